Source: an optimization exercise on an open RTL-to-GDS flow (aim: small area). Production flows keep margins and buffers that such runs may drop. RTL that was checked went through simulation tests only; none was proved equivalent to the original. The runs stand in the order in which they began. Some may have run side by side, so a run need not build on the results above it, and the first need not be the original design. Not every run is shown, and edits may drop behaviour that the tests do not exercise. Only the layout flow was run in runs 3 to 6, 11 and 12; the RTL was not checked for function there. Power figures rest on the tool's default switching activity, not on a simulated workload.

==> flow/design.v <==
module	Reset_Delay( input iCLK, input iRST_N, output reg oRESET);
reg	[11:0]	Cont;
always@(posedge iCLK or negedge iRST_N)
begin
	if(!iRST_N)
	begin
		Cont	<=	0;
		oRESET	<=	1'b0;
	end
	else if(Cont!=12'hFFF)
	begin
		Cont	<=	Cont + 1'b1;
		oRESET	<=	1'b0;
	end
	else
	oRESET	<=	1'b1;
end
endmodule
module LCD_Controller (	
input rst,
input [7:0] iDATA,
input iRS,
input iStart,
output reg oDone,
input iCLK,iRST_N,
output [7:0] LCD_DATA,
output LCD_RW,
output reg LCD_EN,
output LCD_RS	);
parameter	CLK_Divide	=	16;
reg		[4:0]	Cont;
reg		[1:0]	ST;
reg		preStart,mStart;
assign	LCD_DATA	=	iDATA; 
assign	LCD_RW		=	1'b0;
assign	LCD_RS		=	iRS;
always@(posedge iCLK or negedge iRST_N)
begin
	if(!iRST_N)
	begin
		oDone	<=	1'b0;
		LCD_EN	<=	1'b0;
		preStart<=	1'b0;
		mStart	<=	1'b0;
		Cont	<=	0;
		ST		<=	0;
	end
	else
	begin
		if(rst <= 1'b0)
			begin
			oDone	<=	1'b0;
			LCD_EN	<=	1'b0;
			preStart<=	1'b0;
			mStart	<=	1'b0;
			Cont	<=	0;
			ST		<=	0;
			end
		preStart<=	iStart;
		if({preStart,iStart}==2'b01)
		begin
			mStart	<=	1'b1;
			oDone	<=	1'b0;
		end
		if(mStart)
		begin
			case(ST)
			0:	ST	<=	1;	 
			1:	begin
					LCD_EN	<=	1'b1;
					ST		<=	2;
				end
			2:	begin					
					if(Cont<CLK_Divide)
					Cont	<=	Cont + 1'b1;
					else
					ST		<=	3;
				end
			3:	begin
					LCD_EN	<=	1'b0;
					mStart	<=	1'b0;
					oDone	<=	1'b1;
					Cont	<=	0;
					ST		<=	0;
				end
			endcase
		end
	end
end
endmodule
module    LCD_TEST (
	input rst, Pulse,
	input [4:0]Display,
  input iCLK,iRST_N,
  output [7:0]     LCD_DATA,
  output LCD_RW,LCD_EN,LCD_RS  
);
reg    [5:0]    LUT_INDEX;
reg    [8:0]    LUT_DATA;
reg    [5:0]    mLCD_ST;
reg    [9:0]    mDLY;
reg        mLCD_Start;
reg    [7:0]    mLCD_DATA;
reg        mLCD_RS;
wire        mLCD_Done;
parameter    LCD_INTIAL    =    0;
parameter    LCD_LINE1    =    5;
parameter    LCD_CH_LINE    =    LCD_LINE1+16;
parameter    LCD_LINE2    =    LCD_LINE1+16+1;
parameter    LUT_SIZE    =    LCD_LINE1+32+1;
parameter
				Start = 5'd0,
				Correct= 5'd1,
				Wrong = 5'd2,
				Q0 = 5'd3,
				Q1 = 5'd4,
				Q2 = 5'd5,
				Q3 = 5'd6,
				Q4 = 5'd7,
				Q5 = 5'd8,
				Q6 = 5'd9,
				Q7 = 5'd10,
				Q8 = 5'd11,
				Q9 = 5'd12,
				Q10 = 5'd13,
				Q11 = 5'd14,
				Q12 = 5'd15,
				Q13 = 5'd16,
				Q14 = 5'd17,
				Q15 = 5'd18,
				Q20 = 5'd19,
				Q30 = 5'd20,
				Q40 = 5'd21,
				Q50 = 5'd22,
				Q60 = 5'd23,
				Q70 = 5'd24,
				Q80 = 5'd25,
				Q90 = 5'd26;
always@(posedge iCLK or negedge iRST_N)
begin
    if(!iRST_N)
    begin
        LUT_INDEX    <=    0;
        mLCD_ST        <=    0;
        mDLY        <=    0;
        mLCD_Start    <=    0;
        mLCD_DATA    <=    0;
        mLCD_RS        <=    0;
    end
	else
	begin
	if(Pulse == 1'b1)
	begin
			LUT_INDEX    <=    0;
        mLCD_ST        <=    0;
        mDLY        <=    0;
        mLCD_Start    <=    0;
        mLCD_DATA    <=    0;
        mLCD_RS        <=    0;
	end
		if(LUT_INDEX<LUT_SIZE)
        begin
            case(mLCD_ST)
            0:    begin
                    mLCD_DATA    <=    LUT_DATA[7:0];
                    mLCD_RS        <=    LUT_DATA[8];
                    mLCD_Start    <=    1;
                    mLCD_ST        <=    1;
                end
            1:    begin
                    if(mLCD_Done)
                    begin
                        mLCD_Start    <=    0;
                        mLCD_ST        <=    2;                    
                    end
                end
            2:    begin
                    if(mDLY<10'h3FE)
                    mDLY    <=    mDLY + 1'b1;
                    else
                    begin
                        mDLY    <=    0;
                        mLCD_ST    <=    3;
                    end
                end
            3:    begin
                    LUT_INDEX    <=    LUT_INDEX + 1'b1;
                    mLCD_ST    <=    0;
                end
            endcase
        end
		end
end
always @(*)
begin
	case(Display)
	Start:
    case(LUT_INDEX)
    LCD_INTIAL+0:    LUT_DATA    =    9'h038;
    LCD_INTIAL+1:    LUT_DATA    =    9'h00C;
    LCD_INTIAL+2:    LUT_DATA    =    9'h001;
    LCD_INTIAL+3:    LUT_DATA    =    9'h006;
    LCD_INTIAL+4:    LUT_DATA    =    9'h080;
	 LCD_LINE1+0:	LUT_DATA	=	9'h153;	 
		LCD_LINE1+1:	LUT_DATA	=	9'h170;	 
		LCD_LINE1+2:	LUT_DATA	=	9'h161;	 
		LCD_LINE1+3:	LUT_DATA	=	9'h16E;	 
		LCD_LINE1+4:	LUT_DATA	=	9'h169;	 
		LCD_LINE1+5:	LUT_DATA	=	9'h173;	 
		LCD_LINE1+6:	LUT_DATA	=	9'h168;	 
		LCD_LINE1+7:	LUT_DATA	=	9'h13E;	 
		LCD_LINE1+8:	LUT_DATA	=	9'h145;	 
		LCD_LINE1+9:	LUT_DATA	=	9'h16E;	 
		LCD_LINE1+10:	LUT_DATA	=	9'h167;	 
		LCD_LINE1+11:	LUT_DATA	=	9'h16C;	 
		LCD_LINE1+12:	LUT_DATA	=	9'h169;	 
		LCD_LINE1+13:	LUT_DATA	=	9'h173;	 
		LCD_LINE1+14:	LUT_DATA	=	9'h168;	 
		LCD_LINE1+15:	LUT_DATA	=	9'h120;	 
    LCD_CH_LINE:    LUT_DATA    =    9'h0C0;
		LCD_LINE2+0:    LUT_DATA    =    9'h14E;     
    LCD_LINE2+1:    LUT_DATA    =    9'h169;
    LCD_LINE2+2:    LUT_DATA    =    9'h163;
    LCD_LINE2+3:    LUT_DATA    =    9'h165;
    LCD_LINE2+4:    LUT_DATA    =    9'h120;
    LCD_LINE2+5:    LUT_DATA    =    9'h154;
    LCD_LINE2+6:    LUT_DATA    =    9'h16F;
    LCD_LINE2+7:    LUT_DATA    =    9'h120;
    LCD_LINE2+8:    LUT_DATA    =    9'h153;
    LCD_LINE2+9:    LUT_DATA    =    9'h165;
    LCD_LINE2+10:    LUT_DATA    =    9'h165;
    LCD_LINE2+11:    LUT_DATA    =    9'h120;
    LCD_LINE2+12:    LUT_DATA    =    9'h159;
    LCD_LINE2+13:    LUT_DATA    =    9'h16F;
    LCD_LINE2+14:    LUT_DATA    =    9'h175;
    LCD_LINE2+15:    LUT_DATA    =    9'h121;
    default:        LUT_DATA    =    9'h000 ;
    endcase
	Q0:
    case(LUT_INDEX)
    LCD_INTIAL+0:    LUT_DATA    =    9'h038;
    LCD_INTIAL+1:    LUT_DATA    =    9'h00C;
    LCD_INTIAL+2:    LUT_DATA    =    9'h001;
    LCD_INTIAL+3:    LUT_DATA    =    9'h006;
    LCD_INTIAL+4:    LUT_DATA    =    9'h080;
	 LCD_LINE1+0:	LUT_DATA	=	9'h153;	 
		LCD_LINE1+1:	LUT_DATA	=	9'h170;	 
		LCD_LINE1+2:	LUT_DATA	=	9'h161;	 
		LCD_LINE1+3:	LUT_DATA	=	9'h16E;	 
		LCD_LINE1+4:	LUT_DATA	=	9'h169;	 
		LCD_LINE1+5:	LUT_DATA	=	9'h173;	 
		LCD_LINE1+6:	LUT_DATA	=	9'h168;	 
		LCD_LINE1+7:	LUT_DATA	=	9'h13E;	 
		LCD_LINE1+8:	LUT_DATA	=	9'h145;	 
		LCD_LINE1+9:	LUT_DATA	=	9'h16E;	 
		LCD_LINE1+10:	LUT_DATA	=	9'h167;	 
		LCD_LINE1+11:	LUT_DATA	=	9'h16C;	 
		LCD_LINE1+12:	LUT_DATA	=	9'h169;	 
		LCD_LINE1+13:	LUT_DATA	=	9'h173;	 
		LCD_LINE1+14:	LUT_DATA	=	9'h168;	 
		LCD_LINE1+15:	LUT_DATA	=	9'h120;	 
    LCD_CH_LINE:    LUT_DATA    =    9'h0C0;
		LCD_LINE2+0:	LUT_DATA	=	9'h120;	 
		LCD_LINE2+1:	LUT_DATA	=	9'h120;	 
		LCD_LINE2+2:	LUT_DATA	=	9'h120;	 
		LCD_LINE2+3:	LUT_DATA	=	9'h120;	 
		LCD_LINE2+4:	LUT_DATA	=	9'h120;	 
		LCD_LINE2+5:	LUT_DATA	=	9'h120;	 
		LCD_LINE2+6:	LUT_DATA	=	9'h143;	 
		LCD_LINE2+7:	LUT_DATA	=	9'h165;	 
		LCD_LINE2+8:	LUT_DATA	=	9'h172;	 
		LCD_LINE2+9:	LUT_DATA	=	9'h16F;	 
		LCD_LINE2+10:	LUT_DATA	=	9'h13F;	 
		LCD_LINE2+11:	LUT_DATA	=	9'h120;	 
		LCD_LINE2+12:	LUT_DATA	=	9'h120;	 
		LCD_LINE2+13:	LUT_DATA	=	9'h120;	 
		LCD_LINE2+14:	LUT_DATA	=	9'h120;	 
		LCD_LINE2+15:	LUT_DATA	=	9'h120;	 
		default:		LUT_DATA	=	9'h000 ;
		endcase
	Correct: 
		case(LUT_INDEX)
		LCD_INTIAL+0:	LUT_DATA	=	9'h038;
		LCD_INTIAL+1:	LUT_DATA	=	9'h00C;
		LCD_INTIAL+2:	LUT_DATA	=	9'h001;
		LCD_INTIAL+3:	LUT_DATA	=	9'h006;
		LCD_INTIAL+4:	LUT_DATA	=	9'h080;
		LCD_LINE1+0:	LUT_DATA	=	9'h153;	 
		LCD_LINE1+1:	LUT_DATA	=	9'h170;	 
		LCD_LINE1+2:	LUT_DATA	=	9'h161;	 
		LCD_LINE1+3:	LUT_DATA	=	9'h16E;	 
		LCD_LINE1+4:	LUT_DATA	=	9'h169;	 
		LCD_LINE1+5:	LUT_DATA	=	9'h173;	 
		LCD_LINE1+6:	LUT_DATA	=	9'h168;	 
		LCD_LINE1+7:	LUT_DATA	=	9'h13E;	 
		LCD_LINE1+8:	LUT_DATA	=	9'h145;	 
		LCD_LINE1+9:	LUT_DATA	=	9'h16E;	 
		LCD_LINE1+10:	LUT_DATA	=	9'h167;	 
		LCD_LINE1+11:	LUT_DATA	=	9'h16C;	 
		LCD_LINE1+12:	LUT_DATA	=	9'h169;	 
		LCD_LINE1+13:	LUT_DATA	=	9'h173;	 
		LCD_LINE1+14:	LUT_DATA	=	9'h168;	 
		LCD_LINE1+15:	LUT_DATA	=	9'h120;	 
		LCD_CH_LINE:	LUT_DATA	=	9'h0C0;
		LCD_LINE2+0:	LUT_DATA	=	9'h120;	 
		LCD_LINE2+1:	LUT_DATA	=	9'h120;	 
		LCD_LINE2+2:	LUT_DATA	=	9'h120;	 
		LCD_LINE2+3:	LUT_DATA	=	9'h120;	 
		LCD_LINE2+4:	LUT_DATA	=	9'h143;	 
		LCD_LINE2+5:	LUT_DATA	=	9'h16F;	 
		LCD_LINE2+6:	LUT_DATA	=	9'h172;	 
		LCD_LINE2+7:	LUT_DATA	=	9'h172;	 
		LCD_LINE2+8:	LUT_DATA	=	9'h165;	 
		LCD_LINE2+9:	LUT_DATA	=	9'h163;	 
		LCD_LINE2+10:	LUT_DATA	=	9'h174;	 
		LCD_LINE2+11:	LUT_DATA	=	9'h121;	 
		LCD_LINE2+12:	LUT_DATA	=	9'h120;	 
		LCD_LINE2+13:	LUT_DATA	=	9'h120;	 
		LCD_LINE2+14:	LUT_DATA	=	9'h120;	 
		LCD_LINE2+15:	LUT_DATA	=	9'h120;	 
		default:		LUT_DATA	=	9'h000 ;
		endcase
	Wrong:
		case(LUT_INDEX)
		LCD_INTIAL+0:	LUT_DATA	=	9'h038;
		LCD_INTIAL+1:	LUT_DATA	=	9'h00C;
		LCD_INTIAL+2:	LUT_DATA	=	9'h001;
		LCD_INTIAL+3:	LUT_DATA	=	9'h006;
		LCD_INTIAL+4:	LUT_DATA	=	9'h080;
		LCD_LINE1+0:	LUT_DATA	=	9'h153;	 
		LCD_LINE1+1:	LUT_DATA	=	9'h170;	 
		LCD_LINE1+2:	LUT_DATA	=	9'h161;	 
		LCD_LINE1+3:	LUT_DATA	=	9'h16E;	 
		LCD_LINE1+4:	LUT_DATA	=	9'h169;	 
		LCD_LINE1+5:	LUT_DATA	=	9'h173;	 
		LCD_LINE1+6:	LUT_DATA	=	9'h168;	 
		LCD_LINE1+7:	LUT_DATA	=	9'h13E;	 
		LCD_LINE1+8:	LUT_DATA	=	9'h145;	 
		LCD_LINE1+9:	LUT_DATA	=	9'h16E;	 
		LCD_LINE1+10:	LUT_DATA	=	9'h167;	 
		LCD_LINE1+11:	LUT_DATA	=	9'h16C;	 
		LCD_LINE1+12:	LUT_DATA	=	9'h169;	 
		LCD_LINE1+13:	LUT_DATA	=	9'h173;	 
		LCD_LINE1+14:	LUT_DATA	=	9'h168;	 
		LCD_LINE1+15:	LUT_DATA	=	9'h120;	 
		LCD_CH_LINE:	LUT_DATA	=	9'h0C0;
		LCD_LINE2+0:	LUT_DATA	=	9'h120;	 
		LCD_LINE2+1:	LUT_DATA	=	9'h120;	 
		LCD_LINE2+2:	LUT_DATA	=	9'h120;	 
		LCD_LINE2+3:	LUT_DATA	=	9'h120;	 
		LCD_LINE2+4:	LUT_DATA	=	9'h120;	 
		LCD_LINE2+5:	LUT_DATA	=	9'h157;	 
		LCD_LINE2+6:	LUT_DATA	=	9'h172;	 
		LCD_LINE2+7:	LUT_DATA	=	9'h16F;	 
		LCD_LINE2+8:	LUT_DATA	=	9'h16E;	 
		LCD_LINE2+9:	LUT_DATA	=	9'h167;	 
		LCD_LINE2+10:	LUT_DATA	=	9'h121;	 
		LCD_LINE2+11:	LUT_DATA	=	9'h120;	 
		LCD_LINE2+12:	LUT_DATA	=	9'h120;	 
		LCD_LINE2+13:	LUT_DATA	=	9'h120;	 
		LCD_LINE2+14:	LUT_DATA	=	9'h120;	 
		LCD_LINE2+15:	LUT_DATA	=	9'h120;	 
		default:		LUT_DATA	=	9'h000 ;
		endcase
	Q1:
	case(LUT_INDEX)
    LCD_INTIAL+0:    LUT_DATA    =    9'h038;
    LCD_INTIAL+1:    LUT_DATA    =    9'h00C;
    LCD_INTIAL+2:    LUT_DATA    =    9'h001;
    LCD_INTIAL+3:    LUT_DATA    =    9'h006;
    LCD_INTIAL+4:    LUT_DATA    =    9'h080;
		LCD_LINE1+0:	LUT_DATA	=	9'h153;	 
		LCD_LINE1+1:	LUT_DATA	=	9'h170;	 
		LCD_LINE1+2:	LUT_DATA	=	9'h161;	 
		LCD_LINE1+3:	LUT_DATA	=	9'h16E;	 
		LCD_LINE1+4:	LUT_DATA	=	9'h169;	 
		LCD_LINE1+5:	LUT_DATA	=	9'h173;	 
		LCD_LINE1+6:	LUT_DATA	=	9'h168;	 
		LCD_LINE1+7:	LUT_DATA	=	9'h13E;	 
		LCD_LINE1+8:	LUT_DATA	=	9'h145;	 
		LCD_LINE1+9:	LUT_DATA	=	9'h16E;	 
		LCD_LINE1+10:	LUT_DATA	=	9'h167;	 
		LCD_LINE1+11:	LUT_DATA	=	9'h16C;	 
		LCD_LINE1+12:	LUT_DATA	=	9'h169;	 
		LCD_LINE1+13:	LUT_DATA	=	9'h173;	 
		LCD_LINE1+14:	LUT_DATA	=	9'h168;	 
		LCD_LINE1+15:	LUT_DATA	=	9'h120;	 
		LCD_CH_LINE:    LUT_DATA    =    9'h0C0;
		LCD_LINE2+0:	LUT_DATA	=	9'h120;	 
		LCD_LINE2+1:	LUT_DATA	=	9'h120;	 
		LCD_LINE2+2:	LUT_DATA	=	9'h120;	 
		LCD_LINE2+3:	LUT_DATA	=	9'h120;	 
		LCD_LINE2+4:	LUT_DATA	=	9'h120;	 
		LCD_LINE2+5:	LUT_DATA	=	9'h120;	 
		LCD_LINE2+6:	LUT_DATA	=	9'h155;	 
		LCD_LINE2+7:	LUT_DATA	=	9'h16E;	 
		LCD_LINE2+8:	LUT_DATA	=	9'h16F;	 
		LCD_LINE2+9:	LUT_DATA	=	9'h13F;	 
		LCD_LINE2+10:	LUT_DATA	=	9'h120;	 
		LCD_LINE2+11:	LUT_DATA	=	9'h120;	 
		LCD_LINE2+12:	LUT_DATA	=	9'h120;	 
		LCD_LINE2+13:	LUT_DATA	=	9'h120;	 
		LCD_LINE2+14:	LUT_DATA	=	9'h120;	 
		LCD_LINE2+15:	LUT_DATA	=	9'h120;	 
		default:		LUT_DATA	=	9'h000 ;
		endcase
		Q2:
	case(LUT_INDEX)
    LCD_INTIAL+0:    LUT_DATA    =    9'h038;
    LCD_INTIAL+1:    LUT_DATA    =    9'h00C;
    LCD_INTIAL+2:    LUT_DATA    =    9'h001;
    LCD_INTIAL+3:    LUT_DATA    =    9'h006;
    LCD_INTIAL+4:    LUT_DATA    =    9'h080;
		LCD_LINE1+0:	LUT_DATA	=	9'h153;	 
		LCD_LINE1+1:	LUT_DATA	=	9'h170;	 
		LCD_LINE1+2:	LUT_DATA	=	9'h161;	 
		LCD_LINE1+3:	LUT_DATA	=	9'h16E;	 
		LCD_LINE1+4:	LUT_DATA	=	9'h169;	 
		LCD_LINE1+5:	LUT_DATA	=	9'h173;	 
		LCD_LINE1+6:	LUT_DATA	=	9'h168;	 
		LCD_LINE1+7:	LUT_DATA	=	9'h13E;	 
		LCD_LINE1+8:	LUT_DATA	=	9'h145;	 
		LCD_LINE1+9:	LUT_DATA	=	9'h16E;	 
		LCD_LINE1+10:	LUT_DATA	=	9'h167;	 
		LCD_LINE1+11:	LUT_DATA	=	9'h16C;	 
		LCD_LINE1+12:	LUT_DATA	=	9'h169;	 
		LCD_LINE1+13:	LUT_DATA	=	9'h173;	 
		LCD_LINE1+14:	LUT_DATA	=	9'h168;	 
		LCD_LINE1+15:	LUT_DATA	=	9'h120;	 
		LCD_CH_LINE:    LUT_DATA    =    9'h0C0;
		LCD_LINE2+0:	LUT_DATA	=	9'h120;	 
		LCD_LINE2+1:	LUT_DATA	=	9'h120;	 
		LCD_LINE2+2:	LUT_DATA	=	9'h120;	 
		LCD_LINE2+3:	LUT_DATA	=	9'h120;	 
		LCD_LINE2+4:	LUT_DATA	=	9'h120;	 
		LCD_LINE2+5:	LUT_DATA	=	9'h120;	 
		LCD_LINE2+6:	LUT_DATA	=	9'h144;	 
		LCD_LINE2+7:	LUT_DATA	=	9'h16F;	 
		LCD_LINE2+8:	LUT_DATA	=	9'h173;	 
		LCD_LINE2+9:	LUT_DATA	=	9'h13F;	 
		LCD_LINE2+10:	LUT_DATA	=	9'h120;	 
		LCD_LINE2+11:	LUT_DATA	=	9'h120;	 
		LCD_LINE2+12:	LUT_DATA	=	9'h120;	 
		LCD_LINE2+13:	LUT_DATA	=	9'h120;	 
		LCD_LINE2+14:	LUT_DATA	=	9'h120;	 
		LCD_LINE2+15:	LUT_DATA	=	9'h120;	 
		default:		LUT_DATA	=	9'h000 ;
		endcase
	Q3:
		case(LUT_INDEX)
		LCD_INTIAL+0:    LUT_DATA    =    9'h038;
		LCD_INTIAL+1:    LUT_DATA    =    9'h00C;
		LCD_INTIAL+2:    LUT_DATA    =    9'h001;
		LCD_INTIAL+3:    LUT_DATA    =    9'h006;
		LCD_INTIAL+4:    LUT_DATA    =    9'h080;
		LCD_LINE1+0:	LUT_DATA	=	9'h153;	 
		LCD_LINE1+1:	LUT_DATA	=	9'h170;	 
		LCD_LINE1+2:	LUT_DATA	=	9'h161;	 
		LCD_LINE1+3:	LUT_DATA	=	9'h16E;	 
		LCD_LINE1+4:	LUT_DATA	=	9'h169;	 
		LCD_LINE1+5:	LUT_DATA	=	9'h173;	 
		LCD_LINE1+6:	LUT_DATA	=	9'h168;	 
		LCD_LINE1+7:	LUT_DATA	=	9'h13E;	 
		LCD_LINE1+8:	LUT_DATA	=	9'h145;	 
		LCD_LINE1+9:	LUT_DATA	=	9'h16E;	 
		LCD_LINE1+10:	LUT_DATA	=	9'h167;	 
		LCD_LINE1+11:	LUT_DATA	=	9'h16C;	 
		LCD_LINE1+12:	LUT_DATA	=	9'h169;	 
		LCD_LINE1+13:	LUT_DATA	=	9'h173;	 
		LCD_LINE1+14:	LUT_DATA	=	9'h168;	 
		LCD_LINE1+15:	LUT_DATA	=	9'h120;	 
		LCD_CH_LINE:    LUT_DATA    =    9'h0C0;
		LCD_LINE2+0:	LUT_DATA	=	9'h120;	 
		LCD_LINE2+1:	LUT_DATA	=	9'h120;	 
		LCD_LINE2+2:	LUT_DATA	=	9'h120;	 
		LCD_LINE2+3:	LUT_DATA	=	9'h120;	 
		LCD_LINE2+4:	LUT_DATA	=	9'h120;	 
		LCD_LINE2+5:	LUT_DATA	=	9'h154;	 
		LCD_LINE2+6:	LUT_DATA	=	9'h172;	 
		LCD_LINE2+7:	LUT_DATA	=	9'h165;	 
		LCD_LINE2+8:	LUT_DATA	=	9'h173;	 
		LCD_LINE2+9:	LUT_DATA	=	9'h13F;	 
		LCD_LINE2+10:	LUT_DATA	=	9'h120;	 
		LCD_LINE2+11:	LUT_DATA	=	9'h120;	 
		LCD_LINE2+12:	LUT_DATA	=	9'h120;	 
		LCD_LINE2+13:	LUT_DATA	=	9'h120;	 
		LCD_LINE2+14:	LUT_DATA	=	9'h120;	 
		LCD_LINE2+15:	LUT_DATA	=	9'h120;	 
		default:		LUT_DATA	=	9'h000 ;
		endcase
	Q4: 
		case(LUT_INDEX)
		LCD_INTIAL+0:	LUT_DATA	=	9'h038;
		LCD_INTIAL+1:	LUT_DATA	=	9'h00C;
		LCD_INTIAL+2:	LUT_DATA	=	9'h001;
		LCD_INTIAL+3:	LUT_DATA	=	9'h006;
		LCD_INTIAL+4:	LUT_DATA	=	9'h080;
		LCD_LINE1+0:	LUT_DATA	=	9'h153;	 
		LCD_LINE1+1:	LUT_DATA	=	9'h170;	 
		LCD_LINE1+2:	LUT_DATA	=	9'h161;	 
		LCD_LINE1+3:	LUT_DATA	=	9'h16E;	 
		LCD_LINE1+4:	LUT_DATA	=	9'h169;	 
		LCD_LINE1+5:	LUT_DATA	=	9'h173;	 
		LCD_LINE1+6:	LUT_DATA	=	9'h168;	 
		LCD_LINE1+7:	LUT_DATA	=	9'h13E;	 
		LCD_LINE1+8:	LUT_DATA	=	9'h145;	 
		LCD_LINE1+9:	LUT_DATA	=	9'h16E;	 
		LCD_LINE1+10:	LUT_DATA	=	9'h167;	 
		LCD_LINE1+11:	LUT_DATA	=	9'h16C;	 
		LCD_LINE1+12:	LUT_DATA	=	9'h169;	 
		LCD_LINE1+13:	LUT_DATA	=	9'h173;	 
		LCD_LINE1+14:	LUT_DATA	=	9'h168;	 
		LCD_LINE1+15:	LUT_DATA	=	9'h120;	 
		LCD_CH_LINE:	LUT_DATA	=	9'h0C0;
		LCD_LINE2+0:	LUT_DATA	=	9'h120;	 
		LCD_LINE2+1:	LUT_DATA	=	9'h120;	 
		LCD_LINE2+2:	LUT_DATA	=	9'h120;	 
		LCD_LINE2+3:	LUT_DATA	=	9'h120;	 
		LCD_LINE2+4:	LUT_DATA	=	9'h120;	 
		LCD_LINE2+5:	LUT_DATA	=	9'h143;	 
		LCD_LINE2+6:	LUT_DATA	=	9'h175;	 
		LCD_LINE2+7:	LUT_DATA	=	9'h161;	 
		LCD_LINE2+8:	LUT_DATA	=	9'h174;	 
		LCD_LINE2+9:	LUT_DATA	=	9'h172;	 
		LCD_LINE2+10:	LUT_DATA	=	9'h16F;	 
		LCD_LINE2+11:	LUT_DATA	=	9'h13F;	 
		LCD_LINE2+12:	LUT_DATA	=	9'h120;	 
		LCD_LINE2+13:	LUT_DATA	=	9'h120;	 
		LCD_LINE2+14:	LUT_DATA	=	9'h120;	 
		LCD_LINE2+15:	LUT_DATA	=	9'h120;	 
		default:		LUT_DATA	=	9'h000 ;
		endcase
	Q5:
		case(LUT_INDEX)
		LCD_INTIAL+0:	LUT_DATA	=	9'h038;
		LCD_INTIAL+1:	LUT_DATA	=	9'h00C;
		LCD_INTIAL+2:	LUT_DATA	=	9'h001;
		LCD_INTIAL+3:	LUT_DATA	=	9'h006;
		LCD_INTIAL+4:	LUT_DATA	=	9'h080;
		LCD_LINE1+0:	LUT_DATA	=	9'h153;	 
		LCD_LINE1+1:	LUT_DATA	=	9'h170;	 
		LCD_LINE1+2:	LUT_DATA	=	9'h161;	 
		LCD_LINE1+3:	LUT_DATA	=	9'h16E;	 
		LCD_LINE1+4:	LUT_DATA	=	9'h169;	 
		LCD_LINE1+5:	LUT_DATA	=	9'h173;	 
		LCD_LINE1+6:	LUT_DATA	=	9'h168;	 
		LCD_LINE1+7:	LUT_DATA	=	9'h13E;	 
		LCD_LINE1+8:	LUT_DATA	=	9'h145;	 
		LCD_LINE1+9:	LUT_DATA	=	9'h16E;	 
		LCD_LINE1+10:	LUT_DATA	=	9'h167;	 
		LCD_LINE1+11:	LUT_DATA	=	9'h16C;	 
		LCD_LINE1+12:	LUT_DATA	=	9'h169;	 
		LCD_LINE1+13:	LUT_DATA	=	9'h173;	 
		LCD_LINE1+14:	LUT_DATA	=	9'h168;	 
		LCD_LINE1+15:	LUT_DATA	=	9'h120;	 
		LCD_CH_LINE:	LUT_DATA	=	9'h0C0;
		LCD_LINE2+0:	LUT_DATA	=	9'h120;	 
		LCD_LINE2+1:	LUT_DATA	=	9'h120;	 
		LCD_LINE2+2:	LUT_DATA	=	9'h120;	 
		LCD_LINE2+3:	LUT_DATA	=	9'h120;	 
		LCD_LINE2+4:	LUT_DATA	=	9'h120;	 
		LCD_LINE2+5:	LUT_DATA	=	9'h143;	 
		LCD_LINE2+6:	LUT_DATA	=	9'h169;	 
		LCD_LINE2+7:	LUT_DATA	=	9'h16E;	 
		LCD_LINE2+8:	LUT_DATA	=	9'h163;	 
		LCD_LINE2+9:	LUT_DATA	=	9'h16F;	 
		LCD_LINE2+10:	LUT_DATA	=	9'h13F;	 
		LCD_LINE2+11:	LUT_DATA	=	9'h120;	 
		LCD_LINE2+12:	LUT_DATA	=	9'h120;	 
		LCD_LINE2+13:	LUT_DATA	=	9'h120;	 
		LCD_LINE2+14:	LUT_DATA	=	9'h120;	 
		LCD_LINE2+15:	LUT_DATA	=	9'h120;	 
		default:		LUT_DATA	=	9'h000 ;
		endcase
	Q6: 
		case(LUT_INDEX)
		LCD_INTIAL+0:	LUT_DATA	=	9'h038;
		LCD_INTIAL+1:	LUT_DATA	=	9'h00C;
		LCD_INTIAL+2:	LUT_DATA	=	9'h001;
		LCD_INTIAL+3:	LUT_DATA	=	9'h006;
		LCD_INTIAL+4:	LUT_DATA	=	9'h080;
		LCD_LINE1+0:	LUT_DATA	=	9'h153;	 
		LCD_LINE1+1:	LUT_DATA	=	9'h170;	 
		LCD_LINE1+2:	LUT_DATA	=	9'h161;	 
		LCD_LINE1+3:	LUT_DATA	=	9'h16E;	 
		LCD_LINE1+4:	LUT_DATA	=	9'h169;	 
		LCD_LINE1+5:	LUT_DATA	=	9'h173;	 
		LCD_LINE1+6:	LUT_DATA	=	9'h168;	 
		LCD_LINE1+7:	LUT_DATA	=	9'h13E;	 
		LCD_LINE1+8:	LUT_DATA	=	9'h145;	 
		LCD_LINE1+9:	LUT_DATA	=	9'h16E;	 
		LCD_LINE1+10:	LUT_DATA	=	9'h167;	 
		LCD_LINE1+11:	LUT_DATA	=	9'h16C;	 
		LCD_LINE1+12:	LUT_DATA	=	9'h169;	 
		LCD_LINE1+13:	LUT_DATA	=	9'h173;	 
		LCD_LINE1+14:	LUT_DATA	=	9'h168;	 
		LCD_LINE1+15:	LUT_DATA	=	9'h120;	 
		LCD_CH_LINE:	LUT_DATA	=	9'h0C0;
		LCD_LINE2+0:	LUT_DATA	=	9'h120;	 
		LCD_LINE2+1:	LUT_DATA	=	9'h120;	 
		LCD_LINE2+2:	LUT_DATA	=	9'h120;	 
		LCD_LINE2+3:	LUT_DATA	=	9'h120;	 
		LCD_LINE2+4:	LUT_DATA	=	9'h120;	 
		LCD_LINE2+5:	LUT_DATA	=	9'h120;	 
		LCD_LINE2+6:	LUT_DATA	=	9'h153;	 
		LCD_LINE2+7:	LUT_DATA	=	9'h165;	 
		LCD_LINE2+8:	LUT_DATA	=	9'h169;	 
		LCD_LINE2+9:	LUT_DATA	=	9'h173;	 
		LCD_LINE2+10:	LUT_DATA	=	9'h13F;	 
		LCD_LINE2+11:	LUT_DATA	=	9'h120;	 
		LCD_LINE2+12:	LUT_DATA	=	9'h120;	 
		LCD_LINE2+13:	LUT_DATA	=	9'h120;	 
		LCD_LINE2+14:	LUT_DATA	=	9'h120;	 
		LCD_LINE2+15:	LUT_DATA	=	9'h120;	 
		default:		LUT_DATA	=	9'h000 ;
		endcase
	Q7:
		case(LUT_INDEX)
		LCD_INTIAL+0:	LUT_DATA	=	9'h038;
		LCD_INTIAL+1:	LUT_DATA	=	9'h00C;
		LCD_INTIAL+2:	LUT_DATA	=	9'h001;
		LCD_INTIAL+3:	LUT_DATA	=	9'h006;
		LCD_INTIAL+4:	LUT_DATA	=	9'h080;
		LCD_LINE1+0:	LUT_DATA	=	9'h153;	 
		LCD_LINE1+1:	LUT_DATA	=	9'h170;	 
		LCD_LINE1+2:	LUT_DATA	=	9'h161;	 
		LCD_LINE1+3:	LUT_DATA	=	9'h16E;	 
		LCD_LINE1+4:	LUT_DATA	=	9'h169;	 
		LCD_LINE1+5:	LUT_DATA	=	9'h173;	 
		LCD_LINE1+6:	LUT_DATA	=	9'h168;	 
		LCD_LINE1+7:	LUT_DATA	=	9'h13E;	 
		LCD_LINE1+8:	LUT_DATA	=	9'h145;	 
		LCD_LINE1+9:	LUT_DATA	=	9'h16E;	 
		LCD_LINE1+10:	LUT_DATA	=	9'h167;	 
		LCD_LINE1+11:	LUT_DATA	=	9'h16C;	 
		LCD_LINE1+12:	LUT_DATA	=	9'h169;	 
		LCD_LINE1+13:	LUT_DATA	=	9'h173;	 
		LCD_LINE1+14:	LUT_DATA	=	9'h168;	 
		LCD_LINE1+15:	LUT_DATA	=	9'h120;	 
		LCD_CH_LINE:	LUT_DATA	=	9'h0C0;
		LCD_LINE2+0:	LUT_DATA	=	9'h120;	 
		LCD_LINE2+1:	LUT_DATA	=	9'h120;	 
		LCD_LINE2+2:	LUT_DATA	=	9'h120;	 
		LCD_LINE2+3:	LUT_DATA	=	9'h120;	 
		LCD_LINE2+4:	LUT_DATA	=	9'h120;	 
		LCD_LINE2+5:	LUT_DATA	=	9'h153;	 
		LCD_LINE2+6:	LUT_DATA	=	9'h169;	 
		LCD_LINE2+7:	LUT_DATA	=	9'h165;	 
		LCD_LINE2+8:	LUT_DATA	=	9'h174;	 
		LCD_LINE2+9:	LUT_DATA	=	9'h165;	 
		LCD_LINE2+10:	LUT_DATA	=	9'h13F;	 
		LCD_LINE2+11:	LUT_DATA	=	9'h120;	 
		LCD_LINE2+12:	LUT_DATA	=	9'h120;	 
		LCD_LINE2+13:	LUT_DATA	=	9'h120;	 
		LCD_LINE2+14:	LUT_DATA	=	9'h120;	 
		LCD_LINE2+15:	LUT_DATA	=	9'h120;	 
		default:		LUT_DATA	=	9'h000 ;
		endcase
	Q8: 
		case(LUT_INDEX)
		LCD_INTIAL+0:	LUT_DATA	=	9'h038;
		LCD_INTIAL+1:	LUT_DATA	=	9'h00C;
		LCD_INTIAL+2:	LUT_DATA	=	9'h001;
		LCD_INTIAL+3:	LUT_DATA	=	9'h006;
		LCD_INTIAL+4:	LUT_DATA	=	9'h080;
		LCD_LINE1+0:	LUT_DATA	=	9'h153;	 
		LCD_LINE1+1:	LUT_DATA	=	9'h170;	 
		LCD_LINE1+2:	LUT_DATA	=	9'h161;	 
		LCD_LINE1+3:	LUT_DATA	=	9'h16E;	 
		LCD_LINE1+4:	LUT_DATA	=	9'h169;	 
		LCD_LINE1+5:	LUT_DATA	=	9'h173;	 
		LCD_LINE1+6:	LUT_DATA	=	9'h168;	 
		LCD_LINE1+7:	LUT_DATA	=	9'h13E;	 
		LCD_LINE1+8:	LUT_DATA	=	9'h145;	 
		LCD_LINE1+9:	LUT_DATA	=	9'h16E;	 
		LCD_LINE1+10:	LUT_DATA	=	9'h167;	 
		LCD_LINE1+11:	LUT_DATA	=	9'h16C;	 
		LCD_LINE1+12:	LUT_DATA	=	9'h169;	 
		LCD_LINE1+13:	LUT_DATA	=	9'h173;	 
		LCD_LINE1+14:	LUT_DATA	=	9'h168;	 
		LCD_LINE1+15:	LUT_DATA	=	9'h120;	 
		LCD_CH_LINE:	LUT_DATA	=	9'h0C0;
		LCD_LINE2+0:	LUT_DATA	=	9'h120;	 
		LCD_LINE2+1:	LUT_DATA	=	9'h120;	 
		LCD_LINE2+2:	LUT_DATA	=	9'h120;	 
		LCD_LINE2+3:	LUT_DATA	=	9'h120;	 
		LCD_LINE2+4:	LUT_DATA	=	9'h120;	 
		LCD_LINE2+5:	LUT_DATA	=	9'h14F;	 
		LCD_LINE2+6:	LUT_DATA	=	9'h163;	 
		LCD_LINE2+7:	LUT_DATA	=	9'h168;	 
		LCD_LINE2+8:	LUT_DATA	=	9'h16F;	 
		LCD_LINE2+9:	LUT_DATA	=	9'h13F;	 
		LCD_LINE2+10:	LUT_DATA	=	9'h120;	 
		LCD_LINE2+11:	LUT_DATA	=	9'h120;	 
		LCD_LINE2+12:	LUT_DATA	=	9'h120;	 
		LCD_LINE2+13:	LUT_DATA	=	9'h120;	 
		LCD_LINE2+14:	LUT_DATA	=	9'h120;	 
		LCD_LINE2+15:	LUT_DATA	=	9'h120;	 
		default:		LUT_DATA	=	9'h000 ;
		endcase
	Q9:
		case(LUT_INDEX)
		LCD_INTIAL+0:	LUT_DATA	=	9'h038;
		LCD_INTIAL+1:	LUT_DATA	=	9'h00C;
		LCD_INTIAL+2:	LUT_DATA	=	9'h001;
		LCD_INTIAL+3:	LUT_DATA	=	9'h006;
		LCD_INTIAL+4:	LUT_DATA	=	9'h080;
		LCD_LINE1+0:	LUT_DATA	=	9'h153;	 
		LCD_LINE1+1:	LUT_DATA	=	9'h170;	 
		LCD_LINE1+2:	LUT_DATA	=	9'h161;	 
		LCD_LINE1+3:	LUT_DATA	=	9'h16E;	 
		LCD_LINE1+4:	LUT_DATA	=	9'h169;	 
		LCD_LINE1+5:	LUT_DATA	=	9'h173;	 
		LCD_LINE1+6:	LUT_DATA	=	9'h168;	 
		LCD_LINE1+7:	LUT_DATA	=	9'h13E;	 
		LCD_LINE1+8:	LUT_DATA	=	9'h145;	 
		LCD_LINE1+9:	LUT_DATA	=	9'h16E;	 
		LCD_LINE1+10:	LUT_DATA	=	9'h167;	 
		LCD_LINE1+11:	LUT_DATA	=	9'h16C;	 
		LCD_LINE1+12:	LUT_DATA	=	9'h169;	 
		LCD_LINE1+13:	LUT_DATA	=	9'h173;	 
		LCD_LINE1+14:	LUT_DATA	=	9'h168;	 
		LCD_LINE1+15:	LUT_DATA	=	9'h120;	 
		LCD_CH_LINE:	LUT_DATA	=	9'h0C0;
		LCD_LINE2+0:	LUT_DATA	=	9'h120;	 
		LCD_LINE2+1:	LUT_DATA	=	9'h120;	 
		LCD_LINE2+2:	LUT_DATA	=	9'h120;	 
		LCD_LINE2+3:	LUT_DATA	=	9'h120;	 
		LCD_LINE2+4:	LUT_DATA	=	9'h120;	 
		LCD_LINE2+5:	LUT_DATA	=	9'h14E;	 
		LCD_LINE2+6:	LUT_DATA	=	9'h175;	 
		LCD_LINE2+7:	LUT_DATA	=	9'h165;	 
		LCD_LINE2+8:	LUT_DATA	=	9'h176;	 
		LCD_LINE2+9:	LUT_DATA	=	9'h165;	 
		LCD_LINE2+10:	LUT_DATA	=	9'h13F;	 
		LCD_LINE2+11:	LUT_DATA	=	9'h120;	 
		LCD_LINE2+12:	LUT_DATA	=	9'h120;	 
		LCD_LINE2+13:	LUT_DATA	=	9'h120;	 
		LCD_LINE2+14:	LUT_DATA	=	9'h120;	 
		LCD_LINE2+15:	LUT_DATA	=	9'h120;	 
		default:		LUT_DATA	=	9'h000 ;
		endcase
	Q10:
		case(LUT_INDEX)
		LCD_INTIAL+0:    LUT_DATA    =    9'h038;
		LCD_INTIAL+1:    LUT_DATA    =    9'h00C;
		LCD_INTIAL+2:    LUT_DATA    =    9'h001;
		LCD_INTIAL+3:    LUT_DATA    =    9'h006;
		LCD_INTIAL+4:    LUT_DATA    =    9'h080;
		LCD_LINE1+0:	LUT_DATA	=	9'h153;	 
		LCD_LINE1+1:	LUT_DATA	=	9'h170;	 
		LCD_LINE1+2:	LUT_DATA	=	9'h161;	 
		LCD_LINE1+3:	LUT_DATA	=	9'h16E;	 
		LCD_LINE1+4:	LUT_DATA	=	9'h169;	 
		LCD_LINE1+5:	LUT_DATA	=	9'h173;	 
		LCD_LINE1+6:	LUT_DATA	=	9'h168;	 
		LCD_LINE1+7:	LUT_DATA	=	9'h13E;	 
		LCD_LINE1+8:	LUT_DATA	=	9'h145;	 
		LCD_LINE1+9:	LUT_DATA	=	9'h16E;	 
		LCD_LINE1+10:	LUT_DATA	=	9'h167;	 
		LCD_LINE1+11:	LUT_DATA	=	9'h16C;	 
		LCD_LINE1+12:	LUT_DATA	=	9'h169;	 
		LCD_LINE1+13:	LUT_DATA	=	9'h173;	 
		LCD_LINE1+14:	LUT_DATA	=	9'h168;	 
		LCD_LINE1+15:	LUT_DATA	=	9'h120;	 
		LCD_CH_LINE:    LUT_DATA    =    9'h0C0;
		LCD_LINE2+0:	LUT_DATA	=	9'h120;	 
		LCD_LINE2+1:	LUT_DATA	=	9'h120;	 
		LCD_LINE2+2:	LUT_DATA	=	9'h120;	 
		LCD_LINE2+3:	LUT_DATA	=	9'h120;	 
		LCD_LINE2+4:	LUT_DATA	=	9'h120;	 
		LCD_LINE2+5:	LUT_DATA	=	9'h144;	 
		LCD_LINE2+6:	LUT_DATA	=	9'h169;	 
		LCD_LINE2+7:	LUT_DATA	=	9'h165;	 
		LCD_LINE2+8:	LUT_DATA	=	9'h17A;	 
		LCD_LINE2+9:	LUT_DATA	=	9'h13F;	 
		LCD_LINE2+10:	LUT_DATA	=	9'h120;	 
		LCD_LINE2+11:	LUT_DATA	=	9'h120;	 
		LCD_LINE2+12:	LUT_DATA	=	9'h120;	 
		LCD_LINE2+13:	LUT_DATA	=	9'h120;	 
		LCD_LINE2+14:	LUT_DATA	=	9'h120;	 
		LCD_LINE2+15:	LUT_DATA	=	9'h120;	 
		default:		LUT_DATA	=	9'h000 ;
		endcase
		Q11:
		case(LUT_INDEX)
		LCD_INTIAL+0:    LUT_DATA    =    9'h038;
		LCD_INTIAL+1:    LUT_DATA    =    9'h00C;
		LCD_INTIAL+2:    LUT_DATA    =    9'h001;
			LCD_INTIAL+3:    LUT_DATA    =    9'h006;
		 LCD_INTIAL+4:    LUT_DATA    =    9'h080;
		LCD_LINE1+0:	LUT_DATA	=	9'h153;	 
		LCD_LINE1+1:	LUT_DATA	=	9'h170;	 
		LCD_LINE1+2:	LUT_DATA	=	9'h161;	 
		LCD_LINE1+3:	LUT_DATA	=	9'h16E;	 
		LCD_LINE1+4:	LUT_DATA	=	9'h169;	 
		LCD_LINE1+5:	LUT_DATA	=	9'h173;	 
		LCD_LINE1+6:	LUT_DATA	=	9'h168;	 
		LCD_LINE1+7:	LUT_DATA	=	9'h13E;	 
		LCD_LINE1+8:	LUT_DATA	=	9'h145;	 
		LCD_LINE1+9:	LUT_DATA	=	9'h16E;	 
		LCD_LINE1+10:	LUT_DATA	=	9'h167;	 
		LCD_LINE1+11:	LUT_DATA	=	9'h16C;	 
		LCD_LINE1+12:	LUT_DATA	=	9'h169;	 
		LCD_LINE1+13:	LUT_DATA	=	9'h173;	 
		LCD_LINE1+14:	LUT_DATA	=	9'h168;	 
		LCD_LINE1+15:	LUT_DATA	=	9'h120;	 
		LCD_CH_LINE:    LUT_DATA    =    9'h0C0;
		LCD_LINE2+0:	LUT_DATA	=	9'h120;	 
		LCD_LINE2+1:	LUT_DATA	=	9'h120;	 
		LCD_LINE2+2:	LUT_DATA	=	9'h120;	 
		LCD_LINE2+3:	LUT_DATA	=	9'h120;	 
		LCD_LINE2+4:	LUT_DATA	=	9'h120;	 
		LCD_LINE2+5:	LUT_DATA	=	9'h14F;	 
		LCD_LINE2+6:	LUT_DATA	=	9'h16E;	 
		LCD_LINE2+7:	LUT_DATA	=	9'h163;	 
		LCD_LINE2+8:	LUT_DATA	=	9'h165;	 
		LCD_LINE2+9:	LUT_DATA	=	9'h13F;	 
		LCD_LINE2+10:	LUT_DATA	=	9'h120;	 
		LCD_LINE2+11:	LUT_DATA	=	9'h120;	 
		LCD_LINE2+12:	LUT_DATA	=	9'h120;	 
		LCD_LINE2+13:	LUT_DATA	=	9'h120;	 
		LCD_LINE2+14:	LUT_DATA	=	9'h120;	 
		LCD_LINE2+15:	LUT_DATA	=	9'h120;	 
		default:		LUT_DATA	=	9'h000 ;
		endcase
	Q12:
		case(LUT_INDEX)
		LCD_INTIAL+0:    LUT_DATA    =    9'h038;
		LCD_INTIAL+1:    LUT_DATA    =    9'h00C;
		LCD_INTIAL+2:    LUT_DATA    =    9'h001;
		LCD_INTIAL+3:    LUT_DATA    =    9'h006;
		LCD_INTIAL+4:    LUT_DATA    =    9'h080;
		LCD_LINE1+0:	LUT_DATA	=	9'h153;	 
		LCD_LINE1+1:	LUT_DATA	=	9'h170;	 
		LCD_LINE1+2:	LUT_DATA	=	9'h161;	 
		LCD_LINE1+3:	LUT_DATA	=	9'h16E;	 
		LCD_LINE1+4:	LUT_DATA	=	9'h169;	 
		LCD_LINE1+5:	LUT_DATA	=	9'h173;	 
		LCD_LINE1+6:	LUT_DATA	=	9'h168;	 
		LCD_LINE1+7:	LUT_DATA	=	9'h13E;	 
		LCD_LINE1+8:	LUT_DATA	=	9'h145;	 
		LCD_LINE1+9:	LUT_DATA	=	9'h16E;	 
		LCD_LINE1+10:	LUT_DATA	=	9'h167;	 
		LCD_LINE1+11:	LUT_DATA	=	9'h16C;	 
		LCD_LINE1+12:	LUT_DATA	=	9'h169;	 
		LCD_LINE1+13:	LUT_DATA	=	9'h173;	 
		LCD_LINE1+14:	LUT_DATA	=	9'h168;	 
		LCD_LINE1+15:	LUT_DATA	=	9'h120;	 
		LCD_CH_LINE:    LUT_DATA    =    9'h0C0;
		LCD_LINE2+0:	LUT_DATA	=	9'h120;	 
		LCD_LINE2+1:	LUT_DATA	=	9'h120;	 
		LCD_LINE2+2:	LUT_DATA	=	9'h120;	 
		LCD_LINE2+3:	LUT_DATA	=	9'h120;	 
		LCD_LINE2+4:	LUT_DATA	=	9'h120;	 
		LCD_LINE2+5:	LUT_DATA	=	9'h144;	 
		LCD_LINE2+6:	LUT_DATA	=	9'h16F;	 
		LCD_LINE2+7:	LUT_DATA	=	9'h163;	 
		LCD_LINE2+8:	LUT_DATA	=	9'h165;	 
		LCD_LINE2+9:	LUT_DATA	=	9'h13F;	 
		LCD_LINE2+10:	LUT_DATA	=	9'h120;	 
		LCD_LINE2+11:	LUT_DATA	=	9'h120;	 
		LCD_LINE2+12:	LUT_DATA	=	9'h120;	 
		LCD_LINE2+13:	LUT_DATA	=	9'h120;	 
		LCD_LINE2+14:	LUT_DATA	=	9'h120;	 
		LCD_LINE2+15:	LUT_DATA	=	9'h120;	 
		default:		LUT_DATA	=	9'h000 ;
		endcase
	Q13: 
		case(LUT_INDEX)
		LCD_INTIAL+0:	LUT_DATA	=	9'h038;
		LCD_INTIAL+1:	LUT_DATA	=	9'h00C;
		LCD_INTIAL+2:	LUT_DATA	=	9'h001;
		LCD_INTIAL+3:	LUT_DATA	=	9'h006;
		LCD_INTIAL+4:	LUT_DATA	=	9'h080;
		LCD_LINE1+0:	LUT_DATA	=	9'h153;	 
		LCD_LINE1+1:	LUT_DATA	=	9'h170;	 
		LCD_LINE1+2:	LUT_DATA	=	9'h161;	 
		LCD_LINE1+3:	LUT_DATA	=	9'h16E;	 
		LCD_LINE1+4:	LUT_DATA	=	9'h169;	 
		LCD_LINE1+5:	LUT_DATA	=	9'h173;	 
		LCD_LINE1+6:	LUT_DATA	=	9'h168;	 
		LCD_LINE1+7:	LUT_DATA	=	9'h13E;	 
		LCD_LINE1+8:	LUT_DATA	=	9'h145;	 
		LCD_LINE1+9:	LUT_DATA	=	9'h16E;	 
		LCD_LINE1+10:	LUT_DATA	=	9'h167;	 
		LCD_LINE1+11:	LUT_DATA	=	9'h16C;	 
		LCD_LINE1+12:	LUT_DATA	=	9'h169;	 
		LCD_LINE1+13:	LUT_DATA	=	9'h173;	 
		LCD_LINE1+14:	LUT_DATA	=	9'h168;	 
		LCD_LINE1+15:	LUT_DATA	=	9'h120;	 
		LCD_CH_LINE:	LUT_DATA	=	9'h0C0;
		LCD_LINE2+0:	LUT_DATA	=	9'h120;	 
		LCD_LINE2+1:	LUT_DATA	=	9'h120;	 
		LCD_LINE2+2:	LUT_DATA	=	9'h120;	 
		LCD_LINE2+3:	LUT_DATA	=	9'h120;	 
		LCD_LINE2+4:	LUT_DATA	=	9'h120;	 
		LCD_LINE2+5:	LUT_DATA	=	9'h154;	 
		LCD_LINE2+6:	LUT_DATA	=	9'h172;	 
		LCD_LINE2+7:	LUT_DATA	=	9'h165;	 
		LCD_LINE2+8:	LUT_DATA	=	9'h163;	 
		LCD_LINE2+9:	LUT_DATA	=	9'h165;	 
		LCD_LINE2+10:	LUT_DATA	=	9'h13F;	 
		LCD_LINE2+11:	LUT_DATA	=	9'h120;	 
		LCD_LINE2+12:	LUT_DATA	=	9'h120;	 
		LCD_LINE2+13:	LUT_DATA	=	9'h120;	 
		LCD_LINE2+14:	LUT_DATA	=	9'h120;	 
		LCD_LINE2+15:	LUT_DATA	=	9'h120;	 
		default:		LUT_DATA	=	9'h000 ;
		endcase
	Q14:
		case(LUT_INDEX)
		LCD_INTIAL+0:	LUT_DATA	=	9'h038;
		LCD_INTIAL+1:	LUT_DATA	=	9'h00C;
		LCD_INTIAL+2:	LUT_DATA	=	9'h001;
		LCD_INTIAL+3:	LUT_DATA	=	9'h006;
		LCD_INTIAL+4:	LUT_DATA	=	9'h080;
		LCD_LINE1+0:	LUT_DATA	=	9'h153;	 
		LCD_LINE1+1:	LUT_DATA	=	9'h170;	 
		LCD_LINE1+2:	LUT_DATA	=	9'h161;	 
		LCD_LINE1+3:	LUT_DATA	=	9'h16E;	 
		LCD_LINE1+4:	LUT_DATA	=	9'h169;	 
		LCD_LINE1+5:	LUT_DATA	=	9'h173;	 
		LCD_LINE1+6:	LUT_DATA	=	9'h168;	 
		LCD_LINE1+7:	LUT_DATA	=	9'h13E;	 
		LCD_LINE1+8:	LUT_DATA	=	9'h145;	 
		LCD_LINE1+9:	LUT_DATA	=	9'h16E;	 
		LCD_LINE1+10:	LUT_DATA	=	9'h167;	 
		LCD_LINE1+11:	LUT_DATA	=	9'h16C;	 
		LCD_LINE1+12:	LUT_DATA	=	9'h169;	 
		LCD_LINE1+13:	LUT_DATA	=	9'h173;	 
		LCD_LINE1+14:	LUT_DATA	=	9'h168;	 
		LCD_LINE1+15:	LUT_DATA	=	9'h120;	 
		LCD_CH_LINE:	LUT_DATA	=	9'h0C0;
		LCD_LINE2+0:	LUT_DATA	=	9'h120;	 
		LCD_LINE2+1:	LUT_DATA	=	9'h120;	 
		LCD_LINE2+2:	LUT_DATA	=	9'h120;	 
		LCD_LINE2+3:	LUT_DATA	=	9'h120;	 
		LCD_LINE2+4:	LUT_DATA	=	9'h143;	 
		LCD_LINE2+5:	LUT_DATA	=	9'h161;	 
		LCD_LINE2+6:	LUT_DATA	=	9'h174;	 
		LCD_LINE2+7:	LUT_DATA	=	9'h16F;	 
		LCD_LINE2+8:	LUT_DATA	=	9'h172;	 
		LCD_LINE2+9:	LUT_DATA	=	9'h163;	 
		LCD_LINE2+10:	LUT_DATA	=	9'h165;	 
		LCD_LINE2+11:	LUT_DATA	=	9'h13F;	 
		LCD_LINE2+12:	LUT_DATA	=	9'h120;	 
		LCD_LINE2+13:	LUT_DATA	=	9'h120;	 
		LCD_LINE2+14:	LUT_DATA	=	9'h120;	 
		LCD_LINE2+15:	LUT_DATA	=	9'h120;	 
		default:		LUT_DATA	=	9'h000 ;
		endcase
	Q15: 
		case(LUT_INDEX)
		LCD_INTIAL+0:	LUT_DATA	=	9'h038;
		LCD_INTIAL+1:	LUT_DATA	=	9'h00C;
		LCD_INTIAL+2:	LUT_DATA	=	9'h001;
		LCD_INTIAL+3:	LUT_DATA	=	9'h006;
		LCD_INTIAL+4:	LUT_DATA	=	9'h080;
		LCD_LINE1+0:	LUT_DATA	=	9'h153;	 
		LCD_LINE1+1:	LUT_DATA	=	9'h170;	 
		LCD_LINE1+2:	LUT_DATA	=	9'h161;	 
		LCD_LINE1+3:	LUT_DATA	=	9'h16E;	 
		LCD_LINE1+4:	LUT_DATA	=	9'h169;	 
		LCD_LINE1+5:	LUT_DATA	=	9'h173;	 
		LCD_LINE1+6:	LUT_DATA	=	9'h168;	 
		LCD_LINE1+7:	LUT_DATA	=	9'h13E;	 
		LCD_LINE1+8:	LUT_DATA	=	9'h145;	 
		LCD_LINE1+9:	LUT_DATA	=	9'h16E;	 
		LCD_LINE1+10:	LUT_DATA	=	9'h167;	 
		LCD_LINE1+11:	LUT_DATA	=	9'h16C;	 
		LCD_LINE1+12:	LUT_DATA	=	9'h169;	 
		LCD_LINE1+13:	LUT_DATA	=	9'h173;	 
		LCD_LINE1+14:	LUT_DATA	=	9'h168;	 
		LCD_LINE1+15:	LUT_DATA	=	9'h120;	 
		LCD_CH_LINE:	LUT_DATA	=	9'h0C0;
		LCD_LINE2+0:	LUT_DATA	=	9'h120;	 
		LCD_LINE2+1:	LUT_DATA	=	9'h120;	 
		LCD_LINE2+2:	LUT_DATA	=	9'h120;	 
		LCD_LINE2+3:	LUT_DATA	=	9'h120;	 
		LCD_LINE2+4:	LUT_DATA	=	9'h151;	 
		LCD_LINE2+5:	LUT_DATA	=	9'h175;	 
		LCD_LINE2+6:	LUT_DATA	=	9'h169;	 
		LCD_LINE2+7:	LUT_DATA	=	9'h16E;	 
		LCD_LINE2+8:	LUT_DATA	=	9'h163;	 
		LCD_LINE2+9:	LUT_DATA	=	9'h165;	 
		LCD_LINE2+10:	LUT_DATA	=	9'h13F;	 
		LCD_LINE2+11:	LUT_DATA	=	9'h120;	 
		LCD_LINE2+12:	LUT_DATA	=	9'h120;	 
		LCD_LINE2+13:	LUT_DATA	=	9'h120;	 
		LCD_LINE2+14:	LUT_DATA	=	9'h120;	 
		LCD_LINE2+15:	LUT_DATA	=	9'h120;	 
		default:		LUT_DATA	=	9'h000 ;
		endcase
	Q20:
		case(LUT_INDEX)
		LCD_INTIAL+0:	LUT_DATA	=	9'h038;
		LCD_INTIAL+1:	LUT_DATA	=	9'h00C;
		LCD_INTIAL+2:	LUT_DATA	=	9'h001;
		LCD_INTIAL+3:	LUT_DATA	=	9'h006;
		LCD_INTIAL+4:	LUT_DATA	=	9'h080;
		LCD_LINE1+0:	LUT_DATA	=	9'h153;	 
		LCD_LINE1+1:	LUT_DATA	=	9'h170;	 
		LCD_LINE1+2:	LUT_DATA	=	9'h161;	 
		LCD_LINE1+3:	LUT_DATA	=	9'h16E;	 
		LCD_LINE1+4:	LUT_DATA	=	9'h169;	 
		LCD_LINE1+5:	LUT_DATA	=	9'h173;	 
		LCD_LINE1+6:	LUT_DATA	=	9'h168;	 
		LCD_LINE1+7:	LUT_DATA	=	9'h13E;	 
		LCD_LINE1+8:	LUT_DATA	=	9'h145;	 
		LCD_LINE1+9:	LUT_DATA	=	9'h16E;	 
		LCD_LINE1+10:	LUT_DATA	=	9'h167;	 
		LCD_LINE1+11:	LUT_DATA	=	9'h16C;	 
		LCD_LINE1+12:	LUT_DATA	=	9'h169;	 
		LCD_LINE1+13:	LUT_DATA	=	9'h173;	 
		LCD_LINE1+14:	LUT_DATA	=	9'h168;	 
		LCD_LINE1+15:	LUT_DATA	=	9'h120;	 
		LCD_CH_LINE:	LUT_DATA	=	9'h0C0;
		LCD_LINE2+0:	LUT_DATA	=	9'h120;	 
		LCD_LINE2+1:	LUT_DATA	=	9'h120;	 
		LCD_LINE2+2:	LUT_DATA	=	9'h120;	 
		LCD_LINE2+3:	LUT_DATA	=	9'h120;	 
		LCD_LINE2+4:	LUT_DATA	=	9'h156;	 
		LCD_LINE2+5:	LUT_DATA	=	9'h165;	 
		LCD_LINE2+6:	LUT_DATA	=	9'h169;	 
		LCD_LINE2+7:	LUT_DATA	=	9'h16E;	 
		LCD_LINE2+8:	LUT_DATA	=	9'h174;	 
		LCD_LINE2+9:	LUT_DATA	=	9'h165;	 
		LCD_LINE2+10:	LUT_DATA	=	9'h13F;	 
		LCD_LINE2+11:	LUT_DATA	=	9'h120;	 
		LCD_LINE2+12:	LUT_DATA	=	9'h120;	 
		LCD_LINE2+13:	LUT_DATA	=	9'h120;	 
		LCD_LINE2+14:	LUT_DATA	=	9'h120;	 
		LCD_LINE2+15:	LUT_DATA	=	9'h120;	 
		default:		LUT_DATA	=	9'h000 ;
		endcase
	Q30: 
		case(LUT_INDEX)
		LCD_INTIAL+0:	LUT_DATA	=	9'h038;
		LCD_INTIAL+1:	LUT_DATA	=	9'h00C;
		LCD_INTIAL+2:	LUT_DATA	=	9'h001;
		LCD_INTIAL+3:	LUT_DATA	=	9'h006;
		LCD_INTIAL+4:	LUT_DATA	=	9'h080;
		LCD_LINE1+0:	LUT_DATA	=	9'h153;	 
		LCD_LINE1+1:	LUT_DATA	=	9'h170;	 
		LCD_LINE1+2:	LUT_DATA	=	9'h161;	 
		LCD_LINE1+3:	LUT_DATA	=	9'h16E;	 
		LCD_LINE1+4:	LUT_DATA	=	9'h169;	 
		LCD_LINE1+5:	LUT_DATA	=	9'h173;	 
		LCD_LINE1+6:	LUT_DATA	=	9'h168;	 
		LCD_LINE1+7:	LUT_DATA	=	9'h13E;	 
		LCD_LINE1+8:	LUT_DATA	=	9'h145;	 
		LCD_LINE1+9:	LUT_DATA	=	9'h16E;	 
		LCD_LINE1+10:	LUT_DATA	=	9'h167;	 
		LCD_LINE1+11:	LUT_DATA	=	9'h16C;	 
		LCD_LINE1+12:	LUT_DATA	=	9'h169;	 
		LCD_LINE1+13:	LUT_DATA	=	9'h173;	 
		LCD_LINE1+14:	LUT_DATA	=	9'h168;	 
		LCD_LINE1+15:	LUT_DATA	=	9'h120;	 
		LCD_CH_LINE:	LUT_DATA	=	9'h0C0;
		LCD_LINE2+0:	LUT_DATA	=	9'h120;	 
		LCD_LINE2+1:	LUT_DATA	=	9'h120;	 
		LCD_LINE2+2:	LUT_DATA	=	9'h120;	 
		LCD_LINE2+3:	LUT_DATA	=	9'h154;	 
		LCD_LINE2+4:	LUT_DATA	=	9'h172;	 
		LCD_LINE2+5:	LUT_DATA	=	9'h165;	 
		LCD_LINE2+6:	LUT_DATA	=	9'h169;	 
		LCD_LINE2+7:	LUT_DATA	=	9'h16E;	 
		LCD_LINE2+8:	LUT_DATA	=	9'h174;	 
		LCD_LINE2+9:	LUT_DATA	=	9'h161;	 
		LCD_LINE2+10:	LUT_DATA	=	9'h13F;	 
		LCD_LINE2+11:	LUT_DATA	=	9'h120;	 
		LCD_LINE2+12:	LUT_DATA	=	9'h120;	 
		LCD_LINE2+13:	LUT_DATA	=	9'h120;	 
		LCD_LINE2+14:	LUT_DATA	=	9'h120;	 
		LCD_LINE2+15:	LUT_DATA	=	9'h120;	 
		default:		LUT_DATA	=	9'h000 ;
		endcase
	Q40:
		case(LUT_INDEX)
		LCD_INTIAL+0:	LUT_DATA	=	9'h038;
		LCD_INTIAL+1:	LUT_DATA	=	9'h00C;
		LCD_INTIAL+2:	LUT_DATA	=	9'h001;
		LCD_INTIAL+3:	LUT_DATA	=	9'h006;
		LCD_INTIAL+4:	LUT_DATA	=	9'h080;
		LCD_LINE1+0:	LUT_DATA	=	9'h153;	 
		LCD_LINE1+1:	LUT_DATA	=	9'h170;	 
		LCD_LINE1+2:	LUT_DATA	=	9'h161;	 
		LCD_LINE1+3:	LUT_DATA	=	9'h16E;	 
		LCD_LINE1+4:	LUT_DATA	=	9'h169;	 
		LCD_LINE1+5:	LUT_DATA	=	9'h173;	 
		LCD_LINE1+6:	LUT_DATA	=	9'h168;	 
		LCD_LINE1+7:	LUT_DATA	=	9'h13E;	 
		LCD_LINE1+8:	LUT_DATA	=	9'h145;	 
		LCD_LINE1+9:	LUT_DATA	=	9'h16E;	 
		LCD_LINE1+10:	LUT_DATA	=	9'h167;	 
		LCD_LINE1+11:	LUT_DATA	=	9'h16C;	 
		LCD_LINE1+12:	LUT_DATA	=	9'h169;	 
		LCD_LINE1+13:	LUT_DATA	=	9'h173;	 
		LCD_LINE1+14:	LUT_DATA	=	9'h168;	 
		LCD_LINE1+15:	LUT_DATA	=	9'h120;	 
		LCD_CH_LINE:	LUT_DATA	=	9'h0C0;
		LCD_LINE2+0:	LUT_DATA	=	9'h120;	 
		LCD_LINE2+1:	LUT_DATA	=	9'h120;	 
		LCD_LINE2+2:	LUT_DATA	=	9'h120;	 
		LCD_LINE2+3:	LUT_DATA	=	9'h120;	 
		LCD_LINE2+4:	LUT_DATA	=	9'h143;	 
		LCD_LINE2+5:	LUT_DATA	=	9'h161;	 
		LCD_LINE2+6:	LUT_DATA	=	9'h175;	 
		LCD_LINE2+7:	LUT_DATA	=	9'h172;	 
		LCD_LINE2+8:	LUT_DATA	=	9'h165;	 
		LCD_LINE2+9:	LUT_DATA	=	9'h16E;	 
		LCD_LINE2+10:	LUT_DATA	=	9'h174;	 
		LCD_LINE2+11:	LUT_DATA	=	9'h161;	 
		LCD_LINE2+12:	LUT_DATA	=	9'h13F;	 
		LCD_LINE2+13:	LUT_DATA	=	9'h120;	 
		LCD_LINE2+14:	LUT_DATA	=	9'h120;	 
		LCD_LINE2+15:	LUT_DATA	=	9'h120;	 
		default:		LUT_DATA	=	9'h000 ;
		endcase
	Q50:
		case(LUT_INDEX)
		LCD_INTIAL+0:	LUT_DATA	=	9'h038;
		LCD_INTIAL+1:	LUT_DATA	=	9'h00C;
		LCD_INTIAL+2:	LUT_DATA	=	9'h001;
		LCD_INTIAL+3:	LUT_DATA	=	9'h006;
		LCD_INTIAL+4:	LUT_DATA	=	9'h080;
		LCD_LINE1+0:	LUT_DATA	=	9'h153;	 
		LCD_LINE1+1:	LUT_DATA	=	9'h170;	 
		LCD_LINE1+2:	LUT_DATA	=	9'h161;	 
		LCD_LINE1+3:	LUT_DATA	=	9'h16E;	 
		LCD_LINE1+4:	LUT_DATA	=	9'h169;	 
		LCD_LINE1+5:	LUT_DATA	=	9'h173;	 
		LCD_LINE1+6:	LUT_DATA	=	9'h168;	 
		LCD_LINE1+7:	LUT_DATA	=	9'h13E;	 
		LCD_LINE1+8:	LUT_DATA	=	9'h145;	 
		LCD_LINE1+9:	LUT_DATA	=	9'h16E;	 
		LCD_LINE1+10:	LUT_DATA	=	9'h167;	 
		LCD_LINE1+11:	LUT_DATA	=	9'h16C;	 
		LCD_LINE1+12:	LUT_DATA	=	9'h169;	 
		LCD_LINE1+13:	LUT_DATA	=	9'h173;	 
		LCD_LINE1+14:	LUT_DATA	=	9'h168;	 
		LCD_LINE1+15:	LUT_DATA	=	9'h120;	 
		LCD_CH_LINE:	LUT_DATA	=	9'h0C0;
		LCD_LINE2+0:	LUT_DATA	=	9'h120;	 
		LCD_LINE2+1:	LUT_DATA	=	9'h120;	 
		LCD_LINE2+2:	LUT_DATA	=	9'h120;	 
		LCD_LINE2+3:	LUT_DATA	=	9'h143;	 
		LCD_LINE2+4:	LUT_DATA	=	9'h169;	 
		LCD_LINE2+5:	LUT_DATA	=	9'h16E;	 
		LCD_LINE2+6:	LUT_DATA	=	9'h163;	 
		LCD_LINE2+7:	LUT_DATA	=	9'h175;	 
		LCD_LINE2+8:	LUT_DATA	=	9'h165;	 
		LCD_LINE2+9:	LUT_DATA	=	9'h16E;	 
		LCD_LINE2+10:	LUT_DATA	=	9'h174;	 
		LCD_LINE2+11:	LUT_DATA	=	9'h161;	 
		LCD_LINE2+12:	LUT_DATA	=	9'h13F;	 
		LCD_LINE2+13:	LUT_DATA	=	9'h120;	 
		LCD_LINE2+14:	LUT_DATA	=	9'h120;	 
		LCD_LINE2+15:	LUT_DATA	=	9'h120;	 
		default:		LUT_DATA	=	9'h000 ;
		endcase	
	Q60: 
		case(LUT_INDEX)
		LCD_INTIAL+0:	LUT_DATA	=	9'h038;
		LCD_INTIAL+1:	LUT_DATA	=	9'h00C;
		LCD_INTIAL+2:	LUT_DATA	=	9'h001;
		LCD_INTIAL+3:	LUT_DATA	=	9'h006;
		LCD_INTIAL+4:	LUT_DATA	=	9'h080;
		LCD_LINE1+0:	LUT_DATA	=	9'h153;	 
		LCD_LINE1+1:	LUT_DATA	=	9'h170;	 
		LCD_LINE1+2:	LUT_DATA	=	9'h161;	 
		LCD_LINE1+3:	LUT_DATA	=	9'h16E;	 
		LCD_LINE1+4:	LUT_DATA	=	9'h169;	 
		LCD_LINE1+5:	LUT_DATA	=	9'h173;	 
		LCD_LINE1+6:	LUT_DATA	=	9'h168;	 
		LCD_LINE1+7:	LUT_DATA	=	9'h13E;	 
		LCD_LINE1+8:	LUT_DATA	=	9'h145;	 
		LCD_LINE1+9:	LUT_DATA	=	9'h16E;	 
		LCD_LINE1+10:	LUT_DATA	=	9'h167;	 
		LCD_LINE1+11:	LUT_DATA	=	9'h16C;	 
		LCD_LINE1+12:	LUT_DATA	=	9'h169;	 
		LCD_LINE1+13:	LUT_DATA	=	9'h173;	 
		LCD_LINE1+14:	LUT_DATA	=	9'h168;	 
		LCD_LINE1+15:	LUT_DATA	=	9'h120;	 
		LCD_CH_LINE:	LUT_DATA	=	9'h0C0;
		LCD_LINE2+0:	LUT_DATA	=	9'h120;	 
		LCD_LINE2+1:	LUT_DATA	=	9'h120;	 
		LCD_LINE2+2:	LUT_DATA	=	9'h120;	 
		LCD_LINE2+3:	LUT_DATA	=	9'h153;	 
		LCD_LINE2+4:	LUT_DATA	=	9'h165;	 
		LCD_LINE2+5:	LUT_DATA	=	9'h173;	 
		LCD_LINE2+6:	LUT_DATA	=	9'h165;	 
		LCD_LINE2+7:	LUT_DATA	=	9'h16E;	 
		LCD_LINE2+8:	LUT_DATA	=	9'h174;	 
		LCD_LINE2+9:	LUT_DATA	=	9'h161;	 
		LCD_LINE2+10:	LUT_DATA	=	9'h13F;	 
		LCD_LINE2+11:	LUT_DATA	=	9'h120;	 
		LCD_LINE2+12:	LUT_DATA	=	9'h120;	 
		LCD_LINE2+13:	LUT_DATA	=	9'h120;	 
		LCD_LINE2+14:	LUT_DATA	=	9'h120;	 
		LCD_LINE2+15:	LUT_DATA	=	9'h120;	 
		default:		LUT_DATA	=	9'h000 ;
		endcase
	Q70:
		case(LUT_INDEX)
		LCD_INTIAL+0:	LUT_DATA	=	9'h038;
		LCD_INTIAL+1:	LUT_DATA	=	9'h00C;
		LCD_INTIAL+2:	LUT_DATA	=	9'h001;
		LCD_INTIAL+3:	LUT_DATA	=	9'h006;
		LCD_INTIAL+4:	LUT_DATA	=	9'h080;
		LCD_LINE1+0:	LUT_DATA	=	9'h153;	 
		LCD_LINE1+1:	LUT_DATA	=	9'h170;	 
		LCD_LINE1+2:	LUT_DATA	=	9'h161;	 
		LCD_LINE1+3:	LUT_DATA	=	9'h16E;	 
		LCD_LINE1+4:	LUT_DATA	=	9'h169;	 
		LCD_LINE1+5:	LUT_DATA	=	9'h173;	 
		LCD_LINE1+6:	LUT_DATA	=	9'h168;	 
		LCD_LINE1+7:	LUT_DATA	=	9'h13E;	 
		LCD_LINE1+8:	LUT_DATA	=	9'h145;	 
		LCD_LINE1+9:	LUT_DATA	=	9'h16E;	 
		LCD_LINE1+10:	LUT_DATA	=	9'h167;	 
		LCD_LINE1+11:	LUT_DATA	=	9'h16C;	 
		LCD_LINE1+12:	LUT_DATA	=	9'h169;	 
		LCD_LINE1+13:	LUT_DATA	=	9'h173;	 
		LCD_LINE1+14:	LUT_DATA	=	9'h168;	 
		LCD_LINE1+15:	LUT_DATA	=	9'h120;	 
		LCD_CH_LINE:	LUT_DATA	=	9'h0C0;
		LCD_LINE2+0:	LUT_DATA	=	9'h120;	 
		LCD_LINE2+1:	LUT_DATA	=	9'h120;	 
		LCD_LINE2+2:	LUT_DATA	=	9'h120;	 
		LCD_LINE2+3:	LUT_DATA	=	9'h153;	 
		LCD_LINE2+4:	LUT_DATA	=	9'h165;	 
		LCD_LINE2+5:	LUT_DATA	=	9'h174;	 
		LCD_LINE2+6:	LUT_DATA	=	9'h165;	 
		LCD_LINE2+7:	LUT_DATA	=	9'h16E;	 
		LCD_LINE2+8:	LUT_DATA	=	9'h174;	 
		LCD_LINE2+9:	LUT_DATA	=	9'h161;	 
		LCD_LINE2+10:	LUT_DATA	=	9'h13F;	 
		LCD_LINE2+11:	LUT_DATA	=	9'h120;	 
		LCD_LINE2+12:	LUT_DATA	=	9'h120;	 
		LCD_LINE2+13:	LUT_DATA	=	9'h120;	 
		LCD_LINE2+14:	LUT_DATA	=	9'h120;	 
		LCD_LINE2+15:	LUT_DATA	=	9'h120;	 
		default:		LUT_DATA	=	9'h000 ;
		endcase
	Q80: 
		case(LUT_INDEX)
		LCD_INTIAL+0:	LUT_DATA	=	9'h038;
		LCD_INTIAL+1:	LUT_DATA	=	9'h00C;
		LCD_INTIAL+2:	LUT_DATA	=	9'h001;
		LCD_INTIAL+3:	LUT_DATA	=	9'h006;
		LCD_INTIAL+4:	LUT_DATA	=	9'h080;
		LCD_LINE1+0:	LUT_DATA	=	9'h153;	 
		LCD_LINE1+1:	LUT_DATA	=	9'h170;	 
		LCD_LINE1+2:	LUT_DATA	=	9'h161;	 
		LCD_LINE1+3:	LUT_DATA	=	9'h16E;	 
		LCD_LINE1+4:	LUT_DATA	=	9'h169;	 
		LCD_LINE1+5:	LUT_DATA	=	9'h173;	 
		LCD_LINE1+6:	LUT_DATA	=	9'h168;	 
		LCD_LINE1+7:	LUT_DATA	=	9'h13E;	 
		LCD_LINE1+8:	LUT_DATA	=	9'h145;	 
		LCD_LINE1+9:	LUT_DATA	=	9'h16E;	 
		LCD_LINE1+10:	LUT_DATA	=	9'h167;	 
		LCD_LINE1+11:	LUT_DATA	=	9'h16C;	 
		LCD_LINE1+12:	LUT_DATA	=	9'h169;	 
		LCD_LINE1+13:	LUT_DATA	=	9'h173;	 
		LCD_LINE1+14:	LUT_DATA	=	9'h168;	 
		LCD_LINE1+15:	LUT_DATA	=	9'h120;	 
		LCD_CH_LINE:	LUT_DATA	=	9'h0C0;
		LCD_LINE2+0:	LUT_DATA	=	9'h120;	 
		LCD_LINE2+1:	LUT_DATA	=	9'h120;	 
		LCD_LINE2+2:	LUT_DATA	=	9'h120;	 
		LCD_LINE2+3:	LUT_DATA	=	9'h120;	 
		LCD_LINE2+4:	LUT_DATA	=	9'h120;	 
		LCD_LINE2+5:	LUT_DATA	=	9'h14F;	 
		LCD_LINE2+6:	LUT_DATA	=	9'h163;	 
		LCD_LINE2+7:	LUT_DATA	=	9'h168;	 
		LCD_LINE2+8:	LUT_DATA	=	9'h165;	 
		LCD_LINE2+9:	LUT_DATA	=	9'h16E;	 
		LCD_LINE2+10:	LUT_DATA	=	9'h174;	 
		LCD_LINE2+11:	LUT_DATA	=	9'h161;	 
		LCD_LINE2+12:	LUT_DATA	=	9'h13F;	 
		LCD_LINE2+13:	LUT_DATA	=	9'h120;	 
		LCD_LINE2+14:	LUT_DATA	=	9'h120;	 
		LCD_LINE2+15:	LUT_DATA	=	9'h120;	 
		default:		LUT_DATA	=	9'h000 ;
		endcase
	Q90:
		case(LUT_INDEX)
		LCD_INTIAL+0:	LUT_DATA	=	9'h038;
		LCD_INTIAL+1:	LUT_DATA	=	9'h00C;
		LCD_INTIAL+2:	LUT_DATA	=	9'h001;
		LCD_INTIAL+3:	LUT_DATA	=	9'h006;
		LCD_INTIAL+4:	LUT_DATA	=	9'h080;
		LCD_LINE1+0:	LUT_DATA	=	9'h153;	 
		LCD_LINE1+1:	LUT_DATA	=	9'h170;	 
		LCD_LINE1+2:	LUT_DATA	=	9'h161;	 
		LCD_LINE1+3:	LUT_DATA	=	9'h16E;	 
		LCD_LINE1+4:	LUT_DATA	=	9'h169;	 
		LCD_LINE1+5:	LUT_DATA	=	9'h173;	 
		LCD_LINE1+6:	LUT_DATA	=	9'h168;	 
		LCD_LINE1+7:	LUT_DATA	=	9'h13E;	 
		LCD_LINE1+8:	LUT_DATA	=	9'h145;	 
		LCD_LINE1+9:	LUT_DATA	=	9'h16E;	 
		LCD_LINE1+10:	LUT_DATA	=	9'h167;	 
		LCD_LINE1+11:	LUT_DATA	=	9'h16C;	 
		LCD_LINE1+12:	LUT_DATA	=	9'h169;	 
		LCD_LINE1+13:	LUT_DATA	=	9'h173;	 
		LCD_LINE1+14:	LUT_DATA	=	9'h168;	 
		LCD_LINE1+15:	LUT_DATA	=	9'h120;	 
		LCD_CH_LINE:	LUT_DATA	=	9'h0C0;
		LCD_LINE2+0:	LUT_DATA	=	9'h120;	 
		LCD_LINE2+1:	LUT_DATA	=	9'h120;	 
		LCD_LINE2+2:	LUT_DATA	=	9'h120;	 
		LCD_LINE2+3:	LUT_DATA	=	9'h120;	 
		LCD_LINE2+4:	LUT_DATA	=	9'h120;	 
		LCD_LINE2+5:	LUT_DATA	=	9'h14E;	 
		LCD_LINE2+6:	LUT_DATA	=	9'h16F;	 
		LCD_LINE2+7:	LUT_DATA	=	9'h176;	 
		LCD_LINE2+8:	LUT_DATA	=	9'h165;	 
		LCD_LINE2+9:	LUT_DATA	=	9'h16E;	 
		LCD_LINE2+10:	LUT_DATA	=	9'h174;	 
		LCD_LINE2+11:	LUT_DATA	=	9'h161;	 
		LCD_LINE2+12:	LUT_DATA	=	9'h13F;	 
		LCD_LINE2+13:	LUT_DATA	=	9'h120;	 
		LCD_LINE2+14:	LUT_DATA	=	9'h120;	 
		LCD_LINE2+15:	LUT_DATA	=	9'h120;	 
		default:		LUT_DATA	=	9'h000 ;
		endcase
	default:
	case(LUT_INDEX)
    LCD_INTIAL+0:    LUT_DATA    =    9'h038;
    LCD_INTIAL+1:    LUT_DATA    =    9'h00C;
    LCD_INTIAL+2:    LUT_DATA    =    9'h001;
    LCD_INTIAL+3:    LUT_DATA    =    9'h006;
    LCD_INTIAL+4:    LUT_DATA    =    9'h080;
		LCD_LINE1+0:	LUT_DATA	=	9'h153;	 
		LCD_LINE1+1:	LUT_DATA	=	9'h170;	 
		LCD_LINE1+2:	LUT_DATA	=	9'h161;	 
		LCD_LINE1+3:	LUT_DATA	=	9'h16E;	 
		LCD_LINE1+4:	LUT_DATA	=	9'h169;	 
		LCD_LINE1+5:	LUT_DATA	=	9'h173;	 
		LCD_LINE1+6:	LUT_DATA	=	9'h168;	 
		LCD_LINE1+7:	LUT_DATA	=	9'h13E;	 
		LCD_LINE1+8:	LUT_DATA	=	9'h145;	 
		LCD_LINE1+9:	LUT_DATA	=	9'h16E;	 
		LCD_LINE1+10:	LUT_DATA	=	9'h167;	 
		LCD_LINE1+11:	LUT_DATA	=	9'h16C;	 
		LCD_LINE1+12:	LUT_DATA	=	9'h169;	 
		LCD_LINE1+13:	LUT_DATA	=	9'h173;	 
		LCD_LINE1+14:	LUT_DATA	=	9'h168;	 
		LCD_LINE1+15:	LUT_DATA	=	9'h120;	 
		LCD_CH_LINE:    LUT_DATA    =    9'h0C0;
		LCD_LINE2+0:	LUT_DATA	=	9'h120;	 
		LCD_LINE2+1:	LUT_DATA	=	9'h120;	 
		LCD_LINE2+2:	LUT_DATA	=	9'h120;	 
		LCD_LINE2+3:	LUT_DATA	=	9'h120;	 
		LCD_LINE2+4:	LUT_DATA	=	9'h120;	 
		LCD_LINE2+5:	LUT_DATA	=	9'h120;	 
		LCD_LINE2+6:	LUT_DATA	=	9'h120;	 
		LCD_LINE2+7:	LUT_DATA	=	9'h120;	 
		LCD_LINE2+8:	LUT_DATA	=	9'h120;	 
		LCD_LINE2+9:	LUT_DATA	=	9'h120;	 
		LCD_LINE2+10:	LUT_DATA	=	9'h120;	 
		LCD_LINE2+11:	LUT_DATA	=	9'h120;	 
		LCD_LINE2+12:	LUT_DATA	=	9'h120;	 
		LCD_LINE2+13:	LUT_DATA	=	9'h120;	 
		LCD_LINE2+14:	LUT_DATA	=	9'h120;	 
		LCD_LINE2+15:	LUT_DATA	=	9'h120;	 
		default:		LUT_DATA	=	9'h000 ;
		endcase
	endcase
end
LCD_Controller u0(
.rst(rst),
.iDATA(mLCD_DATA),
.iRS(mLCD_RS),
.iStart(mLCD_Start),
.oDone(mLCD_Done),
.iCLK(iCLK),
.iRST_N(iRST_N),
.LCD_DATA(LCD_DATA),
.LCD_RW(LCD_RW),
.LCD_EN(LCD_EN),
.LCD_RS(LCD_RS)    );
endmodule
module lcdlab1(
	input rst,
  input CLOCK_50,	 
  output LCD_ON,	 
  output LCD_RW,	 
  output LCD_EN,	 
  output LCD_RS,	 
  output [7:0] LCD_DATA,	 
  input [4:0] Display,
  input Pulse
);
wire DLY_RST;
Reset_Delay r0(	.iCLK(CLOCK_50),.iRST_N(rst),.oRESET(DLY_RST) );
assign	LCD_ON		=	1'b1;
LCD_TEST u1(
	.rst(rst),
	.Pulse(Pulse),
	.Display(Display),
   .iCLK(CLOCK_50),
   .iRST_N(DLY_RST),
   .LCD_DATA(LCD_DATA),
   .LCD_RW(LCD_RW),
   .LCD_EN(LCD_EN),
   .LCD_RS(LCD_RS)
);
endmodule 
module FinalProject(answer, submit, clk, rst, redOut, greenOut, LCD_ON, LCD_RW, LCD_EN, LCD_RS, LCD_DATA);
output LCD_ON;	 
output LCD_RW;	 
output LCD_EN;	 
output LCD_RS;	 
output [7:0] LCD_DATA;	 
input [10:0] answer;
input submit, clk, rst;
output redOut, greenOut;
reg redOut, greenOut;
reg [7:0] S, NS;
reg Pulse;
reg [10:0] Answer;
reg [4:0] Display;
parameter
				Start = 8'd0,
				pulseS = 8'd13,
				Q0 = 8'd1,
				check0 = 8'd2,
				wrong0 = 8'd3,
				correct0 = 8'd4,
				pulseW0 = 8'd9,
				pulseC0 = 8'd10,
				Q1 = 8'd5,
				check1 = 8'd6,
				wrong1 = 8'd7,
				correct1 = 8'd8,
				pulseW1 = 8'd11,
				pulseC1 = 8'd12,
				Q2 = 8'd14,
				check2 = 8'd15,
				wrong2 = 8'd16,
				correct2 = 8'd17,
				pulseW2 = 8'd18,
				pulseC2 = 8'd19,
				Q3 = 8'd20,
				check3 = 8'd21,
				wrong3 = 8'd22,
				correct3 = 8'd23,
				pulseW3 = 8'd24,
				pulseC3 = 8'd25,
				Q4 = 8'd26,
				check4 = 8'd27,
				wrong4 = 8'd28,
				correct4 = 8'd29,
				pulseW4 = 8'd30,
				pulseC4 = 8'd31,
				Q5 = 8'd32,
				check5 = 8'd33,
				wrong5 = 8'd34,
				correct5 = 8'd35,
				pulseW5 = 8'd36,
				pulseC5 = 8'd37,
				Q6 = 8'd38,
				check6 = 8'd39,
				wrong6 = 8'd40,
				correct6 = 8'd41,
				pulseW6 = 8'd42,
				pulseC6 = 8'd43,
				Q7 = 8'd44,
				check7 = 8'd45,
				wrong7 = 8'd46,
				correct7 = 8'd47,
				pulseW7 = 8'd48,
				pulseC7 = 8'd49,
				Q8 = 8'd50,
				check8 = 8'd51,
				wrong8 = 8'd52,
				correct8 = 8'd53,
				pulseW8 = 8'd54,
				pulseC8 = 8'd55,
				Q9 = 8'd56,
				check9 = 8'd57,
				wrong9 = 8'd58,
				correct9 = 8'd59,
				pulseW9 = 8'd60,
				pulseC9 = 8'd61,
				Q10 = 8'd62,
				check10 = 8'd63,
				wrong10 = 8'd64,
				correct10 = 8'd65,
				pulseW10 = 8'd66,
				pulseC10 = 8'd67,
				Q11 = 8'd68,
				check11 = 8'd69,
				wrong11 = 8'd70,
				correct11 = 8'd71,
				pulseW11 = 8'd72,
				pulseC11 = 8'd73,
				Q12 = 8'd74,
				check12 = 8'd75,
				wrong12 = 8'd76,
				correct12 = 8'd77,
				pulseW12 = 8'd78,
				pulseC12 = 8'd79,
				Q13 = 8'd80,
				check13 = 8'd81,
				wrong13 = 8'd82,
				correct13 = 8'd83,
				pulseW13 = 8'd84,
				pulseC13 = 8'd85,
				Q14 = 8'd86,
				check14 = 8'd87,
				wrong14 = 8'd88,
				correct14 = 8'd89,
				pulseW14 = 8'd90,
				pulseC14 = 8'd91,
				Q15 = 8'd92,
				check15 = 8'd93,
				wrong15 = 8'd94,
				correct15 = 8'd95,
				pulseW15 = 8'd96,
				pulseC15 = 8'd97,
				Q20 = 8'd98,
				check20 = 8'd99,
				wrong20 = 8'd100,
				correct20 = 8'd101,
				pulseW20 = 8'd102,
				pulseC20 = 8'd103,
				Q30 = 8'd104,
				check30 = 8'd105,
				wrong30 = 8'd106,
				correct30 = 8'd107,
				pulseW30 = 8'd108,
				pulseC30 = 8'd109,
				Q40 = 8'd110,
				check40 = 8'd111,
				wrong40 = 8'd112,
				correct40 = 8'd113,
				pulseW40 = 8'd114,
				pulseC40 = 8'd115,
				Q50 = 8'd116,
				check50 = 8'd117,
				wrong50 = 8'd118,
				correct50 = 8'd119,
				pulseW50 = 8'd120,
				pulseC50 = 8'd121,
				Q60 = 8'd122,
				check60 = 8'd123,
				wrong60 = 8'd124,
				correct60 = 8'd125,
				pulseW60 = 8'd126,
				pulseC60 = 8'd127,
				Q70 = 8'd128,
				check70 = 8'd129,
				wrong70 = 8'd130,
				correct70 = 8'd131,
				pulseW70 = 8'd132,
				pulseC70 = 8'd133,
				Q80 = 8'd134,
				check80 = 8'd135,
				wrong80 = 8'd136,
				correct80 = 8'd137,
				pulseW80 = 8'd138,
				pulseC80 = 8'd139,
				Q90 = 8'd140,
				check90 = 8'd141,
				wrong90 = 8'd142,
				correct90 = 8'd143,
				pulseW90 = 8'd144,
				pulseC90 = 8'd145;
		wire [10:0]SWO;
debounce_DE2_SW deb(clk, rst, answer, SWO);		
always @ (posedge clk or negedge rst)
begin
	if (rst == 1'b0)
	begin
		S <= Start;
	end
	else
	begin
		S<= NS;
	end
end
always @ (*)
begin
	case(S) 
	Start: 
	begin
		if(submit == 1'b0)
		begin
			NS = Start;
		end
		else
		begin
		NS = pulseS;
		end
	end
	pulseS: 
		if( submit == 1'b1) 
		begin	
			NS = pulseS;
		end
		else
		begin
			NS = Q0;
		end
	Q0:
	begin
		if (submit == 1'b0)
		begin	
			NS = Q0;
		end
		else
		begin	
			NS = check0;
		end
	end
	check0:
	begin
		if(submit == 1'b1)
		begin 
			if (Answer == 11'b00000000001 )
			begin
				NS = correct0;
			end
			else 
			begin
				NS = wrong0;
			end
		end
		else 
		begin
			NS = Q0;
		end
	end
	wrong0:
	begin
		if (submit == 0)
		begin
			NS = pulseW0;
		end
		else
		begin
			NS = wrong0;
		end
	end
	correct0:
	begin
		if (submit == 0)
		begin
			NS = pulseC0;
		end
		else
		begin
			NS = correct0;
		end
	end
	pulseC0:NS =Q1;
	pulseW0:	NS= Q0;
	Q1:
	begin
		if (submit == 1'b0)
		begin	
			NS = Q1;
		end
		else
		begin	
			NS = check1;
		end
	end
	check1:
	begin
		if(submit == 1'b1)
		begin
			if (Answer == 11'b00000000010 )
			begin
				NS = correct1;
			end
			else 
			begin
				NS = wrong1;
			end
		end
		else 
		begin
			NS = Q1;
		end
	end
	wrong1:
	begin
		if (submit == 0)
		begin
			NS = pulseW1;
		end
		else
		begin
			NS = wrong1;
		end
	end
	correct1:
	begin
		if (submit == 0)
		begin
			NS = pulseC1;
		end
		else
		begin
			NS = correct1;
		end
	end
	pulseC1:NS = Q2;
	pulseW1:	NS= Q1;
	Q2:
	begin
		if (submit == 1'b0)
		begin	
			NS = Q2;
		end
		else
		begin	
			NS = check2;
		end
	end
	check2:
	begin
		if(submit == 1'b1)
		begin 
			if (Answer == 11'b00000000100 )
			begin
				NS = correct2;
			end
			else 
			begin
				NS = wrong2;
			end
		end
		else 
		begin
			NS = Q2;
		end
	end
	wrong2:
	begin
		if (submit == 0)
		begin
			NS = pulseW2;
		end
		else
		begin
			NS = wrong2;
		end
	end
	correct2:
	begin
		if (submit == 0)
		begin
			NS = pulseC2;
		end
		else
		begin
			NS = correct2;
		end
	end
	pulseC2:NS =Q3;
	pulseW2:	NS= Q2;
	Q4:
	begin
		if (submit == 1'b0)
		begin	
			NS = Q4;
		end
		else
		begin	
			NS = check4;
		end
	end
	check4:
	begin
		if(submit == 1'b1)
		begin 
			if (Answer == 11'b00000010000 )
			begin
				NS = correct4;
			end
			else 
			begin
				NS = wrong4;
			end
		end
		else 
		begin
			NS = Q4;
		end
	end
	wrong4:
	begin
		if (submit == 0)
		begin
			NS = pulseW4;
		end
		else
		begin
			NS = wrong4;
		end
	end
	correct4:
	begin
		if (submit == 0)
		begin
			NS = pulseC4;
		end
		else
		begin
			NS = correct4;
		end
	end
	pulseC4:NS =Q5;
	pulseW4:	NS= Q4;
	Q3:
	begin
		if (submit == 1'b0)
		begin	
			NS = Q3;
		end
		else
		begin	
			NS = check3;
		end
	end
	check3:
	begin
		if(submit == 1'b1)
		begin
			if (Answer == 11'b00000001000 )
			begin
				NS = correct3;
			end
			else 
			begin
				NS = wrong3;
			end
		end
		else 
		begin
			NS = Q3;
		end
	end
	wrong3:
	begin
		if (submit == 0)
		begin
			NS = pulseW3;
		end
		else
		begin
			NS = wrong3;
		end
	end
	correct3:
	begin
		if (submit == 0)
		begin
			NS = pulseC3;
		end
		else
		begin
			NS = correct3;
		end
	end
	pulseC3:NS = Q4;
	pulseW3:	NS= Q3;
		Q5:
	begin
		if (submit == 1'b0)
		begin	
			NS = Q5;
		end
		else
		begin	
			NS = check5;
		end
	end
	check5:
	begin
		if(submit == 1'b1)
		begin
			if (Answer == 11'b00000100000 )
			begin
				NS = correct5;
			end
			else 
			begin
				NS = wrong5;
			end
		end
		else 
		begin
			NS = Q5;
		end
	end
	wrong5:
	begin
		if (submit == 0)
		begin
			NS = pulseW5;
		end
		else
		begin
			NS = wrong5;
		end
	end
	correct5:
	begin
		if (submit == 0)
		begin
			NS = pulseC5;
		end
		else
		begin
			NS = correct5;
		end
	end
	pulseC5:NS = Q6;
	pulseW5:	NS= Q5;
	Q6:
	begin
		if (submit == 1'b0)
		begin	
			NS = Q6;
		end
		else
		begin	
			NS = check6;
		end
	end
	check6:
	begin
		if(submit == 1'b1)
		begin 
			if (Answer == 11'b00001000000 )
			begin
				NS = correct6;
			end
			else 
			begin
				NS = wrong6;
			end
		end
		else 
		begin
			NS = Q6;
		end
	end
	wrong6:
	begin
		if (submit == 0)
		begin
			NS = pulseW6;
		end
		else
		begin
			NS = wrong6;
		end
	end
	correct6:
	begin
		if (submit == 0)
		begin
			NS = pulseC6;
		end
		else
		begin
			NS = correct6;
		end
	end
	pulseC6:NS =Q7;
	pulseW6:	NS= Q6;
	Q7:
	begin
		if (submit == 1'b0)
		begin	
			NS = Q7;
		end
		else
		begin	
			NS = check7;
		end
	end
	check7:
	begin
		if(submit == 1'b1)
		begin
			if (Answer == 11'b00010000000 )
			begin
				NS = correct7;
			end
			else 
			begin
				NS = wrong7;
			end
		end
		else 
		begin
			NS = Q7;
		end
	end
	wrong7:
	begin
		if (submit == 0)
		begin
			NS = pulseW7;
		end
		else
		begin
			NS = wrong7;
		end
	end
	correct7:
	begin
		if (submit == 0)
		begin
			NS = pulseC7;
		end
		else
		begin
			NS = correct7;
		end
	end
	pulseC7:NS = Q8;
	pulseW7:	NS= Q7;
	Q8:
	begin
		if (submit == 1'b0)
		begin	
			NS = Q8;
		end
		else
		begin	
			NS = check8;
		end
	end
	check8:
	begin
		if(submit == 1'b1)
		begin
			if (Answer == 11'b00100000000 )
			begin
				NS = correct8;
			end
			else 
			begin
				NS = wrong8;
			end
		end
		else 
		begin
			NS = Q8;
		end
	end
	wrong8:
	begin
		if (submit == 0)
		begin
			NS = pulseW8;
		end
		else
		begin
			NS = wrong8;
		end
	end
	correct8:
	begin
		if (submit == 0)
		begin
			NS = pulseC8;
		end
		else
		begin
			NS = correct8;
		end
	end
	pulseC8:NS = Q9;
	pulseW8:	NS= Q8;
	Q9:
	begin
		if (submit == 1'b0)
		begin	
			NS = Q9;
		end
		else
		begin	
			NS = check9;
		end
	end
	check9:
	begin
		if(submit == 1'b1)
		begin 
			if (Answer == 11'b01000000000 )
			begin
				NS = correct9;
			end
			else 
			begin
				NS = wrong9;
			end
		end
		else 
		begin
			NS = Q9;
		end
	end
	wrong9:
	begin
		if (submit == 1'b0)
		begin
			NS = pulseW9;
		end
		else
		begin
			NS = wrong9;
		end
	end
	correct9:
	begin
		if (submit == 0)
		begin
			NS = pulseC9;
		end
		else
		begin
			NS = correct9;
		end
	end
	pulseC9:NS =Q10;
	pulseW9:	NS= Q9;
	Q10:
	begin
		if (submit == 1'b0)
		begin	
			NS = Q10;
		end
		else
		begin	
			NS = check10;
		end
	end
	check10:
	begin
		if(submit == 1'b1)
		begin
			if (Answer == 11'b10000000000 )
			begin
				NS = correct10;
			end
			else 
			begin
				NS = wrong10;
			end
		end
		else 
		begin
			NS = Q10;
		end
	end
	wrong10:
	begin
		if (submit == 0)
		begin
			NS = pulseW10;
		end
		else
		begin
			NS = wrong10;
		end
	end
	correct10:
	begin
		if (submit == 0)
		begin
			NS = pulseC10;
		end
		else
		begin
			NS = correct10;
		end
	end
	pulseC10:NS = Q11;
	pulseW10:	NS= Q10;
	Q11:
	begin
		if (submit == 1'b0)
		begin	
			NS = Q11;
		end
		else
		begin	
			NS = check11;
		end
	end
	check11:
	begin
		if(submit == 1'b1)
		begin
			if (Answer == 11'b10000000010 )
			begin
				NS = correct11;
			end
			else 
			begin
				NS = wrong11;
			end
		end
		else 
		begin
			NS = Q11;
		end
	end
	wrong11:
	begin
		if (submit == 0)
		begin
			NS = pulseW11;
		end
		else
		begin
			NS = wrong11;
		end
	end
	correct11:
	begin
		if (submit == 0)
		begin
			NS = pulseC11;
		end
		else
		begin
			NS = correct11;
		end
	end
	pulseC11:NS = Q12;
	pulseW11:	NS= Q11;
	Q12:
	begin
		if (submit == 1'b0)
		begin	
			NS = Q12;
		end
		else
		begin	
			NS = check12;
		end
	end
	check12:
	begin
		if(submit == 1'b1)
		begin 
			if (Answer == 11'b10000000100 )
			begin
				NS = correct12;
			end
			else 
			begin
				NS = wrong12;
			end
		end
		else 
		begin
			NS = Q12;
		end
	end
	wrong12:
	begin
		if (submit == 0)
		begin
			NS = pulseW12;
		end
		else
		begin
			NS = wrong12;
		end
	end
	correct12:
	begin
		if (submit == 0)
		begin
			NS = pulseC12;
		end
		else
		begin
			NS = correct12;
		end
	end
	pulseC12:NS =Q13;
	pulseW12:	NS= Q12;
	Q14:
	begin
		if (submit == 1'b0)
		begin	
			NS = Q14;
		end
		else
		begin	
			NS = check14;
		end
	end
	check14:
	begin
		if(submit == 1'b1)
		begin 
			if (Answer == 11'b10000010000 )
			begin
				NS = correct14;
			end
			else 
			begin
				NS = wrong14;
			end
		end
		else 
		begin
			NS = Q14;
		end
	end
	wrong14:
	begin
		if (submit == 0)
		begin
			NS = pulseW14;
		end
		else
		begin
			NS = wrong14;
		end
	end
	correct14:
	begin
		if (submit == 0)
		begin
			NS = pulseC14;
		end
		else
		begin
			NS = correct14;
		end
	end
	pulseC14:NS =Q15;
	pulseW14:	NS= Q14;
	Q13:
	begin
		if (submit == 1'b0)
		begin	
			NS = Q13;
		end
		else
		begin	
			NS = check13;
		end
	end
	check13:
	begin
		if(submit == 1'b1)
		begin
			if (Answer == 11'b10000001000 )
			begin
				NS = correct13;
			end
			else 
			begin
				NS = wrong13;
			end
		end
		else 
		begin
			NS = Q13;
		end
	end
	wrong13:
	begin
		if (submit == 0)
		begin
			NS = pulseW13;
		end
		else
		begin
			NS = wrong13;
		end
	end
	correct13:
	begin
		if (submit == 0)
		begin
			NS = pulseC13;
		end
		else
		begin
			NS = correct13;
		end
	end
	pulseC13:NS = Q14;
	pulseW13:	NS= Q13;
		Q15:
	begin
		if (submit == 1'b0)
		begin	
			NS = Q15;
		end
		else
		begin	
			NS = check15;
		end
	end
	check15:
	begin
		if(submit == 1'b1)
		begin
			if (Answer == 11'b10000100000 )
			begin
				NS = correct15;
			end
			else 
			begin
				NS = wrong15;
			end
		end
		else 
		begin
			NS = Q15;
		end
	end
	wrong15:
	begin
		if (submit == 0)
		begin
			NS = pulseW15;
		end
		else
		begin
			NS = wrong15;
		end
	end
	correct15:
	begin
		if (submit == 0)
		begin
			NS = pulseC15;
		end
		else
		begin
			NS = correct15;
		end
	end
	pulseC15:NS = Q20;
	pulseW15:	NS= Q15;
	Q20:
	begin
		if (submit == 1'b0)
		begin	
			NS = Q20;
		end
		else
		begin	
			NS = check20;
		end
	end
	check20:
	begin
		if(submit == 1'b1)
		begin 
			if (Answer == 11'b00000000101 )
			begin
				NS = correct20;
			end
			else 
			begin
				NS = wrong20;
			end
		end
		else 
		begin
			NS = Q20;
		end
	end
	wrong20:
	begin
		if (submit == 0)
		begin
			NS = pulseW20;
		end
		else
		begin
			NS = wrong20;
		end
	end
	correct20:
	begin
		if (submit == 0)
		begin
			NS = pulseC20;
		end
		else
		begin
			NS = correct20;
		end
	end
	pulseC20:NS = Q30;
	pulseW20:	NS= Q20;
	Q40:
	begin
		if (submit == 1'b0)
		begin	
			NS = Q40;
		end
		else
		begin	
			NS = check40;
		end
	end
	check40:
	begin
		if(submit == 1'b1)
		begin 
			if (Answer == 11'b00000010001 )
			begin
				NS = correct40;
			end
			else 
			begin
				NS = wrong40;
			end
		end
		else 
		begin
			NS = Q40;
		end
	end
	wrong40:
	begin
		if (submit == 0)
		begin
			NS = pulseW40;
		end
		else
		begin
			NS = wrong40;
		end
	end
	correct40:
	begin
		if (submit == 0)
		begin
			NS = pulseC40;
		end
		else
		begin
			NS = correct40;
		end
	end
	pulseC40:NS =Q50;
	pulseW40:	NS= Q40;
	Q30:
	begin
		if (submit == 1'b0)
		begin	
			NS = Q30;
		end
		else
		begin	
			NS = check30;
		end
	end
	check30:
	begin
		if(submit == 1'b1)
		begin
			if (Answer == 11'b00000001001 )
			begin
				NS = correct30;
			end
			else 
			begin
				NS = wrong30;
			end
		end
		else 
		begin
			NS = Q30;
		end
	end
	wrong30:
	begin
		if (submit == 0)
		begin
			NS = pulseW30;
		end
		else
		begin
			NS = wrong30;
		end
	end
	correct30:
	begin
		if (submit == 0)
		begin
			NS = pulseC30;
		end
		else
		begin
			NS = correct30;
		end
	end
	pulseC30:NS = Q40;
	pulseW30:	NS= Q30;
		Q50:
	begin
		if (submit == 1'b0)
		begin	
			NS = Q50;
		end
		else
		begin	
			NS = check50;
		end
	end
	check50:
	begin
		if(submit == 1'b1)
		begin
			if (Answer == 11'b00000100001 )
			begin
				NS = correct50;
			end
			else 
			begin
				NS = wrong50;
			end
		end
		else 
		begin
			NS = Q50;
		end
	end
	wrong50:
	begin
		if (submit == 0)
		begin
			NS = pulseW50;
		end
		else
		begin
			NS = wrong50;
		end
	end
	correct50:
	begin
		if (submit == 0)
		begin
			NS = pulseC50;
		end
		else
		begin
			NS = correct50;
		end
	end
	pulseC50:NS = Q60;
	pulseW50:	NS= Q50;
	Q60:
	begin
		if (submit == 1'b0)
		begin	
			NS = Q60;
		end
		else
		begin	
			NS = check60;
		end
	end
	check60:
	begin
		if(submit == 1'b1)
		begin 
			if (Answer == 11'b00001000001 )
			begin
				NS = correct60;
			end
			else 
			begin
				NS = wrong60;
			end
		end
		else 
		begin
			NS = Q60;
		end
	end
	wrong60:
	begin
		if (submit == 0)
		begin
			NS = pulseW60;
		end
		else
		begin
			NS = wrong60;
		end
	end
	correct60:
	begin
		if (submit == 0)
		begin
			NS = pulseC60;
		end
		else
		begin
			NS = correct60;
		end
	end
	pulseC60:NS =Q70;
	pulseW60:	NS= Q60;
	Q70:
	begin
		if (submit == 1'b0)
		begin	
			NS = Q70;
		end
		else
		begin	
			NS = check70;
		end
	end
	check70:
	begin
		if(submit == 1'b1)
		begin
			if (Answer == 11'b00010000001 )
			begin
				NS = correct70;
			end
			else 
			begin
				NS = wrong70;
			end
		end
		else 
		begin
			NS = Q70;
		end
	end
	wrong70:
	begin
		if (submit == 0)
		begin
			NS = pulseW70;
		end
		else
		begin
			NS = wrong70;
		end
	end
	correct70:
	begin
		if (submit == 0)
		begin
			NS = pulseC70;
		end
		else
		begin
			NS = correct70;
		end
	end
	pulseC70:NS = Q80;
	pulseW70:	NS= Q70;
	Q80:
	begin
		if (submit == 1'b0)
		begin	
			NS = Q80;
		end
		else
		begin	
			NS = check80;
		end
	end
	check80:
	begin
		if(submit == 1'b1)
		begin
			if (Answer == 11'b00100000001 )
			begin
				NS = correct80;
			end
			else 
			begin
				NS = wrong80;
			end
		end
		else 
		begin
			NS = Q80;
		end
	end
	wrong80:
	begin
		if (submit == 0)
		begin
			NS = pulseW80;
		end
		else
		begin
			NS = wrong80;
		end
	end
	correct80:
	begin
		if (submit == 0)
		begin
			NS = pulseC80;
		end
		else
		begin
			NS = correct80;
		end
	end
	pulseC80:NS = Q90;
	pulseW80:	NS= Q80;
	Q90:
	begin
		if (submit == 1'b0)
		begin	
			NS = Q90;
		end
		else
		begin	
			NS = check90;
		end
	end
	check90:
	begin
		if(submit == 1'b1)
		begin 
			if (Answer == 11'b01000000001 )
			begin
				NS = correct90;
			end
			else 
			begin
				NS = wrong90;
			end
		end
		else 
		begin
			NS = Q90;
		end
	end
	wrong90:
	begin
		if (submit == 0)
		begin
			NS = pulseW90;
		end
		else
		begin
			NS = wrong90;
		end
	end
	correct90:
	begin
		if (submit == 0)
		begin
			NS = pulseC90;
		end
		else
		begin
			NS = correct90;
		end
	end
	pulseC90:NS =Start;
	pulseW90:	NS= Q90;
	default:	NS = Start;
	endcase
end	
always @ (posedge clk or negedge rst)
begin
	if(rst == 1'b0)
	begin
	Pulse <= 1'b1;
	greenOut <= 1'b0;
	redOut <= 1'b0;
	Answer <= 10'b0;
	Display <= 5'd0;
	end
	else
	begin
		case(S)
		Start:
		begin
		greenOut <= 1'b0;
		redOut <= 1'b0;
		Display <= 5'd0;
		Pulse <= 1'b0;
		end
		pulseS: Pulse <= 1'b1; 
		Q0: 
		begin
		Pulse <= 1'b0;
		Answer <= SWO;
		greenOut <= 1'b0;
		redOut <= 1'b0;
		Display <= 5'd3;
		end	
	check0: Pulse <= 1'b1;
	correct0: 
		begin
						greenOut <= 1'b1;
						Display <= 5'd1;
						Pulse <= 1'b0;
						Answer <= 11'b0;
		end
	wrong0: 
		begin
		Display <= 5'd2;
			redOut <= 1'b1;
			Pulse <= 1'b0;
		end
		pulseW0: Pulse <= 1'b1;
		pulseC0: Pulse <= 1'b1;
	Q1: 
		begin
		Pulse <= 1'b0;
		Answer <= SWO;
		greenOut <= 1'b0;
		redOut <= 1'b0;
		Display <= 5'd4;
		end
	check1: Pulse <= 1'b1;
	correct1: 
		begin
						greenOut <= 1'b1;
						Pulse <= 1'b0;
						Display <= 5'd1;
						Answer <= 11'b0;
		end
	wrong1: 
		begin
			redOut <= 1'b1;
			Display <= 5'd2;
			Pulse <= 1'b0;
		end
	pulseW1: Pulse <= 1'b1;
	pulseC1: Pulse <= 1'b1;
	Q2: 
		begin
		Pulse <= 1'b0;
		Answer <= SWO;
		greenOut <= 1'b0;
		redOut <= 1'b0;
		Display <= 5'd5;
		end	
	check2: Pulse <= 1'b1;
	correct2: 
		begin
						greenOut <= 1'b1;
						Display <= 5'd1;
						Pulse <= 1'b0;
						Answer <= 11'b0;
		end
	wrong2: 
		begin
			Display <= 5'd2;
			redOut <= 1'b1;
			Pulse <= 1'b0;
		end
	pulseW2: Pulse <= 1'b1;
	pulseC2: Pulse <= 1'b1;
	Q3: 
		begin
		Pulse <= 1'b0;
		Answer <= SWO;
		greenOut <= 1'b0;
		redOut <= 1'b0;
		Display <= 5'd6;
		end
	check3: Pulse <= 1'b1;
	correct3: 
		begin
						Answer <= 11'b0;
						greenOut <= 1'b1;
						Pulse <= 1'b0;
						Display <= 5'd1;
		end
	wrong3: 
		begin
			redOut <= 1'b1;
			Display <= 5'd2;
			Pulse <= 1'b0;
		end
	pulseW3: Pulse <= 1'b1;
	pulseC3: Pulse <= 1'b1;
		Q4: 
		begin
		Pulse <= 1'b0;
		Answer <= SWO;
		greenOut <= 1'b0;
		redOut <= 1'b0;
		Display <= 5'd7;
		end
		check4: Pulse <= 1'b1;
		correct4: 
		begin
						greenOut <= 1'b1;
						Pulse <= 1'b0;
						Display <= 5'd1;
						Answer <= 10'b0;
		end
		wrong4: 
		begin
			redOut <= 1'b1;
			Display <= 5'd2;
			Pulse <= 1'b0;
		end
		pulseW4: Pulse <= 1'b1;
		pulseC4: Pulse <= 1'b1;
	Q5: 
		begin
		Pulse <= 1'b0;
		Answer <= SWO;
		greenOut <= 1'b0;
		redOut <= 1'b0;
		Display <= 5'd8;
		end
	check5: Pulse <= 1'b1;
	correct5: 
		begin
						greenOut <= 1'b1;
						Pulse <= 1'b0;
						Display <= 5'd1;
						Answer <= 11'b0;
		end
	wrong5: 
		begin
			redOut <= 1'b1;
			Display <= 5'd2;
			Pulse <= 1'b0;
		end
	pulseW5: Pulse <= 1'b1;
	pulseC5: Pulse <= 1'b1;
	Q6: 
		begin
		Pulse <= 1'b0;
		Answer <= SWO;
		greenOut <= 1'b0;
		redOut <= 1'b0;
		Display <= 5'd9;
		end
	check6: Pulse <= 1'b1;
	correct6: 
		begin
						greenOut <= 1'b1;
						Pulse <= 1'b0;
						Display <= 5'd1;
						Answer <= 11'b0;
		end
	wrong6: 
		begin
			redOut <= 1'b1;
			Display <= 5'd2;
			Pulse <= 1'b0;
		end
	pulseW6: Pulse <= 1'b1;
	pulseC6: Pulse <= 1'b1;
	Q7: 
		begin
		Pulse <= 1'b0;
		Answer <= SWO;
		greenOut <= 1'b0;
		redOut <= 1'b0;
		Display <= 5'd10;
		end
		check7: Pulse <= 1'b1;
		correct7: 
		begin
						greenOut <= 1'b1;
						Pulse <= 1'b0;
						Display <= 5'd1;
						Answer <= 11'b0;
		end
		wrong7: 
		begin
			redOut <= 1'b1;
			Display <= 5'd2;
			Pulse <= 1'b0;
		end
		pulseW7: Pulse <= 1'b1;
		pulseC7: Pulse <= 1'b1;
	Q8: 
		begin
		Pulse <= 1'b0;
		Answer <= SWO;
		greenOut <= 1'b0;
		redOut <= 1'b0;
		Display <= 5'd11;
		end
	check8: Pulse <= 1'b1;
	correct8: 
		begin
						greenOut <= 1'b1;
						Pulse <= 1'b0;
						Display <= 5'd1;
						Answer <= 11'b0;
		end
	wrong8: 
		begin
			redOut <= 1'b1;
			Display <= 5'd2;
			Pulse <= 1'b0;
		end
	pulseW8: Pulse <= 1'b1;
	pulseC8: Pulse <= 1'b1;
	Q9: 
		begin
		Pulse <= 1'b0;
		Answer <= SWO;
		greenOut <= 1'b0;
		redOut <= 1'b0;
		Display <= 5'd12;
		end
	check9: Pulse <= 1'b1;
	correct9: 
		begin
						greenOut <= 1'b1;
						Pulse <= 1'b0;
						Display <= 5'd1;
						Answer <= 11'b0;
		end
	wrong9: 
		begin
			redOut <= 1'b1;
			Display <= 5'd2;
			Pulse <= 1'b0;
		end
	pulseW9: Pulse <= 1'b1;
	pulseC9: Pulse <= 1'b1;
	Q10: 
		begin
		Pulse <= 1'b0;
		Answer <= SWO;
		greenOut <= 1'b0;
		redOut <= 1'b0;
		Display <= 5'd13;
		end
	check10: Pulse <= 1'b1;
	correct10: 
		begin
						greenOut <= 1'b1;
						Pulse <= 1'b0;
						Display <= 5'd1;
						Answer <= 11'b0;
		end
	wrong10: 
		begin
			redOut <= 1'b1;
			Display <= 5'd2;
			Pulse <= 1'b0;
		end
	pulseW10: Pulse <= 1'b1;
	pulseC10: Pulse <= 1'b1;
	Q11: 
		begin
		Pulse <= 1'b0;
		Answer <= SWO;
		greenOut <= 1'b0;
		redOut <= 1'b0;
		Display <= 5'd14;
		end
	check11: Pulse <= 1'b1;
	correct11: 
		begin
						greenOut <= 1'b1;
						Pulse <= 1'b0;
						Display <= 5'd1;
						Answer <= 11'b0;
		end
	wrong11: 
		begin
			redOut <= 1'b1;
			Display <= 5'd2;
			Pulse <= 1'b0;
		end
	pulseW11: Pulse <= 1'b1;
	pulseC11: Pulse <= 1'b1;
	Q12: 
		begin
		Pulse <= 1'b0;
		Answer <= SWO;
		greenOut <= 1'b0;
		redOut <= 1'b0;
		Display <= 5'd15;
		end	
	check12: Pulse <= 1'b1;
	correct12: 
		begin
						greenOut <= 1'b1;
						Display <= 5'd1;
						Pulse <= 1'b0;
						Answer <= 11'b0;
		end
	wrong12: 
		begin
			Display <= 5'd2;
			redOut <= 1'b1;
			Pulse <= 1'b0;
		end
	pulseW12: Pulse <= 1'b1;
	pulseC12: Pulse <= 1'b1;
	Q13: 
		begin
		Pulse <= 1'b0;
		Answer <= SWO;
		greenOut <= 1'b0;
		redOut <= 1'b0;
		Display <= 5'd16;
		end
	check13: Pulse <= 1'b1;
	correct13: 
		begin
						Answer <= 11'b0;
						greenOut <= 1'b1;
						Pulse <= 1'b0;
						Display <= 5'd1;
		end
	wrong13: 
		begin
			redOut <= 1'b1;
			Display <= 5'd2;
			Pulse <= 1'b0;
		end
	pulseW13: Pulse <= 1'b1;
	pulseC13: Pulse <= 1'b1;
		Q14: 
		begin
		Pulse <= 1'b0;
		Answer <= SWO;
		greenOut <= 1'b0;
		redOut <= 1'b0;
		Display <= 5'd17;
		end
		check14: Pulse <= 1'b1;
		correct14: 
		begin
						greenOut <= 1'b1;
						Pulse <= 1'b0;
						Display <= 5'd1;
						Answer <= 11'b0;
		end
		wrong14: 
		begin
			redOut <= 1'b1;
			Display <= 5'd2;
			Pulse <= 1'b0;
		end
		pulseW14: Pulse <= 1'b1;
		pulseC14: Pulse <= 1'b1;
	Q15: 
		begin
		Pulse <= 1'b0;
		Answer <= SWO;
		greenOut <= 1'b0;
		redOut <= 1'b0;
		Display <= 5'd18;
		end
	check15: Pulse <= 1'b1;
	correct15: 
		begin
						greenOut <= 1'b1;
						Pulse <= 1'b0;
						Display <= 5'd1;
						Answer <= 11'b0;
		end
	wrong15: 
		begin
			redOut <= 1'b1;
			Display <= 5'd2;
			Pulse <= 1'b0;
		end
	pulseW15: Pulse <= 1'b1;
	pulseC15: Pulse <= 1'b1;
	Q20: 
		begin
		Pulse <= 1'b0;
		Answer <= SWO;
		greenOut <= 1'b0;
		redOut <= 1'b0;
		Display <= 5'd19;
		end	
	check20: Pulse <= 1'b1;
	correct20: 
		begin
						greenOut <= 1'b1;
						Display <= 5'd1;
						Pulse <= 1'b0;
						Answer <= 11'b0;
		end
	wrong20: 
		begin
			Display <= 5'd2;
			redOut <= 1'b1;
			Pulse <= 1'b0;
		end
	pulseW20: Pulse <= 1'b1;
	pulseC20: Pulse <= 1'b1;
	Q30: 
		begin
		Pulse <= 1'b0;
		Answer <= SWO;
		greenOut <= 1'b0;
		redOut <= 1'b0;
		Display <= 5'd20;
		end
		check30: Pulse <= 1'b1;
		correct30: 
		begin
						Answer <= 11'b0;
						greenOut <= 1'b1;
						Pulse <= 1'b0;
						Display <= 5'd1;
		end
		wrong30: 
		begin
			redOut <= 1'b1;
			Display <= 5'd2;
			Pulse <= 1'b0;
		end
		pulseW30: Pulse <= 1'b1;
		pulseC30: Pulse <= 1'b1;
		Q40: 
		begin
		Pulse <= 1'b0;
		Answer <= SWO;
		greenOut <= 1'b0;
		redOut <= 1'b0;
		Display <= 5'd21;
		end
		check40: Pulse <= 1'b1;
		correct40: 
		begin
						greenOut <= 1'b1;
						Pulse <= 1'b0;
						Display <= 5'd1;
						Answer <= 11'b0;
		end
		wrong40: 
		begin
			redOut <= 1'b1;
			Display <= 5'd2;
			Pulse <= 1'b0;
		end
		pulseW40: Pulse <= 1'b1;
		pulseC40: Pulse <= 1'b1;
	Q50: 
		begin
		Pulse <= 1'b0;
		Answer <= SWO;
		greenOut <= 1'b0;
		redOut <= 1'b0;
		Display <= 5'd22;
		end
	check50: Pulse <= 1'b1;
	correct50: 
		begin
						greenOut <= 1'b1;
						Pulse <= 1'b0;
						Display <= 5'd1;
						Answer <= 11'b0;
		end
	wrong50: 
		begin
			redOut <= 1'b1;
			Display <= 5'd2;
			Pulse <= 1'b0;
		end
	pulseW50: Pulse <= 1'b1;
	pulseC50: Pulse <= 1'b1;
	Q60: 
		begin
		Pulse <= 1'b0;
		Answer <= SWO;
		greenOut <= 1'b0;
		redOut <= 1'b0;
		Display <= 5'd23;
		end
	check60: Pulse <= 1'b1;
	correct60: 
		begin
						greenOut <= 1'b1;
						Pulse <= 1'b0;
						Display <= 5'd1;
						Answer <= 11'b0;
		end
	wrong60: 
		begin
			redOut <= 1'b1;
			Display <= 5'd2;
			Pulse <= 1'b0;
		end
	pulseW60: Pulse <= 1'b1;
	pulseC60: Pulse <= 1'b1;
	Q70: 
		begin
		Pulse <= 1'b0;
		Answer <= SWO;
		greenOut <= 1'b0;
		redOut <= 1'b0;
		Display <= 5'd24;
		end
		check70: Pulse <= 1'b1;
		correct70: 
		begin
						greenOut <= 1'b1;
						Pulse <= 1'b0;
						Display <= 5'd1;
						Answer <= 11'b0;
		end
		wrong70: 
		begin
			redOut <= 1'b1;
			Display <= 5'd2;
			Pulse <= 1'b0;
		end
		pulseW70: Pulse <= 1'b1;
		pulseC70: Pulse <= 1'b1;
	Q80: 
		begin
		Pulse <= 1'b0;
		Answer <= SWO;
		greenOut <= 1'b0;
		redOut <= 1'b0;
		Display <= 5'd25;
		end
	check80: Pulse <= 1'b1;
	correct80: 
		begin
						greenOut <= 1'b1;
						Pulse <= 1'b0;
						Display <= 5'd1;
						Answer <= 11'b0;
		end
	wrong80: 
		begin
			redOut <= 1'b1;
			Display <= 5'd2;
			Pulse <= 1'b0;
		end
	pulseW80: Pulse <= 1'b1;
	pulseC80: Pulse <= 1'b1;
	Q90: 
		begin
		Pulse <= 1'b0;
		Answer <= SWO;
		greenOut <= 1'b0;
		redOut <= 1'b0;
		Display <= 5'd26;
		end
	check90: Pulse <= 1'b1;
	correct90: 
		begin
						greenOut <= 1'b1;
						Pulse <= 1'b0;
						Display <= 5'd1;
						Answer <= 11'b0;
		end
	wrong90: 
		begin
			redOut <= 1'b1;
			Display <= 5'd2;
			Pulse <= 1'b0;
		end
	pulseW90: Pulse <= 1'b1;
	pulseC90: Pulse <= 1'b1;
		endcase
	end
end
lcdlab1 info(
	.rst(rst),
  .CLOCK_50(clk),	 
  .LCD_ON(LCD_ON),	 
  .LCD_RW(LCD_RW),	 
  .LCD_EN(LCD_EN),	 
  .LCD_RS(LCD_RS),	 
  .LCD_DATA(LCD_DATA),	 
  .Display(Display),
  .Pulse(Pulse)
);
endmodule
module debounce_DE2_SW (clk, rst_n, answer, SWO);
input rst_n, clk;
input [10:0]answer;
output [10:0]SWO;
wire [10:0]SWO;
debouncer sw0(clk, rst_n, answer[0], SWO[0]);
debouncer sw1(clk, rst_n, answer[1], SWO[1]);
debouncer sw2(clk, rst_n, answer[2], SWO[2]);
debouncer sw3(clk, rst_n, answer[3], SWO[3]);
debouncer sw4(clk, rst_n, answer[4], SWO[4]);
debouncer sw5(clk, rst_n, answer[5], SWO[5]);
debouncer sw6(clk, rst_n, answer[6], SWO[6]);
debouncer sw7(clk, rst_n, answer[7], SWO[7]);
debouncer sw8(clk, rst_n, answer[8], SWO[8]);
debouncer sw9(clk, rst_n, answer[9], SWO[9]);
debouncer sw10(clk, rst_n, answer[10], SWO[10]);
endmodule
module debouncer (clk, rst_n, noisy, clean);
input rst_n, clk, noisy;
output clean;
reg xnew, clean;
reg [1:0] b_state;
reg [19:0] b_counter;
parameter 	ON=		2'd0, 
		ON_2_OFF=	2'd1, 
		OFF=		2'd2, 
		OFF_2_ON=	2'd3;
always @ (posedge clk or negedge rst_n) 
begin
	if (rst_n == 1'b0) 
	begin
		b_state <= OFF;
		b_counter <= 20'b0;
		clean <= 1'b0;
	end
	else 
	begin
		case (b_state)
			ON:
			begin
				b_state <= (noisy == 1'b0) ? ON_2_OFF : ON; 
				b_counter <= 20'b0;
				clean <= 1'b1;
			end
			OFF:
			begin
				b_state <= (noisy == 1'b1) ? OFF_2_ON : OFF; 
				b_counter <= 20'b0;
				clean <= 1'b0;
			end
			ON_2_OFF:
			begin
				b_state <= (b_counter >= 20'd5000) ? OFF : ON_2_OFF; 
				b_counter <= b_counter + 1'b1;
				clean <= 1'b1;
			end
			OFF_2_ON:
			begin
				b_state <= (b_counter >= 20'd5000) ? ON : OFF_2_ON; 
				b_counter <= b_counter + 1'b1;
				clean <= 1'b0;
			end
		endcase
	end
end
endmodule
==> flow/run.sh <==
#!/bin/bash
# synth_recipe.tcl (not shown) runs the flow's synth.tcl, then flattens the netlist and writes it again
# the make line also repeats each setting of config.mk as NAME=value (left out here)
make -C /OpenROAD-flow-scripts/flow DESIGN_CONFIG=/design/flow/config.mk WORK_HOME=/design/flow/orfs CLKGATE_MAP_FILE= SYNTH_SCRIPT=/design/flow/synth_recipe.tcl finish
==> flow/config.mk <==
export PLATFORM = sky130hd
export DESIGN_NAME = FinalProject
export DESIGN_NICKNAME = FinalProject
export VERILOG_FILES = /design/flow/design.v
export SDC_FILE = /design/flow/constraint.sdc
export NUM_CORES = 4
export LEC_CHECK = 0
export CAP_MARGIN = 20
export CORE_MARGIN = 2
export CORE_UTILIZATION = 40
export SLEW_MARGIN = 20
==> flow/constraint.sdc <==
create_clock -name core_clock -period 10.0 [get_ports {clk}]
set_input_delay 2.0000 -clock core_clock [delete_from_list [all_inputs] [get_ports {clk}]]
set_output_delay 2.0000 -clock core_clock [all_outputs]
set_load 0.01 [all_outputs]
==> summary.md, run 1 <==
| Metric | Value |
|---|---|
| Clk latency of the worst-skew pair | `around 0.58 ns` |
| TNS Setup | `0 ns` |
| Post-Syn Area | `0.02287 sq mm` |
| Overall Global Routing Usage | `0.2594` |
| DRC Markers | `0` |
| PortBufs | `25` |
| Syn. warnings | `5` |
| Final Util | `0.4414` |
| Fmax | `227.2 MHz` |
| Max Transition Viols Final | `0` |
| Diodes inserted | `0` |
| Detail Route Antenna Nets | `0` |
| Critical path launch point type | `primary input` |
| Layout Nets | `around 2700` |
| Commonest cells after routing, fill and taps aside | `dfrtp_1, nor2_1, nand2_1, o21ai_0, a21oi_1` |
| Total Wirelength | `78540 um` |
| Via count | `21890` |
| Sequential share of power | `0.308` |
| I/O pin count | `28` |
| Status | `timing/DRC/antenna clean` |
| Share of layout cells above drive strength 1 | `0.06562` |
| Number of hold violations in the final report | `0` |
| H-tree Lvls | `2` |
| Die Wd | `between 200 and 250 um` |
| Worst Skew | `around 0.018 ns` |
| Die Area | `0.05910 sq mm` |
| Post-cts resize count | `0` |
| Placed Instances | `around 3400` |
| Pleak | `roughly 10 nW` |
| Critical path arrival | `just under 5 ns` |
| Worst hold path type | `reg2async` |
| Syn_area_per_cell | `a little over 8 sq um` |
| Layout area overhead | `9.033%` |
| Vias in the first global route | `20590` |
| Type of the worst setup path | `in2reg` |
| Synth cell types | `109` |
| Total CTS buffers | `41` |
| Main synth FF type | `dfrtp_1` |
| Starting density of the core | `0.4048` |
| Die span in y | `~240 um` |
| Clk pwr share | `0.287` |
| Cells after synthesis | `around 2800` |
| Post-cts hold buffer count | `0` |
| CP Capture Type | `flip-flop` |
| RD Place Congestion | `around 1.1` |
| Max-capacitance violation count | `0` |
| Worst-Margin Slew | `about 1.1 ns` |
| # fillers | `between 5000 and 6000` |
| Combinational fraction of design power | `0.405` |
| Clock sink count | `between 300 and 400` |
| Post-synth ARST share | `1.000` |
| Psw | `roughly 2.2 mW` |
| Largest net degree at the start of global routing | `78` |
| Final Non-Filler Cells | `approximately 3500` |
| Clk pin slew, worst setup/hold paths | `0.07 ns` |
| Core Region | `between 0.05 and 0.06 sq mm` |
| Peak supply drop | `between 0.1 and 0.15 mV` |
| Sequential cell area fraction in the yosys report | `0.3683` |
| Total grt overflow | `0` |
| Syn_nets | `between 2000 and 3000` |
| Vias/cell | `~6.3` |
| RSZ-0062 raised after global routing | `false` |
| Initial DRT Pass Iterations | `8` |
| Post-synth EDFFs | `0` |
| Setup violations, final | `0` |
| Initial antenna violation count | `0` |
| CTS tree | `done` |
| Post-DP HPWL | `about 54000 um` |
| DR WL/cell | `22.54 um` |
| Root Buffer | `clkbuf_16` |
| DRT iter0 DRCs | `2574` |
| Power per cell area | `just over 200 mW/mm^2` |
| Post-synthesis register bit count | `about 340` |
| CP required | `about 10 ns` |
| Switching portion of total power | `0.4264` |
| Post CTS Setup Buffer Count | `0` |
| Minimum clock period | `around 4.4 ns` |
| Part of the cycle the worst path needs | `0.4401` |
| Relative slew slack | `0.2333` |
| Row cnt | `between 80 and 90` |
| Worst-path fanout max | `21` |
| P_int | `approximately 3 mW` |
| Global-route wire length before repair | `between 100000 and 150000 um` |
| Clock Path Buffers | `3` |
## final timing paths
path                               startpoint               endpoint  slack, ns  cells after the start
hold reg to reg                info.r0.oRESET   info.u1.mLCD_DATA[4]       0.35                      1
hold / removal                 info.r0.oRESET   info.u1.mLCD_DATA[4]       0.35                      1
max in group asynchronous                 rst  deb.sw1.b_counter[12]       6.55                      3
min in group core_clock    info.u1.mLCD_Start    info.u1.u0.preStart       0.40                      0
setup / recovery                       submit                   S[0]       5.60                      7
setup reg to reg                         S[1]              Answer[0]       5.67                      8
## cell usage after synthesis (49+ instances only)
master    count  share of area
nand2_1     246          0.040
buf_2        49          0.011
nor3_1       61          0.013
nor2_1      317          0.052
nand4_1      50          0.014
o21ai_0     187          0.041
and3_1       59          0.016
nand3_1     152          0.033
xor2_1      137          0.052
inv_1        80          0.013
dfrtp_1     324           0.35
clkbuf_1    112          0.018
a21oi_1     174          0.038
xnor2_1      65          0.025
## per-stage QoR
stage / total power [mW] / hold slack (ns) / worst slack [ns] / area, sq um
after floorplan: 2.942 / 0.3671 / 6.607 / 22870
after global placement: 3.631 / 0.3820 / 5.064 / 23570
after detailed placement: 3.610 / 0.3863 / 5.039 / 23570
after CTS: 5.130 / 0.3981 / 5.697 / 24930
after global routing: 5.403 / 0.4091 / 5.404 / 24940
final: 5.168 / 0.3512 / 5.599 / 24940
## worst max-delay path, stage by stage
cell	delay (ns)
clkdlybuf4s50_1	1.04
clkinv_1	0.49
a22o_1	0.31
a311o_1	0.37
a41oi_1	0.19
o2111ai_1	0.14
or3_1	0.32
## cell families after synthesis
group                      Yosys count  share of synthesized area
other                                2                  0.0003284
and+or+nand+nor                   1170                     0.2614
muxes                               17                   0.008207
DFF                                336                     0.3683
adders and majority gates           36                    0.01970
buffers and inverters              277                    0.05176
xor gates and xnor gates           203                    0.07856
AOI/OAI and AO/OA                  734                     0.2117
## power by group through the flow
stage	clock network (mW)	logic [mW]	registers (mW)
floorplan	0	1.40	1.54
global placement	0	2.02	1.61
detailed placement	0	2.00	1.61
CTS	1.53	2.01	1.59
global route	1.60	2.20	1.61
finish	1.48	2.09	1.59
## state kept, by name, indices dropped and copies added (netlist names), 6 cells and up, named ones only
register	flops
deb.sw0.b_counter	20
deb.sw1.b_counter	20
deb.sw10.b_counter	20
deb.sw2.b_counter	20
deb.sw3.b_counter	20
deb.sw4.b_counter	20
deb.sw5.b_counter	20
deb.sw6.b_counter	20
deb.sw7.b_counter	20
deb.sw8.b_counter	20
deb.sw9.b_counter	20
info.r0.Cont	12
Answer	11
info.u1.mDLY	10
S	8
info.u1.mLCD_DATA	8
info.u1.LUT_INDEX	6
info.u1.mLCD_ST	6
## layer usage
| layer | part of all wire | up-vias | track usage |
|---|---|---|---|
| li1 | - | 9916 | - |
| met1 | 0.43 | 10650 | 0.3547 |
| met2 | 0.44 | 1060 | 0.3892 |
| met3 | 0.084 | 258 | 0.05285 |
| met4 | 0.051 | 0 | 0.1296 |
| met5 | 0 | - | 0 |
## area by class of cell
| type | count | area (sq um) | area share |
|---|---|---|---|
| repair buffers | 71 | 600.6 | 0.02409 |
| well taps | 756 | 945.9 | 0.03793 |
| multi-input cells | 2162 | 13280 | 0.5327 |
| inverters | 84 | 315.3 | 0.01264 |
| clock inverters | 13 | 162.7 | 0.006523 |
| clock buffers | 62 | 1195 | 0.04792 |
| flip-flops and latches | 336 | 8432 | 0.3382 |
==> run 2, diff against run 1 <==
==> flow/design.v (replaced) <==
module	Reset_Delay( input iCLK, input iRST_N, input iCarry, output reg oRESET);
reg	[1:0]	Cont;
always@(posedge iCLK or negedge iRST_N)
begin
	if(!iRST_N)
	begin
		Cont	<=	2'd0;
		oRESET	<=	1'b0;
	end
	else if(!oRESET && iCarry)
	begin
		Cont	<=	Cont + 1'b1;
		if(&Cont)
			oRESET	<=	1'b1;
	end
end
endmodule
module LCD_Controller (
input [7:0] iDATA,
input iRS,
input iStart,
output reg oDone,
input iCLK,iRST_N,
output [7:0] LCD_DATA,
output LCD_RW,
output LCD_EN,
output LCD_RS	);
reg		[4:0]	Cont;
reg		preStart;
wire	rise = iStart & ~preStart;
assign	LCD_DATA	=	iDATA;
assign	LCD_RW		=	1'b0;
assign	LCD_RS		=	iRS;
assign	LCD_EN		=	Cont[4] | (&Cont[3:1]);
always@(posedge iCLK or negedge iRST_N)
begin
	if(!iRST_N)
	begin
		oDone	<=	1'b0;
		preStart<=	1'b0;
		Cont	<=	5'd0;
	end
	else
	begin
		preStart<=	iStart;
		if(Cont != 5'd0)
			Cont	<=	Cont + 1'b1;
		else if(rise)
			Cont	<=	5'd12;
		if(&Cont)
			oDone	<=	1'b1;
		else if(rise)
			oDone	<=	1'b0;
	end
end
endmodule
module    LCD_TEST (
	input rst, Pulse,
	input [4:0]Display,
  input iCLK,iRST_N,
  output oCarry,
  output [7:0]     LCD_DATA,
  output LCD_RW,LCD_EN,LCD_RS
);
reg    [5:0]    LUT_INDEX;
wire   [8:0]    LUT_DATA;
reg    [1:0]    mLCD_ST;
reg    [9:0]    mDLY;
reg    [7:0]    mLCD_DATA;
reg        mLCD_RS;
wire        mLCD_Done;
wire        mLCD_Start = (mLCD_ST == 2'd1);
wire        run = ~(LUT_INDEX[5] & LUT_INDEX[4]);
wire        dly_end = ~(mDLY < 10'h3FE);
assign oCarry = &mDLY;
always@(posedge iCLK or negedge iRST_N)
begin
    if(!iRST_N)
    begin
        LUT_INDEX    <=    6'd10;
        mLCD_ST      <=    2'd0;
        mLCD_DATA    <=    8'd0;
        mLCD_RS      <=    1'b0;
    end
    else
    begin
        if(Pulse)
        begin
            LUT_INDEX    <=    6'd10;
            mLCD_ST      <=    2'd0;
            mLCD_DATA    <=    8'd0;
            mLCD_RS      <=    1'b0;
        end
        if(run)
        begin
            case(mLCD_ST)
            2'd0:    begin
                    mLCD_DATA    <=    LUT_DATA[7:0];
                    mLCD_RS      <=    LUT_DATA[8];
                    mLCD_ST      <=    2'd1;
                end
            2'd1:    if(mLCD_Done) mLCD_ST <= 2'd2;
            2'd2:    if(dly_end) mLCD_ST <= 2'd3;
            2'd3:    begin
                    LUT_INDEX    <=    LUT_INDEX + 1'b1;
                    mLCD_ST      <=    2'd0;
                end
            endcase
        end
    end
end
always@(posedge iCLK or negedge rst)
begin
    if(!rst)
        mDLY    <=    10'd0;
    else if(!iRST_N)
        mDLY    <=    mDLY + 1'b1;
    else
    begin
        if(Pulse)
            mDLY    <=    10'd0;
        if(run && mLCD_ST == 2'd2)
            mDLY    <=    dly_end ? 10'd0 : mDLY + 1'b1;
    end
end
LCD_LUT lut(.idx(LUT_INDEX), .disp(Display), .data(LUT_DATA));
LCD_Controller u0(
.iDATA(mLCD_DATA),
.iRS(mLCD_RS),
.iStart(mLCD_Start),
.oDone(mLCD_Done),
.iCLK(iCLK),
.iRST_N(iRST_N),
.LCD_DATA(LCD_DATA),
.LCD_RW(LCD_RW),
.LCD_EN(LCD_EN),
.LCD_RS(LCD_RS)    );
endmodule
module LCD_LUT(input [5:0] idx, input [4:0] disp, output reg [8:0] data);
always @(*) begin
  if (idx[5]) begin
    data[8] = 1'b1;
    case ({disp, idx[3:0]})
      9'd384: data[7:0] = 8'h4E;
      9'd385: data[7:0] = 8'h69;
      9'd386: data[7:0] = 8'h63;
      9'd387: data[7:0] = 8'h65;
      9'd388: data[7:0] = 8'h20;
      9'd389: data[7:0] = 8'h54;
      9'd390: data[7:0] = 8'h6F;
      9'd391: data[7:0] = 8'h20;
      9'd392: data[7:0] = 8'h53;
      9'd393: data[7:0] = 8'h65;
      9'd394: data[7:0] = 8'h65;
      9'd395: data[7:0] = 8'h20;
      9'd396: data[7:0] = 8'h59;
      9'd397: data[7:0] = 8'h6F;
      9'd398: data[7:0] = 8'h75;
      9'd399: data[7:0] = 8'h21;
      9'd0: data[7:0] = 8'h20;
      9'd1: data[7:0] = 8'h20;
      9'd2: data[7:0] = 8'h20;
      9'd3: data[7:0] = 8'h20;
      9'd4: data[7:0] = 8'h20;
      9'd5: data[7:0] = 8'h20;
      9'd6: data[7:0] = 8'h43;
      9'd7: data[7:0] = 8'h65;
      9'd8: data[7:0] = 8'h72;
      9'd9: data[7:0] = 8'h6F;
      9'd10: data[7:0] = 8'h3F;
      9'd11: data[7:0] = 8'h20;
      9'd12: data[7:0] = 8'h20;
      9'd13: data[7:0] = 8'h20;
      9'd14: data[7:0] = 8'h20;
      9'd15: data[7:0] = 8'h20;
      9'd400: data[7:0] = 8'h20;
      9'd401: data[7:0] = 8'h20;
      9'd402: data[7:0] = 8'h20;
      9'd403: data[7:0] = 8'h20;
      9'd404: data[7:0] = 8'h43;
      9'd405: data[7:0] = 8'h6F;
      9'd406: data[7:0] = 8'h72;
      9'd407: data[7:0] = 8'h72;
      9'd408: data[7:0] = 8'h65;
      9'd409: data[7:0] = 8'h63;
      9'd410: data[7:0] = 8'h74;
      9'd411: data[7:0] = 8'h21;
      9'd412: data[7:0] = 8'h20;
      9'd413: data[7:0] = 8'h20;
      9'd414: data[7:0] = 8'h20;
      9'd415: data[7:0] = 8'h20;
      9'd416: data[7:0] = 8'h20;
      9'd417: data[7:0] = 8'h20;
      9'd418: data[7:0] = 8'h20;
      9'd419: data[7:0] = 8'h20;
      9'd420: data[7:0] = 8'h20;
      9'd421: data[7:0] = 8'h57;
      9'd422: data[7:0] = 8'h72;
      9'd423: data[7:0] = 8'h6F;
      9'd424: data[7:0] = 8'h6E;
      9'd425: data[7:0] = 8'h67;
      9'd426: data[7:0] = 8'h21;
      9'd427: data[7:0] = 8'h20;
      9'd428: data[7:0] = 8'h20;
      9'd429: data[7:0] = 8'h20;
      9'd430: data[7:0] = 8'h20;
      9'd431: data[7:0] = 8'h20;
      9'd16: data[7:0] = 8'h20;
      9'd17: data[7:0] = 8'h20;
      9'd18: data[7:0] = 8'h20;
      9'd19: data[7:0] = 8'h20;
      9'd20: data[7:0] = 8'h20;
      9'd21: data[7:0] = 8'h20;
      9'd22: data[7:0] = 8'h55;
      9'd23: data[7:0] = 8'h6E;
      9'd24: data[7:0] = 8'h6F;
      9'd25: data[7:0] = 8'h3F;
      9'd26: data[7:0] = 8'h20;
      9'd27: data[7:0] = 8'h20;
      9'd28: data[7:0] = 8'h20;
      9'd29: data[7:0] = 8'h20;
      9'd30: data[7:0] = 8'h20;
      9'd31: data[7:0] = 8'h20;
      9'd32: data[7:0] = 8'h20;
      9'd33: data[7:0] = 8'h20;
      9'd34: data[7:0] = 8'h20;
      9'd35: data[7:0] = 8'h20;
      9'd36: data[7:0] = 8'h20;
      9'd37: data[7:0] = 8'h20;
      9'd38: data[7:0] = 8'h44;
      9'd39: data[7:0] = 8'h6F;
      9'd40: data[7:0] = 8'h73;
      9'd41: data[7:0] = 8'h3F;
      9'd42: data[7:0] = 8'h20;
      9'd43: data[7:0] = 8'h20;
      9'd44: data[7:0] = 8'h20;
      9'd45: data[7:0] = 8'h20;
      9'd46: data[7:0] = 8'h20;
      9'd47: data[7:0] = 8'h20;
      9'd48: data[7:0] = 8'h20;
      9'd49: data[7:0] = 8'h20;
      9'd50: data[7:0] = 8'h20;
      9'd51: data[7:0] = 8'h20;
      9'd52: data[7:0] = 8'h20;
      9'd53: data[7:0] = 8'h54;
      9'd54: data[7:0] = 8'h72;
      9'd55: data[7:0] = 8'h65;
      9'd56: data[7:0] = 8'h73;
      9'd57: data[7:0] = 8'h3F;
      9'd58: data[7:0] = 8'h20;
      9'd59: data[7:0] = 8'h20;
      9'd60: data[7:0] = 8'h20;
      9'd61: data[7:0] = 8'h20;
      9'd62: data[7:0] = 8'h20;
      9'd63: data[7:0] = 8'h20;
      9'd64: data[7:0] = 8'h20;
      9'd65: data[7:0] = 8'h20;
      9'd66: data[7:0] = 8'h20;
      9'd67: data[7:0] = 8'h20;
      9'd68: data[7:0] = 8'h20;
      9'd69: data[7:0] = 8'h43;
      9'd70: data[7:0] = 8'h75;
      9'd71: data[7:0] = 8'h61;
      9'd72: data[7:0] = 8'h74;
      9'd73: data[7:0] = 8'h72;
      9'd74: data[7:0] = 8'h6F;
      9'd75: data[7:0] = 8'h3F;
      9'd76: data[7:0] = 8'h20;
      9'd77: data[7:0] = 8'h20;
      9'd78: data[7:0] = 8'h20;
      9'd79: data[7:0] = 8'h20;
      9'd80: data[7:0] = 8'h20;
      9'd81: data[7:0] = 8'h20;
      9'd82: data[7:0] = 8'h20;
      9'd83: data[7:0] = 8'h20;
      9'd84: data[7:0] = 8'h20;
      9'd85: data[7:0] = 8'h43;
      9'd86: data[7:0] = 8'h69;
      9'd87: data[7:0] = 8'h6E;
      9'd88: data[7:0] = 8'h63;
      9'd89: data[7:0] = 8'h6F;
      9'd90: data[7:0] = 8'h3F;
      9'd91: data[7:0] = 8'h20;
      9'd92: data[7:0] = 8'h20;
      9'd93: data[7:0] = 8'h20;
      9'd94: data[7:0] = 8'h20;
      9'd95: data[7:0] = 8'h20;
      9'd96: data[7:0] = 8'h20;
      9'd97: data[7:0] = 8'h20;
      9'd98: data[7:0] = 8'h20;
      9'd99: data[7:0] = 8'h20;
      9'd100: data[7:0] = 8'h20;
      9'd101: data[7:0] = 8'h20;
      9'd102: data[7:0] = 8'h53;
      9'd103: data[7:0] = 8'h65;
      9'd104: data[7:0] = 8'h69;
      9'd105: data[7:0] = 8'h73;
      9'd106: data[7:0] = 8'h3F;
      9'd107: data[7:0] = 8'h20;
      9'd108: data[7:0] = 8'h20;
      9'd109: data[7:0] = 8'h20;
      9'd110: data[7:0] = 8'h20;
      9'd111: data[7:0] = 8'h20;
      9'd112: data[7:0] = 8'h20;
      9'd113: data[7:0] = 8'h20;
      9'd114: data[7:0] = 8'h20;
      9'd115: data[7:0] = 8'h20;
      9'd116: data[7:0] = 8'h20;
      9'd117: data[7:0] = 8'h53;
      9'd118: data[7:0] = 8'h69;
      9'd119: data[7:0] = 8'h65;
      9'd120: data[7:0] = 8'h74;
      9'd121: data[7:0] = 8'h65;
      9'd122: data[7:0] = 8'h3F;
      9'd123: data[7:0] = 8'h20;
      9'd124: data[7:0] = 8'h20;
      9'd125: data[7:0] = 8'h20;
      9'd126: data[7:0] = 8'h20;
      9'd127: data[7:0] = 8'h20;
      9'd128: data[7:0] = 8'h20;
      9'd129: data[7:0] = 8'h20;
      9'd130: data[7:0] = 8'h20;
      9'd131: data[7:0] = 8'h20;
      9'd132: data[7:0] = 8'h20;
      9'd133: data[7:0] = 8'h4F;
      9'd134: data[7:0] = 8'h63;
      9'd135: data[7:0] = 8'h68;
      9'd136: data[7:0] = 8'h6F;
      9'd137: data[7:0] = 8'h3F;
      9'd138: data[7:0] = 8'h20;
      9'd139: data[7:0] = 8'h20;
      9'd140: data[7:0] = 8'h20;
      9'd141: data[7:0] = 8'h20;
      9'd142: data[7:0] = 8'h20;
      9'd143: data[7:0] = 8'h20;
      9'd144: data[7:0] = 8'h20;
      9'd145: data[7:0] = 8'h20;
      9'd146: data[7:0] = 8'h20;
      9'd147: data[7:0] = 8'h20;
      9'd148: data[7:0] = 8'h20;
      9'd149: data[7:0] = 8'h4E;
      9'd150: data[7:0] = 8'h75;
      9'd151: data[7:0] = 8'h65;
      9'd152: data[7:0] = 8'h76;
      9'd153: data[7:0] = 8'h65;
      9'd154: data[7:0] = 8'h3F;
      9'd155: data[7:0] = 8'h20;
      9'd156: data[7:0] = 8'h20;
      9'd157: data[7:0] = 8'h20;
      9'd158: data[7:0] = 8'h20;
      9'd159: data[7:0] = 8'h20;
      9'd160: data[7:0] = 8'h20;
      9'd161: data[7:0] = 8'h20;
      9'd162: data[7:0] = 8'h20;
      9'd163: data[7:0] = 8'h20;
      9'd164: data[7:0] = 8'h20;
      9'd165: data[7:0] = 8'h44;
      9'd166: data[7:0] = 8'h69;
      9'd167: data[7:0] = 8'h65;
      9'd168: data[7:0] = 8'h7A;
      9'd169: data[7:0] = 8'h3F;
      9'd170: data[7:0] = 8'h20;
      9'd171: data[7:0] = 8'h20;
      9'd172: data[7:0] = 8'h20;
      9'd173: data[7:0] = 8'h20;
      9'd174: data[7:0] = 8'h20;
      9'd175: data[7:0] = 8'h20;
      9'd176: data[7:0] = 8'h20;
      9'd177: data[7:0] = 8'h20;
      9'd178: data[7:0] = 8'h20;
      9'd179: data[7:0] = 8'h20;
      9'd180: data[7:0] = 8'h20;
      9'd181: data[7:0] = 8'h4F;
      9'd182: data[7:0] = 8'h6E;
      9'd183: data[7:0] = 8'h63;
      9'd184: data[7:0] = 8'h65;
      9'd185: data[7:0] = 8'h3F;
      9'd186: data[7:0] = 8'h20;
      9'd187: data[7:0] = 8'h20;
      9'd188: data[7:0] = 8'h20;
      9'd189: data[7:0] = 8'h20;
      9'd190: data[7:0] = 8'h20;
      9'd191: data[7:0] = 8'h20;
      9'd192: data[7:0] = 8'h20;
      9'd193: data[7:0] = 8'h20;
      9'd194: data[7:0] = 8'h20;
      9'd195: data[7:0] = 8'h20;
      9'd196: data[7:0] = 8'h20;
      9'd197: data[7:0] = 8'h44;
      9'd198: data[7:0] = 8'h6F;
      9'd199: data[7:0] = 8'h63;
      9'd200: data[7:0] = 8'h65;
      9'd201: data[7:0] = 8'h3F;
      9'd202: data[7:0] = 8'h20;
      9'd203: data[7:0] = 8'h20;
      9'd204: data[7:0] = 8'h20;
      9'd205: data[7:0] = 8'h20;
      9'd206: data[7:0] = 8'h20;
      9'd207: data[7:0] = 8'h20;
      9'd208: data[7:0] = 8'h20;
      9'd209: data[7:0] = 8'h20;
      9'd210: data[7:0] = 8'h20;
      9'd211: data[7:0] = 8'h20;
      9'd212: data[7:0] = 8'h20;
      9'd213: data[7:0] = 8'h54;
      9'd214: data[7:0] = 8'h72;
      9'd215: data[7:0] = 8'h65;
      9'd216: data[7:0] = 8'h63;
      9'd217: data[7:0] = 8'h65;
      9'd218: data[7:0] = 8'h3F;
      9'd219: data[7:0] = 8'h20;
      9'd220: data[7:0] = 8'h20;
      9'd221: data[7:0] = 8'h20;
      9'd222: data[7:0] = 8'h20;
      9'd223: data[7:0] = 8'h20;
      9'd224: data[7:0] = 8'h20;
      9'd225: data[7:0] = 8'h20;
      9'd226: data[7:0] = 8'h20;
      9'd227: data[7:0] = 8'h20;
      9'd228: data[7:0] = 8'h43;
      9'd229: data[7:0] = 8'h61;
      9'd230: data[7:0] = 8'h74;
      9'd231: data[7:0] = 8'h6F;
      9'd232: data[7:0] = 8'h72;
      9'd233: data[7:0] = 8'h63;
      9'd234: data[7:0] = 8'h65;
      9'd235: data[7:0] = 8'h3F;
      9'd236: data[7:0] = 8'h20;
      9'd237: data[7:0] = 8'h20;
      9'd238: data[7:0] = 8'h20;
      9'd239: data[7:0] = 8'h20;
      9'd240: data[7:0] = 8'h20;
      9'd241: data[7:0] = 8'h20;
      9'd242: data[7:0] = 8'h20;
      9'd243: data[7:0] = 8'h20;
      9'd244: data[7:0] = 8'h51;
      9'd245: data[7:0] = 8'h75;
      9'd246: data[7:0] = 8'h69;
      9'd247: data[7:0] = 8'h6E;
      9'd248: data[7:0] = 8'h63;
      9'd249: data[7:0] = 8'h65;
      9'd250: data[7:0] = 8'h3F;
      9'd251: data[7:0] = 8'h20;
      9'd252: data[7:0] = 8'h20;
      9'd253: data[7:0] = 8'h20;
      9'd254: data[7:0] = 8'h20;
      9'd255: data[7:0] = 8'h20;
      9'd256: data[7:0] = 8'h20;
      9'd257: data[7:0] = 8'h20;
      9'd258: data[7:0] = 8'h20;
      9'd259: data[7:0] = 8'h20;
      9'd260: data[7:0] = 8'h56;
      9'd261: data[7:0] = 8'h65;
      9'd262: data[7:0] = 8'h69;
      9'd263: data[7:0] = 8'h6E;
      9'd264: data[7:0] = 8'h74;
      9'd265: data[7:0] = 8'h65;
      9'd266: data[7:0] = 8'h3F;
      9'd267: data[7:0] = 8'h20;
      9'd268: data[7:0] = 8'h20;
      9'd269: data[7:0] = 8'h20;
      9'd270: data[7:0] = 8'h20;
      9'd271: data[7:0] = 8'h20;
      9'd272: data[7:0] = 8'h20;
      9'd273: data[7:0] = 8'h20;
      9'd274: data[7:0] = 8'h20;
      9'd275: data[7:0] = 8'h54;
      9'd276: data[7:0] = 8'h72;
      9'd277: data[7:0] = 8'h65;
      9'd278: data[7:0] = 8'h69;
      9'd279: data[7:0] = 8'h6E;
      9'd280: data[7:0] = 8'h74;
      9'd281: data[7:0] = 8'h61;
      9'd282: data[7:0] = 8'h3F;
      9'd283: data[7:0] = 8'h20;
      9'd284: data[7:0] = 8'h20;
      9'd285: data[7:0] = 8'h20;
      9'd286: data[7:0] = 8'h20;
      9'd287: data[7:0] = 8'h20;
      9'd288: data[7:0] = 8'h20;
      9'd289: data[7:0] = 8'h20;
      9'd290: data[7:0] = 8'h20;
      9'd291: data[7:0] = 8'h20;
      9'd292: data[7:0] = 8'h43;
      9'd293: data[7:0] = 8'h61;
      9'd294: data[7:0] = 8'h75;
      9'd295: data[7:0] = 8'h72;
      9'd296: data[7:0] = 8'h65;
      9'd297: data[7:0] = 8'h6E;
      9'd298: data[7:0] = 8'h74;
      9'd299: data[7:0] = 8'h61;
      9'd300: data[7:0] = 8'h3F;
      9'd301: data[7:0] = 8'h20;
      9'd302: data[7:0] = 8'h20;
      9'd303: data[7:0] = 8'h20;
      9'd304: data[7:0] = 8'h20;
      9'd305: data[7:0] = 8'h20;
      9'd306: data[7:0] = 8'h20;
      9'd307: data[7:0] = 8'h43;
      9'd308: data[7:0] = 8'h69;
      9'd309: data[7:0] = 8'h6E;
      9'd310: data[7:0] = 8'h63;
      9'd311: data[7:0] = 8'h75;
      9'd312: data[7:0] = 8'h65;
      9'd313: data[7:0] = 8'h6E;
      9'd314: data[7:0] = 8'h74;
      9'd315: data[7:0] = 8'h61;
      9'd316: data[7:0] = 8'h3F;
      9'd317: data[7:0] = 8'h20;
      9'd318: data[7:0] = 8'h20;
      9'd319: data[7:0] = 8'h20;
      9'd320: data[7:0] = 8'h20;
      9'd321: data[7:0] = 8'h20;
      9'd322: data[7:0] = 8'h20;
      9'd323: data[7:0] = 8'h53;
      9'd324: data[7:0] = 8'h65;
      9'd325: data[7:0] = 8'h73;
      9'd326: data[7:0] = 8'h65;
      9'd327: data[7:0] = 8'h6E;
      9'd328: data[7:0] = 8'h74;
      9'd329: data[7:0] = 8'h61;
      9'd330: data[7:0] = 8'h3F;
      9'd331: data[7:0] = 8'h20;
      9'd332: data[7:0] = 8'h20;
      9'd333: data[7:0] = 8'h20;
      9'd334: data[7:0] = 8'h20;
      9'd335: data[7:0] = 8'h20;
      9'd336: data[7:0] = 8'h20;
      9'd337: data[7:0] = 8'h20;
      9'd338: data[7:0] = 8'h20;
      9'd339: data[7:0] = 8'h53;
      9'd340: data[7:0] = 8'h65;
      9'd341: data[7:0] = 8'h74;
      9'd342: data[7:0] = 8'h65;
      9'd343: data[7:0] = 8'h6E;
      9'd344: data[7:0] = 8'h74;
      9'd345: data[7:0] = 8'h61;
      9'd346: data[7:0] = 8'h3F;
      9'd347: data[7:0] = 8'h20;
      9'd348: data[7:0] = 8'h20;
      9'd349: data[7:0] = 8'h20;
      9'd350: data[7:0] = 8'h20;
      9'd351: data[7:0] = 8'h20;
      9'd352: data[7:0] = 8'h20;
      9'd353: data[7:0] = 8'h20;
      9'd354: data[7:0] = 8'h20;
      9'd355: data[7:0] = 8'h20;
      9'd356: data[7:0] = 8'h20;
      9'd357: data[7:0] = 8'h4F;
      9'd358: data[7:0] = 8'h63;
      9'd359: data[7:0] = 8'h68;
      9'd360: data[7:0] = 8'h65;
      9'd361: data[7:0] = 8'h6E;
      9'd362: data[7:0] = 8'h74;
      9'd363: data[7:0] = 8'h61;
      9'd364: data[7:0] = 8'h3F;
      9'd365: data[7:0] = 8'h20;
      9'd366: data[7:0] = 8'h20;
      9'd367: data[7:0] = 8'h20;
      9'd368: data[7:0] = 8'h20;
      9'd369: data[7:0] = 8'h20;
      9'd370: data[7:0] = 8'h20;
      9'd371: data[7:0] = 8'h20;
      9'd372: data[7:0] = 8'h20;
      9'd373: data[7:0] = 8'h4E;
      9'd374: data[7:0] = 8'h6F;
      9'd375: data[7:0] = 8'h76;
      9'd376: data[7:0] = 8'h65;
      9'd377: data[7:0] = 8'h6E;
      9'd378: data[7:0] = 8'h74;
      9'd379: data[7:0] = 8'h61;
      9'd380: data[7:0] = 8'h3F;
      9'd381: data[7:0] = 8'h20;
      9'd382: data[7:0] = 8'h20;
      9'd383: data[7:0] = 8'h20;
      default: data[7:0] = 8'h20;
    endcase
  end else begin
    case (idx[4:0])
      5'd10: data = 9'h038;
      5'd11: data = 9'h00C;
      5'd12: data = 9'h001;
      5'd13: data = 9'h006;
      5'd14: data = 9'h080;
      5'd15: data = 9'h153;
      5'd16: data = 9'h170;
      5'd17: data = 9'h161;
      5'd18: data = 9'h16E;
      5'd19: data = 9'h169;
      5'd20: data = 9'h173;
      5'd21: data = 9'h168;
      5'd22: data = 9'h13E;
      5'd23: data = 9'h145;
      5'd24: data = 9'h16E;
      5'd25: data = 9'h167;
      5'd26: data = 9'h16C;
      5'd27: data = 9'h169;
      5'd28: data = 9'h173;
      5'd29: data = 9'h168;
      5'd30: data = 9'h120;
      5'd31: data = 9'h0C0;
      default: data = 9'h038;
    endcase
  end
end
endmodule
module lcdlab1(
	input rst,
  input CLOCK_50,
  output LCD_ON,	 
  output LCD_RW,	 
  output LCD_EN,	 
  output LCD_RS,	 
  output [7:0] LCD_DATA,	 
  input [4:0] Display,
  input Pulse
);
wire DLY_RST;
wire DLY_CARRY;
Reset_Delay r0(.iCLK(CLOCK_50), .iRST_N(rst), .iCarry(DLY_CARRY), .oRESET(DLY_RST));
assign	LCD_ON		=	1'b1;
LCD_TEST u1(
	.rst(rst),
	.Pulse(Pulse),
	.Display(Display),
   .iCLK(CLOCK_50),
   .iRST_N(DLY_RST),
   .oCarry(DLY_CARRY),
   .LCD_DATA(LCD_DATA),
   .LCD_RW(LCD_RW),
   .LCD_EN(LCD_EN),
   .LCD_RS(LCD_RS)
);
endmodule
module FinalProject(answer, submit, clk, rst, redOut, greenOut, LCD_ON, LCD_RW, LCD_EN, LCD_RS, LCD_DATA);
output LCD_ON;	 
output LCD_RW;	 
output LCD_EN;	 
output LCD_RS;	 
output [7:0] LCD_DATA;	 
input [10:0] answer;
input submit, clk, rst;
output redOut, greenOut;
reg redOut, greenOut;
localparam	Start   = 3'd0,
		pulseS  = 3'd1,
		Q       = 3'd2,
		check   = 3'd3,
		wrong   = 3'd4,
		correct = 3'd5,
		pulseW  = 3'd6,
		pulseC  = 3'd7;
localparam	D_START   = 5'd24,
		D_CORRECT = 5'd25,
		D_WRONG   = 5'd26;
reg [2:0] S;
reg [4:0] q;
reg Pulse;
reg Match;	 
reg [4:0] Display;
wire [10:0] SWO;
debounce_DE2_SW deb(clk, rst, answer, SWO);
reg [10:0] Key;
always @(*)
begin
	case (q)
	5'd0:  Key = 11'b00000000001;
	5'd1:  Key = 11'b00000000010;
	5'd2:  Key = 11'b00000000100;
	5'd3:  Key = 11'b00000001000;
	5'd4:  Key = 11'b00000010000;
	5'd5:  Key = 11'b00000100000;
	5'd6:  Key = 11'b00001000000;
	5'd7:  Key = 11'b00010000000;
	5'd8:  Key = 11'b00100000000;
	5'd9:  Key = 11'b01000000000;
	5'd10: Key = 11'b10000000000;
	5'd11: Key = 11'b10000000010;
	5'd12: Key = 11'b10000000100;
	5'd13: Key = 11'b10000001000;
	5'd14: Key = 11'b10000010000;
	5'd15: Key = 11'b10000100000;
	5'd16: Key = 11'b00000000101;
	5'd17: Key = 11'b00000001001;
	5'd18: Key = 11'b00000010001;
	5'd19: Key = 11'b00000100001;
	5'd20: Key = 11'b00001000001;
	5'd21: Key = 11'b00010000001;
	5'd22: Key = 11'b00100000001;
	default: Key = 11'b01000000001;
	endcase
end
always @ (posedge clk or negedge rst)
begin
	if (rst == 1'b0)
	begin
		S <= Start;
		q <= 5'd0;
		Pulse <= 1'b1;
		Match <= 1'b0;
		greenOut <= 1'b0;
		redOut <= 1'b0;
		Display <= D_START;
	end
	else
	begin
		case (S)
		Start:
		begin
			greenOut <= 1'b0;
			redOut <= 1'b0;
			Display <= D_START;
			Pulse <= 1'b0;
			if (submit) S <= pulseS;
		end
		pulseS:
		begin
			Pulse <= 1'b1;
			if (!submit) S <= Q;
		end
		Q:
		begin
			Pulse <= 1'b0;
			Match <= (SWO == Key);
			greenOut <= 1'b0;
			redOut <= 1'b0;
			Display <= q;
			if (submit) S <= check;
		end
		check:
		begin
			Pulse <= 1'b1;
			if (!submit) S <= Q;
			else if (Match) S <= correct;
			else S <= wrong;
		end
		wrong:
		begin
			Display <= D_WRONG;
			redOut <= 1'b1;
			Pulse <= 1'b0;
			if (!submit) S <= pulseW;
		end
		correct:
		begin
			greenOut <= 1'b1;
			Display <= D_CORRECT;
			Pulse <= 1'b0;
			if (!submit) S <= pulseC;
		end
		pulseW:
		begin
			Pulse <= 1'b1;
			S <= Q;
		end
		pulseC:
		begin
			Pulse <= 1'b1;
			if (q == 5'd23)
			begin
				q <= 5'd0;
				S <= Start;
			end
			else
			begin
				q <= q + 1'b1;
				S <= Q;
			end
		end
		endcase
	end
end
lcdlab1 info(
	.rst(rst),
  .CLOCK_50(clk),
  .LCD_ON(LCD_ON),
  .LCD_RW(LCD_RW),
  .LCD_EN(LCD_EN),
  .LCD_RS(LCD_RS),
  .LCD_DATA(LCD_DATA),
  .Display(Display),
  .Pulse(Pulse)
);
endmodule
module debounce_DE2_SW (clk, rst_n, answer, SWO);
input rst_n, clk;
input [10:0]answer;
output [10:0]SWO;
wire [10:0]SWO;
debouncer sw0(clk, rst_n, answer[0], SWO[0]);
debouncer sw1(clk, rst_n, answer[1], SWO[1]);
debouncer sw2(clk, rst_n, answer[2], SWO[2]);
debouncer sw3(clk, rst_n, answer[3], SWO[3]);
debouncer sw4(clk, rst_n, answer[4], SWO[4]);
debouncer sw5(clk, rst_n, answer[5], SWO[5]);
debouncer sw6(clk, rst_n, answer[6], SWO[6]);
debouncer sw7(clk, rst_n, answer[7], SWO[7]);
debouncer sw8(clk, rst_n, answer[8], SWO[8]);
debouncer sw9(clk, rst_n, answer[9], SWO[9]);
debouncer sw10(clk, rst_n, answer[10], SWO[10]);
endmodule
module debouncer (clk, rst_n, noisy, clean);
input rst_n, clk, noisy;
output clean;
reg lvl;
reg [12:0] cnt;
wire low0 = ~|cnt[10:0];
wire settled = low0 & ~cnt[11];
wire fresh = settled & cnt[12];
wire last = low0 & cnt[11] & ~cnt[12];
wire fb = (cnt[12] ^ cnt[3] ^ cnt[2] ^ cnt[0]) & ~settled;
assign clean = lvl ^ fresh;
always @ (posedge clk or negedge rst_n)
begin
	if (rst_n == 1'b0)
	begin
		lvl <= 1'b0;
		cnt <= 13'd0;
	end
	else
	begin
		if (settled & (noisy ^ lvl))
			cnt <= 13'h0B1C;
		else
			cnt <= {cnt[11:0], fb};
		if (last)
			lvl <= ~lvl;
	end
end
endmodule
==> run 2 against run 1 <==
Still clean on timing, DRC and antenna. Die area decreased by 51%. Clock skew decreased by 0.0063 ns. Clock power decreased by 43%. Global-route usage decreased by 7.5 points. Cell count decreased by 58%. Power decreased by 32%. Combinational power decreased by 45%. Sequential share of layout area increased by 9.7 points.
==> summary.md, run 2 <==
| Metric | Value |
|---|---|
| PortBufs | `25` |
| Syn_nets | `1218` |
| Synth area leaders | `dfrtp_1, nand2b_1, clkbuf_1` |
| Worst-path fanout max | `23` |
| Count leader, synth | `dfrtp_1` |
| Detail Route Antenna Nets | `0` |
| RD Place Congestion | `0.9353` |
| Global-route wire length before repair | `approximately 43000 um` |
| Post-synth EDFFs | `0` |
| RSZ-0062 raised after global routing | `false` |
| Overall Global Routing Usage | `0.1841` |
| Post-cts resize count | `0` |
| Clk pin slew, worst setup/hold paths | `0.05 ns` |
| Fmax | `267.5 MHz` |
| Total Wirelength | `roughly 26000 um` |
| Met2 Resource Use GR | `0.2806` |
| Starting density of the core | `0.4077` |
| Sequential cell area fraction in the yosys report | `0.4743` |
| Post-Syn Area | `between 0.01 and 0.015 sq mm` |
| Post-DP HPWL | `about 17000 um` |
| Post-synthesis register bit count | `208` |
| Power per cell area | `between 200 and 300 mW/mm^2` |
| Post CTS Setup Buffer Count | `0` |
| Status | `timing/DRC/antenna clean` |
| I/O pin count | `28` |
| Largest net degree at the start of global routing | `roughly 100` |
| Main synth FF type | `dfrtp_1` |
| Clock Path Buffers | `3` |
| Syn. warnings | `6` |
| Root Buffer | `clkbuf_16` |
| Share of layout cells above drive strength 1 | `0.06440` |
| Initial antenna violation count | `1` |
| Die span in y | `~170 um` |
| Part of the cycle the worst path needs | `0.3738` |
| Minimum clock period | `~3.7 ns` |
| TNS Setup | `0 ns` |
| Met3 Use GR | `0.03032` |
| Total grt overflow | `0` |
| Vias/cell | `5.842` |
| Cells after synthesis | `roughly 1200` |
| DRT iter0 DRCs | `just under 900` |
| Post-cts hold buffer count | `0` |
| DR WL/cell | `17.76 um` |
| Die Wd | `between 150 and 200 um` |
| Critical path launch point type | `flip-flop` |
| Initial DRT Pass Iterations | `5` |
| H-tree Lvls | `1` |
| Max-capacitance violation count | `0` |
| Setup violations, final | `0` |
| Worst hold path type | `reg2async` |
| Row cnt | `60` |
| Final Util | `0.4442` |
| Type of the worst setup path | `reg2reg` |
| Die Area | `around 0.029 sq mm` |
| Area leader, netlist | `dfrtp_1` |
| Peak supply drop | `0.1941 mV` |
| Via count | `8529` |
| Post-synth ARST share | `1.000` |
| Clk latency of the worst-skew pair | `approximately 0.5 ns` |
| Worst Skew | `between 0.01 and 0.015 ns` |
| Critical path arrival | `4.08 ns` |
| Commonest cells after routing, fill and taps aside | `dfrtp_1, nand2_1, nor2_1, nand2b_1, o21ai_0` |
| GR peak layer | `met2` |
| Total CTS buffers | `23` |
| Number of hold violations in the final report | `0` |
| Clock sink count | `about 210` |
| CTS tree | `done` |
| Max Transition Viols Final | `0` |
| Synth cell types | `78` |
| Pleak | `between 5 and 6 nW` |
| Most common cell after layout, fill and taps aside | `dfrtp_1` |
| Worst-Margin Slew | `about 1.0 ns` |
| Layout area overhead | `8.951%` |
| DRC Markers | `0` |
| Syn_area_per_cell | `between 9 and 10 sq um` |
| Layout Nets | `1144` |
| Relative slew slack | `0.3200` |
| CP Capture Type | `flip-flop` |
| Synth top area share | `0.4624` |
| Commonest cells in the netlist | `dfrtp_1, clkbuf_1, nand2_1` |
| CP required | `roughly 10 ns` |
| Core Region | `~0.027 sq mm` |
| Grt met1 use | `0.2581` |
| Vias in the first global route | `around 8400` |
==> run 2: cell types whose count changed after synthesis, moves of 48 or more <==
cell / change
a21oi_1: -104
nand3_1: -110
and3_1: -52
nor2_1: -238
dfrtp_1: -121
o21ai_0: -115
xor2_1: -105
inv_1: -63
nand2b_1: +48
nand2_1: -152
==> run 2: layout make-up <==
type,count,area (sq um)
diodes,1,2.502
clock buffers,27,600.6
clock inverters,10,153.9
fillers,2564,14980
inverters,20,75.07
multi-input cells,819,5174
flip-flops and latches,208,5213
well taps,341,426.7
repair buffers,34,325.3
==> run 2: final timing paths <==
check,startpoint,end,slack [ns],depth (start not counted)
setup / recovery,info.u1.LUT_INDEX[1],info.u1.mLCD_DATA[0],6.26,9
hold / removal,info.r0.oRESET,info.u1.mLCD_ST[0],0.14,0
setup reg to reg,info.u1.LUT_INDEX[1],info.u1.mLCD_DATA[0],6.26,9
hold reg to reg,info.r0.oRESET,info.u1.mLCD_ST[0],0.14,0
max in group asynchronous,rst,deb.sw1.cnt[12],7.24,2
min in group core_clock,deb.sw8.cnt[9],deb.sw8.cnt[10],0.37,0
==> run 2: metal layers <==
layer	vias to the layer above	share of wire
li1	3970	-
met4	0	0.042
met3	85	0.073
met1	4103	0.44
met2	371	0.44
met5	-	0
==> run 2: per-stage QoR <==
| step | setup WS, ns | hold WS (ns) | total power [mW] | area [sq um] | instances |
|---|---|---|---|---|---|
| 6_report | 6.262 | 0.1407 | 3.524 | 11970 | 1460 |
| 5_1_grt | 6.032 | 0.1732 | 3.765 | 11970 | 1459 |
| 4_1_cts | 6.302 | 0.1526 | 3.539 | 11960 | 1459 |
| 3_5_place_dp | 6.266 | 0.1494 | 2.665 | 11210 | 1422 |
| 3_3_place_gp | 6.271 | 0.1404 | 2.656 | 11210 | 1422 |
| 2_1_floorplan | 7.240 | 0.3466 | 2.400 | 10990 | 1180 |
==> run 2: critical path, stage by stage (launching register included) <==
cell	delay [ns]
dfstp_2	0.83
inv_1	0.26
ha_1	0.68
and2_1	0.32
o21ai_0	0.22
nand4_1	0.12
a21oi_1	0.15
a21oi_1	0.05
a2111oi_0	0.74
o21ai_0	0.21
==> run 2: cells by family after synthesis <==
| group | Yosys count | synth area share |
|---|---|---|
| AO/OA/AOI/OAI | 286 | 0.1706 |
| multiplexers | 10 | 0.01082 |
| buffers and inverters | 153 | 0.05478 |
| AND/OR/NAND/NOR | 417 | 0.1951 |
| flip-flops | 208 | 0.4743 |
| XOR/XNOR | 80 | 0.06639 |
| other | 2 | 0.0006835 |
| adder cells (fa/ha/maj) | 24 | 0.02733 |
==> run 2: where the power goes <==
group	leakage (nW)	total (mW)	switching [mW]	internal, mW
logic	2.11	1.15	0.620	0.532
registers	2.51	1.52	0.310	1.21
clock network	0.374	0.848	0.319	0.529
total	5.00	3.52	1.25	2.27
==> run 3, diff against run 2 <==
==> flow/design.v (replaced) <==
module	Reset_Delay( input iCLK, input iRST_N, input iWrap, output reg oRESET);
reg	[2:0]	Cont;
always@(posedge iCLK or negedge iRST_N)
begin
	if(!iRST_N)
	begin
		Cont	<=	3'd0;
		oRESET	<=	1'b0;
	end
	else if(!oRESET && iWrap)
	begin
		Cont	<=	Cont + 1'b1;
		if(Cont[2])
			oRESET	<=	1'b1;
	end
end
endmodule
module LCD_Controller (
input [7:0] iDATA,
input iRS,
input iStart,
output reg oDone,
input iCLK,iRST_N,
output [7:0] LCD_DATA,
output LCD_RW,
output LCD_EN,
output LCD_RS	);
reg		[4:0]	Cont;
reg		preStart;
wire	rise = iStart & ~preStart;
assign	LCD_DATA	=	iDATA;
assign	LCD_RW		=	1'b0;
assign	LCD_RS		=	iRS;
assign	LCD_EN		=	Cont[4] | (&Cont[3:1]);
always@(posedge iCLK or negedge iRST_N)
begin
	if(!iRST_N)
	begin
		oDone	<=	1'b0;
		preStart<=	1'b0;
		Cont	<=	5'd0;
	end
	else
	begin
		preStart<=	iStart;
		if(Cont != 5'd0)
			Cont	<=	Cont + 1'b1;
		else if(rise)
			Cont	<=	5'd12;
		if(&Cont)
			oDone	<=	1'b1;
		else if(rise)
			oDone	<=	1'b0;
	end
end
endmodule
module    LCD_TEST (
	input rst, Pulse,
	input [1:0]Kind,
	input [4:0]Qn,
  input iCLK,iRST_N,
  output oWrap,
  output [7:0]     LCD_DATA,
  output LCD_RW,LCD_EN,LCD_RS
);
reg    [5:0]    LUT_INDEX;
wire   [8:0]    LUT_DATA;
reg    [1:0]    mLCD_ST;
reg    [9:0]    mDLY;
reg    [7:0]    mLCD_DATA;
reg        mLCD_RS;
wire        mLCD_Done;
wire        mLCD_Start = (mLCD_ST == 2'd1);
wire        run = ~(LUT_INDEX[5] & LUT_INDEX[4]);
wire   [9:0]    mDLY_next = {mDLY[8:0], mDLY[9] ^ mDLY[6]};
wire        dly_end = (mDLY == 10'h200);
assign oWrap = dly_end;
always@(posedge iCLK or negedge iRST_N)
begin
    if(!iRST_N)
    begin
        LUT_INDEX    <=    6'd10;
        mLCD_ST      <=    2'd0;
        mLCD_DATA    <=    8'd0;
        mLCD_RS      <=    1'b0;
    end
    else
    begin
        if(Pulse)
        begin
            LUT_INDEX    <=    6'd10;
            mLCD_ST      <=    2'd0;
            mLCD_DATA    <=    8'd0;
            mLCD_RS      <=    1'b0;
        end
        if(run)
        begin
            case(mLCD_ST)
            2'd0:    begin
                    mLCD_DATA    <=    LUT_DATA[7:0];
                    mLCD_RS      <=    LUT_DATA[8];
                    mLCD_ST      <=    2'd1;
                end
            2'd1:    if(mLCD_Done) mLCD_ST <= 2'd2;
            2'd2:    if(dly_end) mLCD_ST <= 2'd3;
            2'd3:    begin
                    LUT_INDEX    <=    LUT_INDEX + 1'b1;
                    mLCD_ST      <=    2'd0;
                end
            endcase
        end
    end
end
always@(posedge iCLK or negedge rst)
begin
    if(!rst)
        mDLY    <=    10'h240;
    else if(!iRST_N)
        mDLY    <=    mDLY_next;
    else
    begin
        if(Pulse)
            mDLY    <=    10'h001;
        if(run && mLCD_ST == 2'd2)
            mDLY    <=    mDLY_next;
    end
end
LCD_LUT lut(.idx(LUT_INDEX), .kind(Kind), .qn(Qn), .data(LUT_DATA));
LCD_Controller u0(
.iDATA(mLCD_DATA),
.iRS(mLCD_RS),
.iStart(mLCD_Start),
.oDone(mLCD_Done),
.iCLK(iCLK),
.iRST_N(iRST_N),
.LCD_DATA(LCD_DATA),
.LCD_RW(LCD_RW),
.LCD_EN(LCD_EN),
.LCD_RS(LCD_RS)    );
endmodule
module LCD_LUT(input [5:0] idx, input [1:0] kind, input [4:0] qn, output reg [8:0] data);
always @(*) begin
  if (idx[5]) begin
    data[8] = 1'b1;
    casez ({kind, qn, idx[3:0]})
      {2'b01, 5'b?????, 4'd0}: data[7:0] = 8'h20;
      {2'b01, 5'b?????, 4'd1}: data[7:0] = 8'h20;
      {2'b01, 5'b?????, 4'd2}: data[7:0] = 8'h20;
      {2'b01, 5'b?????, 4'd3}: data[7:0] = 8'h20;
      {2'b01, 5'b?????, 4'd4}: data[7:0] = 8'h20;
      {2'b01, 5'b?????, 4'd5}: data[7:0] = 8'h57;
      {2'b01, 5'b?????, 4'd6}: data[7:0] = 8'h72;
      {2'b01, 5'b?????, 4'd7}: data[7:0] = 8'h6F;
      {2'b01, 5'b?????, 4'd8}: data[7:0] = 8'h6E;
      {2'b01, 5'b?????, 4'd9}: data[7:0] = 8'h67;
      {2'b01, 5'b?????, 4'd10}: data[7:0] = 8'h21;
      {2'b01, 5'b?????, 4'd11}: data[7:0] = 8'h20;
      {2'b01, 5'b?????, 4'd12}: data[7:0] = 8'h20;
      {2'b01, 5'b?????, 4'd13}: data[7:0] = 8'h20;
      {2'b01, 5'b?????, 4'd14}: data[7:0] = 8'h20;
      {2'b01, 5'b?????, 4'd15}: data[7:0] = 8'h20;
      {2'b10, 5'b?????, 4'd0}: data[7:0] = 8'h20;
      {2'b10, 5'b?????, 4'd1}: data[7:0] = 8'h20;
      {2'b10, 5'b?????, 4'd2}: data[7:0] = 8'h20;
      {2'b10, 5'b?????, 4'd3}: data[7:0] = 8'h20;
      {2'b10, 5'b?????, 4'd4}: data[7:0] = 8'h43;
      {2'b10, 5'b?????, 4'd5}: data[7:0] = 8'h6F;
      {2'b10, 5'b?????, 4'd6}: data[7:0] = 8'h72;
      {2'b10, 5'b?????, 4'd7}: data[7:0] = 8'h72;
      {2'b10, 5'b?????, 4'd8}: data[7:0] = 8'h65;
      {2'b10, 5'b?????, 4'd9}: data[7:0] = 8'h63;
      {2'b10, 5'b?????, 4'd10}: data[7:0] = 8'h74;
      {2'b10, 5'b?????, 4'd11}: data[7:0] = 8'h21;
      {2'b10, 5'b?????, 4'd12}: data[7:0] = 8'h20;
      {2'b10, 5'b?????, 4'd13}: data[7:0] = 8'h20;
      {2'b10, 5'b?????, 4'd14}: data[7:0] = 8'h20;
      {2'b10, 5'b?????, 4'd15}: data[7:0] = 8'h20;
      {2'b11, 5'b?????, 4'd0}: data[7:0] = 8'h4E;
      {2'b11, 5'b?????, 4'd1}: data[7:0] = 8'h69;
      {2'b11, 5'b?????, 4'd2}: data[7:0] = 8'h63;
      {2'b11, 5'b?????, 4'd3}: data[7:0] = 8'h65;
      {2'b11, 5'b?????, 4'd4}: data[7:0] = 8'h20;
      {2'b11, 5'b?????, 4'd5}: data[7:0] = 8'h54;
      {2'b11, 5'b?????, 4'd6}: data[7:0] = 8'h6F;
      {2'b11, 5'b?????, 4'd7}: data[7:0] = 8'h20;
      {2'b11, 5'b?????, 4'd8}: data[7:0] = 8'h53;
      {2'b11, 5'b?????, 4'd9}: data[7:0] = 8'h65;
      {2'b11, 5'b?????, 4'd10}: data[7:0] = 8'h65;
      {2'b11, 5'b?????, 4'd11}: data[7:0] = 8'h20;
      {2'b11, 5'b?????, 4'd12}: data[7:0] = 8'h59;
      {2'b11, 5'b?????, 4'd13}: data[7:0] = 8'h6F;
      {2'b11, 5'b?????, 4'd14}: data[7:0] = 8'h75;
      {2'b11, 5'b?????, 4'd15}: data[7:0] = 8'h21;
      {2'b00, 5'd0, 4'd0}: data[7:0] = 8'h20;
      {2'b00, 5'd0, 4'd1}: data[7:0] = 8'h20;
      {2'b00, 5'd0, 4'd2}: data[7:0] = 8'h20;
      {2'b00, 5'd0, 4'd3}: data[7:0] = 8'h20;
      {2'b00, 5'd0, 4'd4}: data[7:0] = 8'h20;
      {2'b00, 5'd0, 4'd5}: data[7:0] = 8'h20;
      {2'b00, 5'd0, 4'd6}: data[7:0] = 8'h43;
      {2'b00, 5'd0, 4'd7}: data[7:0] = 8'h65;
      {2'b00, 5'd0, 4'd8}: data[7:0] = 8'h72;
      {2'b00, 5'd0, 4'd9}: data[7:0] = 8'h6F;
      {2'b00, 5'd0, 4'd10}: data[7:0] = 8'h3F;
      {2'b00, 5'd0, 4'd11}: data[7:0] = 8'h20;
      {2'b00, 5'd0, 4'd12}: data[7:0] = 8'h20;
      {2'b00, 5'd0, 4'd13}: data[7:0] = 8'h20;
      {2'b00, 5'd0, 4'd14}: data[7:0] = 8'h20;
      {2'b00, 5'd0, 4'd15}: data[7:0] = 8'h20;
      {2'b00, 5'd1, 4'd0}: data[7:0] = 8'h20;
      {2'b00, 5'd1, 4'd1}: data[7:0] = 8'h20;
      {2'b00, 5'd1, 4'd2}: data[7:0] = 8'h20;
      {2'b00, 5'd1, 4'd3}: data[7:0] = 8'h20;
      {2'b00, 5'd1, 4'd4}: data[7:0] = 8'h20;
      {2'b00, 5'd1, 4'd5}: data[7:0] = 8'h20;
      {2'b00, 5'd1, 4'd6}: data[7:0] = 8'h55;
      {2'b00, 5'd1, 4'd7}: data[7:0] = 8'h6E;
      {2'b00, 5'd1, 4'd8}: data[7:0] = 8'h6F;
      {2'b00, 5'd1, 4'd9}: data[7:0] = 8'h3F;
      {2'b00, 5'd1, 4'd10}: data[7:0] = 8'h20;
      {2'b00, 5'd1, 4'd11}: data[7:0] = 8'h20;
      {2'b00, 5'd1, 4'd12}: data[7:0] = 8'h20;
      {2'b00, 5'd1, 4'd13}: data[7:0] = 8'h20;
      {2'b00, 5'd1, 4'd14}: data[7:0] = 8'h20;
      {2'b00, 5'd1, 4'd15}: data[7:0] = 8'h20;
      {2'b00, 5'd2, 4'd0}: data[7:0] = 8'h20;
      {2'b00, 5'd2, 4'd1}: data[7:0] = 8'h20;
      {2'b00, 5'd2, 4'd2}: data[7:0] = 8'h20;
      {2'b00, 5'd2, 4'd3}: data[7:0] = 8'h20;
      {2'b00, 5'd2, 4'd4}: data[7:0] = 8'h20;
      {2'b00, 5'd2, 4'd5}: data[7:0] = 8'h20;
      {2'b00, 5'd2, 4'd6}: data[7:0] = 8'h44;
      {2'b00, 5'd2, 4'd7}: data[7:0] = 8'h6F;
      {2'b00, 5'd2, 4'd8}: data[7:0] = 8'h73;
      {2'b00, 5'd2, 4'd9}: data[7:0] = 8'h3F;
      {2'b00, 5'd2, 4'd10}: data[7:0] = 8'h20;
      {2'b00, 5'd2, 4'd11}: data[7:0] = 8'h20;
      {2'b00, 5'd2, 4'd12}: data[7:0] = 8'h20;
      {2'b00, 5'd2, 4'd13}: data[7:0] = 8'h20;
      {2'b00, 5'd2, 4'd14}: data[7:0] = 8'h20;
      {2'b00, 5'd2, 4'd15}: data[7:0] = 8'h20;
      {2'b00, 5'd3, 4'd0}: data[7:0] = 8'h20;
      {2'b00, 5'd3, 4'd1}: data[7:0] = 8'h20;
      {2'b00, 5'd3, 4'd2}: data[7:0] = 8'h20;
      {2'b00, 5'd3, 4'd3}: data[7:0] = 8'h20;
      {2'b00, 5'd3, 4'd4}: data[7:0] = 8'h20;
      {2'b00, 5'd3, 4'd5}: data[7:0] = 8'h54;
      {2'b00, 5'd3, 4'd6}: data[7:0] = 8'h72;
      {2'b00, 5'd3, 4'd7}: data[7:0] = 8'h65;
      {2'b00, 5'd3, 4'd8}: data[7:0] = 8'h73;
      {2'b00, 5'd3, 4'd9}: data[7:0] = 8'h3F;
      {2'b00, 5'd3, 4'd10}: data[7:0] = 8'h20;
      {2'b00, 5'd3, 4'd11}: data[7:0] = 8'h20;
      {2'b00, 5'd3, 4'd12}: data[7:0] = 8'h20;
      {2'b00, 5'd3, 4'd13}: data[7:0] = 8'h20;
      {2'b00, 5'd3, 4'd14}: data[7:0] = 8'h20;
      {2'b00, 5'd3, 4'd15}: data[7:0] = 8'h20;
      {2'b00, 5'd4, 4'd0}: data[7:0] = 8'h20;
      {2'b00, 5'd4, 4'd1}: data[7:0] = 8'h20;
      {2'b00, 5'd4, 4'd2}: data[7:0] = 8'h20;
      {2'b00, 5'd4, 4'd3}: data[7:0] = 8'h20;
      {2'b00, 5'd4, 4'd4}: data[7:0] = 8'h20;
      {2'b00, 5'd4, 4'd5}: data[7:0] = 8'h43;
      {2'b00, 5'd4, 4'd6}: data[7:0] = 8'h75;
      {2'b00, 5'd4, 4'd7}: data[7:0] = 8'h61;
      {2'b00, 5'd4, 4'd8}: data[7:0] = 8'h74;
      {2'b00, 5'd4, 4'd9}: data[7:0] = 8'h72;
      {2'b00, 5'd4, 4'd10}: data[7:0] = 8'h6F;
      {2'b00, 5'd4, 4'd11}: data[7:0] = 8'h3F;
      {2'b00, 5'd4, 4'd12}: data[7:0] = 8'h20;
      {2'b00, 5'd4, 4'd13}: data[7:0] = 8'h20;
      {2'b00, 5'd4, 4'd14}: data[7:0] = 8'h20;
      {2'b00, 5'd4, 4'd15}: data[7:0] = 8'h20;
      {2'b00, 5'd5, 4'd0}: data[7:0] = 8'h20;
      {2'b00, 5'd5, 4'd1}: data[7:0] = 8'h20;
      {2'b00, 5'd5, 4'd2}: data[7:0] = 8'h20;
      {2'b00, 5'd5, 4'd3}: data[7:0] = 8'h20;
      {2'b00, 5'd5, 4'd4}: data[7:0] = 8'h20;
      {2'b00, 5'd5, 4'd5}: data[7:0] = 8'h43;
      {2'b00, 5'd5, 4'd6}: data[7:0] = 8'h69;
      {2'b00, 5'd5, 4'd7}: data[7:0] = 8'h6E;
      {2'b00, 5'd5, 4'd8}: data[7:0] = 8'h63;
      {2'b00, 5'd5, 4'd9}: data[7:0] = 8'h6F;
      {2'b00, 5'd5, 4'd10}: data[7:0] = 8'h3F;
      {2'b00, 5'd5, 4'd11}: data[7:0] = 8'h20;
      {2'b00, 5'd5, 4'd12}: data[7:0] = 8'h20;
      {2'b00, 5'd5, 4'd13}: data[7:0] = 8'h20;
      {2'b00, 5'd5, 4'd14}: data[7:0] = 8'h20;
      {2'b00, 5'd5, 4'd15}: data[7:0] = 8'h20;
      {2'b00, 5'd6, 4'd0}: data[7:0] = 8'h20;
      {2'b00, 5'd6, 4'd1}: data[7:0] = 8'h20;
      {2'b00, 5'd6, 4'd2}: data[7:0] = 8'h20;
      {2'b00, 5'd6, 4'd3}: data[7:0] = 8'h20;
      {2'b00, 5'd6, 4'd4}: data[7:0] = 8'h20;
      {2'b00, 5'd6, 4'd5}: data[7:0] = 8'h20;
      {2'b00, 5'd6, 4'd6}: data[7:0] = 8'h53;
      {2'b00, 5'd6, 4'd7}: data[7:0] = 8'h65;
      {2'b00, 5'd6, 4'd8}: data[7:0] = 8'h69;
      {2'b00, 5'd6, 4'd9}: data[7:0] = 8'h73;
      {2'b00, 5'd6, 4'd10}: data[7:0] = 8'h3F;
      {2'b00, 5'd6, 4'd11}: data[7:0] = 8'h20;
      {2'b00, 5'd6, 4'd12}: data[7:0] = 8'h20;
      {2'b00, 5'd6, 4'd13}: data[7:0] = 8'h20;
      {2'b00, 5'd6, 4'd14}: data[7:0] = 8'h20;
      {2'b00, 5'd6, 4'd15}: data[7:0] = 8'h20;
      {2'b00, 5'd7, 4'd0}: data[7:0] = 8'h20;
      {2'b00, 5'd7, 4'd1}: data[7:0] = 8'h20;
      {2'b00, 5'd7, 4'd2}: data[7:0] = 8'h20;
      {2'b00, 5'd7, 4'd3}: data[7:0] = 8'h20;
      {2'b00, 5'd7, 4'd4}: data[7:0] = 8'h20;
      {2'b00, 5'd7, 4'd5}: data[7:0] = 8'h53;
      {2'b00, 5'd7, 4'd6}: data[7:0] = 8'h69;
      {2'b00, 5'd7, 4'd7}: data[7:0] = 8'h65;
      {2'b00, 5'd7, 4'd8}: data[7:0] = 8'h74;
      {2'b00, 5'd7, 4'd9}: data[7:0] = 8'h65;
      {2'b00, 5'd7, 4'd10}: data[7:0] = 8'h3F;
      {2'b00, 5'd7, 4'd11}: data[7:0] = 8'h20;
      {2'b00, 5'd7, 4'd12}: data[7:0] = 8'h20;
      {2'b00, 5'd7, 4'd13}: data[7:0] = 8'h20;
      {2'b00, 5'd7, 4'd14}: data[7:0] = 8'h20;
      {2'b00, 5'd7, 4'd15}: data[7:0] = 8'h20;
      {2'b00, 5'd8, 4'd0}: data[7:0] = 8'h20;
      {2'b00, 5'd8, 4'd1}: data[7:0] = 8'h20;
      {2'b00, 5'd8, 4'd2}: data[7:0] = 8'h20;
      {2'b00, 5'd8, 4'd3}: data[7:0] = 8'h20;
      {2'b00, 5'd8, 4'd4}: data[7:0] = 8'h20;
      {2'b00, 5'd8, 4'd5}: data[7:0] = 8'h4F;
      {2'b00, 5'd8, 4'd6}: data[7:0] = 8'h63;
      {2'b00, 5'd8, 4'd7}: data[7:0] = 8'h68;
      {2'b00, 5'd8, 4'd8}: data[7:0] = 8'h6F;
      {2'b00, 5'd8, 4'd9}: data[7:0] = 8'h3F;
      {2'b00, 5'd8, 4'd10}: data[7:0] = 8'h20;
      {2'b00, 5'd8, 4'd11}: data[7:0] = 8'h20;
      {2'b00, 5'd8, 4'd12}: data[7:0] = 8'h20;
      {2'b00, 5'd8, 4'd13}: data[7:0] = 8'h20;
      {2'b00, 5'd8, 4'd14}: data[7:0] = 8'h20;
      {2'b00, 5'd8, 4'd15}: data[7:0] = 8'h20;
      {2'b00, 5'd9, 4'd0}: data[7:0] = 8'h20;
      {2'b00, 5'd9, 4'd1}: data[7:0] = 8'h20;
      {2'b00, 5'd9, 4'd2}: data[7:0] = 8'h20;
      {2'b00, 5'd9, 4'd3}: data[7:0] = 8'h20;
      {2'b00, 5'd9, 4'd4}: data[7:0] = 8'h20;
      {2'b00, 5'd9, 4'd5}: data[7:0] = 8'h4E;
      {2'b00, 5'd9, 4'd6}: data[7:0] = 8'h75;
      {2'b00, 5'd9, 4'd7}: data[7:0] = 8'h65;
      {2'b00, 5'd9, 4'd8}: data[7:0] = 8'h76;
      {2'b00, 5'd9, 4'd9}: data[7:0] = 8'h65;
      {2'b00, 5'd9, 4'd10}: data[7:0] = 8'h3F;
      {2'b00, 5'd9, 4'd11}: data[7:0] = 8'h20;
      {2'b00, 5'd9, 4'd12}: data[7:0] = 8'h20;
      {2'b00, 5'd9, 4'd13}: data[7:0] = 8'h20;
      {2'b00, 5'd9, 4'd14}: data[7:0] = 8'h20;
      {2'b00, 5'd9, 4'd15}: data[7:0] = 8'h20;
      {2'b00, 5'd10, 4'd0}: data[7:0] = 8'h20;
      {2'b00, 5'd10, 4'd1}: data[7:0] = 8'h20;
      {2'b00, 5'd10, 4'd2}: data[7:0] = 8'h20;
      {2'b00, 5'd10, 4'd3}: data[7:0] = 8'h20;
      {2'b00, 5'd10, 4'd4}: data[7:0] = 8'h20;
      {2'b00, 5'd10, 4'd5}: data[7:0] = 8'h44;
      {2'b00, 5'd10, 4'd6}: data[7:0] = 8'h69;
      {2'b00, 5'd10, 4'd7}: data[7:0] = 8'h65;
      {2'b00, 5'd10, 4'd8}: data[7:0] = 8'h7A;
      {2'b00, 5'd10, 4'd9}: data[7:0] = 8'h3F;
      {2'b00, 5'd10, 4'd10}: data[7:0] = 8'h20;
      {2'b00, 5'd10, 4'd11}: data[7:0] = 8'h20;
      {2'b00, 5'd10, 4'd12}: data[7:0] = 8'h20;
      {2'b00, 5'd10, 4'd13}: data[7:0] = 8'h20;
      {2'b00, 5'd10, 4'd14}: data[7:0] = 8'h20;
      {2'b00, 5'd10, 4'd15}: data[7:0] = 8'h20;
      {2'b00, 5'd11, 4'd0}: data[7:0] = 8'h20;
      {2'b00, 5'd11, 4'd1}: data[7:0] = 8'h20;
      {2'b00, 5'd11, 4'd2}: data[7:0] = 8'h20;
      {2'b00, 5'd11, 4'd3}: data[7:0] = 8'h20;
      {2'b00, 5'd11, 4'd4}: data[7:0] = 8'h20;
      {2'b00, 5'd11, 4'd5}: data[7:0] = 8'h4F;
      {2'b00, 5'd11, 4'd6}: data[7:0] = 8'h6E;
      {2'b00, 5'd11, 4'd7}: data[7:0] = 8'h63;
      {2'b00, 5'd11, 4'd8}: data[7:0] = 8'h65;
      {2'b00, 5'd11, 4'd9}: data[7:0] = 8'h3F;
      {2'b00, 5'd11, 4'd10}: data[7:0] = 8'h20;
      {2'b00, 5'd11, 4'd11}: data[7:0] = 8'h20;
      {2'b00, 5'd11, 4'd12}: data[7:0] = 8'h20;
      {2'b00, 5'd11, 4'd13}: data[7:0] = 8'h20;
      {2'b00, 5'd11, 4'd14}: data[7:0] = 8'h20;
      {2'b00, 5'd11, 4'd15}: data[7:0] = 8'h20;
      {2'b00, 5'd12, 4'd0}: data[7:0] = 8'h20;
      {2'b00, 5'd12, 4'd1}: data[7:0] = 8'h20;
      {2'b00, 5'd12, 4'd2}: data[7:0] = 8'h20;
      {2'b00, 5'd12, 4'd3}: data[7:0] = 8'h20;
      {2'b00, 5'd12, 4'd4}: data[7:0] = 8'h20;
      {2'b00, 5'd12, 4'd5}: data[7:0] = 8'h44;
      {2'b00, 5'd12, 4'd6}: data[7:0] = 8'h6F;
      {2'b00, 5'd12, 4'd7}: data[7:0] = 8'h63;
      {2'b00, 5'd12, 4'd8}: data[7:0] = 8'h65;
      {2'b00, 5'd12, 4'd9}: data[7:0] = 8'h3F;
      {2'b00, 5'd12, 4'd10}: data[7:0] = 8'h20;
      {2'b00, 5'd12, 4'd11}: data[7:0] = 8'h20;
      {2'b00, 5'd12, 4'd12}: data[7:0] = 8'h20;
      {2'b00, 5'd12, 4'd13}: data[7:0] = 8'h20;
      {2'b00, 5'd12, 4'd14}: data[7:0] = 8'h20;
      {2'b00, 5'd12, 4'd15}: data[7:0] = 8'h20;
      {2'b00, 5'd13, 4'd0}: data[7:0] = 8'h20;
      {2'b00, 5'd13, 4'd1}: data[7:0] = 8'h20;
      {2'b00, 5'd13, 4'd2}: data[7:0] = 8'h20;
      {2'b00, 5'd13, 4'd3}: data[7:0] = 8'h20;
      {2'b00, 5'd13, 4'd4}: data[7:0] = 8'h20;
      {2'b00, 5'd13, 4'd5}: data[7:0] = 8'h54;
      {2'b00, 5'd13, 4'd6}: data[7:0] = 8'h72;
      {2'b00, 5'd13, 4'd7}: data[7:0] = 8'h65;
      {2'b00, 5'd13, 4'd8}: data[7:0] = 8'h63;
      {2'b00, 5'd13, 4'd9}: data[7:0] = 8'h65;
      {2'b00, 5'd13, 4'd10}: data[7:0] = 8'h3F;
      {2'b00, 5'd13, 4'd11}: data[7:0] = 8'h20;
      {2'b00, 5'd13, 4'd12}: data[7:0] = 8'h20;
      {2'b00, 5'd13, 4'd13}: data[7:0] = 8'h20;
      {2'b00, 5'd13, 4'd14}: data[7:0] = 8'h20;
      {2'b00, 5'd13, 4'd15}: data[7:0] = 8'h20;
      {2'b00, 5'd14, 4'd0}: data[7:0] = 8'h20;
      {2'b00, 5'd14, 4'd1}: data[7:0] = 8'h20;
      {2'b00, 5'd14, 4'd2}: data[7:0] = 8'h20;
      {2'b00, 5'd14, 4'd3}: data[7:0] = 8'h20;
      {2'b00, 5'd14, 4'd4}: data[7:0] = 8'h43;
      {2'b00, 5'd14, 4'd5}: data[7:0] = 8'h61;
      {2'b00, 5'd14, 4'd6}: data[7:0] = 8'h74;
      {2'b00, 5'd14, 4'd7}: data[7:0] = 8'h6F;
      {2'b00, 5'd14, 4'd8}: data[7:0] = 8'h72;
      {2'b00, 5'd14, 4'd9}: data[7:0] = 8'h63;
      {2'b00, 5'd14, 4'd10}: data[7:0] = 8'h65;
      {2'b00, 5'd14, 4'd11}: data[7:0] = 8'h3F;
      {2'b00, 5'd14, 4'd12}: data[7:0] = 8'h20;
      {2'b00, 5'd14, 4'd13}: data[7:0] = 8'h20;
      {2'b00, 5'd14, 4'd14}: data[7:0] = 8'h20;
      {2'b00, 5'd14, 4'd15}: data[7:0] = 8'h20;
      {2'b00, 5'd15, 4'd0}: data[7:0] = 8'h20;
      {2'b00, 5'd15, 4'd1}: data[7:0] = 8'h20;
      {2'b00, 5'd15, 4'd2}: data[7:0] = 8'h20;
      {2'b00, 5'd15, 4'd3}: data[7:0] = 8'h20;
      {2'b00, 5'd15, 4'd4}: data[7:0] = 8'h51;
      {2'b00, 5'd15, 4'd5}: data[7:0] = 8'h75;
      {2'b00, 5'd15, 4'd6}: data[7:0] = 8'h69;
      {2'b00, 5'd15, 4'd7}: data[7:0] = 8'h6E;
      {2'b00, 5'd15, 4'd8}: data[7:0] = 8'h63;
      {2'b00, 5'd15, 4'd9}: data[7:0] = 8'h65;
      {2'b00, 5'd15, 4'd10}: data[7:0] = 8'h3F;
      {2'b00, 5'd15, 4'd11}: data[7:0] = 8'h20;
      {2'b00, 5'd15, 4'd12}: data[7:0] = 8'h20;
      {2'b00, 5'd15, 4'd13}: data[7:0] = 8'h20;
      {2'b00, 5'd15, 4'd14}: data[7:0] = 8'h20;
      {2'b00, 5'd15, 4'd15}: data[7:0] = 8'h20;
      {2'b00, 5'd16, 4'd0}: data[7:0] = 8'h20;
      {2'b00, 5'd16, 4'd1}: data[7:0] = 8'h20;
      {2'b00, 5'd16, 4'd2}: data[7:0] = 8'h20;
      {2'b00, 5'd16, 4'd3}: data[7:0] = 8'h20;
      {2'b00, 5'd16, 4'd4}: data[7:0] = 8'h56;
      {2'b00, 5'd16, 4'd5}: data[7:0] = 8'h65;
      {2'b00, 5'd16, 4'd6}: data[7:0] = 8'h69;
      {2'b00, 5'd16, 4'd7}: data[7:0] = 8'h6E;
      {2'b00, 5'd16, 4'd8}: data[7:0] = 8'h74;
      {2'b00, 5'd16, 4'd9}: data[7:0] = 8'h65;
      {2'b00, 5'd16, 4'd10}: data[7:0] = 8'h3F;
      {2'b00, 5'd16, 4'd11}: data[7:0] = 8'h20;
      {2'b00, 5'd16, 4'd12}: data[7:0] = 8'h20;
      {2'b00, 5'd16, 4'd13}: data[7:0] = 8'h20;
      {2'b00, 5'd16, 4'd14}: data[7:0] = 8'h20;
      {2'b00, 5'd16, 4'd15}: data[7:0] = 8'h20;
      {2'b00, 5'd17, 4'd0}: data[7:0] = 8'h20;
      {2'b00, 5'd17, 4'd1}: data[7:0] = 8'h20;
      {2'b00, 5'd17, 4'd2}: data[7:0] = 8'h20;
      {2'b00, 5'd17, 4'd3}: data[7:0] = 8'h54;
      {2'b00, 5'd17, 4'd4}: data[7:0] = 8'h72;
      {2'b00, 5'd17, 4'd5}: data[7:0] = 8'h65;
      {2'b00, 5'd17, 4'd6}: data[7:0] = 8'h69;
      {2'b00, 5'd17, 4'd7}: data[7:0] = 8'h6E;
      {2'b00, 5'd17, 4'd8}: data[7:0] = 8'h74;
      {2'b00, 5'd17, 4'd9}: data[7:0] = 8'h61;
      {2'b00, 5'd17, 4'd10}: data[7:0] = 8'h3F;
      {2'b00, 5'd17, 4'd11}: data[7:0] = 8'h20;
      {2'b00, 5'd17, 4'd12}: data[7:0] = 8'h20;
      {2'b00, 5'd17, 4'd13}: data[7:0] = 8'h20;
      {2'b00, 5'd17, 4'd14}: data[7:0] = 8'h20;
      {2'b00, 5'd17, 4'd15}: data[7:0] = 8'h20;
      {2'b00, 5'd18, 4'd0}: data[7:0] = 8'h20;
      {2'b00, 5'd18, 4'd1}: data[7:0] = 8'h20;
      {2'b00, 5'd18, 4'd2}: data[7:0] = 8'h20;
      {2'b00, 5'd18, 4'd3}: data[7:0] = 8'h20;
      {2'b00, 5'd18, 4'd4}: data[7:0] = 8'h43;
      {2'b00, 5'd18, 4'd5}: data[7:0] = 8'h61;
      {2'b00, 5'd18, 4'd6}: data[7:0] = 8'h75;
      {2'b00, 5'd18, 4'd7}: data[7:0] = 8'h72;
      {2'b00, 5'd18, 4'd8}: data[7:0] = 8'h65;
      {2'b00, 5'd18, 4'd9}: data[7:0] = 8'h6E;
      {2'b00, 5'd18, 4'd10}: data[7:0] = 8'h74;
      {2'b00, 5'd18, 4'd11}: data[7:0] = 8'h61;
      {2'b00, 5'd18, 4'd12}: data[7:0] = 8'h3F;
      {2'b00, 5'd18, 4'd13}: data[7:0] = 8'h20;
      {2'b00, 5'd18, 4'd14}: data[7:0] = 8'h20;
      {2'b00, 5'd18, 4'd15}: data[7:0] = 8'h20;
      {2'b00, 5'd19, 4'd0}: data[7:0] = 8'h20;
      {2'b00, 5'd19, 4'd1}: data[7:0] = 8'h20;
      {2'b00, 5'd19, 4'd2}: data[7:0] = 8'h20;
      {2'b00, 5'd19, 4'd3}: data[7:0] = 8'h43;
      {2'b00, 5'd19, 4'd4}: data[7:0] = 8'h69;
      {2'b00, 5'd19, 4'd5}: data[7:0] = 8'h6E;
      {2'b00, 5'd19, 4'd6}: data[7:0] = 8'h63;
      {2'b00, 5'd19, 4'd7}: data[7:0] = 8'h75;
      {2'b00, 5'd19, 4'd8}: data[7:0] = 8'h65;
      {2'b00, 5'd19, 4'd9}: data[7:0] = 8'h6E;
      {2'b00, 5'd19, 4'd10}: data[7:0] = 8'h74;
      {2'b00, 5'd19, 4'd11}: data[7:0] = 8'h61;
      {2'b00, 5'd19, 4'd12}: data[7:0] = 8'h3F;
      {2'b00, 5'd19, 4'd13}: data[7:0] = 8'h20;
      {2'b00, 5'd19, 4'd14}: data[7:0] = 8'h20;
      {2'b00, 5'd19, 4'd15}: data[7:0] = 8'h20;
      {2'b00, 5'd20, 4'd0}: data[7:0] = 8'h20;
      {2'b00, 5'd20, 4'd1}: data[7:0] = 8'h20;
      {2'b00, 5'd20, 4'd2}: data[7:0] = 8'h20;
      {2'b00, 5'd20, 4'd3}: data[7:0] = 8'h53;
      {2'b00, 5'd20, 4'd4}: data[7:0] = 8'h65;
      {2'b00, 5'd20, 4'd5}: data[7:0] = 8'h73;
      {2'b00, 5'd20, 4'd6}: data[7:0] = 8'h65;
      {2'b00, 5'd20, 4'd7}: data[7:0] = 8'h6E;
      {2'b00, 5'd20, 4'd8}: data[7:0] = 8'h74;
      {2'b00, 5'd20, 4'd9}: data[7:0] = 8'h61;
      {2'b00, 5'd20, 4'd10}: data[7:0] = 8'h3F;
      {2'b00, 5'd20, 4'd11}: data[7:0] = 8'h20;
      {2'b00, 5'd20, 4'd12}: data[7:0] = 8'h20;
      {2'b00, 5'd20, 4'd13}: data[7:0] = 8'h20;
      {2'b00, 5'd20, 4'd14}: data[7:0] = 8'h20;
      {2'b00, 5'd20, 4'd15}: data[7:0] = 8'h20;
      {2'b00, 5'd21, 4'd0}: data[7:0] = 8'h20;
      {2'b00, 5'd21, 4'd1}: data[7:0] = 8'h20;
      {2'b00, 5'd21, 4'd2}: data[7:0] = 8'h20;
      {2'b00, 5'd21, 4'd3}: data[7:0] = 8'h53;
      {2'b00, 5'd21, 4'd4}: data[7:0] = 8'h65;
      {2'b00, 5'd21, 4'd5}: data[7:0] = 8'h74;
      {2'b00, 5'd21, 4'd6}: data[7:0] = 8'h65;
      {2'b00, 5'd21, 4'd7}: data[7:0] = 8'h6E;
      {2'b00, 5'd21, 4'd8}: data[7:0] = 8'h74;
      {2'b00, 5'd21, 4'd9}: data[7:0] = 8'h61;
      {2'b00, 5'd21, 4'd10}: data[7:0] = 8'h3F;
      {2'b00, 5'd21, 4'd11}: data[7:0] = 8'h20;
      {2'b00, 5'd21, 4'd12}: data[7:0] = 8'h20;
      {2'b00, 5'd21, 4'd13}: data[7:0] = 8'h20;
      {2'b00, 5'd21, 4'd14}: data[7:0] = 8'h20;
      {2'b00, 5'd21, 4'd15}: data[7:0] = 8'h20;
      {2'b00, 5'd22, 4'd0}: data[7:0] = 8'h20;
      {2'b00, 5'd22, 4'd1}: data[7:0] = 8'h20;
      {2'b00, 5'd22, 4'd2}: data[7:0] = 8'h20;
      {2'b00, 5'd22, 4'd3}: data[7:0] = 8'h20;
      {2'b00, 5'd22, 4'd4}: data[7:0] = 8'h20;
      {2'b00, 5'd22, 4'd5}: data[7:0] = 8'h4F;
      {2'b00, 5'd22, 4'd6}: data[7:0] = 8'h63;
      {2'b00, 5'd22, 4'd7}: data[7:0] = 8'h68;
      {2'b00, 5'd22, 4'd8}: data[7:0] = 8'h65;
      {2'b00, 5'd22, 4'd9}: data[7:0] = 8'h6E;
      {2'b00, 5'd22, 4'd10}: data[7:0] = 8'h74;
      {2'b00, 5'd22, 4'd11}: data[7:0] = 8'h61;
      {2'b00, 5'd22, 4'd12}: data[7:0] = 8'h3F;
      {2'b00, 5'd22, 4'd13}: data[7:0] = 8'h20;
      {2'b00, 5'd22, 4'd14}: data[7:0] = 8'h20;
      {2'b00, 5'd22, 4'd15}: data[7:0] = 8'h20;
      {2'b00, 5'd23, 4'd0}: data[7:0] = 8'h20;
      {2'b00, 5'd23, 4'd1}: data[7:0] = 8'h20;
      {2'b00, 5'd23, 4'd2}: data[7:0] = 8'h20;
      {2'b00, 5'd23, 4'd3}: data[7:0] = 8'h20;
      {2'b00, 5'd23, 4'd4}: data[7:0] = 8'h20;
      {2'b00, 5'd23, 4'd5}: data[7:0] = 8'h4E;
      {2'b00, 5'd23, 4'd6}: data[7:0] = 8'h6F;
      {2'b00, 5'd23, 4'd7}: data[7:0] = 8'h76;
      {2'b00, 5'd23, 4'd8}: data[7:0] = 8'h65;
      {2'b00, 5'd23, 4'd9}: data[7:0] = 8'h6E;
      {2'b00, 5'd23, 4'd10}: data[7:0] = 8'h74;
      {2'b00, 5'd23, 4'd11}: data[7:0] = 8'h61;
      {2'b00, 5'd23, 4'd12}: data[7:0] = 8'h3F;
      {2'b00, 5'd23, 4'd13}: data[7:0] = 8'h20;
      {2'b00, 5'd23, 4'd14}: data[7:0] = 8'h20;
      {2'b00, 5'd23, 4'd15}: data[7:0] = 8'h20;
      default: data[7:0] = 8'h20;
    endcase
  end else begin
    case (idx[4:0])
      5'd10: data = 9'h038;
      5'd11: data = 9'h00C;
      5'd12: data = 9'h001;
      5'd13: data = 9'h006;
      5'd14: data = 9'h080;
      5'd15: data = 9'h153;
      5'd16: data = 9'h170;
      5'd17: data = 9'h161;
      5'd18: data = 9'h16E;
      5'd19: data = 9'h169;
      5'd20: data = 9'h173;
      5'd21: data = 9'h168;
      5'd22: data = 9'h13E;
      5'd23: data = 9'h145;
      5'd24: data = 9'h16E;
      5'd25: data = 9'h167;
      5'd26: data = 9'h16C;
      5'd27: data = 9'h169;
      5'd28: data = 9'h173;
      5'd29: data = 9'h168;
      5'd30: data = 9'h120;
      5'd31: data = 9'h0C0;
      default: data = 9'h038;
    endcase
  end
end
endmodule
module lcdlab1(
	input rst,
  input CLOCK_50,
  output LCD_ON,	 
  output LCD_RW,	 
  output LCD_EN,	 
  output LCD_RS,	 
  output [7:0] LCD_DATA,	 
  input [1:0] Kind,
  input [4:0] Qn,
  input Pulse
);
wire DLY_RST;
wire DLY_WRAP;
Reset_Delay r0(.iCLK(CLOCK_50), .iRST_N(rst), .iWrap(DLY_WRAP), .oRESET(DLY_RST));
assign	LCD_ON		=	1'b1;
LCD_TEST u1(
	.rst(rst),
	.Pulse(Pulse),
	.Kind(Kind),
	.Qn(Qn),
   .iCLK(CLOCK_50),
   .iRST_N(DLY_RST),
   .oWrap(DLY_WRAP),
   .LCD_DATA(LCD_DATA),
   .LCD_RW(LCD_RW),
   .LCD_EN(LCD_EN),
   .LCD_RS(LCD_RS)
);
endmodule
module FinalProject(answer, submit, clk, rst, redOut, greenOut, LCD_ON, LCD_RW, LCD_EN, LCD_RS, LCD_DATA);
output LCD_ON;	 
output LCD_RW;	 
output LCD_EN;	 
output LCD_RS;	 
output [7:0] LCD_DATA;	 
input [10:0] answer;
input submit, clk, rst;
output redOut, greenOut;
localparam	Start   = 3'd0,
		pulseS  = 3'd1,
		Q       = 3'd2,
		check   = 3'd3,
		wrong   = 3'd4,
		correct = 3'd5,
		pulseW  = 3'd6,
		pulseC  = 3'd7;
localparam	K_Q       = 2'b00,
		K_WRONG   = 2'b01,
		K_CORRECT = 2'b10,
		K_START   = 2'b11;
reg [2:0] S;
reg [4:0] q;
reg Pulse;
reg Match;	 
reg [1:0] Kind;
assign greenOut = Kind[1] & ~Kind[0];
assign redOut = Kind[0] & ~Kind[1];
wire [10:0] SWO;
debounce_DE2_SW deb(clk, rst, answer, SWO);
reg [10:0] Key;
always @(*)
begin
	case (q)
	5'd0:  Key = 11'b00000000001;
	5'd1:  Key = 11'b00000000010;
	5'd2:  Key = 11'b00000000100;
	5'd3:  Key = 11'b00000001000;
	5'd4:  Key = 11'b00000010000;
	5'd5:  Key = 11'b00000100000;
	5'd6:  Key = 11'b00001000000;
	5'd7:  Key = 11'b00010000000;
	5'd8:  Key = 11'b00100000000;
	5'd9:  Key = 11'b01000000000;
	5'd10: Key = 11'b10000000000;
	5'd11: Key = 11'b10000000010;
	5'd12: Key = 11'b10000000100;
	5'd13: Key = 11'b10000001000;
	5'd14: Key = 11'b10000010000;
	5'd15: Key = 11'b10000100000;
	5'd16: Key = 11'b00000000101;
	5'd17: Key = 11'b00000001001;
	5'd18: Key = 11'b00000010001;
	5'd19: Key = 11'b00000100001;
	5'd20: Key = 11'b00001000001;
	5'd21: Key = 11'b00010000001;
	5'd22: Key = 11'b00100000001;
	default: Key = 11'b01000000001;
	endcase
end
always @ (posedge clk or negedge rst)
begin
	if (rst == 1'b0)
	begin
		S <= Start;
		q <= 5'd0;
		Pulse <= 1'b1;
		Match <= 1'b0;
		Kind <= K_START;
	end
	else
	begin
		case (S)
		Start:
		begin
			Kind <= K_START;
			Pulse <= 1'b0;
			if (submit) S <= pulseS;
		end
		pulseS:
		begin
			Pulse <= 1'b1;
			if (!submit) S <= Q;
		end
		Q:
		begin
			Pulse <= 1'b0;
			Match <= (SWO == Key);
			Kind <= K_Q;
			if (submit) S <= check;
		end
		check:
		begin
			Pulse <= 1'b1;
			if (!submit) S <= Q;
			else if (Match) S <= correct;
			else S <= wrong;
		end
		wrong:
		begin
			Kind <= K_WRONG;
			Pulse <= 1'b0;
			if (!submit) S <= pulseW;
		end
		correct:
		begin
			Kind <= K_CORRECT;
			Pulse <= 1'b0;
			if (!submit) S <= pulseC;
		end
		pulseW:
		begin
			Pulse <= 1'b1;
			S <= Q;
		end
		pulseC:
		begin
			Pulse <= 1'b1;
			if (q == 5'd23)
			begin
				q <= 5'd0;
				S <= Start;
			end
			else
			begin
				q <= q + 1'b1;
				S <= Q;
			end
		end
		endcase
	end
end
lcdlab1 info(
	.rst(rst),
  .CLOCK_50(clk),
  .LCD_ON(LCD_ON),
  .LCD_RW(LCD_RW),
  .LCD_EN(LCD_EN),
  .LCD_RS(LCD_RS),
  .LCD_DATA(LCD_DATA),
  .Kind(Kind),
  .Qn(q),
  .Pulse(Pulse)
);
endmodule
module debounce_DE2_SW (clk, rst_n, answer, SWO);
input rst_n, clk;
input [10:0]answer;
output [10:0]SWO;
wire [10:0]SWO;
debouncer sw0(clk, rst_n, answer[0], SWO[0]);
debouncer sw1(clk, rst_n, answer[1], SWO[1]);
debouncer sw2(clk, rst_n, answer[2], SWO[2]);
debouncer sw3(clk, rst_n, answer[3], SWO[3]);
debouncer sw4(clk, rst_n, answer[4], SWO[4]);
debouncer sw5(clk, rst_n, answer[5], SWO[5]);
debouncer sw6(clk, rst_n, answer[6], SWO[6]);
debouncer sw7(clk, rst_n, answer[7], SWO[7]);
debouncer sw8(clk, rst_n, answer[8], SWO[8]);
debouncer sw9(clk, rst_n, answer[9], SWO[9]);
debouncer sw10(clk, rst_n, answer[10], SWO[10]);
endmodule
module debouncer (clk, rst_n, noisy, clean);
input rst_n, clk, noisy;
output clean;
reg lvl;
reg [12:0] cnt;
wire low0 = ~|cnt[10:0];
wire settled = low0 & ~cnt[11];
wire fresh = settled & cnt[12];
wire last = low0 & cnt[11] & ~cnt[12];
wire fb = (cnt[12] ^ cnt[3] ^ cnt[2] ^ cnt[0]) & ~settled;
assign clean = lvl ^ fresh;
always @ (posedge clk or negedge rst_n)
begin
	if (rst_n == 1'b0)
	begin
		lvl <= 1'b0;
		cnt <= 13'd0;
	end
	else
	begin
		if (settled & (noisy ^ lvl))
			cnt <= 13'h0B1C;
		else
			cnt <= {cnt[11:0], fb};
		if (last)
			lvl <= ~lvl;
	end
end
endmodule
--- a/flow/config.mk
+++ b/flow/config.mk
@@ -10,2 +10,3 @@
 export CORE_UTILIZATION = 40
+export CTS_BUF_LIST = sky130_fd_sc_hd__clkbuf_4
 export SLEW_MARGIN = 20
==> run 3 against run 2 <==
Design area fell by 6.0%. Non-clock buffer count fell by 1. Combinational power fell by 16%. Largest power group unchanged. Clock power fell by 16%. Cell count fell by 3.2%. Critical path depth fell by 6. Maximum frequency fell by 14%. Via count fell by 9.8%. Sequential share of layout area rose by 1.9 points. Highest routed layer unchanged.
==> summary.md, run 3 <==
| Metric | Value |
|---|---|
| Power per cell area | `280.3 mW/mm^2` |
| Clock Path Buffers | `3` |
| Slowest CP cell | `dfstp_2` |
| Setup violations, final | `0` |
| Minimum clock period | `between 4 and 5 ns` |
| Syn_nets | `between 1000 and 1500` |
| Post-synthesis register bit count | `between 200 and 250` |
| Type of the worst setup path | `reg2out` |
| Clock sink count | `around 200` |
| Max Transition Viols Final | `0` |
| CP bufs+invs | `2` |
| PnR worst setup slack | `about 5.7 ns` |
| Synth cell types | `80` |
| R2r setup slk | `approximately 6.4 ns` |
| CP Capture Type | `output port` |
| Worst Skew | `0.03617 ns` |
| Die Area | `approximately 0.027 sq mm` |
| Count leader, synth | `dfrtp_1` |
| PortBufs | `25` |
| RSZ-0062 raised after global routing | `false` |
| DRT iter0 DRCs | `604` |
| Pleak | `4.823 nW` |
| Max-capacitance violation count | `0` |
| Initial antenna violation count | `1` |
| Fmax | `roughly 230 MHz` |
| # fillers | `roughly 2400` |
| TNS Setup | `0 ns` |
| Syn. warnings | `6` |
| H-tree Lvls | `2` |
| RD Place Congestion | `between 1 and 1.5` |
| Synth area leaders | `dfrtp_1, nand2b_1, xnor2_1` |
| Root Buffer | `clkbuf_4` |
| Commonest cells in the netlist | `dfrtp_1, clkbuf_1, nand2_1` |
| Post-cts resize count | `0` |
| Status | `timing/DRC/antenna clean` |
| Area leader, netlist | `dfrtp_1` |
| Commonest cells after routing, fill and taps aside | `dfrtp_1, nand2_1, clkbuf_4, nand2b_1, nor2_1` |
| Initial DRT Pass Iterations | `6` |
| Total CTS buffers | `53` |
| Worst-path fanout max | `18` |
| Syn_area_per_cell | `just under 10 sq um` |
| Vias/cell | `around 5.4` |
| Part of the cycle the worst path needs | `0.4340` |
| CP required | `roughly 8 ns` |
| DP Worst Slack | `6.270 ns` |
| Die Wd | `approximately 170 um` |
| Critical path arrival | `2.34 ns` |
| Worst hold path type | `reg2async` |
| Total grt overflow | `0` |
| Peak supply drop | `~0.14 mV` |
| DR WL/cell | `17.30 um` |
| I/O pin count | `28` |
| Via count | `about 7700` |
| Post-synth EDFFs | `0` |
| Cell chain of the critical path | `nand2_1 -> inv_1 -> clkdlybuf4s50_1` |
| Crit-path max cell delay | `around 0.74 ns` |
| Share of layout cells above drive strength 1 | `0.1204` |
| Sequential cell area fraction in the yosys report | `0.4930` |
| Global-route wire length before repair | `between 40000 and 50000 um` |
| Final Util | `0.4445` |
| Clk pin slew, worst setup/hold paths | `roughly 0.070 ns` |
| Post-DP HPWL | `16530 um` |
| Vias in the first global route | `between 7000 and 8000` |
| Synth top area share | `0.4753` |
| Post CTS Setup Buffer Count | `0` |
| Post-synth ARST share | `1.000` |
| Power, Total | `about 3.2 mW` |
| Total Wirelength | `around 24000 um` |
| CTS tree | `done` |
| Relative slew slack | `0.3422` |
| Most common cell after layout, fill and taps aside | `dfrtp_1` |
| Worst-Margin Slew | `between 0.9 and 1 ns` |
| Cells after synthesis | `between 1000 and 1500` |
| Layout area overhead | `8.528%` |
| Overall Global Routing Usage | `0.1868` |
| Starting density of the core | `0.4095` |
| Core Region | `around 0.025 sq mm` |
| Row cnt | `58` |
| Die span in y | `between 150 and 200 um` |
| Clk latency of the worst-skew pair | `approximately 0.64 ns` |
| Post-Syn Area | `0.01037 sq mm` |
| Largest net degree at the start of global routing | `between 100 and 150` |
| Detail Route Antenna Nets | `0` |
| Post-cts hold buffer count | `0` |
| Layout Nets | `about 1100` |
| Number of hold violations in the final report | `0` |
| Main synth FF type | `dfrtp_1` |
| Critical path launch point type | `flip-flop` |
| Kind of cell adding the most delay to the critical path | `buffers and inverters` |
| DRC Markers | `0` |
## run 3: worst paths after layout
path,start,endpoint,cells past startpoint
worst max-delay path,Kind[0],redOut,3
worst min-delay path,info.r0.oRESET,info.u1.mLCD_RS,0
worst max register to register,info.u1.LUT_INDEX[0],info.u1.mLCD_DATA[6],9
worst min register to register,info.r0.oRESET,info.u1.mLCD_RS,0
max in group asynchronous,rst,S[0],2
min in group core_clock,deb.sw0.cnt[9],deb.sw0.cnt[10],0
## run 3: through the flow
step / area [sq um] / instances / hold WS [ns]
2_1_floorplan: 10370 / 1073 / 0.3301
3_3_place_gp: 10570 / 1314 / 0.3593
3_5_place_dp: 10570 / 1314 / 0.3611
4_1_cts: 11250 / 1410 / 0.3605
5_1_grt: 11260 / 1413 / 0.3237
6_report: 11260 / 1413 / 0.2642
## run 3: where the power goes
part	switching [mW]	total, mW	leakage (nW)	internal, mW
logic	0.511	0.969	1.95	0.459
clock network	0.335	0.712	0.404	0.377
registers	0.283	1.47	2.47	1.19
## run 3: logic make-up after synthesis
group	synth area share
AO/OA/AOI/OAI	0.1222
buffers and inverters	0.05911
XOR/XNOR	0.07093
adder cells (fa/ha/maj)	0.02292
other	0.0007240
AND/OR/NAND/NOR	0.2210
multiplexers	0.01013
flip-flops	0.4930
## run 3: layer usage
layer,track usage,routed length (um)
met3,0.03491,1587
met4,0.08063,846
met2,0.2663,10560
met5,0,0
met1,0.2762,11440
## run 3: area by class of cell
cell class / count / area, sq um / area share
diodes: 3 / 7.507 / 0.0006669
well taps: 330 / 412.9 / 0.03668
repair buffers: 33 / 311.5 / 0.02768
clock inverters: 13 / 58.81 / 0.005224
clock buffers: 83 / 623.1 / 0.05535
inverters: 22 / 82.58 / 0.007336
flip-flops and latches: 204 / 5115 / 0.4544
multi-input cells: 725 / 4646 / 0.4127
==> run 4, diff against run 3 <==
--- a/flow/config.mk
+++ b/flow/config.mk
@@ -10,3 +10,4 @@
 export CORE_UTILIZATION = 40
-export CTS_BUF_LIST = sky130_fd_sc_hd__clkbuf_4
+export CTS_BUF_LIST = sky130_fd_sc_hd__clkbuf_8
+export CTS_CLUSTER_SIZE = 30
 export SLEW_MARGIN = 20
==> run 4 against run 3 <==
Cell count down 2.8%. Via count is 1.4% lower. Combinational power barely moved. Maximum frequency is 3.2% higher. Register-to-register slack barely moved. Clock skew decreased by 0.016 ns. Power rose by 2.2%. Critical path depth unchanged. Synthesized area unchanged. Non-clock buffer count is the same. Largest cell class unchanged. Highest routed layer unchanged.
==> summary.md, run 4 <==
| Metric | Value |
|---|---|
| Worst hold path type | `reg2async` |
| Number of hold violations in the final report | `0` |
| Main synth FF type | `dfrtp_1` |
| Worst-path fanout max | `18` |
| Share of layout cells above drive strength 1 | `0.08716` |
| Clock sink count | `just over 200` |
| Post-synth EDFFs | `0` |
| Post-Syn Area | `0.01037 sq mm` |
| Total CTS buffers | `36` |
| Fmax | `approximately 240 MHz` |
| Relative slew slack | `0.3580` |
| Max-capacitance violation count | `0` |
| Switching portion of total power | `0.3460` |
| Post-cts hold buffer count | `0` |
| Die Area | `around 0.027 sq mm` |
| Pleak | `between 4 and 5 nW` |
| Die Wd | `~170 um` |
| Synth top area share | `0.4753` |
| Diodes inserted | `0` |
| Core Region | `approximately 0.025 sq mm` |
| P_int | `approximately 2.1 mW` |
| Combinational fraction of design power | `0.300` |
| DR WL/cell | `roughly 18 um` |
| Minimum clock period | `around 4.2 ns` |
| Row cnt | `58` |
| Cells after synthesis | `roughly 1100` |
| Status | `timing/DRC/antenna clean` |
| CP required | `roughly 8.0 ns` |
| Sequential share of power | `0.457` |
| RD Place Congestion | `approximately 1.0` |
| Clk latency of the worst-skew pair | `~0.5 ns` |
| # fillers | `approximately 2400` |
| Syn. warnings | `6` |
| Setup violations, final | `0` |
| DRT iter0 DRCs | `between 600 and 700` |
| Overall Global Routing Usage | `0.1850` |
| Worst-Margin Slew | `approximately 0.96 ns` |
| Max Transition Viols Final | `0` |
| Cell chain of the critical path | `nand2_1 -> inv_1 -> clkdlybuf4s50_1` |
| Commonest cells after routing, fill and taps aside | `dfrtp_1, nand2_1, nand2b_1, nor2_1, xnor2_1` |
| Via count | `7590` |
| Post CTS Setup Buffer Count | `0` |
| TNS Setup | `0 ns` |
| Detail Route Antenna Nets | `0` |
| Synth area leaders | `dfrtp_1, nand2b_1, xnor2_1` |
| Total Wirelength | `between 20000 and 25000 um` |
| Slowest CP cell | `dfstp_2` |
| Total grt overflow | `0` |
| Root Buffer | `clkbuf_8` |
| Type of the worst setup path | `reg2out` |
| Post-cts resize count | `0` |
| Count leader, synth | `dfrtp_1` |
| Sequential cell area fraction in the yosys report | `0.4930` |
| Layout area overhead | `8.963%` |
| Layout Nets | `1055` |
| CP Capture Type | `output port` |
| Post-synth ARST share | `1.000` |
| I/O pin count | `28` |
| Most common cell after layout, fill and taps aside | `dfrtp_1` |
| Commonest cells in the netlist | `dfrtp_1, clkbuf_1, nand2_1` |
| Vias/cell | `5.524` |
| Power per cell area | `~290 mW/mm^2` |
| Post-synthesis register bit count | `around 200` |
| Reg-to-Reg Start | `info.u1.LUT_INDEX[0]` |
| Worst R2R End | `info.u1.mLCD_DATA[6]` |
| Clk pin slew, worst setup/hold paths | `~0.06 ns` |
| Syn_nets | `1106` |
| Worst Skew | `approximately 0.02 ns` |
| Synth cell types | `80` |
| R2r setup slk | `between 6 and 7 ns` |
| Post-route cell area | `roughly 0.011 sq mm` |
| CTS tree | `done` |
| Part of the cycle the worst path needs | `0.4204` |
| Vias in the first global route | `between 7000 and 8000` |
| Global-route wire length before repair | `39880 um` |
| Die span in y | `about 170 um` |
| Area leader, netlist | `dfrtp_1` |
| Worst R2R Path Depth | `9` |
| Critical path launch point type | `flip-flop` |
| Clock Path Buffers | `3` |
| H-tree Lvls | `2` |
| Clk pwr share | `0.243` |
| Placed inst area | `roughly 0.011 sq mm` |
| Initial DRT Pass Iterations | `5` |
| Psw | `roughly 1.1 mW` |
| Initial antenna violation count | `0` |
| Crit-path max cell delay | `around 0.74 ns` |
| RSZ-0062 raised after global routing | `false` |
| Critical path arrival | `between 2 and 2.5 ns` |
| DRC Markers | `0` |
| Peak supply drop | `0.1501 mV` |
| Syn_area_per_cell | `9.667 sq um` |
| Largest net degree at the start of global routing | `110` |
| Post-DP HPWL | `16530 um` |
| PortBufs | `25` |
| Starting density of the core | `0.4095` |
run 4: cell counts after synthesis:
Identical to the previous run, type by type.
run 4: power by group through the flow:
| stage | clock, mW | combinational (mW) | sequential, mW |
|---|---|---|---|
| floorplan | 0 | 0.851 | 1.38 |
| global placement | 0 | 0.964 | 1.48 |
| detailed placement | 0 | 0.962 | 1.49 |
| CTS | 0.813 | 0.970 | 1.48 |
| global route | 0.854 | 1.08 | 1.53 |
| finish | 0.783 | 0.968 | 1.47 |
run 4: area by class of cell:
type / instances / area (sq um) / area share
multi-input combinational: 725 / 4646 / 0.4110
clock buffer: 42 / 578.1 / 0.05115
tap: 330 / 412.9 / 0.03653
sequential: 204 / 5115 / 0.4526
inverter: 22 / 82.58 / 0.007307
clock inverter: 18 / 156.4 / 0.01384
timing repair buffer: 33 / 311.5 / 0.02757
run 4: worst max-delay path, delay by kind of cell, from the launching register on:
kind,cells,cell delay [ns]
buf+inv,2,0.75
flops,1,0.74
simple gates,1,0.21
run 4: logic make-up (layout without fill, tap and decap cells):
family / Yosys count / count (layout) / synth area share
simple gates: 421 / 421 / 0.2210
flops: 204 / 204 / 0.4930
compound gates: 189 / 189 / 0.1222
buf+inv: 144 / 115 / 0.05911
xor+xnor: 84 / 84 / 0.07093
fa+ha+maj: 19 / 19 / 0.02292
mux: 10 / 10 / 0.01013
other cells: 2 / 2 / 0.0007240
run 4: per-stage QoR:
stage	setup WS (ns)	instances	hold slack (ns)	util	power, mW
floorplan	6.930	1073	0.3301	-	2.235
global placement	6.280	1314	0.3593	0.4172	2.448
detailed placement	6.270	1314	0.3611	0.4172	2.449
CTS	5.774	1374	0.3679	0.4462	3.260
global route	5.696	1374	0.3202	0.4463	3.464
finish	5.796	1374	0.2609	0.4463	3.225
run 4: metal layers:
| layer | track usage | routed length, um | vias to the layer above |
|---|---|---|---|
| li1 | - | - | 3590 |
| met1 | 0.2777 | 11300 | 3663 |
| met2 | 0.2642 | 10560 | 283 |
| met3 | 0.03365 | 1557 | 54 |
| met4 | 0.07036 | 741 | 0 |
| met5 | 0 | 0 | - |
run 4: how the worst max path moves through the flow:
stage,from,to,depth (start not counted)
4_1_cts,Kind[0],redOut,3
3_5_place_dp,rst,deb.sw1.cnt[7],2
3_3_place_gp,rst,deb.sw3.cnt[11],2
5_1_grt,Kind[0],redOut,3
6_report,Kind[0],redOut,3
2_1_floorplan,info.u1.LUT_INDEX[1],info.u1.mLCD_DATA[6],10
==> run 5, diff against run 4 <==
==> flow/flow/run.sh (new file) <==
#!/bin/bash
# Own layout flow: the standard ORFS flow (standard.sh), with two
# changes: synthesis maps the logic with an area-oriented ABC script
# (flow/abc_area.script, in a copy of ORFS's scripts folder), and clock tree
# synthesis uses fewer, larger clusters and no dummy loads.
set -euo pipefail
W=$PWD
rm -rf "$W/scr"
cp -r "$FLOW_HOME/scripts" "$W/scr"
cp "$W/flow/abc_area.script" "$W/scr/abc_area.script"
CTS="$(cat "$W/flow/cts_args.txt")"
bash "$W/standard.sh" SCRIPTS_DIR="$W/scr" ABC_AREA=1 "CTS_ARGS=$CTS" finish > "$W/orfs_make.log" 2>&1
==> flow/flow/abc_area.script (new file) <==
strash
&get -n
&deepsyn -T 30
&dch
&nf -R 1000
&put
topo
==> flow/flow/cts_args.txt (new file) <==
-sink_clustering_enable -repair_clock_nets -dont_use_dummy_load -buf_list sky130_fd_sc_hd__clkbuf_16 -sink_clustering_size 30 -sink_clustering_max_diameter 100
==> flow/standard.sh (new file) <==
#!/bin/bash
# synth_recipe.tcl (not shown) runs the flow's synth.tcl, then flattens the netlist and writes it again
# the make line also repeats each setting of config.mk as NAME=value (left out here)
make -C /OpenROAD-flow-scripts/flow DESIGN_CONFIG=/design/flow/config.mk WORK_HOME=/design/flow/orfs CLKGATE_MAP_FILE= SYNTH_SCRIPT=/design/flow/synth_recipe.tcl "${@:-finish}"
--- a/flow/config.mk
+++ b/flow/config.mk
@@ -10,4 +10,2 @@
 export CORE_UTILIZATION = 40
-export CTS_BUF_LIST = sky130_fd_sc_hd__clkbuf_8
-export CTS_CLUSTER_SIZE = 30
 export SLEW_MARGIN = 20
removed: flow/run.sh
==> run 5 against run 4 <==
Still clean on timing, DRC and antenna. Register-to-register slack got worse by 0.31 ns. Setup slack worse by 0.086 ns. Count of clock-buffer cells in the layout down 31. Via count decreased by 13%. Die area is 9.4% lower. Clock power is 43% lower. Clock skew increased by 0.031 ns. Hold slack got worse by 0.0076 ns. Combinational power increased by 1%. Sequential share of layout area grew 5.4 points. Synthesized cell count is 13% lower. Core utilization down 1.2 points.
==> summary.md, run 5 <==
| Metric | Value |
|---|---|
| Status | `timing/DRC/antenna clean` |
| Layout Nets | `947` |
| I/O pin count | `28` |
| Global-route wire length before repair | `34470 um` |
| P_int | `between 1.5 and 2 mW` |
| Commonest cells after routing, fill and taps aside | `dfrtp_1, nor2_1, nand2_1, nand2b_1, xnor2_1` |
| Main synth FF type | `dfrtp_1` |
| Total Wirelength | `between 20000 and 25000 um` |
| Number of hold violations in the final report | `0` |
| Relative slew slack | `0.3730` |
| Max-capacitance violation count | `0` |
| Worst-path fanout max | `11` |
| Root Buffer | `clkbuf_16` |
| Slowest CP cell | `dfstp_2` |
| DP Worst Slack | `approximately 6.2 ns` |
| Commonest cells in the netlist | `dfrtp_1, nor2_1, nand2_1` |
| Synth top area share | `0.5258` |
| Post-cts resize count | `0` |
| Worst-Margin Slew | `0.9405 ns` |
| Post CTS Setup Buffer Count | `0` |
| Initial antenna violation count | `0` |
| CP required | `about 8.0 ns` |
| Setup violations, final | `0` |
| Clk pin slew, worst setup/hold paths | `~0.1 ns` |
| Vias/cell | `roughly 5.4` |
| Post-synth EDFFs | `0` |
| Switching portion of total power | `0.3673` |
| PortBufs | `25` |
| Diodes inserted | `0` |
| Die Area | `between 0.02 and 0.025 sq mm` |
| Fmax | `roughly 230 MHz` |
| Area leader, netlist | `dfrtp_1` |
| Synth cell types | `57` |
| Clock Path Buffers | `3` |
| Part of the cycle the worst path needs | `0.4290` |
| Largest net degree at the start of global routing | `109` |
| Syn. warnings | `6` |
| Total grt overflow | `0` |
| Post-cts hold buffer count | `0` |
| Vias in the first global route | `roughly 6500` |
| Cell chain of the critical path | `nor2b_1 -> clkdlybuf4s50_1` |
| TNS Setup | `0 ns` |
| Sequential cell area fraction in the yosys report | `0.5454` |
| Crit-path max cell delay | `~0.65 ns` |
| Initial DRT Pass Iterations | `8` |
| Core Region | `0.02326 sq mm` |
| Die span in y | `between 150 and 200 um` |
| Power per cell area | `slightly below 300 mW/mm^2` |
| Synth area leaders | `dfrtp_1, nand2b_1, xnor2_1` |
| Critical path arrival | `roughly 2.3 ns` |
| CP Capture Type | `output port` |
| CTS tree | `done` |
| Worst hold path type | `reg2async` |
| Total CTS buffers | `11` |
| Via count | `6638` |
| Overall Global Routing Usage | `0.1723` |
| DRC Markers | `0` |
| Share of layout cells above drive strength 1 | `0.02851` |
| Die Wd | `157.1 um` |
| Power, Total | `2.916 mW` |
| Clk pwr share | `0.153` |
| Syn_area_per_cell | `between 10 and 15 sq um` |
| H-tree Lvls | `1` |
| Combinational fraction of design power | `0.336` |
| Clk latency of the worst-skew pair | `roughly 0.48 ns` |
| Type of the worst setup path | `reg2out` |
| PnR worst setup slack | `between 5 and 6 ns` |
| Layout area overhead | `7.633%` |
| Psw | `around 1.1 mW` |
| R2r setup slk | `6.05 ns` |
| Final Util | `0.4338` |
| DRT iter0 DRCs | `~740` |
| Post-DP HPWL | `between 10000 and 15000 um` |
| RSZ-0062 raised after global routing | `false` |
| DR WL/cell | `between 15 and 20 um` |
| Post-Syn Area | `0.009376 sq mm` |
| Post-synth ARST share | `1.000` |
| Clock sink count | `just over 200` |
| Critical path launch point type | `flip-flop` |
| # fillers | `2274` |
| Most common cell after layout, fill and taps aside | `dfrtp_1` |
| Worst Skew | `0.05088 ns` |
| Max Transition Viols Final | `0` |
| Post-synthesis register bit count | `204` |
| Peak supply drop | `roughly 0.10 mV` |
| RD Place Congestion | `slightly below 1` |
| Sequential share of power | `0.511` |
| Row cnt | `56` |
| Count leader, synth | `dfrtp_1` |
| Syn_nets | `slightly below 1000` |
| Starting density of the core | `0.4031` |
| Pleak | `between 4 and 5 nW` |
| Detail Route Antenna Nets | `0` |
| Minimum clock period | `between 4 and 5 ns` |
| Cells after synthesis | `about 940` |
## run 5: cell count changes after synthesis, moves of 7 or more
| cell | delta |
|---|---|
| nor2_1 | +32 |
| inv_1 | -21 |
| a22o_1 | +12 |
| nand3b_1 | -14 |
| o31ai_1 | -7 |
| clkbuf_1 | -100 |
| buf_1 | +65 |
| clkinv_1 | +17 |
| buf_4 | -9 |
| buf_2 | -7 |
| o21ai_0 | -10 |
| nand2_1 | -16 |
## run 5: critical path, delay by kind of cell (launching register included)
family	cells	cell delay, ns
buf+inv	1	0.65
flops	1	0.65
simple gates	1	0.52
## run 5: cells by family after synthesis
logic type	count (synthesis)	synth area share
AO/OA/AOI/OAI	156	0.1098
AND/OR/NAND/NOR	391	0.2084
buffers and inverters	85	0.03483
adder cells (fa/ha/maj)	19	0.02535
multiplexers	3	0.003469
other	2	0.0008009
flip-flops	204	0.5454
XOR/XNOR	77	0.07192
## run 5: final timing paths
kind,start,cells after the start,endpoint
setup / recovery,Kind[1],2,greenOut
hold / removal,info.r0.oRESET,1,info.u1.mLCD_ST[1]
setup reg to reg,q[2],10,info.u1.mLCD_DATA[1]
hold reg to reg,info.r0.oRESET,1,info.u1.mLCD_ST[1]
max in group asynchronous,rst,2,Match
min in group core_clock,deb.sw5.cnt[5],0,deb.sw5.cnt[6]
## run 5: final cells by class
| cell class | instances | area, sq um | area share |
|---|---|---|---|
| Sequential cell | 204 | 5114 | 0.5067 |
| Multi-Input combinational cell | 648 | 3936 | 0.3900 |
| Tap cell | 319 | 399.1 | 0.03955 |
| Timing Repair Buffer | 32 | 304.0 | 0.03013 |
| Clock buffer | 11 | 275.3 | 0.02727 |
| Inverter | 17 | 63.81 | 0.006323 |
## run 5: power groups by stage
stage               combinational, mW  clock [mW]  sequential (mW)
floorplan                       0.799           0             1.43
detailed placement              0.971           0             1.51
global route                     1.10       0.494             1.55
finish                          0.980       0.445             1.49
global placement                0.974           0             1.50
CTS                             0.979       0.469             1.50
## run 5: stage by stage
step | instances | area (sq um) | hold WS (ns)
after CTS | 1231 | 10090 | 0.2776
after global placement | 1220 | 9817 | 0.2609
after global routing | 1231 | 10090 | 0.3226
after floorplan | 937 | 9376 | 0.3275
after detailed placement | 1220 | 9817 | 0.2637
final | 1231 | 10090 | 0.2533
## run 5: metal layers
metal  up-vias  GRT usage  share of wire
li1       3155          -              -
met1      3201     0.2583           0.47
met2       230     0.2546           0.43
met3        52    0.02753          0.058
met4         0    0.05671          0.034
met5         -          0              0
==> run 6, diff against run 5 <==
==> flow/flow/cts_args.txt (replaced) <==
-sink_clustering_enable -repair_clock_nets -dont_use_dummy_load -buf_list sky130_fd_sc_hd__clkbuf_8 -sink_clustering_size 20 -sink_clustering_max_diameter 60
==> run 6 against run 5 <==
Largest cell class unchanged. Non-clock buffer count unchanged. Hold slack worse by 0.012 ns. Core utilization down 0.12 points. Power down 0.96%. Still clean on timing, DRC and antenna. Via count about the same. Clock power down 6.7%. Flip-flop and latch count unchanged. Maximum frequency down 1.3%. Wire length up 1.3%.
==> summary.md, run 6 <==
| Metric | Value |
|---|---|
| Total CTS buffers | `18` |
| RD Place Congestion | `~0.96` |
| Total Wirelength | `~21000 um` |
| Post-synthesis register bit count | `204` |
| Clock sink count | `just over 200` |
| Commonest cells in the netlist | `dfrtp_1, nor2_1, nand2_1` |
| Via count | `about 6600` |
| Vias in the first global route | `between 6000 and 7000` |
| CP Capture Type | `output port` |
| Setup violations, final | `0` |
| Post-synth ARST share | `1.000` |
| Clock Path Buffers | `3` |
| Worst Skew | `between 0.04 and 0.05 ns` |
| Clk pin slew, worst setup/hold paths | `~0.10 ns` |
| Relative slew slack | `0.3783` |
| Crit-path max cell delay | `0.68 ns` |
| Initial DRT Pass Iterations | `6` |
| Global-route wire length before repair | `roughly 35000 um` |
| Type of the worst setup path | `reg2out` |
| DR WL/cell | `between 15 and 20 um` |
| Worst R2R Path Depth | `11` |
| Fmax | `about 230 MHz` |
| Die Area | `~0.025 sq mm` |
| DP Worst Slack | `between 6 and 7 ns` |
| DRC Markers | `0` |
| Synth area leaders | `dfrtp_1, nand2b_1, xnor2_1` |
| Synth cell types | `57` |
| Core Region | `~0.023 sq mm` |
| Starting density of the core | `0.4031` |
| Part of the cycle the worst path needs | `0.4349` |
| H-tree Lvls | `1` |
| Critical path launch point type | `flip-flop` |
| CP required | `about 8.0 ns` |
| Die Wd | `157.1 um` |
| Slowest CP cell | `dfstp_2` |
| PnR worst setup slack | `approximately 5.7 ns` |
| Minimum clock period | `between 4 and 5 ns` |
| Syn_nets | `between 900 and 1000` |
| Syn. warnings | `6` |
| Commonest cells after routing, fill and taps aside | `dfrtp_1, nor2_1, nand2_1, nand2b_1, xnor2_1` |
| Post-synth EDFFs | `0` |
| Clk latency of the worst-skew pair | `0.54 ns` |
| Max Transition Viols Final | `0` |
| Root Buffer | `clkbuf_8` |
| Cell chain of the critical path | `nor2b_1 -> clkdlybuf4s50_1` |
| Worst hold path type | `reg2async` |
| Share of layout cells above drive strength 1 | `0.03591` |
| Post-Syn Area | `between 0.009 and 0.01 sq mm` |
| Status | `timing/DRC/antenna clean` |
| Critical path arrival | `roughly 2.4 ns` |
| Sequential cell area fraction in the yosys report | `0.5454` |
| DRT iter0 DRCs | `~750` |
| CP bufs+invs | `1` |
| Worst-path fanout max | `14` |
| Total grt overflow | `0` |
| RSZ-0062 raised after global routing | `false` |
| Post-cts hold buffer count | `0` |
| Post CTS Setup Buffer Count | `0` |
| CP Depth | `2` |
| TNS Setup | `0 ns` |
| Syn_area_per_cell | `between 10 and 15 sq um` |
| Largest net degree at the start of global routing | `109` |
| Layout Nets | `around 950` |
| Detail Route Antenna Nets | `0` |
| Power per cell area | `approximately 290 mW/mm^2` |
| Diodes inserted | `0` |
| Row cnt | `56` |
| Number of hold violations in the final report | `0` |
| Die span in y | `approximately 160 um` |
| PortBufs | `25` |
| Most common cell after layout, fill and taps aside | `dfrtp_1` |
| Cells after synthesis | `about 940` |
| Layout area overhead | `7.340%` |
| Post-cts resize count | `0` |
| Synth top area share | `0.5258` |
| Initial antenna violation count | `0` |
| Pleak | `approximately 4.2 nW` |
| Count leader, synth | `dfrtp_1` |
| Kind of cell adding the most delay to the critical path | `flip-flops` |
| CTS tree | `done` |
| Final Util | `0.4327` |
| Main synth FF type | `dfrtp_1` |
| Post-DP HPWL | `14690 um` |
| I/O pin count | `28` |
| Peak supply drop | `between 0.09 and 0.1 mV` |
| Vias/cell | `5.363` |
| Area leader, netlist | `dfrtp_1` |
| Max-capacitance violation count | `0` |
| Overall Global Routing Usage | `0.1751` |
| Worst-Margin Slew | `about 0.93 ns` |
-- run 6: cell counts after synthesis --
No cell type changed its count.
-- run 6: path summary, 6_finish.rpt --
check	startpoint	end	slack, ns
min	info.r0.oRESET	info.u1.LUT_INDEX[0]	0.24
max	Kind[0]	redOut	5.65
max in group asynchronous	rst	deb.sw3.cnt[10]	6.94
min reg2reg	info.r0.oRESET	info.u1.LUT_INDEX[0]	0.24
max reg2reg	q[2]	info.u1.mLCD_DATA[2]	6.03
min in group core_clock	deb.sw10.cnt[5]	deb.sw10.cnt[6]	0.36
-- run 6: report_power, final --
group | switching [mW] | leakage (nW) | internal, mW
clock network | 0.254 | 0.129 | 0.162
registers | 0.295 | 2.47 | 1.20
logic | 0.531 | 1.62 | 0.450
-- run 6: cell families after synthesis --
group / Yosys count / synth area share
other: 2 / 0.0008009
and+or+nand+nor: 391 / 0.2084
AOI/OAI and AO/OA: 156 / 0.1098
xor gates and xnor gates: 77 / 0.07192
buffers and inverters: 85 / 0.03483
adders and majority gates: 19 / 0.02535
muxes: 3 / 0.003469
DFF: 204 / 0.5454
-- run 6: cell type report --
class / instances / area, sq um
Multi-Input combinational cell: 648 / 3936
Inverter: 17 / 63.81
Tap cell: 319 / 399.1
Sequential cell: 204 / 5114
Fill cell: 2270 / 13200
Clock buffer: 18 / 247.7
Timing Repair Buffer: 32 / 304.0
-- run 6: per-layer routing --
metal,vias to the layer above,wire (um),track usage
met1,3177,9754,0.2576
li1,3168,-,-
met4,0,804,0.06970
met5,-,0,0
met2,234,9118,0.2581
met3,60,1242,0.02863
-- run 6: metrics by stage --
step / cell area [sq um] / hold WS [ns] / cells / power [mW]
floorplan: 9376 / 0.3275 / 937 / 2.230
global placement: 9817 / 0.2609 / 1220 / 2.475
detailed placement: 9817 / 0.2637 / 1220 / 2.480
CTS: 10060 / 0.2646 / 1238 / 2.917
global route: 10060 / 0.3157 / 1238 / 3.121
finish: 10060 / 0.2413 / 1238 / 2.888
==> run 7, diff against run 6 <==
--- a/flow/design.v
+++ b/flow/design.v
@@ -30,2 +30,4 @@
 wire	rise = iStart & ~preStart;
+always@(posedge iCLK)
+	preStart	<=	iStart;
 assign	LCD_DATA	=	iDATA;
@@ -39,3 +41,2 @@
 		oDone	<=	1'b0;
-		preStart<=	1'b0;
 		Cont	<=	5'd0;
@@ -44,3 +45,2 @@
 	begin
-		preStart<=	iStart;
 		if(Cont != 5'd0)
@@ -705,3 +705,2 @@
 		Pulse <= 1'b1;
-		Match <= 1'b0;
 		Kind <= K_START;
@@ -725,3 +724,2 @@
 			Pulse <= 1'b0;
-			Match <= (SWO == Key);
 			Kind <= K_Q;
@@ -770,2 +768,7 @@
 end
+always @ (posedge clk)
+begin
+	if (S == Q)
+		Match <= (SWO == Key);
+end
 lcdlab1 info(
@@ -809,3 +812,3 @@
 wire last = low0 & cnt[11] & ~cnt[12];
-wire fb = (cnt[12] ^ cnt[3] ^ cnt[2] ^ cnt[0]) & ~settled;
+wire fb = cnt[12] ^ cnt[10] ^ cnt[3] ^ (cnt[8] & cnt[0]);
 assign clean = lvl ^ fresh;
@@ -820,6 +823,3 @@
 	begin
-		if (settled & (noisy ^ lvl))
-			cnt <= 13'h0B1C;
-		else
-			cnt <= {cnt[11:0], fb};
+		cnt <= {cnt[11:0], settled ? (noisy ^ lvl) : fb};
 		if (last)
--- a/flow/flow/run.sh
+++ b/flow/flow/run.sh
@@ -11,2 +11,4 @@
 CTS="$(cat "$W/flow/cts_args.txt")"
-bash "$W/standard.sh" SCRIPTS_DIR="$W/scr" ABC_AREA=1 "CTS_ARGS=$CTS" finish > "$W/orfs_make.log" 2>&1
+EXTRA=()
+if [[ -f "$W/flow/buffer_ports_args.txt" ]]; then EXTRA+=("BUFFER_PORTS_ARGS=$(cat "$W/flow/buffer_ports_args.txt")"); fi
+bash "$W/standard.sh" SCRIPTS_DIR="$W/scr" ABC_AREA=1 "CTS_ARGS=$CTS" "${EXTRA[@]}" finish > "$W/orfs_make.log" 2>&1
==> flow/flow/buffer_ports_args.txt (new file) <==
-buffer_cell sky130_fd_sc_hd__buf_1
==> flow/flow/cts_args.txt (replaced) <==
-sink_clustering_enable -repair_clock_nets -dont_use_dummy_load -buf_list {sky130_fd_sc_hd__clkbuf_4 sky130_fd_sc_hd__clkbuf_8} -sink_clustering_size 12 -sink_clustering_max_diameter 50
==> run 7 against run 6 <==
Via count is 3.2% lower. Clock power is about 20% higher. Cell count is 6.9% lower. Sequential share of layout area is 2.6 points higher. First-iteration DRC count is 24% lower. Still clean on timing, DRC and antenna. Synthesized cell count is 12% lower. Largest power group unchanged. Maximum frequency is 6.1% higher. Design area is 4.9% lower.
==> summary.md, run 7 <==
| Metric | Value |
|---|---|
| Status | `timing/DRC/antenna clean` |
| Layout Nets | `~910` |
| Post-synth EDFFs | `1` |
| Syn_nets | `853` |
| Post-synth ARST share | `0.9902` |
| Worst Skew | `0.04730 ns` |
| Syn_area_per_cell | `10.68 sq um` |
| Worst-path fanout max | `25` |
| Commonest cells after routing, fill and taps aside | `dfrtp_1, nand2_1, nor2_1, a21oi_1, xnor2_1` |
| Clk pin slew, worst setup/hold paths | `around 0.060 ns` |
| Total Wirelength | `between 15000 and 20000 um` |
| Max Transition Viols Final | `0` |
| CP Capture Type | `flip-flop` |
| Min Hold Slack | `between 0.2 and 0.3 ns` |
| Relative slew slack | `0.4302` |
| Sequential share of power | `0.497` |
| Total CTS buffers | `26` |
| Syn. warnings | `6` |
| CTS tree | `done` |
| Diodes inserted | `0` |
| Post CTS Setup Buffer Count | `0` |
| Root Buffer | `clkbuf_8` |
| Power per cell area | `201.6 mW/mm^2` |
| Clock Path Buffers | `3` |
| Power, Total | `between 1.5 and 2 mW` |
| Largest net degree at the start of global routing | `between 60 and 70` |
| Worst hold path type | `reg2async` |
| DRC Markers | `0` |
| Max-capacitance violation count | `0` |
| Post-cts hold buffer count | `0` |
| DRT iter0 DRCs | `571` |
| CP required | `around 10 ns` |
| Die span in y | `around 150 um` |
| Cells after synthesis | `820` |
| Post-Syn Area | `0.008756 sq mm` |
| Type of the worst setup path | `reg2reg` |
| Starting density of the core | `0.4050` |
| Die Wd | `152.0 um` |
| Setup violations, final | `0` |
| Most common cell after layout, fill and taps aside | `dfrtp_1` |
| Post-DP HPWL | `13950 um` |
| Post-cts resize count | `0` |
| Count leader, synth | `dfrtp_1` |
| Layout area overhead | `9.303%` |
| Clk pwr share | `0.257` |
| Synth top area share | `0.5573` |
| Core Region | `approximately 0.022 sq mm` |
| Detail Route Antenna Nets | `0` |
| Global-route wire length before repair | `roughly 33000 um` |
| Sequential cell area fraction in the yosys report | `0.5840` |
| RD Place Congestion | `0.9611` |
| Fmax | `between 200 and 250 MHz` |
| I/O pin count | `28` |
| Clk latency of the worst-skew pair | `0.54 ns` |
| Critical path arrival | `approximately 4.5 ns` |
| Critical path launch point type | `flip-flop` |
| Area leader, netlist | `dfrtp_1` |
| Via count | `6425` |
| Worst-Margin Slew | `around 0.84 ns` |
| Clock sink count | `between 200 and 250` |
| Vias in the first global route | `~6200` |
| Row cnt | `54` |
| Main synth FF type | `dfrtp_1` |
| Overall Global Routing Usage | `0.1698` |
| Number of hold violations in the final report | `0` |
| # fillers | `2070` |
| Total grt overflow | `0` |
| Initial antenna violation count | `0` |
| H-tree Lvls | `1` |
| P_int | `1.269 mW` |
| Placed Instances | `1126` |
| DR WL/cell | `17.13 um` |
| Pleak | `roughly 3.8 nW` |
| PortBufs | `25` |
| Synth cell types | `52` |
| Combinational fraction of design power | `0.246` |
| Die Area | `approximately 0.023 sq mm` |
| Initial DRT Pass Iterations | `6` |
| TNS Setup | `0 ns` |
| Synth area leaders | `dfrtp_1, xnor2_1, nand2_1` |
| Minimum clock period | `about 4.1 ns` |
| Vias/cell | `between 5 and 6` |
| Switching portion of total power | `0.3424` |
| Part of the cycle the worst path needs | `0.4100` |
| RSZ-0062 raised after global routing | `false` |
| Commonest cells in the netlist | `dfrtp_1, nand2_1, nor2_1` |
| Share of layout cells above drive strength 1 | `0.04358` |
| Peak supply drop | `between 0.08 and 0.09 mV` |
| Post-synthesis register bit count | `~200` |
| Final Non-Filler Cells | `approximately 1200` |
| Psw | `between 0.6 and 0.7 mW` |
## run 7: area by class of cell
type / count / area (sq um) / area share
Sequential cell: 204 / 5115 / 0.5344
Multi-Input combinational cell: 595 / 3556 / 0.3716
Clock buffer: 26 / 357.8 / 0.03739
Tap cell: 280 / 350.3 / 0.03661
Timing Repair Buffer: 28 / 120.1 / 0.01255
Inverter: 19 / 71.32 / 0.007452
## run 7: cell families (layout without fill, tap and decap cells)
kind of cell | Yosys count | count (layout) | share of synthesized area
xor gates and xnor gates | 74 | 74 | 0.07402
adders and majority gates | 19 | 19 | 0.02715
muxes | 3 | 3 | 0.003715
and+or+nand+nor | 324 | 324 | 0.1759
buffers and inverters | 21 | 73 | 0.009860
other | 2 | 2 | 0.0008577
AOI/OAI and AO/OA | 173 | 173 | 0.1245
DFF | 204 | 204 | 0.5840
## run 7: routing by layer
layer	wire, um	part of all wire	GRT usage
met4	631	0.032	0.05919
met2	8701	0.44	0.2520
met5	0	0	0
met1	9289	0.47	0.2527
met3	1109	0.056	0.02881
## run 7: path summary, 6_finish.rpt
kind / cells past startpoint / endpoint / slack (ns) / from
setup / recovery: 12 / info.u1.mLCD_DATA[0] / 5.90 / q[4]
setup reg to reg: 12 / info.u1.mLCD_DATA[0] / 5.90 / q[4]
min in group core_clock: 0 / deb.sw8.cnt[12] / 0.37 / deb.sw8.cnt[11]
max in group asynchronous: 3 / deb.sw3.cnt[12] / 6.49 / rst
hold / removal: 0 / info.u1.mLCD_ST[1] / 0.26 / info.r0.oRESET
hold reg to reg: 0 / info.u1.mLCD_ST[1] / 0.26 / info.r0.oRESET
## run 7: power by group through the flow
stage                     clock [mW]  sequential [mW]  combinational, mW
final                          0.497            0.959              0.474
after global routing           0.551            0.969              0.528
after CTS                      0.518            0.957              0.470
after detailed placement           0            0.973              0.468
after global placement             0            0.972              0.471
after floorplan                    0            0.957              0.320
## run 7: critical path, stage by stage (launching register included)
cell,delay [ns]
dfrtp_1,0.83
nor2_1,0.23
a22o_1,0.32
nand2_1,0.24
a21oi_1,0.12
o21ai_0,0.16
nor4b_1,0.70
clkinv_1,0.17
nor2_1,0.23
o2111ai_1,0.18
nor4_1,0.37
nand3_1,0.13
a32o_1,0.26
## run 7: per-stage QoR
step | cell area (sq um) | setup slack [ns] | util
2_1_floorplan | 8756 | 7.102 | -
3_3_place_gp | 9211 | 5.812 | 0.4260
3_5_place_dp | 9211 | 5.782 | 0.4260
4_1_cts | 9569 | 6.111 | 0.4426
5_1_grt | 9570 | 5.825 | 0.4427
6_report | 9570 | 5.900 | 0.4427
==> run 8, diff against run 7 <==
==> flow/flow/cts_args.txt (replaced) <==
-sink_clustering_enable -repair_clock_nets -dont_use_dummy_load -buf_list sky130_fd_sc_hd__clkbuf_8 -sink_clustering_size 20 -sink_clustering_max_diameter 60
removed: flow/flow/buffer_ports_args.txt
==> run 8 against run 7 <==
Critical endpoint is now greenOut. Power is 2.7% lower. Sequential share of layout area is 0.28 points lower. Core utilization is 0.24 points higher. Global-route usage is 0.72 points higher. Synthesized cell count stayed put. Count of clock-buffer cells in the layout is 8 lower. Design area is 0.54% higher. Die area stayed put. Clock skew is 0.037 ns higher. Still clean. First-iteration DRC count is 21% higher. Register-to-register slack better by 0.13 ns. Non-clock buffer count is 1 higher.
==> summary.md, run 8 <==
| Metric | Value |
|---|---|
| Status | `timing/DRC/antenna clean` |
| Critical path arrival | `~2.2 ns` |
| DR WL met2 | `8926 um` |
| Worst hold path type | `reg2async` |
| Most common cell after layout, fill and taps aside | `dfrtp_1` |
| Footprint of the multi-input gates | `0.003556 sq mm` |
| Top Layer Used | `met4` |
| Syn_area_per_cell | `about 11 sq um` |
| Final Non-Filler Cells | `around 1100` |
| Initial DRT Pass Iterations | `7` |
| Post-route cell area | `roughly 0.0096 sq mm` |
| # fillers | `2096` |
| Vias/cell | `5.563` |
| Cells after synthesis | `between 800 and 900` |
| Total grt overflow | `0` |
| Clk latency of the worst-skew pair | `0.54 ns` |
| Starting density of the core | `0.4050` |
| Layout Nets | `900` |
| Part of the cycle the worst path needs | `0.4156` |
| Post-Syn Area | `0.008756 sq mm` |
| Pleak | `3.827 nW` |
| Synth cell types | `52` |
| Clock sink count | `between 200 and 250` |
| Synth top area share | `0.5573` |
| Type of the worst setup path | `reg2out` |
| Post-DP HPWL | `around 14000 um` |
| CP required | `around 8 ns` |
| Die span in y | `approximately 150 um` |
| RSZ-0062 raised after global routing | `false` |
| Power per cell area | `roughly 200 mW/mm^2` |
| Core Region | `around 0.022 sq mm` |
| Overall Global Routing Usage | `0.1770` |
| Total Wirelength | `20240 um` |
| Row cnt | `54` |
| Worst Skew | `0.08406 ns` |
| Number of hold violations in the final report | `0` |
| DR WL/cell | `17.68 um` |
| Clk pin slew, worst setup/hold paths | `between 0.1 and 0.15 ns` |
| Commonest cells after routing, fill and taps aside | `dfrtp_1, nand2_1, nor2_1, a21oi_1, xnor2_1` |
| Placed inst area | `between 0.009 and 0.01 sq mm` |
| Placed Instances | `1127` |
| Worst-path fanout max | `11` |
| CTS tree | `done` |
| Relative slew slack | `0.3716` |
| Post-synth EDFFs | `1` |
| Area leader, netlist | `dfrtp_1` |
| DRT iter0 DRCs | `~690` |
| Worst-Margin Slew | `between 0.9 and 1 ns` |
| Post-synthesis register bit count | `~200` |
| Layout area overhead | `9.889%` |
| Max-capacitance violation count | `0` |
| Post-synth ARST share | `0.9902` |
| H-tree Lvls | `1` |
| Detail Route Antenna Nets | `0` |
| Storage cell area | `roughly 0.005 sq mm` |
| I/O pin count | `28` |
| Root Buffer | `clkbuf_8` |
| Share of layout cells above drive strength 1 | `0.03584` |
| Critical path launch point type | `flip-flop` |
| Global-route wire length before repair | `roughly 34000 um` |
| WL met1 | `~9400 um` |
| Total CTS buffers | `18` |
| Via count | `around 6400` |
| Fmax | `roughly 240 MHz` |
| Min Hold Slack | `between 0.3 and 0.4 ns` |
| Peak supply drop | `0.08092 mV` |
| Diodes inserted | `0` |
| CP Capture Type | `output port` |
| RD Place Congestion | `between 0.9 and 1` |
| Synth area leaders | `dfrtp_1, xnor2_1, nand2_1` |
| Count leader, synth | `dfrtp_1` |
| DRC Markers | `0` |
| Commonest cells in the netlist | `dfrtp_1, nand2_1, nor2_1` |
| Post CTS Setup Buffer Count | `0` |
| Reg-to-Reg Start | `q[2]` |
| Met3 Routed Length | `around 1100 um` |
| Clock Path Buffers | `3` |
| Minimum clock period | `just over 4 ns` |
| PortBufs | `25` |
| Largest net degree at the start of global routing | `between 70 and 80` |
| Die Area | `roughly 0.023 sq mm` |
| R2r setup slk | `6.03 ns` |
| TNS Setup | `0 ns` |
| Syn_nets | `roughly 850` |
| Worst R2R End | `info.u1.mLCD_DATA[0]` |
| Syn. warnings | `6` |
| Max Transition Viols Final | `0` |
| Initial antenna violation count | `0` |
| Sequential cell area fraction in the yosys report | `0.5840` |
| Setup violations, final | `0` |
| Main synth FF type | `dfrtp_1` |
| Worst R2R Path Depth | `12` |
| Die Wd | `~150 um` |
| Post-cts hold buffer count | `0` |
| Vias in the first global route | `6314` |
| Post-cts resize count | `0` |
-- run 8: through the flow --
stage	worst slack, ns	total power, mW	utilization
floorplan	7.102	1.277	-
CTS	5.842	1.901	0.4450
finish	5.844	1.877	0.4450
global route	5.720	2.009	0.4450
detailed placement	6.038	1.478	0.4335
global placement	6.039	1.480	0.4335
-- run 8: layer usage --
layer  up-vias  GRT usage
met4         0    0.06676
met2       223     0.2675
li1       3038          -
met5         -          0
met3        57    0.02938
met1      3052     0.2576
-- run 8: layout make-up --
| class | instances | share of cell area |
|---|---|---|
| Sequential cell | 204 | 0.5316 |
| Timing Repair Buffer | 29 | 0.02926 |
| Multi-Input combinational cell | 595 | 0.3696 |
| Inverter | 19 | 0.007412 |
| Tap cell | 280 | 0.03641 |
| Clock buffer | 18 | 0.02575 |
-- run 8: how the worst max path moves through the flow --
stage / to / cells past startpoint / slack [ns] / from
finish: greenOut / 3 / 5.84 / Kind[0]
global route: info.u1.mLCD_DATA[0] / 12 / 5.72 / q[2]
floorplan: info.u1.mLCD_DATA[0] / 12 / 7.10 / q[4]
CTS: greenOut / 3 / 5.84 / Kind[0]
detailed placement: deb.sw1.cnt[11] / 3 / 6.04 / rst
global placement: deb.sw1.cnt[11] / 3 / 6.04 / rst
-- run 8: logic make-up after synthesis --
| group | Yosys count | share of synthesized area |
|---|---|---|
| AND/OR/NAND/NOR | 324 | 0.1759 |
| AO/OA/AOI/OAI | 173 | 0.1245 |
| XOR/XNOR | 74 | 0.07402 |
| multiplexers | 3 | 0.003715 |
| buffers and inverters | 21 | 0.009860 |
| flip-flops | 204 | 0.5840 |
| other | 2 | 0.0008577 |
| adder cells (fa/ha/maj) | 19 | 0.02715 |
-- run 8: worst max-delay path, stage by stage (launching register included) --
cell	delay, ns
dfstp_2	0.67
nand2b_1	0.24
clkinv_1	0.19
clkdlybuf4s50_1	0.52
-- run 8: power by group --
group | switching (mW) | total, mW | internal [mW]
Clock | 0.248 | 0.410 | 0.162
Sequential | 0.0739 | 0.959 | 0.885
Combinational | 0.327 | 0.509 | 0.182
==> run 9, diff against run 8 <==
--- a/flow/design.v
+++ b/flow/design.v
@@ -1,3 +1,2 @@
-module	Reset_Delay( input iCLK, input iRST_N, input iWrap, output reg oRESET);
-reg	[2:0]	Cont;
+module	Reset_Delay( input iCLK, input iRST_N, input iEnd, output reg oRESET);
 always@(posedge iCLK or negedge iRST_N)
@@ -5,12 +4,5 @@
 	if(!iRST_N)
-	begin
-		Cont	<=	3'd0;
 		oRESET	<=	1'b0;
-	end
-	else if(!oRESET && iWrap)
-	begin
-		Cont	<=	Cont + 1'b1;
-		if(Cont[2])
-			oRESET	<=	1'b1;
-	end
+	else if(iEnd)
+		oRESET	<=	1'b1;
 end
@@ -61,3 +53,3 @@
   input iCLK,iRST_N,
-  output oWrap,
+  output oEnd,
   output [7:0]     LCD_DATA,
@@ -66,3 +58,3 @@
 reg    [5:0]    LUT_INDEX;
-wire   [8:0]    LUT_DATA;
+wire   [7:0]    LUT_DATA;
 reg    [1:0]    mLCD_ST;
@@ -70,3 +62,3 @@
 reg    [7:0]    mLCD_DATA;
-reg        mLCD_RS;
+wire        mLCD_RS = ~mLCD_DATA[7] & (mLCD_DATA[6] | (mLCD_DATA[5] & (~mLCD_DATA[4] | mLCD_DATA[1])));
 wire        mLCD_Done;
@@ -76,3 +68,3 @@
 wire        dly_end = (mDLY == 10'h200);
-assign oWrap = dly_end;
+assign oEnd = ~iRST_N & dly_end & (LUT_INDEX == 6'd9);
 always@(posedge iCLK or negedge iRST_N)
@@ -81,6 +73,4 @@
     begin
-        LUT_INDEX    <=    6'd10;
         mLCD_ST      <=    2'd0;
         mLCD_DATA    <=    8'd0;
-        mLCD_RS      <=    1'b0;
     end
@@ -90,6 +80,4 @@
         begin
-            LUT_INDEX    <=    6'd10;
             mLCD_ST      <=    2'd0;
             mLCD_DATA    <=    8'd0;
-            mLCD_RS      <=    1'b0;
         end
@@ -99,4 +87,3 @@
             2'd0:    begin
-                    mLCD_DATA    <=    LUT_DATA[7:0];
-                    mLCD_RS      <=    LUT_DATA[8];
+                    mLCD_DATA    <=    LUT_DATA;
                     mLCD_ST      <=    2'd1;
@@ -105,6 +92,3 @@
             2'd2:    if(dly_end) mLCD_ST <= 2'd3;
-            2'd3:    begin
-                    LUT_INDEX    <=    LUT_INDEX + 1'b1;
-                    mLCD_ST      <=    2'd0;
-                end
+            2'd3:    mLCD_ST      <=    2'd0;
             endcase
@@ -116,2 +100,19 @@
     if(!rst)
+        LUT_INDEX    <=    6'd5;
+    else if(!iRST_N)
+    begin
+        if(dly_end)
+            LUT_INDEX    <=    LUT_INDEX + 1'b1;
+    end
+    else
+    begin
+        if(Pulse)
+            LUT_INDEX    <=    6'd10;
+        if(run && mLCD_ST == 2'd3)
+            LUT_INDEX    <=    LUT_INDEX + 1'b1;
+    end
+end
+always@(posedge iCLK or negedge rst)
+begin
+    if(!rst)
         mDLY    <=    10'h240;
@@ -140,6 +141,5 @@
 endmodule
-module LCD_LUT(input [5:0] idx, input [1:0] kind, input [4:0] qn, output reg [8:0] data);
+module LCD_LUT(input [5:0] idx, input [1:0] kind, input [4:0] qn, output reg [7:0] data);
 always @(*) begin
   if (idx[5]) begin
-    data[8] = 1'b1;
     casez ({kind, qn, idx[3:0]})
@@ -581,25 +581,25 @@
     case (idx[4:0])
-      5'd10: data = 9'h038;
-      5'd11: data = 9'h00C;
-      5'd12: data = 9'h001;
-      5'd13: data = 9'h006;
-      5'd14: data = 9'h080;
-      5'd15: data = 9'h153;
-      5'd16: data = 9'h170;
-      5'd17: data = 9'h161;
-      5'd18: data = 9'h16E;
-      5'd19: data = 9'h169;
-      5'd20: data = 9'h173;
-      5'd21: data = 9'h168;
-      5'd22: data = 9'h13E;
-      5'd23: data = 9'h145;
-      5'd24: data = 9'h16E;
-      5'd25: data = 9'h167;
-      5'd26: data = 9'h16C;
-      5'd27: data = 9'h169;
-      5'd28: data = 9'h173;
-      5'd29: data = 9'h168;
-      5'd30: data = 9'h120;
-      5'd31: data = 9'h0C0;
-      default: data = 9'h038;
+      5'd10: data = 8'h38;
+      5'd11: data = 8'h0C;
+      5'd12: data = 8'h01;
+      5'd13: data = 8'h06;
+      5'd14: data = 8'h80;
+      5'd15: data = 8'h53;
+      5'd16: data = 8'h70;
+      5'd17: data = 8'h61;
+      5'd18: data = 8'h6E;
+      5'd19: data = 8'h69;
+      5'd20: data = 8'h73;
+      5'd21: data = 8'h68;
+      5'd22: data = 8'h3E;
+      5'd23: data = 8'h45;
+      5'd24: data = 8'h6E;
+      5'd25: data = 8'h67;
+      5'd26: data = 8'h6C;
+      5'd27: data = 8'h69;
+      5'd28: data = 8'h73;
+      5'd29: data = 8'h68;
+      5'd30: data = 8'h20;
+      5'd31: data = 8'hC0;
+      default: data = 8'h38;
     endcase
@@ -621,4 +621,4 @@
 wire DLY_RST;
-wire DLY_WRAP;
-Reset_Delay r0(.iCLK(CLOCK_50), .iRST_N(rst), .iWrap(DLY_WRAP), .oRESET(DLY_RST));
+wire DLY_END;
+Reset_Delay r0(.iCLK(CLOCK_50), .iRST_N(rst), .iEnd(DLY_END), .oRESET(DLY_RST));
 assign	LCD_ON		=	1'b1;
@@ -631,3 +631,3 @@
    .iRST_N(DLY_RST),
-   .oWrap(DLY_WRAP),
+   .oEnd(DLY_END),
    .LCD_DATA(LCD_DATA),
==> flow/flow/buffer_ports_args.txt (new file) <==
-buffer_cell sky130_fd_sc_hd__buf_1
==> flow/flow/cts_args.txt (replaced) <==
-sink_clustering_enable -repair_clock_nets -dont_use_dummy_load -buf_list sky130_fd_sc_hd__clkbuf_16 -sink_clustering_size 32 -sink_clustering_max_diameter 60
--- a/flow/config.mk
+++ b/flow/config.mk
@@ -9,3 +9,3 @@
 export CORE_MARGIN = 2
-export CORE_UTILIZATION = 40
+export CORE_UTILIZATION = 65
 export SLEW_MARGIN = 20
==> run 9 against run 8 <==
Flip-flop and latch count decreased by 4. Core utilization increased by 29 points. Critical path depth increased by 9. Count of clock-buffer cells in the layout decreased by 1. Power increased by 4.0%. Die area decreased by 39%. Critical path type is now reg2reg. Largest cell class unchanged. Largest power group unchanged. Highest routed layer unchanged.
==> summary.md, run 9 <==
| Metric | Value |
|---|---|
| Layout Nets | `just under 900` |
| Switching portion of total power | `0.3295` |
| Core Region | `between 0.01 and 0.015 sq mm` |
| RSZ-0062 raised after global routing | `false` |
| DR WL/cell | `around 22 um` |
| Vias in the first global route | `6776` |
| CTS tree | `done` |
| Psw | `0.6436 mW` |
| Worst-path fanout max | `23` |
| Critical path launch point type | `flip-flop` |
| Post-cts hold buffer count | `0` |
| Area leader, netlist | `dfrtp_1` |
| Combinational fraction of design power | `0.229` |
| Overall Global Routing Usage | `0.3339` |
| Die Area | `between 0.01 and 0.015 sq mm` |
| Clk latency of the worst-skew pair | `between 0.4 and 0.5 ns` |
| Via count | `6574` |
| Status | `timing/DRC/antenna clean` |
| Synth cell types | `54` |
| # fillers | `835` |
| H-tree Lvls | `4` |
| Fmax | `254.1 MHz` |
| Post CTS Setup Buffer Count | `0` |
| CP Depth | `12` |
| Post-synth ARST share | `0.9900` |
| Max-capacitance violation count | `0` |
| PnR worst setup slack | `just over 6 ns` |
| Max Transition Viols Final | `0` |
| Power per cell area | `around 210 mW/mm^2` |
| Post-Syn Area | `0.008539 sq mm` |
| TNS Setup | `0 ns` |
| Min Hold Slack | `0.3187 ns` |
| DRT iter0 DRCs | `just under 900` |
| CP Capture Type | `flip-flop` |
| Part of the cycle the worst path needs | `0.3935` |
| Post-synthesis register bit count | `200` |
| Cell chain of the critical path | `nand2b_1 -> o21ai_0 -> nand2_1 -> a21oi_1 -> a21oi_1 -> nand3_1 -> or4_1 -> nor2_1 -> nand2_1 -> or4_1 -> a222oi_1 -> o21ai_0` |
| PortBufs | `25` |
| I/O pin count | `28` |
| DRC Markers | `0` |
| Power, Total | `between 1.5 and 2 mW` |
| Syn_area_per_cell | `10.74 sq um` |
| Die span in y | `118.6 um` |
| DP Worst Slack | `a little under 6 ns` |
| Number of hold violations in the final report | `0` |
| Total Wirelength | `about 22000 um` |
| Clock Path Buffers | `2` |
| Kind of cell adding the most delay to the critical path | `simple AND/OR/NAND/NOR gates` |
| Relative slew slack | `0.3880` |
| Synth top area share | `0.5597` |
| Clock sink count | `200` |
| Final Util | `0.7304` |
| Global-route wire length before repair | `~36000 um` |
| Minimum clock period | `3.935 ns` |
| Worst-Margin Slew | `between 0.9 and 1 ns` |
| Main synth FF type | `dfrtp_1` |
| Diodes inserted | `0` |
| Most common cell after layout, fill and taps aside | `dfrtp_1` |
| Type of the worst setup path | `reg2reg` |
| Sequential cell area fraction in the yosys report | `0.5871` |
| RD Place Congestion | `between 1 and 1.5` |
| Initial antenna violation count | `0` |
| Peak supply drop | `~0.16 mV` |
| Largest net degree at the start of global routing | `74` |
| Vias/cell | `between 6 and 7` |
| Worst hold path type | `reg2async` |
| Syn_nets | `slightly above 800` |
| Commonest cells after routing, fill and taps aside | `dfrtp_1, nand2_1, nor2_1, xnor2_1, a21oi_1` |
| Layout area overhead | `8.820%` |
| Detail Route Antenna Nets | `0` |
| Starting density of the core | `0.6712` |
| Post-DP HPWL | `15280 um` |
| Share of layout cells above drive strength 1 | `0.03456` |
| Sequential share of power | `0.488` |
| Crit-path max cell delay | `between 0.8 and 0.9 ns` |
| Die Wd | `around 120 um` |
| Synth area leaders | `dfrtp_1, xnor2_1, nand2_1` |
| P_int | `between 1 and 1.5 mW` |
| CP bufs+invs | `0` |
| Initial DRT Pass Iterations | `8` |
| Row cnt | `41` |
| Commonest cells in the netlist | `dfrtp_1, nand2_1, nor2_1` |
| Syn. warnings | `6` |
| Total grt overflow | `0` |
| Root Buffer | `clkbuf_16` |
| Setup violations, final | `0` |
| Worst R2R Path Depth | `12` |
| Critical path arrival | `~4.2 ns` |
| Total CTS buffers | `17` |
| Post-synth EDFFs | `1` |
| Count leader, synth | `dfrtp_1` |
| Worst Skew | `between 0.02 and 0.03 ns` |
| Slowest CP cell | `dfrtp_1` |
| Pleak | `between 3 and 4 nW` |
| Post-cts resize count | `0` |
| CP required | `a little over 10 ns` |
| Clk pwr share | `0.282` |
| Cells after synthesis | `about 800` |
| Clk pin slew, worst setup/hold paths | `roughly 0.060 ns` |
-- run 9: cell families after synthesis --
| group | synth area share |
|---|---|
| buffers and inverters | 0.01055 |
| AOI/OAI and AO/OA | 0.1225 |
| other | 0.0008794 |
| adders and majority gates | 0.02344 |
| muxes | 0.001319 |
| DFF | 0.5871 |
| and+or+nand+nor | 0.1722 |
| xor gates and xnor gates | 0.08205 |
-- run 9: path summary, 6_finish.rpt --
| kind | end | slack, ns | startpoint |
|---|---|---|---|
| hold / removal | info.u1.mLCD_ST[1] | 0.32 | info.r0.oRESET |
| setup reg to reg | info.u1.mLCD_DATA[1] | 6.07 | q[3] |
| max in group asynchronous | deb.sw8.lvl | 6.37 | rst |
| setup / recovery | info.u1.mLCD_DATA[1] | 6.07 | q[3] |
| min in group core_clock | deb.sw7.cnt[2] | 0.37 | deb.sw7.cnt[1] |
| hold reg to reg | info.u1.mLCD_ST[1] | 0.32 | info.r0.oRESET |
-- run 9: metal layers --
layer | GRT usage | routed length [um] | part of all wire
met1 | 0.4311 | 9052 | 0.41
met4 | 0.1376 | 803 | 0.036
met2 | 0.5593 | 11250 | 0.50
met5 | 0 | 0 | 0
met3 | 0.06226 | 1240 | 0.055
-- run 9: power by group through the flow --
stage | Combinational, mW | Clock [mW] | Sequential (mW)
2_1_floorplan | 0.299 | 0 | 0.942
3_3_place_gp | 0.422 | 0 | 0.960
3_5_place_dp | 0.432 | 0 | 0.965
4_1_cts | 0.439 | 0.559 | 0.950
5_1_grt | 0.485 | 0.589 | 0.961
6_report | 0.448 | 0.552 | 0.954
-- run 9: final cells by class --
type / count / area [sq um] / area share
clock buffer: 17 / 425.4 / 0.04578
inverter: 20 / 75.07 / 0.008079
timing repair buffer: 29 / 127.6 / 0.01373
tap: 172 / 215.2 / 0.02316
sequential: 200 / 5014 / 0.5395
multi-input combinational: 573 / 3436 / 0.3697
-- run 9: stage by stage --
stage / area [sq um] / std cells
after CTS: 9293 / 1011
after global routing: 9293 / 1011
after global placement: 8867 / 994
after detailed placement: 8867 / 994
final: 9293 / 1011
after floorplan: 8539 / 795
==> run 10, diff against run 9 <==
==> flow/flow/cts_args.txt (replaced) <==
-sink_clustering_enable -repair_clock_nets -dont_use_dummy_load -buf_list sky130_fd_sc_hd__clkbuf_8 -sink_clustering_size 20 -sink_clustering_max_diameter 50
==> run 10 against run 9 <==
Die area is the same. Flip-flop and latch count is the same. Cell count is the same. Wire length shrank 6.1%. Critical path depth is the same. Maximum frequency grew 0.40%. Synthesized cell count is the same. Clock skew grew 0.0087 ns. First-iteration DRC count shrank 19%. Sequential share of layout area grew 1.1 points. Hold slack gained 0.0011 ns. Global-route usage shrank 1.4 points. Largest cell class unchanged.
==> summary.md, run 10 <==
| Metric | Value |
|---|---|
| Post-DP HPWL | `between 15000 and 20000 um` |
| Post-synthesis register bit count | `200` |
| Initial DRT Pass Iterations | `7` |
| R2r setup slk | `6.08 ns` |
| Reg-to-Reg Start | `q[3]` |
| CP Capture Type | `flip-flop` |
| Share of layout cells above drive strength 1 | `0.03456` |
| CP required | `just over 10 ns` |
| Initial antenna violation count | `0` |
| Number of hold violations in the final report | `0` |
| Die span in y | `approximately 120 um` |
| Minimum clock period | `about 3.9 ns` |
| Global-route wire length before repair | `34740 um` |
| CP bufs+invs | `0` |
| DR WL/cell | `approximately 21 um` |
| PnR worst setup slack | `approximately 6.1 ns` |
| CTS tree | `done` |
| Setup violations, final | `0` |
| Worst-Margin Slew | `0.9167 ns` |
| Row cnt | `approximately 40` |
| Largest net degree at the start of global routing | `74` |
| I/O pin count | `28` |
| Commonest cells after routing, fill and taps aside | `dfrtp_1, nand2_1, nor2_1, xnor2_1, a21oi_1` |
| Worst R2R Path Depth | `12` |
| Placed inst area | `slightly below 0.009 sq mm` |
| Post-synth EDFFs | `1` |
| Cells after synthesis | `around 800` |
| Status | `timing/DRC/antenna clean` |
| Main synth FF type | `dfrtp_1` |
| Fmax | `between 200 and 300 MHz` |
| Relative slew slack | `0.3889` |
| Total grt overflow | `0` |
| RSZ-0062 raised after global routing | `false` |
| Starting density of the core | `0.6712` |
| PortBufs | `25` |
| Detail Route Antenna Nets | `0` |
| Layout Nets | `just under 900` |
| Count leader, synth | `dfrtp_1` |
| Synth area leaders | `dfrtp_1, xnor2_1, nand2_1` |
| Sequential cell area fraction in the yosys report | `0.5871` |
| Worst-path fanout max | `23` |
| Most common cell after layout, fill and taps aside | `dfrtp_1` |
| Layout area overhead | `6.579%` |
| Core Region | `0.01272 sq mm` |
| Kind of cell adding the most delay to the critical path | `simple AND/OR/NAND/NOR gates` |
| Vias/cell | `roughly 6.4` |
| Worst Skew | `~0.036 ns` |
| Syn. warnings | `6` |
| Worst R2R End | `info.u1.mLCD_DATA[1]` |
| Syn_nets | `~830` |
| Post-route cell area | `0.009101 sq mm` |
| Final Util | `0.7154` |
| Max Transition Viols Final | `0` |
| Min Hold Slack | `between 0.3 and 0.4 ns` |
| GR peak layer | `met2` |
| Critical path launch point type | `flip-flop` |
| Met3 Use GR | `0.06322` |
| Via count | `between 6000 and 7000` |
| Met2 Resource Use GR | `0.5140` |
| Syn_area_per_cell | `between 10 and 15 sq um` |
| Storage cell area | `between 0.005 and 0.006 sq mm` |
| Synth top area share | `0.5597` |
| Part of the cycle the worst path needs | `0.3920` |
| DRT iter0 DRCs | `between 700 and 800` |
| Post-cts hold buffer count | `0` |
| Worst hold path type | `reg2async` |
| Final Non-Filler Cells | `1011` |
| Overall Global Routing Usage | `0.3196` |
| Critical path arrival | `about 4.2 ns` |
| Type of the worst setup path | `reg2reg` |
| Vias in the first global route | `6613` |
| Total Wirelength | `roughly 21000 um` |
| Post-Syn Area | `0.008539 sq mm` |
| Post-cts resize count | `0` |
| Slowest CP cell | `dfrtp_1` |
| RD Place Congestion | `between 1 and 1.5` |
| # fillers | `slightly below 900` |
| CP Depth | `12` |
| Peak supply drop | `roughly 0.20 mV` |
| Clock sink count | `200` |
| Diodes inserted | `0` |
| Area leader, netlist | `dfrtp_1` |
| Critical path origin | `q[3]` |
| Grt met1 use | `0.4234` |
| Footprint of the multi-input gates | `between 0.003 and 0.004 sq mm` |
| Clk latency of the worst-skew pair | `0.47 ns` |
| Post-synth ARST share | `0.9900` |
| Die Area | `roughly 0.014 sq mm` |
| Cell chain of the critical path | `nand2b_1 -> o21ai_0 -> nand2_1 -> a21oi_1 -> a21oi_1 -> nand3_1 -> or4_1 -> nor2_1 -> nand2_1 -> or4_1 -> a222oi_1 -> o21ai_0` |
| Clk pin slew, worst setup/hold paths | `roughly 0.070 ns` |
| TNS Setup | `0 ns` |
| Crit-path max cell delay | `0.84 ns` |
| Power, Total | `~1.8 mW` |
| Power per cell area | `approximately 190 mW/mm^2` |
| Clock Path Buffers | `2` |
| Critical path capture point | `info.u1.mLCD_DATA[1]` |
| Root Buffer | `clkbuf_8` |
| H-tree Lvls | `4` |
| Die Wd | `118.6 um` |
| DRC Markers | `0` |
| Total CTS buffers | `17` |
| DP Worst Slack | `around 6 ns` |
| Post CTS Setup Buffer Count | `0` |
| Commonest cells in the netlist | `dfrtp_1, nand2_1, nor2_1` |
| Pleak | `3.557 nW` |
| Max-capacitance violation count | `0` |
| Placed Instances | `994` |
| Synth cell types | `54` |
-- run 10: layer usage --
| metal | vias to the layer above | wire, um |
|---|---|---|
| met3 | 73 | 1337 |
| met4 | 0 | 788 |
| met1 | 3114 | 8641 |
| met5 | - | 0 |
| met2 | 305 | 10220 |
| li1 | 2935 | - |
-- run 10: kinds of logic after synthesis --
family                   Yosys count  share of synthesized area
adder cells (fa/ha/maj)           16                    0.02344
flip-flops                       200                     0.5871
other                              2                  0.0008794
multiplexers                       1                   0.001319
AND/OR/NAND/NOR                  311                     0.1722
XOR/XNOR                          80                    0.08205
buffers and inverters             22                    0.01055
AO/OA/AOI/OAI                    163                     0.1225
-- run 10: how the worst min path moves through the flow --
stage          slack [ns]  depth (start not counted)      startpoint              endpoint
6_report             0.32                          0  info.r0.oRESET    info.u1.mLCD_ST[1]
5_1_grt              0.37                          0  deb.sw7.cnt[7]        deb.sw7.cnt[8]
4_1_cts              0.34                          0  info.r0.oRESET    info.u1.mLCD_ST[0]
3_5_place_dp         0.33                          0  info.r0.oRESET    info.u1.mLCD_ST[0]
3_3_place_gp         0.32                          0  info.r0.oRESET    info.u1.mLCD_ST[0]
2_1_floorplan        0.24                          0  info.r0.oRESET  info.u1.mLCD_DATA[0]
-- run 10: area by class of cell --
class,count,share of cell area
inverters,20,0.008249
multi-input cells,573,0.3775
flip-flops and latches,200,0.5509
clock buffers,17,0.02571
repair buffers,29,0.01402
well taps,172,0.02365
-- run 10: report_power, final --
part           total (mW)  switching (mW)  internal [mW]
clock               0.379           0.228          0.150
combinational       0.440           0.293          0.147
sequential          0.952          0.0867          0.866
total                1.77           0.608           1.16
==> run 11, diff against run 10 <==
--- a/flow/design.v
+++ b/flow/design.v
@@ -647,14 +647,10 @@
 output redOut, greenOut;
-localparam	Start   = 3'd0,
-		pulseS  = 3'd1,
-		Q       = 3'd2,
-		check   = 3'd3,
-		wrong   = 3'd4,
-		correct = 3'd5,
-		pulseW  = 3'd6,
-		pulseC  = 3'd7;
-localparam	K_Q       = 2'b00,
-		K_WRONG   = 2'b01,
-		K_CORRECT = 2'b10,
-		K_START   = 2'b11;
+localparam	Q       = 3'b000,
+		wrong   = 3'b001,
+		correct = 3'b010,
+		Start   = 3'b011,
+		check   = 3'b100,
+		pulseW  = 3'b101,
+		pulseC  = 3'b110,
+		pulseS  = 3'b111;
 reg [2:0] S;
@@ -705,3 +701,3 @@
 		Pulse <= 1'b1;
-		Kind <= K_START;
+		Kind <= Start[1:0];
 	end
@@ -709,23 +705,11 @@
 	begin
+		Pulse <= S[2];
+		if (!S[2])
+			Kind <= S[1:0];
 		case (S)
-		Start:
-		begin
-			Kind <= K_START;
-			Pulse <= 1'b0;
-			if (submit) S <= pulseS;
-		end
-		pulseS:
-		begin
-			Pulse <= 1'b1;
-			if (!submit) S <= Q;
-		end
-		Q:
-		begin
-			Pulse <= 1'b0;
-			Kind <= K_Q;
-			if (submit) S <= check;
-		end
+		Start:   if (submit) S <= pulseS;
+		pulseS:  if (!submit) S <= Q;
+		Q:       if (submit) S <= check;
 		check:
 		begin
-			Pulse <= 1'b1;
 			if (!submit) S <= Q;
@@ -734,22 +718,7 @@
 		end
-		wrong:
-		begin
-			Kind <= K_WRONG;
-			Pulse <= 1'b0;
-			if (!submit) S <= pulseW;
-		end
-		correct:
-		begin
-			Kind <= K_CORRECT;
-			Pulse <= 1'b0;
-			if (!submit) S <= pulseC;
-		end
-		pulseW:
-		begin
-			Pulse <= 1'b1;
-			S <= Q;
-		end
+		wrong:   if (!submit) S <= pulseW;
+		correct: if (!submit) S <= pulseC;
+		pulseW:  S <= Q;
 		pulseC:
 		begin
-			Pulse <= 1'b1;
 			if (q == 5'd23)
==> flow/flow/cts_args.txt (replaced) <==
-sink_clustering_enable -repair_clock_nets -dont_use_dummy_load -buf_list sky130_fd_sc_hd__clkbuf_8 -sink_clustering_size 26 -sink_clustering_max_diameter 60
==> run 11 against run 10 <==
Still clean on timing, DRC and antenna. Cell count is 0.59% lower. Clock skew is 0.0028 ns higher. Flip-flop and latch count stayed put. Register-to-register slack better by 0.05 ns. Power is 4.7% lower. Largest cell class unchanged. Combinational power is 14% lower.
==> summary.md, run 11 <==
| Metric | Value |
|---|---|
| Status | `timing/DRC/antenna clean` |
| Syn_area_per_cell | `between 10 and 15 sq um` |
| Psw | `~0.55 mW` |
| CP bufs+invs | `1` |
| Number of hold violations in the final report | `0` |
| Initial DRT Pass Iterations | `8` |
| DRT iter0 DRCs | `about 850` |
| Sequential cell area fraction in the yosys report | `0.5859` |
| Clock sink count | `200` |
| Clock Path Buffers | `2` |
| Detail Route Antenna Nets | `0` |
| Critical path origin | `q[2]` |
| Fmax | `~260 MHz` |
| Count leader, synth | `dfrtp_1` |
| Total grt overflow | `0` |
| Via count | `between 6000 and 7000` |
| Clk latency of the worst-skew pair | `approximately 0.46 ns` |
| Vias in the first global route | `~6600` |
| Type of the worst setup path | `reg2reg` |
| Core Region | `around 0.013 sq mm` |
| Most common cell after layout, fill and taps aside | `dfrtp_1` |
| Initial antenna violation count | `0` |
| RSZ-0062 raised after global routing | `false` |
| Worst-path fanout max | `21` |
| RD Place Congestion | `between 1 and 1.5` |
| Syn. warnings | `6` |
| Part of the cycle the worst path needs | `0.3866` |
| Peak supply drop | `0.1231 mV` |
| Power per cell area | `185.1 mW/mm^2` |
| Sequential share of power | `0.551` |
| TNS Setup | `0 ns` |
| Total Wirelength | `a little over 20000 um` |
| Die Area | `between 0.01 and 0.015 sq mm` |
| Post-DP HPWL | `approximately 15000 um` |
| Min Hold Slack | `0.3348 ns` |
| Root Buffer | `clkbuf_8` |
| Share of layout cells above drive strength 1 | `0.03601` |
| Commonest cells in the netlist | `dfrtp_1, nand2_1, nor2_1` |
| DR WL/cell | `~21 um` |
| Critical path arrival | `roughly 4.2 ns` |
| I/O pin count | `28` |
| Die span in y | `118.8 um` |
| Setup violations, final | `0` |
| Area leader, netlist | `dfrtp_1` |
| Relative slew slack | `0.3304` |
| Combinational fraction of design power | `0.225` |
| Diodes inserted | `0` |
| Clk pwr share | `0.224` |
| Post-Syn Area | `between 0.008 and 0.009 sq mm` |
| CP Capture Type | `flip-flop` |
| H-tree Lvls | `4` |
| Largest net degree at the start of global routing | `69` |
| Storage cell area | `approximately 0.0050 sq mm` |
| Reg-to-Reg Start | `q[2]` |
| Overall Global Routing Usage | `0.3091` |
| CTS tree | `done` |
| Minimum clock period | `3.866 ns` |
| P_int | `1.140 mW` |
| Worst hold path type | `reg2async` |
| Max Transition Viols Final | `0` |
| Row cnt | `just over 40` |
| CP required | `between 10 and 15 ns` |
| Kind of cell adding the most delay to the critical path | `simple AND/OR/NAND/NOR gates` |
| Worst Skew | `~0.039 ns` |
| # fillers | `894` |
| Critical path launch point type | `flip-flop` |
| Crit-path max cell delay | `0.81 ns` |
| Layout area overhead | `6.475%` |
| Syn_nets | `between 800 and 900` |
| Starting density of the core | `0.6729` |
| Layout Nets | `~870` |
| DRC Markers | `0` |
| Post-synthesis register bit count | `200` |
| Post-cts hold buffer count | `0` |
| Commonest cells after routing, fill and taps aside | `dfrtp_1, nand2_1, nor2_1, xnor2_1, a21oi_1` |
| Cell chain of the critical path | `clkinv_1 -> nor2_1 -> nand2_1 -> o211ai_1 -> o221ai_1 -> a31oi_1 -> o21ai_0 -> or4_1 -> a222oi_1 -> o21ai_0` |
| PortBufs | `25` |
| Max-capacitance violation count | `0` |
| Vias/cell | `between 6 and 7` |
| Clk pin slew, worst setup/hold paths | `0.07 ns` |
| Pleak | `3.644 nW` |
| Post-synth ARST share | `0.9900` |
| Synth area leaders | `dfrtp_1, xnor2_1, nand2_1` |
| Global-route wire length before repair | `34020 um` |
| Post-cts resize count | `0` |
| Post-synth EDFFs | `1` |
| Post CTS Setup Buffer Count | `0` |
| Cells after synthesis | `790` |
| Footprint of the multi-input gates | `0.003473 sq mm` |
| Synth cell types | `54` |
| Slowest CP cell | `dfrtp_1` |
| Main synth FF type | `dfrtp_1` |
| Synth top area share | `0.5525` |
| Worst-Margin Slew | `around 0.99 ns` |
| Die Wd | `118.8 um` |
| Total CTS buffers | `17` |
| Critical Path Most Common Cell | `o21ai_0` |
| Switching portion of total power | `0.3242` |
[run 11: cell count changes after synthesis, sizes merged, moves of 4 or more]
| cell | previous run | this run |
|---|---|---|
| nand2 | 81 | 87 |
| o22ai | 12 | 8 |
| clkinv | 20 | 15 |
| nor2 | 79 | 63 |
| o21a | 0 | 5 |
| a22oi | 5 | 1 |
| a31oi | 8 | 18 |
| or3 | 14 | 18 |
| nand3 | 38 | 33 |
| nor3 | 32 | 39 |
[run 11: final timing paths]
kind / end / slack [ns] / cells past startpoint
min in group core_clock: deb.sw3.cnt[6] / 0.37 / 0
setup / recovery: info.u1.mLCD_DATA[1] / 6.13 / 10
max in group asynchronous: deb.sw2.lvl / 6.38 / 3
hold / removal: info.u1.mLCD_ST[1] / 0.33 / 0
hold reg to reg: info.u1.mLCD_ST[1] / 0.33 / 0
setup reg to reg: info.u1.mLCD_DATA[1] / 6.13 / 10
[run 11: cell type report]
class,instances,area share
Timing Repair Buffer,28,0.01318
Multi-Input combinational cell,573,0.3811
Clock buffer,17,0.02567
Inverter,15,0.006177
Tap cell,172,0.02361
Sequential cell,200,0.5503
[run 11: layer usage]
metal	track usage	vias to the layer above	wire length, um
met5	0	-	0
li1	-	2936	-
met3	0.05792	97	1294
met1	0.4015	3136	8386
met2	0.5011	325	9929
met4	0.1548	0	1120
[run 11: worst reg2reg max path, stage by stage, from the launching register on]
cell	delay (ns)
dfrtp_1	0.81
clkinv_1	0.49
nor2_1	0.53
nand2_1	0.30
o211ai_1	0.17
o221ai_1	0.18
a31oi_1	0.17
o21ai_0	0.16
or4_1	0.55
a222oi_1	0.28
o21ai_0	0.11
[run 11: logic make-up (layout without fill, tap and decap cells)]
family	count (synthesis)	in the layout	synth area share
DFF	200	200	0.5859
AOI/OAI and AO/OA	167	167	0.1260
muxes	4	4	0.004969
adders and majority gates	16	16	0.02338
other	2	2	0.0008773
buffers and inverters	17	60	0.008330
and+or+nand+nor	305	305	0.1697
xor gates and xnor gates	79	79	0.08083
[run 11: power by group through the flow]
stage	logic (mW)	registers [mW]	clock network, mW
after CTS	0.368	0.927	0.387
after global routing	0.412	0.936	0.414
after global placement	0.356	0.940	0
after floorplan	0.253	0.925	0
final	0.380	0.930	0.377
after detailed placement	0.365	0.943	0
[run 11: stage by stage]
step	power, mW	cells	utilization	worst slack [ns]	instance area [sq um]
CTS	1.682	1005	0.7165	6.182	9115
finish	1.687	1005	0.7165	6.134	9115
global route	1.762	1005	0.7165	5.870	9115
global placement	1.296	988	0.6981	5.937	8881
detailed placement	1.307	988	0.6981	5.784	8881
floorplan	1.178	790	-	6.987	8561
==> run 12, diff against run 11 <==
--- a/flow/design.v
+++ b/flow/design.v
@@ -22,4 +22,4 @@
 wire	rise = iStart & ~preStart;
-always@(posedge iCLK)
-	preStart	<=	iStart;
+wire	idle = (Cont == 5'd0);
+wire	fb = Cont[4] ^ ~(Cont[3] | Cont[2]);
 assign	LCD_DATA	=	iDATA;
@@ -27,3 +27,5 @@
 assign	LCD_RS		=	iRS;
-assign	LCD_EN		=	Cont[4] | (&Cont[3:1]);
+assign	LCD_EN		=	Cont[4] | Cont[3] | Cont[2] | (Cont[1] & ~Cont[0]);
+always@(posedge iCLK)
+	preStart	<=	iStart;
 always@(posedge iCLK or negedge iRST_N)
@@ -37,7 +39,4 @@
 	begin
-		if(Cont != 5'd0)
-			Cont	<=	Cont + 1'b1;
-		else if(rise)
-			Cont	<=	5'd12;
-		if(&Cont)
+		Cont	<=	{Cont[3:0], idle ? rise : fb};
+		if(Cont == 5'b10000)
 			oDone	<=	1'b1;
==> flow/flow/cts_args.txt (replaced) <==
-sink_clustering_enable -repair_clock_nets -dont_use_dummy_load -buf_list {sky130_fd_sc_hd__clkbuf_2 sky130_fd_sc_hd__clkbuf_4 sky130_fd_sc_hd__clkbuf_8} -sink_clustering_size 20 -sink_clustering_max_diameter 80
==> run 12 against run 11 <==
Synthesized cell count grew 0.76%. Combinational power rose by 5%. Clock power grew 2%. Non-clock buffer count unchanged. Critical path type unchanged. Power grew 1.6%. Wire length rose by 3.7%. Core utilization decreased by 0.35 points. Global-route usage increased by 1.5 points. Die area decreased by 0.55%.
==> summary.md, run 12 <==
| Metric | Value |
|---|---|
| DRC Markers | `0` |
| Starting density of the core | `0.6691` |
| Die Wd | `118.4 um` |
| Layout area overhead | `6.556%` |
| Synth top area share | `0.5556` |
| Slowest CP cell | `a2111oi_0` |
| Power per cell area | `189.1 mW/mm^2` |
| Critical path launch point type | `flip-flop` |
| Fmax | `260.3 MHz` |
| RD Place Congestion | `around 1.0` |
| RSZ-0062 raised after global routing | `false` |
| Clock sink count | `200` |
| Syn. warnings | `6` |
| Via count | `about 6600` |
| Cell chain of the critical path | `clkinv_1 -> ha_1 -> nand2_1 -> nor2_1 -> a2111oi_0 -> o22ai_1 -> a211oi_1 -> o21ai_0 -> a21oi_1 -> o21ai_0 -> nor2_1 -> nand3_1 -> or3_1 -> a32o_1` |
| Crit-path max cell delay | `0.50 ns` |
| Syn_area_per_cell | `around 11 sq um` |
| Post CTS Setup Buffer Count | `0` |
| CTS tree | `done` |
| Die Area | `around 0.014 sq mm` |
| Minimum clock period | `~3.8 ns` |
| Vias/cell | `roughly 6.5` |
| Root Buffer | `clkbuf_8` |
| Clock Path Buffers | `2` |
| Commonest cells after routing, fill and taps aside | `dfrtp_1, nand2_1, nor2_1, xnor2_1, a21oi_1` |
| Largest net degree at the start of global routing | `95` |
| H-tree Lvls | `4` |
| Global-route wire length before repair | `around 35000 um` |
| Worst Skew | `slightly above 0.04 ns` |
| Core Region | `between 0.01 and 0.015 sq mm` |
| Post-cts resize count | `0` |
| Met2 Resource Use GR | `0.5217` |
| Sequential cell area fraction in the yosys report | `0.5893` |
| Met3 Use GR | `0.06226` |
| Grt met1 use | `0.4366` |
| Synth cell types | `between 50 and 60` |
| Vias in the first global route | `between 6000 and 7000` |
| Main synth FF type | `dfrtp_1` |
| DRT iter0 DRCs | `~650` |
| Count leader, synth | `dfrtp_1` |
| Worst hold path type | `reg2async` |
| Setup violations, final | `0` |
| CP Capture Type | `flip-flop` |
| Placed Instances | `roughly 1000` |
| Syn_nets | `between 800 and 900` |
| Share of layout cells above drive strength 1 | `0.03576` |
| Peak supply drop | `approximately 0.22 mV` |
| Post-synth ARST share | `0.9900` |
| GR peak layer | `met2` |
| DR WL/cell | `between 20 and 25 um` |
| Post-synth EDFFs | `1` |
| CP bufs+invs | `1` |
| TNS Setup | `0 ns` |
| Diodes inserted | `0` |
| Total Wirelength | `between 20000 and 25000 um` |
| Total grt overflow | `0` |
| Post-DP HPWL | `around 15000 um` |
| Critical path arrival | `about 4.2 ns` |
| Pleak | `around 3.6 nW` |
| Max-capacitance violation count | `0` |
| Die span in y | `118.4 um` |
| Type of the worst setup path | `reg2reg` |
| Post-synthesis register bit count | `200` |
| Worst-Margin Slew | `a little over 1 ns` |
| CP required | `approximately 10 ns` |
| Synth area leaders | `dfrtp_1, xnor2_1, nand2_1` |
| Post-cts hold buffer count | `0` |
| Final Non-Filler Cells | `between 1000 and 1500` |
| Initial DRT Pass Iterations | `5` |
| Layout Nets | `between 800 and 900` |
| Initial antenna violation count | `0` |
| Worst-path fanout max | `14` |
| Area leader, netlist | `dfrtp_1` |
| Kind of cell adding the most delay to the critical path | `compound AO/OA/AOI/OAI gates` |
| Row cnt | `around 40` |
| Post-Syn Area | `about 0.0085 sq mm` |
| Total CTS buffers | `17` |
| Status | `timing/DRC/antenna clean` |
| Clk pin slew, worst setup/hold paths | `0.09 ns` |
| Commonest cells in the netlist | `dfrtp_1, nand2_1, nor2_1` |
| Cells after synthesis | `796` |
| Part of the cycle the worst path needs | `0.3842` |
| Clk latency of the worst-skew pair | `roughly 0.46 ns` |
| Max Transition Viols Final | `0` |
| Overall Global Routing Usage | `0.3237` |
| Most common cell after layout, fill and taps aside | `dfrtp_1` |
| Power, Total | `approximately 1.7 mW` |
| I/O pin count | `28` |
| Relative slew slack | `0.3118` |
| Number of hold violations in the final report | `0` |
| Detail Route Antenna Nets | `0` |
| PortBufs | `25` |
-- run 12: layout make-up --
cell class / instances / area [sq um]
sequential: 200 / 5016
tap: 172 / 215.2
timing repair buffer: 28 / 123.9
clock buffer: 17 / 234.0
multi-input combinational: 580 / 3428
inverter: 14 / 52.55
fill: 924 / 3652
-- run 12: path summary, 6_finish.rpt --
path                                     start  slack (ns)  depth (start not counted)              endpoint
worst max register to register            q[0]        6.16                         14  info.u1.mLCD_DATA[0]
min in group core_clock         deb.sw2.cnt[7]        0.36                          0        deb.sw2.cnt[8]
worst min register to register  info.r0.oRESET        0.34                          0    info.u1.mLCD_ST[0]
max in group asynchronous                  rst        6.69                          3  info.u1.LUT_INDEX[1]
worst max-delay path                      q[0]        6.16                         14  info.u1.mLCD_DATA[0]
worst min-delay path            info.r0.oRESET        0.34                          0    info.u1.mLCD_ST[0]
-- run 12: logic make-up (layout without fill, tap and decap cells) --
| group | Yosys count | in the layout | share of synthesized area |
|---|---|---|---|
| and+or+nand+nor | 326 | 326 | 0.1798 |
| AOI/OAI and AO/OA | 163 | 163 | 0.1244 |
| muxes | 3 | 3 | 0.003528 |
| adders and majority gates | 13 | 13 | 0.01911 |
| buffers and inverters | 16 | 59 | 0.007937 |
| other | 2 | 2 | 0.0008823 |
| xor gates and xnor gates | 73 | 73 | 0.07511 |
| DFF | 200 | 200 | 0.5893 |
-- run 12: layer usage --
metal,vias up,part of all wire
met5,-,0
met4,0,0.039
met3,73,0.071
met2,339,0.49
met1,3243,0.40
li1,2941,-
-- run 12: where the power goes --
| group | switching (mW) | leakage [nW] | internal, mW | total (mW) |
|---|---|---|---|---|
| Clock | 0.232 | 0.122 | 0.151 | 0.383 |
| Combinational | 0.275 | 1.15 | 0.123 | 0.398 |
| Sequential | 0.0712 | 2.36 | 0.863 | 0.934 |
-- run 12: through the flow --
step	setup WS (ns)	utilization	cell area [sq um]	hold WS [ns]
after floorplan	7.052	-	8512	0.2480
after global placement	5.925	0.6942	8832	0.3120
after detailed placement	5.759	0.6942	8832	0.3246
after CTS	6.233	0.7126	9066	0.3579
after global routing	5.750	0.7129	9070	0.3760
final	6.158	0.7129	9070	0.3450
==> run 13, diff against run 12 <==
--- a/flow/design.v
+++ b/flow/design.v
@@ -737,6 +737,3 @@
 always @ (posedge clk)
-begin
-	if (S == Q)
-		Match <= (SWO == Key);
-end
+	Match <= (SWO == Key);
 lcdlab1 info(
==> flow/flow/run.sh (replaced) <==
#!/bin/bash
# Own layout flow: the standard ORFS flow (standard.sh), with these
# changes: synthesis leaves adders to ABC (no half/full-adder cells) and maps
# the logic with an area-oriented ABC script (flow/abc_area.script, in a copy
# of ORFS's scripts folder); clock tree synthesis uses the options in
# flow/cts_args.txt (larger clusters, no dummy loads); the ports get the
# buffer cell named in flow/buffer_ports_args.txt.
set -euo pipefail
W=$PWD
rm -rf "$W/scr"
cp -r "$FLOW_HOME/scripts" "$W/scr"
cp "$W/flow/abc_area.script" "$W/scr/abc_area.script"
CTS="$(cat "$W/flow/cts_args.txt")"
EXTRA=()
if [[ -f "$W/flow/buffer_ports_args.txt" ]]; then EXTRA+=("BUFFER_PORTS_ARGS=$(cat "$W/flow/buffer_ports_args.txt")"); fi
bash "$W/standard.sh" SCRIPTS_DIR="$W/scr" ABC_AREA=1 ADDER_MAP_FILE= "CTS_ARGS=$CTS" "${EXTRA[@]}" finish > "$W/orfs_make.log" 2>&1
==> flow/flow/cts_args.txt (replaced) <==
-sink_clustering_enable -repair_clock_nets -dont_use_dummy_load -buf_list sky130_fd_sc_hd__clkbuf_8 -sink_clustering_size 20 -sink_clustering_max_diameter 50
==> run 13 against run 12 <==
Register-to-register slack worse by 1.4 ns. Power shrank 5.0%. Sequential power increased by 0.9%. Synthesized area is 3.1% lower. Clock power is 2% higher. Design area is 3.0% lower. Setup slack worse by 1.4 ns. Hold slack lost 0.056 ns. Core utilization is 0.99 points lower. Global-route usage fell by 1.1 points. Critical path type unchanged. Largest cell class unchanged.
==> summary.md, run 13 <==
| Metric | Value |
|---|---|
| Status | `timing/DRC/antenna clean` |
| Clk latency of the worst-skew pair | `approximately 0.47 ns` |
| Final Util | `0.7030` |
| Synth top area share | `0.5733` |
| Cells after synthesis | `760` |
| DRC Markers | `0` |
| Die span in y | `roughly 120 um` |
| Overall Global Routing Usage | `0.3131` |
| RSZ-0062 raised after global routing | `false` |
| Setup violations, final | `0` |
| Detail Route Antenna Nets | `0` |
| Layout Nets | `818` |
| Total grt overflow | `0` |
| Power per cell area | `185.2 mW/mm^2` |
| Worst-path fanout max | `15` |
| CP Capture Type | `flip-flop` |
| Count leader, synth | `dfrtp_1` |
| RD Place Congestion | `1.006` |
| Most common cell after layout, fill and taps aside | `dfrtp_1` |
| Share of layout cells above drive strength 1 | `0.03616` |
| Largest net degree at the start of global routing | `roughly 90` |
| Number of hold violations in the final report | `0` |
| TNS Setup | `0 ns` |
| Worst Skew | `about 0.034 ns` |
| Pleak | `3.518 nW` |
| Syn. warnings | `6` |
| Commonest cells after routing, fill and taps aside | `dfrtp_1, nand2_1, nor2_1, a21oi_1, xnor2_1` |
| DRT iter0 DRCs | `between 500 and 600` |
| Final Non-Filler Cells | `~970` |
| Core Region | `about 0.013 sq mm` |
| Vias/cell | `6.360` |
| Global-route wire length before repair | `approximately 32000 um` |
| Initial antenna violation count | `0` |
| Post-DP HPWL | `14120 um` |
| Synth cell types | `52` |
| Worst-Margin Slew | `0.9068 ns` |
| Area leader, netlist | `dfrtp_1` |
| Post-synth EDFFs | `0` |
| Row cnt | `41` |
| Worst R2R Path Depth | `18` |
| Max-capacitance violation count | `0` |
| # fillers | `927` |
| Max Transition Viols Final | `0` |
| Root Buffer | `clkbuf_8` |
| PortBufs | `25` |
| H-tree Lvls | `4` |
| Post-synth ARST share | `0.9900` |
| Diodes inserted | `0` |
| Starting density of the core | `0.6590` |
| Die Area | `about 0.014 sq mm` |
| CTS tree | `done` |
| Die Wd | `around 120 um` |
| Layout area overhead | `6.674%` |
| Post-synthesis register bit count | `200` |
| Placed Instances | `~960` |
| DR WL/cell | `slightly above 20 um` |
| Commonest cells in the netlist | `dfrtp_1, nand2_1, nor2_1` |
| Vias in the first global route | `6133` |
| Syn_nets | `774` |
| Post CTS Setup Buffer Count | `0` |
| Relative slew slack | `0.3908` |
| CP required | `about 10 ns` |
| Part of the cycle the worst path needs | `0.5279` |
| Initial DRT Pass Iterations | `7` |
| Worst hold path type | `reg2async` |
| Via count | `6195` |
| Critical path arrival | `between 5 and 6 ns` |
| Total Wirelength | `between 15000 and 20000 um` |
| Synth area leaders | `dfrtp_1, xnor2_1, nand2_1` |
| Post-Syn Area | `0.008249 sq mm` |
| Sequential cell area fraction in the yosys report | `0.6069` |
| Clock sink count | `200` |
| Fmax | `between 150 and 200 MHz` |
| Minimum clock period | `around 5.3 ns` |
| I/O pin count | `28` |
| Clk pin slew, worst setup/hold paths | `around 0.08 ns` |
| Peak supply drop | `approximately 0.16 mV` |
| Total CTS buffers | `17` |
| Post-cts resize count | `0` |
| Main synth FF type | `dfrtp_1` |
| Clock Path Buffers | `2` |
| Post-cts hold buffer count | `0` |
| Type of the worst setup path | `reg2reg` |
| Syn_area_per_cell | `between 10 and 15 sq um` |
| Critical path launch point type | `flip-flop` |
## run 13: cell types whose count changed in the layout (fill, tap and decap cells not counted), sizes merged, moves of 7 or more
cell,previous run,this run
nor3,29,37
a21oi,45,55
o21ai,34,22
nand2,88,81
nor2,85,74
ha,13,0
## run 13: power by group
group	switching [mW]	leakage [nW]	internal, mW	total (mW)
registers	0.0838	2.36	0.859	0.942
logic	0.195	1.03	0.101	0.296
clock network	0.240	0.122	0.151	0.391
## run 13: critical path: stages, from the launching register on
cell and delay (ns):
dfrtp_1 0.60, nor2b_1 0.48, nand2_1 0.14, nor3_1 0.72
nand3_1 0.23, o32a_1 0.26, nand2_1 0.09, a21oi_1 0.06
nor3_1 0.22, a211oi_1 0.09, nand2_1 0.12, nor3_1 0.05
and3_1 0.22, a21oi_1 0.21, nand2_1 0.10, or3_1 0.37
or4_1 0.56, or3_1 0.39, a32o_1 0.25
## run 13: layer usage
| metal | global-route usage | wire length [um] | vias to the layer above |
|---|---|---|---|
| met1 | 0.4122 | 8266 | 3035 |
| met4 | 0.1247 | 575 | 0 |
| met5 | 0 | 0 | - |
| met2 | 0.5050 | 9512 | 296 |
| met3 | 0.07992 | 1373 | 70 |
| li1 | - | - | 2794 |
## run 13: logic make-up after synthesis
logic type      synth area share
buf+inv                 0.006825
compound gates            0.1101
simple gates              0.1875
xor+xnor                 0.08281
flops                     0.6069
other cells            0.0009104
mux                     0.005005
## run 13: area by class of cell
class                           count  area, sq um  area share
Sequential cell                   200         5006      0.5689
Timing Repair Buffer               27        116.4     0.01322
Multi-Input combinational cell    547         3187      0.3622
Tap cell                          172        215.2     0.02446
Inverter                           11        41.29    0.004692
Clock buffer                       17        234.0     0.02659
## run 13: worst paths after layout
| kind | startpoint | end | slack, ns |
|---|---|---|---|
| max | q[1] | info.u1.mLCD_DATA[6] | 4.72 |
| min | info.r0.oRESET | info.u1.mLCD_ST[1] | 0.29 |
| max reg2reg | q[1] | info.u1.mLCD_DATA[6] | 4.72 |
| min reg2reg | info.r0.oRESET | info.u1.mLCD_ST[1] | 0.29 |
| max in group asynchronous | rst | info.u1.LUT_INDEX[4] | 6.64 |
| min in group core_clock | deb.sw5.cnt[5] | deb.sw5.cnt[6] | 0.36 |
## run 13: per-stage QoR
stage | setup slack, ns | total power, mW | instance area [sq um] | hold WS [ns]
2_1_floorplan | 5.685 | 1.129 | 8249 | 0.2297
3_3_place_gp | 4.948 | 1.239 | 8562 | 0.2864
3_5_place_dp | 4.877 | 1.243 | 8562 | 0.3181
4_1_cts | 4.855 | 1.623 | 8796 | 0.3228
5_1_grt | 4.321 | 1.700 | 8800 | 0.3600
6_report | 4.721 | 1.630 | 8800 | 0.2894
==> run 14, diff against run 13 <==
--- a/flow/design.v
+++ b/flow/design.v
@@ -771,10 +771,8 @@
 output clean;
-reg lvl;
+reg clean;
 reg [12:0] cnt;
-wire low0 = ~|cnt[10:0];
-wire settled = low0 & ~cnt[11];
+wire settled = ~|cnt[11:0];
 wire fresh = settled & cnt[12];
-wire last = low0 & cnt[11] & ~cnt[12];
-wire fb = cnt[12] ^ cnt[10] ^ cnt[3] ^ (cnt[8] & cnt[0]);
-assign clean = lvl ^ fresh;
+wire m = cnt[9] ? cnt[2] : cnt[5];
+wire in = cnt[12] ^ (settled ? (noisy ^ clean) : ~m);
 always @ (posedge clk or negedge rst_n)
@@ -783,3 +781,3 @@
 	begin
-		lvl <= 1'b0;
+		clean <= 1'b0;
 		cnt <= 13'd0;
@@ -788,5 +786,5 @@
 	begin
-		cnt <= {cnt[11:0], settled ? (noisy ^ lvl) : fb};
-		if (last)
-			lvl <= ~lvl;
+		cnt <= {cnt[11:0], in};
+		if (fresh)
+			clean <= ~clean;
 	end
==> run 14 against run 13 <==
Hold slack improved by 0.0048 ns. Synthesized area shrank 3.5%. Register-to-register slack got worse by 0.68 ns. Largest cell class unchanged. Global-route usage down 0.26 points. Highest routed layer unchanged. Power increased by 41%. First-iteration DRC count up 44%. Design area down 3.4%. Critical path depth grew 2. Core utilization is 0.73 points higher.
==> summary.md, run 14 <==
| Metric | Value |
|---|---|
| Post-synth EDFFs | `0` |
| Syn_area_per_cell | `11.14 sq um` |
| Synth area leaders | `dfrtp_1, nor4_1, nor2_1` |
| Syn_nets | `approximately 730` |
| Global-route wire length before repair | `~31000 um` |
| P_int | `1.500 mW` |
| Max-capacitance violation count | `0` |
| TNS Setup | `0 ns` |
| Post-synthesis register bit count | `200` |
| Layout Nets | `a little under 800` |
| Switching portion of total power | `0.3468` |
| RSZ-0062 raised after global routing | `false` |
| Worst R2R Path Depth | `20` |
| Top Layer Used | `met4` |
| Commonest cells after routing, fill and taps aside | `dfrtp_1, nor2_1, nand2_1, o21ai_0, nor4_1` |
| Type of the worst setup path | `reg2reg` |
| Compound-gate portion of the synthesized area | `0.1130` |
| Core Region | `around 0.012 sq mm` |
| Post-DP HPWL | `roughly 14000 um` |
| Die span in y | `between 100 and 150 um` |
| Worst R2R End | `info.u1.mLCD_DATA[4]` |
| Psw | `about 0.8 mW` |
| Synth cell types | `between 50 and 60` |
| Initial antenna violation count | `0` |
| Sequential cell area fraction in the yosys report | `0.6287` |
| Total grt overflow | `0` |
| CP required | `approximately 10 ns` |
| Detail Route Antenna Nets | `0` |
| Overall Global Routing Usage | `0.3105` |
| Fmax | `approximately 170 MHz` |
| Post CTS Setup Buffer Count | `0` |
| Pleak | `around 3.5 nW` |
| Post-cts hold buffer count | `0` |
| Sequential share of power | `0.636` |
| Critical path launch point type | `flip-flop` |
| Power per cell area | `270.2 mW/mm^2` |
| Cells after synthesis | `~700` |
| Post-route cell area | `about 0.0085 sq mm` |
| Max Transition Viols Final | `0` |
| R2r setup slk | `4.04 ns` |
| Clk pwr share | `0.165` |
| Total CTS buffers | `17` |
| Simple-gate share of the synthesized area | `0.1959` |
| Final Util | `0.7104` |
| Largest net degree at the start of global routing | `between 90 and 100` |
| DR WL met2 | `between 8000 and 9000 um` |
| Number of hold violations in the final report | `0` |
| Post-synthesis adder-cell area fraction | `0` |
| Root Buffer | `clkbuf_8` |
| Vias/cell | `6.641` |
| Die Area | `between 0.01 and 0.015 sq mm` |
| RD Place Congestion | `1.085` |
| Area leader, netlist | `dfrtp_1` |
| Layout area overhead | `6.710%` |
| Total Wirelength | `19160 um` |
| Clk pin slew, worst setup/hold paths | `around 0.08 ns` |
| Met3 Routed Length | `between 1500 and 2000 um` |
| Reg-to-Reg Start | `q[2]` |
| H-tree Lvls | `4` |
| Critical path origin | `q[2]` |
| Starting density of the core | `0.6657` |
| WL met1 | `around 8100 um` |
| Setup violations, final | `0` |
| Status | `timing/DRC/antenna clean` |
| Diodes inserted | `0` |
| Share of layout cells above drive strength 1 | `0.04084` |
| Combinational fraction of design power | `0.199` |
| Relative slew slack | `0.3825` |
| Clock Path Buffers | `2` |
| Clk latency of the worst-skew pair | `approximately 0.46 ns` |
| I/O pin count | `28` |
| Syn. warnings | `6` |
| Synth Area in XOR/XNOR | `0.04070` |
| Main synth FF type | `dfrtp_1` |
| Critical path capture point | `info.u1.mLCD_DATA[4]` |
| Post-Syn Area | `~0.008 sq mm` |
| Vias in the first global route | `approximately 6000` |
| Synth top area share | `0.5940` |
| Die Wd | `between 100 and 150 um` |
| CP Capture Type | `flip-flop` |
| Count leader, synth | `dfrtp_1` |
| Worst hold path type | `reg2async` |
| Critical path arrival | `6.29 ns` |
| Clock sink count | `200` |
| DRC Markers | `0` |
| PortBufs | `25` |
| Post-synth ARST share | `0.9900` |
| Peak supply drop | `0.2242 mV` |
| CTS tree | `done` |
| Commonest cells in the netlist | `dfrtp_1, nor2_1, nand2_1` |
| Part of the cycle the worst path needs | `0.5962` |
| Row cnt | `40` |
| Placed inst area | `0.008259 sq mm` |
| Worst-path fanout max | `24` |
| Most common cell after layout, fill and taps aside | `dfrtp_1` |
| Minimum clock period | `5.962 ns` |
| Worst Skew | `roughly 0.040 ns` |
| Via count | `6017` |
| Worst-Margin Slew | `a little over 0.9 ns` |
| Initial DRT Pass Iterations | `6` |
| Largest family of logic cells by synthesized area | `simple AND/OR/NAND/NOR gates` |
| Mux contribution to synthesized area | `0.01508` |
| Post-cts resize count | `0` |
| DR WL/cell | `21.15 um` |
| DRT iter0 DRCs | `855` |
[run 14: final cells by class]
class,count,area [sq um]
inverter,8,30.03
sequential,200,5006
tap,147,183.9
timing repair buffer,29,131.4
fill,835,3465
multi-input combinational,505,2912
clock buffer,17,234.0
[run 14: how the worst min path moves through the flow]
stage	to	slack (ns)	startpoint
2_1_floorplan	info.u1.mLCD_DATA[0]	0.23	info.r0.oRESET
3_3_place_gp	info.u1.mLCD_ST[1]	0.29	info.r0.oRESET
3_5_place_dp	info.u1.u0.Cont[2]	0.30	info.r0.oRESET
4_1_cts	info.u1.u0.Cont[2]	0.31	info.r0.oRESET
5_1_grt	info.u1.u0.Cont[2]	0.37	info.r0.oRESET
6_report	info.u1.u0.Cont[2]	0.29	info.r0.oRESET
[run 14: stage by stage]
| stage | total power [mW] | std cells | hold slack, ns | setup WS (ns) |
|---|---|---|---|---|
| floorplan | 1.686 | 715 | 0.2297 | 5.274 |
| global placement | 1.862 | 889 | 0.2892 | 4.464 |
| detailed placement | 1.908 | 889 | 0.3032 | 4.288 |
| CTS | 2.290 | 906 | 0.3147 | 4.250 |
| global route | 2.421 | 906 | 0.3665 | 3.713 |
| finish | 2.296 | 906 | 0.2942 | 4.038 |
[run 14: kinds of logic (layout without fill, tap and decap cells)]
logic type | Yosys count | in the layout
flops | 200 | 200
mux | 12 | 12
simple gates | 311 | 311
other cells | 2 | 2
buf+inv | 10 | 54
xor+xnor | 37 | 37
compound gates | 143 | 143
[run 14: power by group through the flow]
stage	Clock [mW]	Combinational [mW]	Sequential (mW)
6_report	0.379	0.457	1.46
5_1_grt	0.416	0.504	1.50
4_1_cts	0.386	0.448	1.45
3_5_place_dp	0	0.446	1.46
3_3_place_gp	0	0.428	1.43
2_1_floorplan	0	0.323	1.36
[run 14: worst max-delay path: stages, from the launching register on]
cell and delay (ns):
dfrtp_1 0.89, nor2b_1 0.34, nor2b_1 0.28, nor2_1 0.09
o21ai_0 0.45, nand2b_1 0.17, nor3_1 0.38, a31o_1 0.19
nor3_1 0.07, o211a_1 0.15, nor4_1 0.40, o21ai_0 0.21
a211o_1 0.33, nor4b_1 0.48, o21ai_0 0.15, and3_1 0.19
nand2_1 0.07, or3_1 0.13, o31ai_1 0.11, or4_1 0.52
a32o_1 0.25
[run 14: routing by layer]
layer / vias up / track usage
li1: 2716 / -
met4: 0 / 0.1244
met2: 312 / 0.4726
met1: 2932 / 0.4294
met5: - / 0
met3: 57 / 0.08576
==> run 15, diff against run 14 <==
--- a/flow/design.v
+++ b/flow/design.v
@@ -699,3 +699,2 @@
 		q <= 5'd0;
-		Pulse <= 1'b1;
 		Kind <= Start[1:0];
@@ -704,3 +703,2 @@
 	begin
-		Pulse <= S[2];
 		if (!S[2])
@@ -737,2 +735,4 @@
 always @ (posedge clk)
+	Pulse <= S[2];
+always @ (posedge clk)
 	Match <= (SWO == Key);
==> run 15 against run 14 <==
Design area is 0.28% lower. Still clean. Synthesized area is 0.30% lower. Highest routed layer unchanged. Flip-flop and latch count stayed put. Die area is 0.29% lower. Non-clock buffer count stayed put.
==> summary.md, run 15 <==
| Metric | Value |
|---|---|
| Critical Path Most Common Cell | `a211oi_1` |
| Global-route wire length before repair | `about 35000 um` |
| Critical path launch point type | `flip-flop` |
| Via count | `slightly above 6000` |
| Main synth FF type | `dfrtp_1` |
| Pleak | `3.451 nW` |
| Setup violations, final | `0` |
| Most common cell after layout, fill and taps aside | `dfrtp_1` |
| Synth area leaders | `dfrtp_1, nand2_1, nor4_1` |
| Post-cts resize count | `0` |
| Synth cell types | `50` |
| Part of the cycle the worst path needs | `0.5775` |
| Row cnt | `40` |
| RSZ-0062 raised after global routing | `false` |
| Post-DP HPWL | `15050 um` |
| Fmax | `173.2 MHz` |
| Syn_area_per_cell | `~11 sq um` |
| Sequential cell area fraction in the yosys report | `0.6298` |
| Worst-path fanout max | `18` |
| DRT iter0 DRCs | `702` |
| DRC Markers | `0` |
| CP required | `between 10 and 15 ns` |
| Post-synth ARST share | `0.9850` |
| Worst-Margin Slew | `roughly 0.85 ns` |
| Count leader, synth | `dfrtp_1` |
| Post-cts hold buffer count | `0` |
| Syn_nets | `726` |
| Slowest CP cell | `dfrtp_1` |
| Minimum clock period | `5.775 ns` |
| CTS tree | `done` |
| Diodes inserted | `0` |
| Type of the worst setup path | `reg2reg` |
| I/O pin count | `28` |
| Largest net degree at the start of global routing | `just under 90` |
| Initial antenna violation count | `0` |
| Status | `timing/DRC/antenna clean` |
| Clock sink count | `200` |
| Crit-path max cell delay | `approximately 0.70 ns` |
| Cell chain of the critical path | `nor2b_1 -> o21ai_0 -> a21oi_1 -> a21oi_1 -> nand2b_1 -> o21ai_0 -> or4_1 -> nor2_1 -> nand4_1 -> a211oi_1 -> a211oi_1 -> nand2_1 -> or3_1 -> nor4_1 -> a31oi_1 -> and2_0 -> nand3_1 -> nor3_1 -> a211oi_1 -> nand4_1 -> nor4_1 -> o31ai_1` |
| Detail Route Antenna Nets | `0` |
| Power per cell area | `roughly 290 mW/mm^2` |
| Layout area overhead | `6.730%` |
| Number of hold violations in the final report | `0` |
| Total Wirelength | `~21000 um` |
| Overall Global Routing Usage | `0.3504` |
| Area leader, netlist | `dfrtp_1` |
| Vias/cell | `6.909` |
| Die Wd | `about 110 um` |
| Core Region | `between 0.01 and 0.015 sq mm` |
| Post-synthesis register bit count | `200` |
| Max-capacitance violation count | `0` |
| Total grt overflow | `0` |
| Die Area | `between 0.01 and 0.015 sq mm` |
| Peak supply drop | `between 0.2 and 0.25 mV` |
| RD Place Congestion | `1.083` |
| Root Buffer | `clkbuf_8` |
| Worst hold path type | `reg2async` |
| Post-synth EDFFs | `0` |
| Clk pin slew, worst setup/hold paths | `roughly 0.080 ns` |
| Clk latency of the worst-skew pair | `0.47 ns` |
| Vias in the first global route | `roughly 6300` |
| Initial DRT Pass Iterations | `7` |
| Starting density of the core | `0.6637` |
| Post CTS Setup Buffer Count | `0` |
| Max Transition Viols Final | `0` |
| CP Capture Type | `flip-flop` |
| Critical path arrival | `approximately 6.1 ns` |
| Share of layout cells above drive strength 1 | `0.03968` |
| Syn. warnings | `6` |
| Final Util | `0.7084` |
| TNS Setup | `0 ns` |
| Layout Nets | `around 770` |
| Relative slew slack | `0.4176` |
| Worst Skew | `approximately 0.04 ns` |
| Die span in y | `between 100 and 150 um` |
| Total CTS buffers | `17` |
| H-tree Lvls | `4` |
| Cells after synthesis | `712` |
| Commonest cells after routing, fill and taps aside | `dfrtp_1, nand2_1, nor2_1, o21ai_0, a21oi_1` |
| DR WL/cell | `roughly 23 um` |
| Commonest cells in the netlist | `dfrtp_1, nand2_1, nor2_1` |
| PortBufs | `25` |
| Clock Path Buffers | `2` |
| Post-Syn Area | `0.007939 sq mm` |
| Synth top area share | `0.5957` |
run 15: cell count changes in the layout (fill, tap and decap cells not counted), sizes merged, moves of 5 or more:
cell,delta
and3,-5
o21ai,-7
nor4,-7
or3,-7
nand2b,-6
a21oi,+11
nor2,-5
a211oi,+5
nand2,+5
nand3,+6
run 15: where the power goes:
part	total (mW)	switching, mW	internal (mW)	leakage (nW)
clock network	0.385	0.234	0.151	0.122
logic	0.549	0.345	0.204	0.933
registers	1.49	0.324	1.16	2.40
run 15: area by class of cell:
cell class,count,area [sq um]
tap,147,183.9
clock buffer,17,234.0
sequential,200,5000
timing repair buffer,29,131.4
inverter,12,45.04
fill,822,3488
multi-input combinational,498,2879
run 15: final timing paths:
check	from	endpoint	slack (ns)	cells after the start
max	q[3]	info.u1.mLCD_DATA[1]	4.22	22
min	info.r0.oRESET	info.u1.mLCD_ST[1]	0.30	0
max reg2reg	q[3]	info.u1.mLCD_DATA[1]	4.22	22
min reg2reg	info.r0.oRESET	info.u1.mLCD_ST[1]	0.30	0
max in group asynchronous	rst	info.u1.mDLY[1]	7.14	2
min in group core_clock	deb.sw1.cnt[11]	deb.sw1.cnt[12]	0.36	0
run 15: cells by family after synthesis:
logic type,Yosys count,share of synthesized area
AOI/OAI and AO/OA,164,0.1316
other,2,0.0009460
muxes,13,0.01655
buffers and inverters,14,0.007564
and+or+nand+nor,280,0.1705
DFF,200,0.6298
xor gates and xnor gates,39,0.04303
run 15: critical path: cells and delay by family, from the launching register on:
| kind | cells | cell delay [ns] |
|---|---|---|
| and+or+nand+nor | 13 | 2.95 |
| DFF | 1 | 0.70 |
| AOI/OAI and AO/OA | 9 | 2.00 |
run 15: metal layers:
metal	part of all wire	wire, um	vias up	GRT usage
met5	0	0	-	0
met4	0.036	748	0	0.1407
met3	0.075	1583	74	0.08100
met2	0.48	10080	339	0.5436
met1	0.41	8645	3128	0.4858
li1	-	-	2698	-
run 15: metrics by stage:
stage | hold WS (ns) | power, mW | instance area [sq um] | cells | setup slack (ns)
finish | 0.3031 | 2.422 | 8473 | 903 | 4.225
global placement | 0.2876 | 1.958 | 8235 | 886 | 4.624
global route | 0.3560 | 2.547 | 8473 | 903 | 3.826
detailed placement | 0.3156 | 2.016 | 8235 | 886 | 4.595
floorplan | 0.2297 | 1.745 | 7939 | 712 | 5.399
CTS | 0.3275 | 2.410 | 8469 | 903 | 4.561
==> run 16, diff against run 15 <==
==> flow/flow/cts_args.txt (replaced) <==
-sink_clustering_enable -repair_clock_nets -dont_use_dummy_load -buf_list sky130_fd_sc_hd__buf_6 -sink_clustering_size 20 -sink_clustering_max_diameter 50
==> run 16 against run 15 <==
Clock skew is 0.0033 ns higher. Die area is the same. Power is 1.1% lower. Sequential share of layout area up 0.30 points. Critical path type unchanged. Setup slack better by 0.017 ns. Global-route usage is 0.60 points lower. Largest power group unchanged. Synthesized cell count unchanged.
==> summary.md, run 16 <==
| Metric | Value |
|---|---|
| Clock sink count | `200` |
| Starting density of the core | `0.6637` |
| Critical Path Most Common Cell | `a211oi_1` |
| CP Capture Type | `flip-flop` |
| RSZ-0062 raised after global routing | `false` |
| Placed Instances | `between 800 and 900` |
| DRC Markers | `0` |
| Initial antenna violation count | `0` |
| Kind of cell adding the most delay to the critical path | `simple AND/OR/NAND/NOR gates` |
| Cells after synthesis | `712` |
| Total CTS buffers | `17` |
| Total Wirelength | `about 21000 um` |
| I/O pin count | `28` |
| Post-cts hold buffer count | `0` |
| Worst Skew | `between 0.04 and 0.05 ns` |
| Via count | `6254` |
| Clk latency of the worst-skew pair | `roughly 0.44 ns` |
| Crit-path max cell delay | `about 0.68 ns` |
| Global-route wire length before repair | `roughly 34000 um` |
| Main synth FF type | `dfrtp_1` |
| Number of hold violations in the final report | `0` |
| Die Wd | `around 110 um` |
| H-tree Lvls | `4` |
| CTS tree | `done` |
| Storage cell area | `about 0.005 sq mm` |
| Relative slew slack | `0.4307` |
| Type of the worst setup path | `reg2reg` |
| Max-capacitance violation count | `0` |
| Most common cell after layout, fill and taps aside | `dfrtp_1` |
| Post-cts resize count | `0` |
| RD Place Congestion | `~1.1` |
| Syn. warnings | `6` |
| Row cnt | `40` |
| TNS Setup | `0 ns` |
| Fmax | `roughly 170 MHz` |
| Critical path arrival | `approximately 6.0 ns` |
| Layout Nets | `about 770` |
| Syn_area_per_cell | `11.15 sq um` |
| Final Non-Filler Cells | `around 900` |
| CP bufs+invs | `0` |
| Critical path launch point type | `flip-flop` |
| CP required | `around 10 ns` |
| Peak supply drop | `~0.26 mV` |
| Cell chain of the critical path | `nor2b_1 -> o21ai_0 -> a21oi_1 -> a21oi_1 -> nand2b_1 -> o21ai_0 -> or4_1 -> nor2_1 -> nand4_1 -> a211oi_1 -> a211oi_1 -> nand2_1 -> or3_1 -> nor4_1 -> a31oi_1 -> and2_0 -> nand3_1 -> nor3_1 -> a211oi_1 -> nand4_1 -> nor4_1 -> o31ai_1` |
| Minimum clock period | `around 5.8 ns` |
| Vias/cell | `~7` |
| Pleak | `3.432 nW` |
| Clk pin slew, worst setup/hold paths | `0.09 ns` |
| Status | `timing/DRC/antenna clean` |
| Vias in the first global route | `6218` |
| Die Area | `~0.013 sq mm` |
| Initial DRT Pass Iterations | `7` |
| Largest net degree at the start of global routing | `87` |
| Commonest cells in the netlist | `dfrtp_1, nand2_1, nor2_1` |
| Max Transition Viols Final | `0` |
| Layout area overhead | `6.194%` |
| Synth area leaders | `dfrtp_1, nand2_1, nor4_1` |
| DRT iter0 DRCs | `659` |
| Worst-Margin Slew | `approximately 0.83 ns` |
| Slowest CP cell | `dfrtp_1` |
| Syn_nets | `about 730` |
| Worst-path fanout max | `18` |
| Clock Path Buffers | `2` |
| Commonest cells after routing, fill and taps aside | `dfrtp_1, nand2_1, nor2_1, o21ai_0, a21oi_1` |
| # fillers | `834` |
| Area leader, netlist | `dfrtp_1` |
| Synth top area share | `0.5957` |
| Share of layout cells above drive strength 1 | `0.03968` |
| Core Region | `~0.012 sq mm` |
| Worst hold path type | `reg2async` |
| Synth cell types | `50` |
| Root Buffer | `buf_6` |
| PortBufs | `25` |
| Count leader, synth | `dfrtp_1` |
| Total grt overflow | `0` |
| Overall Global Routing Usage | `0.3444` |
| Setup violations, final | `0` |
| Sequential cell area fraction in the yosys report | `0.6298` |
| Part of the cycle the worst path needs | `0.5758` |
| Detail Route Antenna Nets | `0` |
| Post-synth ARST share | `0.9850` |
| Post-DP HPWL | `roughly 15000 um` |
| Post-synth EDFFs | `0` |
| Post CTS Setup Buffer Count | `0` |
| Diodes inserted | `0` |
| Post-synthesis register bit count | `200` |
| Post-Syn Area | `a little under 0.008 sq mm` |
| Power per cell area | `284.2 mW/mm^2` |
| Footprint of the multi-input gates | `about 0.0029 sq mm` |
| DR WL/cell | `around 23 um` |
| Die span in y | `around 110 um` |
[run 16: path summary, 6_finish.rpt]
path	startpoint	to	slack (ns)	depth (start not counted)
min in group core_clock	deb.sw1.cnt[11]	deb.sw1.cnt[12]	0.36	0
min	info.r0.oRESET	info.u1.mLCD_ST[1]	0.30	0
min reg2reg	info.r0.oRESET	info.u1.mLCD_ST[1]	0.30	0
max in group asynchronous	rst	info.u1.mDLY[1]	7.10	2
max	q[3]	info.u1.mLCD_DATA[1]	4.24	22
max reg2reg	q[3]	info.u1.mLCD_DATA[1]	4.24	22
[run 16: logic make-up (layout without fill, tap and decap cells)]
logic type	after synthesis	in the layout	synth area share
simple gates	280	280	0.1705
flops	200	200	0.6298
compound gates	164	164	0.1316
xor+xnor	39	39	0.04303
buf+inv	14	58	0.007564
mux	13	13	0.01655
other cells	2	2	0.0009460
[run 16: stage by stage]
step           hold WS (ns)  total power [mW]  setup slack (ns)  instance area (sq um)  utilization
2_1_floorplan        0.2297             1.745             5.399                   7939            -
3_3_place_gp         0.2876             1.958             4.624                   8235       0.6885
3_5_place_dp         0.3156             2.016             4.595                   8235       0.6885
4_1_cts              0.3277             2.386             4.556                   8427       0.7045
5_1_grt              0.3554             2.524             3.824                   8431       0.7048
6_report             0.3027             2.396             4.242                   8431       0.7048
[run 16: cell type report]
class,instances,area share
repair buffers,29,0.01558
flip-flops and latches,200,0.5931
well taps,147,0.02182
multi-input cells,498,0.3415
inverters,12,0.005343
clock buffers,17,0.02271
[run 16: where the power goes]
group          total [mW]  internal [mW]  switching, mW
Sequential           1.49           1.17          0.322
Clock               0.363          0.130          0.233
Combinational       0.546          0.204          0.342
[run 16: worst register-to-register path: stages, from the launching register on]
cell and delay [ns]:
dfrtp_1 0.68, nor2b_1 0.40, o21ai_0 0.21, a21oi_1 0.22, a21oi_1 0.07, nand2b_1 0.28
o21ai_0 0.33, or4_1 0.22, nor2_1 0.07, nand4_1 0.16, a211oi_1 0.08, a211oi_1 0.28
nand2_1 0.13, or3_1 0.37, nor4_1 0.48, a31oi_1 0.21, and2_0 0.24, nand3_1 0.12
nor3_1 0.06, a211oi_1 0.42, nand4_1 0.20, nor4_1 0.27, o31ai_1 0.13
[run 16: metal layers]
metal | wire length, um | track usage | share of wire | up-vias
met2 | 9925 | 0.5341 | 0.48 | 357
met4 | 764 | 0.1366 | 0.037 | 0
met1 | 8485 | 0.4830 | 0.41 | 3116
met5 | 0 | 0 | 0 | -
met3 | 1626 | 0.07358 | 0.078 | 76
li1 | - | - | - | 2705
==> run 17, diff against run 16 <==
--- a/flow/flow/run.sh
+++ b/flow/flow/run.sh
@@ -5,3 +5,3 @@
 # of ORFS's scripts folder); clock tree synthesis uses the options in
-# flow/cts_args.txt (larger clusters, no dummy loads); the ports get the
+# flow/cts_args.txt (buf_6 clock buffers, no dummy loads); the ports get the
 # buffer cell named in flow/buffer_ports_args.txt.
==> run 17 against run 16 <==
Largest power group unchanged. Register-to-register slack hardly changed. Critical endpoint unchanged. Flip-flop and latch count unchanged. Critical path type unchanged. Setup slack unchanged. Count of clock-buffer cells in the layout did not move. Sequential power barely moved. Combinational power hardly changed. Wire length is the same. Sequential share of layout area stayed put. Largest cell class unchanged. Core utilization is the same. Non-clock buffer count did not move. Synthesized area is the same.
==> summary.md, run 17 <==
| Metric | Value |
|---|---|
| Status | `timing/DRC/antenna clean` |
| TNS Setup | `0 ns` |
| Die Area | `approximately 0.013 sq mm` |
| Clk pin slew, worst setup/hold paths | `0.09 ns` |
| Clk latency of the worst-skew pair | `0.44 ns` |
| Final Util | `0.7048` |
| Post-synthesis adder-cell area fraction | `0` |
| Area leader, netlist | `dfrtp_1` |
| Post CTS Setup Buffer Count | `0` |
| Clk pwr share | `0.151` |
| Vias in the first global route | `6218` |
| Critical path origin | `q[3]` |
| Pleak | `~3.4 nW` |
| Placed Instances | `886` |
| WL met1 | `~8500 um` |
| Relative slew slack | `0.4307` |
| Worst Skew | `0.04306 ns` |
| Simple-gate share of the synthesized area | `0.1705` |
| Reg-to-Reg Start | `q[3]` |
| Max Transition Viols Final | `0` |
| Combinational fraction of design power | `0.228` |
| DR WL met2 | `9925 um` |
| Type of the worst setup path | `reg2reg` |
| Fmax | `173.7 MHz` |
| Commonest cells in the netlist | `dfrtp_1, nand2_1, nor2_1` |
| Commonest cells after routing, fill and taps aside | `dfrtp_1, nand2_1, nor2_1, o21ai_0, a21oi_1` |
| Synth top area share | `0.5957` |
| Top Layer Used | `met4` |
| Overall Global Routing Usage | `0.3444` |
| Critical path arrival | `between 6 and 7 ns` |
| Power per cell area | `284.2 mW/mm^2` |
| Crit-path max cell delay | `a little under 0.7 ns` |
| Worst-path fanout max | `18` |
| DR WL/cell | `between 20 and 25 um` |
| Post-synth EDFFs | `0` |
| Count leader, synth | `dfrtp_1` |
| Syn. warnings | `6` |
| P_int | `1.500 mW` |
| Via count | `6254` |
| Row cnt | `40` |
| Synth area leaders | `dfrtp_1, nand2_1, nor4_1` |
| Layout Nets | `772` |
| Peak supply drop | `~0.26 mV` |
| Worst-Margin Slew | `approximately 0.83 ns` |
| Mux contribution to synthesized area | `0.01655` |
| Switching portion of total power | `0.3741` |
| Met3 Routed Length | `1626 um` |
| Post-route cell area | `about 0.0084 sq mm` |
| RD Place Congestion | `around 1.1` |
| PortBufs | `25` |
| Total CTS buffers | `17` |
| Syn_area_per_cell | `between 10 and 15 sq um` |
| I/O pin count | `28` |
| Share of layout cells above drive strength 1 | `0.03968` |
| CP bufs+invs | `0` |
| Most common cell after layout, fill and taps aside | `dfrtp_1` |
| CP required | `between 10 and 15 ns` |
| Critical path launch point type | `flip-flop` |
| Post-synthesis register bit count | `200` |
| Total grt overflow | `0` |
| Post-DP HPWL | `~15000 um` |
| Min Hold Slack | `between 0.3 and 0.4 ns` |
| Syn_nets | `726` |
| DRT iter0 DRCs | `~660` |
| DRC Markers | `0` |
| Main synth FF type | `dfrtp_1` |
| Largest net degree at the start of global routing | `between 80 and 90` |
| Sequential share of power | `0.621` |
| Kind of cell adding the most delay to the critical path | `simple AND/OR/NAND/NOR gates` |
| Compound-gate portion of the synthesized area | `0.1316` |
| Post-cts hold buffer count | `0` |
| Initial antenna violation count | `0` |
| Vias/cell | `6.926` |
| Setup violations, final | `0` |
| Die Wd | `between 100 and 150 um` |
| Psw | `0.8963 mW` |
| Part of the cycle the worst path needs | `0.5758` |
| CP Capture Type | `flip-flop` |
| Die span in y | `about 110 um` |
| Synth Area in XOR/XNOR | `0.04303` |
| Core Region | `0.01196 sq mm` |
| Starting density of the core | `0.6637` |
| Total Wirelength | `20800 um` |
| Largest family of logic cells by synthesized area | `simple AND/OR/NAND/NOR gates` |
| Slowest CP cell | `dfrtp_1` |
| Post-synth ARST share | `0.9850` |
| Final Non-Filler Cells | `903` |
| Diodes inserted | `0` |
| Post-cts resize count | `0` |
| Sequential cell area fraction in the yosys report | `0.6298` |
| Number of hold violations in the final report | `0` |
| Placed inst area | `~0.0082 sq mm` |
| Layout area overhead | `6.194%` |
| RSZ-0062 raised after global routing | `false` |
| Clock sink count | `200` |
| CTS tree | `done` |
| Synth cell types | `50` |
| Root Buffer | `buf_6` |
| Initial DRT Pass Iterations | `7` |
| Clock Path Buffers | `2` |
| Detail Route Antenna Nets | `0` |
| Critical Path Most Common Cell | `a211oi_1` |
| H-tree Lvls | `4` |
| Max-capacitance violation count | `0` |
| Cells after synthesis | `between 700 and 800` |
| Post-Syn Area | `slightly below 0.008 sq mm` |
| Global-route wire length before repair | `around 34000 um` |
| Worst hold path type | `reg2async` |
| Minimum clock period | `~5.8 ns` |
| Cell chain of the critical path | `nor2b_1 -> o21ai_0 -> a21oi_1 -> a21oi_1 -> nand2b_1 -> o21ai_0 -> or4_1 -> nor2_1 -> nand4_1 -> a211oi_1 -> a211oi_1 -> nand2_1 -> or3_1 -> nor4_1 -> a31oi_1 -> and2_0 -> nand3_1 -> nor3_1 -> a211oi_1 -> nand4_1 -> nor4_1 -> o31ai_1` |
==> run 17: cell counts after synthesis <==
Identical to the previous run, type by type.
==> run 17: final cells by class <==
| type | count | area (sq um) |
|---|---|---|
| inverter | 12 | 45.04 |
| timing repair buffer | 29 | 131.4 |
| sequential | 200 | 5000 |
| clock buffer | 17 | 191.4 |
| multi-input combinational | 498 | 2879 |
| fill | 834 | 3531 |
| tap | 147 | 183.9 |
==> run 17: cells by family after synthesis <==
logic type / count (synthesis)
AOI/OAI and AO/OA: 164
xor gates and xnor gates: 39
and+or+nand+nor: 280
muxes: 13
DFF: 200
other: 2
buffers and inverters: 14
==> run 17: power by group through the flow <==
stage	Combinational (mW)	Clock, mW	Sequential (mW)
after floorplan	0.366	0	1.38
after global placement	0.510	0	1.45
after detailed placement	0.528	0	1.49
after CTS	0.533	0.372	1.48
after global routing	0.591	0.399	1.53
final	0.546	0.363	1.49
==> run 17: path summary, 6_finish.rpt <==
| kind | endpoint | slack [ns] | cells after the start |
|---|---|---|---|
| min reg2reg | info.u1.mLCD_ST[1] | 0.30 | 0 |
| max reg2reg | info.u1.mLCD_DATA[1] | 4.24 | 22 |
| min | info.u1.mLCD_ST[1] | 0.30 | 0 |
| max | info.u1.mLCD_DATA[1] | 4.24 | 22 |
| max in group asynchronous | info.u1.mDLY[1] | 7.10 | 2 |
| min in group core_clock | deb.sw1.cnt[12] | 0.36 | 0 |
==> run 17: layer usage <==
layer,up-vias,global-route usage
met5,-,0
met4,0,0.1366
met3,76,0.07358
met2,357,0.5341
met1,3116,0.4830
li1,2705,-
==> run 17: stage by stage <==
stage	power (mW)	setup slack [ns]
global placement	1.958	4.624
finish	2.396	4.242
CTS	2.386	4.556
global route	2.524	3.824
detailed placement	2.016	4.595
floorplan	1.745	5.399

## re-timing with driven ports
The results above use ideal ports. As a check the final layouts listed here were re-extracted and re-timed, cells and wires unchanged. Step 1 assumes that a clkbuf_16 drives the clock port and a buf_2 every other input. Step 2, shift: input delay + t, output delay - t, t = (earliest + latest rising clock arrival at the registers) / 2. This alone moves slack from input paths to output paths. Slacks: ideal ports / drivers / drivers and shift; pairs: ideal ports / drivers.
run | t, ns | setup slack, ns | latest minus earliest clock arrival (ns) | worst register clock-pin slew, ns | cell pins on the clock port's net
run 1 | 0.626 | 5.599 / 5.634 / 5.008 | 0.021 / 0.022 | 0.07 / 0.07 | 1
run 2 | 0.538 | 6.262 / 6.262 / 6.262 | 0.012 / 0.013 | 0.06 / 0.06 | 1
run 3 | 0.665 | 5.660 / 5.620 / 6.285 | 0.037 / 0.037 | 0.08 / 0.08 | 1
run 4 | 0.538 | 5.796 / 5.757 / 6.295 | 0.027 / 0.027 | 0.07 / 0.07 | 1
run 5 | 0.493 | 5.710 / 5.667 / 6.049 | 0.051 / 0.051 | 0.11 / 0.11 | 1
run 6 | 0.554 | 5.651 / 5.613 / 6.028 | 0.050 / 0.049 | 0.11 / 0.11 | 1
run 7 | 0.554 | 5.900 / 5.900 / 5.900 | 0.058 / 0.057 | 0.09 / 0.09 | 1
run 8 | 0.533 | 5.844 / 5.807 / 6.026 | 0.084 / 0.084 | 0.11 / 0.11 | 1
run 9 | 0.464 | 6.065 / 6.065 / 5.922 | 0.028 / 0.027 | 0.07 / 0.07 | 1
run 10 | 0.489 | 6.080 / 6.080 / 5.959 | 0.036 / 0.036 | 0.09 / 0.09 | 1
run 11 | 0.476 | 6.134 / 6.127 / 5.917 | 0.040 / 0.040 | 0.10 / 0.10 | 1
run 12 | 0.478 | 6.158 / 6.158 / 6.158 | 0.041 / 0.042 | 0.10 / 0.10 | 1
run 13 | 0.494 | 4.721 / 4.721 / 4.721 | 0.039 / 0.039 | 0.10 / 0.10 | 1
run 14 | 0.473 | 4.038 / 4.038 / 4.038 | 0.041 / 0.042 | 0.10 / 0.10 | 1
run 15 | 0.491 | 4.225 / 4.225 / 4.225 | 0.042 / 0.043 | 0.11 / 0.11 | 1
run 16 | 0.459 | 4.242 / 4.242 / 4.242 | 0.045 / 0.045 | 0.12 / 0.12 | 1
run 17 | 0.459 | 4.242 / 4.242 / 4.242 | 0.045 / 0.045 | 0.12 / 0.12 | 1
After both steps every run listed still meets setup and hold. For run 1, which loses most, drivers alone change the setup slack by +0.035 ns; drivers and shift together by -0.591 ns. Setup slack includes reset recovery checks.
